Background: an optimization exercise with open tools, aiming at small area and a short achievable clock period. Do not read the settings as production practice.
At most, simulation tests tie the RTL to the original design; equivalence was not proved.
The runs stand in the order in which they began. Some may have run side by side, so a run need not build on the results above it, and the first need not be the original design.
The series may have gaps, and a smaller design here may also do less where the tests do not look.
No functional check of the RTL was part of runs 2 to 10, 13 and 34.

[flow/design.v]
module fir_16tap (
	input wire				clk,           
	input wire              rst,           
	input wire signed	[15:0]		xin,		 
	output wire signed	[35:0]		yout		 
);
wire signed [15:0]	x_n0,x_n1,x_n2,x_n3,x_n4,x_n5,x_n6,x_n7,x_n8,x_n9,x_n10,x_n11,x_n12,x_n13,x_n14,x_n15;
wire signed [31:0]	y0,y1,y2,y3,y4,y5,y6,y7,y8,y9,y10,y11,y12,y13,y14,y15;
wire signed [15:0] a0,a1,a2,a3,a4,a5,a6,a7,a8,a9,a10,a11,a12,a13,a14,a15;
assign	a0 = 16'd0;			 
assign	a1 = 16'd1;			 
assign	a2 = 16'd2;			 
assign	a3 = 16'd3;			 
assign	a4 = 16'd4;			 
assign	a5 = 16'd5;			 
assign	a6 = 16'd6;			 
assign	a7 = 16'd7;			 
assign	a8 = 16'd8;			 
assign	a9 = 16'd9;			 
assign	a10 = 16'd10;			 
assign	a11 = 16'd11;			 
assign	a12 = 16'd12;			 
assign	a13 = 16'd13;			 
assign	a14 = 16'd14;			 
assign	a15 = 16'd15;			 
assign x_n0=xin;
dff dff1(.rst(rst),.clk(clk),.d(x_n0[15:0]),.q(x_n1[15:0]));
dff dff2(.rst(rst),.clk(clk),.d(x_n1[15:0]),.q(x_n2[15:0]));
dff dff3(.rst(rst),.clk(clk),.d(x_n2[15:0]),.q(x_n3[15:0]));
dff dff4(.rst(rst),.clk(clk),.d(x_n3[15:0]),.q(x_n4[15:0]));
dff dff5(.rst(rst),.clk(clk),.d(x_n4[15:0]),.q(x_n5[15:0]));
dff dff6(.rst(rst),.clk(clk),.d(x_n5[15:0]),.q(x_n6[15:0]));
dff dff7(.rst(rst),.clk(clk),.d(x_n6[15:0]),.q(x_n7[15:0]));
dff dff8(.rst(rst),.clk(clk),.d(x_n7[15:0]),.q(x_n8[15:0]));
dff dff9(.rst(rst),.clk(clk),.d(x_n8[15:0]),.q(x_n9[15:0]));
dff dff10(.rst(rst),.clk(clk),.d(x_n9[15:0]),.q(x_n10[15:0]));
dff dff11(.rst(rst),.clk(clk),.d(x_n10[15:0]),.q(x_n11[15:0]));
dff dff12(.rst(rst),.clk(clk),.d(x_n11[15:0]),.q(x_n12[15:0]));
dff dff13(.rst(rst),.clk(clk),.d(x_n12[15:0]),.q(x_n13[15:0]));
dff dff14(.rst(rst),.clk(clk),.d(x_n13[15:0]),.q(x_n14[15:0]));
dff dff15(.rst(rst),.clk(clk),.d(x_n14[15:0]),.q(x_n15[15:0]));
assign y0=x_n0*a0;
assign y1=x_n1*a1;
assign y2=x_n2*a2;
assign y3=x_n3*a3;
assign y4=x_n4*a4;
assign y5=x_n5*a5;
assign y6=x_n6*a6;
assign y7=x_n7*a7;
assign y8=x_n8*a8;
assign y9=x_n9*a9;
assign y10=x_n10*a10;
assign y11=x_n11*a11;
assign y12=x_n12*a12;
assign y13=x_n13*a13;
assign y14=x_n14*a14;
assign y15=x_n15*a15;
assign yout=y0+y1+y2+y3+y4+y5+y6+y7+y8+y9+y10+y11+y12+y13+y14+y15;
endmodule
module dff (
	input		rst,		 
	input		clk,		 
	input		[15:0]		d,
	output reg	[15:0] 		q
);  
always @ (posedge clk) begin
	if (rst)
		q <= 0;  
    else
		q <= d;
end
endmodule  
[flow/config.mk]
export PLATFORM = sky130hd
export DESIGN_NAME = fir_16tap
export DESIGN_NICKNAME = fir_16tap
export VERILOG_FILES = /design/flow/design.v
export SDC_FILE = /design/flow/constraint.sdc
export NUM_CORES = 4
export LEC_CHECK = 0
export CAP_MARGIN = 20
export CORE_MARGIN = 2
export CORE_UTILIZATION = 40
export SLEW_MARGIN = 20
[flow/run.sh]
#!/bin/bash
# synth_recipe.tcl (not shown) runs the flow's synth.tcl, then flattens the netlist and writes it again
# the make line also repeats each setting of config.mk as NAME=value (left out here)
make -C /OpenROAD-flow-scripts/flow DESIGN_CONFIG=/design/flow/config.mk WORK_HOME=/design/flow/orfs CLKGATE_MAP_FILE= SYNTH_SCRIPT=/design/flow/synth_recipe.tcl finish
[flow/constraint.sdc]
create_clock -name core_clock -period 12.5 [get_ports {clk}]
set_input_delay 2.5000 -clock core_clock [delete_from_list [all_inputs] [get_ports {clk}]]
set_output_delay 2.5000 -clock core_clock [all_outputs]
set_load 0.01 [all_outputs]
==> Implementation_results.wiki, run 1 <==
{| class="wikitable"
! Metric !! Value
|-
| Async set-or-reset flop fraction in the synthesized netlist || 0%
|-
| # DRC || 0
|-
| Setup-violating endpoint count in the final report || 0
|-
| Arr. time, crit path || ~9700 ps
|-
| Layout filler cell count || 5992
|-
| Compound-cell area share of the yosys netlist || around 5.6%
|-
| Final clock skew || about 24 ps
|-
| Type of the most critical hold path || reg -> reg
|-
| Net count after synthesis || 3375
|-
| Final HPWL from detailed placement || 51100 µm
|-
| GP Congestion || 0.853
|-
| Core region area || 63200 µm²
|-
| Post-Place Cells || 3424
|-
| Post-synthesis share of cell area spent on xor and xnor gates || 2.49%
|-
| Number of hold buffers added after cts || 0
|-
| Commonest non-fill, non-tap cells in the layout || inv_1, fa_1, ha_1
|-
| Hold wc startpoint || dff8.q[14]$_SDFF_PP0_
|-
| Final count of hold timing violations || 0
|-
| Pre-Repair DR Iteration Count || 5
|-
| Adder and majority gate portion of the synthesized area || 53.0%
|-
| R2r startpoint || dff11.q[15]$_SDFF_PP0_
|-
| Deepest clock path buffer count || 3
|-
| Global route overflow || 0
|-
| Critical Path Sink Type || output port
|-
| Result of the run || finished clean
|-
| Area share of and/or/nand/nor cells after synthesis || 7.86%
|-
| Cell chosen for the clock root || clkbuf_16
|-
| Number of enable flip-flop cells after synthesis || 0
|-
| Primary FF master, synth || dfxtp_1
|-
| Average detailed-routed wire length per instance || between 15 and 20 µm
|-
| Global-route wire length before repair || just under 100000 µm
|-
| Largest family of logic cells by synthesized area || adder cells
|-
| Final instance area || 28500 µm²
|-
| Number of cells traversed by the worst hold path || 2
|-
| Number of global-route vias before repair || around 18k
|-
| Maximum number of pins on one net before global-route repair || 87
|-
| Worst r2r path cells || 2
|-
| Clock sink count || 240
|-
| Proportion of layout cells with a drive suffix above 1 || 4.62%
|-
| Clock slew at reported path FFs || roughly 70 ps
|-
| Fin cells || 3485
|-
| Chip Width || ~260 µm
|-
| Worst path most repeated cell || fa_1
|-
| Worst Setup Path Type || reg -> out
|-
| Slowest CP cell || fa_1
|-
| Average cell area after synthesis || 10.0 µm²
|-
| Number of antenna diodes || 0
|-
| Initial drt markers || 579
|-
| Count of yosys warnings during synthesis || 1
|-
| Share of the clock period used by the worst path after layout || 97.4%
|-
| Effective utilization at floorplan || 40.6%
|-
| Mux contribution to synthesized area || 0.195%
|-
| Number of nets at the end of the flow || 3438
|-
| Setup TNS after final layout || 0 ps
|-
| Final-report max-slew violation count || 0
|-
| Max-slew headroom at the worst pin || 30.0%
|-
| Top fanout value on the critical path || 6
|-
| Area added between synthesis and finish || 11.0%
|-
| Antenna-violating nets left || 0
|-
| # rows || 92
|-
| Number of vias per cell after detailed routing || 4.60
|-
| Routed vias || between 15k and 20k
|-
| Total of flip-flops plus latches after synthesis || 240
|-
| Sequential fraction of the synthesis area || between 10% and 20%
|-
| Count of pins on the block boundary || 54
|-
| Die Outline Area || 66200 µm²
|-
| Worst hold slack after final layout || between 400 and 500 ps
|-
| Cell Area, Placed || 27100 µm²
|-
| Post-synthesis instance area || 25700 µm²
|-
| Reg-to-reg endpoint || dff12.q[15]$_SDFF_PP0_
|-
| Aggregate routed wire length || 59700 µm
|-
| WP data required || 10000 ps
|-
| Number of I/O port buffers || 53
|-
| Slew at the pin closest to its max-slew limit || 1050 ps
|-
| Minimum clock period after layout || 12180 ps
|-
| Most common cell after layout, fill and taps aside || inv_1
|-
| Antenna violations before repair || 0
|-
| Number of instances in the synthesized netlist || 2553
|-
| Total global routing track utilization || 19.0%
|-
| Endpoint, Worst Hold || dff9.q[14]$_SDFF_PP0_
|-
| H-tree levels || 1
|-
| Number of distinct library cell variants in the gate-level netlist after synthesis || between 60 and 70
|-
| Vert. Die Dim || 257 µm
|-
| CTS tree || done
|-
| MaxCap Viol Count || 0
|-
| Clock Latency Late Sink || 590 ps
|-
| Kind of start point of the critical path || flop
|-
| CTS buffer count || 30
|-
| Largest stage delay on the critical path || 620 ps
|-
| Worst-case register-to-register setup slack || 11510 ps
|-
| Maximum operating frequency || 82.1 MHz
|}
cells by family (layout without fill, tap and decap cells):
kind of cell,Yosys count,after routing
flip-flops,240,240
XOR/XNOR,73,73
AND/OR/NAND/NOR,397,397
AO/OA/AOI/OAI,209,209
buffers and inverters,825,911
adder cells (fa/ha/maj),804,804
multiplexers,5,5
registers in the layout (all words and copies together), names as in the netlist:
signal,flops
dff1.q,16
dff10.q,16
dff11.q,16
dff12.q,16
dff13.q,16
dff14.q,16
dff15.q,16
dff2.q,16
dff3.q,16
dff4.q,16
dff5.q,16
dff6.q,16
dff7.q,16
dff8.q,16
dff9.q,16
per-stage QoR:
stage	utilization [%]	setup WS (ps)
floorplan	-	1340
global placement	43.0	301
detailed placement	43.0	212
CTS	44.8	20.9
global route	45.1	-13.5
finish	45.1	323
synthesized netlist by cell type (3+ instances only):
cell / count / area [µm²]
xor2_1: 23 / 201
o211ai_1: 6 / 45.0
mux2i_1: 5 / 50.1
xnor2_1: 50 / 438
o21ai_0: 21 / 105
ha_1: 333 / 4170
buf_4: 4 / 30.0
o21a_1: 16 / 120
nand2_1: 29 / 109
and4_1: 3 / 26.3
nand4_1: 5 / 31.3
or3_1: 3 / 18.8
o31ai_1: 5 / 37.5
inv_1: 789 / 2960
a21boi_1: 3 / 22.5
nand3_1: 7 / 35.0
nor3_1: 17 / 85.1
o22ai_1: 5 / 31.3
o21bai_1: 4 / 30.0
fa_1: 471 / 9430
nor2_1: 152 / 571
a31oi_1: 6 / 37.5
dfxtp_1: 240 / 4800
a211oi_1: 10 / 75.1
and3_1: 6 / 37.5
nor2b_1: 155 / 970
a21o_1: 26 / 195
clkbuf_1: 30 / 113
a221oi_1: 3 / 26.3
nand2b_1: 13 / 81.3
o21ai_1: 17 / 85.1
a21oi_1: 53 / 265
o31a_1: 3 / 26.3
routing by layer:
| metal | vias up | global-route usage, % | wire [µm] |
|---|---|---|---|
| met3 | 97 | 2.00 | 1360 |
| met1 | 8007 | 23.2 | 24500 |
| met5 | - | 0 | 0 |
| met4 | 0 | 6.20 | 2260 |
| met2 | 210 | 34.8 | 31600 |
| li1 | 7701 | - | - |
worst max path at each step:
stage	startpoint	to	slack, ps	depth (start not counted)
6_report	dff12.q[1]$_SDFF_PP0_	yout[30]	320	33
4_1_cts	dff14.q[2]$_SDFF_PP0_	yout[23]	20	35
3_5_place_dp	dff14.q[3]$_SDFF_PP0_	yout[35]	210	35
3_3_place_gp	dff14.q[2]$_SDFF_PP0_	yout[32]	300	35
2_1_floorplan	dff14.q[2]$_SDFF_PP0_	yout[32]	1340	35
5_1_grt	dff14.q[1]$_SDFF_PP0_	yout[30]	-10	34
critical path, delay by kind of cell, from the launching register on:
family,cells,cell delay (ps)
adder cells (fa/ha/maj),12,5150
flip-flops,1,330
buffers and inverters,9,960
AND/OR/NAND/NOR,2,230
AO/OA/AOI/OAI,10,2430
final cells by class:
cell class	count	area, µm²	area share [%]
Clock buffer	34	817	2.87
Clock inverter	21	199	0.698
Inverter	789	2960	10.4
Multi-Input combinational cell	1488	18000	63.2
Sequential cell	240	4810	16.9
Tap cell	846	1060	3.72
Timing Repair Buffer	67	639	2.24
what timing repair did:
item | 4_1_cts | 5_1_grt
pin swaps | 7 | 19
gates resized for setup | 30 | 42
endpoints found under the setup margin | 15 | 21
setup buffers | 5 | 1
Power of run 1 is not shown: the default activity estimate is doubtful for this run.
==> run 2, diff against run 1 <==
==> flow/design.v (replaced) <==
module fir_16tap (
	input  wire               clk,
	input  wire               rst,
	input  wire signed [15:0] xin,
	output wire signed [35:0] yout
);
reg signed [15:0] d [1:14];      
reg signed [15:0] x15;           
reg signed [22:0] y;
reg signed [19:0] w;
reg        [3:0]  cnt;           
wire              v14 = &cnt[3:1];
wire signed [15:0] x14m = v14 ? d[14] : 16'sd0;
integer k;
always @(posedge clk) begin
	d[1] <= xin;
	for (k = 2; k <= 14; k = k + 1)
		d[k] <= d[k-1];
end
always @(posedge clk) begin
	if (rst) begin
		cnt <= 4'd0;
		x15 <= 16'sd0;
		y   <= 23'sd0;
		w   <= 20'sd0;
	end else begin
		if (cnt != 4'd15)
			cnt <= cnt + 4'd1;
		x15 <= x14m;
		y   <= y + w - 23'sd15 * x15 + xin;
		w   <= w - x14m + xin;
	end
end
assign yout = y;
endmodule
==> run 2 against run 1 <==
- still clean on timing, DRC and antenna
- count of clock-buffer cells in the layout grew 6
- worst hold slack lost 130 ps
- cell count shrank 56%
- non-clock buffer count shrank 13
- flip-flop and latch count grew 47
- sequential share of layout area grew 25 points
- largest cell class is now registers
==> Implementation_results.wiki, run 2 <==
{| class="wikitable"
! Metric !! Value
|-
| Cell chosen for the clock root || clkbuf_16
|-
| Die Outline Area || 31000 µm² (-53%)
|-
| Final clock skew || 15.5 ps (-8.24 ps)
|-
| Max FFs per register || 224
|-
| Average cell area after synthesis || 11.3 µm² (+12%)
|-
| R2r startpoint || x15[6]$_SDFF_PP0_
|-
| Final HPWL from detailed placement || 14900 µm (-71%)
|-
| Count of yosys warnings during synthesis || 2 (+1)
|-
| Total of flip-flops plus latches after synthesis || 287 (+20%)
|-
| Global route overflow || 0 (unchanged)
|-
| Synth top cells by count || dfxtp_1, inv_1, fa_1
|-
| Chip Width || 176 µm (-32%)
|-
| Number of I/O port buffers || 53 (unchanged)
|-
| Primary FF master, synth || dfxtp_1
|-
| Main area contributors after synthesis || dfxtp_1, fa_1, ha_1, inv_1, nor2_1
|-
| Clock sink count || 287 (+20%)
|-
| # rows || 63 (-32%)
|-
| Routed vias || 6655 (-58%)
|-
| Async set-or-reset flop fraction in the synthesized netlist || 0% (unchanged)
|-
| Number of cells traversed by the worst hold path || 0 (-2)
|-
| Slew at the pin closest to its max-slew limit || 850 ps (-199 ps)
|-
| GP Congestion || 0.825 (-3.3%)
|-
| Unrepaired setup endpoints after global routing || false
|-
| WP data required || 12950 ps (+2950 ps)
|-
| Setup-violating endpoint count in the final report || 0 (unchanged)
|-
| Result of the run || finished clean
|-
| Number of enable flip-flop cells after synthesis || 0 (unchanged)
|-
| Sequential fraction of the synthesis area || 48.5% (+30 points)
|-
| Number of nets at the end of the flow || 1309 (-62%)
|-
| Deepest clock path buffer count || 3 (unchanged)
|-
| Total global routing track utilization || 13.9% (-5.1 points)
|-
| Number of global-route vias before repair || 6995 (-61%)
|-
| Commonest non-fill, non-tap cells in the layout || dfxtp_1, inv_1, fa_1
|-
| Cell Area, Placed || 12700 µm² (-53%)
|-
| Aggregate routed wire length || 20300 µm (-66%)
|-
| CTS buffer count || 30 (unchanged)
|-
| Combined area of the multi-input logic cells || 5090 µm² (-72%)
|-
| Number of antenna diodes || 0 (unchanged)
|-
| Number of instances in the synthesized netlist || 1051 (-59%)
|-
| Final count of hold timing violations || 0 (unchanged)
|-
| Worst-case register-to-register setup slack || 7870 ps (-3640 ps)
|-
| Max-slew headroom at the worst pin || 43.3% (+13 points)
|-
| Average detailed-routed wire length per instance || 13.3 µm (-22%)
|-
| Proportion of layout cells with a drive suffix above 1 || 5.31% (+0.68 points)
|-
| Core occupancy in the finished layout || 46.8% (+1.7 points)
|-
| Clock slew at reported path FFs || 60 ps (about the same)
|-
| Minimum clock period after layout || 6650 ps (-5530 ps)
|-
| Core region area || 29400 µm² (-53%)
|-
| Number of gates resized after cts || 0 (-100%)
|-
| Setup TNS after final layout || 0 ps (unchanged)
|-
| Post-synthesis instance area || 11900 µm² (-54%)
|-
| Final instance area || 13800 µm² (-52%)
|-
| Kind of start point of the critical path || primary input
|-
| Arr. time, crit path || 7100 ps (-2580 ps)
|-
| Biggest register || d
|-
| Biggest area consumer among synthesized cells || dfxtp_1
|-
| Top fanout value on the critical path || 11 (+5)
|-
| Maximum number of pins on one net before global-route repair || 70 (-20%)
|-
| Effective utilization at floorplan || 40.3% (-0.28 points)
|-
| Number of hold buffers added after cts || 0 (unchanged)
|-
| Endpoint, Worst Hold || d[6][3]$_DFF_P_
|-
| MaxCap Viol Count || 0 (unchanged)
|-
| Global-route wire length before repair || 34800 µm (-64%)
|-
| Share of the clock period used by the worst path after layout || 53.2% (-44 points)
|-
| Proportion of netlist area held by the largest area contributor || 48.5% (+12 points)
|-
| Hold wc startpoint || d[5][3]$_DFF_P_
|-
| Final-report max-slew violation count || 0 (unchanged)
|-
| Number of vias per cell after detailed routing || 4.38 (-4.8%)
|-
| Dominant cell by count in the synthesized netlist || dfxtp_1
|-
| Post-CTS Setup Repair Bufs || 0 (-5)
|-
| Registers with the most flip-flops || d: 224 flops, y: 23 flops, w: 20 flops
|-
| Vert. Die Dim || 176 µm (-32%)
|-
| Worst Setup Path Type || in -> reg
|-
| Antenna-violating nets left || 0 (unchanged)
|-
| Critical Path Sink Type || flop
|-
| # DRC || 0 (unchanged)
|-
| Number of distinct library cell variants in the gate-level netlist after synthesis || 50 (-21%)
|-
| Clock Latency Late Sink || 570 ps (-20 ps)
|-
| Most common cell after layout, fill and taps aside || dfxtp_1
|-
| Area added between synthesis and finish || 16.0%
|-
| Area of all sequential standard cells || 5750 µm² (+20%)
|-
| Type of the most critical hold path || reg -> reg
|-
| Layout filler cell count || 2691 (-55%)
|-
| Antenna violations before repair || 0 (unchanged)
|-
| H-tree levels || 1 (unchanged)
|-
| Initial drt markers || 373 (-36%)
|-
| Worst r2r path cells || 15 (+13)
|-
| CTS tree || done
|-
| Reg-to-reg endpoint || y[20]$_SDFF_PP0_
|-
| Pre-Repair DR Iteration Count || 4 (-1)
|-
| Count of pins on the block boundary || 54 (unchanged)
|-
| Maximum operating frequency || 150 MHz (+83%)
|-
| Net count after synthesis || 1252 (-63%)
|}
[run 2: cell types whose count changed after synthesis, sizes merged, moves of 32 or more]
cell	change
ha	-259
inv	-563
nor2b	-129
xnor2	-32
nor2	-90
fa	-362
dfxtp	+47
[run 2: stage by stage]
step	instances	setup WS [ps]	hold WS (ps)
after floorplan	1051	6060	310
after global placement	1466	5270	311
after detailed placement	1466	5200	312
after CTS	1521	5810	320
after global routing	1521	5520	325
final	1521	5850	318
[run 2: cell type report]
class | instances | area share [%]
multi-input combinational | 509 | 37.0
timing repair buffer | 54 | 3.88
sequential | 287 | 41.8
clock inverter | 15 | 1.56
clock buffer | 40 | 6.02
inverter | 226 | 6.17
tap | 390 | 3.55
[run 2: worst max-delay path by stage]
stage	to	depth (start not counted)	from	slack (ps)
4_1_cts	y[20]$_SDFF_PP0_	14	xin[15]	5810
5_1_grt	y[20]$_SDFF_PP0_	14	xin[15]	5520
3_3_place_gp	y[20]$_SDFF_PP0_	14	xin[15]	5270
6_report	y[20]$_SDFF_PP0_	14	xin[15]	5850
2_1_floorplan	y[15]$_SDFF_PP0_	15	xin[5]	6060
3_5_place_dp	y[20]$_SDFF_PP0_	14	xin[15]	5200
[run 2: worst max-delay path: stages]
cell	delay (ps)
clkdlybuf4s50_1	950
fa_1	550
fa_1	500
fa_1	540
inv_1	50
fa_1	470
inv_1	40
ha_1	360
a21oi_1	190
o21ai_0	130
a21boi_0	190
o21ai_0	100
a41oi_1	190
mux2_2	350
[run 2: routing by layer]
metal,vias up,part of all wire [%],wire length (µm),GRT usage (%)
met5,-,0,0,0
met3,43,4.2,853,2.52
met1,3189,50,10100,19.8
met4,0,3.2,656,4.79
met2,99,43,8670,21.5
li1,3324,-,-,-
[run 2: cells by family (layout without fill, tap and decap cells)]
family | after synthesis | count (layout) | share of synthesized area (%)
compound gates | 107 | 107 | 6.08
xor+xnor | 40 | 40 | 2.96
fa+ha+maj | 183 | 183 | 26.2
buf+inv | 255 | 335 | 8.55
flops | 287 | 287 | 48.5
mux | 6 | 6 | 0.538
simple gates | 173 | 173 | 7.18
Power of run 2 is not shown: default switching activity piles up to over one toggle a cycle in this logic, so the estimate is an artifact.
==> run 3, diff against run 2 <==
==> flow/design.v (replaced) <==
module fir_16tap (
	input  wire               clk,
	input  wire               rst,
	input  wire signed [15:0] xin,
	output wire signed [35:0] yout
);
reg signed [15:0] d [1:15];      
reg signed [22:0] y;
reg signed [19:0] s;
reg        [3:0]  cnt;           
wire               v15  = &cnt;
wire signed [15:0] x15m = v15 ? d[15] : 16'sd0;
wire signed [19:0] a = s - x15m;
wire signed [22:0] b = y + s - $signed({x15m, 4'd0});
wire signed [19:0] s_n;
wire signed [22:0] y_n;
fir_add #(.N(20)) u_adds (.a(a), .x(xin), .s(s_n));
fir_add #(.N(23)) u_addy (.a(b), .x(xin), .s(y_n));
integer k;
always @(posedge clk) begin
	d[1] <= xin;
	for (k = 2; k <= 15; k = k + 1)
		d[k] <= d[k-1];
end
always @(posedge clk) begin
	if (rst) begin
		cnt <= 4'd0;
		y   <= 23'sd0;
		s   <= 20'sd0;
	end else begin
		if (!v15)
			cnt <= cnt + 4'd1;
		y   <= y_n;
		s   <= s_n;
	end
end
assign yout = y;
endmodule
module fir_add #(parameter N = 20) (
	input  wire signed [N-1:0] a,
	input  wire signed [15:0]  x,
	output wire signed [N-1:0] s
);
assign s = a + x;
endmodule
==> run 3 against run 2 <==
- final area decreased by 13%
- first-iteration DRC count decreased by 29%
- via count decreased by 16%
- largest cell class unchanged
- still clean
- cell count decreased by 14%
==> Implementation_results.wiki, run 3 <==
{| class="wikitable"
! Metric !! Value
|-
| Total global routing track utilization || 13.4% (-0.49 points)
|-
| Core region area || 25000 µm² (-15%)
|-
| Number of cells traversed by the worst hold path || 0 (unchanged)
|-
| Number of antenna diodes || 0 (unchanged)
|-
| # rows || 58 (-7.9%)
|-
| Clock slew at reported path FFs || 70 ps (about the same)
|-
| Async set-or-reset flop fraction in the synthesized netlist || 0% (unchanged)
|-
| Count of yosys warnings during synthesis || 2 (unchanged)
|-
| Global routing met1 resource utilization || 18.6% (-1.1 points)
|-
| Average detailed-routed wire length per instance || 12.8 µm (-4.0%)
|-
| Global route overflow || 0 (unchanged)
|-
| Slew at the pin closest to its max-slew limit || 969 ps (+118 ps)
|-
| CTS tree || done
|-
| Routed vias || 5591 (-16%)
|-
| Cell Area, Placed || 10900 µm² (-14%)
|-
| Hold wc startpoint || d[12][1]$_DFF_P_
|-
| Core occupancy in the finished layout || 47.8% (+1.0 points)
|-
| Aggregate routed wire length || 16700 µm (-18%)
|-
| Number of global-route vias before repair || 5840 (-17%)
|-
| CTS buffer count || 28 (-6.7%)
|-
| Main area contributors after synthesis || dfxtp_1, fa_1, inv_1, ha_1, nor2_1
|-
| H-tree levels || 1 (unchanged)
|-
| Commonest non-fill, non-tap cells in the layout || dfxtp_1, inv_1, nor2_1
|-
| Kind of start point of the critical path || primary input
|-
| Share of the clock period used by the worst path after layout || 41.9% (-11 points)
|-
| Number of gates resized after cts || 0 (unchanged)
|-
| Post-synthesis share of cell area spent on xor and xnor gates || 3.29% (+0.34 points)
|-
| Cell chosen for the clock root || clkbuf_16
|-
| Post-synthesis instance area || 10100 µm² (-15%)
|-
| Chip Width || 163 µm (-7.5%)
|-
| Setup-violating endpoint count in the final report || 0 (unchanged)
|-
| Proportion of netlist area held by the largest area contributor || 56.9% (+8.4 points)
|-
| Peak-usage layer in the global routing report || met2
|-
| Endpoint, Worst Hold || d[13][1]$_DFF_P_
|-
| Deepest clock path buffer count || 3 (unchanged)
|-
| Pre-Repair DR Iteration Count || 4 (unchanged)
|-
| Effective utilization at floorplan || 40.5% (+0.17 points)
|-
| Average cell area after synthesis || 11.3 µm² (+0.12%)
|-
| Number of enable flip-flop cells after synthesis || 0 (unchanged)
|-
| Worst r2r path cells || 15 (unchanged)
|-
| Biggest register || d
|-
| Largest family of logic cells by synthesized area || adder cells
|-
| Final clock skew || 27.1 ps (+11.5 ps)
|-
| Area added between synthesis and finish || 18.0%
|-
| Arr. time, crit path || 5660 ps (-1440 ps)
|-
| Mux contribution to synthesized area || 0.718% (+0.18 points)
|-
| Adder and majority gate portion of the synthesized area || 17.4% (-8.8 points)
|-
| Number of distinct library cell variants in the gate-level netlist after synthesis || 51 (+2.0%)
|-
| Minimum clock period after layout || 5240 ps (-1410 ps)
|-
| Registers with the most flip-flops || d: 240 flops, y: 23 flops, s: 20 flops
|-
| Met3 routing resource usage after global routing || 2.60% (+0.078 points)
|-
| Worst-case register-to-register setup slack || 7590 ps (-280 ps)
|-
| Maximum number of pins on one net before global-route repair || 55 (-21%)
|-
| Reg-to-reg endpoint || y[22]$_SDFF_PP0_
|-
| Layout filler cell count || 2323 (-14%)
|-
| Number of I/O port buffers || 53 (unchanged)
|-
| Biggest area consumer among synthesized cells || dfxtp_1
|-
| Antenna violations before repair || 0 (unchanged)
|-
| GP Congestion || 0.840 (+1.8%)
|-
| Antenna-violating nets left || 0 (unchanged)
|-
| Final instance area || 11900 µm² (-13%)
|-
| Count of pins on the block boundary || 54 (unchanged)
|-
| Final-report max-slew violation count || 0 (unchanged)
|-
| Total of flip-flops plus latches after synthesis || 287 (unchanged)
|-
| Setup TNS after final layout || 0 ps (unchanged)
|-
| WP data required || 12910 ps (-40 ps)
|-
| Vert. Die Dim || 163 µm (-7.5%)
|-
| Global routing usage on met2 || 21.6% (+0.098 points)
|-
| Number of instances in the synthesized netlist || 895 (-15%)
|-
| Dominant cell by count in the synthesized netlist || dfxtp_1
|-
| Sequential fraction of the synthesis area || 56.9% (+8.4 points)
|-
| Most common cell after layout, fill and taps aside || dfxtp_1
|-
| Number of hold buffers added after cts || 0 (unchanged)
|-
| Clock sink count || 287 (unchanged)
|-
| Global-route wire length before repair || 28600 µm (-18%)
|-
| MaxCap Viol Count || 0 (unchanged)
|-
| Maximum operating frequency || 191 MHz (+27%)
|-
| Worst Setup Path Type || in -> reg
|-
| Number of vias per cell after detailed routing || 4.29 (-2.0%)
|-
| Primary FF master, synth || dfxtp_1
|-
| Post-CTS Setup Repair Bufs || 0 (unchanged)
|-
| Net count after synthesis || 1018 (-19%)
|-
| Unrepaired setup endpoints after global routing || false
|-
| Number of nets at the end of the flow || 1076 (-18%)
|-
| Top fanout value on the critical path || 3 (-8)
|-
| Area share of and/or/nand/nor cells after synthesis || 6.82% (-0.36 points)
|-
| Critical Path Sink Type || flop
|-
| Result of the run || finished clean
|-
| Final HPWL from detailed placement || 11900 µm (-20%)
|-
| Proportion of layout cells with a drive suffix above 1 || 6.57% (+1.3 points)
|-
| Compound-cell area share of the yosys netlist || 6.71% (+0.63 points)
|-
| # DRC || 0 (unchanged)
|-
| Max FFs per register || 240 (+7.1%)
|-
| Initial drt markers || 263 (-29%)
|-
| Clock Latency Late Sink || 550 ps (-20 ps)
|-
| Type of the most critical hold path || reg -> reg
|-
| Synth top cells by count || dfxtp_1, inv_1, nor2_1
|-
| Die Outline Area || 26600 µm² (-14%)
|-
| R2r startpoint || cnt[0]$_SDFFE_PP0P_
|-
| Max-slew headroom at the worst pin || 35.4% (-7.9 points)
|-
| Final count of hold timing violations || 0 (unchanged)
|}
==> run 3: cell families after synthesis <==
group | count (synthesis)
buffers and inverters | 208
and+or+nand+nor | 153
DFF | 287
xor gates and xnor gates | 38
AOI/OAI and AO/OA | 97
adders and majority gates | 105
muxes | 7
==> run 3: worst max path at each step <==
stage                       start  depth (start not counted)  slack, ps                to
after floorplan           xin[15]                          9       7540  y[21]$_SDFF_PP0_
after CTS                  xin[4]                         12       7240  y[22]$_SDFF_PP0_
after global placement     xin[4]                         12       6700  y[22]$_SDFF_PP0_
final                      xin[0]                         14       7260  y[21]$_SDFF_PP0_
after global routing      xin[15]                         11       6940  y[20]$_SDFF_PP0_
after detailed placement   xin[2]                         11       6690  y[21]$_SDFF_PP0_
==> run 3: routing by layer <==
metal / part of all wire [%] / wire (µm)
met5: 0 / 0
met4: 2.1 / 345
met3: 4.5 / 756
met2: 43 / 7180
met1: 50 / 8390
==> run 3: final cells by class <==
type	instances	area (µm²)	share of cell area [%]
Clock buffer	33	749	6.28
Clock inverter	18	255	2.14
Sequential cell	287	5750	48.2
Multi-Input combinational cell	400	3530	29.6
Inverter	182	683	5.73
Timing Repair Buffer	54	553	4.64
Tap cell	330	413	3.46
==> run 3: worst max-delay path, stage by stage <==
cell             delay (ps)
clkdlybuf4s50_1         470
inv_1                    80
fa_1                    390
inv_1                    60
ha_1                    160
inv_1                    60
fa_1                    400
nand2b_1                190
a21oi_1                 200
nor2b_1                 100
o21ai_1                 280
a21oi_1                 160
o31ai_1                 250
mux2_2                  360
==> run 3: stage by stage <==
stage	cells	hold slack (ps)	setup slack, ps
after detailed placement	1252	312	6690
after floorplan	895	310	7540
final	1304	306	7260
after global routing	1304	314	6940
after CTS	1303	304	7240
after global placement	1252	310	6700
Power of run 3 is left out for the same reason.
==> run 4, diff against run 3 <==
--- a/flow/config.mk
+++ b/flow/config.mk
@@ -10,2 +10,3 @@
 export CORE_UTILIZATION = 40
 export SLEW_MARGIN = 20
+export SYNTH_HIERARCHICAL = 1
==> run 4 against run 3 <==
- synthesized cell count increased by 24%
- die area rose by 13%
- flip-flop and latch count is the same
==> Implementation_results.wiki, run 4 <==
{| class="wikitable"
! Metric !! Value
|-
| Result of the run || finished clean
|-
| Most common cell after layout, fill and taps aside || dfxtp_1
|-
| Worst Setup Path Type || reg -> reg
|-
| Count of yosys warnings during synthesis || 8 (+6)
|-
| # rows || 62 (+6.9%)
|-
| Final count of hold timing violations || 0 (unchanged)
|-
| Arr. time, crit path || 6020 ps (+360 ps)
|-
| Core region area || 28500 µm² (+14%)
|-
| Global-route wire length before repair || 36500 µm (+28%)
|-
| Aggregate routed wire length || 22300 µm (+34%)
|-
| Antenna violations before repair || 0 (unchanged)
|-
| Sequential fraction of the synthesis area || 50.0% (-6.8 points)
|-
| Die Outline Area || 30100 µm² (+13%)
|-
| CTS tree || done
|-
| Number of hold buffers added after cts || 0 (unchanged)
|-
| Final clock skew || 35.3 ps (+8.17 ps)
|-
| Global route overflow || 0 (unchanged)
|-
| Number of I/O port buffers || 53 (unchanged)
|-
| Total global routing track utilization || 15.0% (+1.5 points)
|-
| PnR worst setup slack || 6860 ps (-397 ps)
|-
| Post-synthesis instance area || 11500 µm² (+14%)
|-
| Slew at the pin closest to its max-slew limit || 994 ps (+25.6 ps)
|-
| Initial drt markers || 361 (+37%)
|-
| Pre-Repair DR Iteration Count || 5 (+1)
|-
| H-tree levels || 1 (unchanged)
|-
| Setup TNS after final layout || 0 ps (unchanged)
|-
| Primary FF master, synth || dfxtp_1
|-
| Synth top cells by count || dfxtp_1, inv_1, ha_1
|-
| Main area contributors after synthesis || dfxtp_1, ha_1, inv_1, fa_1, xnor2_1
|-
| Number of gates resized after cts || 0 (unchanged)
|-
| CTS buffer count || 30 (+7.1%)
|-
| Pre-CTS worst setup slack || 6920 ps (+225 ps)
|-
| Type of the most critical hold path || reg -> reg
|-
| Effective utilization at floorplan || 40.3% (-0.14 points)
|-
| WP data required || 12880 ps (-30 ps)
|-
| Post-CTS Setup Repair Bufs || 0 (unchanged)
|-
| Routed vias || 7650 (+37%)
|-
| Dominant cell by count in the synthesized netlist || dfxtp_1
|-
| Share of the clock period used by the worst path after layout || 45.1% (+3.2 points)
|-
| Deepest clock path buffer count || 3 (unchanged)
|-
| GP Congestion || 0.880 (+4.8%)
|-
| Biggest register || d
|-
| Number of global-route vias before repair || 7206 (+23%)
|-
| Setup-violating endpoint count in the final report || 0 (unchanged)
|-
| Area added between synthesis and finish || 16.4%
|-
| Async set-or-reset flop fraction in the synthesized netlist || 0% (unchanged)
|-
| Top fanout value on the critical path || 17 (+14)
|-
| # DRC || 0 (unchanged)
|-
| Unrepaired setup endpoints after global routing || false
|-
| Final-report max-slew violation count || 0 (unchanged)
|-
| Minimum clock period after layout || 5640 ps (+397 ps)
|-
| Final instance area || 13400 µm² (+12%)
|-
| Count of pins on the block boundary || 54 (unchanged)
|-
| Kind of start point of the critical path || flop
|-
| Vert. Die Dim || 173 µm (+6.4%)
|-
| Clock slew at reported path FFs || 60 ps (about the same)
|-
| Commonest non-fill, non-tap cells in the layout || dfxtp_1, inv_1, ha_1
|-
| Clock sink count || 287 (unchanged)
|-
| Layout filler cell count || 2700 (+16%)
|-
| Number of antenna diodes || 0 (unchanged)
|-
| MaxCap Viol Count || 0 (unchanged)
|-
| Average detailed-routed wire length per instance || 14.2 µm (+11%)
|-
| Proportion of layout cells with a drive suffix above 1 || 7.09% (+0.52 points)
|-
| Number of vias per cell after detailed routing || 4.88 (+14%)
|-
| Biggest area consumer among synthesized cells || dfxtp_1
|-
| Number of instances in the synthesized netlist || 1109 (+24%)
|-
| Number of distinct library cell variants in the gate-level netlist after synthesis || 85 (+67%)
|-
| Net count after synthesis || 1234 (+21%)
|-
| Number of nets at the end of the flow || 1288 (+20%)
|-
| Critical Path Sink Type || flop
|-
| Maximum operating frequency || 177 MHz (-7.0%)
|-
| Max FFs per register || 240 (unchanged)
|-
| Average cell area after synthesis || 10.4 µm² (-8.3%)
|-
| Cell chosen for the clock root || clkbuf_16
|-
| Maximum number of pins on one net before global-route repair || 48 (-13%)
|-
| Total of flip-flops plus latches after synthesis || 287 (unchanged)
|-
| Worst hold slack after final layout || 320 ps (+13.9 ps)
|-
| Proportion of netlist area held by the largest area contributor || 50.0% (-6.8 points)
|-
| Registers with the most flip-flops || d: 240 flops, y: 23 flops, s: 20 flops
|-
| Number of enable flip-flop cells after synthesis || 0 (unchanged)
|-
| Max-slew headroom at the worst pin || 33.7% (-1.7 points)
|-
| Final HPWL from detailed placement || 16700 µm (+40%)
|-
| Chip Width || 173 µm (+6.4%)
|-
| Clock Latency Late Sink || 560 ps (about the same)
|-
| Antenna-violating nets left || 0 (unchanged)
|-
| Cell Area, Placed || 12300 µm² (+13%)
|}
run 4: path summary, 6_finish.rpt:
check / cells after the start / endpoint / slack (ps) / startpoint
setup / recovery: 21 / y[22]$_SDFF_PP0_ / 6860 / cnt[0]$_SDFFE_PP0P_
hold / removal: 0 / d[10][7]$_DFF_P_ / 320 / d[9][7]$_DFF_P_
setup reg to reg: 21 / y[22]$_SDFF_PP0_ / 6860 / cnt[0]$_SDFFE_PP0P_
hold reg to reg: 0 / d[10][7]$_DFF_P_ / 320 / d[9][7]$_DFF_P_
run 4: layout make-up:
type | instances | area (µm²) | share of cell area (%)
sequential | 287 | 5750 | 43.0
tap | 384 | 480 | 3.59
clock buffer | 36 | 803 | 6.01
multi-input combinational | 674 | 5130 | 38.4
inverter | 116 | 435 | 3.26
timing repair buffer | 54 | 533 | 3.99
clock inverter | 18 | 241 | 1.81
run 4: kinds of logic after synthesis:
kind of cell / count (synthesis) / share of synthesized area (%)
AND/OR/NAND/NOR: 256 / 11.5
flip-flops: 287 / 50.0
buffers and inverters: 148 / 5.34
adder cells (fa/ha/maj): 107 / 13.0
multiplexers: 3 / 0.305
XOR/XNOR: 66 / 5.03
AO/OA/AOI/OAI: 242 / 14.8
run 4: critical path, cell delays in order, from the launching register on:
cell      delay, ps
dfxtp_1         390
ha_1            260
and3_1          670
nand2_1         180
inv_1           100
fa_1            400
inv_1            70
ha_1            280
a21o_1          220
or3_1           350
o21a_1          260
a211oi_1        300
or3b_2          170
nand3_1          70
ha_1            440
and3_1          280
a221o_2         390
a21oi_4         160
o211ai_1        100
a31oi_1         200
xnor2_1          70
nor2b_1         120
run 4: routing by layer:
layer | GRT usage, % | routed length, µm
met5 | 0 | 0
met4 | 5.37 | 743
met3 | 2.72 | 1240
met2 | 22.7 | 9340
met1 | 21.3 | 11000
run 4: through the flow:
| stage | std cells | util (%) |
|---|---|---|
| detailed placement | 1515 | 43.3 |
| finish | 1569 | 46.9 |
| CTS | 1569 | 46.9 |
| floorplan | 1109 | - |
| global placement | 1515 | 43.3 |
| global route | 1569 | 46.9 |
Power of run 4 is left out for the same reason.
==> run 5, diff against run 4 <==
==> flow/design.v (replaced) <==
module fir_16tap (
	input  wire               clk,
	input  wire               rst,
	input  wire signed [15:0] xin,
	output wire signed [35:0] yout
);
reg  [15:0] d [1:14];            
reg  [15:0] m;                   
reg  [22:0] y;
reg  [22:0] u;
reg  [3:0]  cnt;                 
wire [22:0] mx = {{7{m[15]}}, m};
wire [22:0] b  = {y[21:0], 1'b0} - u - {mx[18:0], 4'd0};
wire [22:0] y_n;
fir_add u_add (.a(b), .x(xin), .s(y_n));
integer k;
always @(posedge clk) begin
	d[1] <= xin;
	for (k = 2; k <= 14; k = k + 1)
		d[k] <= d[k-1];
end
always @(posedge clk) begin
	if (rst || !(&cnt[3:1]))
		m <= 16'd0;
	else
		m <= d[14];
end
always @(posedge clk) begin
	if (rst) begin
		cnt <= 4'd0;
		y   <= 23'd0;
		u   <= 23'd0;
	end else begin
		if (!(&cnt))
			cnt <= cnt + 4'd1;
		y   <= y_n;
		u   <= y - {mx[18:0], 4'd0} + mx;
	end
end
assign yout = {{13{y[22]}}, y};
endmodule
module fir_add (
	input  wire [22:0] a,
	input  wire [15:0] x,
	output wire [22:0] s
);
assign s = a + {{7{x[15]}}, x};
endmodule
==> run 5 against run 4 <==
- worst hold slack gained 3.1 ps
- cell count shrank 13%
- highest routed layer unchanged
- via count shrank 15%
- register-to-register slack gained 940 ps
- non-clock buffer count is the same
- final area shrank 6.5%
- fmax grew 20%
- sequential share of layout area grew 3.5 points
- core utilization grew 0.73 points
==> Implementation_results.wiki, run 5 <==
{| class="wikitable"
! Metric !! Value
|-
| Unrepaired setup endpoints after global routing || false
|-
| Total of flip-flops plus latches after synthesis || 290 (+1.0%)
|-
| Post-synthesis instance area || 10700 µm² (-6.5%)
|-
| Area added between synthesis and finish || 16.3% (about the same)
|-
| Clock slew at reported path FFs || 60 ps (about the same)
|-
| Average cell area after synthesis || 11.2 µm² (+8.2%)
|-
| Final clock skew || 27.0 ps (-8.23 ps)
|-
| Die Outline Area || 28200 µm² (-6.3%)
|-
| Type of the most critical hold path || reg -> reg
|-
| Post-CTS Setup Repair Bufs || 0 (unchanged)
|-
| Aggregate routed wire length || 19600 µm (-12%)
|-
| Vert. Die Dim || 168 µm (-3.2%)
|-
| Biggest register || d
|-
| Combined area of the multi-input logic cells || 4360 µm² (-15%)
|-
| MaxCap Viol Count || 0 (unchanged)
|-
| Top fanout value on the critical path || 5 (-12)
|-
| Number of hold buffers added after cts || 0 (unchanged)
|-
| Kind of start point of the critical path || flop
|-
| Number of nets at the end of the flow || 1140 (-11%)
|-
| Proportion of netlist area held by the largest area contributor || 54.1% (+4.0 points)
|-
| Count of pins on the block boundary || 54 (unchanged)
|-
| Commonest non-fill, non-tap cells in the layout || dfxtp_1, inv_1, ha_1
|-
| Setup TNS after final layout || 0 ps (unchanged)
|-
| Dominant cell by count in the synthesized netlist || dfxtp_1
|-
| Global route overflow || 0 (unchanged)
|-
| Chip Width || 168 µm (-3.2%)
|-
| CTS buffer count || 28 (-6.7%)
|-
| Antenna violations before repair || 0 (unchanged)
|-
| Layout filler cell count || 2407 (-11%)
|-
| Area of all sequential standard cells || 5810 µm² (+1.0%)
|-
| Pre-Repair DR Iteration Count || 5 (unchanged)
|-
| Synth top cells by count || dfxtp_1, inv_1, ha_1
|-
| Arr. time, crit path || 5150 ps (-870 ps)
|-
| Sequential fraction of the synthesis area || 54.1% (+4.0 points)
|-
| CTS tree || done
|-
| Net count after synthesis || 1083 (-12%)
|-
| Share of the clock period used by the worst path after layout || 37.6% (-7.5 points)
|-
| Global-route wire length before repair || 31700 µm (-13%)
|-
| Number of antenna diodes || 0 (unchanged)
|-
| Cell chosen for the clock root || clkbuf_16
|-
| Slew at the pin closest to its max-slew limit || 737 ps (-258 ps)
|-
| Maximum number of pins on one net before global-route repair || 56 (+17%)
|-
| # rows || 59 (-4.8%)
|-
| Biggest area consumer among synthesized cells || dfxtp_1
|-
| Antenna-violating nets left || 0 (unchanged)
|-
| Number of gates resized after cts || 0 (unchanged)
|-
| Worst Setup Path Type || reg -> reg
|-
| Main area contributors after synthesis || dfxtp_1, ha_1, fa_1, inv_1, xnor2_1
|-
| Final-report max-slew violation count || 0 (unchanged)
|-
| Average detailed-routed wire length per instance || 14.3 µm (+0.39%)
|-
| Number of distinct library cell variants in the gate-level netlist after synthesis || 63 (-26%)
|-
| Setup-violating endpoint count in the final report || 0 (unchanged)
|-
| Number of I/O port buffers || 53 (unchanged)
|-
| Proportion of layout cells with a drive suffix above 1 || 7.53% (+0.44 points)
|-
| WP data required || 12960 ps (+80 ps)
|-
| Number of enable flip-flop cells after synthesis || 0 (unchanged)
|-
| Initial drt markers || 334 (-7.5%)
|-
| Maximum operating frequency || 213 MHz (+20%)
|-
| Count of yosys warnings during synthesis || 8 (unchanged)
|-
| Clock sink count || 290 (+1.0%)
|-
| Clock Latency Late Sink || 540 ps (-20 ps)
|-
| Core region area || 26200 µm² (-8.0%)
|-
| Deepest clock path buffer count || 3 (unchanged)
|-
| Minimum clock period after layout || 4700 ps (-942 ps)
|-
| Async set-or-reset flop fraction in the synthesized netlist || 0% (unchanged)
|-
| Primary FF master, synth || dfxtp_1
|-
| Final HPWL from detailed placement || 14500 µm (-14%)
|-
| Critical Path Sink Type || flop
|-
| GP Congestion || 0.819 (-6.9%)
|-
| Effective utilization at floorplan || 41.0% (+0.64 points)
|-
| Total global routing track utilization || 13.9% (-1.0 points)
|-
| Most common cell after layout, fill and taps aside || dfxtp_1
|-
| Number of global-route vias before repair || 6319 (-12%)
|-
| Final count of hold timing violations || 0 (unchanged)
|-
| Result of the run || finished clean
|-
| H-tree levels || 1 (unchanged)
|-
| Max FFs per register || 224 (-6.7%)
|-
| # DRC || 0 (unchanged)
|-
| Registers with the most flip-flops || d: 224 flops, u: 23 flops, y: 23 flops
|-
| Number of instances in the synthesized netlist || 958 (-14%)
|-
| Routed vias || 6484 (-15%)
|-
| Max-slew headroom at the worst pin || 50.8% (+17 points)
|-
| Number of vias per cell after detailed routing || 4.73 (-3.0%)
|}
==> run 5: metal layers <==
metal	up-vias	global-route usage, %	routed length, µm
met4	0	4.05	359
met3	31	2.56	910
li1	3279	-	-
met5	-	0	0
met1	3050	19.2	9690
met2	124	22.4	8630
==> run 5: critical path, stage by stage (launching register included) <==
cell,delay [ps]
dfxtp_1,360
inv_1,110
fa_1,500
ha_1,390
a21oi_1,110
a31oi_1,550
a2111oi_2,80
o31ai_1,380
nor2b_1,220
nand2b_1,130
xor2_1,250
ha_1,290
nand3_1,100
nor2_1,260
nand2_1,100
nor4b_1,340
o2bb2ai_1,130
a41oi_1,150
nor2b_1,140
==> run 5: cells by family after synthesis <==
logic type	synth area share [%]
DFF	54.1
and+or+nand+nor	8.83
AOI/OAI and AO/OA	11.5
buffers and inverters	5.32
adders and majority gates	14.9
xor gates and xnor gates	4.81
muxes	0.513
==> run 5: area by class of cell <==
cell class | instances | share of cell area [%]
Sequential cell | 290 | 46.5
Clock buffer | 37 | 6.44
Clock inverter | 14 | 1.19
Tap cell | 335 | 3.36
Multi-Input combinational cell | 529 | 34.9
Timing Repair Buffer | 54 | 4.27
Inverter | 112 | 3.37
==> run 5: worst paths after layout <==
path | from | end | slack, ps | cells after the start
max | m[4]$_SDFF_PP0_ | y[21]$_SDFF_PP0_ | 7800 | 18
min reg2reg | d[5][8]$_DFF_P_ | d[6][8]$_DFF_P_ | 320 | 0
min | d[5][8]$_DFF_P_ | d[6][8]$_DFF_P_ | 320 | 0
max reg2reg | m[4]$_SDFF_PP0_ | y[21]$_SDFF_PP0_ | 7800 | 18
==> run 5: modules after synthesis, one instance, submodules excluded <==
module | area [µm²] | cells
fir_16tap | 9570 | 804
fir_add | 1170 | 154
==> run 5: through the flow <==
stage | setup slack [ps] | util (%) | cells | hold WS, ps | instance area (µm²)
after floorplan | 8090 | - | 958 | 310 | 10700
after global placement | 7330 | 44.0 | 1320 | 310 | 11500
after detailed placement | 7290 | 44.0 | 1320 | 312 | 11500
after CTS | 7840 | 47.7 | 1371 | 324 | 12500
after global routing | 7480 | 47.7 | 1371 | 328 | 12500
final | 7800 | 47.7 | 1371 | 323 | 12500
Power of run 5 is left out for the same reason.
==> run 6, diff against run 5 <==
==> flow/flow/run.sh (new file) <==
#!/bin/bash
# The standard layout, with a tighter setup target for timing repair, small
# port buffers and no dummy clock loads.  make's output goes to make.log.
set -euo pipefail
bash standard.sh \
  SETUP_SLACK_MARGIN=9.0 \
  "BUFFER_PORTS_ARGS=-buffer_cell sky130_fd_sc_hd__buf_2" \
  "CTS_ARGS=-sink_clustering_enable -repair_clock_nets -dont_use_dummy_load" \
  finish > make.log 2>&1
==> flow/standard.sh (new file) <==
#!/bin/bash
# synth_recipe.tcl (not shown) runs the flow's synth.tcl, then flattens the netlist and writes it again
# the make line also repeats each setting of config.mk as NAME=value (left out here)
make -C /OpenROAD-flow-scripts/flow DESIGN_CONFIG=/design/flow/config.mk WORK_HOME=/design/flow/orfs CLKGATE_MAP_FILE= SYNTH_SCRIPT=/design/flow/synth_recipe.tcl "${@:-finish}"
removed: flow/run.sh
==> run 6 against run 5 <==
- critical path depth is the same
- first-iteration DRC count shrank 29%
- critical path type unchanged
- final area up 8.6%
- non-clock buffer count rose by 55
- setup slack improved by 610 ps
==> Implementation_results.wiki, run 6 <==
{| class="wikitable"
! Metric !! Value
|-
| Result of the run || finished clean
|-
| Slew at the pin closest to its max-slew limit || 706 ps (-31.2 ps)
|-
| Vert. Die Dim || 168 µm (unchanged)
|-
| Worst r2r path cells || 18 (unchanged)
|-
| Deepest clock path buffer count || 3 (unchanged)
|-
| Maximum number of pins on one net before global-route repair || 56 (unchanged)
|-
| Biggest area consumer among synthesized cells || dfxtp_1
|-
| Main area contributors after synthesis || dfxtp_1, ha_1, fa_1, inv_1, xnor2_1
|-
| Global-route wire length before repair || 34400 µm (+8.6%)
|-
| Endpoint, Worst Hold || d[4][12]$_DFF_P_
|-
| Initial drt markers || 238 (-29%)
|-
| Clock Latency Late Sink || 550 ps (about the same)
|-
| Max-slew headroom at the worst pin || 52.7% (+1.8 points)
|-
| Global route overflow || 0 (unchanged)
|-
| Number of antenna diodes || 0 (unchanged)
|-
| Average cell area after synthesis || 11.2 µm² (unchanged)
|-
| Core region area || 26200 µm² (unchanged)
|-
| Slowest CP cell || fa_1
|-
| Async set-or-reset flop fraction in the synthesized netlist || 0% (unchanged)
|-
| Setup TNS after final layout || 0 ps (unchanged)
|-
| Top fanout value on the critical path || 7 (+2)
|-
| Primary FF master, synth || dfxtp_1
|-
| Setup-violating endpoint count in the final report || 0 (unchanged)
|-
| MaxCap Viol Count || 0 (unchanged)
|-
| Proportion of netlist area held by the largest area contributor || 54.1% (unchanged)
|-
| CTS tree || done
|-
| Worst Setup Path Type || reg -> reg
|-
| Final count of hold timing violations || 0 (unchanged)
|-
| Post-synthesis instance area || 10700 µm² (unchanged)
|-
| Antenna-violating nets left || 0 (unchanged)
|-
| Total global routing track utilization || 15.2% (+1.2 points)
|-
| Pre-Repair DR Iteration Count || 6 (+1)
|-
| Chip Width || 168 µm (unchanged)
|-
| GP Congestion || 0.875 (+6.8%)
|-
| Antenna violations before repair || 0 (unchanged)
|-
| Dominant cell by count in the synthesized netlist || dfxtp_1
|-
| Commonest non-fill, non-tap cells in the layout || dfxtp_1, inv_1, buf_4
|-
| Largest stage delay on the critical path || 580 ps (+30 ps)
|-
| Registers with the most flip-flops || d: 224 flops, u: 23 flops, y: 23 flops
|-
| Total of flip-flops plus latches after synthesis || 290 (unchanged)
|-
| Final clock skew || 38.9 ps (+11.9 ps)
|-
| Number of vias per cell after detailed routing || 4.76 (+0.66%)
|-
| Type of the most critical hold path || reg -> reg
|-
| Max FFs per register || 224 (unchanged)
|-
| Most common cell after layout, fill and taps aside || dfxtp_1
|-
| Clock sink count || 290 (unchanged)
|-
| Net count after synthesis || 1083 (unchanged)
|-
| Count of pins on the block boundary || 54 (unchanged)
|-
| Ordered list of cells on the worst path || inv_1, fa_1, ha_4, a21oi_1, o21ai_2, a32oi_4, a31oi_1, o31ai_1, nor2b_2, xnor2_1, ha_2, nand3_2, nor2_4, nand2_2, nor4b_2, o2bb2ai_1, a41oi_1, nor2b_1
|-
| # rows || 59 (unchanged)
|-
| Share of the clock period used by the worst path after layout || 32.7% (-4.9 points)
|-
| CTS buffer count || 29 (+3.6%)
|-
| WP data required || 12940 ps (-20 ps)
|-
| Final-report max-slew violation count || 0 (unchanged)
|-
| Synth top cells by count || dfxtp_1, inv_1, ha_1
|-
| Worst-case register-to-register setup slack || 8410 ps (+610 ps)
|-
| Number of cells traversed by the worst hold path || 0 (unchanged)
|-
| PnR worst setup slack || 8410 ps (+606 ps)
|-
| Proportion of layout cells with a drive suffix above 1 || 27.9% (+20 points)
|-
| Maximum operating frequency || 244 MHz (+15%)
|-
| Sequential fraction of the synthesis area || 54.1% (unchanged)
|-
| Number of I/O port buffers || 53 (unchanged)
|-
| Die Outline Area || 28200 µm² (unchanged)
|-
| Number of enable flip-flop cells after synthesis || 0 (unchanged)
|-
| Average detailed-routed wire length per instance || 15.1 µm (+5.4%)
|-
| # DRC || 0 (unchanged)
|-
| Number of global-route vias before repair || 6670 (+5.6%)
|-
| Arr. time, crit path || 4540 ps (-610 ps)
|-
| H-tree levels || 1 (unchanged)
|-
| Effective utilization at floorplan || 41.0% (unchanged)
|-
| Area added between synthesis and finish || 26.4%
|-
| Count of yosys warnings during synthesis || 8 (unchanged)
|-
| Critical Path Sink Type || flop
|-
| Hold wc startpoint || d[3][12]$_DFF_P_
|-
| R2r startpoint || m[6]$_SDFF_PP0_
|-
| Biggest register || d
|-
| Aggregate routed wire length || 21200 µm (+8.0%)
|-
| Number of distinct library cell variants in the gate-level netlist after synthesis || 63 (unchanged)
|-
| Clock slew at reported path FFs || 60 ps (about the same)
|-
| Unrepaired setup endpoints after global routing || true
|-
| Final HPWL from detailed placement || 14700 µm (+1.5%)
|-
| Pre-CTS worst setup slack || 7950 ps (+655 ps)
|-
| Routed vias || 6684 (+3.1%)
|-
| Number of instances in the synthesized netlist || 958 (unchanged)
|-
| Minimum clock period after layout || 4090 ps (-606 ps)
|-
| Number of nets at the end of the flow || 1196 (+4.9%)
|-
| Kind of start point of the critical path || flop
|-
| Cell chosen for the clock root || clkbuf_16
|-
| Reg-to-reg endpoint || y[21]$_SDFF_PP0_
|}
==> run 6: cell type report <==
class,instances,area [µm²]
sequential,290,5880
clock buffer,29,726
tap,335,419
fill,2195,12600
inverter,112,420
multi-input combinational,529,5210
timing repair buffer,109,907
==> run 6: repair_timing <==
action / CTS / global route
pin swaps: 38 / 39
gates cloned: 0 / 0
buffers inserted: 31 / 24
endpoints found under the setup margin: 68 / 53
hold buffers: 0 / 0
resized for setup: 132 / 60
hold endpoints to repair: 0 / 0
==> run 6: modules after synthesis (local to each module, per instance) <==
| module | cell area (µm²) | cells inside |
|---|---|---|
| fir_16tap | 9570 | 804 |
| fir_add | 1170 | 154 |
==> run 6: worst max-delay path by stage <==
stage / from / end / depth (start not counted)
6_report: m[6]$_SDFF_PP0_ / y[21]$_SDFF_PP0_ / 18
5_1_grt: m[6]$_SDFF_PP0_ / y[21]$_SDFF_PP0_ / 18
4_1_cts: y[3]$_SDFF_PP0_ / y[21]$_SDFF_PP0_ / 18
3_5_place_dp: xin[0] / y[16]$_SDFF_PP0_ / 11
3_3_place_gp: xin[0] / y[16]$_SDFF_PP0_ / 11
2_1_floorplan: xin[0] / y[16]$_SDFF_PP0_ / 10
==> run 6: logic make-up (layout without fill, tap and decap cells) <==
kind of cell,count (synthesis),after routing,synth area share [%]
DFF,290,290,54.1
and+or+nand+nor,181,181,8.83
AOI/OAI and AO/OA,177,177,11.5
buffers and inverters,139,250,5.32
adders and majority gates,107,107,14.9
xor gates and xnor gates,59,59,4.81
muxes,5,5,0.513
==> run 6: per-layer routing <==
metal	wire length [µm]	track usage, %	part of all wire, %
met4	735	6.09	3.5
met2	9590	24.5	45
met5	0	0	0
met1	9880	20.1	47
met3	947	2.94	4.5
==> run 6: worst max-delay path, delay by kind of cell (launching register included) <==
family          cells  cell delay [ps]
compound gates      7             1200
xor+xnor            1               90
fa+ha+maj           3             1250
buf+inv             1              100
flops               1              350
simple gates        6             1000
==> run 6: per-stage QoR <==
step	hold WS, ps	util, %	instance area, µm²	cells
final	301	51.8	13600	1404
after global routing	298	51.8	13600	1404
after CTS	300	49.9	13100	1380
after detailed placement	312	44.0	11500	1320
after global placement	310	44.0	11500	1320
after floorplan	310	-	11000	958
Power of run 6 is left out for the same reason.
==> run 7, diff against run 6 <==
==> flow/design.v (replaced) <==
module fir_16tap (
	input  wire               clk,
	input  wire               rst,
	input  wire signed [15:0] xin,
	output wire signed [35:0] yout
);
reg  [15:0] d [1:14];            
reg  [15:0] m;                   
reg  [22:0] y;
reg  [22:0] v;
reg  [3:0]  cnt;                 
wire        mv = &cnt[3:1];      
wire [15:0] mn = mv ? d[14] : 16'd0;
wire [22:0] b;
wire [22:0] y_n;
fir_add2 u_b   (.a({y[21:0], 1'b0}), .b(v), .s(b));
fir_addx u_add (.a(b), .x(xin), .s(y_n));
integer k;
always @(posedge clk) begin
	d[1] <= xin;
	for (k = 2; k <= 14; k = k + 1)
		d[k] <= d[k-1];
end
always @(posedge clk) begin
	if (rst) begin
		cnt <= 4'd0;
		m   <= 16'd0;
		y   <= 23'd0;
		v   <= 23'd0;
	end else begin
		if (!(&cnt))
			cnt <= cnt + 4'd1;
		m   <= mn;
		y   <= y_n;
		v   <= {{3{m[15]}}, m, 4'd0} - {{7{m[15]}}, m} - y - {{3{mn[15]}}, mn, 4'd0};
	end
end
assign yout = {{13{y[22]}}, y};
endmodule
module fir_add2 (
	input  wire [22:0] a,
	input  wire [22:0] b,
	output wire [22:0] s
);
assign s = a + b;
endmodule
module fir_addx (
	input  wire [22:0] a,
	input  wire [15:0] x,
	output wire [22:0] s
);
assign s = a + {{7{x[15]}}, x};
endmodule
--- a/flow/flow/run.sh
+++ b/flow/flow/run.sh
@@ -4,5 +4,5 @@
 set -euo pipefail
 bash standard.sh \
-  SETUP_SLACK_MARGIN=9.0 \
+  SETUP_SLACK_MARGIN=8.8 \
   "BUFFER_PORTS_ARGS=-buffer_cell sky130_fd_sc_hd__buf_2" \
   "CTS_ARGS=-sink_clustering_enable -repair_clock_nets -dont_use_dummy_load" \
==> run 7 against run 6 <==
- first-iteration DRC count rose by 2.5%
- count of clock-buffer cells in the layout did not move
- synthesized area rose by 5.8%
- flip-flop and latch count did not move
- fmax rose by 3.5%
- core utilization fell by 0.92 points
- setup slack improved by 140 ps
==> Implementation_results.wiki, run 7 <==
{| class="wikitable"
! Metric !! Value
|-
| Result of the run || finished clean
|-
| Cell type group with the largest total delay on the critical path || compound AO/OA/AOI/OAI gates
|-
| Antenna violations before repair || 0 (unchanged)
|-
| Proportion of layout cells with a drive suffix above 1 || 27.7% (-0.14 points)
|-
| Most common cell after layout, fill and taps aside || dfxtp_1
|-
| Slowest CP cell || fa_1
|-
| Arr. time, crit path || 4330 ps (-210 ps)
|-
| Share of the clock period used by the worst path after layout || 31.6% (-1.1 points)
|-
| Average cell area after synthesis || 10.8 µm² (-3.7%)
|-
| Area share of and/or/nand/nor cells after synthesis || 11.3% (+2.5 points)
|-
| Max FFs per register || 224 (unchanged)
|-
| Final count of hold timing violations || 0 (unchanged)
|-
| Clock slew at reported path FFs || 60 ps (about the same)
|-
| Commonest non-fill, non-tap cells in the layout || dfxtp_1, nor2_1, nand2_1
|-
| Vert. Die Dim || 173 µm (+2.8%)
|-
| Sequential fraction of the synthesis area || 51.1% (-3.0 points)
|-
| Effective utilization at floorplan || 40.8% (-0.20 points)
|-
| Biggest register || d
|-
| Global route overflow || 0 (unchanged)
|-
| Final clock skew || 51.0 ps (+12.0 ps)
|-
| CTS buffer count || 29 (unchanged)
|-
| Routed vias || 7429 (+11%)
|-
| Layout filler cell count || 2449 (+12%)
|-
| CP Buf/Inv Count || 1 (unchanged)
|-
| Die Outline Area || 29800 µm² (+5.6%)
|-
| Number of nets at the end of the flow || 1275 (+6.6%)
|-
| Final HPWL from detailed placement || 16400 µm (+12%)
|-
| Final-report max-slew violation count || 0 (unchanged)
|-
| Largest family of logic cells by synthesized area || compound AO/OA/AOI/OAI gates
|-
| Mux contribution to synthesized area || 0.771% (+0.26 points)
|-
| Synth top cells by count || dfxtp_1, ha_1, nor2_1
|-
| Primary FF master, synth || dfxtp_1
|-
| MaxCap Viol Count || 0 (unchanged)
|-
| Combined area of the multi-input logic cells || 6210 µm² (+19%)
|-
| Initial drt markers || 244 (+2.5%)
|-
| Post-synthesis share of cell area spent on xor and xnor gates || 5.40% (+0.59 points)
|-
| Type of the most critical hold path || reg -> reg
|-
| Biggest area consumer among synthesized cells || dfxtp_1
|-
| Number of instances in the synthesized netlist || 1052 (+9.8%)
|-
| Area added between synthesis and finish || 24.7%
|-
| Total global routing track utilization || 15.3% (+0.16 points)
|-
| Net count after synthesis || 1175 (+8.5%)
|-
| Maximum operating frequency || 253 MHz (+3.5%)
|-
| GP Congestion || 0.853 (-2.5%)
|-
| Max-slew headroom at the worst pin || 44.2% (-8.5 points)
|-
| Top fanout value on the critical path || 5 (-2)
|-
| Async set-or-reset flop fraction in the synthesized netlist || 0% (unchanged)
|-
| Number of hold buffers added after cts || 0 (unchanged)
|-
| # DRC || 0 (unchanged)
|-
| Deepest clock path buffer count || 3 (unchanged)
|-
| CTS tree || done
|-
| Aggregate routed wire length || 23300 µm (+10%)
|-
| Area of all sequential standard cells || 5830 µm² (-0.91%)
|-
| Main area contributors after synthesis || dfxtp_1, ha_1, fa_1, xnor2_1, a21oi_1
|-
| Clock sink count || 290 (unchanged)
|-
| Cell chosen for the clock root || clkbuf_16
|-
| Proportion of netlist area held by the largest area contributor || 51.1% (-3.0 points)
|-
| Number of antenna diodes || 0 (unchanged)
|-
| Antenna-violating nets left || 0 (unchanged)
|-
| Number of global-route vias before repair || 7497 (+12%)
|-
| Count of pins on the block boundary || 54 (unchanged)
|-
| Number of vias per cell after detailed routing || 4.86 (+2.1%)
|-
| Dominant cell by count in the synthesized netlist || dfxtp_1
|-
| Worst path most repeated cell || ha_4
|-
| Number of I/O port buffers || 53 (unchanged)
|-
| Compound-cell area share of the yosys netlist || 14.7% (+3.2 points)
|-
| Average detailed-routed wire length per instance || 15.2 µm (+1.2%)
|-
| WP data required || 12880 ps (-60 ps)
|-
| Setup TNS after final layout || 0 ps (unchanged)
|-
| # rows || 61 (+3.4%)
|-
| Chip Width || 173 µm (+2.8%)
|-
| Post-synthesis instance area || 11400 µm² (+5.8%)
|-
| Clock Latency Late Sink || 550 ps (about the same)
|-
| Maximum number of pins on one net before global-route repair || 74 (+32%)
|-
| Core region area || 27900 µm² (+6.3%)
|-
| Kind of start point of the critical path || flop
|-
| Pre-Repair DR Iteration Count || 5 (-1)
|-
| Adder and majority gate portion of the synthesized area || 13.0% (-2.0 points)
|-
| Critical Path Sink Type || flop
|-
| Number of enable flip-flop cells after synthesis || 0 (unchanged)
|-
| Slew at the pin closest to its max-slew limit || 837 ps (+131 ps)
|-
| Setup-violating endpoint count in the final report || 0 (unchanged)
|-
| Worst Setup Path Type || reg -> reg
|-
| Minimum clock period after layout || 3950 ps (-139 ps)
|-
| Registers with the most flip-flops || d: 224 flops, v: 23 flops, y: 23 flops
|-
| Global-route wire length before repair || 37400 µm (+8.9%)
|-
| Ordered list of cells on the worst path || inv_2, ha_4, and4bb_2, o2111ai_4, a21oi_2, o21a_1, nor2_2, xnor2_2, fa_1, ha_4, or4_4, o21ba_4, a211oi_2, mux2_1
|-
| Count of yosys warnings during synthesis || 8 (unchanged)
|-
| Unrepaired setup endpoints after global routing || true
|-
| Number of distinct library cell variants in the gate-level netlist after synthesis || 76 (+21%)
|-
| Total of flip-flops plus latches after synthesis || 290 (unchanged)
|-
| Largest stage delay on the critical path || 480 ps (-100 ps)
|-
| H-tree levels || 1 (unchanged)
|}
## run 7: changes by cell type after synthesis, moves of 13 or more
cell     previous run  this run
fa_1               35        21
a21oi_1            52        65
inv_1             112        58
nor2_1             47        74
and2_1             19         5
nand2_1            29        62
## run 7: cell families after synthesis
| kind of cell | count (synthesis) |
|---|---|
| AOI/OAI and AO/OA | 229 |
| xor gates and xnor gates | 70 |
| and+or+nand+nor | 257 |
| buffers and inverters | 92 |
| other | 1 |
| adders and majority gates | 105 |
| muxes | 8 |
| DFF | 290 |
## run 7: stage by stage
step           util [%]  instances  area [µm²]  setup WS [ps]  hold WS [ps]
4_1_cts            48.7       1498       13600           8580           289
3_3_place_gp       44.1       1450       12300           7960           310
3_5_place_dp       44.1       1450       12300           7960           312
6_report           50.9       1528       14200           8550           281
5_1_grt            50.9       1528       14200           8450           293
2_1_floorplan         -       1052       11700           8290           310
## run 7: Yosys stat by module (local to each module, per instance)
module | cells | times used
fir_add2 | 157 | 1
fir_16tap | 741 | 1
fir_addx | 154 | 1
## run 7: layout make-up
type	instances	share of cell area [%]
clock buffers	29	5.12
inverters	58	1.54
multi-input cells	670	43.9
flip-flops and latches	290	41.2
well taps	378	3.34
repair buffers	103	4.99
## run 7: path summary, 6_finish.rpt
check / to / depth (start not counted) / startpoint / slack (ps)
worst min-delay path: d[7][9]$_DFF_P_ / 0 / d[6][9]$_DFF_P_ / 280
worst min register to register: d[7][9]$_DFF_P_ / 0 / d[6][9]$_DFF_P_ / 280
worst max register to register: v[21]$_SDFF_PP0_ / 14 / m[4]$_SDFF_PP0_ / 8550
worst max-delay path: v[21]$_SDFF_PP0_ / 14 / m[4]$_SDFF_PP0_ / 8550
## run 7: layer usage
metal	part of all wire [%]	wire length [µm]	GRT usage, %
met1	48	11100	20.5
met2	46	10700	25.2
met3	3.7	873	2.19
met4	2.7	622	5.63
met5	0	0	0
## run 7: what timing repair did
action | CTS | global route
gates resized for setup | 86 | 78
pin swaps | 52 | 60
buffers inserted | 19 | 30
endpoints found under the setup margin | 38 | 43
gates cloned | 0 | 0
Power of run 7 is not shown: the default activity estimate is doubtful for this run.
## Run 8: large edit since run 7, in outline
flow/design.v: 53 -> 520 lines; modules unchanged: 0
  fir_16tap: edited, 39 -> 520 lines, shown in part
  removed: fir_add2, fir_addx
==> module fir_16tap, changes in run 8, first 38 of 513 lines <==
@@ -11,9 +11,490 @@
 reg  [3:0]  cnt;                 
 wire        mv = &cnt[3:1];      
-wire [15:0] mn = mv ? d[14] : 16'd0;
-wire [22:0] b;
-wire [22:0] y_n;
-fir_add2 u_b   (.a({y[21:0], 1'b0}), .b(v), .s(b));
-fir_addx u_add (.a(b), .x(xin), .s(y_n));
+wire [15:0] mn = mv ? {~d[14][15], d[14][14:0]} : 16'h8000;
+wire [15:0] xf = {~xin[15], xin[14:0]};
+wire s1 = ~m[1] ^ ~y[1] ^ 1'b1;
+wire c2 = (~m[1] & ~y[1]) | (~m[1] & 1'b1) | (~y[1] & 1'b1);
+wire s3 = m[0] ^ ~m[4] ^ ~y[4];
+wire c4 = (m[0] & ~m[4]) | (m[0] & ~y[4]) | (~m[4] & ~y[4]);
+wire s5 = m[1] ^ ~m[5] ^ ~y[5];
+wire c6 = (m[1] & ~m[5]) | (m[1] & ~y[5]) | (~m[5] & ~y[5]);
+wire s7 = m[2] ^ ~m[6] ^ ~y[6];
+wire c8 = (m[2] & ~m[6]) | (m[2] & ~y[6]) | (~m[6] & ~y[6]);
+wire s9 = m[3] ^ ~m[7] ^ ~y[7];
+wire c10 = (m[3] & ~m[7]) | (m[3] & ~y[7]) | (~m[7] & ~y[7]);
+wire s11 = m[4] ^ ~m[8] ^ ~y[8];
+wire c12 = (m[4] & ~m[8]) | (m[4] & ~y[8]) | (~m[8] & ~y[8]);
+wire s13 = m[5] ^ ~m[9] ^ ~y[9];
+wire c14 = (m[5] & ~m[9]) | (m[5] & ~y[9]) | (~m[9] & ~y[9]);
+wire s15 = m[6] ^ ~m[10] ^ ~y[10];
+wire c16 = (m[6] & ~m[10]) | (m[6] & ~y[10]) | (~m[10] & ~y[10]);
+wire s17 = m[7] ^ ~m[11] ^ ~y[11];
+wire c18 = (m[7] & ~m[11]) | (m[7] & ~y[11]) | (~m[11] & ~y[11]);
+wire s19 = m[8] ^ ~m[12] ^ ~y[12];
+wire c20 = (m[8] & ~m[12]) | (m[8] & ~y[12]) | (~m[12] & ~y[12]);
+wire s21 = m[9] ^ ~m[13] ^ ~y[13];
+wire c22 = (m[9] & ~m[13]) | (m[9] & ~y[13]) | (~m[13] & ~y[13]);
+wire s23 = m[10] ^ ~m[14] ^ ~y[14];
+wire c24 = (m[10] & ~m[14]) | (m[10] & ~y[14]) | (~m[14] & ~y[14]);
+wire s25 = m[11] ^ ~m[15] ^ ~y[15];
+wire c26 = (m[11] & ~m[15]) | (m[11] & ~y[15]) | (~m[15] & ~y[15]);
+wire s27 = m[12] ^ ~y[16] ^ ~mn[12];
+wire c28 = (m[12] & ~y[16]) | (m[12] & ~mn[12]) | (~y[16] & ~mn[12]);
--- a/flow/config.mk
+++ b/flow/config.mk
@@ -10,3 +10,2 @@
 export CORE_UTILIZATION = 40
 export SLEW_MARGIN = 20
-export SYNTH_HIERARCHICAL = 1
==> run 8 against run 7 <==
- still clean on timing, DRC and antenna
- fmax fell by 12%
- flip-flop and latch count did not move
- routed wire length fell by 34%
- first-iteration DRC count fell by 41%
- sequential share of layout area rose by 9.0 points
- count of clock-buffer cells in the layout did not move
- synthesized cell count fell by 24%
- critical endpoint is now y[14]$_SDFF_PP0_
- largest cell class is now registers
- highest routed layer unchanged
==> Implementation_results.wiki, run 8 <==
{| class="wikitable"
! Metric !! Value
|-
| Result of the run || finished clean
|-
| # DRC || 0 (unchanged)
|-
| Number of enable flip-flop cells after synthesis || 0 (unchanged)
|-
| Maximum number of pins on one net before global-route repair || 67 (-9.5%)
|-
| Max FFs per register || 224 (unchanged)
|-
| Effective utilization at floorplan || 40.7% (-0.044 points)
|-
| Share of the clock period used by the worst path after layout || 35.8% (+4.2 points)
|-
| Final HPWL from detailed placement || 11100 µm (-32%)
|-
| Total global routing track utilization || 12.3% (-3.0 points)
|-
| Top fanout value on the critical path || 2 (-3)
|-
| Antenna violations before repair || 0 (unchanged)
|-
| Number of vias per cell after detailed routing || 4.39 (-9.7%)
|-
| Clock slew at reported path FFs || 60 ps (about the same)
|-
| Biggest register || d
|-
| Worst r2r path cells || 17 (+3)
|-
| Chip Width || 161 µm (-6.6%)
|-
| WP data required || 12940 ps (+60 ps)
|-
| Net count after synthesis || 943 (-20%)
|-
| Area added between synthesis and finish || 17.5%
|-
| Count of pins on the block boundary || 54 (unchanged)
|-
| Post-synthesis instance area || 9880 µm² (-13%)
|-
| Async set-or-reset flop fraction in the synthesized netlist || 0% (unchanged)
|-
| Number of hold buffers added after cts || 0 (unchanged)
|-
| Worst Setup Path Type || in -> reg
|-
| Proportion of layout cells with a drive suffix above 1 || 18.5% (-9.3 points)
|-
| Commonest non-fill, non-tap cells in the layout || dfxtp_1, inv_1, ha_1
|-
| CTS tree || done
|-
| Number of instances in the synthesized netlist || 802 (-24%)
|-
| Unrepaired setup endpoints after global routing || true
|-
| Count of yosys warnings during synthesis || 2 (-6)
|-
| PnR worst setup slack || 8020 ps (-522 ps)
|-
| Area of all sequential standard cells || 5820 µm² (-0.11%)
|-
| Clock sink count || 290 (unchanged)
|-
| Reg-to-reg endpoint || y[19]$_SDFF_PP0_
|-
| Global-route wire length before repair || 25800 µm (-31%)
|-
| Max-slew headroom at the worst pin || 51.6% (+7.4 points)
|-
| Proportion of netlist area held by the largest area contributor || 58.8% (+7.7 points)
|-
| Dominant cell by count in the synthesized netlist || dfxtp_1
|-
| Die Outline Area || 26000 µm² (-13%)
|-
| Arr. time, crit path || 4920 ps (+590 ps)
|-
| Setup-violating endpoint count in the final report || 0 (unchanged)
|-
| Synth top cells by count || dfxtp_1, inv_1, ha_1
|-
| Number of distinct library cell variants in the gate-level netlist after synthesis || 43 (-43%)
|-
| Sequential fraction of the synthesis area || 58.8% (+7.7 points)
|-
| Registers with the most flip-flops || d: 224 flops, v: 23 flops, y: 23 flops
|-
| GP Congestion || 0.789 (-7.6%)
|-
| Vert. Die Dim || 161 µm (-6.6%)
|-
| Antenna-violating nets left || 0 (unchanged)
|-
| Kind of start point of the critical path || primary input
|-
| Pre-CTS worst setup slack || 7280 ps (-683 ps)
|-
| Number of I/O port buffers || 53 (unchanged)
|-
| Initial drt markers || 145 (-41%)
|-
| Total of flip-flops plus latches after synthesis || 290 (unchanged)
|-
| R2r startpoint || y[8]$_SDFF_PP0_
|-
| Routed vias || 5280 (-29%)
|-
| Primary FF master, synth || dfxtp_1
|-
| H-tree levels || 1 (unchanged)
|-
| Global route overflow || 0 (unchanged)
|-
| Layout filler cell count || 2221 (-9.3%)
|-
| Final clock skew || 26.9 ps (-24.1 ps)
|-
| Average cell area after synthesis || 12.3 µm² (+14%)
|-
| Combined area of the multi-input logic cells || 3810 µm² (-39%)
|-
| Final-report max-slew violation count || 0 (unchanged)
|-
| Worst setup endpoint || y[14]$_SDFF_PP0_
|-
| Average detailed-routed wire length per instance || 12.8 µm (-16%)
|-
| Main area contributors after synthesis || dfxtp_1, fa_1, ha_1, inv_1, nor2_1
|-
| Start point of the critical path || xin[0]
|-
| Aggregate routed wire length || 15400 µm (-34%)
|-
| Critical Path Sink Type || flop
|-
| Number of antenna diodes || 0 (unchanged)
|-
| Maximum operating frequency || 223 MHz (-12%)
|-
| Final count of hold timing violations || 0 (unchanged)
|-
| Clock Latency Late Sink || 530 ps (-20 ps)
|-
| # rows || 57 (-6.6%)
|-
| Biggest area consumer among synthesized cells || dfxtp_1
|-
| Cell chosen for the clock root || clkbuf_16
|-
| Core region area || 24200 µm² (-13%)
|-
| Slew at the pin closest to its max-slew limit || 725 ps (-112 ps)
|-
| Pre-Repair DR Iteration Count || 4 (-1)
|-
| Worst-case register-to-register setup slack || 8450 ps (-100 ps)
|-
| Most common cell after layout, fill and taps aside || dfxtp_1
|-
| Minimum clock period after layout || 4480 ps (+522 ps)
|-
| MaxCap Viol Count || 0 (unchanged)
|-
| Deepest clock path buffer count || 3 (unchanged)
|-
| Number of nets at the end of the flow || 1021 (-20%)
|-
| Setup TNS after final layout || 0 ps (unchanged)
|-
| CTS buffer count || 29 (unchanged)
|-
| Type of the most critical hold path || reg -> reg
|-
| Number of global-route vias before repair || 5329 (-29%)
|}
run 8: cell types whose count changed in the layout (fill, tap and decap cells not counted), sizes merged, moves of 26 or more:
cell	delta
nand2	-44
inv	+59
o21ai	-31
fa	+35
buf	-34
xnor2	-28
nor2	-26
a21oi	-46
run 8: how the worst min path moves through the flow:
stage,startpoint,depth (start not counted),slack [ps],to
final,d[11][13]$_DFF_P_,0,310,d[12][13]$_DFF_P_
after floorplan,d[9][0]$_DFF_P_,0,310,d[10][0]$_DFF_P_
after CTS,d[1][14]$_DFF_P_,0,310,d[2][14]$_DFF_P_
after detailed placement,d[10][9]$_DFF_P_,0,310,d[11][9]$_DFF_P_
after global routing,d[13][13]$_DFF_P_,0,320,d[14][13]$_DFF_P_
after global placement,d[5][9]$_DFF_P_,0,310,d[6][9]$_DFF_P_
run 8: critical path, cell delays in order:
cell	delay, ps
buf_6	100
ha_4	140
fa_2	360
a211o_1	270
o211ai_1	180
nor4_2	100
a21oi_2	220
nand2b_1	110
a21oi_2	160
o21bai_1	90
a21oi_2	150
fa_2	440
nor2_1	100
run 8: layer usage:
| metal | track usage (%) | up-vias | part of all wire, % |
|---|---|---|---|
| met1 | 16.4 | 2527 | 47 |
| met2 | 20.2 | 80 | 47 |
| met3 | 2.59 | 29 | 3.8 |
| li1 | - | 2644 | - |
| met4 | 3.61 | 0 | 2.7 |
| met5 | 0 | - | 0 |
run 8: final cells by class:
| cell class | instances | area share, % |
|---|---|---|
| Clock buffer | 29 | 6.25 |
| Inverter | 117 | 3.81 |
| Multi-Input combinational cell | 373 | 32.8 |
| Sequential cell | 290 | 50.2 |
| Tap cell | 324 | 3.49 |
| Timing Repair Buffer | 69 | 3.44 |
run 8: through the flow:
stage,hold WS (ps),area (µm²),util [%],cells
floorplan,310,9920,-,802
global placement,310,10500,43.2,1158
detailed placement,312,10500,43.2,1158
CTS,313,11400,47.1,1194
global route,316,11600,47.8,1202
finish,310,11600,47.8,1202
run 8: cell families (layout without fill, tap and decap cells):
kind of cell | after synthesis | after routing | synth area share [%]
AND/OR/NAND/NOR | 132 | 132 | 6.71
buffers and inverters | 139 | 215 | 5.78
adder cells (fa/ha/maj) | 123 | 123 | 19.8
multiplexers | 1 | 1 | 0.101
XOR/XNOR | 35 | 35 | 3.24
flip-flops | 290 | 290 | 58.8
AO/OA/AOI/OAI | 82 | 82 | 5.55
run 8: timing repair:
item,in CTS,in global routing
gates resized for setup,37,36
endpoints found under the setup margin,39,27
pin swaps,19,16
setup buffers,7,8
Power of run 8 is not shown: the default activity estimate is doubtful for this run.
==> run 9, diff against run 8 <==
==> flow/design.v (replaced) <==
module fir_16tap (
	input  wire               clk,
	input  wire               rst,
	input  wire signed [15:0] xin,
	output wire signed [35:0] yout
);
reg  [15:0] d [1:14];            
reg  [15:0] m;                   
reg  [22:0] y;
reg  [22:0] v;
reg  [3:0]  cnt;                 
wire        mv = &cnt[3:1];      
wire [15:0] mn = mv ? {~d[14][15], d[14][14:0]} : 16'h8000;
wire [15:0] xf = {~xin[15], xin[14:0]};
wire s1 = ~m[1] ^ ~y[1] ^ 1'b1;
wire c2 = (~m[1] & ~y[1]) | (~m[1] & 1'b1) | (~y[1] & 1'b1);
wire s3 = m[0] ^ ~m[4] ^ ~y[4];
wire c4 = (m[0] & ~m[4]) | (m[0] & ~y[4]) | (~m[4] & ~y[4]);
wire s5 = m[1] ^ ~m[5] ^ ~y[5];
wire c6 = (m[1] & ~m[5]) | (m[1] & ~y[5]) | (~m[5] & ~y[5]);
wire s7 = m[2] ^ ~m[6] ^ ~y[6];
wire c8 = (m[2] & ~m[6]) | (m[2] & ~y[6]) | (~m[6] & ~y[6]);
wire s9 = m[3] ^ ~m[7] ^ ~y[7];
wire c10 = (m[3] & ~m[7]) | (m[3] & ~y[7]) | (~m[7] & ~y[7]);
wire s11 = m[4] ^ ~m[8] ^ ~y[8];
wire c12 = (m[4] & ~m[8]) | (m[4] & ~y[8]) | (~m[8] & ~y[8]);
wire s13 = m[5] ^ ~m[9] ^ ~y[9];
wire c14 = (m[5] & ~m[9]) | (m[5] & ~y[9]) | (~m[9] & ~y[9]);
wire s15 = m[6] ^ ~m[10] ^ ~y[10];
wire c16 = (m[6] & ~m[10]) | (m[6] & ~y[10]) | (~m[10] & ~y[10]);
wire s17 = m[7] ^ ~m[11] ^ ~y[11];
wire c18 = (m[7] & ~m[11]) | (m[7] & ~y[11]) | (~m[11] & ~y[11]);
wire s19 = m[8] ^ ~m[12] ^ ~y[12];
wire c20 = (m[8] & ~m[12]) | (m[8] & ~y[12]) | (~m[12] & ~y[12]);
wire s21 = m[9] ^ ~m[13] ^ ~y[13];
wire c22 = (m[9] & ~m[13]) | (m[9] & ~y[13]) | (~m[13] & ~y[13]);
wire s23 = m[10] ^ ~m[14] ^ ~y[14];
wire c24 = (m[10] & ~m[14]) | (m[10] & ~y[14]) | (~m[14] & ~y[14]);
wire s25 = m[11] ^ ~m[15] ^ ~y[15];
wire c26 = (m[11] & ~m[15]) | (m[11] & ~y[15]) | (~m[15] & ~y[15]);
wire s27 = m[12] ^ ~y[16] ^ ~mn[12];
wire c28 = (m[12] & ~y[16]) | (m[12] & ~mn[12]) | (~y[16] & ~mn[12]);
wire s29 = m[13] ^ ~y[17] ^ ~mn[13];
wire c30 = (m[13] & ~y[17]) | (m[13] & ~mn[13]) | (~y[17] & ~mn[13]);
wire s31 = m[14] ^ ~y[18] ^ ~mn[14];
wire c32 = (m[14] & ~y[18]) | (m[14] & ~mn[14]) | (~y[18] & ~mn[14]);
wire s33 = m[15] ^ ~y[19] ^ ~mn[15];
wire c34 = (m[15] & ~y[19]) | (m[15] & ~mn[15]) | (~y[19] & ~mn[15]);
wire s35 = c2 ^ ~m[2] ^ ~y[2];
wire c36 = (c2 & ~m[2]) | (c2 & ~y[2]) | (~m[2] & ~y[2]);
wire s37 = s3 ^ ~mn[0] ^ 1'b1;
wire c38 = (s3 & ~mn[0]) | (s3 & 1'b1) | (~mn[0] & 1'b1);
wire s39 = c4 ^ s5 ^ ~mn[1];
wire c40 = (c4 & s5) | (c4 & ~mn[1]) | (s5 & ~mn[1]);
wire s41 = c6 ^ s7 ^ ~mn[2];
wire c42 = (c6 & s7) | (c6 & ~mn[2]) | (s7 & ~mn[2]);
wire s43 = c8 ^ s9 ^ ~mn[3];
wire c44 = (c8 & s9) | (c8 & ~mn[3]) | (s9 & ~mn[3]);
wire s45 = c10 ^ s11 ^ ~mn[4];
wire c46 = (c10 & s11) | (c10 & ~mn[4]) | (s11 & ~mn[4]);
wire s47 = c12 ^ s13 ^ ~mn[5];
wire c48 = (c12 & s13) | (c12 & ~mn[5]) | (s13 & ~mn[5]);
wire s49 = c14 ^ s15 ^ ~mn[6];
wire c50 = (c14 & s15) | (c14 & ~mn[6]) | (s15 & ~mn[6]);
wire s51 = c16 ^ s17 ^ ~mn[7];
wire c52 = (c16 & s17) | (c16 & ~mn[7]) | (s17 & ~mn[7]);
wire s53 = c18 ^ s19 ^ ~mn[8];
wire c54 = (c18 & s19) | (c18 & ~mn[8]) | (s19 & ~mn[8]);
wire s55 = c20 ^ s21 ^ ~mn[9];
wire c56 = (c20 & s21) | (c20 & ~mn[9]) | (s21 & ~mn[9]);
wire s57 = c22 ^ s23 ^ ~mn[10];
wire c58 = (c22 & s23) | (c22 & ~mn[10]) | (s23 & ~mn[10]);
wire s59 = c24 ^ s25 ^ ~mn[11];
wire c60 = (c24 & s25) | (c24 & ~mn[11]) | (s25 & ~mn[11]);
wire s61 = c26 ^ s27 ^ 1'b1;
wire c62 = (c26 & s27) | (c26 & 1'b1) | (s27 & 1'b1);
wire s63 = c28 ^ s29 ^ 1'b1;
wire c64 = (c28 & s29) | (c28 & 1'b1) | (s29 & 1'b1);
wire s65 = c30 ^ s31 ^ 1'b1;
wire c66 = (c30 & s31) | (c30 & 1'b1) | (s31 & 1'b1);
wire s67 = c32 ^ s33 ^ 1'b1;
wire c68 = (c32 & s33) | (c32 & 1'b1) | (s33 & 1'b1);
wire s69 = c36 ^ ~m[3] ^ ~y[3];
wire c70 = (c36 & ~m[3]) | (c36 & ~y[3]) | (~m[3] & ~y[3]);
wire s71 = c68 ^ c34 ^ ~y[20];
wire c72 = (c68 & c34) | (c68 & ~y[20]) | (c34 & ~y[20]);
wire s73 = c72 ^ ~y[21] ^ 1'b1;
wire c74 = (c72 & ~y[21]) | (c72 & 1'b1) | (~y[21] & 1'b1);
wire s75 = c74 ^ ~y[22] ^ 1'b1;
wire vp76 = ~m[0] ^ ~y[0];
wire vg77 = ~m[0] & ~y[0];
wire vp78 = c70 ^ s37;
wire vg79 = c70 & s37;
wire vp80 = c38 ^ s39;
wire vg81 = c38 & s39;
wire vp82 = c40 ^ s41;
wire vg83 = c40 & s41;
wire vp84 = c42 ^ s43;
wire vg85 = c42 & s43;
wire vp86 = c44 ^ s45;
wire vg87 = c44 & s45;
wire vp88 = c46 ^ s47;
wire vg89 = c46 & s47;
wire vp90 = c48 ^ s49;
wire vg91 = c48 & s49;
wire vp92 = c50 ^ s51;
wire vg93 = c50 & s51;
wire vp94 = c52 ^ s53;
wire vg95 = c52 & s53;
wire vp96 = c54 ^ s55;
wire vg97 = c54 & s55;
wire vp98 = c56 ^ s57;
wire vg99 = c56 & s57;
wire vp100 = c58 ^ s59;
wire vg101 = c58 & s59;
wire vp102 = c60 ^ s61;
wire vg103 = c60 & s61;
wire vp104 = c62 ^ s63;
wire vg105 = c62 & s63;
wire vp106 = c64 ^ s65;
wire vg107 = c64 & s65;
wire vp108 = c66 ^ s67;
wire vg109 = c66 & s67;
wire vG110 = s1 & vg77;
wire vP111 = s69 & s35;
wire vG112 = vg81 | (vp80 & vg79);
wire vP113 = vp80 & vp78;
wire vG114 = vg85 | (vp84 & vg83);
wire vP115 = vp84 & vp82;
wire vG116 = vg89 | (vp88 & vg87);
wire vP117 = vp88 & vp86;
wire vG118 = vg93 | (vp92 & vg91);
wire vP119 = vp92 & vp90;
wire vG120 = vg97 | (vp96 & vg95);
wire vP121 = vp96 & vp94;
wire vG122 = vg101 | (vp100 & vg99);
wire vP123 = vp100 & vp98;
wire vG124 = vg105 | (vp104 & vg103);
wire vP125 = vp104 & vp102;
wire vG126 = vg109 | (vp108 & vg107);
wire vP127 = vp108 & vp106;
wire vP128 = s73 & s71;
wire vG129 = s35 & vG110;
wire vG130 = vP111 & vG110;
wire vG131 = vg83 | (vp82 & vG112);
wire vP132 = vp82 & vP113;
wire vG133 = vG114 | (vP115 & vG112);
wire vP134 = vP115 & vP113;
wire vG135 = vg91 | (vp90 & vG116);
wire vP136 = vp90 & vP117;
wire vG137 = vG118 | (vP119 & vG116);
wire vP138 = vP119 & vP117;
wire vG139 = vg99 | (vp98 & vG120);
wire vP140 = vp98 & vP121;
wire vG141 = vG122 | (vP123 & vG120);
wire vP142 = vP123 & vP121;
wire vG143 = vg107 | (vp106 & vG124);
wire vP144 = vp106 & vP125;
wire vG145 = vG126 | (vP127 & vG124);
wire vP146 = vP127 & vP125;
wire vP147 = s75 & vP128;
wire vG148 = vg79 | (vp78 & vG130);
wire vG149 = vG112 | (vP113 & vG130);
wire vG150 = vG131 | (vP132 & vG130);
wire vG151 = vG133 | (vP134 & vG130);
wire vG152 = vg95 | (vp94 & vG137);
wire vP153 = vp94 & vP138;
wire vG154 = vG120 | (vP121 & vG137);
wire vP155 = vP121 & vP138;
wire vG156 = vG139 | (vP140 & vG137);
wire vP157 = vP140 & vP138;
wire vG158 = vG141 | (vP142 & vG137);
wire vP159 = vP142 & vP138;
wire vG160 = s71 & vG145;
wire vP161 = s71 & vP146;
wire vG162 = vP128 & vG145;
wire vP163 = vP128 & vP146;
wire vG164 = vP147 & vG145;
wire vP165 = vP147 & vP146;
wire vG166 = vg87 | (vp86 & vG151);
wire vG167 = vG116 | (vP117 & vG151);
wire vG168 = vG135 | (vP136 & vG151);
wire vG169 = vG137 | (vP138 & vG151);
wire vG170 = vG152 | (vP153 & vG151);
wire vG171 = vG154 | (vP155 & vG151);
wire vG172 = vG156 | (vP157 & vG151);
wire vG173 = vG158 | (vP159 & vG151);
wire vG174 = vg103 | (vp102 & vG173);
wire vG175 = vG124 | (vP125 & vG173);
wire vG176 = vG143 | (vP144 & vG173);
wire vG177 = vG145 | (vP146 & vG173);
wire vG178 = vG160 | (vP161 & vG173);
wire vG179 = vG162 | (vP163 & vG173);
wire vG180 = vG164 | (vP165 & vG173);
wire vs181 = s1 ^ vg77;
wire vs182 = s35 ^ vG110;
wire vs183 = s69 ^ vG129;
wire vs184 = vp78 ^ vG130;
wire vs185 = vp80 ^ vG148;
wire vs186 = vp82 ^ vG149;
wire vs187 = vp84 ^ vG150;
wire vs188 = vp86 ^ vG151;
wire vs189 = vp88 ^ vG166;
wire vs190 = vp90 ^ vG167;
wire vs191 = vp92 ^ vG168;
wire vs192 = vp94 ^ vG169;
wire vs193 = vp96 ^ vG170;
wire vs194 = vp98 ^ vG171;
wire vs195 = vp100 ^ vG172;
wire vs196 = vp102 ^ vG173;
wire vs197 = vp104 ^ vG174;
wire vs198 = vp106 ^ vG175;
wire vs199 = vp108 ^ vG176;
wire vs200 = s71 ^ vG177;
wire vs201 = s73 ^ vG178;
wire vs202 = s75 ^ vG179;
wire bp203 = y[0] ^ v[1];
wire bg204 = y[0] & v[1];
wire bp205 = y[1] ^ v[2];
wire bg206 = y[1] & v[2];
wire bp207 = y[2] ^ v[3];
wire bg208 = y[2] & v[3];
wire bp209 = y[3] ^ v[4];
wire bg210 = y[3] & v[4];
wire bp211 = y[4] ^ v[5];
wire bg212 = y[4] & v[5];
wire bp213 = y[5] ^ v[6];
wire bg214 = y[5] & v[6];
wire bp215 = y[6] ^ v[7];
wire bg216 = y[6] & v[7];
wire bp217 = y[7] ^ v[8];
wire bg218 = y[7] & v[8];
wire bp219 = y[8] ^ v[9];
wire bg220 = y[8] & v[9];
wire bp221 = y[9] ^ v[10];
wire bg222 = y[9] & v[10];
wire bp223 = y[10] ^ v[11];
wire bg224 = y[10] & v[11];
wire bp225 = y[11] ^ v[12];
wire bg226 = y[11] & v[12];
wire bp227 = y[12] ^ v[13];
wire bg228 = y[12] & v[13];
wire bp229 = y[13] ^ v[14];
wire bg230 = y[13] & v[14];
wire bp231 = y[14] ^ v[15];
wire bg232 = y[14] & v[15];
wire bp233 = y[15] ^ v[16];
wire bg234 = y[15] & v[16];
wire bp235 = y[16] ^ v[17];
wire bg236 = y[16] & v[17];
wire bp237 = y[17] ^ v[18];
wire bg238 = y[17] & v[18];
wire bp239 = y[18] ^ v[19];
wire bg240 = y[18] & v[19];
wire bp241 = y[19] ^ v[20];
wire bg242 = y[19] & v[20];
wire bp243 = y[20] ^ v[21];
wire bg244 = y[20] & v[21];
wire bp245 = y[21] ^ v[22];
wire bg246 = y[21] & v[22];
wire bG247 = bg208 | (bp207 & bg206);
wire bP248 = bp207 & bp205;
wire bG249 = bg212 | (bp211 & bg210);
wire bP250 = bp211 & bp209;
wire bG251 = bg216 | (bp215 & bg214);
wire bP252 = bp215 & bp213;
wire bG253 = bg220 | (bp219 & bg218);
wire bP254 = bp219 & bp217;
wire bG255 = bg224 | (bp223 & bg222);
wire bP256 = bp223 & bp221;
wire bG257 = bg228 | (bp227 & bg226);
wire bP258 = bp227 & bp225;
wire bG259 = bg232 | (bp231 & bg230);
wire bP260 = bp231 & bp229;
wire bG261 = bg236 | (bp235 & bg234);
wire bP262 = bp235 & bp233;
wire bG263 = bg240 | (bp239 & bg238);
wire bP264 = bp239 & bp237;
wire bG265 = bg244 | (bp243 & bg242);
wire bP266 = bp243 & bp241;
wire bG267 = bg206 | (bp205 & bg204);
wire bG268 = bG247 | (bP248 & bg204);
wire bG269 = bg214 | (bp213 & bG249);
wire bP270 = bp213 & bP250;
wire bG271 = bG251 | (bP252 & bG249);
wire bP272 = bP252 & bP250;
wire bG273 = bg222 | (bp221 & bG253);
wire bP274 = bp221 & bP254;
wire bG275 = bG255 | (bP256 & bG253);
wire bP276 = bP256 & bP254;
wire bG277 = bg230 | (bp229 & bG257);
wire bP278 = bp229 & bP258;
wire bG279 = bG259 | (bP260 & bG257);
wire bP280 = bP260 & bP258;
wire bG281 = bg238 | (bp237 & bG261);
wire bP282 = bp237 & bP262;
wire bG283 = bG263 | (bP264 & bG261);
wire bP284 = bP264 & bP262;
wire bG285 = bg246 | (bp245 & bG265);
wire bP286 = bp245 & bP266;
wire bG287 = bg210 | (bp209 & bG268);
wire bG288 = bG249 | (bP250 & bG268);
wire bG289 = bG269 | (bP270 & bG268);
wire bG290 = bG271 | (bP272 & bG268);
wire bG291 = bg226 | (bp225 & bG275);
wire bP292 = bp225 & bP276;
wire bG293 = bG257 | (bP258 & bG275);
wire bP294 = bP258 & bP276;
wire bG295 = bG277 | (bP278 & bG275);
wire bP296 = bP278 & bP276;
wire bG297 = bG279 | (bP280 & bG275);
wire bP298 = bP280 & bP276;
wire bG299 = bg242 | (bp241 & bG283);
wire bP300 = bp241 & bP284;
wire bG301 = bG265 | (bP266 & bG283);
wire bP302 = bP266 & bP284;
wire bG303 = bG285 | (bP286 & bG283);
wire bP304 = bP286 & bP284;
wire bG305 = bg218 | (bp217 & bG290);
wire bG306 = bG253 | (bP254 & bG290);
wire bG307 = bG273 | (bP274 & bG290);
wire bG308 = bG275 | (bP276 & bG290);
wire bG309 = bG291 | (bP292 & bG290);
wire bG310 = bG293 | (bP294 & bG290);
wire bG311 = bG295 | (bP296 & bG290);
wire bG312 = bG297 | (bP298 & bG290);
wire bG313 = bg234 | (bp233 & bG312);
wire bG314 = bG261 | (bP262 & bG312);
wire bG315 = bG281 | (bP282 & bG312);
wire bG316 = bG283 | (bP284 & bG312);
wire bG317 = bG299 | (bP300 & bG312);
wire bG318 = bG301 | (bP302 & bG312);
wire bG319 = bG303 | (bP304 & bG312);
wire bs320 = bp205 ^ bg204;
wire bs321 = bp207 ^ bG267;
wire bs322 = bp209 ^ bG268;
wire bs323 = bp211 ^ bG287;
wire bs324 = bp213 ^ bG288;
wire bs325 = bp215 ^ bG289;
wire bs326 = bp217 ^ bG290;
wire bs327 = bp219 ^ bG305;
wire bs328 = bp221 ^ bG306;
wire bs329 = bp223 ^ bG307;
wire bs330 = bp225 ^ bG308;
wire bs331 = bp227 ^ bG309;
wire bs332 = bp229 ^ bG310;
wire bs333 = bp231 ^ bG311;
wire bs334 = bp233 ^ bG312;
wire bs335 = bp235 ^ bG313;
wire bs336 = bp237 ^ bG314;
wire bs337 = bp239 ^ bG315;
wire bs338 = bp241 ^ bG316;
wire bs339 = bp243 ^ bG317;
wire bs340 = bp245 ^ bG318;
wire [22:0] bsum341 = {bs340,bs339,bs338,bs337,bs336,bs335,bs334,bs333,bs332,bs331,bs330,bs329,bs328,bs327,bs326,bs325,bs324,bs323,bs322,bs321,bs320,bp203,v[0]};
wire yp342 = bsum341[0] ^ xf[0];
wire yg343 = bsum341[0] & xf[0];
wire yp344 = bsum341[1] ^ xf[1];
wire yg345 = bsum341[1] & xf[1];
wire yp346 = bsum341[2] ^ xf[2];
wire yg347 = bsum341[2] & xf[2];
wire yp348 = bsum341[3] ^ xf[3];
wire yg349 = bsum341[3] & xf[3];
wire yp350 = bsum341[4] ^ xf[4];
wire yg351 = bsum341[4] & xf[4];
wire yp352 = bsum341[5] ^ xf[5];
wire yg353 = bsum341[5] & xf[5];
wire yp354 = bsum341[6] ^ xf[6];
wire yg355 = bsum341[6] & xf[6];
wire yp356 = bsum341[7] ^ xf[7];
wire yg357 = bsum341[7] & xf[7];
wire yp358 = bsum341[8] ^ xf[8];
wire yg359 = bsum341[8] & xf[8];
wire yp360 = bsum341[9] ^ xf[9];
wire yg361 = bsum341[9] & xf[9];
wire yp362 = bsum341[10] ^ xf[10];
wire yg363 = bsum341[10] & xf[10];
wire yp364 = bsum341[11] ^ xf[11];
wire yg365 = bsum341[11] & xf[11];
wire yp366 = bsum341[12] ^ xf[12];
wire yg367 = bsum341[12] & xf[12];
wire yp368 = bsum341[13] ^ xf[13];
wire yg369 = bsum341[13] & xf[13];
wire yp370 = bsum341[14] ^ xf[14];
wire yg371 = bsum341[14] & xf[14];
wire yp372 = bsum341[15] ^ xf[15];
wire yg373 = bsum341[15] & xf[15];
wire yG374 = yg345 | (yp344 & yg343);
wire yG375 = yg349 | (yp348 & yg347);
wire yP376 = yp348 & yp346;
wire yG377 = yg353 | (yp352 & yg351);
wire yP378 = yp352 & yp350;
wire yG379 = yg357 | (yp356 & yg355);
wire yP380 = yp356 & yp354;
wire yG381 = yg361 | (yp360 & yg359);
wire yP382 = yp360 & yp358;
wire yG383 = yg365 | (yp364 & yg363);
wire yP384 = yp364 & yp362;
wire yG385 = yg369 | (yp368 & yg367);
wire yP386 = yp368 & yp366;
wire yG387 = yg373 | (yp372 & yg371);
wire yP388 = yp372 & yp370;
wire yP389 = bsum341[17] & bsum341[16];
wire yP390 = bsum341[19] & bsum341[18];
wire yP391 = bsum341[21] & bsum341[20];
wire yG392 = yg347 | (yp346 & yG374);
wire yG393 = yG375 | (yP376 & yG374);
wire yG394 = yg355 | (yp354 & yG377);
wire yP395 = yp354 & yP378;
wire yG396 = yG379 | (yP380 & yG377);
wire yP397 = yP380 & yP378;
wire yG398 = yg363 | (yp362 & yG381);
wire yP399 = yp362 & yP382;
wire yG400 = yG383 | (yP384 & yG381);
wire yP401 = yP384 & yP382;
wire yG402 = yg371 | (yp370 & yG385);
wire yP403 = yp370 & yP386;
wire yG404 = yG387 | (yP388 & yG385);
wire yP405 = yP388 & yP386;
wire yP406 = bsum341[18] & yP389;
wire yP407 = yP390 & yP389;
wire yP408 = bsum341[22] & yP391;
wire yG409 = yg351 | (yp350 & yG393);
wire yG410 = yG377 | (yP378 & yG393);
wire yG411 = yG394 | (yP395 & yG393);
wire yG412 = yG396 | (yP397 & yG393);
wire yG413 = yg367 | (yp366 & yG400);
wire yP414 = yp366 & yP401;
wire yG415 = yG385 | (yP386 & yG400);
wire yP416 = yP386 & yP401;
wire yG417 = yG402 | (yP403 & yG400);
wire yP418 = yP403 & yP401;
wire yG419 = yG404 | (yP405 & yG400);
wire yP420 = yP405 & yP401;
wire yP421 = bsum341[20] & yP407;
wire yP422 = yP391 & yP407;
wire yP423 = yP408 & yP407;
wire yG424 = yg359 | (yp358 & yG412);
wire yG425 = yG381 | (yP382 & yG412);
wire yG426 = yG398 | (yP399 & yG412);
wire yG427 = yG400 | (yP401 & yG412);
wire yG428 = yG413 | (yP414 & yG412);
wire yG429 = yG415 | (yP416 & yG412);
wire yG430 = yG417 | (yP418 & yG412);
wire yG431 = yG419 | (yP420 & yG412);
wire yG432 = bsum341[16] & yG431;
wire yG433 = yP389 & yG431;
wire yG434 = yP406 & yG431;
wire yG435 = yP407 & yG431;
wire yG436 = yP421 & yG431;
wire yG437 = yP422 & yG431;
wire yG438 = yP423 & yG431;
wire ys439 = yp344 ^ yg343;
wire ys440 = yp346 ^ yG374;
wire ys441 = yp348 ^ yG392;
wire ys442 = yp350 ^ yG393;
wire ys443 = yp352 ^ yG409;
wire ys444 = yp354 ^ yG410;
wire ys445 = yp356 ^ yG411;
wire ys446 = yp358 ^ yG412;
wire ys447 = yp360 ^ yG424;
wire ys448 = yp362 ^ yG425;
wire ys449 = yp364 ^ yG426;
wire ys450 = yp366 ^ yG427;
wire ys451 = yp368 ^ yG428;
wire ys452 = yp370 ^ yG429;
wire ys453 = yp372 ^ yG430;
wire ys454 = bsum341[16] ^ yG431;
wire ys455 = bsum341[17] ^ yG432;
wire ys456 = bsum341[18] ^ yG433;
wire ys457 = bsum341[19] ^ yG434;
wire ys458 = bsum341[20] ^ yG435;
wire ys459 = bsum341[21] ^ yG436;
wire ys460 = bsum341[22] ^ yG437;
wire [22:0] y_n = {ys460,ys459,ys458,ys457,ys456,ys455,ys454,ys453,ys452,ys451,ys450,ys449,ys448,ys447,ys446,ys445,ys444,ys443,ys442,ys441,ys440,ys439,yp342};
wire [22:0] v_n = {vs202,vs201,vs200,vs199,vs198,vs197,vs196,vs195,vs194,vs193,vs192,vs191,vs190,vs189,vs188,vs187,vs186,vs185,vs184,vs183,vs182,vs181,vp76};
integer k;
always @(posedge clk) begin
	d[1] <= xin;
	for (k = 2; k <= 14; k = k + 1)
		d[k] <= d[k-1];
end
always @(posedge clk) begin
	if (rst) begin
		cnt <= 4'd0;
		m   <= 16'h8000;
		y   <= 23'd0;
		v   <= 23'h7f8000;
	end else begin
		if (!(&cnt))
			cnt <= cnt + 4'd1;
		m   <= mn;
		y   <= y_n;
		v   <= v_n;
	end
end
assign yout = {{13{y[22]}}, y};
endmodule
==> run 9 against run 8 <==
- still clean
- non-clock buffer count grew 6
- global-route usage grew 0.33 points
- cell count shrank 0.50%
- critical endpoint is now y[16]$_SDFF_PP0_
==> Implementation_results.wiki, run 9 <==
{| class="wikitable"
! Metric !! Value
|-
| Result of the run || finished clean
|-
| Area added between synthesis and finish || 17.6% (about the same)
|-
| Max-slew headroom at the worst pin || 49.4% (-2.3 points)
|-
| Unrepaired setup endpoints after global routing || true
|-
| Core region area || 24000 µm² (-0.88%)
|-
| Primary FF master, synth || dfxtp_1
|-
| Most common cell after layout, fill and taps aside || dfxtp_1
|-
| Layout filler cell count || 2154 (-3.0%)
|-
| Maximum number of pins on one net before global-route repair || 68 (+1.5%)
|-
| Number of hold buffers added after cts || 0 (unchanged)
|-
| Average cell area after synthesis || 12.3 µm² (-0.26%)
|-
| Final HPWL from detailed placement || 10600 µm (-4.2%)
|-
| Aggregate routed wire length || 15500 µm (+0.78%)
|-
| Clock slew at reported path FFs || 60 ps (about the same)
|-
| Endpoint, Worst Hold || d[12][2]$_DFF_P_
|-
| Sequential fraction of the synthesis area || 59.8% (+1.0 points)
|-
| Arr. time, crit path || 4790 ps (-130 ps)
|-
| Main area contributors after synthesis || dfxtp_1, fa_1, ha_1, inv_1, nor2_1
|-
| MaxCap Viol Count || 0 (unchanged)
|-
| Pre-Repair DR Iteration Count || 4 (unchanged)
|-
| Number of I/O port buffers || 53 (unchanged)
|-
| Maximum operating frequency || 226 MHz (+1.3%)
|-
| Cell chosen for the clock root || clkbuf_16
|-
| Max FFs per register || 224 (unchanged)
|-
| Biggest register || d
|-
| Number of distinct library cell variants in the gate-level netlist after synthesis || 59 (+37%)
|-
| WP data required || 12870 ps (-70 ps)
|-
| Number of antenna diodes || 0 (unchanged)
|-
| Worst r2r path cells || 18 (+1)
|-
| Registers with the most flip-flops || d: 224 flops, v: 23 flops, y: 23 flops
|-
| Final count of hold timing violations || 0 (unchanged)
|-
| Synth top cells by count || dfxtp_1, inv_1, ha_1
|-
| Net count after synthesis || 913 (-3.2%)
|-
| Antenna violations before repair || 0 (unchanged)
|-
| Start point of the critical path || xin[0]
|-
| Top fanout value on the critical path || 3 (+1)
|-
| Count of pins on the block boundary || 54 (unchanged)
|-
| Final-report max-slew violation count || 0 (unchanged)
|-
| Global routing usage on met2 || 20.0% (-0.24 points)
|-
| Routed vias || 5225 (-1.0%)
|-
| Dominant cell by count in the synthesized netlist || dfxtp_1
|-
| # rows || 57 (unchanged)
|-
| Met3 routing resource usage after global routing || 2.57% (-0.022 points)
|-
| Critical Path Sink Type || flop
|-
| Proportion of netlist area held by the largest area contributor || 59.8% (+1.0 points)
|-
| Global routing met1 resource utilization || 17.3% (+0.86 points)
|-
| Total of flip-flops plus latches after synthesis || 290 (unchanged)
|-
| Number of global-route vias before repair || 5276 (-0.99%)
|-
| Setup TNS after final layout || 0 ps (unchanged)
|-
| GP Congestion || 0.801 (+1.5%)
|-
| Total global routing track utilization || 12.6% (+0.33 points)
|-
| Commonest non-fill, non-tap cells in the layout || dfxtp_1, inv_1, ha_1
|-
| Number of instances in the synthesized netlist || 790 (-1.5%)
|-
| Deepest clock path buffer count || 3 (unchanged)
|-
| Async set-or-reset flop fraction in the synthesized netlist || 0% (unchanged)
|-
| # DRC || 0 (unchanged)
|-
| R2r startpoint || y[2]$_SDFF_PP0_
|-
| Global-route wire length before repair || 26000 µm (+0.75%)
|-
| Number of vias per cell after detailed routing || 4.37 (-0.55%)
|-
| Final clock skew || 36.7 ps (+9.86 ps)
|-
| Chip Width || 160 µm (-0.86%)
|-
| CTS tree || done
|-
| Vert. Die Dim || 160 µm (-0.86%)
|-
| Share of the clock period used by the worst path after layout || 35.4% (-0.45 points)
|-
| Global route overflow || 0 (unchanged)
|-
| Initial drt markers || 136 (-6.2%)
|-
| Count of yosys warnings during synthesis || 2 (unchanged)
|-
| Reg-to-reg endpoint || y[16]$_SDFF_PP0_
|-
| H-tree levels || 1 (unchanged)
|-
| Average detailed-routed wire length per instance || 13.0 µm (+1.3%)
|-
| Hold wc startpoint || d[11][2]$_DFF_P_
|-
| Peak-usage layer in the global routing report || met2
|-
| Clock Latency Late Sink || 540 ps (about the same)
|-
| Number of enable flip-flop cells after synthesis || 0 (unchanged)
|-
| Kind of start point of the critical path || primary input
|-
| Worst Setup Path Type || in -> reg
|-
| Worst-case register-to-register setup slack || 8290 ps (-160 ps)
|-
| Minimum clock period after layout || 4420 ps (-55.9 ps)
|-
| Effective utilization at floorplan || 40.4% (-0.36 points)
|-
| Setup-violating endpoint count in the final report || 0 (unchanged)
|-
| Number of cells traversed by the worst hold path || 0 (unchanged)
|-
| Post-synthesis instance area || 9700 µm² (-1.7%)
|-
| Type of the most critical hold path || reg -> reg
|-
| Die Outline Area || 25500 µm² (-1.7%)
|-
| Clock sink count || 290 (unchanged)
|-
| CTS buffer count || 29 (unchanged)
|-
| Number of nets at the end of the flow || 997 (-2.4%)
|-
| Biggest area consumer among synthesized cells || dfxtp_1
|-
| Proportion of layout cells with a drive suffix above 1 || 19.2% (+0.70 points)
|-
| Slew at the pin closest to its max-slew limit || 759 ps (+34.0 ps)
|-
| Antenna-violating nets left || 0 (unchanged)
|}
-- run 9: cell count changes in the layout (fill, tap and decap cells not counted), sizes merged, moves of 4 or more --
cell,change
a21o,-7
and2,+4
buf,+6
fa,-15
inv,-30
nand2b,-7
nor2,+7
nor2b,-4
nor3,+16
o21ai,+9
xor2,+4
-- run 9: critical path, stage by stage --
cell      delay, ps
buf_8           100
ha_4            150
fa_2            380
a211oi_4        250
o21ai_2         110
a21oi_4         220
nor3b_2          80
o21a_1          230
nor2_2          120
o21ai_2          90
a21o_1          180
ha_4            230
nor2b_1         130
-- run 9: how the worst max path moves through the flow --
stage	endpoint	depth (start not counted)
after floorplan	y[16]$_SDFF_PP0_	12
after global placement	y[17]$_SDFF_PP0_	14
after detailed placement	y[21]$_SDFF_PP0_	12
after CTS	y[21]$_SDFF_PP0_	12
after global routing	y[17]$_SDFF_PP0_	14
final	y[16]$_SDFF_PP0_	13
-- run 9: final cells by class --
class / instances / area, µm² / area share [%]
Clock buffer: 29 / 726 / 6.36
Inverter: 87 / 327 / 2.86
Multi-Input combinational cell: 391 / 3680 / 32.3
Sequential cell: 290 / 5820 / 51.0
Tap cell: 324 / 405 / 3.55
Timing Repair Buffer: 75 / 452 / 3.96
-- run 9: cells by family after synthesis --
kind of cell               count (synthesis)  share of synthesized area (%)
adders and majority gates                105                           16.7
muxes                                      2                          0.219
and+or+nand+nor                          160                           8.35
buffers and inverters                    109                           4.80
xor gates and xnor gates                  36                           3.33
DFF                                      290                           59.8
AOI/OAI and AO/OA                         88                           6.77
-- run 9: layer usage --
metal  up-vias  routed length, µm
met4         0                371
met2        65               6820
li1       2696                  -
met1      2431               7710
met3        33                592
met5         -                  0
-- run 9: metrics by stage --
stage	std cells	hold WS [ps]	setup slack (ps)	area [µm²]	util (%)
after detailed placement	1146	312	7340	10300	42.8
after global routing	1196	285	7980	11400	47.5
after CTS	1190	288	8080	11300	46.8
after global placement	1146	310	7380	10300	42.8
after floorplan	790	310	7810	9750	-
final	1196	287	8080	11400	47.5
-- run 9: repair_timing --
action                                 4_1_cts  5_1_grt
endpoints found under the hold margin        0        0
resized for setup                           29       24
setup endpoints to repair                   38       31
setup buffers                               15        6
pin swaps                                   17       14
Power of run 9 is not shown: the default activity estimate is doubtful for this run.
==> run 10, diff against run 9 <==
--- a/flow/config.mk
+++ b/flow/config.mk
@@ -9,3 +9,6 @@
 export CORE_MARGIN = 2
 export CORE_UTILIZATION = 40
+export CTS_BUF_LIST = sky130_fd_sc_hd__clkbuf_4 sky130_fd_sc_hd__clkbuf_8
+export CTS_CLUSTER_DIAMETER = 80
+export CTS_CLUSTER_SIZE = 30
 export SLEW_MARGIN = 20
==> run 10 against run 9 <==
- routed wire length is the same
- cell count unchanged
- sequential share of layout area unchanged
- fmax did not move
- largest cell class unchanged
==> Implementation_results.wiki, run 10 <==
{| class="wikitable"
! Metric !! Value
|-
| Result of the run || finished clean
|-
| Count of pins on the block boundary || 54 (unchanged)
|-
| Unrepaired setup endpoints after global routing || true
|-
| Proportion of layout cells with a drive suffix above 1 || 19.2% (unchanged)
|-
| Average cell area after synthesis || 12.3 µm² (unchanged)
|-
| Routed vias || 5225 (unchanged)
|-
| Aggregate routed wire length || 15500 µm (unchanged)
|-
| Post-synthesis instance area || 9700 µm² (unchanged)
|-
| Number of distinct library cell variants in the gate-level netlist after synthesis || 59 (unchanged)
|-
| Clock slew at reported path FFs || 60 ps (about the same)
|-
| WP data required || 12870 ps (about the same)
|-
| Final-report max-slew violation count || 0 (unchanged)
|-
| Maximum number of pins on one net before global-route repair || 68 (unchanged)
|-
| Minimum clock period after layout || 4420 ps (unchanged)
|-
| Async set-or-reset flop fraction in the synthesized netlist || 0% (unchanged)
|-
| Number of vias per cell after detailed routing || 4.37 (unchanged)
|-
| Mux contribution to synthesized area || 0.219% (unchanged)
|-
| Slowest CP cell || fa_2
|-
| Number of antenna diodes || 0 (unchanged)
|-
| CTS tree || done
|-
| Number of I/O port buffers || 53 (unchanged)
|-
| Biggest register || d
|-
| Deepest clock path buffer count || 3 (unchanged)
|-
| Count of yosys warnings during synthesis || 2 (unchanged)
|-
| Antenna violations before repair || 0 (unchanged)
|-
| Dominant cell by count in the synthesized netlist || dfxtp_1
|-
| Total of flip-flops plus latches after synthesis || 290 (unchanged)
|-
| Setup-violating endpoint count in the final report || 0 (unchanged)
|-
| # rows || 57 (unchanged)
|-
| Final clock skew || 36.7 ps (unchanged)
|-
| CP Buf/Inv Count || 1 (unchanged)
|-
| Total global routing track utilization || 12.6% (unchanged)
|-
| Post-synthesis share of cell area spent on xor and xnor gates || 3.33% (unchanged)
|-
| Core region area || 24000 µm² (unchanged)
|-
| Area added between synthesis and finish || 17.6% (unchanged)
|-
| Cell type group with the largest total delay on the critical path || compound AO/OA/AOI/OAI gates
|-
| # DRC || 0 (unchanged)
|-
| Effective utilization at floorplan || 40.4% (unchanged)
|-
| Number of enable flip-flop cells after synthesis || 0 (unchanged)
|-
| Clock Latency Late Sink || 540 ps (about the same)
|-
| Area share of and/or/nand/nor cells after synthesis || 8.35% (unchanged)
|-
| CTS buffer count || 29 (unchanged)
|-
| Most common cell after layout, fill and taps aside || dfxtp_1
|-
| Average detailed-routed wire length per instance || 13.0 µm (unchanged)
|-
| H-tree levels || 1 (unchanged)
|-
| Main area contributors after synthesis || dfxtp_1, fa_1, ha_1, inv_1, nor2_1
|-
| Setup TNS after final layout || 0 ps (unchanged)
|-
| Largest stage delay on the critical path || 380 ps (about the same)
|-
| Global route overflow || 0 (unchanged)
|-
| Commonest non-fill, non-tap cells in the layout || dfxtp_1, inv_1, ha_1
|-
| Primary FF master, synth || dfxtp_1
|-
| Net count after synthesis || 913 (unchanged)
|-
| Max FFs per register || 224 (unchanged)
|-
| Number of instances in the synthesized netlist || 790 (unchanged)
|-
| Cell chosen for the clock root || clkbuf_16
|-
| Arr. time, crit path || 4790 ps (about the same)
|-
| Global-route wire length before repair || 26000 µm (unchanged)
|-
| Kind of start point of the critical path || primary input
|-
| Chip Width || 160 µm (unchanged)
|-
| Number of global-route vias before repair || 5276 (unchanged)
|-
| Maximum operating frequency || 226 MHz (unchanged)
|-
| Registers with the most flip-flops || d: 224 flops, v: 23 flops, y: 23 flops
|-
| Initial drt markers || 136 (unchanged)
|-
| Largest family of logic cells by synthesized area || adder cells
|-
| Critical Path Sink Type || flop
|-
| GP Congestion || 0.801 (unchanged)
|-
| MaxCap Viol Count || 0 (unchanged)
|-
| Slew at the pin closest to its max-slew limit || 759 ps (unchanged)
|-
| Top fanout value on the critical path || 3 (unchanged)
|-
| Type of the most critical hold path || reg -> reg
|-
| Ordered list of cells on the worst path || buf_8, ha_4, fa_2, a211oi_4, o21ai_2, a21oi_4, nor3b_2, o21a_1, nor2_2, o21ai_2, a21o_1, ha_4, nor2b_1
|-
| Vert. Die Dim || 160 µm (unchanged)
|-
| Synth top cells by count || dfxtp_1, inv_1, ha_1
|-
| Pre-Repair DR Iteration Count || 4 (unchanged)
|-
| Number of nets at the end of the flow || 997 (unchanged)
|-
| Compound-cell area share of the yosys netlist || 6.77% (unchanged)
|-
| Worst Setup Path Type || in -> reg
|-
| Adder and majority gate portion of the synthesized area || 16.7% (unchanged)
|-
| Share of the clock period used by the worst path after layout || 35.4% (unchanged)
|-
| Antenna-violating nets left || 0 (unchanged)
|-
| Max-slew headroom at the worst pin || 49.4% (unchanged)
|-
| Clock sink count || 290 (unchanged)
|-
| Sequential fraction of the synthesis area || 59.8% (unchanged)
|-
| Final HPWL from detailed placement || 10600 µm (unchanged)
|-
| Biggest area consumer among synthesized cells || dfxtp_1
|-
| Proportion of netlist area held by the largest area contributor || 59.8% (unchanged)
|-
| Die Outline Area || 25500 µm² (unchanged)
|-
| Final count of hold timing violations || 0 (unchanged)
|}
run 10: repair_timing:
| action | in CTS | in global routing |
|---|---|---|
| hold buffers | 0 | 0 |
| resized for setup | 29 | 24 |
| pin swaps | 17 | 14 |
| setup buffers | 15 | 6 |
| endpoints found under the hold margin | 0 | 0 |
| setup endpoints to repair | 38 | 31 |
run 10: cells by family (layout without fill, tap and decap cells):
kind of cell / Yosys count / count (layout)
xor+xnor: 36 / 36
fa+ha+maj: 105 / 105
flops: 290 / 290
compound gates: 88 / 88
simple gates: 160 / 160
mux: 2 / 2
buf+inv: 109 / 191
run 10: layout make-up:
cell class	instances	area (µm²)
inverter	87	327
tap	324	405
clock buffer	29	726
timing repair buffer	75	452
sequential	290	5820
fill	2154	12600
multi-input combinational	391	3680
run 10: final timing paths:
path | start | endpoint | slack, ps | cells after the start
worst min register to register | d[11][2]$_DFF_P_ | d[12][2]$_DFF_P_ | 290 | 0
worst max register to register | y[2]$_SDFF_PP0_ | y[16]$_SDFF_PP0_ | 8290 | 18
worst min-delay path | d[11][2]$_DFF_P_ | d[12][2]$_DFF_P_ | 290 | 0
worst max-delay path | xin[0] | y[16]$_SDFF_PP0_ | 8080 | 13
run 10: metrics by stage:
| stage | util, % | instance area, µm² | std cells | hold WS [ps] | setup slack [ps] |
|---|---|---|---|---|---|
| finish | 47.5 | 11400 | 1196 | 287 | 8080 |
| global route | 47.5 | 11400 | 1196 | 285 | 7980 |
| CTS | 46.8 | 11300 | 1190 | 288 | 8080 |
| detailed placement | 42.8 | 10300 | 1146 | 312 | 7340 |
| global placement | 42.8 | 10300 | 1146 | 310 | 7380 |
| floorplan | - | 9750 | 790 | 310 | 7810 |
run 10: layer usage:
metal	global-route usage [%]	up-vias	wire length, µm
met4	4.30	0	371
li1	-	2696	-
met5	0	-	0
met3	2.57	33	592
met2	20.0	65	6820
met1	17.3	2431	7710
Power of run 10 is not shown: the default activity estimate is doubtful for this run.
==> run 11, diff against run 10 <==
==> flow/design.v (replaced) <==
module fir_16tap (
	input  wire               clk,
	input  wire               rst,
	input  wire signed [15:0] xin,
	output wire signed [35:0] yout
);
reg  [15:0] d [1:14];            
reg  [15:0] m;                   
reg  [22:0] y;
reg  [22:0] v;
reg  [3:0]  cnt;                 
wire        mv = &cnt[3:1];      
wire [15:0] mn = mv ? {~d[14][15], d[14][14:0]} : 16'h8000;
wire [15:0] xf = {~xin[15], xin[14:0]};
wire [22:0] y_n, v_n;
wire [22:0] p = {y[21:0], 1'b0} ^ v;    
wire [22:0] g = {y[21:0], 1'b0} & v;
fir_v u_v (.y(y), .m(m), .mn(mn), .s(v_n));
fir_y u_y (.p(p), .g(g), .xf(xf), .s(y_n));
integer k;
always @(posedge clk) begin
	d[1] <= xin;
	for (k = 2; k <= 14; k = k + 1)
		d[k] <= d[k-1];
end
always @(posedge clk) begin
	if (rst) begin
		cnt <= 4'd0;
		m   <= 16'h8000;
		y   <= 23'd0;
		v   <= 23'h7f8000;
	end else begin
		if (!(&cnt))
			cnt <= cnt + 4'd1;
		m   <= mn;
		y   <= y_n;
		v   <= v_n;
	end
end
assign yout = {{13{y[22]}}, y};
endmodule
module fir_v (
	input  wire [22:0] y,
	input  wire [15:0] m,
	input  wire [15:0] mn,
	output wire [22:0] s
);
wire s1 = ~m[1] ^ ~y[1] ^ 1'b1;
wire c2 = (~m[1] & ~y[1]) | (~m[1] & 1'b1) | (~y[1] & 1'b1);
wire s3 = m[0] ^ ~m[4] ^ ~y[4];
wire c4 = (m[0] & ~m[4]) | (m[0] & ~y[4]) | (~m[4] & ~y[4]);
wire s5 = m[1] ^ ~m[5] ^ ~y[5];
wire c6 = (m[1] & ~m[5]) | (m[1] & ~y[5]) | (~m[5] & ~y[5]);
wire s7 = m[2] ^ ~m[6] ^ ~y[6];
wire c8 = (m[2] & ~m[6]) | (m[2] & ~y[6]) | (~m[6] & ~y[6]);
wire s9 = m[3] ^ ~m[7] ^ ~y[7];
wire c10 = (m[3] & ~m[7]) | (m[3] & ~y[7]) | (~m[7] & ~y[7]);
wire s11 = m[4] ^ ~m[8] ^ ~y[8];
wire c12 = (m[4] & ~m[8]) | (m[4] & ~y[8]) | (~m[8] & ~y[8]);
wire s13 = m[5] ^ ~m[9] ^ ~y[9];
wire c14 = (m[5] & ~m[9]) | (m[5] & ~y[9]) | (~m[9] & ~y[9]);
wire s15 = m[6] ^ ~m[10] ^ ~y[10];
wire c16 = (m[6] & ~m[10]) | (m[6] & ~y[10]) | (~m[10] & ~y[10]);
wire s17 = m[7] ^ ~m[11] ^ ~y[11];
wire c18 = (m[7] & ~m[11]) | (m[7] & ~y[11]) | (~m[11] & ~y[11]);
wire s19 = m[8] ^ ~m[12] ^ ~y[12];
wire c20 = (m[8] & ~m[12]) | (m[8] & ~y[12]) | (~m[12] & ~y[12]);
wire s21 = m[9] ^ ~m[13] ^ ~y[13];
wire c22 = (m[9] & ~m[13]) | (m[9] & ~y[13]) | (~m[13] & ~y[13]);
wire s23 = m[10] ^ ~m[14] ^ ~y[14];
wire c24 = (m[10] & ~m[14]) | (m[10] & ~y[14]) | (~m[14] & ~y[14]);
wire s25 = m[11] ^ ~m[15] ^ ~y[15];
wire c26 = (m[11] & ~m[15]) | (m[11] & ~y[15]) | (~m[15] & ~y[15]);
wire s27 = m[12] ^ ~y[16] ^ ~mn[12];
wire c28 = (m[12] & ~y[16]) | (m[12] & ~mn[12]) | (~y[16] & ~mn[12]);
wire s29 = m[13] ^ ~y[17] ^ ~mn[13];
wire c30 = (m[13] & ~y[17]) | (m[13] & ~mn[13]) | (~y[17] & ~mn[13]);
wire s31 = m[14] ^ ~y[18] ^ ~mn[14];
wire c32 = (m[14] & ~y[18]) | (m[14] & ~mn[14]) | (~y[18] & ~mn[14]);
wire s33 = m[15] ^ ~y[19] ^ ~mn[15];
wire c34 = (m[15] & ~y[19]) | (m[15] & ~mn[15]) | (~y[19] & ~mn[15]);
wire s35 = c2 ^ ~m[2] ^ ~y[2];
wire c36 = (c2 & ~m[2]) | (c2 & ~y[2]) | (~m[2] & ~y[2]);
wire s37 = s3 ^ ~mn[0] ^ 1'b1;
wire c38 = (s3 & ~mn[0]) | (s3 & 1'b1) | (~mn[0] & 1'b1);
wire s39 = c4 ^ s5 ^ ~mn[1];
wire c40 = (c4 & s5) | (c4 & ~mn[1]) | (s5 & ~mn[1]);
wire s41 = c6 ^ s7 ^ ~mn[2];
wire c42 = (c6 & s7) | (c6 & ~mn[2]) | (s7 & ~mn[2]);
wire s43 = c8 ^ s9 ^ ~mn[3];
wire c44 = (c8 & s9) | (c8 & ~mn[3]) | (s9 & ~mn[3]);
wire s45 = c10 ^ s11 ^ ~mn[4];
wire c46 = (c10 & s11) | (c10 & ~mn[4]) | (s11 & ~mn[4]);
wire s47 = c12 ^ s13 ^ ~mn[5];
wire c48 = (c12 & s13) | (c12 & ~mn[5]) | (s13 & ~mn[5]);
wire s49 = c14 ^ s15 ^ ~mn[6];
wire c50 = (c14 & s15) | (c14 & ~mn[6]) | (s15 & ~mn[6]);
wire s51 = c16 ^ s17 ^ ~mn[7];
wire c52 = (c16 & s17) | (c16 & ~mn[7]) | (s17 & ~mn[7]);
wire s53 = c18 ^ s19 ^ ~mn[8];
wire c54 = (c18 & s19) | (c18 & ~mn[8]) | (s19 & ~mn[8]);
wire s55 = c20 ^ s21 ^ ~mn[9];
wire c56 = (c20 & s21) | (c20 & ~mn[9]) | (s21 & ~mn[9]);
wire s57 = c22 ^ s23 ^ ~mn[10];
wire c58 = (c22 & s23) | (c22 & ~mn[10]) | (s23 & ~mn[10]);
wire s59 = c24 ^ s25 ^ ~mn[11];
wire c60 = (c24 & s25) | (c24 & ~mn[11]) | (s25 & ~mn[11]);
wire s61 = c26 ^ s27 ^ 1'b1;
wire c62 = (c26 & s27) | (c26 & 1'b1) | (s27 & 1'b1);
wire s63 = c28 ^ s29 ^ 1'b1;
wire c64 = (c28 & s29) | (c28 & 1'b1) | (s29 & 1'b1);
wire s65 = c30 ^ s31 ^ 1'b1;
wire c66 = (c30 & s31) | (c30 & 1'b1) | (s31 & 1'b1);
wire s67 = c32 ^ s33 ^ 1'b1;
wire c68 = (c32 & s33) | (c32 & 1'b1) | (s33 & 1'b1);
wire s69 = c36 ^ ~m[3] ^ ~y[3];
wire c70 = (c36 & ~m[3]) | (c36 & ~y[3]) | (~m[3] & ~y[3]);
wire s71 = c68 ^ c34 ^ ~y[20];
wire c72 = (c68 & c34) | (c68 & ~y[20]) | (c34 & ~y[20]);
wire s73 = c72 ^ ~y[21] ^ 1'b1;
wire c74 = (c72 & ~y[21]) | (c72 & 1'b1) | (~y[21] & 1'b1);
wire s75 = c74 ^ ~y[22] ^ 1'b1;
wire vp76 = ~m[0] ^ ~y[0];
wire vg77 = ~m[0] & ~y[0];
wire vp78 = c70 ^ s37;
wire vg79 = c70 & s37;
wire vp80 = c38 ^ s39;
wire vg81 = c38 & s39;
wire vp82 = c40 ^ s41;
wire vg83 = c40 & s41;
wire vp84 = c42 ^ s43;
wire vg85 = c42 & s43;
wire vp86 = c44 ^ s45;
wire vg87 = c44 & s45;
wire vp88 = c46 ^ s47;
wire vg89 = c46 & s47;
wire vp90 = c48 ^ s49;
wire vg91 = c48 & s49;
wire vp92 = c50 ^ s51;
wire vg93 = c50 & s51;
wire vp94 = c52 ^ s53;
wire vg95 = c52 & s53;
wire vp96 = c54 ^ s55;
wire vg97 = c54 & s55;
wire vp98 = c56 ^ s57;
wire vg99 = c56 & s57;
wire vp100 = c58 ^ s59;
wire vg101 = c58 & s59;
wire vp102 = c60 ^ s61;
wire vg103 = c60 & s61;
wire vp104 = c62 ^ s63;
wire vg105 = c62 & s63;
wire vp106 = c64 ^ s65;
wire vg107 = c64 & s65;
wire vp108 = c66 ^ s67;
wire vg109 = c66 & s67;
wire [22:0] vsum110 = {s75,s73,s71,c66,c64,c62,c60,c58,c56,c54,c52,c50,c48,c46,c44,c42,c40,c38,c70,s69,s35,s1,~m[0]} + {1'b0,1'b0,1'b0,s67,s65,s63,s61,s59,s57,s55,s53,s51,s49,s47,s45,s43,s41,s39,s37,1'b0,1'b0,1'b0,~y[0]};
assign s = {vsum110[22],vsum110[21],vsum110[20],vsum110[19],vsum110[18],vsum110[17],vsum110[16],vsum110[15],vsum110[14],vsum110[13],vsum110[12],vsum110[11],vsum110[10],vsum110[9],vsum110[8],vsum110[7],vsum110[6],vsum110[5],vsum110[4],vsum110[3],vsum110[2],vsum110[1],vsum110[0]};
endmodule
module fir_y (
	input  wire [22:0] p,
	input  wire [22:0] g,
	input  wire [15:0] xf,
	output wire [22:0] s
);
wire q1 = p[0] ^ xf[0];
wire k2 = g[0] | (p[0] & xf[0]);
wire q3 = p[1] ^ xf[1];
wire k4 = g[1] | (p[1] & xf[1]);
wire q5 = p[2] ^ xf[2];
wire k6 = g[2] | (p[2] & xf[2]);
wire q7 = p[3] ^ xf[3];
wire k8 = g[3] | (p[3] & xf[3]);
wire q9 = p[4] ^ xf[4];
wire k10 = g[4] | (p[4] & xf[4]);
wire q11 = p[5] ^ xf[5];
wire k12 = g[5] | (p[5] & xf[5]);
wire q13 = p[6] ^ xf[6];
wire k14 = g[6] | (p[6] & xf[6]);
wire q15 = p[7] ^ xf[7];
wire k16 = g[7] | (p[7] & xf[7]);
wire q17 = p[8] ^ xf[8];
wire k18 = g[8] | (p[8] & xf[8]);
wire q19 = p[9] ^ xf[9];
wire k20 = g[9] | (p[9] & xf[9]);
wire q21 = p[10] ^ xf[10];
wire k22 = g[10] | (p[10] & xf[10]);
wire q23 = p[11] ^ xf[11];
wire k24 = g[11] | (p[11] & xf[11]);
wire q25 = p[12] ^ xf[12];
wire k26 = g[12] | (p[12] & xf[12]);
wire q27 = p[13] ^ xf[13];
wire k28 = g[13] | (p[13] & xf[13]);
wire q29 = p[14] ^ xf[14];
wire k30 = g[14] | (p[14] & xf[14]);
wire q31 = p[15] ^ xf[15];
wire k32 = g[15] | (p[15] & xf[15]);
wire yp33 = k2 ^ q3;
wire yg34 = k2 & q3;
wire yp35 = k4 ^ q5;
wire yg36 = k4 & q5;
wire yp37 = k6 ^ q7;
wire yg38 = k6 & q7;
wire yp39 = k8 ^ q9;
wire yg40 = k8 & q9;
wire yp41 = k10 ^ q11;
wire yg42 = k10 & q11;
wire yp43 = k12 ^ q13;
wire yg44 = k12 & q13;
wire yp45 = k14 ^ q15;
wire yg46 = k14 & q15;
wire yp47 = k16 ^ q17;
wire yg48 = k16 & q17;
wire yp49 = k18 ^ q19;
wire yg50 = k18 & q19;
wire yp51 = k20 ^ q21;
wire yg52 = k20 & q21;
wire yp53 = k22 ^ q23;
wire yg54 = k22 & q23;
wire yp55 = k24 ^ q25;
wire yg56 = k24 & q25;
wire yp57 = k26 ^ q27;
wire yg58 = k26 & q27;
wire yp59 = k28 ^ q29;
wire yg60 = k28 & q29;
wire yp61 = k30 ^ q31;
wire yg62 = k30 & q31;
wire yp63 = k32 ^ p[16];
wire yg64 = k32 & p[16];
wire yp65 = g[16] ^ p[17];
wire yg66 = g[16] & p[17];
wire yp67 = g[17] ^ p[18];
wire yg68 = g[17] & p[18];
wire yp69 = g[18] ^ p[19];
wire yg70 = g[18] & p[19];
wire yp71 = g[19] ^ p[20];
wire yg72 = g[19] & p[20];
wire yp73 = g[20] ^ p[21];
wire yg74 = g[20] & p[21];
wire yp75 = g[21] ^ p[22];
wire yg76 = g[21] & p[22];
wire [22:0] ysum77 = {g[21],g[20],g[19],g[18],g[17],g[16],k32,k30,k28,k26,k24,k22,k20,k18,k16,k14,k12,k10,k8,k6,k4,k2,q1} + {p[22],p[21],p[20],p[19],p[18],p[17],p[16],q31,q29,q27,q25,q23,q21,q19,q17,q15,q13,q11,q9,q7,q5,q3,1'b0};
assign s = {ysum77[22],ysum77[21],ysum77[20],ysum77[19],ysum77[18],ysum77[17],ysum77[16],ysum77[15],ysum77[14],ysum77[13],ysum77[12],ysum77[11],ysum77[10],ysum77[9],ysum77[8],ysum77[7],ysum77[6],ysum77[5],ysum77[4],ysum77[3],ysum77[2],ysum77[1],ysum77[0]};
endmodule
--- a/flow/config.mk
+++ b/flow/config.mk
@@ -9,6 +9,4 @@
 export CORE_MARGIN = 2
 export CORE_UTILIZATION = 40
-export CTS_BUF_LIST = sky130_fd_sc_hd__clkbuf_4 sky130_fd_sc_hd__clkbuf_8
-export CTS_CLUSTER_DIAMETER = 80
-export CTS_CLUSTER_SIZE = 30
 export SLEW_MARGIN = 20
+export SYNTH_HIERARCHICAL = 1
==> run 11 against run 10 <==
- still clean on timing, DRC and antenna
- non-clock buffer count is 7 higher
- global-route usage increased by 1.5 points
- cell count up 7.6%
- routed wire length rose by 18%
- final area up 8.6%
- core utilization rose by 1.7 points
- critical endpoint is now y[17]$_SDFF_PP0_
==> Implementation_results.wiki, run 11 <==
{| class="wikitable"
! Metric !! Value
|-
| Result of the run || finished clean
|-
| Aggregate routed wire length || 18300 µm (+18%)
|-
| Number of hold buffers added after cts || 0 (unchanged)
|-
| Pre-CTS worst setup slack || 7480 ps (+142 ps)
|-
| Critical Path Sink Type || flop
|-
| Share of the clock period used by the worst path after layout || 34.4% (-0.92 points)
|-
| Primary FF master, synth || dfxtp_1
|-
| Deepest clock path buffer count || 3 (unchanged)
|-
| Vert. Die Dim || 164 µm (+2.8%)
|-
| Average detailed-routed wire length per instance || 14.2 µm (+9.8%)
|-
| Area added between synthesis and finish || 20.6%
|-
| Most common cell after layout, fill and taps aside || dfxtp_1
|-
| Setup-violating endpoint count in the final report || 0 (unchanged)
|-
| Count of pins on the block boundary || 54 (unchanged)
|-
| WP data required || 12850 ps (-20 ps)
|-
| Met3 routed wirelength || 683 µm (+15%)
|-
| Number of vias per cell after detailed routing || 4.57 (+4.6%)
|-
| Number of enable flip-flop cells after synthesis || 0 (unchanged)
|-
| Initial drt markers || 201 (+48%)
|-
| Total of flip-flops plus latches after synthesis || 290 (unchanged)
|-
| Global route overflow || 0 (unchanged)
|-
| Biggest area consumer among synthesized cells || dfxtp_1
|-
| # DRC || 0 (unchanged)
|-
| Cell Area, Placed || 11100 µm² (+7.8%)
|-
| Chip Width || 164 µm (+2.8%)
|-
| Top fanout value on the critical path || 4 (+1)
|-
| Main area contributors after synthesis || dfxtp_1, ha_1, fa_1, inv_1, xnor2_1
|-
| Final instance area || 12400 µm² (+8.6%)
|-
| Kind of start point of the critical path || primary input
|-
| Arr. time, crit path || 4660 ps (-130 ps)
|-
| Maximum number of pins on one net before global-route repair || 53 (-22%)
|-
| Async set-or-reset flop fraction in the synthesized netlist || 0% (unchanged)
|-
| PnR worst setup slack || 8200 ps (+115 ps)
|-
| Effective utilization at floorplan || 40.8% (+0.44 points)
|-
| Clock sink count || 290 (unchanged)
|-
| Top routing layer in use || met4
|-
| Unrepaired setup endpoints after global routing || true
|-
| Final count of hold timing violations || 0 (unchanged)
|-
| Number of antenna diodes || 0 (unchanged)
|-
| Cell chosen for the clock root || clkbuf_16
|-
| Max FFs per register || 224 (unchanged)
|-
| Clock Latency Late Sink || 540 ps (about the same)
|-
| Post-synthesis instance area || 10300 µm² (+5.9%)
|-
| Registers with the most flip-flops || d: 224 flops, v: 23 flops, y: 23 flops
|-
| Count of yosys warnings during synthesis || 8 (+6)
|-
| Setup TNS after final layout || 0 ps (unchanged)
|-
| Final-report max-slew violation count || 0 (unchanged)
|-
| # rows || 58 (+1.8%)
|-
| Number of instances in the synthesized netlist || 877 (+11%)
|-
| CTS tree || done
|-
| Die Outline Area || 27000 µm² (+5.8%)
|-
| Commonest non-fill, non-tap cells in the layout || dfxtp_1, inv_1, ha_1
|-
| MaxCap Viol Count || 0 (unchanged)
|-
| Slew at the pin closest to its max-slew limit || 992 ps (+233 ps)
|-
| Worst Setup Path Type || in -> reg
|-
| Clock slew at reported path FFs || 60 ps (about the same)
|-
| Number of nets at the end of the flow || 1093 (+9.6%)
|-
| Number of distinct library cell variants in the gate-level netlist after synthesis || 73 (+24%)
|-
| H-tree levels || 1 (unchanged)
|-
| Proportion of netlist area held by the largest area contributor || 56.5% (-3.3 points)
|-
| M1 WL || 9000 µm (+17%)
|-
| Net count after synthesis || 1011 (+11%)
|-
| CTS buffer count || 28 (-3.4%)
|-
| Antenna violations before repair || 0 (unchanged)
|-
| Maximum operating frequency || 232 MHz (+2.7%)
|-
| Proportion of layout cells with a drive suffix above 1 || 24.0% (+4.9 points)
|-
| Number of I/O port buffers || 53 (unchanged)
|-
| Antenna-violating nets left || 0 (unchanged)
|-
| Global-route wire length before repair || 30100 µm (+16%)
|-
| Synth top cells by count || dfxtp_1, ha_1, inv_1
|-
| Average cell area after synthesis || 11.7 µm² (-4.6%)
|-
| Pre-Repair DR Iteration Count || 4 (unchanged)
|-
| Minimum clock period after layout || 4300 ps (-115 ps)
|-
| Dominant cell by count in the synthesized netlist || dfxtp_1
|-
| Final clock skew || 50.2 ps (+13.4 ps)
|-
| GP Congestion || 0.799 (-0.25%)
|-
| Max-slew headroom at the worst pin || 33.9% (-16 points)
|-
| Biggest register || d
|-
| Wire length on met2 || 8370 µm (+23%)
|-
| Sequential fraction of the synthesis area || 56.5% (-3.3 points)
|-
| Number of global-route vias before repair || 5969 (+13%)
|-
| Core occupancy in the finished layout || 49.2% (+1.7 points)
|-
| Routed vias || 5881 (+13%)
|-
| Total global routing track utilization || 14.1% (+1.5 points)
|-
| Core region area || 25200 µm² (+4.8%)
|-
| Type of the most critical hold path || reg -> reg
|-
| Final HPWL from detailed placement || 13100 µm (+23%)
|}
run 11: final cells by class:
type | count | area (µm²)
clock buffers | 28 | 701
multi-input cells | 476 | 4570
well taps | 330 | 413
fillers | 2197 | 12800
repair buffers | 82 | 574
flip-flops and latches | 290 | 5820
inverters | 81 | 312
run 11: timing repair:
action                                  CTS  global route
endpoints found under the setup margin   37            39
pin swaps                                50            25
resized for setup                        63            25
setup buffers                            23             6
hold endpoints to repair                  0             0
run 11: metal layers:
layer	vias up	track usage [%]
met1	2770	20.0
li1	3016	-
met5	-	0
met4	0	4.27
met3	24	2.07
met2	71	22.3
run 11: per-stage QoR:
stage | hold WS [ps] | instances
after floorplan | 310 | 877
after global placement | 310 | 1230
after detailed placement | 312 | 1230
after CTS | 288 | 1281
after global routing | 296 | 1287
final | 289 | 1287
run 11: cells by family after synthesis:
| kind of cell | after synthesis | share of synthesized area [%] |
|---|---|---|
| other cells | 1 | 0.0365 |
| xor+xnor | 35 | 2.98 |
| fa+ha+maj | 116 | 16.4 |
| simple gates | 200 | 10.7 |
| flops | 290 | 56.5 |
| compound gates | 121 | 8.21 |
| buf+inv | 111 | 4.93 |
| mux | 3 | 0.292 |
run 11: Yosys stat by module (local to each module, per instance):
module | flip-flops and latches | area (µm²) | times used | cells
fir_16tap | 290 | 6860 | 1 | 447
fir_y | 0 | 1440 | 1 | 185
fir_v | 0 | 1980 | 1 | 245
run 11: worst paths after layout:
kind	from	endpoint	slack, ps	cells past startpoint
worst max-delay path	xin[0]	y[17]$_SDFF_PP0_	8200	14
worst min register to register	d[4][8]$_DFF_P_	d[5][8]$_DFF_P_	290	0
worst min-delay path	d[4][8]$_DFF_P_	d[5][8]$_DFF_P_	290	0
worst max register to register	y[11]$_SDFF_PP0_	v[18]$_SDFF_PP1_	8990	10
run 11: worst max-delay path: stages:
cell      delay (ps)
buf_8            100
ha_4             140
or2_4            240
ha_4             160
inv_2             50
fa_2             220
nor2b_4           40
o31a_1           320
o31ai_4          190
buf_6            150
o21bai_4          60
a221oi_2         270
xnor2_1           80
nor2b_1          120
Power of run 11 is not shown: the default activity estimate is doubtful for this run.
==> run 12, diff against run 11 <==
--- a/flow/design.v
+++ b/flow/design.v
@@ -13,9 +13,8 @@
 wire [15:0] mn = mv ? {~d[14][15], d[14][14:0]} : 16'h8000;
 wire [15:0] xf = {~xin[15], xin[14:0]};
-wire [22:0] y_n, v_n;
-wire [22:0] p = {y[21:0], 1'b0} ^ v;    
-wire [22:0] g = {y[21:0], 1'b0} & v;
+wire [22:0] b, y_n, v_n;
 fir_v u_v (.y(y), .m(m), .mn(mn), .s(v_n));
-fir_y u_y (.p(p), .g(g), .xf(xf), .s(y_n));
+fir_b u_b (.y(y), .v(v), .s(b));
+fir_y u_y (.b(b), .xf(xf), .s(y_n));
 integer k;
 always @(posedge clk) begin
@@ -158,87 +157,94 @@
 assign s = {vsum110[22],vsum110[21],vsum110[20],vsum110[19],vsum110[18],vsum110[17],vsum110[16],vsum110[15],vsum110[14],vsum110[13],vsum110[12],vsum110[11],vsum110[10],vsum110[9],vsum110[8],vsum110[7],vsum110[6],vsum110[5],vsum110[4],vsum110[3],vsum110[2],vsum110[1],vsum110[0]};
 endmodule
+module fir_b (
+	input  wire [22:0] y,
+	input  wire [22:0] v,
+	output wire [22:0] s
+);
+wire bp1 = y[0] ^ v[1];
+wire bg2 = y[0] & v[1];
+wire bp3 = y[1] ^ v[2];
+wire bg4 = y[1] & v[2];
+wire bp5 = y[2] ^ v[3];
+wire bg6 = y[2] & v[3];
+wire bp7 = y[3] ^ v[4];
+wire bg8 = y[3] & v[4];
+wire bp9 = y[4] ^ v[5];
+wire bg10 = y[4] & v[5];
+wire bp11 = y[5] ^ v[6];
+wire bg12 = y[5] & v[6];
+wire bp13 = y[6] ^ v[7];
+wire bg14 = y[6] & v[7];
+wire bp15 = y[7] ^ v[8];
+wire bg16 = y[7] & v[8];
+wire bp17 = y[8] ^ v[9];
+wire bg18 = y[8] & v[9];
+wire bp19 = y[9] ^ v[10];
+wire bg20 = y[9] & v[10];
+wire bp21 = y[10] ^ v[11];
+wire bg22 = y[10] & v[11];
+wire bp23 = y[11] ^ v[12];
+wire bg24 = y[11] & v[12];
+wire bp25 = y[12] ^ v[13];
+wire bg26 = y[12] & v[13];
+wire bp27 = y[13] ^ v[14];
+wire bg28 = y[13] & v[14];
+wire bp29 = y[14] ^ v[15];
+wire bg30 = y[14] & v[15];
+wire bp31 = y[15] ^ v[16];
+wire bg32 = y[15] & v[16];
+wire bp33 = y[16] ^ v[17];
+wire bg34 = y[16] & v[17];
+wire bp35 = y[17] ^ v[18];
+wire bg36 = y[17] & v[18];
+wire bp37 = y[18] ^ v[19];
+wire bg38 = y[18] & v[19];
+wire bp39 = y[19] ^ v[20];
+wire bg40 = y[19] & v[20];
+wire bp41 = y[20] ^ v[21];
+wire bg42 = y[20] & v[21];
+wire bp43 = y[21] ^ v[22];
+wire bg44 = y[21] & v[22];
+wire [22:0] bsum45 = {y[21],y[20],y[19],y[18],y[17],y[16],y[15],y[14],y[13],y[12],y[11],y[10],y[9],y[8],y[7],y[6],y[5],y[4],y[3],y[2],y[1],y[0],v[0]} + {v[22],v[21],v[20],v[19],v[18],v[17],v[16],v[15],v[14],v[13],v[12],v[11],v[10],v[9],v[8],v[7],v[6],v[5],v[4],v[3],v[2],v[1],1'b0};
+assign s = {bsum45[22],bsum45[21],bsum45[20],bsum45[19],bsum45[18],bsum45[17],bsum45[16],bsum45[15],bsum45[14],bsum45[13],bsum45[12],bsum45[11],bsum45[10],bsum45[9],bsum45[8],bsum45[7],bsum45[6],bsum45[5],bsum45[4],bsum45[3],bsum45[2],bsum45[1],bsum45[0]};
+endmodule
 module fir_y (
-	input  wire [22:0] p,
-	input  wire [22:0] g,
+	input  wire [22:0] b,
 	input  wire [15:0] xf,
 	output wire [22:0] s
 );
-wire q1 = p[0] ^ xf[0];
-wire k2 = g[0] | (p[0] & xf[0]);
-wire q3 = p[1] ^ xf[1];
-wire k4 = g[1] | (p[1] & xf[1]);
-wire q5 = p[2] ^ xf[2];
-wire k6 = g[2] | (p[2] & xf[2]);
-wire q7 = p[3] ^ xf[3];
-wire k8 = g[3] | (p[3] & xf[3]);
-wire q9 = p[4] ^ xf[4];
-wire k10 = g[4] | (p[4] & xf[4]);
-wire q11 = p[5] ^ xf[5];
-wire k12 = g[5] | (p[5] & xf[5]);
-wire q13 = p[6] ^ xf[6];
-wire k14 = g[6] | (p[6] & xf[6]);
-wire q15 = p[7] ^ xf[7];
-wire k16 = g[7] | (p[7] & xf[7]);
-wire q17 = p[8] ^ xf[8];
-wire k18 = g[8] | (p[8] & xf[8]);
-wire q19 = p[9] ^ xf[9];
-wire k20 = g[9] | (p[9] & xf[9]);
-wire q21 = p[10] ^ xf[10];
-wire k22 = g[10] | (p[10] & xf[10]);
-wire q23 = p[11] ^ xf[11];
-wire k24 = g[11] | (p[11] & xf[11]);
-wire q25 = p[12] ^ xf[12];
-wire k26 = g[12] | (p[12] & xf[12]);
-wire q27 = p[13] ^ xf[13];
-wire k28 = g[13] | (p[13] & xf[13]);
-wire q29 = p[14] ^ xf[14];
-wire k30 = g[14] | (p[14] & xf[14]);
-wire q31 = p[15] ^ xf[15];
-wire k32 = g[15] | (p[15] & xf[15]);
-wire yp33 = k2 ^ q3;
-wire yg34 = k2 & q3;
-wire yp35 = k4 ^ q5;
-wire yg36 = k4 & q5;
-wire yp37 = k6 ^ q7;
-wire yg38 = k6 & q7;
-wire yp39 = k8 ^ q9;
-wire yg40 = k8 & q9;
-wire yp41 = k10 ^ q11;
-wire yg42 = k10 & q11;
-wire yp43 = k12 ^ q13;
-wire yg44 = k12 & q13;
-wire yp45 = k14 ^ q15;
-wire yg46 = k14 & q15;
-wire yp47 = k16 ^ q17;
-wire yg48 = k16 & q17;
-wire yp49 = k18 ^ q19;
-wire yg50 = k18 & q19;
-wire yp51 = k20 ^ q21;
-wire yg52 = k20 & q21;
-wire yp53 = k22 ^ q23;
-wire yg54 = k22 & q23;
-wire yp55 = k24 ^ q25;
-wire yg56 = k24 & q25;
-wire yp57 = k26 ^ q27;
-wire yg58 = k26 & q27;
-wire yp59 = k28 ^ q29;
-wire yg60 = k28 & q29;
-wire yp61 = k30 ^ q31;
-wire yg62 = k30 & q31;
-wire yp63 = k32 ^ p[16];
-wire yg64 = k32 & p[16];
-wire yp65 = g[16] ^ p[17];
-wire yg66 = g[16] & p[17];
-wire yp67 = g[17] ^ p[18];
-wire yg68 = g[17] & p[18];
-wire yp69 = g[18] ^ p[19];
-wire yg70 = g[18] & p[19];
-wire yp71 = g[19] ^ p[20];
-wire yg72 = g[19] & p[20];
-wire yp73 = g[20] ^ p[21];
-wire yg74 = g[20] & p[21];
-wire yp75 = g[21] ^ p[22];
-wire yg76 = g[21] & p[22];
-wire [22:0] ysum77 = {g[21],g[20],g[19],g[18],g[17],g[16],k32,k30,k28,k26,k24,k22,k20,k18,k16,k14,k12,k10,k8,k6,k4,k2,q1} + {p[22],p[21],p[20],p[19],p[18],p[17],p[16],q31,q29,q27,q25,q23,q21,q19,q17,q15,q13,q11,q9,q7,q5,q3,1'b0};
-assign s = {ysum77[22],ysum77[21],ysum77[20],ysum77[19],ysum77[18],ysum77[17],ysum77[16],ysum77[15],ysum77[14],ysum77[13],ysum77[12],ysum77[11],ysum77[10],ysum77[9],ysum77[8],ysum77[7],ysum77[6],ysum77[5],ysum77[4],ysum77[3],ysum77[2],ysum77[1],ysum77[0]};
-endmodule
+wire yp1 = b[0] ^ xf[0];
+wire yg2 = b[0] & xf[0];
+wire yp3 = b[1] ^ xf[1];
+wire yg4 = b[1] & xf[1];
+wire yp5 = b[2] ^ xf[2];
+wire yg6 = b[2] & xf[2];
+wire yp7 = b[3] ^ xf[3];
+wire yg8 = b[3] & xf[3];
+wire yp9 = b[4] ^ xf[4];
+wire yg10 = b[4] & xf[4];
+wire yp11 = b[5] ^ xf[5];
+wire yg12 = b[5] & xf[5];
+wire yp13 = b[6] ^ xf[6];
+wire yg14 = b[6] & xf[6];
+wire yp15 = b[7] ^ xf[7];
+wire yg16 = b[7] & xf[7];
+wire yp17 = b[8] ^ xf[8];
+wire yg18 = b[8] & xf[8];
+wire yp19 = b[9] ^ xf[9];
+wire yg20 = b[9] & xf[9];
+wire yp21 = b[10] ^ xf[10];
+wire yg22 = b[10] & xf[10];
+wire yp23 = b[11] ^ xf[11];
+wire yg24 = b[11] & xf[11];
+wire yp25 = b[12] ^ xf[12];
+wire yg26 = b[12] & xf[12];
+wire yp27 = b[13] ^ xf[13];
+wire yg28 = b[13] & xf[13];
+wire yp29 = b[14] ^ xf[14];
+wire yg30 = b[14] & xf[14];
+wire yp31 = b[15] ^ xf[15];
+wire yg32 = b[15] & xf[15];
+wire [22:0] ysum33 = {b[22],b[21],b[20],b[19],b[18],b[17],b[16],b[15],b[14],b[13],b[12],b[11],b[10],b[9],b[8],b[7],b[6],b[5],b[4],b[3],b[2],b[1],b[0]} + {1'b0,1'b0,1'b0,1'b0,1'b0,1'b0,1'b0,xf[15],xf[14],xf[13],xf[12],xf[11],xf[10],xf[9],xf[8],xf[7],xf[6],xf[5],xf[4],xf[3],xf[2],xf[1],xf[0]};
+assign s = {ysum33[22],ysum33[21],ysum33[20],ysum33[19],ysum33[18],ysum33[17],ysum33[16],ysum33[15],ysum33[14],ysum33[13],ysum33[12],ysum33[11],ysum33[10],ysum33[9],ysum33[8],ysum33[7],ysum33[6],ysum33[5],ysum33[4],ysum33[3],ysum33[2],ysum33[1],ysum33[0]};
+endmodule
==> flow/flow/run.sh (replaced) <==
#!/bin/bash
# The standard layout, with a tighter setup target for timing repair, small
# port buffers and a clock tree of small buffers without dummy loads.
# make's output goes to make.log.
set -euo pipefail
bash standard.sh \
  SETUP_SLACK_MARGIN=8.8 \
  "BUFFER_PORTS_ARGS=-buffer_cell sky130_fd_sc_hd__buf_2" \
  "CTS_ARGS=-sink_clustering_enable -repair_clock_nets -dont_use_dummy_load -buf_list {sky130_fd_sc_hd__clkbuf_8} -sink_clustering_size 20 -sink_clustering_max_diameter 50" \
  finish > make.log 2>&1
--- a/flow/config.mk
+++ b/flow/config.mk
@@ -8,5 +8,5 @@
 export CAP_MARGIN = 20
 export CORE_MARGIN = 2
-export CORE_UTILIZATION = 40
+export CORE_UTILIZATION = 65
 export SLEW_MARGIN = 20
 export SYNTH_HIERARCHICAL = 1
==> run 12 against run 11 <==
- still clean on timing, DRC and antenna
- count of clock-buffer cells in the layout shrank 4
- register-to-register slack lost 200 ps
- flip-flop and latch count is the same
- cell count shrank 4.8%
- synthesized cell count grew 6.7%
- worst hold slack gained 11 ps
- first-iteration DRC count grew 54%
- sequential share of layout area grew 1.9 points
- routed wire length grew 11%
- setup slack gained 370 ps
==> Implementation_results.wiki, run 12 <==
{| class="wikitable"
! Metric !! Value
|-
| Result of the run || finished clean
|-
| Max-slew headroom at the worst pin || 38.7% (+4.8 points)
|-
| Maximum operating frequency || 254 MHz (+9.3%)
|-
| Number of antenna diodes || 0 (unchanged)
|-
| Global-route wire length before repair || 32300 µm (+7.3%)
|-
| Vert. Die Dim || 131 µm (-20%)
|-
| Cell type group with the largest total delay on the critical path || compound AO/OA/AOI/OAI gates
|-
| Start point of the critical path || xin[0]
|-
| Main area contributors after synthesis || dfxtp_1, ha_1, fa_1, inv_1, xnor2_1
|-
| Cell chosen for the clock root || clkbuf_8
|-
| Reg-to-reg endpoint || y[22]$_SDFF_PP0_
|-
| Setup-violating endpoint count in the final report || 0 (unchanged)
|-
| Commonest non-fill, non-tap cells in the layout || dfxtp_1, inv_1, nor2_1
|-
| Area added between synthesis and finish || 13.3%
|-
| Dominant cell by count in the synthesized netlist || dfxtp_1
|-
| Worst Setup Path Type || in -> reg
|-
| Deepest clock path buffer count || 3 (unchanged)
|-
| Number of hold buffers added after cts || 0 (unchanged)
|-
| Final-report max-slew violation count || 0 (unchanged)
|-
| Final HPWL from detailed placement || 14300 µm (+9.7%)
|-
| Share of the clock period used by the worst path after layout || 31.5% (-2.9 points)
|-
| Most common cell after layout, fill and taps aside || dfxtp_1
|-
| Average cell area after synthesis || 11.2 µm² (-4.2%)
|-
| Final clock skew || 59.7 ps (+9.58 ps)
|-
| CP Buf/Inv Count || 1 (-2)
|-
| Kind of start point of the critical path || primary input
|-
| Antenna violations before repair || 0 (unchanged)
|-
| Number of I/O port buffers || 53 (unchanged)
|-
| CTS buffer count || 24 (-14%)
|-
| Core region area || 15800 µm² (-37%)
|-
| PnR worst setup slack || 8560 ps (+366 ps)
|-
| Net count after synthesis || 1049 (+3.8%)
|-
| Largest stage delay on the critical path || 350 ps (+30 ps)
|-
| Die Outline Area || 17200 µm² (-36%)
|-
| Pre-Repair DR Iteration Count || 5 (+1)
|-
| Arr. time, crit path || 4360 ps (-300 ps)
|-
| Proportion of netlist area held by the largest area contributor || 55.3% (-1.2 points)
|-
| H-tree levels || 1 (unchanged)
|-
| Type of the most critical hold path || reg -> reg
|-
| Core occupancy in the finished layout || 75.2% (+26 points)
|-
| Registers with the most flip-flops || d: 224 flops, v: 23 flops, y: 23 flops
|-
| Primary FF master, synth || dfxtp_1
|-
| Final count of hold timing violations || 0 (unchanged)
|-
| Effective utilization at floorplan || 66.4% (+26 points)
|-
| Routed vias || 6555 (+11%)
|-
| Clock slew at reported path FFs || 100 ps (+40 ps)
|-
| CTS tree || done
|-
| Cell Area, Placed || 11000 µm² (-0.98%)
|-
| Antenna-violating nets left || 0 (unchanged)
|-
| Aggregate routed wire length || 20300 µm (+11%)
|-
| # DRC || 0 (unchanged)
|-
| Chip Width || 131 µm (-20%)
|-
| Count of yosys warnings during synthesis || 8 (unchanged)
|-
| Global route overflow || 0 (unchanged)
|-
| Unrepaired setup endpoints after global routing || true
|-
| Setup TNS after final layout || 0 ps (unchanged)
|-
| Number of global-route vias before repair || 6575 (+10%)
|-
| Maximum number of pins on one net before global-route repair || 53 (unchanged)
|-
| Synth top cells by count || dfxtp_1, inv_1, ha_1
|-
| Clock sink count || 290 (unchanged)
|-
| Number of nets at the end of the flow || 1124 (+2.8%)
|-
| Number of distinct library cell variants in the gate-level netlist after synthesis || 73 (unchanged)
|-
| Worst-case register-to-register setup slack || 8790 ps (-200 ps)
|-
| Average detailed-routed wire length per instance || 16.6 µm (+17%)
|-
| Critical Path Sink Type || flop
|-
| # rows || 46 (-21%)
|-
| WP data required || 12920 ps (+70 ps)
|-
| Async set-or-reset flop fraction in the synthesized netlist || 0% (unchanged)
|-
| Total of flip-flops plus latches after synthesis || 290 (unchanged)
|-
| Minimum clock period after layout || 3940 ps (-366 ps)
|-
| Biggest register || d
|}
==> run 12: changes by cell type in the layout (fill, tap and decap cells not counted), sizes merged, moves of 4 or more <==
cell    before  now
nor2        50   59
nand2b       3    7
xnor2       24   36
nand4        4   10
or2         28   11
nand3        6   15
a21o        13   18
nand2       35   48
xor2        11   20
clkbuf      28   24
a21oi       36   58
ha          85   63
==> run 12: kinds of logic (layout without fill, tap and decap cells) <==
| kind of cell | count (synthesis) | count (layout) | share of synthesized area [%] |
|---|---|---|---|
| flip-flops | 290 | 290 | 55.3 |
| AND/OR/NAND/NOR | 221 | 221 | 11.1 |
| AO/OA/AOI/OAI | 157 | 157 | 10.2 |
| adder cells (fa/ha/maj) | 95 | 95 | 13.6 |
| buffers and inverters | 115 | 188 | 4.95 |
| XOR/XNOR | 56 | 56 | 4.67 |
| multiplexers | 2 | 2 | 0.191 |
==> run 12: routing by layer <==
layer / GRT usage, % / wire [µm] / vias to the layer above
met3: 4.17 / 918 / 51
met5: 0 / 0 / -
met4: 8.51 / 760 / 0
met2: 38.7 / 9660 / 191
met1: 30.0 / 8960 / 3098
li1: - / - / 3215
==> run 12: area by class of cell <==
type,count,area (µm²)
Tap cell,216,270
Clock buffer,24,330
Inverter,84,315
Timing Repair Buffer,80,502
Fill cell,1099,3930
Sequential cell,290,5820
Multi-Input combinational cell,531,4660
==> run 12: Yosys stat by module, one instance, submodules excluded <==
| module | area [µm²] | cells inside | flops+latches |
|---|---|---|---|
| fir_b | 1030 | 138 | 0 |
| fir_16tap | 6580 | 424 | 290 |
| fir_y | 922 | 129 | 0 |
| fir_v | 1980 | 245 | 0 |
==> run 12: what timing repair did <==
action,CTS,global route
setup endpoints to repair,33,34
pin swaps,11,20
buffers inserted,11,16
resized for setup,31,47
==> run 12: worst min-delay path by stage <==
stage	slack, ps	from	depth (start not counted)	to
detailed placement	310	d[4][5]$_DFF_P_	0	d[5][5]$_DFF_P_
global placement	310	d[6][3]$_DFF_P_	0	d[7][3]$_DFF_P_
finish	300	d[12][13]$_DFF_P_	0	d[13][13]$_DFF_P_
floorplan	310	d[9][0]$_DFF_P_	0	d[10][0]$_DFF_P_
global route	300	d[12][13]$_DFF_P_	0	d[13][13]$_DFF_P_
CTS	310	d[10][15]$_DFF_P_	0	d[11][15]$_DFF_P_
==> run 12: per-stage QoR <==
| step | cells | hold WS [ps] |
|---|---|---|
| 6_report | 1225 | 301 |
| 5_1_grt | 1225 | 299 |
| 4_1_cts | 1209 | 306 |
| 3_5_place_dp | 1174 | 312 |
| 3_3_place_gp | 1174 | 310 |
| 2_1_floorplan | 936 | 310 |
Power of run 12 is not shown: the default activity estimate is doubtful for this run.
==> run 13, diff against run 12 <==
==> flow/design.v: back to that of run 9 <==
--- a/flow/config.mk
+++ b/flow/config.mk
@@ -10,3 +10,2 @@
 export CORE_UTILIZATION = 65
 export SLEW_MARGIN = 20
-export SYNTH_HIERARCHICAL = 1
==> run 13 against run 12 <==
- still clean on timing, DRC and antenna
- core utilization shrank 0.86 points
- final area down 9.2%
- non-clock buffer count is 11 lower
- sequential share of layout area increased by 4.9 points
- synthesized cell count is 16% lower
- cell count down 15%
- via count shrank 19%
- critical path type unchanged
==> Implementation_results.wiki, run 13 <==
{| class="wikitable"
! Metric !! Value
|-
| Net count after synthesis || 913 (-13%)
|-
| Core region area || 14500 µm² (-8.2%)
|-
| # DRC || 0 (unchanged)
|-
| WP data required || 12880 ps (-40 ps)
|-
| Most common cell after layout, fill and taps aside || dfxtp_1
|-
| Global route overflow || 0 (unchanged)
|-
| Core occupancy in the finished layout || 74.3% (-0.86 points)
|-
| Proportion of layout cells with a drive suffix above 1 || a little under a fifth
|-
| Critical Path Sink Type || flop
|-
| Number of instances in the synthesized netlist || 790
|-
| Main area contributors after synthesis || dfxtp_1, fa_1, ha_1, inv_1, nor2_1
|-
| Final HPWL from detailed placement || 11200 µm (-22%)
|-
| Setup TNS after final layout || 0 ps (unchanged)
|-
| Post-synthesis instance area || 9700 µm²
|-
| Setup-violating endpoint count in the final report || 0 (unchanged)
|-
| Clock slew at reported path FFs || 110 ps (about the same)
|-
| # rows || 44 (-4.3%)
|-
| Number of antenna diodes || 0 (unchanged)
|-
| Number of I/O port buffers || 53 (unchanged)
|-
| Chip Width || 126 µm (-3.8%)
|-
| CTS tree || done
|-
| Total of flip-flops plus latches after synthesis || 290 (unchanged)
|-
| Average cell area after synthesis || 12.3 µm² (+9.4%)
|-
| Registers with the most flip-flops || d: 224 flops, v: 23 flops, y: 23 flops
|-
| Unrepaired setup endpoints after global routing || true
|-
| Maximum number of pins on one net before global-route repair || 68 (+28%)
|-
| Top fanout value on the critical path || 3
|-
| Kind of start point of the critical path || primary input
|-
| Primary FF master, synth || dfxtp_1
|-
| Minimum clock period after layout || 4490 ps (+550 ps)
|-
| Routed vias || 5295 (-19%)
|-
| Worst r2r path cells || 19
|-
| Max FFs per register || 224
|-
| Slew at the pin closest to its max-slew limit || 781 ps
|-
| Maximum operating frequency || 223 MHz (-12%)
|-
| Global-route wire length before repair || 26100 µm (-19%)
|-
| H-tree levels || 1 (unchanged)
|-
| Count of pins on the block boundary || 54
|-
| Cell chosen for the clock root || clkbuf_8
|-
| Number of hold buffers added after cts || 0 (unchanged)
|-
| Post-synthesis share of cell area spent on xor and xnor gates || 3.33% (-1.3 points)
|-
| CTS buffer count || 24 (unchanged)
|-
| Compound-cell area share of the yosys netlist || 6.77% (-3.4 points)
|-
| Final clock skew || 53.5 ps (-6.20 ps)
|-
| Number of vias per cell after detailed routing || 5.07
|-
| Sequential fraction of the synthesis area || 59.8%
|-
| Arr. time, crit path || 4870 ps (+510 ps)
|-
| Adder and majority gate portion of the synthesized area || 16.7% (+3.1 points)
|-
| Hold wc startpoint || d[1][1]$_DFF_P_
|-
| Deepest clock path buffer count || 3 (unchanged)
|-
| Die Outline Area || 15900 µm² (-7.4%)
|-
| Number of cells traversed by the worst hold path || 0 (unchanged)
|-
| Number of global-route vias before repair || 5506 (-16%)
|-
| Dominant cell by count in the synthesized netlist || dfxtp_1
|-
| Synth top cells by count || dfxtp_1, inv_1, ha_1
|-
| Vert. Die Dim || 126 µm (-3.8%)
|-
| Clock Latency Late Sink || roughly 530 ps
|-
| Endpoint, Worst Hold || d[2][1]$_DFF_P_
|-
| Share of the clock period used by the worst path after layout || 35.9% (+4.4 points)
|-
| Aggregate routed wire length || 15900 µm (-22%)
|-
| Total global routing track utilization || 20.3%
|-
| Worst Setup Path Type || in -> reg
|-
| Number of distinct library cell variants in the gate-level netlist after synthesis || 59 (-19%)
|-
| Area share of and/or/nand/nor cells after synthesis || 8.35% (-2.8 points)
|-
| Antenna-violating nets left || 0 (unchanged)
|-
| Antenna violations before repair || 0 (unchanged)
|-
| Area added between synthesis and finish || 11.3%
|-
| Largest family of logic cells by synthesized area || adder cells
|-
| Pre-Repair DR Iteration Count || 4 (-1)
|-
| Biggest register || d
|-
| Mux contribution to synthesized area || 0.219% (+0.029 points)
|-
| Proportion of netlist area held by the largest area contributor || 59.8% (+4.6 points)
|-
| Effective utilization at floorplan || 66.8% (+0.38 points)
|-
| GP Congestion || between 0.8 and 0.9
|-
| Commonest non-fill, non-tap cells in the layout || dfxtp_1, inv_1, ha_1
|-
| Number of nets at the end of the flow || 986 (-12%)
|-
| Final count of hold timing violations || 0 (unchanged)
|-
| Final-report max-slew violation count || 0 (unchanged)
|-
| Type of the most critical hold path || reg -> reg
|-
| MaxCap Viol Count || 0
|-
| Initial drt markers || 179
|-
| Async set-or-reset flop fraction in the synthesized netlist || 0% (unchanged)
|-
| Biggest area consumer among synthesized cells || dfxtp_1
|-
| R2r startpoint || y[2]$_SDFF_PP0_
|-
| Average detailed-routed wire length per instance || 15.2 µm (-8.2%)
|-
| Worst-case register-to-register setup slack || 8200 ps (-590 ps)
|-
| Count of yosys warnings during synthesis || 2 (-6)
|-
| Number of enable flip-flop cells after synthesis || 0
|-
| Result of the run || finished clean
|-
| Max-slew headroom at the worst pin || 48.0% (+9.3 points)
|-
| Reg-to-reg endpoint || y[21]$_SDFF_PP0_
|-
| Clock sink count || 290 (unchanged)
|}
-- run 13: stage by stage --
stage	hold slack, ps	std cells	worst slack (ps)	area, µm²
after global placement	310	1006	7400	10100
final	297	1045	8010	10800
after global routing	306	1045	7960	10800
after detailed placement	312	1006	7280	10100
after floorplan	310	790	7810	9750
after CTS	302	1038	7920	10600
-- run 13: kinds of logic after synthesis --
| group | Yosys count |
|---|---|
| adders and majority gates | 105 |
| AOI/OAI and AO/OA | 88 |
| DFF | 290 |
| muxes | 2 |
| and+or+nand+nor | 160 |
| buffers and inverters | 109 |
| xor gates and xnor gates | 36 |
-- run 13: worst max-delay path by stage --
stage,slack [ps],to,depth (start not counted),from
6_report,8010,y[21]$_SDFF_PP0_,12,xin[0]
5_1_grt,7960,y[21]$_SDFF_PP0_,12,xin[0]
4_1_cts,7920,y[21]$_SDFF_PP0_,12,xin[0]
3_5_place_dp,7280,y[21]$_SDFF_PP0_,12,xin[0]
3_3_place_gp,7400,y[21]$_SDFF_PP0_,12,xin[0]
2_1_floorplan,7810,y[16]$_SDFF_PP0_,12,xin[0]
-- run 13: what timing repair did --
| action | in CTS | in global routing |
|---|---|---|
| pin swaps | 13 | 22 |
| resized for setup | 18 | 45 |
| buffers inserted | 8 | 7 |
| setup endpoints to repair | 41 | 28 |
-- run 13: final cells by class --
| cell class | count | area, µm² |
|---|---|---|
| Fill cell | 1005 | 3730 |
| Sequential cell | 290 | 5820 |
| Multi-Input combinational cell | 391 | 3680 |
| Timing Repair Buffer | 69 | 418 |
| Clock buffer | 24 | 330 |
| Tap cell | 184 | 230 |
| Inverter | 87 | 327 |
-- run 13: metal layers --
| metal | GRT usage [%] | routed length (µm) | up-vias |
|---|---|---|---|
| met3 | 2.59 | 508 | 25 |
| met2 | 33.8 | 7370 | 83 |
| met1 | 28.1 | 7720 | 2516 |
| li1 | - | - | 2671 |
| met4 | 5.75 | 293 | 0 |
| met5 | 0 | 0 | - |
-- run 13: critical path, cell delays in order --
cell and delay (ps):
buf_8 100, ha_4 150, fa_2 370, a211oi_4 240, o21ai_2 110, a21oi_2 240, nor3_2 80, o31ai_4 280
nand3b_4 210, a211oi_2 40, a211oi_2 200, mux2_1 340
Power of run 13 is not shown: the default activity estimate is doubtful for this run.
==> run 14, diff against run 13 <==
==> flow/design.v: back to that of run 12 <==
--- a/flow/config.mk
+++ b/flow/config.mk
@@ -6,6 +6,8 @@
 export NUM_CORES = 4
 export LEC_CHECK = 0
+export ABC_AREA = 1
 export CAP_MARGIN = 20
 export CORE_MARGIN = 2
 export CORE_UTILIZATION = 65
 export SLEW_MARGIN = 20
+export SYNTH_HIERARCHICAL = 1
==> run 14 against run 13 <==
- still clean on timing, DRC and antenna
- global-route usage is 5.5 points higher
- clock skew up 10 ps
- non-clock buffer count down 15
- core utilization shrank 4.0 points
- die area is 21% higher
- worst hold slack worse by 25 ps
- final area grew 17%
- critical path type is now reg -> out
==> Implementation_results.wiki, run 14 <==
{| class="wikitable"
! Metric !! Value
|-
| Average cell area after synthesis || 8.37 µm² (-32%)
|-
| CTS buffer count || 24 (unchanged)
|-
| Kind of start point of the critical path || flop
|-
| CTS tree || done
|-
| Cell type group with the largest total delay on the critical path || flip-flops
|-
| Final-report max-slew violation count || 0 (unchanged)
|-
| Fin cells || 1696 (+62%)
|-
| Critical Path Sink Type || output port
|-
| Initial drt markers || 377 (+110%)
|-
| Biggest area consumer among synthesized cells || dfxtp_1
|-
| Pre-Repair DR Iteration Count || 5 (+1)
|-
| Core occupancy in the finished layout || 70.3% (-4.0 points)
|-
| Number of instances in the synthesized netlist || 1412 (+79%)
|-
| Proportion of netlist area held by the largest area contributor || 49.1% (-11 points)
|-
| Average detailed-routed wire length per instance || 14.5 µm (-4.5%)
|-
| Clock sink count || 290 (unchanged)
|-
| Hold wc startpoint || d[13][6]$_DFF_P_
|-
| Number of nets at the end of the flow || 1582 (+60%)
|-
| Number of vias per cell after detailed routing || 4.90 (-3.4%)
|-
| Die Outline Area || 19300 µm² (+21%)
|-
| Antenna violations before repair || 0 (unchanged)
|-
| Setup-violating endpoint count in the final report || 0 (unchanged)
|-
| Area added between synthesis and finish || 6.53%
|-
| Number of distinct library cell variants in the gate-level netlist after synthesis || 31 (-47%)
|-
| Setup TNS after final layout || 0 ps (unchanged)
|-
| Registers with the most flip-flops || d: 224 flops, v: 23 flops, y: 23 flops
|-
| Max FFs per register || 224 (unchanged)
|-
| # DRC || 0 (unchanged)
|-
| Type of the most critical hold path || reg -> reg
|-
| Clock Latency Late Sink || 550 ps (+20 ps)
|-
| # rows || 49 (+11%)
|-
| Post-Place Cells || 1671 (+66%)
|-
| Routed vias || 8303 (+57%)
|-
| Main area contributors after synthesis || dfxtp_1, nand2_1, inv_1, ha_1, fa_1
|-
| Number of antenna diodes || 0 (unchanged)
|-
| Aggregate routed wire length || 24600 µm (+55%)
|-
| CP Buf/Inv Count || 1 (unchanged)
|-
| Global route overflow || 0 (unchanged)
|-
| Sequential fraction of the synthesis area || 49.1% (-11 points)
|-
| Final clock skew || 63.5 ps (+9.96 ps)
|-
| Final HPWL from detailed placement || 19300 µm (+72%)
|-
| Result of the run || finished clean
|-
| Maximum number of pins on one net before global-route repair || 64 (-5.9%)
|-
| MaxCap Viol Count || 0 (unchanged)
|-
| Unrepaired setup endpoints after global routing || true
|-
| Number of global-route vias before repair || 8198 (+49%)
|-
| Cell chosen for the clock root || clkbuf_8
|-
| Reg-to-reg endpoint || v[22]$_SDFF_PP1_
|-
| Total of flip-flops plus latches after synthesis || 290 (unchanged)
|-
| Layout filler cell count || 1439 (+43%)
|-
| Worst r2r path cells || 20 (+1)
|-
| Share of the clock period used by the worst path after layout || 29.2% (-6.7 points)
|-
| Global-route wire length before repair || 39500 µm (+52%)
|-
| Slew at the pin closest to its max-slew limit || 821 ps (+40.5 ps)
|-
| Proportion of layout cells with a drive suffix above 1 || 10.4% (-8.8 points)
|-
| Deepest clock path buffer count || 3 (unchanged)
|-
| Maximum operating frequency || 274 MHz (+23%)
|-
| Vert. Die Dim || 139 µm (+10%)
|-
| Count of pins on the block boundary || 54 (unchanged)
|-
| Biggest register || d
|-
| Commonest non-fill, non-tap cells in the layout || nand2_1, inv_1, dfxtp_1
|-
| WP data required || 10000 ps (-2880 ps)
|-
| Endpoint, Worst Hold || d[14][6]$_DFF_P_
|-
| Most common cell after layout, fill and taps aside || nand2_1
|-
| Effective utilization at floorplan || 66.0% (-0.75 points)
|-
| Number of enable flip-flop cells after synthesis || 0 (unchanged)
|-
| Net count after synthesis || 1525 (+67%)
|-
| R2r startpoint || cnt[2]$_SDFFE_PP0N_
|-
| Number of I/O port buffers || 53 (unchanged)
|-
| Arr. time, crit path || 1150 ps (-3720 ps)
|-
| Core region area || 17900 µm² (+23%)
|-
| Clock slew at reported path FFs || 110 ps (about the same)
|-
| Chip Width || 139 µm (+10%)
|-
| Count of yosys warnings during synthesis || 8 (+6)
|-
| Total global routing track utilization || 25.7% (+5.5 points)
|-
| Async set-or-reset flop fraction in the synthesized netlist || 0% (unchanged)
|-
| Slowest CP cell || dfxtp_2
|-
| Final count of hold timing violations || 0 (unchanged)
|-
| Largest stage delay on the critical path || 440 ps (+70 ps)
|-
| H-tree levels || 1 (unchanged)
|-
| Primary FF master, synth || dfxtp_1
|-
| Minimum clock period after layout || 3650 ps (-837 ps)
|-
| Number of cells traversed by the worst hold path || 0 (unchanged)
|-
| Synth top cells by count || nand2_1, dfxtp_1, inv_1
|-
| Ordered list of cells on the worst path || buf_2
|-
| Antenna-violating nets left || 0 (unchanged)
|-
| Dominant cell by count in the synthesized netlist || nand2_1
|-
| Max-slew headroom at the worst pin || 45.3% (-2.7 points)
|-
| Top fanout value on the critical path || 3 (unchanged)
|-
| Worst-case register-to-register setup slack || 9040 ps (+840 ps)
|-
| Worst Setup Path Type || reg -> out
|-
| Post-synthesis instance area || 11800 µm² (+22%)
|-
| GP Congestion || 0.907 (+8.2%)
|-
| Post-CTS Setup Repair Bufs || 0 (-8)
|}
## run 14: changes by cell type after synthesis, moves of 10 or more
cell     change
xnor2_1     -10
o21ai_0     -12
nand4_1     +11
nor2_1      +77
inv_1      +201
nor3_2      +14
nand3_1     +53
xor2_1      +11
o21a_1      -10
nor2b_1     -16
nand2_1    +339
nor3_1      -12
a21oi_1     +18
## run 14: kinds of logic (layout without fill, tap and decap cells)
group,count (synthesis),in the layout,share of synthesized area [%]
and+or+nand+nor,628,629,23.0
xor gates and xnor gates,36,36,2.67
buffers and inverters,312,366,10.7
adders and majority gates,95,95,12.1
DFF,290,290,49.1
AOI/OAI and AO/OA,51,51,2.47
## run 14: layout make-up
type	count	area [µm²]	share of cell area [%]
Sequential cell	290	5830	46.3
Multi-Input combinational cell	811	4790	38.0
Inverter	288	1080	8.59
Timing Repair Buffer	54	273	2.17
Clock buffer	24	330	2.62
Tap cell	229	287	2.28
## run 14: per-stage QoR
| stage | hold WS, ps | area (µm²) | setup WS (ps) |
|---|---|---|---|
| 2_1_floorplan | 310 | 11800 | 8740 |
| 3_3_place_gp | 310 | 12200 | 8260 |
| 4_1_cts | 270 | 12600 | 8800 |
| 6_report | 272 | 12600 | 8850 |
| 5_1_grt | 271 | 12600 | 8770 |
| 3_5_place_dp | 312 | 12200 | 8300 |
## run 14: metal layers
metal / wire length, µm / share of wire (%) / track usage (%)
met1: 11100 / 45 / 33.7
met5: 0 / 0 / 0
met2: 11900 / 48 / 45.4
met3: 1020 / 4.1 / 3.52
met4: 616 / 2.5 / 6.22
## run 14: worst max path at each step
stage / from / cells after the start / to
2_1_floorplan: xin[0] / 11 / y[16]$_SDFF_PP0_
3_3_place_gp: xin[9] / 11 / y[18]$_SDFF_PP0_
3_5_place_dp: xin[9] / 11 / y[18]$_SDFF_PP0_
4_1_cts: y[3]$_SDFF_PP0_ / 1 / yout[3]
5_1_grt: cnt[2]$_SDFFE_PP0N_ / 20 / v[22]$_SDFF_PP1_
6_report: y[15]$_SDFF_PP0_ / 1 / yout[15]
## run 14: repair_timing
action	in CTS	in global routing
gates resized for setup	11	11
pin swaps	0	1
setup endpoints to repair	24	28
cloned	0	1
hold buffers	0	0
## run 14: Yosys stat by module (local to each module, per instance)
module | flops+latches | area, µm² | copies in the design
fir_16tap | 290 | 6730 | 1
fir_v | 0 | 2310 | 1
fir_b | 0 | 1470 | 1
fir_y | 0 | 1320 | 1
Power of run 14 is not shown: the default activity estimate is doubtful for this run.
==> run 15, diff against run 14 <==
--- a/flow/flow/run.sh
+++ b/flow/flow/run.sh
@@ -5,5 +5,5 @@
 set -euo pipefail
 bash standard.sh \
-  SETUP_SLACK_MARGIN=8.8 \
+  SETUP_SLACK_MARGIN=8.5 \
   "BUFFER_PORTS_ARGS=-buffer_cell sky130_fd_sc_hd__buf_2" \
   "CTS_ARGS=-sink_clustering_enable -repair_clock_nets -dont_use_dummy_load -buf_list {sky130_fd_sc_hd__clkbuf_8} -sink_clustering_size 20 -sink_clustering_max_diameter 50" \
--- a/flow/config.mk
+++ b/flow/config.mk
@@ -6,5 +6,4 @@
 export NUM_CORES = 4
 export LEC_CHECK = 0
-export ABC_AREA = 1
 export CAP_MARGIN = 20
 export CORE_MARGIN = 2
==> run 15 against run 14 <==
- register-to-register slack worse by 370 ps
- final area is 9.3% lower
- highest routed layer unchanged
- largest cell class unchanged
- count of clock-buffer cells in the layout fell by 1
- critical endpoint is now y[14]$_SDFF_PP0_
- core utilization grew 1.8 points
- clock skew barely moved
==> Implementation_results.wiki, run 15 <==
{| class="wikitable"
! Metric !! Value
|-
| Antenna violations before repair || 0 (unchanged)
|-
| Post-Place Cells || 1175 (-30%)
|-
| Number of vias per cell after detailed routing || 5.36 (+9.4%)
|-
| Post-synthesis instance area || 10500 µm² (-11%)
|-
| CTS tree || done
|-
| Pre-Repair DR Iteration Count || 5 (unchanged)
|-
| Chip Width || 131 µm (-5.5%)
|-
| Arr. time, crit path || 4370 ps (+3220 ps)
|-
| Core region area || 15800 µm² (-12%)
|-
| Global-route wire length before repair || 33100 µm (-16%)
|-
| Max FFs per register || 224 (unchanged)
|-
| Result of the run || finished clean
|-
| Biggest register || d
|-
| Minimum clock period after layout || 3980 ps (+327 ps)
|-
| Share of the clock period used by the worst path after layout || 31.8% (+2.6 points)
|-
| Average detailed-routed wire length per instance || 16.8 µm (+16%)
|-
| Global routing usage on met2 || 41.5% (-3.9 points)
|-
| Worst r2r path cells || 11 (-45%)
|-
| Max-slew headroom at the worst pin || 36.2% (-9.1 points)
|-
| Final-report max-slew violation count || 0 (unchanged)
|-
| Top fanout value on the critical path || 3 (unchanged)
|-
| Cell chosen for the clock root || clkbuf_8
|-
| # rows || 46 (-6.1%)
|-
| Aggregate routed wire length || 20400 µm (-17%)
|-
| Total of flip-flops plus latches after synthesis || 290 (unchanged)
|-
| Start point of the critical path || xin[0]
|-
| Proportion of netlist area held by the largest area contributor || 55.3% (+6.1 points)
|-
| Unrepaired setup endpoints after global routing || false
|-
| Global routing met1 resource utilization || 30.5% (-3.3 points)
|-
| Final HPWL from detailed placement || 15100 µm (-22%)
|-
| Proportion of layout cells with a drive suffix above 1 || 14.5% (+4.1 points)
|-
| Final count of hold timing violations || 0 (unchanged)
|-
| Routed vias || 6482 (-22%)
|-
| Net count after synthesis || 1049 (-31%)
|-
| Type of the most critical hold path || reg -> reg
|-
| Critical Path Sink Type || flop
|-
| Total global routing track utilization || 23.9% (-1.8 points)
|-
| # DRC || 0 (unchanged)
|-
| Dominant cell by count in the synthesized netlist || dfxtp_1
|-
| Number of global-route vias before repair || 6679 (-19%)
|-
| Peak-usage layer in the global routing report || met2
|-
| Number of instances in the synthesized netlist || 936 (-34%)
|-
| MaxCap Viol Count || 0 (unchanged)
|-
| Count of pins on the block boundary || 54 (unchanged)
|-
| Number of enable flip-flop cells after synthesis || 0 (unchanged)
|-
| Vert. Die Dim || 131 µm (-5.5%)
|-
| CTS buffer count || 23 (-4.2%)
|-
| Maximum operating frequency || 251 MHz (-8.2%)
|-
| Commonest non-fill, non-tap cells in the layout || dfxtp_1, inv_1, nor2_1
|-
| GP Congestion || 0.921 (+1.5%)
|-
| Number of I/O port buffers || 53 (unchanged)
|-
| Setup-violating endpoint count in the final report || 0 (unchanged)
|-
| Effective utilization at floorplan || 66.4% (+0.37 points)
|-
| Biggest area consumer among synthesized cells || dfxtp_1
|-
| Initial drt markers || 313 (-17%)
|-
| Deepest clock path buffer count || 3 (unchanged)
|-
| Sequential fraction of the synthesis area || 55.3% (+6.1 points)
|-
| Global route overflow || 0 (unchanged)
|-
| Final clock skew || 64.0 ps (+0.476 ps)
|-
| Synth top cells by count || dfxtp_1, inv_1, ha_1
|-
| Clock Latency Late Sink || 540 ps (about the same)
|-
| Worst-case register-to-register setup slack || 8670 ps (-370 ps)
|-
| Clock slew at reported path FFs || 100 ps (about the same)
|-
| Average cell area after synthesis || 11.2 µm² (+34%)
|-
| Worst Setup Path Type || in -> reg
|-
| WP data required || 12890 ps (+2890 ps)
|-
| Fin cells || 1210 (-29%)
|-
| Reg-to-reg endpoint || v[15]$_SDFF_PP1_
|-
| Worst setup endpoint || y[14]$_SDFF_PP0_
|-
| Slew at the pin closest to its max-slew limit || 957 ps (+136 ps)
|-
| Number of antenna diodes || 0 (unchanged)
|-
| Primary FF master, synth || dfxtp_1
|-
| Main area contributors after synthesis || dfxtp_1, ha_1, fa_1, inv_1, xnor2_1
|-
| R2r startpoint || y[5]$_SDFF_PP0_
|-
| Maximum number of pins on one net before global-route repair || 53 (-17%)
|-
| Count of yosys warnings during synthesis || 8 (unchanged)
|-
| Area added between synthesis and finish || 8.66%
|-
| Antenna-violating nets left || 0 (unchanged)
|-
| Die Outline Area || 17200 µm² (-11%)
|-
| Met3 routing resource usage after global routing || 3.67% (+0.14 points)
|-
| H-tree levels || 1 (unchanged)
|-
| Number of distinct library cell variants in the gate-level netlist after synthesis || 73 (+140%)
|-
| Kind of start point of the critical path || primary input
|-
| Number of nets at the end of the flow || 1109 (-30%)
|-
| Async set-or-reset flop fraction in the synthesized netlist || 0% (unchanged)
|-
| Clock sink count || 290 (unchanged)
|-
| Most common cell after layout, fill and taps aside || dfxtp_1
|-
| Setup TNS after final layout || 0 ps (unchanged)
|-
| Registers with the most flip-flops || d: 224 flops, v: 23 flops, y: 23 flops
|}
[run 15: worst min-delay path by stage]
stage                          start                to  depth (start not counted)
floorplan            d[9][0]$_DFF_P_  d[10][0]$_DFF_P_                          0
global placement    d[3][13]$_DFF_P_  d[4][13]$_DFF_P_                          0
detailed placement  d[3][15]$_DFF_P_  d[4][15]$_DFF_P_                          0
CTS                  d[4][5]$_DFF_P_   d[5][5]$_DFF_P_                          0
global route         d[4][5]$_DFF_P_   d[5][5]$_DFF_P_                          0
finish               d[4][5]$_DFF_P_   d[5][5]$_DFF_P_                          0
[run 15: logic make-up (layout without fill, tap and decap cells)]
| family | after synthesis | in the layout | synth area share [%] |
|---|---|---|---|
| AO/OA/AOI/OAI | 157 | 157 | 10.2 |
| XOR/XNOR | 56 | 56 | 4.67 |
| adder cells (fa/ha/maj) | 95 | 95 | 13.6 |
| buffers and inverters | 115 | 173 | 4.95 |
| flip-flops | 290 | 290 | 55.3 |
| multiplexers | 2 | 2 | 0.191 |
| AND/OR/NAND/NOR | 221 | 221 | 11.1 |
[run 15: area by class of cell]
| type | instances | area [µm²] |
|---|---|---|
| Sequential cell | 290 | 5810 |
| Fill cell | 1131 | 4410 |
| Multi-Input combinational cell | 531 | 4340 |
| Timing Repair Buffer | 66 | 369 |
| Clock buffer | 23 | 317 |
| Inverter | 84 | 315 |
| Tap cell | 216 | 270 |
[run 15: worst max-delay path, cell delays in order]
cell,delay (ps)
buf_6,100
ha_4,150
fa_2,340
a21o_1,210
a31oi_4,230
o21ai_4,110
a221oi_4,330
o21ai_2,110
xor2_1,140
and2b_1,160
[run 15: per-module statistics from Yosys (local to each module, per instance)]
module	area, µm²	flip-flops and latches	cells inside	times used
fir_16tap	6580	290	424	1
fir_b	1030	0	138	1
fir_v	1980	0	245	1
fir_y	922	0	129	1
[run 15: timing repair]
action	CTS	global route
setup buffers	0	12
hold buffers	0	0
gates cloned	0	0
endpoints found under the setup margin	4	17
gates resized for setup	5	21
pin swaps	1	14
[run 15: layer usage]
metal / part of all wire (%) / up-vias
li1: - / 3191
met1: 43 / 3071
met2: 49 / 174
met3: 4.3 / 46
met4: 3.9 / 0
met5: 0 / -
[run 15: per-stage QoR]
| stage | utilization, % | setup WS, ps | area (µm²) | hold WS, ps |
|---|---|---|---|---|
| after detailed placement | 68.8 | 7930 | 10900 | 312 |
| after CTS | 71.0 | 8510 | 11200 | 272 |
| final | 72.1 | 8520 | 11400 | 272 |
| after global placement | 68.8 | 7980 | 10900 | 309 |
| after global routing | 72.1 | 8480 | 11400 | 276 |
| after floorplan | - | 8260 | 10500 | 310 |
Power of run 15 is not shown: the default activity estimate is doubtful for this run.
==> run 16, diff against run 15 <==
--- a/flow/flow/run.sh
+++ b/flow/flow/run.sh
@@ -5,5 +5,5 @@
 set -euo pipefail
 bash standard.sh \
-  SETUP_SLACK_MARGIN=8.5 \
+  SETUP_SLACK_MARGIN=8.2 \
   "BUFFER_PORTS_ARGS=-buffer_cell sky130_fd_sc_hd__buf_2" \
   "CTS_ARGS=-sink_clustering_enable -repair_clock_nets -dont_use_dummy_load -buf_list {sky130_fd_sc_hd__clkbuf_8} -sink_clustering_size 20 -sink_clustering_max_diameter 50" \
==> run 16 against run 15 <==
- still clean
- routed wire length down 4.7%
- worst hold slack better by 24 ps
- count of clock-buffer cells in the layout unchanged
- critical path depth down 1
- clock skew down 11 ps
- global-route usage down 1.2 points
- final area down 2.0%
- setup slack worse by 94 ps
- highest routed layer unchanged
==> Implementation_results.wiki, run 16 <==
{| class="wikitable"
! Metric !! Value
|-
| Minimum clock period after layout || 4070 ps (+94.1 ps)
|-
| Clock Latency Late Sink || 530 ps (about the same)
|-
| Biggest area consumer among synthesized cells || dfxtp_1
|-
| Area of all sequential standard cells || 5810 µm² (unchanged)
|-
| Core region area || 15800 µm² (unchanged)
|-
| Result of the run || finished clean
|-
| Max FFs per register || 224 (unchanged)
|-
| Share of the clock period used by the worst path after layout || 32.6% (+0.75 points)
|-
| Async set-or-reset flop fraction in the synthesized netlist || 0% (unchanged)
|-
| Slew at the pin closest to its max-slew limit || 949 ps (-7.82 ps)
|-
| Setup-violating endpoint count in the final report || 0 (unchanged)
|-
| Effective utilization at floorplan || 66.4% (unchanged)
|-
| Chip Width || 131 µm (unchanged)
|-
| Count of yosys warnings during synthesis || 8 (unchanged)
|-
| Final clock skew || 52.6 ps (-11.4 ps)
|-
| Registers with the most flip-flops || d: 224 flops, v: 23 flops, y: 23 flops
|-
| Antenna-violating nets left || 0 (unchanged)
|-
| WP data required || 12900 ps (about the same)
|-
| Number of nets at the end of the flow || 1096 (-1.2%)
|-
| CTS buffer count || 23 (unchanged)
|-
| Count of pins on the block boundary || 54 (unchanged)
|-
| Vert. Die Dim || 131 µm (unchanged)
|-
| MaxCap Viol Count || 0 (unchanged)
|-
| Cell Area, Placed || 10800 µm² (-0.33%)
|-
| Number of cells traversed by the worst hold path || 0 (unchanged)
|-
| Layout filler cell count || 1168 (+3.3%)
|-
| Average cell area after synthesis || 11.2 µm² (unchanged)
|-
| Number of global-route vias before repair || 6497 (-2.7%)
|-
| Primary FF master, synth || dfxtp_1
|-
| Total global routing track utilization || 22.7% (-1.2 points)
|-
| Post-synthesis instance area || 10500 µm² (unchanged)
|-
| Final instance area || 11200 µm² (-2.0%)
|-
| Number of vias per cell after detailed routing || 5.35 (-0.11%)
|-
| Initial drt markers || 405 (+29%)
|-
| Synth top cells by count || dfxtp_1, inv_1, ha_1
|-
| H-tree levels || 1 (unchanged)
|-
| Core occupancy in the finished layout || 70.7% (-1.4 points)
|-
| # DRC || 0 (unchanged)
|-
| GP Congestion || 0.892 (-3.1%)
|-
| Top fanout value on the critical path || 5 (+2)
|-
| Commonest non-fill, non-tap cells in the layout || dfxtp_1, inv_1, ha_1
|-
| Number of antenna diodes || 0 (unchanged)
|-
| Biggest register || d
|-
| Global-route wire length before repair || 31600 µm (-4.5%)
|-
| Routed vias || 6405 (-1.2%)
|-
| Most common cell after layout, fill and taps aside || dfxtp_1
|-
| Number of I/O port buffers || 53 (unchanged)
|-
| Total of flip-flops plus latches after synthesis || 290 (unchanged)
|-
| Clock sink count || 290 (unchanged)
|-
| CTS tree || done
|-
| Setup TNS after final layout || 0 ps (unchanged)
|-
| Critical Path Sink Type || flop
|-
| Maximum operating frequency || 245 MHz (-2.3%)
|-
| Unrepaired setup endpoints after global routing || false
|-
| Maximum number of pins on one net before global-route repair || 53 (unchanged)
|-
| Antenna violations before repair || 0 (unchanged)
|-
| Combined area of the multi-input logic cells || 4210 µm² (-2.9%)
|-
| Cell chosen for the clock root || clkbuf_8
|-
| Proportion of netlist area held by the largest area contributor || 55.3% (unchanged)
|-
| Global route overflow || 0 (unchanged)
|-
| Clock slew at reported path FFs || 110 ps (about the same)
|-
| Max-slew headroom at the worst pin || 36.7% (+0.52 points)
|-
| Pre-CTS worst setup slack || 7920 ps (-9.31 ps)
|-
| Final count of hold timing violations || 0 (unchanged)
|-
| Post-CTS Setup Repair Bufs || 0 (unchanged)
|-
| Worst Setup Path Type || in -> reg
|-
| Final-report max-slew violation count || 0 (unchanged)
|-
| Number of enable flip-flop cells after synthesis || 0 (unchanged)
|-
| # rows || 46 (unchanged)
|-
| Dominant cell by count in the synthesized netlist || dfxtp_1
|-
| PnR worst setup slack || 8430 ps (-94.1 ps)
|-
| Aggregate routed wire length || 19400 µm (-4.7%)
|-
| Final HPWL from detailed placement || 14500 µm (-4.3%)
|-
| Kind of start point of the critical path || primary input
|-
| Number of instances in the synthesized netlist || 936 (unchanged)
|-
| Arr. time, crit path || 4480 ps (+110 ps)
|-
| Die Outline Area || 17200 µm² (unchanged)
|-
| Net count after synthesis || 1049 (unchanged)
|-
| Proportion of layout cells with a drive suffix above 1 || 11.8% (-2.7 points)
|-
| Pre-Repair DR Iteration Count || 5 (unchanged)
|-
| Type of the most critical hold path || reg -> reg
|-
| Main area contributors after synthesis || dfxtp_1, ha_1, fa_1, inv_1, xnor2_1
|-
| Deepest clock path buffer count || 3 (unchanged)
|-
| Sequential fraction of the synthesis area || 55.3% (unchanged)
|-
| Average detailed-routed wire length per instance || 16.2 µm (-3.7%)
|-
| Number of distinct library cell variants in the gate-level netlist after synthesis || 73 (unchanged)
|-
| Area added between synthesis and finish || 6.48%
|-
| Worst r2r path cells || 18 (+7)
|}
[run 16: cell counts after synthesis]
Identical to the previous run, type by type.
[run 16: layout make-up]
cell class	count	share of cell area, %
tap	216	2.42
clock buffer	23	2.83
timing repair buffer	53	2.37
multi-input combinational	531	37.7
sequential	290	51.9
inverter	84	2.82
[run 16: stage by stage]
step / instances / hold slack (ps)
after global placement: 1174 / 310
after CTS: 1197 / 299
after detailed placement: 1174 / 312
after floorplan: 936 / 310
after global routing: 1197 / 299
final: 1197 / 296
[run 16: path summary, 6_finish.rpt]
path / start / endpoint / slack (ps)
worst max-delay path: xin[6] / y[19]$_SDFF_PP0_ / 8430
worst max register to register: y[0]$_SDFF_PP0_ / y[18]$_SDFF_PP0_ / 8460
worst min register to register: d[11][11]$_DFF_P_ / d[12][11]$_DFF_P_ / 300
worst min-delay path: d[11][11]$_DFF_P_ / d[12][11]$_DFF_P_ / 300
[run 16: cells by family after synthesis]
logic type                 Yosys count  share of synthesized area, %
DFF                                290                          55.3
and+or+nand+nor                    221                          11.1
AOI/OAI and AO/OA                  157                          10.2
buffers and inverters              115                          4.95
adders and majority gates           95                          13.6
xor gates and xnor gates            56                          4.67
muxes                                2                         0.191
[run 16: layer usage]
metal,GRT usage [%],share of wire (%)
met3,3.90,5.0
met1,30.0,45
met4,7.49,2.6
met5,0,0
met2,38.2,47
[run 16: critical path: stages]
cell     delay, ps
buf_2          110
ha_1           340
nand2_1        140
o21ai_0        190
a21oi_1         90
o21ai_0        610
a21oi_1        190
xnor2_1        160
nor2b_1        140
[run 16: Yosys stat by module (local to each module, per instance)]
module | area [µm²] | times used | flip-flops and latches
fir_b | 1030 | 1 | 0
fir_y | 922 | 1 | 0
fir_v | 1980 | 1 | 0
fir_16tap | 6580 | 1 | 290
[run 16: what timing repair did]
item	4_1_cts	5_1_grt
endpoints found under the setup margin	0	9
hold buffers	0	0
gates resized for setup	0	5
Power of run 16 is not shown: the default activity estimate is doubtful for this run.
==> run 17, diff against run 16 <==
==> flow/flow/run.sh (replaced) <==
#!/bin/bash
# The standard layout, with: ORFS synthesis run through flow/my_synth.tcl,
# which is synth_recipe.tcl with Yosys's abc pass given flow/abc.script;
# a tighter setup target for timing repair; small port buffers; and a clock
# tree of small buffers without dummy loads.  make's output goes to make.log.
set -euo pipefail
export MY_ABC_SCRIPT="$PWD/flow/abc.script"
bash standard.sh \
  "SYNTH_SCRIPT=$PWD/flow/my_synth.tcl"  \
  SETUP_SLACK_MARGIN=8.5 \
  "BUFFER_PORTS_ARGS=-buffer_cell sky130_fd_sc_hd__buf_2" \
  "CTS_ARGS=-sink_clustering_enable -repair_clock_nets -dont_use_dummy_load -buf_list {sky130_fd_sc_hd__clkbuf_8} -sink_clustering_size 20 -sink_clustering_max_diameter 50" \
  finish > make.log 2>&1
==> flow/flow/abc.script (new file) <==
&get -n
&st
&syn2
&dch
&nf
&put
buffer -c
topo
stime -c
upsize -c
dnsize -c
==> flow/flow/my_synth.tcl (new file) <==
proc synth {args} { yosys synth -nofsm -noshare {*}$args }
proc abc {args} {
  set i [lsearch -exact $args -script]
  if {$i >= 0 && [info exists ::env(MY_ABC_SCRIPT)]} { lset args [expr {$i + 1}] $::env(MY_ABC_SCRIPT) }
  yosys abc {*}$args
}
source $::env(SCRIPTS_DIR)/synth.tcl
# left out here: clear keep_hierarchy, flatten, clean up, hide names made inside functions, write 1_2_yosys.v
==> run 17 against run 16 <==
- cell count grew 2.4%
- routed wire length grew 18%
- global-route usage grew 4.3 points
==> Implementation_results.wiki, run 17 <==
{| class="wikitable"
! Metric !! Value
|-
| Registers with the most flip-flops || d: 224 flops, v: 23 flops, y: 23 flops
|-
| Minimum clock period after layout || 3940 ps (-136 ps)
|-
| Post-synthesis share of cell area spent on xor and xnor gates || 5.40% (+0.73 points)
|-
| Count of pins on the block boundary || 54 (unchanged)
|-
| MaxCap Viol Count || 0 (unchanged)
|-
| Arr. time, crit path || 4330 ps (-150 ps)
|-
| # rows || 46 (unchanged)
|-
| Final HPWL from detailed placement || 17800 µm (+23%)
|-
| Maximum operating frequency || 254 MHz (+3.5%)
|-
| Antenna-violating nets left || 0 (unchanged)
|-
| Biggest area consumer among synthesized cells || dfxtp_1
|-
| Global route overflow || 0 (unchanged)
|-
| Proportion of netlist area held by the largest area contributor || 55.0% (-0.20 points)
|-
| Type of the most critical hold path || reg -> reg
|-
| Antenna violations before repair || 0 (unchanged)
|-
| Critical Path Sink Type || flop
|-
| Die Outline Area || 17300 µm² (+0.36%)
|-
| Max-slew headroom at the worst pin || 31.1% (-5.6 points)
|-
| CTS tree || done
|-
| Global-route wire length before repair || 36500 µm (+15%)
|-
| Average cell area after synthesis || 10.9 µm² (-3.0%)
|-
| Aggregate routed wire length || 22800 µm (+18%)
|-
| Effective utilization at floorplan || 66.4% (about the same)
|-
| Number of nets at the end of the flow || 1125 (+2.6%)
|-
| H-tree levels || 1 (unchanged)
|-
| Async set-or-reset flop fraction in the synthesized netlist || 0% (unchanged)
|-
| Synth top cells by count || dfxtp_1, nand2_1, inv_1
|-
| WP data required || 12900 ps (about the same)
|-
| # DRC || 0 (unchanged)
|-
| Biggest register || d
|-
| Top fanout value on the critical path || 3 (-2)
|-
| Proportion of layout cells with a drive suffix above 1 || 13.1% (+1.2 points)
|-
| Number of antenna diodes || 0 (unchanged)
|-
| CTS buffer count || 24 (+4.3%)
|-
| Initial drt markers || 361 (-11%)
|-
| Worst r2r path cells || 14 (-4)
|-
| Number of vias per cell after detailed routing || 5.44 (+1.7%)
|-
| Count of yosys warnings during synthesis || 8 (unchanged)
|-
| Share of the clock period used by the worst path after layout || 31.5% (-1.1 points)
|-
| Primary FF master, synth || dfxtp_1
|-
| Number of distinct library cell variants in the gate-level netlist after synthesis || 63 (-14%)
|-
| Unrepaired setup endpoints after global routing || false
|-
| Routed vias || 6673 (+4.2%)
|-
| Worst Setup Path Type || in -> reg
|-
| Number of global-route vias before repair || 7124 (+9.7%)
|-
| Pre-Repair DR Iteration Count || 4 (-1)
|-
| Slew at the pin closest to its max-slew limit || 1030 ps (+83.9 ps)
|-
| Core region area || 15900 µm² (+0.36%)
|-
| Clock sink count || 290 (unchanged)
|-
| Maximum number of pins on one net before global-route repair || 53 (unchanged)
|-
| Number of enable flip-flop cells after synthesis || 0 (unchanged)
|-
| Area share of and/or/nand/nor cells after synthesis || 12.4% (+1.2 points)
|-
| Total global routing track utilization || 27.0% (+4.3 points)
|-
| Result of the run || finished clean
|-
| Area of all sequential standard cells || 5810 µm² (unchanged)
|-
| Clock Latency Late Sink || 570 ps (+40 ps)
|-
| Average detailed-routed wire length per instance || 18.6 µm (+15%)
|-
| Most common cell after layout, fill and taps aside || dfxtp_1
|-
| Deepest clock path buffer count || 3 (unchanged)
|-
| Main area contributors after synthesis || dfxtp_1, ha_1, fa_1, a21oi_1, nand2_1
|-
| Clock slew at reported path FFs || 110 ps (about the same)
|-
| Area added between synthesis and finish || 6.57% (about the same)
|-
| Net count after synthesis || 1082 (+3.1%)
|-
| Compound-cell area share of the yosys netlist || 9.03% (-1.2 points)
|-
| GP Congestion || 0.887 (-0.64%)
|-
| Final clock skew || 94.8 ps (+42.2 ps)
|-
| Number of I/O port buffers || 53 (unchanged)
|-
| Largest family of logic cells by synthesized area || adder cells
|-
| Setup-violating endpoint count in the final report || 0 (unchanged)
|-
| Layout filler cell count || 1156 (-1.0%)
|-
| Commonest non-fill, non-tap cells in the layout || dfxtp_1, nand2_1, inv_1
|-
| Number of instances in the synthesized netlist || 969 (+3.5%)
|-
| Sequential fraction of the synthesis area || 55.0% (-0.20 points)
|-
| Combined area of the multi-input logic cells || 4300 µm² (+2.0%)
|-
| Setup TNS after final layout || 0 ps (unchanged)
|-
| Dominant cell by count in the synthesized netlist || dfxtp_1
|-
| Mux contribution to synthesized area || 0.0949% (-0.096 points)
|-
| Kind of start point of the critical path || primary input
|-
| Final-report max-slew violation count || 0 (unchanged)
|-
| Adder and majority gate portion of the synthesized area || 13.5% (-0.050 points)
|-
| Max FFs per register || 224 (unchanged)
|-
| Total of flip-flops plus latches after synthesis || 290 (unchanged)
|-
| Vert. Die Dim || 131 µm (+0.18%)
|-
| Chip Width || 131 µm (+0.18%)
|-
| Final count of hold timing violations || 0 (unchanged)
|-
| Number of cells traversed by the worst hold path || 0 (unchanged)
|-
| Post-synthesis instance area || 10500 µm² (+0.37%)
|-
| Cell chosen for the clock root || clkbuf_8
|}
==> run 17: logic make-up (layout without fill, tap and decap cells) <==
logic type	count (synthesis)	after routing
compound gates	149	149
xor+xnor	65	65
fa+ha+maj	95	95
buf+inv	107	148
flops	290	290
mux	1	1
simple gates	262	262
==> run 17: metal layers <==
layer	track usage, %	wire [µm]	up-vias
met4	7.79	658	0
met1	34.0	9870	3215
met5	0	0	-
met3	4.48	991	46
met2	48.0	11300	175
li1	-	-	3237
==> run 17: area by class of cell <==
type | count | area share, %
multi-input combinational | 572 | 38.3
clock buffer | 24 | 2.94
inverter | 71 | 2.37
sequential | 290 | 51.7
timing repair buffer | 53 | 2.36
tap | 216 | 2.40
==> run 17: timing repair <==
item,4_1_cts,5_1_grt
setup buffers,0,0
endpoints found under the hold margin,0,0
endpoints found under the setup margin,0,2
gates resized for setup,0,2
hold buffers,0,0
==> run 17: final timing paths <==
kind	startpoint	slack, ps	end
setup reg to reg	y[1]$_SDFF_PP0_	8770	y[16]$_SDFF_PP0_
hold reg to reg	d[1][8]$_DFF_P_	270	d[2][8]$_DFF_P_
setup / recovery	xin[0]	8560	y[14]$_SDFF_PP0_
hold / removal	d[1][8]$_DFF_P_	270	d[2][8]$_DFF_P_
==> run 17: Yosys stat by module, one instance, submodules excluded <==
module     area, µm²  cells inside  copies in the design  flip-flops and latches
fir_16tap       6550           423                     1                     290
fir_v           1960           249                     1                       0
fir_b           1100           162                     1                       0
fir_y            931           135                     1                       0
==> run 17: through the flow <==
step                      util, %  hold slack (ps)  cell area (µm²)  std cells  worst slack (ps)
after floorplan                 -              310            10600        969              8490
after global placement       68.6              309            10900       1202              8060
after detailed placement     68.6              312            10900       1202              7960
after CTS                    70.7              266            11200       1226              8550
after global routing         70.8              265            11200       1226              8490
final                        70.8              268            11200       1226              8560
==> run 17: worst max-delay path, cell delays in order <==
cell,delay [ps]
buf_2,90
ha_2,220
fa_2,260
nand3_2,80
a21oi_1,250
nor2b_1,120
o41ai_1,540
xor2_1,120
nor2b_1,150
Power of run 17 is not shown: the default activity estimate is doubtful for this run.
==> run 18, diff against run 17 <==
==> flow/design.v: back to that of run 11 <==
--- a/flow/flow/run.sh
+++ b/flow/flow/run.sh
@@ -1,5 +1,6 @@
 #!/bin/bash
 # The standard layout, with: ORFS synthesis run through flow/my_synth.tcl,
-# which is synth_recipe.tcl with Yosys's abc pass given flow/abc.script;
+# which is synth_recipe.tcl with Yosys's abc pass given flow/abc.script,
+# and without the full-adder extraction (ADDER_MAP_FILE empty);
 # a tighter setup target for timing repair; small port buffers; and a clock
 # tree of small buffers without dummy loads.  make's output goes to make.log.
@@ -7,5 +8,5 @@
 export MY_ABC_SCRIPT="$PWD/flow/abc.script"
 bash standard.sh \
-  "SYNTH_SCRIPT=$PWD/flow/my_synth.tcl"  \
+  "SYNTH_SCRIPT=$PWD/flow/my_synth.tcl" ADDER_MAP_FILE= \
   SETUP_SLACK_MARGIN=8.5 \
   "BUFFER_PORTS_ARGS=-buffer_cell sky130_fd_sc_hd__buf_2" \
==> flow/flow/abc.script (replaced) <==
&get -n
&st
&dch
&nf -R 1000
&put
buffer -c
topo
stime -c
upsize -c
dnsize -c
==> run 18 against run 17 <==
- routed wire length fell by 19%
- fmax fell by 0.23%
- critical endpoint is now y[19]$_SDFF_PP0_
- still clean on timing, DRC and antenna
- cell count fell by 1.5%
- count of clock-buffer cells in the layout fell by 2
- critical path depth rose by 2
- non-clock buffer count rose by 8
- largest cell class unchanged
- highest routed layer unchanged
- critical path type unchanged
- synthesized cell count fell by 1.0%
==> Implementation_results.wiki, run 18 <==
{| class="wikitable"
! Metric !! Value
|-
| Share of the clock period used by the worst path after layout || 31.6% (+0.074 points)
|-
| Die Outline Area || 16600 µm² (-4.0%)
|-
| Proportion of layout cells with a drive suffix above 1 || 18.3% (+5.3 points)
|-
| Max-slew headroom at the worst pin || 52.1% (+21 points)
|-
| Number of distinct library cell variants in the gate-level netlist after synthesis || 58 (-7.9%)
|-
| Effective utilization at floorplan || 66.5% (+0.13 points)
|-
| Proportion of netlist area held by the largest area contributor || 57.4% (+2.4 points)
|-
| Global route overflow || 0 (unchanged)
|-
| Antenna-violating nets left || 0 (unchanged)
|-
| Core region area || 15200 µm² (-4.3%)
|-
| Cell chosen for the clock root || clkbuf_8
|-
| Chip Width || 129 µm (-2.0%)
|-
| Number of nets at the end of the flow || 1040 (-7.6%)
|-
| MaxCap Viol Count || 0 (unchanged)
|-
| Unrepaired setup endpoints after global routing || true
|-
| Worst hold slack after final layout || 277 ps (+8.49 ps)
|-
| Worst Setup Path Type || in -> reg
|-
| Worst-case register-to-register setup slack || 8920 ps (+150 ps)
|-
| Kind of start point of the critical path || primary input
|-
| Average detailed-routed wire length per instance || 15.4 µm (-17%)
|-
| Final clock skew || 57.8 ps (-37.0 ps)
|-
| Reg-to-reg endpoint || v[15]$_SDFF_PP1_
|-
| Number of hold buffers added after cts || 0 (unchanged)
|-
| Global-route wire length before repair || 30200 µm (-17%)
|-
| Maximum number of pins on one net before global-route repair || 67 (+26%)
|-
| CTS tree || done
|-
| Final-report max-slew violation count || 0 (unchanged)
|-
| Count of pins on the block boundary || 54 (unchanged)
|-
| Max FFs per register || 224 (unchanged)
|-
| Hold wc startpoint || d[6][0]$_DFF_P_
|-
| Total of flip-flops plus latches after synthesis || 290 (unchanged)
|-
| Initial drt markers || 386 (+6.9%)
|-
| Number of enable flip-flop cells after synthesis || 0 (unchanged)
|-
| Cell Area, Placed || 10600 µm² (-3.1%)
|-
| Slew at the pin closest to its max-slew limit || 718 ps (-315 ps)
|-
| WP data required || 12890 ps (about the same)
|-
| Clock slew at reported path FFs || 90 ps (-20 ps)
|-
| Setup TNS after final layout || 0 ps (unchanged)
|-
| Pre-CTS worst setup slack || 7900 ps (-57.0 ps)
|-
| Commonest non-fill, non-tap cells in the layout || dfxtp_1, nor2_1, xnor2_1
|-
| Final count of hold timing violations || 0 (unchanged)
|-
| Synth top cells by count || dfxtp_1, nor2_1, xnor2_1
|-
| Final instance area || 11100 µm² (-1.4%)
|-
| Pre-Repair DR Iteration Count || 5 (+1)
|-
| Area added between synthesis and finish || 9.60%
|-
| GP Congestion || 0.873 (-1.6%)
|-
| H-tree levels || 1 (unchanged)
|-
| Result of the run || finished clean
|-
| Type of the most critical hold path || reg -> reg
|-
| Critical Path Sink Type || flop
|-
| Average cell area after synthesis || 10.5 µm² (-3.1%)
|-
| Arr. time, crit path || 4340 ps (about the same)
|-
| Sequential fraction of the synthesis area || 57.4% (+2.4 points)
|-
| Number of instances in the synthesized netlist || 959 (-1.0%)
|-
| # rows || 45 (-2.2%)
|-
| Biggest register || d
|-
| Top fanout value on the critical path || 3 (unchanged)
|-
| # DRC || 0 (unchanged)
|-
| Maximum operating frequency || 253 MHz (-0.23%)
|-
| Number of vias per cell after detailed routing || 5.23 (-3.9%)
|-
| Number of I/O port buffers || 53 (unchanged)
|-
| Aggregate routed wire length || 18600 µm (-19%)
|-
| Total global routing track utilization || 22.7% (-4.3 points)
|-
| Worst r2r path cells || 14 (unchanged)
|-
| Deepest clock path buffer count || 3 (unchanged)
|-
| Dominant cell by count in the synthesized netlist || dfxtp_1
|-
| Main area contributors after synthesis || dfxtp_1, xnor2_1, xor2_1, nor2_1, nor2b_1
|-
| Net count after synthesis || 977 (-9.7%)
|-
| Clock Latency Late Sink || 540 ps (-30 ps)
|-
| Number of global-route vias before repair || 6214 (-13%)
|-
| Most common cell after layout, fill and taps aside || dfxtp_1
|-
| Routed vias || 6319 (-5.3%)
|-
| Count of yosys warnings during synthesis || 8 (unchanged)
|-
| PnR worst setup slack || 8550 ps (-9.27 ps)
|-
| Async set-or-reset flop fraction in the synthesized netlist || 0% (unchanged)
|-
| Vert. Die Dim || 129 µm (-2.0%)
|-
| Number of cells traversed by the worst hold path || 0 (unchanged)
|-
| Biggest area consumer among synthesized cells || dfxtp_1
|-
| Setup-violating endpoint count in the final report || 0 (unchanged)
|-
| CTS buffer count || 22 (-8.3%)
|-
| R2r startpoint || m[5]$_SDFF_PP0_
|-
| Clock sink count || 290 (unchanged)
|-
| Final HPWL from detailed placement || 13100 µm (-26%)
|-
| Post-synthesis instance area || 10100 µm² (-4.1%)
|-
| Registers with the most flip-flops || d: 224 flops, v: 23 flops, y: 23 flops
|-
| Endpoint, Worst Hold || d[7][0]$_DFF_P_
|-
| Number of antenna diodes || 0 (unchanged)
|-
| Primary FF master, synth || dfxtp_1
|-
| Antenna violations before repair || 0 (unchanged)
|-
| Minimum clock period after layout || 3950 ps (+9.27 ps)
|}
==> run 18: Yosys stat by module (local to each module, per instance) <==
module	area (µm²)	cells inside	flip-flops and latches	copies in the design
fir_16tap	6840	468	290	1
fir_y	1350	200	0	1
fir_v	1920	291	0	1
==> run 18: logic make-up (layout without fill, tap and decap cells) <==
logic type / Yosys count / in the layout / share of synthesized area [%]
buffers and inverters: 33 / 94 / 1.83
other: 1 / 1 / 0.0371
DFF: 290 / 290 / 57.4
xor gates and xnor gates: 147 / 147 / 13.3
and+or+nand+nor: 342 / 342 / 18.1
adders and majority gates: 4 / 4 / 0.396
AOI/OAI and AO/OA: 142 / 142 / 8.87
==> run 18: final cells by class <==
cell class | count | area, µm²
tap | 188 | 235
multi-input combinational | 636 | 4370
inverter | 11 | 41.3
timing repair buffer | 61 | 325
clock buffer | 22 | 303
sequential | 290 | 5810
fill | 1103 | 4120
==> run 18: timing repair <==
action,in CTS,in global routing
gates cloned,0,0
setup endpoints to repair,1,7
buffers inserted,2,5
pin swaps,2,10
resized for setup,2,25
==> run 18: how the worst max path moves through the flow <==
stage / startpoint / to / slack [ps]
finish: xin[6] / y[19]$_SDFF_PP0_ / 8550
global route: xin[8] / y[22]$_SDFF_PP0_ / 8460
CTS: xin[13] / y[22]$_SDFF_PP0_ / 8540
detailed placement: xin[12] / y[22]$_SDFF_PP0_ / 7900
global placement: xin[13] / y[22]$_SDFF_PP0_ / 7870
floorplan: xin[4] / y[16]$_SDFF_PP0_ / 8390
==> run 18: critical path, cell delays in order <==
cell and delay [ps]:
buf_2 140, xor2_2 200, xnor2_2 220, buf_4 160
a21oi_2 70, and3_1 220, a21oi_2 160, a21oi_2 130
o41ai_2 280, xnor2_1 110, nor2b_1 150
==> run 18: per-stage QoR <==
step	instances	util (%)
finish	1208	72.9
global route	1208	72.9
CTS	1203	71.7
detailed placement	1179	69.5
global placement	1179	69.5
floorplan	959	-
==> run 18: metal layers <==
| metal | track usage [%] | vias to the layer above | wire (µm) |
|---|---|---|---|
| met3 | 3.37 | 36 | 776 |
| met5 | 0 | - | 0 |
| li1 | - | 3186 | - |
| met2 | 37.7 | 123 | 8710 |
| met1 | 31.3 | 2974 | 8630 |
| met4 | 6.20 | 0 | 442 |
Power of run 18 is not shown: the default activity estimate is doubtful for this run.
==> run 19, diff against run 18 <==
==> flow/design.v: back to that of run 12 <==
--- a/flow/flow/run.sh
+++ b/flow/flow/run.sh
@@ -1,6 +1,5 @@
 #!/bin/bash
 # The standard layout, with: ORFS synthesis run through flow/my_synth.tcl,
-# which is synth_recipe.tcl with Yosys's abc pass given flow/abc.script,
-# and without the full-adder extraction (ADDER_MAP_FILE empty);
+# which is synth_recipe.tcl with Yosys's abc pass given flow/abc.script;
 # a tighter setup target for timing repair; small port buffers; and a clock
 # tree of small buffers without dummy loads.  make's output goes to make.log.
==> run 19 against run 18 <==
- final area rose by 0.78%
- synthesized area rose by 2.3%
- worst hold slack barely moved
- via count rose by 0.43%
- critical path depth rose by 3
- flip-flop and latch count did not move
- non-clock buffer count fell by 4
- fmax barely moved
- clock skew rose by 6.1 ps
- first-iteration DRC count fell by 13%
==> Implementation_results.wiki, run 19 <==
{| class="wikitable"
! Metric !! Value
|-
| Maximum operating frequency || 253 MHz (about the same)
|-
| Cell chosen for the clock root || clkbuf_8
|-
| Core region area || 15700 µm² (+3.4%)
|-
| H-tree levels || 1 (unchanged)
|-
| Number of antenna diodes || 0 (unchanged)
|-
| Unrepaired setup endpoints after global routing || true
|-
| Chip Width || 130 µm (+1.1%)
|-
| Antenna-violating nets left || 0 (unchanged)
|-
| Setup TNS after final layout || 0 ps (unchanged)
|-
| Antenna violations before repair || 0 (unchanged)
|-
| Number of instances in the synthesized netlist || 991 (+3.3%)
|-
| Count of yosys warnings during synthesis || 8 (unchanged)
|-
| Effective utilization at floorplan || 65.9% (-0.66 points)
|-
| Async set-or-reset flop fraction in the synthesized netlist || 0% (unchanged)
|-
| Average cell area after synthesis || 10.4 µm² (-0.97%)
|-
| Main area contributors after synthesis || dfxtp_1, xnor2_1, xor2_1, nand2_1, nor2b_1
|-
| Biggest area consumer among synthesized cells || dfxtp_1
|-
| Final-report max-slew violation count || 0 (unchanged)
|-
| Count of pins on the block boundary || 54 (unchanged)
|-
| GP Congestion || 0.872 (-0.13%)
|-
| # rows || 46 (+2.2%)
|-
| Number of hold buffers added after cts || 0 (unchanged)
|-
| Slew at the pin closest to its max-slew limit || 667 ps (-50.7 ps)
|-
| Deepest clock path buffer count || 3 (unchanged)
|-
| Global route overflow || 0 (unchanged)
|-
| Average detailed-routed wire length per instance || 14.3 µm (-6.8%)
|-
| # DRC || 0 (unchanged)
|-
| Final clock skew || 63.9 ps (+6.10 ps)
|-
| Share of the clock period used by the worst path after layout || 31.6% (about the same)
|-
| CTS buffer count || 22 (unchanged)
|-
| Arr. time, crit path || 4370 ps (+30 ps)
|-
| Worst r2r path cells || 18 (+4)
|-
| Number of vias per cell after detailed routing || 5.02 (-4.0%)
|-
| Most common cell after layout, fill and taps aside || dfxtp_1
|-
| Critical Path Sink Type || flop
|-
| WP data required || 12920 ps (+30 ps)
|-
| Setup-violating endpoint count in the final report || 0 (unchanged)
|-
| Post-synthesis instance area || 10300 µm² (+2.3%)
|-
| Clock slew at reported path FFs || 110 ps (+20 ps)
|-
| Max-slew headroom at the worst pin || 55.5% (+3.4 points)
|-
| Result of the run || finished clean
|-
| Sequential fraction of the synthesis area || 56.1% (-1.3 points)
|-
| Net count after synthesis || 1009 (+3.3%)
|-
| Number of distinct library cell variants in the gate-level netlist after synthesis || 63 (+8.6%)
|-
| Total global routing track utilization || 21.4% (-1.3 points)
|-
| Worst Setup Path Type || in -> reg
|-
| Number of cells traversed by the worst hold path || 0 (unchanged)
|-
| CTS tree || done
|-
| Routed vias || 6346 (+0.43%)
|-
| Number of global-route vias before repair || 5899 (-5.1%)
|-
| Type of the most critical hold path || reg -> reg
|-
| Number of I/O port buffers || 53 (unchanged)
|-
| Total of flip-flops plus latches after synthesis || 290 (unchanged)
|-
| Area added between synthesis and finish || 7.93%
|-
| Clock sink count || 290 (unchanged)
|-
| Initial drt markers || 337 (-13%)
|-
| Maximum number of pins on one net before global-route repair || 67 (unchanged)
|-
| Number of nets at the end of the flow || 1068 (+2.7%)
|-
| Top fanout value on the critical path || 4 (+1)
|-
| Dominant cell by count in the synthesized netlist || dfxtp_1
|-
| Minimum clock period after layout || 3950 ps (-0.140 ps)
|-
| Proportion of netlist area held by the largest area contributor || 56.1% (-1.3 points)
|-
| Clock Latency Late Sink || 550 ps (about the same)
|-
| Primary FF master, synth || dfxtp_1
|-
| MaxCap Viol Count || 0 (unchanged)
|-
| Final HPWL from detailed placement || 13300 µm (+0.89%)
|-
| Commonest non-fill, non-tap cells in the layout || dfxtp_1, xnor2_1, nand2_1
|-
| Biggest register || d
|-
| Pre-Repair DR Iteration Count || 4 (-1)
|-
| Proportion of layout cells with a drive suffix above 1 || 15.1% (-3.3 points)
|-
| Global-route wire length before repair || 28400 µm (-6.0%)
|-
| Registers with the most flip-flops || d: 224 flops, v: 23 flops, y: 23 flops
|-
| Vert. Die Dim || 130 µm (+1.1%)
|-
| Number of enable flip-flop cells after synthesis || 0 (unchanged)
|-
| Aggregate routed wire length || 18100 µm (-2.5%)
|-
| Max FFs per register || 224 (unchanged)
|-
| Kind of start point of the critical path || primary input
|-
| Final count of hold timing violations || 0 (unchanged)
|-
| Die Outline Area || 16900 µm² (+2.3%)
|-
| Synth top cells by count || dfxtp_1, xnor2_1, nand2_1
|}
run 19: kinds of logic (layout without fill, tap and decap cells):
logic type,after synthesis,count (layout),synth area share (%)
AND/OR/NAND/NOR,329,329,16.9
flip-flops,290,290,56.1
AO/OA/AOI/OAI,168,168,10.2
XOR/XNOR,168,168,14.6
buffers and inverters,32,89,1.75
adder cells (fa/ha/maj),4,4,0.387
run 19: Yosys stat by module (local to each module, per instance):
module	area, µm²	times used
fir_16tap	6540	1
fir_v	1920	1
fir_b	1060	1
fir_y	832	1
run 19: layer usage:
layer / track usage, % / up-vias / part of all wire, % / wire, µm
met5: 0 / - / 0 / 0
met4: 5.44 / 0 / 2.2 / 393
met3: 3.94 / 34 / 5.2 / 943
met2: 33.7 / 134 / 43 / 7700
met1: 30.7 / 2854 / 50 / 9050
li1: - / 3324 / - / -
run 19: area by class of cell:
type / instances / area [µm²]
flip-flops and latches: 290 / 5810
fillers: 1212 / 4540
multi-input cells: 669 / 4450
clock buffers: 22 / 303
repair buffers: 57 / 298
well taps: 216 / 270
inverters: 10 / 37.5
run 19: timing repair:
item / 4_1_cts / 5_1_grt
resized for setup: 0 / 12
setup endpoints to repair: 0 / 8
hold endpoints to repair: 0 / 0
buffers inserted: 0 / 3
run 19: worst paths after layout:
path / slack [ps] / start / endpoint
setup / recovery: 8550 / xin[1] / y[20]$_SDFF_PP0_
hold / removal: 280 / d[8][8]$_DFF_P_ / d[9][8]$_DFF_P_
setup reg to reg: 8720 / y[6]$_SDFF_PP0_ / y[22]$_SDFF_PP0_
hold reg to reg: 280 / d[8][8]$_DFF_P_ / d[9][8]$_DFF_P_
run 19: critical path: stages:
cell	delay, ps
buf_4	130
xor2_2	140
and3_4	210
a21o_4	190
a31o_4	230
nand3_4	90
nand2_4	60
a21oi_4	170
nor2b_4	70
nand3_4	100
nor2b_4	50
buf_4	120
xor2_1	130
nor2b_1	140
run 19: through the flow:
stage / instances / setup WS, ps / hold slack (ps) / area [µm²] / util [%]
2_1_floorplan: 991 / 8300 / 310 / 10400 / -
3_3_place_gp: 1239 / 7990 / 310 / 10800 / 68.6
3_5_place_dp: 1239 / 7930 / 312 / 10800 / 68.6
4_1_cts: 1261 / 8520 / 280 / 11100 / 70.6
5_1_grt: 1264 / 8460 / 276 / 11200 / 71.1
6_report: 1264 / 8550 / 277 / 11200 / 71.1
Power of run 19 is not shown: the default activity estimate is doubtful for this run.
==> run 20, diff against run 19 <==
==> flow/design.v: back to that of run 11 <==
==> flow/flow/run.sh (replaced) <==
#!/bin/bash
# The standard layout, with: ORFS synthesis run through flow/my_synth.tcl,
# which is synth_recipe.tcl with Yosys's abc pass given flow/abc.script,
# and without the full-adder extraction (ADDER_MAP_FILE empty);
# a tighter setup target for timing repair; small port buffers; and a clock
# tree of small buffers without dummy loads.  make's output goes to make.log.
set -euo pipefail
export MY_ABC_SCRIPT="$PWD/flow/abc.script"
bash standard.sh \
  "SYNTH_SCRIPT=$PWD/flow/my_synth.tcl" ADDER_MAP_FILE= \
  SETUP_SLACK_MARGIN=8.7 \
  "BUFFER_PORTS_ARGS=-buffer_cell sky130_fd_sc_hd__buf_2" \
  "CTS_ARGS=-sink_clustering_enable -repair_clock_nets -dont_use_dummy_load -buf_list {sky130_fd_sc_hd__clkbuf_8} -sink_clustering_size 20 -sink_clustering_max_diameter 50" \
  finish > make.log 2>&1
==> run 20 against run 19 <==
- still clean on timing, DRC and antenna
- worst hold slack worse by 20 ps
- non-clock buffer count up 27
- synthesized cell count fell by 3.2%
- global-route usage is 1.8 points higher
- clock skew grew 36 ps
- cell count decreased by 2.6%
- count of clock-buffer cells in the layout did not move
- via count up 1.1%
- flip-flop and latch count unchanged
- highest routed layer unchanged
==> Implementation_results.wiki, run 20 <==
{| class="wikitable"
! Metric !! Value
|-
| Registers with the most flip-flops || d: 224 flops, v: 23 flops, y: 23 flops
|-
| Layout filler cell count || 1024 (-16%)
|-
| Core region area || 15200 µm² (-3.2%)
|-
| CTS buffer count || 22 (unchanged)
|-
| Chip Width || 129 µm (-1.1%)
|-
| Area of all sequential standard cells || 5810 µm² (unchanged)
|-
| Count of yosys warnings during synthesis || 8 (unchanged)
|-
| Critical Path Sink Type || flop
|-
| Total global routing track utilization || 23.2% (+1.8 points)
|-
| Commonest non-fill, non-tap cells in the layout || dfxtp_1, nor2_1, xnor2_1
|-
| CP Buf/Inv Count || 2 (unchanged)
|-
| Biggest area consumer among synthesized cells || dfxtp_1
|-
| Aggregate routed wire length || 19400 µm (+7.1%)
|-
| GP Congestion || 0.879 (+0.86%)
|-
| Net count after synthesis || 977 (-3.2%)
|-
| Result of the run || finished clean
|-
| Max-slew headroom at the worst pin || 50.9% (-4.6 points)
|-
| Main area contributors after synthesis || dfxtp_1, xnor2_1, xor2_1, nor2_1, nor2b_1
|-
| Final clock skew || 99.9 ps (+36.0 ps)
|-
| Kind of start point of the critical path || primary input
|-
| Final count of hold timing violations || 0 (unchanged)
|-
| Maximum operating frequency || 254 MHz (+0.43%)
|-
| Deepest clock path buffer count || 3 (unchanged)
|-
| MaxCap Viol Count || 0 (unchanged)
|-
| PnR worst setup slack || 8570 ps (+16.7 ps)
|-
| Vert. Die Dim || 129 µm (-1.1%)
|-
| Synth top cells by count || dfxtp_1, nor2_1, xnor2_1
|-
| # DRC || 0 (unchanged)
|-
| Proportion of layout cells with a drive suffix above 1 || 22.7% (+7.6 points)
|-
| Average cell area after synthesis || 10.5 µm² (+0.98%)
|-
| Number of instances in the synthesized netlist || 959 (-3.2%)
|-
| Final-report max-slew violation count || 0 (unchanged)
|-
| Global-route wire length before repair || 30600 µm (+7.9%)
|-
| Sequential fraction of the synthesis area || 57.4% (+1.3 points)
|-
| # rows || 45 (-2.2%)
|-
| Worst r2r path cells || 14 (-4)
|-
| Number of cells traversed by the worst hold path || 0 (unchanged)
|-
| Maximum number of pins on one net before global-route repair || 67 (unchanged)
|-
| Number of enable flip-flop cells after synthesis || 0 (unchanged)
|-
| Setup-violating endpoint count in the final report || 0 (unchanged)
|-
| Global route overflow || 0 (unchanged)
|-
| Proportion of netlist area held by the largest area contributor || 57.4% (+1.3 points)
|-
| H-tree levels || 1 (unchanged)
|-
| Antenna-violating nets left || 0 (unchanged)
|-
| Clock Latency Late Sink || 560 ps (about the same)
|-
| Largest stage delay on the critical path || 310 ps (+80 ps)
|-
| Number of vias per cell after detailed routing || 5.21 (+3.8%)
|-
| Pre-CTS worst setup slack || 7990 ps (+60.2 ps)
|-
| Dominant cell by count in the synthesized netlist || dfxtp_1
|-
| Area added between synthesis and finish || 13.9%
|-
| Core occupancy in the finished layout || 75.8% (+4.7 points)
|-
| Number of hold buffers added after cts || 0 (unchanged)
|-
| Type of the most critical hold path || reg -> reg
|-
| Share of the clock period used by the worst path after layout || 31.4% (-0.13 points)
|-
| Number of distinct library cell variants in the gate-level netlist after synthesis || 58 (-7.9%)
|-
| Average detailed-routed wire length per instance || 15.7 µm (+10%)
|-
| WP data required || 12890 ps (-30 ps)
|-
| Die Outline Area || 16600 µm² (-2.2%)
|-
| Initial drt markers || 283 (-16%)
|-
| Arr. time, crit path || 4320 ps (-50 ps)
|-
| Setup TNS after final layout || 0 ps (unchanged)
|-
| Slew at the pin closest to its max-slew limit || 736 ps (+68.7 ps)
|-
| Effective utilization at floorplan || 66.5% (+0.66 points)
|-
| Async set-or-reset flop fraction in the synthesized netlist || 0% (unchanged)
|-
| Combined area of the multi-input logic cells || 4580 µm² (+2.9%)
|-
| Number of global-route vias before repair || 6455 (+9.4%)
|-
| Routed vias || 6418 (+1.1%)
|-
| Number of I/O port buffers || 53 (unchanged)
|-
| Antenna violations before repair || 0 (unchanged)
|-
| Worst Setup Path Type || in -> reg
|-
| Slowest CP cell || o31ai_2
|-
| Ordered list of cells on the worst path || buf_6, xor2_4, xnor2_2, buf_4, nand2_2, o21ai_2, a21oi_2, nor3_2, nor2_2, o31ai_2, xor2_1, nor2b_1
|-
| Number of antenna diodes || 0 (unchanged)
|-
| Stages on worst setup path || 12 (-2)
|-
| Clock slew at reported path FFs || 110 ps (about the same)
|-
| Worst hold slack after final layout || 257 ps (-19.7 ps)
|-
| Most common cell after layout, fill and taps aside || dfxtp_1
|-
| Clock sink count || 290 (unchanged)
|-
| Minimum clock period after layout || 3930 ps (-16.7 ps)
|-
| Top fanout value on the critical path || 3 (-1)
|-
| Cell type group with the largest total delay on the critical path || XOR/XNOR gates
|-
| Total of flip-flops plus latches after synthesis || 290 (unchanged)
|-
| Cell chosen for the clock root || clkbuf_8
|-
| CTS tree || done
|-
| Pre-Repair DR Iteration Count || 4 (unchanged)
|-
| Count of pins on the block boundary || 54 (unchanged)
|-
| Primary FF master, synth || dfxtp_1
|-
| Number of nets at the end of the flow || 1063 (-0.47%)
|-
| Post-synthesis instance area || 10100 µm² (-2.3%)
|-
| Biggest register || d
|-
| Unrepaired setup endpoints after global routing || true
|-
| Max FFs per register || 224 (unchanged)
|-
| Final HPWL from detailed placement || 13100 µm (-1.3%)
|}
==> run 20: cell types whose count changed in the layout (fill, tap and decap cells not counted), moves of 6 or more <==
cell / delta
xor2_1: -6
a21oi_1: -14
nor2_1: +24
and2_1: +21
nand2_1: -42
buf_4: +25
xnor2_1: -26
nor2_2: +6
a21oi_2: +11
nand2_2: +6
o21ai_0: -24
a21oi_4: +8
==> run 20: modules after synthesis (local to each module, per instance) <==
| module | area, µm² | cells inside |
|---|---|---|
| fir_16tap | 6840 | 468 |
| fir_v | 1920 | 291 |
| fir_y | 1350 | 200 |
==> run 20: kinds of logic (layout without fill, tap and decap cells) <==
logic type,count (synthesis),after routing,synth area share (%)
AND/OR/NAND/NOR,342,342,18.1
flip-flops,290,290,57.4
XOR/XNOR,147,147,13.3
AO/OA/AOI/OAI,142,142,8.87
buffers and inverters,33,117,1.83
adder cells (fa/ha/maj),4,4,0.396
other,1,1,0.0371
==> run 20: final timing paths <==
check | startpoint | end | slack (ps)
setup reg to reg | m[5]$_SDFF_PP0_ | v[15]$_SDFF_PP1_ | 8950
hold / removal | d[12][2]$_DFF_P_ | d[13][2]$_DFF_P_ | 260
hold reg to reg | d[12][2]$_DFF_P_ | d[13][2]$_DFF_P_ | 260
setup / recovery | xin[6] | y[16]$_SDFF_PP0_ | 8570
==> run 20: routing by layer <==
layer	up-vias	part of all wire (%)	global-route usage (%)
met5	-	0	0
met4	0	2.9	8.18
met3	45	5.0	3.74
met2	142	47	39.5
met1	3003	45	30.1
li1	3228	-	-
==> run 20: worst reg2reg max path: stages (launching register included) <==
cell and delay (ps):
dfxtp_1 490, xnor2_1 180, xnor2_1 160, or2_1 160
or2b_1 250, a21oi_1 330, nand2b_1 250, nor2_1 80
a211oi_2 340, o21ai_1 190, a21boi_1 330, inv_1 70
a21oi_1 200, xor2_1 100, or2_2 280
==> run 20: cell type report <==
cell class	instances	share of cell area [%]
sequential	290	50.4
multi-input combinational	636	39.8
timing repair buffer	84	4.75
clock buffer	22	2.63
tap	188	2.04
inverter	11	0.359
==> run 20: stage by stage <==
stage	cell area, µm²	std cells
floorplan	10200	959
global placement	10600	1179
detailed placement	10600	1179
CTS	11300	1221
global route	11500	1231
finish	11500	1231
==> run 20: repair_timing <==
| item | CTS | global route |
|---|---|---|
| resized for setup | 40 | 35 |
| cloned | 0 | 0 |
| endpoints found under the setup margin | 7 | 27 |
| pin swaps | 25 | 10 |
| setup buffers | 20 | 10 |
Power of run 20 is not shown: the default activity estimate is doubtful for this run.
==> run 21, diff against run 20 <==
--- a/flow/flow/run.sh
+++ b/flow/flow/run.sh
@@ -9,5 +9,5 @@
 bash standard.sh \
   "SYNTH_SCRIPT=$PWD/flow/my_synth.tcl" ADDER_MAP_FILE= \
-  SETUP_SLACK_MARGIN=8.7 \
+  SETUP_SLACK_MARGIN=8.5 \
   "BUFFER_PORTS_ARGS=-buffer_cell sky130_fd_sc_hd__buf_2" \
   "CTS_ARGS=-sink_clustering_enable -repair_clock_nets -dont_use_dummy_load -buf_list {sky130_fd_sc_hd__clkbuf_8} -sink_clustering_size 20 -sink_clustering_max_diameter 50" \
==> flow/flow/abc.script (replaced) <==
&get -n
&st
&dch
&nf -R 1000
&put
topo
stime -c
==> run 21 against run 20 <==
- still clean on timing, DRC and antenna
- count of clock-buffer cells in the layout is 1 higher
- worst hold slack better by 2.4 ps
- critical path depth is 3 lower
- final area is 3.7% lower
- die area is 3.0% lower
- sequential share of layout area is 1.9 points higher
- clock skew is 32 ps lower
- register-to-register slack worse by 200 ps
- setup slack worse by 40 ps
- cell count is 2.0% lower
- routed wire length is 4.4% lower
- flip-flop and latch count stayed put
==> Implementation_results.wiki, run 21 <==
{| class="wikitable"
! Metric !! Value
|-
| Commonest non-fill, non-tap cells in the layout || dfxtp_1, nor2_1, xnor2_1
|-
| Final count of hold timing violations || 0 (unchanged)
|-
| Setup-violating endpoint count in the final report || 0 (unchanged)
|-
| Stages on worst setup path || 9 (-3)
|-
| Number of vias per cell after detailed routing || 5.24 (+0.48%)
|-
| Ordered list of cells on the worst path || buf_2, xnor2_1, xor2_2, a21oi_1, o21ai_1, a21o_1, a31oi_1, xnor2_1, nor2b_1
|-
| Vert. Die Dim || 127 µm (-1.5%)
|-
| Maximum number of pins on one net before global-route repair || 67 (unchanged)
|-
| Post-synthesis instance area || 9800 µm² (-3.1%)
|-
| Worst path most repeated cell || xnor2_1
|-
| # DRC || 0 (unchanged)
|-
| Die Outline Area || 16100 µm² (-3.0%)
|-
| Primary FF master, synth || dfxtp_1
|-
| Number of nets at the end of the flow || 1042 (-2.0%)
|-
| Routed vias || 6318 (-1.6%)
|-
| Number of I/O port buffers || 53 (unchanged)
|-
| CP Buf/Inv Count || 1 (-1)
|-
| Arr. time, crit path || 4320 ps (about the same)
|-
| Final HPWL from detailed placement || 13000 µm (-0.43%)
|-
| Proportion of netlist area held by the largest area contributor || 59.3% (+1.8 points)
|-
| Number of instances in the synthesized netlist || 951 (-0.83%)
|-
| Proportion of layout cells with a drive suffix above 1 || 15.7% (-7.1 points)
|-
| Number of antenna diodes || 0 (unchanged)
|-
| Most common cell after layout, fill and taps aside || dfxtp_1
|-
| Core occupancy in the finished layout || 75.7% (about the same)
|-
| Result of the run || finished clean
|-
| Global-route wire length before repair || 29800 µm (-2.7%)
|-
| Clock Latency Late Sink || 540 ps (-20 ps)
|-
| Final clock skew || 67.6 ps (-32.3 ps)
|-
| GP Congestion || 0.887 (+0.85%)
|-
| Share of the clock period used by the worst path after layout || 31.8% (+0.32 points)
|-
| Async set-or-reset flop fraction in the synthesized netlist || 0% (unchanged)
|-
| Max FFs per register || 224 (unchanged)
|-
| Max-slew headroom at the worst pin || 50.6% (-0.36 points)
|-
| Aggregate routed wire length || 18500 µm (-4.4%)
|-
| WP data required || 12850 ps (-40 ps)
|-
| Kind of start point of the critical path || primary input
|-
| # rows || 44 (-2.2%)
|-
| Maximum operating frequency || 252 MHz (-1.0%)
|-
| Number of enable flip-flop cells after synthesis || 0 (unchanged)
|-
| Total of flip-flops plus latches after synthesis || 290 (unchanged)
|-
| Dominant cell by count in the synthesized netlist || dfxtp_1
|-
| Effective utilization at floorplan || 66.9% (+0.39 points)
|-
| MaxCap Viol Count || 0 (unchanged)
|-
| Core region area || 14600 µm² (-3.7%)
|-
| Setup TNS after final layout || 0 ps (unchanged)
|-
| Start point of the critical path || xin[8]
|-
| Clock slew at reported path FFs || 110 ps (about the same)
|-
| Main area contributors after synthesis || dfxtp_1, xnor2_1, xor2_1, nor2b_1, nor2_1
|-
| Pre-Repair DR Iteration Count || 5 (+1)
|-
| Net count after synthesis || 969 (-0.82%)
|-
| Biggest register || d
|-
| Worst-case register-to-register setup slack || 8750 ps (-200 ps)
|-
| Chip Width || 127 µm (-1.5%)
|-
| Count of yosys warnings during synthesis || 8 (unchanged)
|-
| Number of hold buffers added after cts || 0 (unchanged)
|-
| Biggest area consumer among synthesized cells || dfxtp_1
|-
| Initial drt markers || 307 (+8.5%)
|-
| Global route overflow || 0 (unchanged)
|-
| Minimum clock period after layout || 3970 ps (+39.9 ps)
|-
| Clock sink count || 290 (unchanged)
|-
| Average detailed-routed wire length per instance || 15.4 µm (-2.4%)
|-
| Largest stage delay on the critical path || 330 ps (+20 ps)
|-
| Antenna violations before repair || 0 (unchanged)
|-
| Reg-to-reg endpoint || v[22]$_SDFF_PP1_
|-
| Unrepaired setup endpoints after global routing || true
|-
| Critical Path Sink Type || flop
|-
| Worst setup endpoint || y[17]$_SDFF_PP0_
|-
| Worst Setup Path Type || in -> reg
|-
| Sequential fraction of the synthesis area || 59.3% (+1.8 points)
|-
| Average cell area after synthesis || 10.3 µm² (-2.3%)
|-
| Antenna-violating nets left || 0 (unchanged)
|-
| Worst r2r path cells || 14 (unchanged)
|-
| Slew at the pin closest to its max-slew limit || 741 ps (+5.38 ps)
|-
| Post-Place Cells || 1175 (-0.34%)
|-
| H-tree levels || 1 (unchanged)
|-
| R2r startpoint || m[7]$_SDFF_PP0_
|-
| Number of distinct library cell variants in the gate-level netlist after synthesis || 33 (-43%)
|-
| Deepest clock path buffer count || 3 (unchanged)
|-
| Type of the most critical hold path || reg -> reg
|-
| Fin cells || 1206 (-2.0%)
|-
| Area added between synthesis and finish || 13.2%
|-
| CTS tree || done
|-
| CTS buffer count || 23 (+4.5%)
|-
| Registers with the most flip-flops || d: 224 flops, v: 23 flops, y: 23 flops
|-
| Top fanout value on the critical path || 4 (+1)
|-
| Cell type group with the largest total delay on the critical path || compound AO/OA/AOI/OAI gates
|-
| Final-report max-slew violation count || 0 (unchanged)
|-
| Synth top cells by count || dfxtp_1, nor2_1, xnor2_1
|-
| Number of global-route vias before repair || 6379 (-1.2%)
|-
| Total global routing track utilization || 22.8% (-0.38 points)
|-
| Count of pins on the block boundary || 54 (unchanged)
|-
| Cell chosen for the clock root || clkbuf_8
|-
| Slowest CP cell || xnor2_1
|}
==> run 21: changes by cell type in the layout (fill, tap and decap cells not counted), moves of 9 or more <==
cell	change
and2_0	+49
and2_1	-33
and2_2	-12
buf_4	-21
clkinv_1	+9
inv_1	-10
nor2b_1	+11
or2_0	+21
or2_1	-13
==> run 21: what timing repair did <==
item                                    in CTS  in global routing
endpoints found under the setup margin       6                 13
pin swaps                                    1                 16
buffers inserted                             1                  7
gates resized for setup                      1                 64
==> run 21: area by class of cell <==
| cell class | count | area [µm²] |
|---|---|---|
| flip-flops and latches | 290 | 5810 |
| multi-input cells | 636 | 4350 |
| fillers | 1006 | 3550 |
| repair buffers | 62 | 343 |
| clock buffers | 23 | 317 |
| well taps | 184 | 230 |
| inverters | 11 | 45.0 |
==> run 21: how the worst min path moves through the flow <==
stage                       from                end  cells past startpoint
2_1_floorplan    d[9][0]$_DFF_P_   d[10][0]$_DFF_P_                      0
3_3_place_gp     d[6][7]$_DFF_P_    d[7][7]$_DFF_P_                      0
3_5_place_dp   d[13][11]$_DFF_P_  d[14][11]$_DFF_P_                      0
4_1_cts          d[3][2]$_DFF_P_    d[4][2]$_DFF_P_                      0
5_1_grt          d[3][2]$_DFF_P_    d[4][2]$_DFF_P_                      0
6_report         d[3][2]$_DFF_P_    d[4][2]$_DFF_P_                      0
==> run 21: cell families after synthesis <==
family	synth area share [%]
and+or+nand+nor	17.4
other	0.0383
adders and majority gates	0.409
buffers and inverters	1.49
xor gates and xnor gates	13.1
DFF	59.3
AOI/OAI and AO/OA	8.26
==> run 21: per-stage QoR <==
step / hold WS, ps / setup slack, ps / instance area, µm²
after floorplan: 310 / 8420 / 10000
after global placement: 309 / 7930 / 10400
after detailed placement: 312 / 7950 / 10400
after CTS: 268 / 8520 / 10700
after global routing: 260 / 8380 / 11100
final: 260 / 8530 / 11100
==> run 21: Yosys stat by module (local to each module, per instance) <==
module	flops+latches	copies in the design
fir_16tap	290	1
fir_y	0	1
fir_v	0	1
==> run 21: layer usage <==
layer | part of all wire, % | vias up | GRT usage, %
li1 | - | 3193 | -
met1 | 45 | 2913 | 29.5
met2 | 46 | 153 | 38.5
met3 | 4.9 | 59 | 4.22
met4 | 4.0 | 0 | 8.47
met5 | 0 | - | 0
Power of run 21 is not shown: the default activity estimate is doubtful for this run.
==> run 22, diff against run 21 <==
==> flow/design.v: back to that of run 12 <==
--- a/flow/flow/run.sh
+++ b/flow/flow/run.sh
@@ -1,6 +1,5 @@
 #!/bin/bash
 # The standard layout, with: ORFS synthesis run through flow/my_synth.tcl,
-# which is synth_recipe.tcl with Yosys's abc pass given flow/abc.script,
-# and without the full-adder extraction (ADDER_MAP_FILE empty);
+# which is synth_recipe.tcl with Yosys's abc pass given flow/abc.script;
 # a tighter setup target for timing repair; small port buffers; and a clock
 # tree of small buffers without dummy loads.  make's output goes to make.log.
==> flow/flow/abc.script (replaced) <==
&get -n
&st
&dch
&nf -R 1000
&put
buffer -c
topo
stime -c
upsize -c
dnsize -c
--- a/flow/config.mk
+++ b/flow/config.mk
@@ -8,5 +8,5 @@
 export CAP_MARGIN = 20
 export CORE_MARGIN = 2
-export CORE_UTILIZATION = 65
+export CORE_UTILIZATION = 75
 export SLEW_MARGIN = 20
 export SYNTH_HIERARCHICAL = 1
==> run 22 against run 21 <==
- via count rose by 6.7%
- non-clock buffer count down 4
- final area rose by 0.39%
- still clean on timing, DRC and antenna
- first-iteration DRC count rose by 68%
==> Implementation_results.wiki, run 22 <==
{| class="wikitable"
! Metric !! Value
|-
| Result of the run || finished clean
|-
| Setup TNS after final layout || 0 ps (unchanged)
|-
| H-tree levels || 1 (unchanged)
|-
| Mux contribution to synthesized area || 0% (unchanged)
|-
| Biggest register || d
|-
| Area added between synthesis and finish || 7.58%
|-
| MaxCap Viol Count || 0 (unchanged)
|-
| Max FFs per register || 224 (unchanged)
|-
| Adder and majority gate portion of the synthesized area || 0.387% (-0.022 points)
|-
| Total global routing track utilization || 27.1% (+4.3 points)
|-
| Clock Latency Late Sink || 550 ps (about the same)
|-
| GP Congestion || 0.910 (+2.7%)
|-
| Number of vias per cell after detailed routing || 5.51 (+5.1%)
|-
| Final count of hold timing violations || 0 (unchanged)
|-
| CTS buffer count || 22 (-4.3%)
|-
| Biggest area consumer among synthesized cells || dfxtp_1
|-
| Cell chosen for the clock root || clkbuf_8
|-
| Maximum operating frequency || 246 MHz (-2.5%)
|-
| Proportion of layout cells with a drive suffix above 1 || 15.5% (-0.12 points)
|-
| Area share of and/or/nand/nor cells after synthesis || 16.9% (-0.47 points)
|-
| Critical Path Sink Type || flop
|-
| Average detailed-routed wire length per instance || 16.4 µm (+7.0%)
|-
| Synth top cells by count || dfxtp_1, xnor2_1, nand2_1
|-
| Initial drt markers || 517 (+68%)
|-
| Number of enable flip-flop cells after synthesis || 0 (unchanged)
|-
| Antenna violations before repair || 0 (unchanged)
|-
| Unrepaired setup endpoints after global routing || true
|-
| Antenna-violating nets left || 0 (unchanged)
|-
| Dominant cell by count in the synthesized netlist || dfxtp_1
|-
| # rows || 42 (-4.5%)
|-
| Cell Area, Placed || 10700 µm² (+3.0%)
|-
| Main area contributors after synthesis || dfxtp_1, xnor2_1, xor2_1, nand2_1, nor2b_1
|-
| Worst-case register-to-register setup slack || 8540 ps (-210 ps)
|-
| Clock slew at reported path FFs || 100 ps (about the same)
|-
| Pre-Repair DR Iteration Count || 5 (unchanged)
|-
| Core region area || 13300 µm² (-8.9%)
|-
| Number of antenna diodes || 0 (unchanged)
|-
| Max-slew headroom at the worst pin || 54.1% (+3.6 points)
|-
| Slew at the pin closest to its max-slew limit || 688 ps (-53.5 ps)
|-
| Share of the clock period used by the worst path after layout || 32.6% (+0.80 points)
|-
| Final instance area || 11100 µm² (+0.39%)
|-
| Async set-or-reset flop fraction in the synthesized netlist || 0% (unchanged)
|-
| Net count after synthesis || 1009 (+4.1%)
|-
| Number of global-route vias before repair || 6537 (+2.5%)
|-
| WP data required || 12860 ps (about the same)
|-
| Worst Setup Path Type || in -> reg
|-
| Final clock skew || 73.3 ps (+5.68 ps)
|-
| Registers with the most flip-flops || d: 224 flops, v: 23 flops, y: 23 flops
|-
| Number of instances in the synthesized netlist || 991 (+4.2%)
|-
| Average cell area after synthesis || 10.4 µm² (+1.4%)
|-
| Deepest clock path buffer count || 3 (unchanged)
|-
| Commonest non-fill, non-tap cells in the layout || dfxtp_1, xnor2_1, nand2_1
|-
| Type of the most critical hold path || reg -> reg
|-
| Global route overflow || 0 (unchanged)
|-
| Sequential fraction of the synthesis area || 56.1% (-3.2 points)
|-
| # DRC || 0 (unchanged)
|-
| Compound-cell area share of the yosys netlist || 10.2% (+2.0 points)
|-
| Post-synthesis instance area || 10300 µm² (+5.6%)
|-
| CTS tree || done
|-
| Count of yosys warnings during synthesis || 8 (unchanged)
|-
| Top fanout value on the critical path || 4 (unchanged)
|-
| Layout filler cell count || 767 (-24%)
|-
| Die Outline Area || 14800 µm² (-8.2%)
|-
| Final HPWL from detailed placement || 14400 µm (+10%)
|-
| Clock sink count || 290 (unchanged)
|-
| Vert. Die Dim || 121 µm (-4.2%)
|-
| Minimum clock period after layout || 4070 ps (+99.8 ps)
|-
| Effective utilization at floorplan || 77.5% (+11 points)
|-
| Number of I/O port buffers || 53 (unchanged)
|-
| PnR worst setup slack || 8430 ps (-99.8 ps)
|-
| Count of pins on the block boundary || 54 (unchanged)
|-
| Proportion of netlist area held by the largest area contributor || 56.1% (-3.2 points)
|-
| Chip Width || 121 µm (-4.2%)
|-
| Primary FF master, synth || dfxtp_1
|-
| Arr. time, crit path || 4430 ps (+110 ps)
|-
| Setup-violating endpoint count in the final report || 0 (unchanged)
|-
| Total of flip-flops plus latches after synthesis || 290 (unchanged)
|-
| Routed vias || 6744 (+6.7%)
|-
| Number of nets at the end of the flow || 1069 (+2.6%)
|-
| Maximum number of pins on one net before global-route repair || 67 (unchanged)
|-
| Final-report max-slew violation count || 0 (unchanged)
|-
| Most common cell after layout, fill and taps aside || dfxtp_1
|-
| Global-route wire length before repair || 31500 µm (+6.0%)
|-
| Number of distinct library cell variants in the gate-level netlist after synthesis || 63 (+91%)
|-
| Number of hold buffers added after cts || 0 (unchanged)
|-
| Pre-CTS worst setup slack || 7910 ps (-38.2 ps)
|-
| Post-synthesis share of cell area spent on xor and xnor gates || 14.6% (+1.4 points)
|-
| Largest family of logic cells by synthesized area || simple AND/OR/NAND/NOR gates
|-
| Kind of start point of the critical path || primary input
|-
| Aggregate routed wire length || 20100 µm (+8.6%)
|}
==> run 22: cell types whose count changed in the layout (fill, tap and decap cells not counted), sizes merged, moves of 6 or more <==
| cell | before | now |
|---|---|---|
| nand2 | 57 | 93 |
| nor2 | 107 | 73 |
| o21ai | 41 | 65 |
| and2 | 51 | 28 |
| xnor2 | 80 | 101 |
| and2b | 0 | 10 |
| clkinv | 9 | 0 |
| inv | 1 | 10 |
| nor2b | 65 | 57 |
| nand3 | 14 | 20 |
==> run 22: cells by family after synthesis <==
logic type | count (synthesis)
flip-flops | 290
buffers and inverters | 32
AND/OR/NAND/NOR | 329
AO/OA/AOI/OAI | 168
adder cells (fa/ha/maj) | 4
XOR/XNOR | 168
==> run 22: layout make-up <==
| cell class | count | area (µm²) | area share, % |
|---|---|---|---|
| clock buffers | 22 | 303 | 2.72 |
| well taps | 176 | 220 | 1.98 |
| inverters | 10 | 37.5 | 0.337 |
| multi-input cells | 669 | 4460 | 40.1 |
| flip-flops and latches | 290 | 5810 | 52.2 |
| repair buffers | 58 | 305 | 2.74 |
==> run 22: per-stage QoR <==
stage               cells  utilization, %  hold WS (ps)
finish               1225            83.4           287
floorplan             991               -           310
global placement     1199            80.4           309
CTS                  1224            82.9           285
detailed placement   1199            80.4           312
global route         1225            83.4           289
==> run 22: worst paths after layout <==
kind         cells after the start               end              from
min                              0  d[12][7]$_DFF_P_  d[11][7]$_DFF_P_
min reg2reg                      0  d[12][7]$_DFF_P_  d[11][7]$_DFF_P_
max reg2reg                     18  y[21]$_SDFF_PP0_   y[1]$_SDFF_PP0_
max                             12  y[21]$_SDFF_PP0_            xin[8]
==> run 22: modules after synthesis, one instance, submodules excluded <==
module / flip-flops and latches / area [µm²] / cells inside / copies in the design
fir_16tap: 290 / 6540 / 401 / 1
fir_b: 0 / 1060 / 171 / 1
fir_y: 0 / 832 / 128 / 1
fir_v: 0 / 1920 / 291 / 1
==> run 22: timing repair <==
item,in CTS,in global routing
setup endpoints to repair,3,4
gates cloned,0,0
hold endpoints to repair,0,0
pin swaps,1,1
buffers inserted,3,1
resized for setup,3,13
==> run 22: routing by layer <==
layer | track usage [%] | part of all wire [%] | wire length [µm]
met1 | 36.2 | 45 | 9020
met2 | 45.7 | 46 | 9360
met3 | 4.70 | 6.1 | 1220
met4 | 7.47 | 2.6 | 532
met5 | 0 | 0 | 0
==> run 22: critical path: stages <==
cell and delay [ps]:
buf_2 120, xnor2_1 210, nor2_1 280, nand2_1 150
nor2_1 230, a21oi_4 100, nor2b_4 150, nand3_4 110
nor2b_4 190, nand3_2 100, nor2b_1 160, nor2b_1 120
Power of run 22 is not shown: the default activity estimate is doubtful for this run.
==> run 23, diff against run 22 <==
--- a/flow/flow/run.sh
+++ b/flow/flow/run.sh
@@ -10,4 +10,4 @@
   SETUP_SLACK_MARGIN=8.5 \
   "BUFFER_PORTS_ARGS=-buffer_cell sky130_fd_sc_hd__buf_2" \
-  "CTS_ARGS=-sink_clustering_enable -repair_clock_nets -dont_use_dummy_load -buf_list {sky130_fd_sc_hd__clkbuf_8} -sink_clustering_size 20 -sink_clustering_max_diameter 50" \
+  "CTS_ARGS=-sink_clustering_enable -repair_clock_nets -dont_use_dummy_load -buf_list {sky130_fd_sc_hd__clkbuf_4 sky130_fd_sc_hd__clkbuf_8} -sink_clustering_size 12 -sink_clustering_max_diameter 40" \
   finish > make.log 2>&1
--- a/flow/config.mk
+++ b/flow/config.mk
@@ -8,5 +8,5 @@
 export CAP_MARGIN = 20
 export CORE_MARGIN = 2
-export CORE_UTILIZATION = 75
+export CORE_UTILIZATION = 65
 export SLEW_MARGIN = 20
 export SYNTH_HIERARCHICAL = 1
==> run 23 against run 22 <==
- die area is 15% higher
- final area is 2.2% higher
- flip-flop and latch count stayed put
- synthesized cell count stayed put
- non-clock buffer count is 3 higher
- core utilization is 11 points lower
- routed wire length is 9.2% lower
- critical path type unchanged
- largest cell class unchanged
- highest routed layer unchanged
==> Implementation_results.wiki, run 23 <==
{| class="wikitable"
! Metric !! Value
|-
| Number of instances in the synthesized netlist || 991 (unchanged)
|-
| Sequential fraction of the synthesis area || 56.1% (unchanged)
|-
| Worst hold slack after final layout || 310 ps (+23.6 ps)
|-
| WP data required || 12860 ps (about the same)
|-
| Effective utilization at floorplan || 65.9% (-12 points)
|-
| Most common cell after layout, fill and taps aside || dfxtp_1
|-
| Aggregate routed wire length || 18300 µm (-9.2%)
|-
| Mux contribution to synthesized area || 0% (unchanged)
|-
| Final count of hold timing violations || 0 (unchanged)
|-
| Arr. time, crit path || 4280 ps (-150 ps)
|-
| Number of antenna diodes || 0 (unchanged)
|-
| Biggest area consumer among synthesized cells || dfxtp_1
|-
| Antenna-violating nets left || 0 (unchanged)
|-
| Global-route wire length before repair || 28600 µm (-9.2%)
|-
| # rows || 46 (+9.5%)
|-
| Worst setup endpoint || y[21]$_SDFF_PP0_
|-
| Clock slew at reported path FFs || 60 ps (-40 ps)
|-
| Number of global-route vias before repair || 5996 (-8.3%)
|-
| Proportion of layout cells with a drive suffix above 1 || 16.6% (+1.1 points)
|-
| MaxCap Viol Count || 0 (unchanged)
|-
| Critical Path Sink Type || flop
|-
| Maximum number of pins on one net before global-route repair || 67 (unchanged)
|-
| Reg-to-reg endpoint || y[21]$_SDFF_PP0_
|-
| Core region area || 15700 µm² (+18%)
|-
| Commonest non-fill, non-tap cells in the layout || dfxtp_1, xnor2_1, nand2_1
|-
| Setup TNS after final layout || 0 ps (unchanged)
|-
| Worst r2r path cells || 18 (unchanged)
|-
| # DRC || 0 (unchanged)
|-
| Number of distinct library cell variants in the gate-level netlist after synthesis || 63 (unchanged)
|-
| Kind of start point of the critical path || primary input
|-
| Type of the most critical hold path || reg -> reg
|-
| Dominant cell by count in the synthesized netlist || dfxtp_1
|-
| Main area contributors after synthesis || dfxtp_1, xnor2_1, xor2_1, nand2_1, nor2b_1
|-
| GP Congestion || 0.872 (-4.3%)
|-
| Routed vias || 6446 (-4.4%)
|-
| Average cell area after synthesis || 10.4 µm² (unchanged)
|-
| Adder and majority gate portion of the synthesized area || 0.387% (unchanged)
|-
| Unrepaired setup endpoints after global routing || false
|-
| Count of pins on the block boundary || 54 (unchanged)
|-
| Die Outline Area || 16900 µm² (+15%)
|-
| Cell chosen for the clock root || clkbuf_8
|-
| Net count after synthesis || 1009 (unchanged)
|-
| Clock Latency Late Sink || 520 ps (-30 ps)
|-
| Setup-violating endpoint count in the final report || 0 (unchanged)
|-
| Result of the run || finished clean
|-
| Post-synthesis share of cell area spent on xor and xnor gates || 14.6% (unchanged)
|-
| Total of flip-flops plus latches after synthesis || 290 (unchanged)
|-
| Final clock skew || 54.7 ps (-18.6 ps)
|-
| Total global routing track utilization || 21.8% (-5.3 points)
|-
| Number of nets at the end of the flow || 1085 (+1.5%)
|-
| Antenna violations before repair || 0 (unchanged)
|-
| Primary FF master, synth || dfxtp_1
|-
| Share of the clock period used by the worst path after layout || 31.4% (-1.2 points)
|-
| Worst-case register-to-register setup slack || 8780 ps (+240 ps)
|-
| Global route overflow || 0 (unchanged)
|-
| H-tree levels || 2 (+1)
|-
| Final HPWL from detailed placement || 13300 µm (-7.8%)
|-
| Biggest register || d
|-
| Chip Width || 130 µm (+7.2%)
|-
| Number of I/O port buffers || 53 (unchanged)
|-
| Max-slew headroom at the worst pin || 56.5% (+2.4 points)
|-
| Compound-cell area share of the yosys netlist || 10.2% (unchanged)
|-
| Post-synthesis instance area || 10300 µm² (unchanged)
|-
| Count of yosys warnings during synthesis || 8 (unchanged)
|-
| Average detailed-routed wire length per instance || 14.3 µm (-13%)
|-
| Initial drt markers || 334 (-35%)
|-
| Pre-Repair DR Iteration Count || 5 (unchanged)
|-
| R2r startpoint || y[6]$_SDFF_PP0_
|-
| Vert. Die Dim || 130 µm (+7.2%)
|-
| Number of vias per cell after detailed routing || 5.03 (-8.6%)
|-
| Area added between synthesis and finish || 9.95%
|-
| Registers with the most flip-flops || d: 224 flops, v: 23 flops, y: 23 flops
|-
| CTS buffer count || 35 (+59%)
|-
| Start point of the critical path || xin[1]
|-
| Maximum operating frequency || 255 MHz (+3.8%)
|-
| Async set-or-reset flop fraction in the synthesized netlist || 0% (unchanged)
|-
| Number of enable flip-flop cells after synthesis || 0 (unchanged)
|-
| Area share of and/or/nand/nor cells after synthesis || 16.9% (unchanged)
|-
| Final-report max-slew violation count || 0 (unchanged)
|-
| Clock sink count || 290 (unchanged)
|-
| Proportion of netlist area held by the largest area contributor || 56.1% (unchanged)
|-
| Worst Setup Path Type || in -> reg
|-
| Largest family of logic cells by synthesized area || simple AND/OR/NAND/NOR gates
|-
| Top fanout value on the critical path || 4 (unchanged)
|-
| Minimum clock period after layout || 3920 ps (-147 ps)
|-
| Deepest clock path buffer count || 3 (unchanged)
|-
| CTS tree || done
|-
| Synth top cells by count || dfxtp_1, xnor2_1, nand2_1
|-
| Slew at the pin closest to its max-slew limit || 652 ps (-35.7 ps)
|-
| Max FFs per register || 224 (unchanged)
|}
==> run 23: cell counts after synthesis <==
Identical to the previous run, type by type.
==> run 23: what timing repair did <==
item,CTS,global route
hold buffers,0,0
buffers inserted,1,6
endpoints found under the setup margin,2,6
endpoints found under the hold margin,0,0
resized for setup,1,15
pin swaps,0,5
==> run 23: kinds of logic (layout without fill, tap and decap cells) <==
| kind of cell | count (synthesis) | after routing |
|---|---|---|
| AND/OR/NAND/NOR | 329 | 329 |
| flip-flops | 290 | 290 |
| AO/OA/AOI/OAI | 168 | 168 |
| XOR/XNOR | 168 | 168 |
| buffers and inverters | 32 | 106 |
| adder cells (fa/ha/maj) | 4 | 4 |
==> run 23: metal layers <==
| layer | track usage, % | routed length (µm) | vias up |
|---|---|---|---|
| met5 | 0 | 0 | - |
| met4 | 7.27 | 392 | 0 |
| met3 | 4.39 | 832 | 37 |
| met2 | 33.6 | 7930 | 134 |
| met1 | 30.9 | 9130 | 2909 |
| li1 | - | - | 3366 |
==> run 23: final cells by class <==
type / instances / area (µm²)
tap: 216 / 270
fill: 1181 / 4330
inverter: 10 / 37.5
clock buffer: 35 / 482
timing repair buffer: 61 / 332
multi-input combinational: 669 / 4450
sequential: 290 / 5810
==> run 23: worst min-delay path by stage <==
stage	depth (start not counted)	slack, ps	end	startpoint
after floorplan	0	310	d[10][0]$_DFF_P_	d[9][0]$_DFF_P_
after global placement	0	310	d[8][15]$_DFF_P_	d[7][15]$_DFF_P_
after detailed placement	0	310	d[11][14]$_DFF_P_	d[10][14]$_DFF_P_
after CTS	0	310	d[3][8]$_DFF_P_	d[2][8]$_DFF_P_
after global routing	0	310	d[6][7]$_DFF_P_	d[5][7]$_DFF_P_
final	0	310	d[3][8]$_DFF_P_	d[2][8]$_DFF_P_
==> run 23: per-module statistics from Yosys (local to each module, per instance) <==
| module | cells | times used | flops+latches |
|---|---|---|---|
| fir_b | 171 | 1 | 0 |
| fir_y | 128 | 1 | 0 |
| fir_16tap | 401 | 1 | 290 |
| fir_v | 291 | 1 | 0 |
==> run 23: critical path: stages <==
cell	delay [ps]
buf_6	100
xor2_2	150
and3_4	220
a21o_4	100
a31o_4	170
nand3_4	80
nand2_4	90
a21oi_4	60
nor2b_4	140
nand3_4	100
nor2b_4	170
nand3_2	110
nor2b_1	160
nor2b_1	120
==> run 23: through the flow <==
step / cells / setup slack (ps) / utilization (%) / cell area (µm²)
final: 1281 / 8580 / 72.4 / 11400
after detailed placement: 1239 / 7930 / 68.6 / 10800
after floorplan: 991 / 8300 / - / 10400
after global routing: 1281 / 8490 / 72.4 / 11400
after global placement: 1239 / 7990 / 68.6 / 10800
after CTS: 1275 / 8500 / 71.7 / 11300
Power of run 23 is not shown: the default activity estimate is doubtful for this run.
==> run 24, diff against run 23 <==
==> flow/design.v: back to that of run 11 <==
==> flow/flow/run.sh (replaced) <==
#!/bin/bash
# The standard layout, with:
# - ORFS synthesis run through flow/my_synth.tcl, which is synth_recipe.tcl
#   with Yosys's abc pass given flow/abc.script and the full-adder
#   extraction limited to full adders in module fir_v;
# - a tighter setup target for timing repair;
# - small port buffers;
# - a clock tree of small buffers without dummy loads.
# make's output goes to make.log.
set -euo pipefail
export MY_ABC_SCRIPT="$PWD/flow/abc.script"
export MY_EXTRACT_FA="-fa fir_v"
bash standard.sh \
  "SYNTH_SCRIPT=$PWD/flow/my_synth.tcl" \
  SETUP_SLACK_MARGIN=8.5 \
  "BUFFER_PORTS_ARGS=-buffer_cell sky130_fd_sc_hd__buf_2" \
  "CTS_ARGS=-sink_clustering_enable -repair_clock_nets -dont_use_dummy_load -buf_list {sky130_fd_sc_hd__clkbuf_8} -sink_clustering_size 20 -sink_clustering_max_diameter 50" \
  finish > make.log 2>&1
==> flow/flow/abc.script (replaced) <==
&get -n
&st
&dch
&nf -R 1000
&put
topo
stime -c
--- a/flow/flow/my_synth.tcl
+++ b/flow/flow/my_synth.tcl
@@ -5,4 +5,8 @@
   yosys abc {*}$args
 }
+proc extract_fa {args} {
+  if {[info exists ::env(MY_EXTRACT_FA)]} { set args $::env(MY_EXTRACT_FA) }
+  yosys extract_fa {*}$args
+}
 source $::env(SCRIPTS_DIR)/synth.tcl
 # left out here: clear keep_hierarchy, flatten, clean up, hide names made inside functions, write 1_2_yosys.v
==> run 24 against run 23 <==
- routed wire length is 4.6% lower
- global-route usage is 0.71 points higher
- fmax is 2.4% lower
- die area is 6.5% lower
- final area is 5.0% lower
- clock skew is 2.6 ps higher
- synthesized area is 6.7% lower
- worst hold slack worse by 21 ps
- still clean on timing, DRC and antenna
==> Implementation_results.wiki, run 24 <==
{| class="wikitable"
! Metric !! Value
|-
| Final-report max-slew violation count || 0 (unchanged)
|-
| Share of the clock period used by the worst path after layout || 32.2% (+0.78 points)
|-
| Arr. time, crit path || 4430 ps (+150 ps)
|-
| Routed vias || 5894 (-8.6%)
|-
| Critical Path Sink Type || flop
|-
| Commonest non-fill, non-tap cells in the layout || dfxtp_1, nor2_1, nor2b_1
|-
| Global-route wire length before repair || 29000 µm (+1.3%)
|-
| Cell chosen for the clock root || clkbuf_8
|-
| Final HPWL from detailed placement || 12800 µm (-3.2%)
|-
| Fin cells || 1145 (-11%)
|-
| Deepest clock path buffer count || 3 (unchanged)
|-
| H-tree levels || 1 (-1)
|-
| Worst Setup Path Type || in -> reg
|-
| Total global routing track utilization || 22.5% (+0.71 points)
|-
| Antenna-violating nets left || 0 (unchanged)
|-
| Cell Area, Placed || 10300 µm² (-4.7%)
|-
| CTS tree || done
|-
| Most common cell after layout, fill and taps aside || dfxtp_1
|-
| WP data required || 12910 ps (+50 ps)
|-
| Final count of hold timing violations || 0 (unchanged)
|-
| Kind of start point of the critical path || primary input
|-
| Biggest register || d
|-
| Average cell area after synthesis || 10.8 µm² (+3.8%)
|-
| CTS buffer count || 23 (-34%)
|-
| Proportion of layout cells with a drive suffix above 1 || 14.6% (-2.1 points)
|-
| Biggest area consumer among synthesized cells || dfxtp_1
|-
| Number of global-route vias before repair || 5993 (-0.050%)
|-
| Dominant cell by count in the synthesized netlist || dfxtp_1
|-
| Pre-Repair DR Iteration Count || 4 (-1)
|-
| Clock Latency Late Sink || 540 ps (+20 ps)
|-
| Number of enable flip-flop cells after synthesis || 0 (unchanged)
|-
| Chip Width || 126 µm (-3.3%)
|-
| Slew at the pin closest to its max-slew limit || 704 ps (+52.3 ps)
|-
| Count of pins on the block boundary || 54 (unchanged)
|-
| Max-slew headroom at the worst pin || 53.0% (-3.5 points)
|-
| CP Buf/Inv Count || 1 (unchanged)
|-
| Minimum clock period after layout || 4020 ps (+97.2 ps)
|-
| Initial drt markers || 339 (+1.5%)
|-
| Total of flip-flops plus latches after synthesis || 290 (unchanged)
|-
| Max FFs per register || 224 (unchanged)
|-
| Cell type group with the largest total delay on the critical path || compound AO/OA/AOI/OAI gates
|-
| Number of vias per cell after detailed routing || 5.15 (+2.3%)
|-
| Global route overflow || 0 (unchanged)
|-
| Sequential fraction of the synthesis area || 60.2% (+4.1 points)
|-
| Vert. Die Dim || 126 µm (-3.3%)
|-
| Number of antenna diodes || 0 (unchanged)
|-
| Core region area || 14500 µm² (-7.5%)
|-
| Number of I/O port buffers || 53 (unchanged)
|-
| Proportion of netlist area held by the largest area contributor || 60.2% (+4.1 points)
|-
| Maximum number of pins on one net before global-route repair || 67 (unchanged)
|-
| Unrepaired setup endpoints after global routing || true
|-
| Number of instances in the synthesized netlist || 890 (-10%)
|-
| Net count after synthesis || 938 (-7.0%)
|-
| # DRC || 0 (unchanged)
|-
| Type of the most critical hold path || reg -> reg
|-
| Effective utilization at floorplan || 66.4% (+0.55 points)
|-
| Clock sink count || 290 (unchanged)
|-
| Ordered list of cells on the worst path || clkbuf_4, xnor2_4, xor2_2, a21oi_2, nand3b_1, and3_4, a21oi_4, a21oi_4, o41ai_4, xnor2_1, nor2b_1
|-
| Top fanout value on the critical path || 3 (-1)
|-
| Setup TNS after final layout || 0 ps (unchanged)
|-
| MaxCap Viol Count || 0 (unchanged)
|-
| Number of distinct library cell variants in the gate-level netlist after synthesis || 34 (-46%)
|-
| Worst hold slack after final layout || 289 ps (-21.4 ps)
|-
| Largest stage delay on the critical path || 320 ps (+100 ps)
|-
| Final instance area || 10800 µm² (-5.0%)
|-
| GP Congestion || 0.945 (+8.4%)
|-
| Async set-or-reset flop fraction in the synthesized netlist || 0% (unchanged)
|-
| Primary FF master, synth || dfxtp_1
|-
| Registers with the most flip-flops || d: 224 flops, v: 23 flops, y: 23 flops
|-
| Post-Place Cells || 1114 (-10%)
|-
| Worst path most repeated cell || a21oi_4
|-
| Antenna violations before repair || 0 (unchanged)
|-
| Average detailed-routed wire length per instance || 15.2 µm (+6.7%)
|-
| Slowest CP cell || o41ai_4
|-
| Aggregate routed wire length || 17400 µm (-4.6%)
|-
| Area added between synthesis and finish || 12.0%
|-
| Final clock skew || 57.3 ps (+2.61 ps)
|-
| Setup-violating endpoint count in the final report || 0 (unchanged)
|-
| Number of hold buffers added after cts || 0 (unchanged)
|-
| Main area contributors after synthesis || dfxtp_1, fa_1, xnor2_1, nor2_1, nor2b_1
|-
| Synth top cells by count || dfxtp_1, nor2_1, xnor2_1
|-
| Count of yosys warnings during synthesis || 8 (unchanged)
|-
| Layout filler cell count || 1033 (-13%)
|-
| Post-synthesis instance area || 9650 µm² (-6.7%)
|-
| Result of the run || finished clean
|-
| Clock slew at reported path FFs || 100 ps (+40 ps)
|-
| Maximum operating frequency || 249 MHz (-2.4%)
|-
| Number of nets at the end of the flow || 1011 (-6.8%)
|-
| Die Outline Area || 15800 µm² (-6.5%)
|-
| # rows || 44 (-4.3%)
|}
## run 24: modules after synthesis, one instance, submodules excluded
| module | copies in the design | flops+latches | area (µm²) | cells inside |
|---|---|---|---|---|
| fir_16tap | 1 | 290 | 6760 | 460 |
| fir_v | 1 | 0 | 1700 | 230 |
| fir_y | 1 | 0 | 1200 | 200 |
## run 24: worst paths after layout
kind,startpoint,end,slack (ps),cells past startpoint
setup reg to reg,cnt[1]$_SDFFE_PP0N_,v[22]$_SDFF_PP1_,8730,16
hold / removal,d[12][12]$_DFF_P_,d[13][12]$_DFF_P_,290,0
hold reg to reg,d[12][12]$_DFF_P_,d[13][12]$_DFF_P_,290,0
setup / recovery,xin[2],y[19]$_SDFF_PP0_,8480,11
## run 24: worst register-to-register path, delay by kind of cell (launching register included)
kind	cells	cell delay, ps
AO/OA/AOI/OAI	3	590
XOR/XNOR	2	270
adder cells (fa/ha/maj)	1	520
buffers and inverters	1	120
flip-flops	1	430
AND/OR/NAND/NOR	9	1730
## run 24: repair_timing
item	in CTS	in global routing
pin swaps	0	10
resized for setup	2	31
buffers inserted	0	8
endpoints found under the setup margin	3	14
## run 24: layout make-up
class	count	area, µm²	share of cell area (%)
Clock buffer	23	317	2.93
Inverter	46	173	1.60
Multi-Input combinational cell	540	3950	36.6
Sequential cell	290	5810	53.7
Tap cell	184	230	2.13
Timing Repair Buffer	62	335	3.10
## run 24: layer usage
metal | track usage [%] | vias up | part of all wire, % | wire length (µm)
met1 | 30.7 | 2801 | 46 | 7990
li1 | - | 2926 | - | -
met3 | 3.95 | 35 | 4.6 | 806
met2 | 37.1 | 132 | 47 | 8150
met4 | 6.79 | 0 | 2.8 | 486
met5 | 0 | - | 0 | 0
## run 24: metrics by stage
step	utilization [%]	setup WS (ps)
3_3_place_gp	70.7	7970
4_1_cts	72.9	8520
5_1_grt	74.4	8430
3_5_place_dp	70.7	7950
2_1_floorplan	-	8420
6_report	74.4	8480
## run 24: logic make-up after synthesis
logic type      share of synthesized area, %
fa+ha+maj                               6.33
flops                                   60.2
other cells                           0.0389
simple gates                            14.7
buf+inv                                 2.88
compound gates                          6.65
xor+xnor                                9.26
Power of run 24 is not shown: the default activity estimate is doubtful for this run.
==> run 25, diff against run 24 <==
==> flow/flow/abc.script (replaced) <==
&get -n
&st
&dch
&nf -R 1000
&put
buffer -c
topo
stime -c
upsize -c
dnsize -c
==> run 25 against run 24 <==
- clock skew grew 5.5 ps
- critical path depth grew 2
- still clean on timing, DRC and antenna
- final area grew 1.8%
- largest cell class unchanged
- register-to-register slack gained 150 ps
- synthesized cell count grew 0.90%
- via count shrank 0.73%
- die area grew 2.9%
- setup slack gained 74 ps
==> Implementation_results.wiki, run 25 <==
{| class="wikitable"
! Metric !! Value
|-
| Main area contributors after synthesis || dfxtp_1, fa_1, xnor2_1, nor2_1, xor2_1
|-
| Type of the most critical hold path || reg -> reg
|-
| Combined area of the multi-input logic cells || 4120 µm² (+4.2%)
|-
| Number of cells traversed by the worst hold path || 0 (unchanged)
|-
| Setup TNS after final layout || 0 ps (unchanged)
|-
| Max FFs per register || 224 (unchanged)
|-
| Biggest register || d
|-
| Sequential fraction of the synthesis area || 58.4% (-1.7 points)
|-
| Largest family of logic cells by synthesized area || simple AND/OR/NAND/NOR gates
|-
| Aggregate routed wire length || 18300 µm (+4.9%)
|-
| Async set-or-reset flop fraction in the synthesized netlist || 0% (unchanged)
|-
| Primary FF master, synth || dfxtp_1
|-
| Average detailed-routed wire length per instance || 15.9 µm (+4.1%)
|-
| Number of hold buffers added after cts || 0 (unchanged)
|-
| Clock Latency Late Sink || 550 ps (about the same)
|-
| Maximum operating frequency || 253 MHz (+1.9%)
|-
| Area added between synthesis and finish || 10.7%
|-
| Antenna violations before repair || 1 (+1)
|-
| Maximum number of pins on one net before global-route repair || 67 (unchanged)
|-
| Cell chosen for the clock root || clkbuf_8
|-
| Post-synthesis instance area || 9940 µm² (+3.0%)
|-
| # rows || 45 (+2.3%)
|-
| Clock slew at reported path FFs || 110 ps (about the same)
|-
| Pre-Repair DR Iteration Count || 4 (unchanged)
|-
| Routed vias || 5851 (-0.73%)
|-
| Biggest area consumer among synthesized cells || dfxtp_1
|-
| GP Congestion || 0.884 (-6.4%)
|-
| Max-slew headroom at the worst pin || 52.6% (-0.42 points)
|-
| Most common cell after layout, fill and taps aside || dfxtp_1
|-
| Number of distinct library cell variants in the gate-level netlist after synthesis || 56 (+65%)
|-
| Initial drt markers || 242 (-29%)
|-
| Global-route wire length before repair || 29400 µm (+1.5%)
|-
| Final clock skew || 62.8 ps (+5.45 ps)
|-
| Die Outline Area || 16300 µm² (+2.9%)
|-
| Proportion of layout cells with a drive suffix above 1 || 20.7% (+6.2 points)
|-
| Count of pins on the block boundary || 54 (unchanged)
|-
| Number of nets at the end of the flow || 1014 (+0.30%)
|-
| Result of the run || finished clean
|-
| Number of vias per cell after detailed routing || 5.07 (-1.4%)
|-
| Proportion of netlist area held by the largest area contributor || 58.4% (-1.7 points)
|-
| Synth top cells by count || dfxtp_1, nor2_1, xnor2_1
|-
| Area share of and/or/nand/nor cells after synthesis || 15.6% (+0.90 points)
|-
| Global route overflow || 0 (unchanged)
|-
| Slew at the pin closest to its max-slew limit || 711 ps (+6.24 ps)
|-
| Dominant cell by count in the synthesized netlist || dfxtp_1
|-
| Top fanout value on the critical path || 3 (unchanged)
|-
| # DRC || 0 (unchanged)
|-
| Share of the clock period used by the worst path after layout || 31.6% (-0.59 points)
|-
| Net count after synthesis || 946 (+0.85%)
|-
| Worst r2r path cells || 17 (+1)
|-
| Top routing layer in use || met4
|-
| Total of flip-flops plus latches after synthesis || 290 (unchanged)
|-
| Layout filler cell count || 1100 (+6.5%)
|-
| Vert. Die Dim || 128 µm (+1.4%)
|-
| Kind of start point of the critical path || primary input
|-
| Antenna-violating nets left || 0 (unchanged)
|-
| Final HPWL from detailed placement || 13400 µm (+4.3%)
|-
| Met3 routed wirelength || 783 µm (-2.9%)
|-
| Number of I/O port buffers || 53 (unchanged)
|-
| Average cell area after synthesis || 11.1 µm² (+2.1%)
|-
| Fin cells || 1153 (+0.70%)
|-
| Final count of hold timing violations || 0 (unchanged)
|-
| Post-Place Cells || 1118 (+0.36%)
|-
| Commonest non-fill, non-tap cells in the layout || dfxtp_1, nor2_1, xnor2_1, buf_2, inv_1
|-
| M1 WL || 8510 µm (+6.5%)
|-
| Arr. time, crit path || 4320 ps (-110 ps)
|-
| Number of enable flip-flop cells after synthesis || 0 (unchanged)
|-
| Chip Width || 128 µm (+1.4%)
|-
| Adder and majority gate portion of the synthesized area || 6.14% (-0.18 points)
|-
| Setup-violating endpoint count in the final report || 0 (unchanged)
|-
| Number of global-route vias before repair || 5996 (+0.050%)
|-
| Number of instances in the synthesized netlist || 898 (+0.90%)
|-
| WP data required || 12870 ps (-40 ps)
|-
| Final-report max-slew violation count || 0 (unchanged)
|-
| Count of yosys warnings during synthesis || 8 (unchanged)
|-
| CTS tree || done
|-
| Critical Path Sink Type || flop
|-
| Compound-cell area share of the yosys netlist || 7.18% (+0.53 points)
|-
| CTS buffer count || 23 (unchanged)
|-
| Total global routing track utilization || 22.9% (+0.37 points)
|-
| Wire length on met2 || 8610 µm (+5.6%)
|-
| H-tree levels || 1 (unchanged)
|-
| Core region area || 15100 µm² (+3.8%)
|-
| Area of all sequential standard cells || 5810 µm² (unchanged)
|-
| Mux contribution to synthesized area || 0% (unchanged)
|-
| Minimum clock period after layout || 3950 ps (-73.8 ps)
|-
| Post-synthesis share of cell area spent on xor and xnor gates || 9.44% (+0.19 points)
|-
| Clock sink count || 290 (unchanged)
|-
| Effective utilization at floorplan || 65.9% (-0.55 points)
|-
| Registers with the most flip-flops || d: 224 flops, v: 23 flops, y: 23 flops
|-
| Deepest clock path buffer count || 3 (unchanged)
|-
| Worst Setup Path Type || in -> reg
|-
| Unrepaired setup endpoints after global routing || true
|-
| MaxCap Viol Count || 0 (unchanged)
|}
==> run 25: cell types whose count changed in the layout (fill, tap and decap cells not counted), moves of 7 or more <==
cell      change
and2_0       -38
and2_1       +22
and2_2       +12
and2b_2       +7
clkinv_1     -46
inv_1        +46
nor2b_1      -12
or2_0         -9
or2_2         +8
==> run 25: logic make-up after synthesis <==
| kind of cell | after synthesis |
|---|---|
| other | 1 |
| buffers and inverters | 68 |
| xor gates and xnor gates | 102 |
| DFF | 290 |
| AOI/OAI and AO/OA | 115 |
| and+or+nand+nor | 291 |
| adders and majority gates | 31 |
==> run 25: worst max-delay path, cell delays in order <==
cell     delay (ps)
buf_2           160
xnor2_4         180
xor2_2          190
buf_4           150
nand3_1         110
nand2_2         140
inv_1            80
o21ai_4         190
nand3_1         130
nand2_2         120
a41oi_2         100
xnor2_1         140
nor2b_1         120
==> run 25: cell type report <==
cell class | count | area share (%)
sequential | 290 | 52.8
inverter | 46 | 1.57
tap | 188 | 2.14
multi-input combinational | 540 | 37.4
timing repair buffer | 65 | 3.23
clock buffer | 23 | 2.88
antenna | 1 | 0.0227
==> run 25: what timing repair did <==
| item | in CTS | in global routing |
|---|---|---|
| resized for setup | 7 | 31 |
| endpoints found under the setup margin | 2 | 9 |
| pin swaps | 5 | 12 |
| endpoints found under the hold margin | 0 | 0 |
| setup buffers | 2 | 9 |
==> run 25: Yosys stat by module (local to each module, per instance) <==
module	flops+latches	cell area [µm²]	times used	cells
fir_16tap	290	6840	1	468
fir_v	0	1750	1	230
fir_y	0	1350	1	200
==> run 25: routing by layer <==
metal	global-route usage (%)	vias up
met3	3.76	36
met1	31.4	2766
li1	-	2941
met5	0	-
met2	38.1	108
met4	5.82	0
==> run 25: worst paths after layout <==
| kind | slack, ps | from | end |
|---|---|---|---|
| min | 280 | d[9][10]$_DFF_P_ | d[10][10]$_DFF_P_ |
| min reg2reg | 280 | d[9][10]$_DFF_P_ | d[10][10]$_DFF_P_ |
| max reg2reg | 8880 | cnt[1]$_SDFFE_PP0N_ | v[22]$_SDFF_PP1_ |
| max | 8550 | xin[2] | y[22]$_SDFF_PP0_ |
==> run 25: per-stage QoR <==
step	utilization [%]	cell area (µm²)	setup slack (ps)	hold slack, ps
detailed placement	68.9	10400	7960	312
CTS	71.4	10800	8500	280
global route	72.9	11000	8410	270
floorplan	-	10000	8390	310
global placement	68.9	10400	7950	309
finish	72.9	11000	8550	277
Power of run 25 is not shown: the default activity estimate is doubtful for this run.
==> run 26, diff against run 25 <==
--- a/flow/flow/run.sh
+++ b/flow/flow/run.sh
@@ -14,5 +14,5 @@
   "SYNTH_SCRIPT=$PWD/flow/my_synth.tcl" \
   SETUP_SLACK_MARGIN=8.5 \
-  "BUFFER_PORTS_ARGS=-buffer_cell sky130_fd_sc_hd__buf_2" \
+  "BUFFER_PORTS_ARGS=-buffer_cell sky130_fd_sc_hd__buf_1" \
   "CTS_ARGS=-sink_clustering_enable -repair_clock_nets -dont_use_dummy_load -buf_list {sky130_fd_sc_hd__clkbuf_8} -sink_clustering_size 20 -sink_clustering_max_diameter 50" \
   finish > make.log 2>&1
==> run 26 against run 25 <==
- cell count barely moved
- clock skew up 26 ps
- synthesized cell count unchanged
- via count fell by 0.10%
- highest routed layer unchanged
==> Implementation_results.wiki, run 26 <==
{| class="wikitable"
! Metric !! Value
|-
| Result of the run || finished clean
|-
| Count of pins on the block boundary || 54 (unchanged)
|-
| Cell Area, Placed || 10300 µm² (-0.63%)
|-
| Final count of hold timing violations || 0 (unchanged)
|-
| Type of the most critical hold path || reg -> reg
|-
| Global-route wire length before repair || 29000 µm (-1.5%)
|-
| Main area contributors after synthesis || dfxtp_1, fa_1, xnor2_1, nor2_1, xor2_1
|-
| Area of all sequential standard cells || 5810 µm² (unchanged)
|-
| CTS tree || done
|-
| Post-synthesis instance area || 9940 µm² (unchanged)
|-
| Biggest register || d
|-
| Maximum operating frequency || 253 MHz (-0.18%)
|-
| Average cell area after synthesis || 11.1 µm² (unchanged)
|-
| Aggregate routed wire length || 18100 µm (-1.3%)
|-
| Routed vias || 5845 (-0.10%)
|-
| MaxCap Viol Count || 0 (unchanged)
|-
| Count of yosys warnings during synthesis || 8 (unchanged)
|-
| Slew at the pin closest to its max-slew limit || 698 ps (-12.5 ps)
|-
| Max FFs per register || 224 (unchanged)
|-
| Maximum number of pins on one net before global-route repair || 67 (unchanged)
|-
| Number of vias per cell after detailed routing || 5.07 (about the same)
|-
| Minimum clock period after layout || 3950 ps (+7.22 ps)
|-
| Chip Width || 128 µm (unchanged)
|-
| Max-slew headroom at the worst pin || 53.5% (+0.83 points)
|-
| Final HPWL from detailed placement || 13000 µm (-2.9%)
|-
| Dominant cell by count in the synthesized netlist || dfxtp_1
|-
| Number of hold buffers added after cts || 0 (unchanged)
|-
| Combined area of the multi-input logic cells || 4190 µm² (+1.7%)
|-
| Effective utilization at floorplan || 65.9% (unchanged)
|-
| Total of flip-flops plus latches after synthesis || 290 (unchanged)
|-
| Setup-violating endpoint count in the final report || 0 (unchanged)
|-
| Antenna-violating nets left || 0 (unchanged)
|-
| Pre-Repair DR Iteration Count || 4 (unchanged)
|-
| Clock Latency Late Sink || 550 ps (about the same)
|-
| Number of I/O port buffers || 53 (unchanged)
|-
| WP data required || 12830 ps (-40 ps)
|-
| Arr. time, crit path || 4280 ps (-40 ps)
|-
| GP Congestion || 0.912 (+3.2%)
|-
| Net count after synthesis || 946 (unchanged)
|-
| Worst Setup Path Type || in -> reg
|-
| Biggest area consumer among synthesized cells || dfxtp_1
|-
| Number of instances in the synthesized netlist || 898 (unchanged)
|-
| Cell chosen for the clock root || clkbuf_8
|-
| Share of the clock period used by the worst path after layout || 31.6% (+0.058 points)
|-
| Async set-or-reset flop fraction in the synthesized netlist || 0% (unchanged)
|-
| Worst r2r path cells || 15 (-2)
|-
| Unrepaired setup endpoints after global routing || true
|-
| Registers with the most flip-flops || d: 224 flops, v: 23 flops, y: 23 flops
|-
| # rows || 45 (unchanged)
|-
| # DRC || 0 (unchanged)
|-
| Number of cells traversed by the worst hold path || 0 (unchanged)
|-
| Number of distinct library cell variants in the gate-level netlist after synthesis || 56 (unchanged)
|-
| CTS buffer count || 22 (-4.3%)
|-
| Number of global-route vias before repair || 5988 (-0.13%)
|-
| Core region area || 15100 µm² (unchanged)
|-
| Proportion of netlist area held by the largest area contributor || 58.4% (unchanged)
|-
| Final instance area || 11000 µm² (+0.20%)
|-
| Primary FF master, synth || dfxtp_1
|-
| Number of antenna diodes || 0 (-1)
|-
| Worst-case register-to-register setup slack || 8850 ps (-30 ps)
|-
| Final clock skew || 88.4 ps (+25.7 ps)
|-
| Kind of start point of the critical path || primary input
|-
| Average detailed-routed wire length per instance || 15.7 µm (-1.2%)
|-
| Synth top cells by count || dfxtp_1, nor2_1, xnor2_1
|-
| Clock slew at reported path FFs || 110 ps (about the same)
|-
| Global route overflow || 0 (unchanged)
|-
| Area added between synthesis and finish || 11.0%
|-
| Sequential fraction of the synthesis area || 58.4% (unchanged)
|-
| Die Outline Area || 16300 µm² (unchanged)
|-
| Total global routing track utilization || 22.3% (-0.51 points)
|-
| Layout filler cell count || 1093 (-0.64%)
|-
| Number of nets at the end of the flow || 1014 (unchanged)
|-
| Deepest clock path buffer count || 3 (unchanged)
|-
| Final-report max-slew violation count || 0 (unchanged)
|-
| Top fanout value on the critical path || 4 (+1)
|-
| Antenna violations before repair || 0 (-1)
|-
| Vert. Die Dim || 128 µm (unchanged)
|-
| Setup TNS after final layout || 0 ps (unchanged)
|-
| H-tree levels || 1 (unchanged)
|-
| Critical Path Sink Type || flop
|-
| Clock sink count || 290 (unchanged)
|-
| Number of enable flip-flop cells after synthesis || 0 (unchanged)
|-
| Commonest non-fill, non-tap cells in the layout || dfxtp_1, nor2_1, xnor2_1
|-
| Initial drt markers || 327 (+35%)
|-
| Proportion of layout cells with a drive suffix above 1 || 16.5% (-4.3 points)
|-
| Most common cell after layout, fill and taps aside || dfxtp_1
|}
-- run 26: path summary, 6_finish.rpt --
check / from / endpoint
hold reg to reg: d[3][5]$_DFF_P_ / d[4][5]$_DFF_P_
setup reg to reg: y[7]$_SDFF_PP0_ / v[22]$_SDFF_PP1_
setup / recovery: xin[3] / y[22]$_SDFF_PP0_
hold / removal: d[3][5]$_DFF_P_ / d[4][5]$_DFF_P_
-- run 26: area by class of cell --
type                       instances  area share, %
sequential                       290           52.6
multi-input combinational        540           38.0
timing repair buffer              66           2.94
clock buffer                      22           2.75
tap                              188           2.13
inverter                          46           1.57
-- run 26: critical path, stage by stage --
cell and delay, ps:
clkbuf_2 150, xnor2_4 250, xor2_4 230, nand3_1 130, nand2_2 120, inv_1 60
o21ai_2 200, nand3_1 110, nand2_2 120, a41oi_2 110, xnor2_1 150, nor2b_1 130
-- run 26: through the flow --
stage	hold slack [ps]	worst slack, ps	util [%]	std cells
global route	283	8460	73.1	1152
floorplan	310	8390	-	898
global placement	310	7900	68.5	1118
detailed placement	312	7940	68.5	1118
finish	277	8550	73.1	1152
CTS	279	8500	70.7	1141
-- run 26: cell families after synthesis --
family,Yosys count,share of synthesized area (%)
other,1,0.0377
flip-flops,290,58.4
adder cells (fa/ha/maj),31,6.14
buffers and inverters,68,3.19
XOR/XNOR,102,9.44
AO/OA/AOI/OAI,115,7.18
AND/OR/NAND/NOR,291,15.6
-- run 26: metal layers --
| metal | part of all wire, % | vias to the layer above | GRT usage [%] | wire (µm) |
|---|---|---|---|---|
| met5 | 0 | - | 0 | 0 |
| met4 | 2.1 | 0 | 5.95 | 376 |
| met3 | 4.4 | 31 | 3.63 | 786 |
| met2 | 46 | 106 | 36.0 | 8380 |
| met1 | 47 | 2767 | 31.8 | 8510 |
| li1 | - | 2941 | - | - |
-- run 26: modules after synthesis (local to each module, per instance) --
module | times used | area, µm² | cells inside
fir_y | 1 | 1350 | 200
fir_16tap | 1 | 6840 | 468
fir_v | 1 | 1750 | 230
-- run 26: timing repair --
action,CTS,global route
endpoints found under the setup margin,3,8
pin swaps,4,20
gates resized for setup,4,59
setup buffers,1,11
Power of run 26 is not shown: the default activity estimate is doubtful for this run.
==> run 27, diff against run 26 <==
--- a/flow/flow/run.sh
+++ b/flow/flow/run.sh
@@ -13,6 +13,6 @@
 bash standard.sh \
   "SYNTH_SCRIPT=$PWD/flow/my_synth.tcl" \
-  SETUP_SLACK_MARGIN=8.5 \
-  "BUFFER_PORTS_ARGS=-buffer_cell sky130_fd_sc_hd__buf_1" \
+  SETUP_SLACK_MARGIN=8.4 \
+  "BUFFER_PORTS_ARGS=-buffer_cell sky130_fd_sc_hd__buf_2" \
   "CTS_ARGS=-sink_clustering_enable -repair_clock_nets -dont_use_dummy_load -buf_list {sky130_fd_sc_hd__clkbuf_8} -sink_clustering_size 20 -sink_clustering_max_diameter 50" \
   finish > make.log 2>&1
==> run 27 against run 26 <==
- register-to-register slack is essentially flat
- flip-flop and latch count is the same
- non-clock buffer count decreased by 9
- count of clock-buffer cells in the layout rose by 2
- clock skew shrank 21 ps
- setup slack improved by 1.5 ps
- critical path type unchanged
- largest cell class unchanged
==> Implementation_results.wiki, run 27 <==
{| class="wikitable"
! Metric !! Value
|-
| Result of the run || finished clean
|-
| Final-report max-slew violation count || 0 (unchanged)
|-
| Post-synthesis instance area || 9940 µm² (unchanged)
|-
| Commonest non-fill, non-tap cells in the layout || dfxtp_1, nor2_1, xnor2_1
|-
| Setup TNS after final layout || 0 ps (unchanged)
|-
| Primary FF master, synth || dfxtp_1
|-
| Area added between synthesis and finish || 8.28%
|-
| Clock sink count || 290 (unchanged)
|-
| Aggregate routed wire length || 18000 µm (-0.28%)
|-
| Maximum number of pins on one net before global-route repair || 67 (unchanged)
|-
| Global routing usage on met2 || 37.7% (+1.7 points)
|-
| Core region area || 15100 µm² (unchanged)
|-
| Total global routing track utilization || 22.9% (+0.55 points)
|-
| Effective utilization at floorplan || 65.9% (unchanged)
|-
| Endpoint, Worst Hold || d[6][2]$_DFF_P_
|-
| # DRC || 0 (unchanged)
|-
| R2r startpoint || cnt[1]$_SDFFE_PP0N_
|-
| Vert. Die Dim || 128 µm (unchanged)
|-
| Async set-or-reset flop fraction in the synthesized netlist || 0% (unchanged)
|-
| Clock slew at reported path FFs || 110 ps (about the same)
|-
| # rows || 45 (unchanged)
|-
| Top fanout value on the critical path || 5 (+1)
|-
| Average detailed-routed wire length per instance || 15.7 µm (+0.33%)
|-
| Clock Latency Late Sink || 560 ps (about the same)
|-
| Number of nets at the end of the flow || 1007 (-0.69%)
|-
| Number of enable flip-flop cells after synthesis || 0 (unchanged)
|-
| Final HPWL from detailed placement || 13200 µm (+1.9%)
|-
| Pre-Repair DR Iteration Count || 4 (unchanged)
|-
| Arr. time, crit path || 4340 ps (+60 ps)
|-
| Minimum clock period after layout || 3950 ps (-1.48 ps)
|-
| Slew at the pin closest to its max-slew limit || 691 ps (-7.39 ps)
|-
| Biggest area consumer among synthesized cells || dfxtp_1
|-
| Unrepaired setup endpoints after global routing || true
|-
| Maximum operating frequency || 253 MHz (about the same)
|-
| Cell chosen for the clock root || clkbuf_8
|-
| Chip Width || 128 µm (unchanged)
|-
| Kind of start point of the critical path || primary input
|-
| Setup-violating endpoint count in the final report || 0 (unchanged)
|-
| Type of the most critical hold path || reg -> reg
|-
| Peak-usage layer in the global routing report || met2
|-
| Reg-to-reg endpoint || v[21]$_SDFF_PP1_
|-
| Worst-case register-to-register setup slack || 8850 ps (about the same)
|-
| Biggest register || d
|-
| Number of antenna diodes || 0 (unchanged)
|-
| Antenna-violating nets left || 0 (unchanged)
|-
| CTS tree || done
|-
| Final count of hold timing violations || 0 (unchanged)
|-
| Number of instances in the synthesized netlist || 898 (unchanged)
|-
| Global routing met1 resource utilization || 32.0% (+0.16 points)
|-
| WP data required || 12890 ps (+60 ps)
|-
| H-tree levels || 1 (unchanged)
|-
| Met3 routing resource usage after global routing || 3.63% (unchanged)
|-
| Critical Path Sink Type || flop
|-
| Deepest clock path buffer count || 3 (unchanged)
|-
| Main area contributors after synthesis || dfxtp_1, fa_1, xnor2_1, nor2_1, xor2_1
|-
| Count of yosys warnings during synthesis || 8 (unchanged)
|-
| CTS buffer count || 24 (+9.1%)
|-
| Max-slew headroom at the worst pin || 53.9% (+0.49 points)
|-
| Initial drt markers || 201 (-39%)
|-
| Proportion of layout cells with a drive suffix above 1 || 17.9% (+1.4 points)
|-
| Worst r2r path cells || 16 (+1)
|-
| Worst Setup Path Type || in -> reg
|-
| GP Congestion || 0.855 (-6.3%)
|-
| Count of pins on the block boundary || 54 (unchanged)
|-
| Registers with the most flip-flops || d: 224 flops, v: 23 flops, y: 23 flops
|-
| Global-route wire length before repair || 29300 µm (+1.2%)
|-
| Number of I/O port buffers || 53 (unchanged)
|-
| Die Outline Area || 16300 µm² (unchanged)
|-
| Dominant cell by count in the synthesized netlist || dfxtp_1
|-
| Hold wc startpoint || d[5][2]$_DFF_P_
|-
| Total of flip-flops plus latches after synthesis || 290 (unchanged)
|-
| Number of distinct library cell variants in the gate-level netlist after synthesis || 56 (unchanged)
|-
| MaxCap Viol Count || 0 (unchanged)
|-
| Global route overflow || 0 (unchanged)
|-
| Number of cells traversed by the worst hold path || 0 (unchanged)
|-
| Share of the clock period used by the worst path after layout || 31.6% (about the same)
|-
| Number of vias per cell after detailed routing || 5.08 (about the same)
|-
| Max FFs per register || 224 (unchanged)
|-
| Antenna violations before repair || 0 (unchanged)
|-
| Average cell area after synthesis || 11.1 µm² (unchanged)
|-
| Sequential fraction of the synthesis area || 58.4% (unchanged)
|-
| Final clock skew || 67.3 ps (-21.1 ps)
|-
| Routed vias || 5814 (-0.53%)
|-
| Number of global-route vias before repair || 5979 (-0.15%)
|-
| Net count after synthesis || 946 (unchanged)
|-
| Synth top cells by count || dfxtp_1, nor2_1, xnor2_1
|-
| Most common cell after layout, fill and taps aside || dfxtp_1
|-
| Proportion of netlist area held by the largest area contributor || 58.4% (unchanged)
|}
==> run 27: logic make-up after synthesis <==
logic type	synth area share [%]
AND/OR/NAND/NOR	15.6
AO/OA/AOI/OAI	7.18
adder cells (fa/ha/maj)	6.14
buffers and inverters	3.19
other	0.0377
flip-flops	58.4
XOR/XNOR	9.44
==> run 27: how the worst max path moves through the flow <==
stage               slack [ps]          endpoint    start
finish                    8550  y[22]$_SDFF_PP0_  xin[14]
global route              8390  y[22]$_SDFF_PP0_  xin[13]
CTS                       8480  y[22]$_SDFF_PP0_  xin[13]
detailed placement        7950  y[22]$_SDFF_PP0_  xin[13]
global placement          7940  y[22]$_SDFF_PP0_  xin[12]
floorplan                 8390  y[20]$_SDFF_PP0_   xin[4]
==> run 27: critical path, stage by stage <==
cell	delay, ps
buf_2	120
a21oi_1	380
xor2_2	310
a21oi_1	140
o21ai_0	270
nand3_1	120
o2111ai_1	110
a41oi_1	80
xnor2_1	170
nor2b_1	130
==> run 27: layout make-up <==
| class | count | area (µm²) |
|---|---|---|
| Clock buffer | 24 | 330 |
| Fill cell | 1101 | 4330 |
| Inverter | 46 | 173 |
| Multi-Input combinational cell | 540 | 3920 |
| Sequential cell | 290 | 5810 |
| Tap cell | 188 | 235 |
| Timing Repair Buffer | 57 | 295 |
==> run 27: per-stage QoR <==
stage	util [%]	setup WS, ps	hold slack [ps]	instance area (µm²)	cells
floorplan	-	8390	310	9980	898
global placement	68.6	7940	310	10300	1118
detailed placement	68.6	7950	312	10300	1118
CTS	70.8	8480	290	10700	1142
global route	71.3	8390	284	10800	1145
finish	71.3	8550	291	10800	1145
==> run 27: what timing repair did <==
action	CTS	global route
gates resized for setup	0	9
hold buffers	0	0
setup buffers	0	3
endpoints found under the setup margin	0	4
==> run 27: Yosys stat by module (local to each module, per instance) <==
module	cells	cell area [µm²]
fir_v	230	1750
fir_y	200	1350
fir_16tap	468	6840
==> run 27: metal layers <==
| layer | part of all wire, % | vias to the layer above |
|---|---|---|
| met4 | 2.2 | 0 |
| met3 | 5.1 | 33 |
| li1 | - | 2930 |
| met2 | 45 | 103 |
| met5 | 0 | - |
| met1 | 47 | 2748 |
Power of run 27 is not shown: the default activity estimate is doubtful for this run.
==> run 28, diff against run 27 <==
--- a/flow/flow/run.sh
+++ b/flow/flow/run.sh
@@ -13,5 +13,5 @@
 bash standard.sh \
   "SYNTH_SCRIPT=$PWD/flow/my_synth.tcl" \
-  SETUP_SLACK_MARGIN=8.4 \
+  SETUP_SLACK_MARGIN=8.0 \
   "BUFFER_PORTS_ARGS=-buffer_cell sky130_fd_sc_hd__buf_2" \
   "CTS_ARGS=-sink_clustering_enable -repair_clock_nets -dont_use_dummy_load -buf_list {sky130_fd_sc_hd__clkbuf_8} -sink_clustering_size 20 -sink_clustering_max_diameter 50" \
==> run 28 against run 27 <==
- flip-flop and latch count stayed put
- critical path type unchanged
- highest routed layer unchanged
- synthesized cell count stayed put
- non-clock buffer count is 3 lower
- routed wire length is 4.2% lower
- via count is 0.60% lower
- die area stayed put
- critical path depth is 3 higher
- setup slack worse by 70 ps
- sequential share of layout area is 0.58 points higher
- global-route usage is 1.1 points lower
- first-iteration DRC count is 12% higher
==> Implementation_results.wiki, run 28 <==
{| class="wikitable"
! Metric !! Value
|-
| Dominant cell by count in the synthesized netlist || dfxtp_1
|-
| Number of global-route vias before repair || 5848 (-2.2%)
|-
| Main area contributors after synthesis || dfxtp_1, fa_1, xnor2_1, nor2_1, xor2_1
|-
| Total of flip-flops plus latches after synthesis || 290 (unchanged)
|-
| Most common cell after layout, fill and taps aside || dfxtp_1
|-
| Registers with the most flip-flops || d: 224 flops, v: 23 flops, y: 23 flops
|-
| Chip Width || 128 µm (unchanged)
|-
| Total global routing track utilization || 21.7% (-1.1 points)
|-
| Clock slew at reported path FFs || 90 ps (-20 ps)
|-
| Kind of start point of the critical path || primary input
|-
| Arr. time, crit path || 4420 ps (+80 ps)
|-
| Biggest area consumer among synthesized cells || dfxtp_1
|-
| Result of the run || finished clean
|-
| Worst hold slack after final layout || 278 ps (-12.8 ps)
|-
| Final count of hold timing violations || 0 (unchanged)
|-
| Top fanout value on the critical path || 4 (-1)
|-
| Sequential fraction of the synthesis area || 58.4% (unchanged)
|-
| Layout filler cell count || 1125 (+2.2%)
|-
| Number of instances in the synthesized netlist || 898 (unchanged)
|-
| Share of the clock period used by the worst path after layout || 32.2% (+0.56 points)
|-
| Slew at the pin closest to its max-slew limit || 694 ps (+3.19 ps)
|-
| Async set-or-reset flop fraction in the synthesized netlist || 0% (unchanged)
|-
| Maximum operating frequency || 249 MHz (-1.8%)
|-
| Pre-Repair DR Iteration Count || 4 (unchanged)
|-
| Die Outline Area || 16300 µm² (unchanged)
|-
| Hold wc startpoint || d[8][10]$_DFF_P_
|-
| Antenna violations before repair || 0 (unchanged)
|-
| Combined area of the multi-input logic cells || 3820 µm² (-2.7%)
|-
| Ordered list of cells on the worst path || buf_2, and2_1, nor2_2, nor3_2, nor2b_2, a21oi_1, o21ai_2, a21oi_2, nor3_2, nor2_2, o31ai_1, xor2_1, nor2b_1
|-
| Core region area || 15100 µm² (unchanged)
|-
| Number of I/O port buffers || 53 (unchanged)
|-
| Number of distinct library cell variants in the gate-level netlist after synthesis || 56 (unchanged)
|-
| H-tree levels || 1 (unchanged)
|-
| Initial drt markers || 226 (+12%)
|-
| Number of hold buffers added after cts || 0 (unchanged)
|-
| Antenna-violating nets left || 0 (unchanged)
|-
| Effective utilization at floorplan || 65.9% (unchanged)
|-
| CTS tree || done
|-
| Worst r2r path cells || 17 (+1)
|-
| Vert. Die Dim || 128 µm (unchanged)
|-
| Clock Latency Late Sink || 560 ps (about the same)
|-
| MaxCap Viol Count || 0 (unchanged)
|-
| Routed vias || 5779 (-0.60%)
|-
| Proportion of layout cells with a drive suffix above 1 || 16.0% (-1.8 points)
|-
| Number of cells traversed by the worst hold path || 0 (unchanged)
|-
| Average cell area after synthesis || 11.1 µm² (unchanged)
|-
| Proportion of netlist area held by the largest area contributor || 58.4% (unchanged)
|-
| Minimum clock period after layout || 4020 ps (+70.5 ps)
|-
| Commonest non-fill, non-tap cells in the layout || dfxtp_1, nor2_1, xnor2_1
|-
| Biggest register || d
|-
| Final clock skew || 52.2 ps (-15.2 ps)
|-
| GP Congestion || 0.855 (about the same)
|-
| Synth top cells by count || dfxtp_1, nor2_1, xnor2_1
|-
| # rows || 45 (unchanged)
|-
| Number of nets at the end of the flow || 1005 (-0.20%)
|-
| Slowest CP cell || a21oi_1
|-
| Max-slew headroom at the worst pin || 53.7% (-0.21 points)
|-
| Cell chosen for the clock root || clkbuf_8
|-
| Clock sink count || 290 (unchanged)
|-
| Critical Path Sink Type || flop
|-
| Setup-violating endpoint count in the final report || 0 (unchanged)
|-
| Area of all sequential standard cells || 5810 µm² (unchanged)
|-
| R2r startpoint || cnt[1]$_SDFFE_PP0N_
|-
| Setup TNS after final layout || 0 ps (unchanged)
|-
| Global-route wire length before repair || 28300 µm (-3.6%)
|-
| Final HPWL from detailed placement || 12800 µm (-3.7%)
|-
| Post-synthesis instance area || 9940 µm² (unchanged)
|-
| Final-report max-slew violation count || 0 (unchanged)
|-
| WP data required || 12900 ps (about the same)
|-
| Maximum number of pins on one net before global-route repair || 67 (unchanged)
|-
| Global route overflow || 0 (unchanged)
|-
| Count of pins on the block boundary || 54 (unchanged)
|-
| Max FFs per register || 224 (unchanged)
|-
| Number of gates resized after cts || 0 (unchanged)
|-
| Count of yosys warnings during synthesis || 8 (unchanged)
|-
| Unrepaired setup endpoints after global routing || false
|-
| # DRC || 0 (unchanged)
|-
| Number of vias per cell after detailed routing || 5.06 (-0.43%)
|-
| Deepest clock path buffer count || 3 (unchanged)
|-
| Type of the most critical hold path || reg -> reg
|-
| Number of antenna diodes || 0 (unchanged)
|-
| CTS buffer count || 25 (+4.2%)
|-
| Primary FF master, synth || dfxtp_1
|-
| Aggregate routed wire length || 17200 µm (-4.2%)
|-
| Average detailed-routed wire length per instance || 15.1 µm (-4.1%)
|-
| Number of enable flip-flop cells after synthesis || 0 (unchanged)
|-
| Net count after synthesis || 946 (unchanged)
|-
| Area added between synthesis and finish || 7.13%
|-
| Largest stage delay on the critical path || 290 ps (-90 ps)
|-
| Post-CTS Setup Repair Bufs || 0 (unchanged)
|-
| Start point of the critical path || xin[4]
|-
| Worst Setup Path Type || in -> reg
|}
## run 28: cell counts after synthesis
Identical to the previous run, type by type.
## run 28: worst max-delay path: cells and delay by family
kind / cells / cell delay (ps)
AO/OA/AOI/OAI: 4 / 660
AND/OR/NAND/NOR: 7 / 1010
XOR/XNOR: 1 / 150
buffers and inverters: 1 / 100
## run 28: path summary, 6_finish.rpt
path         slack, ps                to
max               8480  y[16]$_SDFF_PP0_
min reg2reg        280  d[9][10]$_DFF_P_
max reg2reg       8900  v[22]$_SDFF_PP1_
min                280  d[9][10]$_DFF_P_
## run 28: cells by family after synthesis
family	synth area share [%]
other	0.0377
flip-flops	58.4
buffers and inverters	3.19
adder cells (fa/ha/maj)	6.14
AND/OR/NAND/NOR	15.6
AO/OA/AOI/OAI	7.18
XOR/XNOR	9.44
## run 28: final cells by class
cell class | count | area share, %
multi-input cells | 540 | 35.8
well taps | 188 | 2.21
repair buffers | 54 | 2.56
inverters | 46 | 1.62
flip-flops and latches | 290 | 54.5
clock buffers | 25 | 3.23
## run 28: through the flow
step	cell area [µm²]	util [%]	instances	worst slack (ps)
2_1_floorplan	9940	-	898	8310
3_3_place_gp	10300	68.3	1118	7960
3_5_place_dp	10300	68.3	1118	7940
4_1_cts	10600	70.6	1143	8500
5_1_grt	10600	70.6	1143	8280
6_report	10600	70.6	1143	8480
## run 28: layer usage
layer  share of wire, %  track usage [%]  vias up
met5                  0                0        -
met3                4.3             3.63       37
met2                 45             34.7      101
met1                 48             30.9     2711
li1                   -                -     2930
met4                2.7             6.27        0
## run 28: per-module statistics from Yosys (local to each module, per instance)
module / cell area [µm²] / flops+latches / cells inside
fir_16tap: 6840 / 290 / 468
fir_y: 1350 / 0 / 200
fir_v: 1750 / 0 / 230
Power of run 28 is not shown: the default activity estimate is doubtful for this run.
==> run 29, diff against run 28 <==
--- a/flow/flow/run.sh
+++ b/flow/flow/run.sh
@@ -13,5 +13,5 @@
 bash standard.sh \
   "SYNTH_SCRIPT=$PWD/flow/my_synth.tcl" \
-  SETUP_SLACK_MARGIN=8.0 \
+  SETUP_SLACK_MARGIN=8.2 \
   "BUFFER_PORTS_ARGS=-buffer_cell sky130_fd_sc_hd__buf_2" \
   "CTS_ARGS=-sink_clustering_enable -repair_clock_nets -dont_use_dummy_load -buf_list {sky130_fd_sc_hd__clkbuf_8} -sink_clustering_size 20 -sink_clustering_max_diameter 50" \
==> run 29 against run 28 <==
- global-route usage stayed put
- final area is the same
- die area unchanged
- synthesized area stayed put
- core utilization unchanged
- setup slack unchanged
- fmax unchanged
- sequential share of layout area unchanged
- via count unchanged
- non-clock buffer count stayed put
- synthesized cell count stayed put
- critical path depth stayed put
- critical path type unchanged
- critical endpoint unchanged
==> Implementation_results.wiki, run 29 <==
{| class="wikitable"
! Metric !! Value
|-
| Critical Path Sink Type || flop
|-
| Arr. time, crit path || 4420 ps (about the same)
|-
| Area of all sequential standard cells || 5810 µm² (unchanged)
|-
| WP data required || 12900 ps (about the same)
|-
| Antenna violations before repair || 0 (unchanged)
|-
| Post-synthesis instance area || 9940 µm² (unchanged)
|-
| Share of the clock period used by the worst path after layout || 32.2% (unchanged)
|-
| Clock Latency Late Sink || 560 ps (about the same)
|-
| Number of nets at the end of the flow || 1005 (unchanged)
|-
| Number of instances in the synthesized netlist || 898 (unchanged)
|-
| Commonest non-fill, non-tap cells in the layout || dfxtp_1, nor2_1, xnor2_1
|-
| Average detailed-routed wire length per instance || 15.1 µm (unchanged)
|-
| Clock slew at reported path FFs || 90 ps (about the same)
|-
| Number of antenna diodes || 0 (unchanged)
|-
| Top fanout value on the critical path || 4 (unchanged)
|-
| Antenna-violating nets left || 0 (unchanged)
|-
| # rows || 45 (unchanged)
|-
| Worst Setup Path Type || in -> reg
|-
| Effective utilization at floorplan || 65.9% (unchanged)
|-
| Chip Width || 128 µm (unchanged)
|-
| Registers with the most flip-flops || d: 224 flops, v: 23 flops, y: 23 flops
|-
| Layout filler cell count || 1125 (unchanged)
|-
| Core region area || 15100 µm² (unchanged)
|-
| Async set-or-reset flop fraction in the synthesized netlist || 0% (unchanged)
|-
| Kind of start point of the critical path || primary input
|-
| Deepest clock path buffer count || 3 (unchanged)
|-
| Net count after synthesis || 946 (unchanged)
|-
| Slowest CP cell || a21oi_1
|-
| Routed vias || 5779 (unchanged)
|-
| Initial drt markers || 226 (unchanged)
|-
| Cell chosen for the clock root || clkbuf_8
|-
| Biggest register || d
|-
| H-tree levels || 1 (unchanged)
|-
| Average cell area after synthesis || 11.1 µm² (unchanged)
|-
| Area added between synthesis and finish || 7.13% (unchanged)
|-
| Count of yosys warnings during synthesis || 8 (unchanged)
|-
| Clock sink count || 290 (unchanged)
|-
| Unrepaired setup endpoints after global routing || false
|-
| Max FFs per register || 224 (unchanged)
|-
| Global route overflow || 0 (unchanged)
|-
| Cell type group with the largest total delay on the critical path || simple AND/OR/NAND/NOR gates
|-
| Setup-violating endpoint count in the final report || 0 (unchanged)
|-
| Result of the run || finished clean
|-
| Worst hold slack after final layout || 278 ps (unchanged)
|-
| Total of flip-flops plus latches after synthesis || 290 (unchanged)
|-
| Count of pins on the block boundary || 54 (unchanged)
|-
| Proportion of netlist area held by the largest area contributor || 58.4% (unchanged)
|-
| CP Buf/Inv Count || 1 (unchanged)
|-
| Final HPWL from detailed placement || 12800 µm (unchanged)
|-
| Maximum operating frequency || 249 MHz (unchanged)
|-
| Number of distinct library cell variants in the gate-level netlist after synthesis || 56 (unchanged)
|-
| Vert. Die Dim || 128 µm (unchanged)
|-
| Global-route wire length before repair || 28300 µm (unchanged)
|-
| MaxCap Viol Count || 0 (unchanged)
|-
| Largest stage delay on the critical path || 290 ps (about the same)
|-
| Post-Place Cells || 1118 (unchanged)
|-
| Final clock skew || 52.2 ps (unchanged)
|-
| Combined area of the multi-input logic cells || 3820 µm² (unchanged)
|-
| Primary FF master, synth || dfxtp_1
|-
| Post-CTS Setup Repair Bufs || 0 (unchanged)
|-
| Final count of hold timing violations || 0 (unchanged)
|-
| Main area contributors after synthesis || dfxtp_1, fa_1, xnor2_1, nor2_1, xor2_1
|-
| Number of global-route vias before repair || 5848 (unchanged)
|-
| Biggest area consumer among synthesized cells || dfxtp_1
|-
| Synth top cells by count || dfxtp_1, nor2_1, xnor2_1
|-
| Setup TNS after final layout || 0 ps (unchanged)
|-
| Dominant cell by count in the synthesized netlist || dfxtp_1
|-
| # DRC || 0 (unchanged)
|-
| Maximum number of pins on one net before global-route repair || 67 (unchanged)
|-
| Number of vias per cell after detailed routing || 5.06 (unchanged)
|-
| Number of I/O port buffers || 53 (unchanged)
|-
| Pre-Repair DR Iteration Count || 4 (unchanged)
|-
| GP Congestion || 0.855 (unchanged)
|-
| Most common cell after layout, fill and taps aside || dfxtp_1
|-
| CTS tree || done
|-
| Number of enable flip-flop cells after synthesis || 0 (unchanged)
|-
| Final-report max-slew violation count || 0 (unchanged)
|-
| Number of hold buffers added after cts || 0 (unchanged)
|-
| Aggregate routed wire length || 17200 µm (unchanged)
|-
| Fin cells || 1143 (unchanged)
|-
| Die Outline Area || 16300 µm² (unchanged)
|-
| Total global routing track utilization || 21.7% (unchanged)
|-
| Minimum clock period after layout || 4020 ps (unchanged)
|-
| Sequential fraction of the synthesis area || 58.4% (unchanged)
|-
| Max-slew headroom at the worst pin || 53.7% (unchanged)
|-
| Slew at the pin closest to its max-slew limit || 694 ps (unchanged)
|-
| Ordered list of cells on the worst path || buf_2, and2_1, nor2_2, nor3_2, nor2b_2, a21oi_1, o21ai_2, a21oi_2, nor3_2, nor2_2, o31ai_1, xor2_1, nor2b_1
|-
| Proportion of layout cells with a drive suffix above 1 || 16.0% (unchanged)
|-
| Number of gates resized after cts || 0 (unchanged)
|-
| CTS buffer count || 25 (unchanged)
|-
| Type of the most critical hold path || reg -> reg
|}
## run 29: through the flow
| stage | setup WS (ps) | utilization [%] | cell area, µm² |
|---|---|---|---|
| floorplan | 8310 | - | 9940 |
| global placement | 7960 | 68.3 | 10300 |
| detailed placement | 7940 | 68.3 | 10300 |
| CTS | 8500 | 70.6 | 10600 |
| global route | 8280 | 70.6 | 10600 |
| finish | 8480 | 70.6 | 10600 |
## run 29: cells by family after synthesis
kind of cell               synth area share (%)
and+or+nand+nor                            15.6
other                                    0.0377
AOI/OAI and AO/OA                          7.18
DFF                                        58.4
buffers and inverters                      3.19
adders and majority gates                  6.14
xor gates and xnor gates                   9.44
## run 29: routing by layer
layer  vias up  GRT usage (%)  part of all wire (%)
met2       101           34.7                    45
met5         -              0                     0
met4         0           6.27                   2.7
li1       2930              -                     -
met1      2711           30.9                    48
met3        37           3.63                   4.3
## run 29: final cells by class
class | count | share of cell area [%]
Multi-Input combinational cell | 540 | 35.8
Inverter | 46 | 1.62
Sequential cell | 290 | 54.5
Timing Repair Buffer | 54 | 2.56
Tap cell | 188 | 2.21
Clock buffer | 25 | 3.23
## run 29: per-module statistics from Yosys, one instance, submodules excluded
module,cells inside,flops+latches
fir_16tap,468,290
fir_v,230,0
fir_y,200,0
## run 29: worst reg2reg max path, delay by kind of cell, from the launching register on
kind / cells / cell delay (ps)
adder cells (fa/ha/maj): 1 / 530
XOR/XNOR: 2 / 460
flip-flops: 1 / 430
buffers and inverters: 1 / 50
AO/OA/AOI/OAI: 2 / 220
AND/OR/NAND/NOR: 11 / 1770
## run 29: final timing paths
path,cells past startpoint,end,slack [ps],startpoint
min,0,d[9][10]$_DFF_P_,280,d[8][10]$_DFF_P_
max reg2reg,17,v[22]$_SDFF_PP1_,8900,cnt[1]$_SDFFE_PP0N_
max,13,y[16]$_SDFF_PP0_,8480,xin[4]
min reg2reg,0,d[9][10]$_DFF_P_,280,d[8][10]$_DFF_P_
Power of run 29 is not shown: the default activity estimate is doubtful for this run.
==> run 30, diff against run 29 <==
--- a/flow/flow/run.sh
+++ b/flow/flow/run.sh
@@ -13,5 +13,5 @@
 bash standard.sh \
   "SYNTH_SCRIPT=$PWD/flow/my_synth.tcl" \
-  SETUP_SLACK_MARGIN=8.2 \
+  SETUP_SLACK_MARGIN=8.3 \
   "BUFFER_PORTS_ARGS=-buffer_cell sky130_fd_sc_hd__buf_2" \
   "CTS_ARGS=-sink_clustering_enable -repair_clock_nets -dont_use_dummy_load -buf_list {sky130_fd_sc_hd__clkbuf_8} -sink_clustering_size 20 -sink_clustering_max_diameter 50" \
==> flow/flow/abc.script (replaced) <==
&get -n
&st
&dch
&nf -R 1000
&put
topo
stime -c
==> run 30 against run 29 <==
- routed wire length rose by 1.3%
- setup slack got worse by 75 ps
- core utilization rose by 1.6 points
- cell count fell by 0.17%
- critical path depth did not move
- critical endpoint unchanged
- highest routed layer unchanged
==> Implementation_results.wiki, run 30 <==
{| class="wikitable"
! Metric !! Value
|-
| Chip Width || 126 µm (-1.4%)
|-
| Proportion of netlist area held by the largest area contributor || 60.2% (+1.7 points)
|-
| Top fanout value on the critical path || 4 (unchanged)
|-
| Number of instances in the synthesized netlist || 890 (-0.89%)
|-
| Number of hold buffers added after cts || 0 (unchanged)
|-
| Final count of hold timing violations || 0 (unchanged)
|-
| Core region area || 14500 µm² (-3.7%)
|-
| Mux contribution to synthesized area || 0% (unchanged)
|-
| Number of nets at the end of the flow || 1007 (+0.20%)
|-
| Number of I/O port buffers || 53 (unchanged)
|-
| Post-synthesis instance area || 9650 µm² (-2.9%)
|-
| Result of the run || finished clean
|-
| Max FFs per register || 224 (unchanged)
|-
| Aggregate routed wire length || 17500 µm (+1.3%)
|-
| Number of antenna diodes || 0 (unchanged)
|-
| Antenna violations before repair || 0 (unchanged)
|-
| Commonest non-fill, non-tap cells in the layout || dfxtp_1, nor2_1, xnor2_1
|-
| Global-route wire length before repair || 28900 µm (+2.2%)
|-
| Die Outline Area || 15800 µm² (-2.8%)
|-
| Total of flip-flops plus latches after synthesis || 290 (unchanged)
|-
| Average detailed-routed wire length per instance || 15.3 µm (+1.5%)
|-
| Setup TNS after final layout || 0 ps (unchanged)
|-
| MaxCap Viol Count || 0 (unchanged)
|-
| Count of pins on the block boundary || 54 (unchanged)
|-
| Sequential fraction of the synthesis area || 60.2% (+1.7 points)
|-
| Primary FF master, synth || dfxtp_1
|-
| Adder and majority gate portion of the synthesized area || 6.33% (+0.18 points)
|-
| Start point of the critical path || xin[4]
|-
| Cell chosen for the clock root || clkbuf_8
|-
| Max-slew headroom at the worst pin || 50.5% (-3.3 points)
|-
| Compound-cell area share of the yosys netlist || 6.65% (-0.53 points)
|-
| Slew at the pin closest to its max-slew limit || 743 ps (+48.8 ps)
|-
| Type of the most critical hold path || reg -> reg
|-
| Largest family of logic cells by synthesized area || simple AND/OR/NAND/NOR gates
|-
| Global route overflow || 0 (unchanged)
|-
| Global routing met1 resource utilization || 30.6% (-0.30 points)
|-
| Worst Setup Path Type || in -> reg
|-
| Number of enable flip-flop cells after synthesis || 0 (unchanged)
|-
| Share of the clock period used by the worst path after layout || 32.8% (+0.60 points)
|-
| Number of vias per cell after detailed routing || 5.12 (+1.3%)
|-
| Proportion of layout cells with a drive suffix above 1 || 10.2% (-5.8 points)
|-
| Routed vias || 5845 (+1.1%)
|-
| GP Congestion || 0.910 (+6.4%)
|-
| Most common cell after layout, fill and taps aside || dfxtp_1
|-
| Post-synthesis share of cell area spent on xor and xnor gates || 9.26% (-0.19 points)
|-
| Initial drt markers || 383 (+69%)
|-
| R2r startpoint || cnt[1]$_SDFFE_PP0N_
|-
| Setup-violating endpoint count in the final report || 0 (unchanged)
|-
| CTS tree || done
|-
| Final clock skew || 56.1 ps (+3.86 ps)
|-
| Count of yosys warnings during synthesis || 8 (unchanged)
|-
| # rows || 44 (-2.2%)
|-
| Area share of and/or/nand/nor cells after synthesis || 14.7% (-0.90 points)
|-
| Critical Path Sink Type || flop
|-
| Registers with the most flip-flops || d: 224 flops, v: 23 flops, y: 23 flops
|-
| WP data required || 12850 ps (-50 ps)
|-
| Clock slew at reported path FFs || 100 ps (about the same)
|-
| Maximum number of pins on one net before global-route repair || 67 (unchanged)
|-
| CTS buffer count || 24 (-4.0%)
|-
| Synth top cells by count || dfxtp_1, nor2_1, xnor2_1
|-
| Final-report max-slew violation count || 0 (unchanged)
|-
| Peak-usage layer in the global routing report || met2
|-
| Pre-Repair DR Iteration Count || 5 (+1)
|-
| Clock Latency Late Sink || 540 ps (-20 ps)
|-
| Number of global-route vias before repair || 6006 (+2.7%)
|-
| Average cell area after synthesis || 10.8 µm² (-2.0%)
|-
| Minimum clock period after layout || 4100 ps (+74.6 ps)
|-
| Vert. Die Dim || 126 µm (-1.4%)
|-
| Effective utilization at floorplan || 66.4% (+0.55 points)
|-
| Antenna-violating nets left || 0 (unchanged)
|-
| Biggest register || d
|-
| Maximum operating frequency || 244 MHz (-1.8%)
|-
| Net count after synthesis || 938 (-0.85%)
|-
| Clock sink count || 290 (unchanged)
|-
| H-tree levels || 1 (unchanged)
|-
| Final HPWL from detailed placement || 12800 µm (+0.73%)
|-
| Global routing usage on met2 || 37.2% (+2.6 points)
|-
| Main area contributors after synthesis || dfxtp_1, fa_1, xnor2_1, nor2_1, nor2b_1
|-
| Async set-or-reset flop fraction in the synthesized netlist || 0% (unchanged)
|-
| Unrepaired setup endpoints after global routing || true
|-
| Biggest area consumer among synthesized cells || dfxtp_1
|-
| Area added between synthesis and finish || 8.63%
|-
| Dominant cell by count in the synthesized netlist || dfxtp_1
|-
| Number of distinct library cell variants in the gate-level netlist after synthesis || 34 (-39%)
|-
| Hold wc startpoint || d[13][3]$_DFF_P_
|-
| Deepest clock path buffer count || 3 (unchanged)
|-
| Kind of start point of the critical path || primary input
|-
| Layout filler cell count || 1059 (-5.9%)
|-
| Met3 routing resource usage after global routing || 4.08% (+0.45 points)
|-
| # DRC || 0 (unchanged)
|-
| Arr. time, crit path || 4440 ps (+20 ps)
|-
| Total global routing track utilization || 22.6% (+0.86 points)
|}
run 30: final timing paths:
check                                         to  slack (ps)  cells past startpoint
worst max-delay path            y[16]$_SDFF_PP0_        8400                     13
worst min-delay path            d[14][3]$_DFF_P_         270                      0
worst max register to register  v[22]$_SDFF_PP1_        8690                     16
worst min register to register  d[14][3]$_DFF_P_         270                      0
run 30: cell type report:
type / count / area [µm²] / share of cell area [%]
Clock buffer: 24 / 330 / 3.15
Tap cell: 184 / 230 / 2.20
Multi-Input combinational cell: 540 / 3650 / 34.8
Inverter: 46 / 173 / 1.65
Timing Repair Buffer: 57 / 295 / 2.82
Sequential cell: 290 / 5810 / 55.4
run 30: per-module statistics from Yosys, one instance, submodules excluded:
module | area [µm²] | flops+latches
fir_v | 1700 | 0
fir_y | 1200 | 0
fir_16tap | 6760 | 290
run 30: critical path, cell delays in order:
cell     delay (ps)
buf_2           110
and2_0          160
nor2_1          180
o21ai_0         120
nor2b_2         190
a21oi_1         240
o21ai_1         130
a21oi_2         170
nor3_1           80
nor2_2          180
o31ai_2          90
xor2_1          140
nor2b_1         150
run 30: through the flow:
stage	instances	instance area [µm²]	utilization (%)	hold slack (ps)	setup slack, ps
5_1_grt	1141	10500	72.1	265	8230
3_5_place_dp	1114	10100	69.5	312	7770
3_3_place_gp	1114	10100	69.5	310	7850
4_1_cts	1140	10400	71.8	272	8350
2_1_floorplan	890	9700	-	310	8300
6_report	1141	10500	72.1	268	8400
run 30: what timing repair did:
item                                    4_1_cts  5_1_grt
pin swaps                                     1        1
buffers inserted                              2        1
endpoints found under the setup margin        1        9
gates resized for setup                       0        9
run 30: kinds of logic (layout without fill, tap and decap cells):
| kind of cell | Yosys count | count (layout) |
|---|---|---|
| XOR/XNOR | 102 | 102 |
| adder cells (fa/ha/maj) | 31 | 31 |
| flip-flops | 290 | 290 |
| AO/OA/AOI/OAI | 115 | 115 |
| buffers and inverters | 60 | 127 |
| AND/OR/NAND/NOR | 291 | 291 |
| other | 1 | 1 |
run 30: per-layer routing:
metal / vias up / share of wire [%]
met2: 136 / 46
met4: 0 / 2.9
li1: 2931 / -
met1: 2746 / 46
met3: 32 / 4.6
met5: - / 0
Power of run 30 is not shown: the default activity estimate is doubtful for this run.
==> run 31, diff against run 30 <==
--- a/flow/flow/run.sh
+++ b/flow/flow/run.sh
@@ -13,5 +13,5 @@
 bash standard.sh \
   "SYNTH_SCRIPT=$PWD/flow/my_synth.tcl" \
-  SETUP_SLACK_MARGIN=8.3 \
+  SETUP_SLACK_MARGIN=8.4 \
   "BUFFER_PORTS_ARGS=-buffer_cell sky130_fd_sc_hd__buf_2" \
   "CTS_ARGS=-sink_clustering_enable -repair_clock_nets -dont_use_dummy_load -buf_list {sky130_fd_sc_hd__clkbuf_8} -sink_clustering_size 20 -sink_clustering_max_diameter 50" \
--- a/flow/config.mk
+++ b/flow/config.mk
@@ -8,5 +8,5 @@
 export CAP_MARGIN = 20
 export CORE_MARGIN = 2
-export CORE_UTILIZATION = 65
+export CORE_UTILIZATION = 70
 export SLEW_MARGIN = 20
 export SYNTH_HIERARCHICAL = 1
==> run 31 against run 30 <==
- setup slack improved by 46 ps
- core utilization rose by 7.3 points
- synthesized cell count did not move
- die area fell by 6.9%
- clock skew fell by 3.9 ps
- register-to-register slack barely moved
- routed wire length rose by 8.1%
- non-clock buffer count fell by 2
- sequential share of layout area fell by 0.65 points
- still clean
- critical endpoint is now y[15]$_SDFF_PP0_
- worst hold slack improved by 20 ps
- first-iteration DRC count rose by 27%
- final area rose by 1.2%
==> Implementation_results.wiki, run 31 <==
{| class="wikitable"
! Metric !! Value
|-
| Result of the run || finished clean
|-
| Max-slew headroom at the worst pin || 50.4% (-0.12 points)
|-
| Global-route wire length before repair || 30800 µm (+6.4%)
|-
| Number of hold buffers added after cts || 0 (unchanged)
|-
| Maximum number of pins on one net before global-route repair || 67 (unchanged)
|-
| Number of I/O port buffers || 53 (unchanged)
|-
| Sequential fraction of the synthesis area || 60.2% (unchanged)
|-
| Average detailed-routed wire length per instance || 16.7 µm (+9.3%)
|-
| Aggregate routed wire length || 18900 µm (+8.1%)
|-
| Worst Setup Path Type || in -> reg
|-
| Critical Path Sink Type || flop
|-
| Clock slew at reported path FFs || 110 ps (about the same)
|-
| Reg-to-reg endpoint || v[22]$_SDFF_PP1_
|-
| Most common cell after layout, fill and taps aside || dfxtp_1
|-
| Final HPWL from detailed placement || 14200 µm (+10%)
|-
| Worst r2r path cells || 16 (unchanged)
|-
| Number of nets at the end of the flow || 1002 (-0.50%)
|-
| Die Outline Area || 14700 µm² (-6.9%)
|-
| Clock sink count || 290 (unchanged)
|-
| Biggest area consumer among synthesized cells || dfxtp_1
|-
| Arr. time, crit path || 4430 ps (about the same)
|-
| Deepest clock path buffer count || 3 (unchanged)
|-
| Pre-Repair DR Iteration Count || 5 (unchanged)
|-
| WP data required || 12870 ps (+20 ps)
|-
| GP Congestion || 0.894 (-1.7%)
|-
| Start point of the critical path || xin[2]
|-
| Core region area || 13300 µm² (-8.2%)
|-
| Cell chosen for the clock root || clkbuf_8
|-
| Average cell area after synthesis || 10.8 µm² (unchanged)
|-
| Minimum clock period after layout || 4050 ps (-46.2 ps)
|-
| Number of vias per cell after detailed routing || 5.33 (+4.0%)
|-
| Number of distinct library cell variants in the gate-level netlist after synthesis || 34 (unchanged)
|-
| Registers with the most flip-flops || d: 224 flops, v: 23 flops, y: 23 flops
|-
| Final clock skew || 52.1 ps (-3.91 ps)
|-
| Number of enable flip-flop cells after synthesis || 0 (unchanged)
|-
| Antenna-violating nets left || 0 (unchanged)
|-
| Setup TNS after final layout || 0 ps (unchanged)
|-
| Total global routing track utilization || 26.7% (+4.1 points)
|-
| Number of global-route vias before repair || 6311 (+5.1%)
|-
| Dominant cell by count in the synthesized netlist || dfxtp_1
|-
| Net count after synthesis || 938 (unchanged)
|-
| Synth top cells by count || dfxtp_1, nor2_1, xnor2_1
|-
| Slew at the pin closest to its max-slew limit || 745 ps (+1.73 ps)
|-
| Top fanout value on the critical path || 3 (-1)
|-
| Proportion of layout cells with a drive suffix above 1 || 12.6% (+2.4 points)
|-
| Commonest non-fill, non-tap cells in the layout || dfxtp_1, nor2_1, xnor2_1
|-
| Primary FF master, synth || dfxtp_1
|-
| H-tree levels || 1 (unchanged)
|-
| Count of pins on the block boundary || 54 (unchanged)
|-
| Unrepaired setup endpoints after global routing || true
|-
| Setup-violating endpoint count in the final report || 0 (unchanged)
|-
| Number of antenna diodes || 0 (unchanged)
|-
| Vert. Die Dim || 121 µm (-3.5%)
|-
| Max FFs per register || 224 (unchanged)
|-
| Type of the most critical hold path || reg -> reg
|-
| CTS buffer count || 21 (-13%)
|-
| Clock Latency Late Sink || 530 ps (about the same)
|-
| # rows || 42 (-4.5%)
|-
| CTS tree || done
|-
| # DRC || 0 (unchanged)
|-
| Antenna violations before repair || 0 (unchanged)
|-
| Total of flip-flops plus latches after synthesis || 290 (unchanged)
|-
| Async set-or-reset flop fraction in the synthesized netlist || 0% (unchanged)
|-
| Biggest register || d
|-
| Kind of start point of the critical path || primary input
|-
| Main area contributors after synthesis || dfxtp_1, fa_1, xnor2_1, nor2_1, nor2b_1
|-
| Effective utilization at floorplan || 72.3% (+5.9 points)
|-
| R2r startpoint || cnt[1]$_SDFFE_PP0N_
|-
| Proportion of netlist area held by the largest area contributor || 60.2% (unchanged)
|-
| Maximum operating frequency || 247 MHz (+1.1%)
|-
| Routed vias || 6009 (+2.8%)
|-
| Post-synthesis instance area || 9650 µm² (unchanged)
|-
| MaxCap Viol Count || 0 (unchanged)
|-
| Final-report max-slew violation count || 0 (unchanged)
|-
| Area added between synthesis and finish || 9.92%
|-
| Count of yosys warnings during synthesis || 8 (unchanged)
|-
| Number of instances in the synthesized netlist || 890 (unchanged)
|-
| Chip Width || 121 µm (-3.5%)
|-
| Worst setup endpoint || y[15]$_SDFF_PP0_
|-
| Final count of hold timing violations || 0 (unchanged)
|-
| Worst hold slack after final layout || 288 ps (+20.3 ps)
|-
| Worst-case register-to-register setup slack || 8690 ps (about the same)
|-
| Share of the clock period used by the worst path after layout || 32.4% (-0.37 points)
|-
| Initial drt markers || 485 (+27%)
|-
| Global route overflow || 0 (unchanged)
|}
==> run 31: cell counts after synthesis <==
Identical to the previous run, type by type.
==> run 31: worst min path at each step <==
stage	start	to	cells past startpoint	slack, ps
finish	d[2][2]$_DFF_P_	d[3][2]$_DFF_P_	0	290
global route	d[10][2]$_DFF_P_	d[11][2]$_DFF_P_	0	280
CTS	d[2][2]$_DFF_P_	d[3][2]$_DFF_P_	0	290
detailed placement	d[5][4]$_DFF_P_	d[6][4]$_DFF_P_	0	310
global placement	d[5][9]$_DFF_P_	d[6][9]$_DFF_P_	0	310
floorplan	d[9][0]$_DFF_P_	d[10][0]$_DFF_P_	0	310
==> run 31: what timing repair did <==
action                                  4_1_cts  5_1_grt
buffers inserted                              0        1
endpoints found under the hold margin         0        0
gates resized for setup                       0       23
endpoints found under the setup margin        0       11
==> run 31: area by class of cell <==
class	instances	area (µm²)
sequential	290	5810
fill	820	2740
tap	176	220
clock buffer	21	289
timing repair buffer	55	280
multi-input combinational	540	3840
inverter	46	173
==> run 31: cell families (layout without fill, tap and decap cells) <==
logic type	after synthesis	count (layout)	synth area share [%]
compound gates	115	115	6.65
simple gates	291	291	14.7
fa+ha+maj	31	31	6.33
other cells	1	1	0.0389
buf+inv	60	122	2.88
xor+xnor	102	102	9.26
flops	290	290	60.2
==> run 31: per-module statistics from Yosys, one instance, submodules excluded <==
| module | cells inside | cell area, µm² | flops+latches |
|---|---|---|---|
| fir_16tap | 460 | 6760 | 290 |
| fir_v | 230 | 1700 | 0 |
| fir_y | 200 | 1200 | 0 |
==> run 31: stage by stage <==
stage | worst slack [ps] | instance area [µm²] | std cells | utilization [%]
2_1_floorplan | 8400 | 9800 | 890 | -
3_3_place_gp | 7920 | 10200 | 1106 | 76.3
3_5_place_dp | 7950 | 10200 | 1106 | 76.3
4_1_cts | 8440 | 10500 | 1127 | 78.5
5_1_grt | 8350 | 10600 | 1128 | 79.5
6_report | 8450 | 10600 | 1128 | 79.5
==> run 31: layer usage <==
layer | wire, µm | track usage (%) | vias up
li1 | - | - | 2916
met3 | 1020 | 4.75 | 47
met2 | 9250 | 46.6 | 165
met5 | 0 | 0 | -
met4 | 513 | 7.40 | 0
met1 | 8100 | 34.3 | 2881
==> run 31: worst max-delay path, cell delays in order <==
cell	delay, ps
buf_2	150
xnor2_4	170
xor2_2	250
a21oi_2	110
nand3b_1	200
and3_1	180
a21oi_2	180
a21oi_2	120
o31ai_1	310
xor2_1	100
nor2b_1	140
Power of run 31 is not shown: the default activity estimate is doubtful for this run.
==> run 32, diff against run 31 <==
--- a/flow/config.mk
+++ b/flow/config.mk
@@ -8,5 +8,6 @@
 export CAP_MARGIN = 20
 export CORE_MARGIN = 2
-export CORE_UTILIZATION = 70
+export CORE_UTILIZATION = 65
+export GPL_TIMING_DRIVEN = 1
 export SLEW_MARGIN = 20
 export SYNTH_HIERARCHICAL = 1
==> run 32 against run 31 <==
- register-to-register slack about the same
- setup slack better by 30 ps
- final area decreased by 0.60%
- global-route usage fell by 2.9 points
- critical path type unchanged
- largest cell class unchanged
==> Implementation_results.wiki, run 32 <==
{| class="wikitable"
! Metric !! Value
|-
| Dominant cell by count in the synthesized netlist || dfxtp_1
|-
| Slew at the pin closest to its max-slew limit || 751 ps (+6.74 ps)
|-
| Kind of start point of the critical path || primary input
|-
| Number of global-route vias before repair || 6008 (-4.8%)
|-
| Slowest CP cell || a21oi_1
|-
| Clock slew at reported path FFs || 110 ps (about the same)
|-
| # DRC || 0 (unchanged)
|-
| Average detailed-routed wire length per instance || 16.3 µm (-2.4%)
|-
| Initial drt markers || 285 (-41%)
|-
| Global route overflow || 0 (unchanged)
|-
| Cell chosen for the clock root || clkbuf_8
|-
| Proportion of netlist area held by the largest area contributor || 60.2% (unchanged)
|-
| Async set-or-reset flop fraction in the synthesized netlist || 0% (unchanged)
|-
| Worst Setup Path Type || in -> reg
|-
| Pre-Repair DR Iteration Count || 5 (unchanged)
|-
| Final HPWL from detailed placement || 13500 µm (-4.3%)
|-
| Max-slew headroom at the worst pin || 49.9% (-0.45 points)
|-
| WP data required || 12910 ps (+40 ps)
|-
| Worst hold slack after final layout || 288 ps (+0.0930 ps)
|-
| Main area contributors after synthesis || dfxtp_1, fa_1, xnor2_1, nor2_1, nor2b_1
|-
| Effective utilization at floorplan || 66.4% (-5.9 points)
|-
| Unrepaired setup endpoints after global routing || true
|-
| Top fanout value on the critical path || 3 (unchanged)
|-
| Type of the most critical hold path || reg -> reg
|-
| Chip Width || 126 µm (+3.6%)
|-
| # rows || 44 (+4.8%)
|-
| Area of all sequential standard cells || 5810 µm² (unchanged)
|-
| Number of instances in the synthesized netlist || 890 (unchanged)
|-
| Antenna-violating nets left || 0 (unchanged)
|-
| Commonest non-fill, non-tap cells in the layout || dfxtp_1, nor2_1, xnor2_1
|-
| Maximum number of pins on one net before global-route repair || 67 (unchanged)
|-
| Number of vias per cell after detailed routing || 5.22 (-2.1%)
|-
| MaxCap Viol Count || 0 (unchanged)
|-
| H-tree levels || 1 (unchanged)
|-
| Number of enable flip-flop cells after synthesis || 0 (unchanged)
|-
| Vert. Die Dim || 126 µm (+3.6%)
|-
| Count of pins on the block boundary || 54 (unchanged)
|-
| Antenna violations before repair || 0 (unchanged)
|-
| Arr. time, crit path || 4430 ps (about the same)
|-
| Maximum operating frequency || 249 MHz (+0.74%)
|-
| Setup-violating endpoint count in the final report || 0 (unchanged)
|-
| Sequential fraction of the synthesis area || 60.2% (unchanged)
|-
| Setup TNS after final layout || 0 ps (unchanged)
|-
| Number of distinct library cell variants in the gate-level netlist after synthesis || 34 (unchanged)
|-
| Clock sink count || 290 (unchanged)
|-
| Core region area || 14500 µm² (+8.9%)
|-
| CTS buffer count || 22 (+4.8%)
|-
| Proportion of layout cells with a drive suffix above 1 || 11.3% (-1.3 points)
|-
| Clock Latency Late Sink || 540 ps (about the same)
|-
| Number of nets at the end of the flow || 1002 (unchanged)
|-
| Final clock skew || 54.9 ps (+2.78 ps)
|-
| Final instance area || 10500 µm² (-0.60%)
|-
| Area added between synthesis and finish || 9.26%
|-
| GP Congestion || 0.888 (-0.62%)
|-
| Ordered list of cells on the worst path || buf_2, a21oi_1, xnor2_1, nand2_1, nor2_1, a21oi_2, nor3_1, nor2_2, o31ai_1, xor2_1, nor2b_1
|-
| Max FFs per register || 224 (unchanged)
|-
| Registers with the most flip-flops || d: 224 flops, v: 23 flops, y: 23 flops
|-
| Biggest area consumer among synthesized cells || dfxtp_1
|-
| Global-route wire length before repair || 30000 µm (-2.6%)
|-
| Count of yosys warnings during synthesis || 8 (unchanged)
|-
| Synth top cells by count || dfxtp_1, nor2_1, xnor2_1
|-
| Total of flip-flops plus latches after synthesis || 290 (unchanged)
|-
| Combined area of the multi-input logic cells || 3760 µm² (-2.1%)
|-
| Average cell area after synthesis || 10.8 µm² (unchanged)
|-
| Result of the run || finished clean
|-
| Routed vias || 5926 (-1.4%)
|-
| Biggest register || d
|-
| Deepest clock path buffer count || 3 (unchanged)
|-
| Share of the clock period used by the worst path after layout || 32.2% (-0.24 points)
|-
| Total global routing track utilization || 23.8% (-2.9 points)
|-
| CTS tree || done
|-
| Net count after synthesis || 938 (unchanged)
|-
| Final count of hold timing violations || 0 (unchanged)
|-
| Critical Path Sink Type || flop
|-
| Final-report max-slew violation count || 0 (unchanged)
|-
| Primary FF master, synth || dfxtp_1
|-
| Number of antenna diodes || 0 (unchanged)
|-
| Minimum clock period after layout || 4020 ps (-29.8 ps)
|-
| Number of I/O port buffers || 53 (unchanged)
|-
| Post-synthesis instance area || 9650 µm² (unchanged)
|-
| Layout filler cell count || 987 (+20%)
|-
| Most common cell after layout, fill and taps aside || dfxtp_1
|-
| Aggregate routed wire length || 18600 µm (-1.7%)
|-
| Cell Area, Placed || 10200 µm² (about the same)
|-
| Largest stage delay on the critical path || 330 ps (+20 ps)
|-
| Die Outline Area || 15800 µm² (+7.4%)
|}
==> run 32: changes by cell type in the layout (fill, tap and decap cells not counted), moves of 3 or more <==
cell     change
xnor2_2      -3
xnor2_1      +3
xor2_1       +6
xor2_2       -6
==> run 32: worst paths after layout <==
path	end	from	depth (start not counted)	slack, ps
worst min register to register	d[5][3]$_DFF_P_	d[4][3]$_DFF_P_	0	290
worst max register to register	v[19]$_SDFF_PP1_	m[1]$_SDFF_PP0_	12	8700
worst max-delay path	y[16]$_SDFF_PP0_	xin[3]	11	8480
worst min-delay path	d[5][3]$_DFF_P_	d[4][3]$_DFF_P_	0	290
==> run 32: routing by layer <==
| metal | up-vias | track usage, % | wire length [µm] |
|---|---|---|---|
| met5 | - | 0 | 0 |
| met4 | 0 | 8.86 | 637 |
| met3 | 44 | 4.16 | 888 |
| met2 | 178 | 39.5 | 8640 |
| met1 | 2776 | 31.8 | 8400 |
| li1 | 2928 | - | - |
==> run 32: repair_timing <==
item | CTS | global route
hold endpoints to repair | 0 | 0
endpoints found under the setup margin | 0 | 11
hold buffers | 0 | 0
setup buffers | 0 | 0
resized for setup | 0 | 9
==> run 32: area by class of cell <==
class,count,area share [%]
Sequential cell,290,55.1
Multi-Input combinational cell,540,35.7
Clock buffer,22,2.87
Timing Repair Buffer,54,2.59
Tap cell,184,2.18
Inverter,46,1.64
==> run 32: cells by family (layout without fill, tap and decap cells) <==
group                    count (synthesis)  count (layout)  share of synthesized area, %
AND/OR/NAND/NOR                        291             291                          14.7
flip-flops                             290             290                          60.2
AO/OA/AOI/OAI                          115             115                          6.65
XOR/XNOR                               102             102                          9.26
buffers and inverters                   60             122                          2.88
adder cells (fa/ha/maj)                 31              31                          6.33
other                                    1               1                        0.0389
==> run 32: modules after synthesis, one instance, submodules excluded <==
module | cells | times used
fir_y | 200 | 1
fir_v | 230 | 1
fir_16tap | 460 | 1
==> run 32: stage by stage <==
stage | setup slack (ps) | utilization [%] | instances
global route | 8360 | 72.6 | 1136
CTS | 8520 | 72.3 | 1136
finish | 8480 | 72.6 | 1136
floorplan | 8400 | - | 890
detailed placement | 7920 | 70.2 | 1114
global placement | 7970 | 70.2 | 1114
==> run 32: critical path, delay by kind of cell <==
family / cells / cell delay (ps)
compound gates: 3 / 740
xor+xnor: 2 / 330
buf+inv: 1 / 120
simple gates: 5 / 750
Power of run 32 is not shown: the default activity estimate is doubtful for this run.
==> run 33, diff against run 32 <==
--- a/flow/config.mk
+++ b/flow/config.mk
@@ -9,5 +9,4 @@
 export CORE_MARGIN = 2
 export CORE_UTILIZATION = 65
-export GPL_TIMING_DRIVEN = 1
 export SLEW_MARGIN = 20
 export SYNTH_HIERARCHICAL = 1
==> run 33 against run 32 <==
- die area is the same
- fmax unchanged
- sequential share of layout area unchanged
- non-clock buffer count stayed put
- still clean on timing, DRC and antenna
- synthesized area stayed put
==> Implementation_results.wiki, run 33 <==
{| class="wikitable"
! Metric !! Value
|-
| H-tree levels || 1 (unchanged)
|-
| Initial drt markers || 285 (unchanged)
|-
| Final clock skew || 54.9 ps (unchanged)
|-
| # rows || 44 (unchanged)
|-
| Type of the most critical hold path || reg -> reg
|-
| Primary FF master, synth || dfxtp_1
|-
| WP data required || 12910 ps (about the same)
|-
| Number of antenna diodes || 0 (unchanged)
|-
| Die Outline Area || 15800 µm² (unchanged)
|-
| Number of enable flip-flop cells after synthesis || 0 (unchanged)
|-
| Chip Width || 126 µm (unchanged)
|-
| Clock slew at reported path FFs || 110 ps (about the same)
|-
| Adder and majority gate portion of the synthesized area || 6.33% (unchanged)
|-
| Async set-or-reset flop fraction in the synthesized netlist || 0% (unchanged)
|-
| Setup TNS after final layout || 0 ps (unchanged)
|-
| Number of vias per cell after detailed routing || 5.22 (unchanged)
|-
| Total of flip-flops plus latches after synthesis || 290 (unchanged)
|-
| Commonest non-fill, non-tap cells in the layout || dfxtp_1, nor2_1, xnor2_1
|-
| Post-synthesis instance area || 9650 µm² (unchanged)
|-
| Registers with the most flip-flops || d: 224 flops, v: 23 flops, y: 23 flops
|-
| Biggest register || d
|-
| Number of nets at the end of the flow || 1002 (unchanged)
|-
| Mux contribution to synthesized area || 0% (unchanged)
|-
| Kind of start point of the critical path || primary input
|-
| Number of instances in the synthesized netlist || 890 (unchanged)
|-
| Result of the run || finished clean
|-
| Cell chosen for the clock root || clkbuf_8
|-
| Max FFs per register || 224 (unchanged)
|-
| MaxCap Viol Count || 0 (unchanged)
|-
| Proportion of netlist area held by the largest area contributor || 60.2% (unchanged)
|-
| Clock sink count || 290 (unchanged)
|-
| Biggest area consumer among synthesized cells || dfxtp_1
|-
| Antenna-violating nets left || 0 (unchanged)
|-
| Critical Path Sink Type || flop
|-
| Post-synthesis share of cell area spent on xor and xnor gates || 9.26% (unchanged)
|-
| Routed vias || 5926 (unchanged)
|-
| Global-route wire length before repair || 30000 µm (unchanged)
|-
| Dominant cell by count in the synthesized netlist || dfxtp_1
|-
| # DRC || 0 (unchanged)
|-
| Largest family of logic cells by synthesized area || simple AND/OR/NAND/NOR gates
|-
| CTS tree || done
|-
| Total global routing track utilization || 23.8% (unchanged)
|-
| Area share of and/or/nand/nor cells after synthesis || 14.7% (unchanged)
|-
| Aggregate routed wire length || 18600 µm (unchanged)
|-
| Area added between synthesis and finish || 9.26% (unchanged)
|-
| Count of yosys warnings during synthesis || 8 (unchanged)
|-
| Unrepaired setup endpoints after global routing || true
|-
| Slew at the pin closest to its max-slew limit || 751 ps (unchanged)
|-
| Sequential fraction of the synthesis area || 60.2% (unchanged)
|-
| Global route overflow || 0 (unchanged)
|-
| Effective utilization at floorplan || 66.4% (unchanged)
|-
| Vert. Die Dim || 126 µm (unchanged)
|-
| Net count after synthesis || 938 (unchanged)
|-
| Number of global-route vias before repair || 6008 (unchanged)
|-
| Average detailed-routed wire length per instance || 16.3 µm (unchanged)
|-
| Most common cell after layout, fill and taps aside || dfxtp_1
|-
| Maximum number of pins on one net before global-route repair || 67 (unchanged)
|-
| CTS buffer count || 22 (unchanged)
|-
| Count of pins on the block boundary || 54 (unchanged)
|-
| Share of the clock period used by the worst path after layout || 32.2% (unchanged)
|-
| Worst Setup Path Type || in -> reg
|-
| Top fanout value on the critical path || 3 (unchanged)
|-
| Final-report max-slew violation count || 0 (unchanged)
|-
| Number of I/O port buffers || 53 (unchanged)
|-
| Arr. time, crit path || 4430 ps (about the same)
|-
| Main area contributors after synthesis || dfxtp_1, fa_1, xnor2_1, nor2_1, nor2b_1
|-
| Pre-Repair DR Iteration Count || 5 (unchanged)
|-
| Proportion of layout cells with a drive suffix above 1 || 11.3% (unchanged)
|-
| Number of distinct library cell variants in the gate-level netlist after synthesis || 34 (unchanged)
|-
| Setup-violating endpoint count in the final report || 0 (unchanged)
|-
| Core region area || 14500 µm² (unchanged)
|-
| Deepest clock path buffer count || 3 (unchanged)
|-
| Final HPWL from detailed placement || 13500 µm (unchanged)
|-
| Minimum clock period after layout || 4020 ps (unchanged)
|-
| Antenna violations before repair || 0 (unchanged)
|-
| Worst-case register-to-register setup slack || 8700 ps (about the same)
|-
| Max-slew headroom at the worst pin || 49.9% (unchanged)
|-
| Compound-cell area share of the yosys netlist || 6.65% (unchanged)
|-
| Final count of hold timing violations || 0 (unchanged)
|-
| Clock Latency Late Sink || 540 ps (about the same)
|-
| GP Congestion || 0.888 (unchanged)
|-
| Average cell area after synthesis || 10.8 µm² (unchanged)
|-
| Synth top cells by count || dfxtp_1, nor2_1, xnor2_1
|-
| Maximum operating frequency || 249 MHz (unchanged)
|}
[run 33: cell counts after synthesis]
Identical to the previous run, type by type.
[run 33: area by class of cell]
cell class | instances | area, µm²
clock buffer | 22 | 303
fill | 987 | 3990
tap | 184 | 230
multi-input combinational | 540 | 3760
inverter | 46 | 173
timing repair buffer | 54 | 273
sequential | 290 | 5810
[run 33: per-module statistics from Yosys, one instance, submodules excluded]
module	copies in the design	cell area, µm²	cells	flops+latches
fir_16tap	1	6760	460	290
fir_v	1	1700	230	0
fir_y	1	1200	200	0
[run 33: cell families after synthesis]
family,Yosys count
AOI/OAI and AO/OA,115
xor gates and xnor gates,102
adders and majority gates,31
buffers and inverters,60
DFF,290
other,1
and+or+nand+nor,291
[run 33: path summary, 6_finish.rpt]
check	start	end	depth (start not counted)
worst max-delay path	xin[3]	y[16]$_SDFF_PP0_	11
worst min-delay path	d[4][3]$_DFF_P_	d[5][3]$_DFF_P_	0
worst max register to register	m[1]$_SDFF_PP0_	v[19]$_SDFF_PP1_	12
worst min register to register	d[4][3]$_DFF_P_	d[5][3]$_DFF_P_	0
[run 33: metal layers]
metal  share of wire (%)  GRT usage, %  routed length, µm  up-vias
met4                 3.4          8.86                637        0
met1                  45          31.8               8400     2776
met2                  47          39.5               8640      178
met3                 4.8          4.16                888       44
met5                   0             0                  0        -
li1                    -             -                  -     2928
[run 33: per-stage QoR]
stage / util (%) / instances / setup slack, ps / hold slack (ps) / cell area, µm²
3_5_place_dp: 70.2 / 1114 / 7920 / 312 / 10200
2_1_floorplan: - / 890 / 8400 / 310 / 9800
5_1_grt: 72.6 / 1136 / 8360 / 290 / 10500
3_3_place_gp: 70.2 / 1114 / 7970 / 310 / 10200
4_1_cts: 72.3 / 1136 / 8520 / 289 / 10500
6_report: 72.6 / 1136 / 8480 / 288 / 10500
[run 33: worst max-delay path: stages]
cell and delay, ps:
buf_2 120, a21oi_1 330, xnor2_1 220, nand2_1 140, nor2_1 160, a21oi_2 100, nor3_1 180, nor2_2 110
o31ai_1 310, xor2_1 110, nor2b_1 160
[run 33: what timing repair did]
item | CTS | global route
hold buffers | 0 | 0
buffers inserted | 0 | 0
resized for setup | 0 | 9
endpoints found under the hold margin | 0 | 0
endpoints found under the setup margin | 0 | 11
Power of run 33 is not shown: the default activity estimate is doubtful for this run.
==> run 34, diff against run 33 <==
--- a/flow/design.v
+++ b/flow/design.v
@@ -10,11 +10,13 @@
 reg  [22:0] v;
 reg  [3:0]  cnt;                 
+reg         rr;                  
+wire [22:0] ye = rr ? 23'd0 : y;    
 wire        mv = &cnt[3:1];      
 wire [15:0] mn = mv ? {~d[14][15], d[14][14:0]} : 16'h8000;
 wire [15:0] xf = {~xin[15], xin[14:0]};
 wire [22:0] y_n, v_n;
-wire [22:0] p = {y[21:0], 1'b0} ^ v;    
-wire [22:0] g = {y[21:0], 1'b0} & v;
-fir_v u_v (.y(y), .m(m), .mn(mn), .s(v_n));
+wire [22:0] p = {ye[21:0], 1'b0} ^ v;   
+wire [22:0] g = {ye[21:0], 1'b0} & v;
+fir_v u_v (.y(ye), .m(m), .mn(mn), .s(v_n));
 fir_y u_y (.p(p), .g(g), .xf(xf), .s(y_n));
 integer k;
@@ -25,8 +27,11 @@
 end
 always @(posedge clk) begin
+	rr <= rst;
+	y  <= y_n;
+end
+always @(posedge clk) begin
 	if (rst) begin
 		cnt <= 4'd0;
 		m   <= 16'h8000;
-		y   <= 23'd0;
 		v   <= 23'h7f8000;
 	end else begin
@@ -34,9 +39,8 @@
 			cnt <= cnt + 4'd1;
 		m   <= mn;
-		y   <= y_n;
 		v   <= v_n;
 	end
 end
-assign yout = {{13{y[22]}}, y};
+assign yout = {{13{ye[22]}}, ye};
 endmodule
 module fir_v (
==> run 34 against run 33 <==
- worst hold slack improved by 2.7 ps
- final area increased by 0.42%
- critical endpoint is now yout[21]
- fmax is 2.4% lower
- core utilization is 0.30 points higher
- cell count up 0.88%
- clock skew is 17 ps higher
- count of clock-buffer cells in the layout is 2 higher
- synthesized cell count rose by 0.67%
- highest routed layer unchanged
==> Implementation_results.wiki, run 34 <==
{| class="wikitable"
! Metric !! Value
|-
| Share of the clock period used by the worst path after layout || 33.0% (+0.79 points)
|-
| Worst Setup Path Type || reg -> out
|-
| Core region area || 14500 µm² (unchanged)
|-
| Primary FF master, synth || dfxtp_1
|-
| Global route overflow || 0 (unchanged)
|-
| H-tree levels || 1 (unchanged)
|-
| Layout filler cell count || 1028 (+4.2%)
|-
| Slowest CP cell || dfxtp_4
|-
| Worst-case register-to-register setup slack || 8580 ps (-120 ps)
|-
| Top fanout value on the critical path || 23 (+20)
|-
| Number of instances in the synthesized netlist || 896 (+0.67%)
|-
| GP Congestion || 0.885 (-0.35%)
|-
| Setup-violating endpoint count in the final report || 0 (unchanged)
|-
| Antenna-violating nets left || 0 (unchanged)
|-
| Arr. time, crit path || 1620 ps (-2810 ps)
|-
| Clock slew at reported path FFs || 110 ps (about the same)
|-
| Post-synthesis instance area || 9660 µm² (+0.12%)
|-
| Number of global-route vias before repair || 6271 (+4.4%)
|-
| Cell chosen for the clock root || clkbuf_8
|-
| Maximum operating frequency || 243 MHz (-2.4%)
|-
| Final clock skew || 72.2 ps (+17.3 ps)
|-
| Vert. Die Dim || 126 µm (about the same)
|-
| Minimum clock period after layout || 4120 ps (+98.7 ps)
|-
| Pre-Repair DR Iteration Count || 5 (unchanged)
|-
| Chip Width || 126 µm (about the same)
|-
| Number of nets at the end of the flow || 1012 (+1.0%)
|-
| Final-report max-slew violation count || 0 (unchanged)
|-
| Number of I/O port buffers || 53 (unchanged)
|-
| Count of pins on the block boundary || 54 (unchanged)
|-
| Critical Path Sink Type || output port
|-
| CTS buffer count || 24 (+9.1%)
|-
| Core occupancy in the finished layout || 72.9% (+0.30 points)
|-
| Count of yosys warnings during synthesis || 8 (unchanged)
|-
| Initial drt markers || 338 (+19%)
|-
| Unrepaired setup endpoints after global routing || true
|-
| # DRC || 0 (unchanged)
|-
| Aggregate routed wire length || 19700 µm (+6.1%)
|-
| Net count after synthesis || 944 (+0.64%)
|-
| Dominant cell by count in the synthesized netlist || dfxtp_1
|-
| Number of vias per cell after detailed routing || 5.25 (+0.60%)
|-
| Main area contributors after synthesis || dfxtp_1, fa_1, xnor2_1, nor2_1, nor2b_1
|-
| Final instance area || 10600 µm² (+0.42%)
|-
| Total of flip-flops plus latches after synthesis || 291 (+0.34%)
|-
| Async set-or-reset flop fraction in the synthesized netlist || 0% (unchanged)
|-
| Proportion of layout cells with a drive suffix above 1 || 12.6% (+1.2 points)
|-
| Cell type group with the largest total delay on the critical path || flip-flops
|-
| Antenna violations before repair || 0 (unchanged)
|-
| Deepest clock path buffer count || 3 (unchanged)
|-
| Area added between synthesis and finish || 9.58%
|-
| Type of the most critical hold path || reg -> reg
|-
| Global-route wire length before repair || 31200 µm (+3.9%)
|-
| # rows || 44 (unchanged)
|-
| Max FFs per register || 224 (unchanged)
|-
| WP data required || 10000 ps (-2910 ps)
|-
| Synth top cells by count || dfxtp_1, nor2_1, xnor2_1
|-
| CTS tree || done
|-
| Final HPWL from detailed placement || 13900 µm (+2.7%)
|-
| Largest stage delay on the critical path || 470 ps (+140 ps)
|-
| Routed vias || 6014 (+1.5%)
|-
| Setup TNS after final layout || 0 ps (unchanged)
|-
| Proportion of netlist area held by the largest area contributor || 60.3% (+0.14 points)
|-
| Effective utilization at floorplan || 66.5% (+0.077 points)
|-
| Cell Area, Placed || 10100 µm² (-1.0%)
|-
| Maximum number of pins on one net before global-route repair || 45 (-33%)
|-
| Commonest non-fill, non-tap cells in the layout || dfxtp_1, nor2_1, xnor2_1
|-
| Number of enable flip-flop cells after synthesis || 0 (unchanged)
|-
| Biggest area consumer among synthesized cells || dfxtp_1
|-
| Kind of start point of the critical path || flop
|-
| Die Outline Area || 15900 µm² (+0.11%)
|-
| Average detailed-routed wire length per instance || 17.2 µm (+5.2%)
|-
| Slew at the pin closest to its max-slew limit || 919 ps (+168 ps)
|-
| Clock Latency Late Sink || 560 ps (+20 ps)
|-
| Biggest register || d
|-
| Final count of hold timing violations || 0 (unchanged)
|-
| Registers with the most flip-flops || d: 224 flops, v: 23 flops, y: 23 flops
|-
| Clock sink count || 291 (+0.34%)
|-
| Sequential fraction of the synthesis area || 60.3% (+0.14 points)
|-
| Total global routing track utilization || 24.6% (+0.77 points)
|-
| Max-slew headroom at the worst pin || 38.7% (-11 points)
|-
| CP Buf/Inv Count || 1 (unchanged)
|-
| Ordered list of cells on the worst path || nor2b_1, buf_2
|-
| Most common cell after layout, fill and taps aside || dfxtp_1
|-
| MaxCap Viol Count || 0 (unchanged)
|-
| Result of the run || finished clean
|-
| Number of antenna diodes || 0 (unchanged)
|-
| Number of distinct library cell variants in the gate-level netlist after synthesis || 32 (-5.9%)
|-
| Average cell area after synthesis || 10.8 µm² (-0.55%)
|}
-- run 34: changes by cell type after synthesis, sizes merged, moves of 2 or more --
cell	before	now
nor2	99	102
nand2	52	55
xor2	37	34
and2	40	42
a31oi	5	3
a21oi	54	56
nand3	14	18
o21a	4	2
-- run 34: timing repair --
| action | in CTS | in global routing |
|---|---|---|
| cloned | 0 | 0 |
| pin swaps | 0 | 3 |
| hold endpoints to repair | 0 | 0 |
| endpoints found under the setup margin | 40 | 38 |
| gates resized for setup | 14 | 23 |
| setup buffers | 0 | 3 |
| hold buffers | 0 | 0 |
-- run 34: cell families after synthesis --
group | after synthesis | share of synthesized area [%]
adder cells (fa/ha/maj) | 30 | 6.22
buffers and inverters | 61 | 2.91
AO/OA/AOI/OAI | 112 | 6.36
other | 1 | 0.0388
AND/OR/NAND/NOR | 301 | 15.1
flip-flops | 291 | 60.3
XOR/XNOR | 100 | 9.06
-- run 34: Yosys stat by module, one instance, submodules excluded --
module / flops+latches / copies in the design / cells inside
fir_16tap: 291 / 1 / 461
fir_v: 0 / 1 / 235
fir_y: 0 / 1 / 200
-- run 34: path summary, 6_finish.rpt --
check	startpoint	endpoint	cells past startpoint
setup / recovery	rr$_DFF_P_	yout[21]	2
hold / removal	d[13][1]$_DFF_P_	d[14][1]$_DFF_P_	0
setup reg to reg	rr$_DFF_P_	v[22]$_SDFF_PP1_	15
hold reg to reg	d[13][1]$_DFF_P_	d[14][1]$_DFF_P_	0
-- run 34: area by class of cell --
class                      count  area (µm²)  share of cell area (%)
tap                          184         230                    2.17
timing repair buffer          56         288                    2.72
sequential                   291        5830                    55.1
clock buffer                  24         330                    3.12
multi-input combinational    544        3730                    35.3
inverter                      47         176                    1.67
-- run 34: layer usage --
| metal | routed length (µm) | track usage (%) |
|---|---|---|
| met2 | 9570 | 42.3 |
| met1 | 8410 | 31.4 |
| met4 | 652 | 8.27 |
| met5 | 0 | 0 |
| met3 | 1060 | 4.89 |
-- run 34: metrics by stage --
step	instances	setup slack [ps]	hold WS [ps]
after detailed placement	1119	7850	312
after CTS	1143	8350	287
after global routing	1146	8280	291
after floorplan	896	8400	310
after global placement	1119	7980	310
final	1146	8380	291
Power of run 34 is not shown: the default activity estimate is doubtful for this run.
==> run 35, diff against run 34 <==
--- a/flow/design.v
+++ b/flow/design.v
@@ -10,13 +10,11 @@
 reg  [22:0] v;
 reg  [3:0]  cnt;                 
-reg         rr;                  
-wire [22:0] ye = rr ? 23'd0 : y;    
 wire        mv = &cnt[3:1];      
 wire [15:0] mn = mv ? {~d[14][15], d[14][14:0]} : 16'h8000;
 wire [15:0] xf = {~xin[15], xin[14:0]};
 wire [22:0] y_n, v_n;
-wire [22:0] p = {ye[21:0], 1'b0} ^ v;   
-wire [22:0] g = {ye[21:0], 1'b0} & v;
-fir_v u_v (.y(ye), .m(m), .mn(mn), .s(v_n));
+wire [22:0] p = {y[21:0], 1'b0} ^ v;    
+wire [22:0] g = {y[21:0], 1'b0} & v;
+fir_v u_v (.y(y), .m(m), .mn(mn), .s(v_n));
 fir_y u_y (.p(p), .g(g), .xf(xf), .s(y_n));
 integer k;
@@ -27,11 +25,8 @@
 end
 always @(posedge clk) begin
-	rr <= rst;
-	y  <= y_n;
-end
-always @(posedge clk) begin
 	if (rst) begin
 		cnt <= 4'd0;
 		m   <= 16'h8000;
+		y   <= 23'd0;
 		v   <= 23'h7f8000;
 	end else begin
@@ -39,8 +34,9 @@
 			cnt <= cnt + 4'd1;
 		m   <= mn;
+		y   <= y_n;
 		v   <= v_n;
 	end
 end
-assign yout = {{13{ye[22]}}, ye};
+assign yout = {{13{y[22]}}, y};
 endmodule
 module fir_v (
--- a/flow/config.mk
+++ b/flow/config.mk
@@ -6,7 +6,7 @@
 export NUM_CORES = 4
 export LEC_CHECK = 0
-export CAP_MARGIN = 20
+export CAP_MARGIN = 5
 export CORE_MARGIN = 2
 export CORE_UTILIZATION = 65
-export SLEW_MARGIN = 20
+export SLEW_MARGIN = 5
 export SYNTH_HIERARCHICAL = 1
==> run 35 against run 34 <==
- still clean on timing, DRC and antenna
- clock skew fell by 17 ps
- register-to-register slack improved by 120 ps
- synthesized cell count fell by 0.67%
- fmax rose by 2.5%
- final area fell by 0.41%
- synthesized area fell by 0.12%
==> Implementation_results.wiki, run 35 <==
{| class="wikitable"
! Metric !! Value
|-
| Cell type group with the largest total delay on the critical path || simple AND/OR/NAND/NOR gates
|-
| Chip Width || 126 µm (about the same)
|-
| Pre-CTS worst setup slack || 7920 ps (+67.7 ps)
|-
| Biggest area consumer among synthesized cells || dfxtp_1
|-
| Arr. time, crit path || 4430 ps (+2810 ps)
|-
| Setup TNS after final layout || 0 ps (unchanged)
|-
| Type of the most critical hold path || reg -> reg
|-
| Final count of hold timing violations || 0 (unchanged)
|-
| Maximum number of pins on one net before global-route repair || 67 (+49%)
|-
| Minimum clock period after layout || 4020 ps (-98.7 ps)
|-
| Clock Latency Late Sink || 540 ps (-20 ps)
|-
| Final instance area || 10500 µm² (-0.41%)
|-
| Clock sink count || 290 (-0.34%)
|-
| Most common cell after layout, fill and taps aside || dfxtp_1
|-
| Max-slew headroom at the worst pin || 49.9% (+11 points)
|-
| Clock slew at reported path FFs || 110 ps (about the same)
|-
| Total of flip-flops plus latches after synthesis || 290 (-0.34%)
|-
| Share of the clock period used by the worst path after layout || 32.2% (-0.79 points)
|-
| Initial drt markers || 285 (-16%)
|-
| Top fanout value on the critical path || 3 (-87%)
|-
| Final-report max-slew violation count || 0 (unchanged)
|-
| Synth top cells by count || dfxtp_1, nor2_1, xnor2_1
|-
| Final HPWL from detailed placement || 13500 µm (-2.6%)
|-
| Main area contributors after synthesis || dfxtp_1, fa_1, xnor2_1, nor2_1, nor2b_1
|-
| Aggregate routed wire length || 18600 µm (-5.7%)
|-
| Antenna violations before repair || 0 (unchanged)
|-
| Number of distinct library cell variants in the gate-level netlist after synthesis || 34 (+6.3%)
|-
| Routed vias || 5926 (-1.5%)
|-
| WP data required || 12910 ps (+2910 ps)
|-
| Number of antenna diodes || 0 (unchanged)
|-
| Global-route wire length before repair || 30000 µm (-3.7%)
|-
| H-tree levels || 1 (unchanged)
|-
| GP Congestion || 0.888 (+0.35%)
|-
| Antenna-violating nets left || 0 (unchanged)
|-
| Cell chosen for the clock root || clkbuf_8
|-
| Count of yosys warnings during synthesis || 8 (unchanged)
|-
| Largest stage delay on the critical path || 330 ps (-140 ps)
|-
| Number of nets at the end of the flow || 1002 (-0.99%)
|-
| Unrepaired setup endpoints after global routing || true
|-
| Slowest CP cell || a21oi_1
|-
| Critical Path Sink Type || flop
|-
| Area added between synthesis and finish || 9.26%
|-
| # DRC || 0 (unchanged)
|-
| CTS buffer count || 22 (-8.3%)
|-
| Layout filler cell count || 987 (-4.0%)
|-
| # rows || 44 (unchanged)
|-
| Proportion of layout cells with a drive suffix above 1 || 11.3% (-1.2 points)
|-
| Number of enable flip-flop cells after synthesis || 0 (unchanged)
|-
| Worst Setup Path Type || in -> reg
|-
| Pre-Repair DR Iteration Count || 5 (unchanged)
|-
| PnR worst setup slack || 8480 ps (+98.7 ps)
|-
| Post-synthesis instance area || 9650 µm² (-0.12%)
|-
| Slew at the pin closest to its max-slew limit || 751 ps (-168 ps)
|-
| Async set-or-reset flop fraction in the synthesized netlist || 0% (unchanged)
|-
| Kind of start point of the critical path || primary input
|-
| Ordered list of cells on the worst path || buf_2, a21oi_1, xnor2_1, nand2_1, nor2_1, a21oi_2, nor3_1, nor2_2, o31ai_1, xor2_1, nor2b_1
|-
| Number of instances in the synthesized netlist || 890 (-0.67%)
|-
| Number of global-route vias before repair || 6008 (-4.2%)
|-
| Average cell area after synthesis || 10.8 µm² (+0.56%)
|-
| Proportion of netlist area held by the largest area contributor || 60.2% (-0.14 points)
|-
| Final clock skew || 54.9 ps (-17.3 ps)
|-
| Effective utilization at floorplan || 66.4% (-0.077 points)
|-
| Average detailed-routed wire length per instance || 16.3 µm (-4.9%)
|-
| Setup-violating endpoint count in the final report || 0 (unchanged)
|-
| Total global routing track utilization || 23.8% (-0.77 points)
|-
| Count of pins on the block boundary || 54 (unchanged)
|-
| Deepest clock path buffer count || 3 (unchanged)
|-
| Post-CTS Setup Repair Bufs || 0 (unchanged)
|-
| Result of the run || finished clean
|-
| Global route overflow || 0 (unchanged)
|-
| CTS tree || done
|-
| Registers with the most flip-flops || d: 224 flops, v: 23 flops, y: 23 flops
|-
| CP Buf/Inv Count || 1 (unchanged)
|-
| Dominant cell by count in the synthesized netlist || dfxtp_1
|-
| Vert. Die Dim || 126 µm (about the same)
|-
| Primary FF master, synth || dfxtp_1
|-
| Number of I/O port buffers || 53 (unchanged)
|-
| Max FFs per register || 224 (unchanged)
|-
| Worst hold slack after final layout || 288 ps (-2.71 ps)
|-
| MaxCap Viol Count || 0 (unchanged)
|-
| Core region area || 14500 µm² (unchanged)
|-
| Biggest register || d
|-
| Die Outline Area || 15800 µm² (-0.11%)
|-
| Commonest non-fill, non-tap cells in the layout || dfxtp_1, nor2_1, xnor2_1
|-
| Cell Area, Placed || 10200 µm² (+1.1%)
|-
| Maximum operating frequency || 249 MHz (+2.5%)
|-
| Number of vias per cell after detailed routing || 5.22 (-0.60%)
|-
| Net count after synthesis || 938 (-0.64%)
|-
| Sequential fraction of the synthesis area || 60.2% (-0.14 points)
|}
run 35: cells by family after synthesis:
family / count (synthesis) / synth area share (%)
AOI/OAI and AO/OA: 115 / 6.65
other: 1 / 0.0389
DFF: 290 / 60.2
xor gates and xnor gates: 102 / 9.26
adders and majority gates: 31 / 6.33
buffers and inverters: 60 / 2.88
and+or+nand+nor: 291 / 14.7
run 35: through the flow:
stage | cells | utilization (%)
after floorplan | 890 | -
after global placement | 1114 | 70.2
after detailed placement | 1114 | 70.2
after CTS | 1136 | 72.3
after global routing | 1136 | 72.6
final | 1136 | 72.6
run 35: worst paths after layout:
path	from	end	slack (ps)	cells after the start
max	xin[3]	y[16]$_SDFF_PP0_	8480	11
min	d[4][3]$_DFF_P_	d[5][3]$_DFF_P_	290	0
max reg2reg	m[1]$_SDFF_PP0_	v[19]$_SDFF_PP1_	8700	12
min reg2reg	d[4][3]$_DFF_P_	d[5][3]$_DFF_P_	290	0
run 35: cell type report:
type / count / area, µm² / area share, %
multi-input combinational: 540 / 3760 / 35.7
tap: 184 / 230 / 2.18
timing repair buffer: 54 / 273 / 2.59
inverter: 46 / 173 / 1.64
clock buffer: 22 / 303 / 2.87
sequential: 290 / 5810 / 55.1
run 35: Yosys stat by module (local to each module, per instance):
module	flip-flops and latches	cell area, µm²
fir_16tap	290	6760
fir_v	0	1700
fir_y	0	1200
run 35: routing by layer:
metal	part of all wire (%)	GRT usage, %	vias to the layer above	routed length [µm]
met3	4.8	4.16	44	888
li1	-	-	2928	-
met5	0	0	-	0
met2	47	39.5	178	8640
met1	45	31.8	2776	8400
met4	3.4	8.86	0	637
run 35: what timing repair did:
action,in CTS,in global routing
hold buffers,0,0
setup endpoints to repair,0,11
gates resized for setup,0,9
Power of run 35 is not shown: the default activity estimate is doubtful for this run.
==> run 36, diff against run 35 <==
--- a/flow/config.mk
+++ b/flow/config.mk
@@ -6,7 +6,8 @@
 export NUM_CORES = 4
 export LEC_CHECK = 0
-export CAP_MARGIN = 5
+export CAP_MARGIN = 20
 export CORE_MARGIN = 2
 export CORE_UTILIZATION = 65
-export SLEW_MARGIN = 5
+export SLEW_MARGIN = 20
 export SYNTH_HIERARCHICAL = 1
+export TNS_END_PERCENT = 10
==> run 36 against run 35 <==
- die area did not move
- cell count rose by 0.26%
- still clean
- largest cell class unchanged
- critical path type unchanged
- critical path depth did not move
- highest routed layer unchanged
- register-to-register slack got worse by 90 ps
==> Implementation_results.wiki, run 36 <==
{| class="wikitable"
! Metric !! Value
|-
| Mux contribution to synthesized area || 0% (unchanged)
|-
| Global routing met1 resource utilization || 33.5% (+1.7 points)
|-
| Global route overflow || 0 (unchanged)
|-
| Cell chosen for the clock root || clkbuf_8
|-
| Setup-violating endpoint count in the final report || 0 (unchanged)
|-
| Post-Place Cells || 1114 (unchanged)
|-
| Largest family of logic cells by synthesized area || simple AND/OR/NAND/NOR gates
|-
| WP data required || 12850 ps (-60 ps)
|-
| Core region area || 14500 µm² (unchanged)
|-
| Routed vias || 5959 (+0.56%)
|-
| Number of enable flip-flop cells after synthesis || 0 (unchanged)
|-
| Slowest CP cell || a21oi_1
|-
| Clock sink count || 290 (unchanged)
|-
| Total of flip-flops plus latches after synthesis || 290 (unchanged)
|-
| Setup TNS after final layout || 0 ps (unchanged)
|-
| Final-report max-slew violation count || 0 (unchanged)
|-
| Primary FF master, synth || dfxtp_1
|-
| Clock slew at reported path FFs || 110 ps (about the same)
|-
| Total global routing track utilization || 25.3% (+1.5 points)
|-
| Type of the most critical hold path || reg -> reg
|-
| # DRC || 0 (unchanged)
|-
| Final count of hold timing violations || 0 (unchanged)
|-
| Biggest register || d
|-
| Maximum operating frequency || 244 MHz (-1.9%)
|-
| Number of I/O port buffers || 53 (unchanged)
|-
| Arr. time, crit path || 4450 ps (+20 ps)
|-
| Max-slew headroom at the worst pin || 49.5% (-0.43 points)
|-
| Met3 routing resource usage after global routing || 3.82% (-0.34 points)
|-
| Largest stage delay on the critical path || 300 ps (-30 ps)
|-
| Compound-cell area share of the yosys netlist || 6.65% (unchanged)
|-
| Sequential fraction of the synthesis area || 60.2% (unchanged)
|-
| MaxCap Viol Count || 0 (unchanged)
|-
| Post-synthesis share of cell area spent on xor and xnor gates || 9.26% (unchanged)
|-
| Initial drt markers || 389 (+36%)
|-
| CTS tree || done
|-
| Slew at the pin closest to its max-slew limit || 758 ps (+6.50 ps)
|-
| Layout filler cell count || 972 (-1.5%)
|-
| Pre-Repair DR Iteration Count || 5 (unchanged)
|-
| Cell Area, Placed || 10200 µm² (-0.18%)
|-
| Unrepaired setup endpoints after global routing || true
|-
| Registers with the most flip-flops || d: 224 flops, v: 23 flops, y: 23 flops
|-
| Number of distinct library cell variants in the gate-level netlist after synthesis || 34 (unchanged)
|-
| Clock Latency Late Sink || 550 ps (about the same)
|-
| Effective utilization at floorplan || 66.4% (unchanged)
|-
| Final instance area || 10600 µm² (+0.37%)
|-
| Area added between synthesis and finish || 9.66%
|-
| Cell type group with the largest total delay on the critical path || simple AND/OR/NAND/NOR gates
|-
| Top fanout value on the critical path || 4 (+1)
|-
| Synth top cells by count || dfxtp_1, nor2_1, xnor2_1
|-
| Number of global-route vias before repair || 6253 (+4.1%)
|-
| Max FFs per register || 224 (unchanged)
|-
| CP Buf/Inv Count || 1 (unchanged)
|-
| Peak-usage layer in the global routing report || met2
|-
| Number of nets at the end of the flow || 1005 (+0.30%)
|-
| GP Congestion || 0.902 (+1.5%)
|-
| Deepest clock path buffer count || 3 (unchanged)
|-
| Final HPWL from detailed placement || 14400 µm (+6.4%)
|-
| Dominant cell by count in the synthesized netlist || dfxtp_1
|-
| Biggest area consumer among synthesized cells || dfxtp_1
|-
| Vert. Die Dim || 126 µm (unchanged)
|-
| Net count after synthesis || 938 (unchanged)
|-
| Commonest non-fill, non-tap cells in the layout || dfxtp_1, nor2_1, xnor2_1
|-
| Number of vias per cell after detailed routing || 5.23 (+0.29%)
|-
| Proportion of layout cells with a drive suffix above 1 || 11.6% (+0.28 points)
|-
| Aggregate routed wire length || 19500 µm (+5.2%)
|-
| H-tree levels || 1 (unchanged)
|-
| Ordered list of cells on the worst path || buf_2, a21oi_1, xor2_2, nand3_1, nand2_2, a21oi_2, nor3_1, nor2_2, o31ai_1, xor2_1, nor2b_1
|-
| Number of antenna diodes || 0 (unchanged)
|-
| Average cell area after synthesis || 10.8 µm² (unchanged)
|-
| Number of instances in the synthesized netlist || 890 (unchanged)
|-
| Chip Width || 126 µm (unchanged)
|-
| Final clock skew || 61.5 ps (+6.59 ps)
|-
| Die Outline Area || 15800 µm² (unchanged)
|-
| Average detailed-routed wire length per instance || 17.2 µm (+5.0%)
|-
| Count of pins on the block boundary || 54 (unchanged)
|-
| Post-synthesis instance area || 9650 µm² (unchanged)
|-
| Maximum number of pins on one net before global-route repair || 67 (unchanged)
|-
| Proportion of netlist area held by the largest area contributor || 60.2% (unchanged)
|-
| Share of the clock period used by the worst path after layout || 32.8% (+0.62 points)
|-
| Result of the run || finished clean
|-
| CTS buffer count || 24 (+9.1%)
|-
| Area share of and/or/nand/nor cells after synthesis || 14.7% (unchanged)
|-
| Antenna-violating nets left || 0 (unchanged)
|-
| Kind of start point of the critical path || primary input
|-
| Critical Path Sink Type || flop
|-
| Worst Setup Path Type || in -> reg
|-
| Main area contributors after synthesis || dfxtp_1, fa_1, xnor2_1, nor2_1, nor2b_1
|-
| Global-route wire length before repair || 31900 µm (+6.3%)
|-
| Antenna violations before repair || 0 (unchanged)
|-
| Adder and majority gate portion of the synthesized area || 6.33% (unchanged)
|-
| Fin cells || 1139 (+0.26%)
|-
| Count of yosys warnings during synthesis || 8 (unchanged)
|-
| Async set-or-reset flop fraction in the synthesized netlist || 0% (unchanged)
|-
| Minimum clock period after layout || 4100 ps (+77.7 ps)
|-
| # rows || 44 (unchanged)
|-
| Global routing usage on met2 || 43.1% (+3.6 points)
|-
| Most common cell after layout, fill and taps aside || dfxtp_1
|}
[run 36: changes by cell type in the layout (fill, tap and decap cells not counted), sizes merged]
cell,delta
buf,+1
clkbuf,+2
[run 36: worst reg2reg max path, stage by stage (launching register included)]
cell      delay, ps
dfxtp_1         460
and3_4          400
and2_0          250
clkinv_1        110
fa_1            540
xor2_1          390
nand2_1         100
nand2_1         100
a211oi_1         60
nor2_1          230
nand3_1         120
nand2_1         140
nand4_1         120
o211ai_1        200
nand2_1         150
nor2_1          160
xnor2_1         100
or2_0           200
[run 36: cell type report]
type	instances	area (µm²)	share of cell area, %
sequential	290	5810	54.9
timing repair buffer	55	280	2.65
clock buffer	24	330	3.12
multi-input combinational	540	3760	35.6
tap	184	230	2.18
inverter	46	173	1.63
[run 36: timing repair]
item	4_1_cts	5_1_grt
pin swaps	0	2
hold buffers	0	0
gates resized for setup	1	13
setup endpoints to repair	7	11
cloned	0	0
setup buffers	0	1
[run 36: through the flow]
stage	hold slack, ps	setup slack, ps	utilization, %
floorplan	310	8380	-
global placement	310	7830	70.1
detailed placement	312	7760	70.1
CTS	288	8270	72.3
global route	294	8300	72.8
finish	284	8400	72.8
[run 36: cell families after synthesis]
| kind of cell | count (synthesis) |
|---|---|
| AOI/OAI and AO/OA | 115 |
| xor gates and xnor gates | 102 |
| adders and majority gates | 31 |
| buffers and inverters | 60 |
| DFF | 290 |
| other | 1 |
| and+or+nand+nor | 291 |
[run 36: final timing paths]
check,slack (ps),end,startpoint,cells after the start
hold / removal,280,d[13][5]$_DFF_P_,d[12][5]$_DFF_P_,0
setup / recovery,8400,y[16]$_SDFF_PP0_,xin[2],11
setup reg to reg,8610,v[22]$_SDFF_PP1_,cnt[1]$_SDFFE_PP0N_,17
hold reg to reg,280,d[13][5]$_DFF_P_,d[12][5]$_DFF_P_,0
[run 36: metal layers]
layer	up-vias	part of all wire, %
li1	2938	-
met4	0	3.2
met1	2823	44
met5	-	0
met2	148	48
met3	50	4.5
[run 36: per-module statistics from Yosys (local to each module, per instance)]
module	flip-flops and latches	area, µm²	cells	copies in the design
fir_16tap	290	6760	460	1
fir_v	0	1700	230	1
fir_y	0	1200	200	1
Power of run 36 is not shown: the default activity estimate is doubtful for this run.
==> run 37, diff against run 36 <==
==> flow/flow/abc.script (replaced) <==
&get -n
&st
&dch
&nf
&put
topo
stime -c
--- a/flow/config.mk
+++ b/flow/config.mk
@@ -11,3 +11,2 @@
 export SLEW_MARGIN = 20
 export SYNTH_HIERARCHICAL = 1
-export TNS_END_PERCENT = 10
==> run 37 against run 36 <==
- still clean on timing, DRC and antenna
- clock skew rose by 8.5 ps
- global-route usage fell by 1.7 points
- worst hold slack improved by 3.4 ps
- die area rose by 2.5%
- flip-flop and latch count did not move
==> Implementation_results.wiki, run 37 <==
{| class="wikitable"
! Metric !! Value
|-
| Setup-violating endpoint count in the final report || 0 (unchanged)
|-
| Number of distinct library cell variants in the gate-level netlist after synthesis || 39 (+15%)
|-
| Setup TNS after final layout || 0 ps (unchanged)
|-
| CP Buf/Inv Count || 1 (unchanged)
|-
| Layout filler cell count || 1067 (+9.8%)
|-
| Effective utilization at floorplan || 65.9% (-0.56 points)
|-
| Commonest non-fill, non-tap cells in the layout || dfxtp_1, nor2_1, xnor2_1
|-
| Kind of start point of the critical path || primary input
|-
| Total of flip-flops plus latches after synthesis || 290 (unchanged)
|-
| Global-route wire length before repair || 30300 µm (-5.1%)
|-
| Number of global-route vias before repair || 6068 (-3.0%)
|-
| Number of instances in the synthesized netlist || 915 (+2.8%)
|-
| Max-slew headroom at the worst pin || 45.8% (-3.7 points)
|-
| Final count of hold timing violations || 0 (unchanged)
|-
| Number of enable flip-flop cells after synthesis || 0 (unchanged)
|-
| Pre-Repair DR Iteration Count || 5 (unchanged)
|-
| Post-synthesis share of cell area spent on xor and xnor gates || 9.74% (+0.49 points)
|-
| Dominant cell by count in the synthesized netlist || dfxtp_1
|-
| Core region area || 15000 µm² (+3.4%)
|-
| Final clock skew || 70.0 ps (+8.49 ps)
|-
| Number of vias per cell after detailed routing || 5.24 (+0.15%)
|-
| Mux contribution to synthesized area || 0% (unchanged)
|-
| Number of nets at the end of the flow || 1034 (+2.9%)
|-
| Slowest CP cell || o221ai_1
|-
| Most common cell after layout, fill and taps aside || dfxtp_1
|-
| # DRC || 0 (unchanged)
|-
| Maximum number of pins on one net before global-route repair || 67 (unchanged)
|-
| Area added between synthesis and finish || 10.7%
|-
| Antenna violations before repair || 0 (unchanged)
|-
| Clock sink count || 290 (unchanged)
|-
| Compound-cell area share of the yosys netlist || 7.46% (+0.81 points)
|-
| Chip Width || 127 µm (+1.2%)
|-
| Minimum clock period after layout || 4070 ps (-27.0 ps)
|-
| Cell chosen for the clock root || clkbuf_8
|-
| Aggregate routed wire length || 19000 µm (-3.0%)
|-
| Type of the most critical hold path || reg -> reg
|-
| Biggest register || d
|-
| Adder and majority gate portion of the synthesized area || 6.17% (-0.16 points)
|-
| CTS tree || done
|-
| # rows || 45 (+2.3%)
|-
| Worst Setup Path Type || in -> reg
|-
| Proportion of netlist area held by the largest area contributor || 58.6% (-1.5 points)
|-
| Count of yosys warnings during synthesis || 8 (unchanged)
|-
| Total global routing track utilization || 23.7% (-1.7 points)
|-
| Final-report max-slew violation count || 0 (unchanged)
|-
| Result of the run || finished clean
|-
| GP Congestion || 0.914 (+1.3%)
|-
| Global route overflow || 0 (unchanged)
|-
| Routed vias || 6141 (+3.1%)
|-
| H-tree levels || 1 (unchanged)
|-
| Async set-or-reset flop fraction in the synthesized netlist || 0% (unchanged)
|-
| Biggest area consumer among synthesized cells || dfxtp_1
|-
| CTS buffer count || 24 (unchanged)
|-
| Average detailed-routed wire length per instance || 16.2 µm (-5.7%)
|-
| Antenna-violating nets left || 0 (unchanged)
|-
| Number of antenna diodes || 0 (unchanged)
|-
| Average cell area after synthesis || 10.8 µm² (-0.24%)
|-
| Die Outline Area || 16200 µm² (+2.5%)
|-
| Max FFs per register || 224 (unchanged)
|-
| WP data required || 12860 ps (about the same)
|-
| Area share of and/or/nand/nor cells after synthesis || 15.2% (+0.48 points)
|-
| Share of the clock period used by the worst path after layout || 32.6% (-0.22 points)
|-
| Largest family of logic cells by synthesized area || simple AND/OR/NAND/NOR gates
|-
| Vert. Die Dim || 127 µm (+1.2%)
|-
| Primary FF master, synth || dfxtp_1
|-
| Maximum operating frequency || 246 MHz (+0.66%)
|-
| Initial drt markers || 375 (-3.6%)
|-
| Number of hold buffers added after cts || 0 (unchanged)
|-
| Deepest clock path buffer count || 3 (unchanged)
|-
| Ordered list of cells on the worst path || buf_2, a21oi_2, xor2_2, nand2_1, o221ai_1, a21oi_1, o41ai_2, xnor2_1, nor2b_1
|-
| Final HPWL from detailed placement || 14200 µm (-1.4%)
|-
| Sequential fraction of the synthesis area || 58.6% (-1.5 points)
|-
| Count of pins on the block boundary || 54 (unchanged)
|-
| Registers with the most flip-flops || d: 224 flops, v: 23 flops, y: 23 flops
|-
| Clock Latency Late Sink || 540 ps (about the same)
|-
| Post-synthesis instance area || 9900 µm² (+2.6%)
|-
| Arr. time, crit path || 4430 ps (-20 ps)
|-
| Main area contributors after synthesis || dfxtp_1, fa_1, xnor2_1, nor2_1, xor2_1
|-
| Cell type group with the largest total delay on the critical path || compound AO/OA/AOI/OAI gates
|-
| Unrepaired setup endpoints after global routing || true
|-
| Critical Path Sink Type || flop
|-
| Proportion of layout cells with a drive suffix above 1 || 12.6% (+0.98 points)
|-
| Clock slew at reported path FFs || 100 ps (about the same)
|-
| Synth top cells by count || dfxtp_1, nor2_1, xnor2_1
|-
| Largest stage delay on the critical path || 320 ps (+20 ps)
|-
| Top fanout value on the critical path || 6 (+2)
|-
| MaxCap Viol Count || 0 (unchanged)
|-
| Slew at the pin closest to its max-slew limit || 811 ps (+52.8 ps)
|-
| Net count after synthesis || 963 (+2.7%)
|-
| Number of I/O port buffers || 53 (unchanged)
|}
[run 37: final timing paths]
path	startpoint	endpoint	slack, ps	depth (start not counted)
setup / recovery	xin[5]	y[19]$_SDFF_PP0_	8430	9
hold / removal	d[6][10]$_DFF_P_	d[7][10]$_DFF_P_	290	0
setup reg to reg	cnt[1]$_SDFFE_PP0N_	v[22]$_SDFF_PP1_	8680	12
hold reg to reg	d[6][10]$_DFF_P_	d[7][10]$_DFF_P_	290	0
[run 37: what timing repair did]
action                     CTS  global route
setup endpoints to repair    0             8
gates resized for setup      0            12
buffers inserted             0             5
[run 37: Yosys stat by module (local to each module, per instance)]
module	copies in the design	cell area [µm²]	flip-flops and latches
fir_v	1	1820	0
fir_y	1	1310	0
fir_16tap	1	6780	290
[run 37: cell type report]
cell class / count / area, µm² / share of cell area, %
Sequential cell: 290 / 5810 / 53.0
Multi-Input combinational cell: 566 / 4110 / 37.5
Clock buffer: 24 / 330 / 3.01
Timing Repair Buffer: 59 / 310 / 2.83
Tap cell: 188 / 235 / 2.15
Inverter: 45 / 169 / 1.54
[run 37: worst register-to-register path: stages, from the launching register on]
cell	delay, ps
dfxtp_1	450
and3_2	440
and2_0	190
clkinv_1	90
fa_1	490
xnor2_1	530
o21ai_0	290
a21oi_1	230
o221ai_1	230
a21oi_1	320
nor2_1	100
xnor2_1	130
or2_0	200
[run 37: layer usage]
metal,wire (µm),GRT usage [%]
met1,8860,33.9
met2,8660,37.7
met3,1040,4.19
met4,400,6.33
met5,0,0
[run 37: cell families after synthesis]
family,after synthesis
AO/OA/AOI/OAI,126
XOR/XNOR,107
adder cells (fa/ha/maj),31
buffers and inverters,59
flip-flops,290
other,1
AND/OR/NAND/NOR,301
[run 37: through the flow]
step | area, µm² | instances | util [%] | hold slack (ps) | setup WS [ps]
4_1_cts | 10900 | 1167 | 72.2 | 289 | 8440
2_1_floorplan | 10100 | 915 | - | 310 | 8370
3_3_place_gp | 10500 | 1143 | 70.0 | 309 | 7840
6_report | 11000 | 1172 | 72.9 | 288 | 8430
5_1_grt | 11000 | 1172 | 72.9 | 287 | 8270
3_5_place_dp | 10500 | 1143 | 70.0 | 312 | 7890
Power of run 37 is not shown: the default activity estimate is doubtful for this run.
==> run 38, diff against run 37 <==
==> flow/flow/abc.script (replaced) <==
&get -n
&st
&syn2
&dch
&nf
&put
buffer -c
topo
stime -c
upsize -c
dnsize -c
==> run 38 against run 37 <==
- clock skew down 12 ps
- routed wire length grew 0.71%
- die area is 2.4% higher
- sequential share of layout area is 0.48 points higher
- critical path type unchanged
==> Implementation_results.wiki, run 38 <==
{| class="wikitable"
! Metric !! Value
|-
| Aggregate routed wire length || 19100 µm (+0.71%)
|-
| Final HPWL from detailed placement || 14200 µm (-0.26%)
|-
| Setup TNS after final layout || 0 ps (unchanged)
|-
| Clock slew at reported path FFs || 100 ps (about the same)
|-
| # DRC || 0 (unchanged)
|-
| Count of pins on the block boundary || 54 (unchanged)
|-
| Number of distinct library cell variants in the gate-level netlist after synthesis || 62 (+59%)
|-
| Global route overflow || 0 (unchanged)
|-
| MaxCap Viol Count || 0 (unchanged)
|-
| Biggest register || d
|-
| Chip Width || 129 µm (+1.2%)
|-
| Synth top cells by count || dfxtp_1, nor2_1, nand2_1
|-
| H-tree levels || 1 (unchanged)
|-
| Number of antenna diodes || 0 (unchanged)
|-
| Type of the most critical hold path || reg -> reg
|-
| Layout filler cell count || 1056 (-1.0%)
|-
| Max-slew headroom at the worst pin || 33.2% (-13 points)
|-
| Unrepaired setup endpoints after global routing || false
|-
| Final clock skew || 58.0 ps (-12.0 ps)
|-
| Average detailed-routed wire length per instance || 16.3 µm (+0.62%)
|-
| Antenna violations before repair || 0 (unchanged)
|-
| Area added between synthesis and finish || 7.10%
|-
| Effective utilization at floorplan || 66.7% (+0.88 points)
|-
| Core region area || 15200 µm² (+1.1%)
|-
| Post-synthesis instance area || 10100 µm² (+2.5%)
|-
| Maximum operating frequency || 250 MHz (+1.7%)
|-
| Antenna-violating nets left || 0 (unchanged)
|-
| CTS buffer count || 22 (-8.3%)
|-
| Combined area of the multi-input logic cells || 4090 µm² (-0.52%)
|-
| Result of the run || finished clean
|-
| Share of the clock period used by the worst path after layout || 32.0% (-0.55 points)
|-
| Number of hold buffers added after cts || 0 (unchanged)
|-
| Number of instances in the synthesized netlist || 934 (+2.1%)
|-
| Clock Latency Late Sink || 520 ps (-20 ps)
|-
| # rows || 45 (unchanged)
|-
| Number of vias per cell after detailed routing || 5.23 (-0.22%)
|-
| Kind of start point of the critical path || primary input
|-
| Pre-Repair DR Iteration Count || 5 (unchanged)
|-
| CTS tree || done
|-
| Number of nets at the end of the flow || 1035 (+0.097%)
|-
| Deepest clock path buffer count || 3 (unchanged)
|-
| Average cell area after synthesis || 10.9 µm² (+0.39%)
|-
| Die Outline Area || 16600 µm² (+2.4%)
|-
| Routed vias || 6133 (-0.13%)
|-
| Proportion of netlist area held by the largest area contributor || 57.2% (-1.4 points)
|-
| Max FFs per register || 224 (unchanged)
|-
| Area of all sequential standard cells || 5810 µm² (about the same)
|-
| Main area contributors after synthesis || dfxtp_1, fa_1, xor2_1, xnor2_1, nor2_1
|-
| Registers with the most flip-flops || d: 224 flops, v: 23 flops, y: 23 flops
|-
| Number of global-route vias before repair || 6169 (+1.7%)
|-
| Dominant cell by count in the synthesized netlist || dfxtp_1
|-
| WP data required || 12870 ps (about the same)
|-
| Vert. Die Dim || 129 µm (+1.2%)
|-
| Clock sink count || 290 (unchanged)
|-
| Net count after synthesis || 982 (+2.0%)
|-
| Arr. time, crit path || 4380 ps (-50 ps)
|-
| Initial drt markers || 427 (+14%)
|-
| Top fanout value on the critical path || 4 (-2)
|-
| Primary FF master, synth || dfxtp_1
|-
| Count of yosys warnings during synthesis || 8 (unchanged)
|-
| Most common cell after layout, fill and taps aside || dfxtp_1
|-
| Global-route wire length before repair || 30400 µm (+0.34%)
|-
| Proportion of layout cells with a drive suffix above 1 || 12.7% (+0.089 points)
|-
| Critical Path Sink Type || flop
|-
| Worst Setup Path Type || in -> reg
|-
| Slew at the pin closest to its max-slew limit || 1000 ps (+192 ps)
|-
| Async set-or-reset flop fraction in the synthesized netlist || 0% (unchanged)
|-
| Total of flip-flops plus latches after synthesis || 290 (unchanged)
|-
| Total global routing track utilization || 23.4% (-0.30 points)
|-
| Sequential fraction of the synthesis area || 57.2% (-1.4 points)
|-
| Number of I/O port buffers || 53 (unchanged)
|-
| Final-report max-slew violation count || 0 (unchanged)
|-
| Biggest area consumer among synthesized cells || dfxtp_1
|-
| Final count of hold timing violations || 0 (unchanged)
|-
| Minimum clock period after layout || 4000 ps (-68.4 ps)
|-
| Commonest non-fill, non-tap cells in the layout || dfxtp_1, nor2_1, nand2_1
|-
| Cell chosen for the clock root || clkbuf_8
|-
| Maximum number of pins on one net before global-route repair || 53 (-21%)
|-
| Number of enable flip-flop cells after synthesis || 0 (unchanged)
|-
| GP Congestion || 0.927 (+1.4%)
|-
| Setup-violating endpoint count in the final report || 0 (unchanged)
|}
==> run 38: path summary, 6_finish.rpt <==
path / end / slack [ps] / cells after the start / start
max: y[21]$_SDFF_PP0_ / 8500 / 10 / xin[4]
max reg2reg: v[22]$_SDFF_PP1_ / 8790 / 12 / cnt[1]$_SDFFE_PP0N_
min reg2reg: d[5][1]$_DFF_P_ / 260 / 0 / d[4][1]$_DFF_P_
min: d[5][1]$_DFF_P_ / 260 / 0 / d[4][1]$_DFF_P_
==> run 38: critical path: stages <==
cell	delay, ps
buf_2	130
xor2_2	230
xor2_2	300
o21a_1	220
o31ai_4	100
a31oi_2	280
o21ai_2	130
a31oi_1	260
xor2_1	100
nor2b_1	140
==> run 38: cells by family after synthesis <==
logic type      Yosys count  share of synthesized area, %
compound gates          132                          8.81
xor+xnor                104                          9.72
fa+ha+maj                30                          5.92
buf+inv                  68                          3.17
flops                   290                          57.2
other cells               1                        0.0370
simple gates            309                          15.1
==> run 38: timing repair <==
action / 4_1_cts / 5_1_grt
setup endpoints to repair: 0 / 10
gates resized for setup: 0 / 6
endpoints found under the hold margin: 0 / 0
buffers inserted: 0 / 0
==> run 38: per-module statistics from Yosys, one instance, submodules excluded <==
module,cells inside,flops+latches,times used
fir_v,252,0,1
fir_y,196,0,1
fir_16tap,486,290,1
==> run 38: cell type report <==
class | count | area share (%)
tap | 188 | 2.16
sequential | 290 | 53.4
timing repair buffer | 53 | 2.44
clock buffer | 22 | 2.79
multi-input combinational | 576 | 37.6
inverter | 44 | 1.52
==> run 38: stage by stage <==
step           hold slack [ps]  worst slack (ps)  instances  instance area (µm²)  util, %
2_1_floorplan              310              8390        934                10200        -
3_3_place_gp               310              8010       1151                10500     69.3
3_5_place_dp               312              7970       1151                10500     69.3
4_1_cts                    259              8510       1173                10800     71.3
5_1_grt                    251              8400       1173                10900     71.5
6_report                   260              8500       1173                10900     71.5
==> run 38: routing by layer <==
layer / GRT usage (%) / part of all wire [%] / vias up
met5: 0 / 0 / -
met2: 39.0 / 46 / 146
met3: 4.53 / 5.1 / 33
met4: 5.75 / 2.1 / 0
met1: 31.7 / 47 / 2887
li1: - / - / 3067
Power of run 38 is not shown: the default activity estimate is doubtful for this run.
==> run 39, diff against run 38 <==
==> flow/flow/abc.script (replaced) <==
&get -n
&st
&syn2
&dch
&nf -R 1000
&put
topo
stime -c
==> run 39 against run 38 <==
- worst hold slack gained 18 ps
- count of clock-buffer cells in the layout is the same
- non-clock buffer count grew 17
- first-iteration DRC count shrank 13%
- core utilization grew 2.6 points
- final area shrank 0.50%
- critical path type unchanged
- critical endpoint unchanged
- highest routed layer unchanged
==> Implementation_results.wiki, run 39 <==
{| class="wikitable"
! Metric !! Value
|-
| Die Outline Area || 15900 µm² (-4.1%)
|-
| Final count of hold timing violations || 0 (unchanged)
|-
| Average cell area after synthesis || 10.5 µm² (-3.0%)
|-
| Worst r2r path cells || 15 (+3)
|-
| Top fanout value on the critical path || 3 (-1)
|-
| Worst setup endpoint || y[21]$_SDFF_PP0_
|-
| Number of vias per cell after detailed routing || 5.25 (+0.48%)
|-
| Maximum operating frequency || 223 MHz (-11%)
|-
| Cell chosen for the clock root || clkbuf_8
|-
| Final-report max-slew violation count || 0 (unchanged)
|-
| Worst Setup Path Type || in -> reg
|-
| Clock sink count || 290 (unchanged)
|-
| Effective utilization at floorplan || 66.6% (-0.15 points)
|-
| Main area contributors after synthesis || dfxtp_1, fa_1, nor2_1, xnor2_1, xor2_1
|-
| Start point of the critical path || xin[2]
|-
| GP Congestion || 0.918 (-0.95%)
|-
| Area of all sequential standard cells || 5810 µm² (about the same)
|-
| Number of I/O port buffers || 53 (unchanged)
|-
| Number of antenna diodes || 0 (unchanged)
|-
| Number of hold buffers added after cts || 0 (unchanged)
|-
| Reg-to-reg endpoint || v[22]$_SDFF_PP1_
|-
| Max-slew headroom at the worst pin || 40.5% (+7.3 points)
|-
| # DRC || 0 (unchanged)
|-
| Arr. time, crit path || 4820 ps (+440 ps)
|-
| Maximum number of pins on one net before global-route repair || 53 (unchanged)
|-
| Number of global-route vias before repair || 6134 (-0.57%)
|-
| Number of nets at the end of the flow || 1050 (+1.4%)
|-
| Result of the run || finished clean
|-
| Deepest clock path buffer count || 3 (unchanged)
|-
| Critical Path Sink Type || flop
|-
| Setup TNS after final layout || 0 ps (unchanged)
|-
| Kind of start point of the critical path || primary input
|-
| Final HPWL from detailed placement || 12900 µm (-8.7%)
|-
| Max FFs per register || 224 (unchanged)
|-
| Unrepaired setup endpoints after global routing || true
|-
| Core region area || 14600 µm² (-4.0%)
|-
| Proportion of layout cells with a drive suffix above 1 || 13.9% (+1.2 points)
|-
| Dominant cell by count in the synthesized netlist || dfxtp_1
|-
| Number of instances in the synthesized netlist || 922 (-1.3%)
|-
| Worst-case register-to-register setup slack || 8550 ps (-240 ps)
|-
| Antenna violations before repair || 0 (unchanged)
|-
| Aggregate routed wire length || 18700 µm (-1.8%)
|-
| Sequential fraction of the synthesis area || 59.8% (+2.5 points)
|-
| Layout filler cell count || 986 (-6.6%)
|-
| Primary FF master, synth || dfxtp_1
|-
| Async set-or-reset flop fraction in the synthesized netlist || 0% (unchanged)
|-
| Chip Width || 126 µm (-2.1%)
|-
| Antenna-violating nets left || 0 (unchanged)
|-
| WP data required || 12840 ps (-30 ps)
|-
| Post-synthesis instance area || 9710 µm² (-4.3%)
|-
| Clock slew at reported path FFs || 90 ps (about the same)
|-
| Area added between synthesis and finish || 11.3%
|-
| Clock Latency Late Sink || 560 ps (+40 ps)
|-
| Initial drt markers || 372 (-13%)
|-
| Global-route wire length before repair || 29300 µm (-3.4%)
|-
| H-tree levels || 1 (unchanged)
|-
| Commonest non-fill, non-tap cells in the layout || dfxtp_1, nor2_1, nand2_1
|-
| Share of the clock period used by the worst path after layout || 35.9% (+3.9 points)
|-
| Average detailed-routed wire length per instance || 15.8 µm (-2.7%)
|-
| Minimum clock period after layout || 4490 ps (+482 ps)
|-
| MaxCap Viol Count || 0 (unchanged)
|-
| Pre-Repair DR Iteration Count || 6 (+1)
|-
| Global route overflow || 0 (unchanged)
|-
| Combined area of the multi-input logic cells || 3880 µm² (-5.2%)
|-
| Type of the most critical hold path || reg -> reg
|-
| Biggest register || d
|-
| Routed vias || 6220 (+1.4%)
|-
| Registers with the most flip-flops || d: 224 flops, v: 23 flops, y: 23 flops
|-
| Total global routing track utilization || 22.8% (-0.55 points)
|-
| Final clock skew || 86.6 ps (+28.6 ps)
|-
| # rows || 44 (-2.2%)
|-
| Total of flip-flops plus latches after synthesis || 290 (unchanged)
|-
| CTS buffer count || 22 (unchanged)
|-
| Vert. Die Dim || 126 µm (-2.1%)
|-
| R2r startpoint || m[1]$_SDFF_PP0_
|-
| Biggest area consumer among synthesized cells || dfxtp_1
|-
| Count of yosys warnings during synthesis || 8 (unchanged)
|-
| Slew at the pin closest to its max-slew limit || 893 ps (-109 ps)
|-
| Setup-violating endpoint count in the final report || 0 (unchanged)
|-
| Net count after synthesis || 970 (-1.2%)
|-
| Proportion of netlist area held by the largest area contributor || 59.8% (+2.5 points)
|-
| CTS tree || done
|-
| Number of enable flip-flop cells after synthesis || 0 (unchanged)
|-
| Most common cell after layout, fill and taps aside || dfxtp_1
|-
| Synth top cells by count || dfxtp_1, nor2_1, nand2_1
|-
| Number of distinct library cell variants in the gate-level netlist after synthesis || 38 (-39%)
|-
| Count of pins on the block boundary || 54 (unchanged)
|}
==> run 39: cell count changes in the layout (fill, tap and decap cells not counted), sizes merged, moves of 6 or more <==
cell / change
xor2: -19
inv: -42
nor2b: -9
clkinv: +46
nor2: +36
nand2b: -6
and2: -8
buf: +17
xnor2: +8
a21o: -6
==> run 39: logic make-up after synthesis <==
kind of cell / share of synthesized area (%)
XOR/XNOR: 8.30
flip-flops: 59.8
multiplexers: 0.116
AND/OR/NAND/NOR: 16.0
other: 0.0386
adder cells (fa/ha/maj): 6.29
buffers and inverters: 2.94
AO/OA/AOI/OAI: 6.56
==> run 39: final cells by class <==
class	count	area share (%)
repair buffers	70	3.77
flip-flops and latches	290	53.8
inverters	48	1.67
clock buffers	22	2.80
well taps	184	2.13
multi-input cells	570	35.9
==> run 39: how the worst min path moves through the flow <==
| stage | from | end | slack, ps | cells past startpoint |
|---|---|---|---|---|
| 2_1_floorplan | d[9][0]$_DFF_P_ | d[10][0]$_DFF_P_ | 310 | 0 |
| 3_3_place_gp | d[7][14]$_DFF_P_ | d[8][14]$_DFF_P_ | 310 | 0 |
| 3_5_place_dp | d[9][10]$_DFF_P_ | d[10][10]$_DFF_P_ | 310 | 0 |
| 4_1_cts | d[3][12]$_DFF_P_ | d[4][12]$_DFF_P_ | 280 | 0 |
| 5_1_grt | d[3][12]$_DFF_P_ | d[4][12]$_DFF_P_ | 280 | 0 |
| 6_report | d[3][12]$_DFF_P_ | d[4][12]$_DFF_P_ | 280 | 0 |
==> run 39: layer usage <==
layer  part of all wire, %  global-route usage (%)  vias up
met1                    44                    31.4     2954
met2                    48                    37.3      177
met3                   5.3                    3.95       40
met5                     0                       0        -
met4                   2.8                    7.24        0
li1                      -                       -     3049
==> run 39: modules after synthesis (local to each module, per instance) <==
module     copies in the design  flip-flops and latches
fir_16tap                     1                     290
fir_v                         1                       0
fir_y                         1                       0
==> run 39: worst max-delay path, cell delays in order <==
cell,delay [ps]
buf_12,110
xor2_4,180
xnor2_2,220
a21oi_2,100
nand2b_4,160
nor2_4,90
a211oi_2,40
nand3b_1,200
nor2_1,180
nor2_1,110
or3_1,320
o211ai_1,180
a31oi_1,140
xor2_1,160
nor2b_1,130
==> run 39: timing repair <==
action                                  4_1_cts  5_1_grt
endpoints found under the hold margin         0        0
endpoints found under the setup margin       12       15
setup buffers                                 4       12
pin swaps                                     8       24
resized for setup                            18       42
==> run 39: metrics by stage <==
stage                     instances  hold slack, ps  cell area (µm²)  util (%)  worst slack, ps
after global routing           1184             283            10800      74.1             7900
after global placement         1146             309            10100      69.4             7590
after floorplan                 922             310             9720         -             7920
after detailed placement       1146             312            10100      69.4             7520
final                          1184             278            10800      74.1             8010
after CTS                      1172             282            10500      72.2             8100
Power of run 39 is not shown: the default activity estimate is doubtful for this run.
==> run 40, diff against run 39 <==
==> flow/flow/abc.script (replaced) <==
strash
dch
map -a
topo
stime -c
==> run 40 against run 39 <==
- still clean
- register-to-register slack better by 150 ps
- final area rose by 4.2%
- core utilization hardly changed
- worst hold slack improved by 4.1 ps
- non-clock buffer count down 3
- die area up 4.3%
- first-iteration DRC count is 31% lower
- routed wire length is 4.6% lower
- synthesized cell count increased by 22%
- count of clock-buffer cells in the layout did not move
- setup slack improved by 510 ps
- highest routed layer unchanged
==> Implementation_results.wiki, run 40 <==
{| class="wikitable"
! Metric !! Value
|-
| Kind of start point of the critical path || primary input
|-
| # rows || 45 (+2.3%)
|-
| Primary FF master, synth || dfxtp_1
|-
| Worst Setup Path Type || in -> reg
|-
| Cell type group with the largest total delay on the critical path || simple AND/OR/NAND/NOR gates
|-
| Number of hold buffers added after cts || 0 (unchanged)
|-
| Async set-or-reset flop fraction in the synthesized netlist || 0% (unchanged)
|-
| Die Outline Area || 16600 µm² (+4.3%)
|-
| Result of the run || finished clean
|-
| Slowest CP cell || a21oi_1
|-
| Deepest clock path buffer count || 3 (unchanged)
|-
| Synth top cells by count || dfxtp_1, nor2_1, clkinv_1
|-
| Area of all sequential standard cells || 5810 µm² (about the same)
|-
| Max-slew headroom at the worst pin || 51.3% (+11 points)
|-
| Main area contributors after synthesis || dfxtp_1, nor2_1, clkinv_1, fa_1, and2_2
|-
| Unrepaired setup endpoints after global routing || true
|-
| Average detailed-routed wire length per instance || 12.9 µm (-19%)
|-
| Number of vias per cell after detailed routing || 4.76 (-9.4%)
|-
| Top fanout value on the critical path || 5 (+2)
|-
| Global-route wire length before repair || 29600 µm (+1.0%)
|-
| Antenna violations before repair || 0 (unchanged)
|-
| Largest stage delay on the critical path || 200 ps (-120 ps)
|-
| Total of flip-flops plus latches after synthesis || 290 (unchanged)
|-
| Critical Path Sink Type || flop
|-
| Vert. Die Dim || 129 µm (+2.1%)
|-
| Share of the clock period used by the worst path after layout || 31.8% (-4.1 points)
|-
| Biggest area consumer among synthesized cells || dfxtp_1
|-
| Initial drt markers || 255 (-31%)
|-
| CTS tree || done
|-
| Routed vias || 6599 (+6.1%)
|-
| Number of instances in the synthesized netlist || 1124 (+22%)
|-
| H-tree levels || 1 (unchanged)
|-
| Aggregate routed wire length || 17900 µm (-4.6%)
|-
| Global route overflow || 0 (unchanged)
|-
| Ordered list of cells on the worst path || buf_2, and2_4, nor2_2, nand2_2, inv_4, nor2_4, a21oi_1, inv_2, a21oi_2, o21ai_2, nand3_1, o211ai_1, nand3_1, o2111ai_2, xor2_1, inv_2, nor2_1
|-
| Final HPWL from detailed placement || 13300 µm (+2.5%)
|-
| Post-Place Cells || 1353 (+18%)
|-
| Number of global-route vias before repair || 6438 (+5.0%)
|-
| MaxCap Viol Count || 0 (unchanged)
|-
| Clock sink count || 290 (unchanged)
|-
| Final count of hold timing violations || 0 (unchanged)
|-
| Number of distinct library cell variants in the gate-level netlist after synthesis || 30 (-21%)
|-
| Sequential fraction of the synthesis area || 57.2% (-2.6 points)
|-
| Commonest non-fill, non-tap cells in the layout || dfxtp_1, nor2_1, clkinv_1
|-
| Count of yosys warnings during synthesis || 8 (unchanged)
|-
| Cell Area, Placed || 10700 µm² (+6.1%)
|-
| Fin cells || 1387 (+17%)
|-
| Total global routing track utilization || 22.4% (-0.42 points)
|-
| Cell chosen for the clock root || clkbuf_8
|-
| Maximum operating frequency || 252 MHz (+13%)
|-
| Max FFs per register || 224 (unchanged)
|-
| Layout filler cell count || 1117 (+13%)
|-
| Average cell area after synthesis || 9.03 µm² (-14%)
|-
| Final clock skew || 37.9 ps (-48.7 ps)
|-
| Arr. time, crit path || 4360 ps (-460 ps)
|-
| Proportion of netlist area held by the largest area contributor || 57.2% (-2.6 points)
|-
| Registers with the most flip-flops || d: 224 flops, v: 23 flops, y: 23 flops
|-
| Count of pins on the block boundary || 54 (unchanged)
|-
| Pre-Repair DR Iteration Count || 5 (-1)
|-
| GP Congestion || 0.925 (+0.74%)
|-
| Area added between synthesis and finish || 11.0%
|-
| Antenna-violating nets left || 0 (unchanged)
|-
| Effective utilization at floorplan || 66.8% (+0.18 points)
|-
| WP data required || 12880 ps (+40 ps)
|-
| Number of I/O port buffers || 53 (unchanged)
|-
| Type of the most critical hold path || reg -> reg
|-
| # DRC || 0 (unchanged)
|-
| Chip Width || 129 µm (+2.1%)
|-
| Setup-violating endpoint count in the final report || 0 (unchanged)
|-
| Clock Latency Late Sink || 540 ps (-20 ps)
|-
| Biggest register || d
|-
| Core occupancy in the finished layout || 74.1% (about the same)
|-
| Net count after synthesis || 1172 (+21%)
|-
| Dominant cell by count in the synthesized netlist || dfxtp_1
|-
| Number of antenna diodes || 0 (unchanged)
|-
| CTS buffer count || 22 (unchanged)
|-
| Most common cell after layout, fill and taps aside || dfxtp_1
|-
| Proportion of layout cells with a drive suffix above 1 || 19.2% (+5.3 points)
|-
| Number of enable flip-flop cells after synthesis || 0 (unchanged)
|-
| Number of nets at the end of the flow || 1249 (+19%)
|-
| Core region area || 15200 µm² (+4.2%)
|-
| Combined area of the multi-input logic cells || 3740 µm² (-3.7%)
|-
| Final instance area || 11300 µm² (+4.2%)
|-
| Minimum clock period after layout || 3970 ps (-512 ps)
|-
| Maximum number of pins on one net before global-route repair || 65 (+23%)
|-
| Clock slew at reported path FFs || 100 ps (about the same)
|-
| CP Buf/Inv Count || 4 (+3)
|-
| Slew at the pin closest to its max-slew limit || 731 ps (-162 ps)
|-
| Final-report max-slew violation count || 0 (unchanged)
|-
| Setup TNS after final layout || 0 ps (unchanged)
|-
| Post-synthesis instance area || 10100 µm² (+4.5%)
|}
## run 40: changes by cell type in the layout (fill, tap and decap cells not counted), sizes merged, moves of 13 or more
cell    before  now
inv          2   15
nor3         9   23
clkinv      46  196
nor2       141  265
nor2b       43    0
and2        29   43
xnor2       57   15
## run 40: layout make-up
cell class	instances	share of cell area (%)
Tap cell	188	2.09
Sequential cell	290	51.6
Inverter	211	7.21
Clock buffer	22	2.69
Multi-Input combinational cell	609	33.2
Timing Repair Buffer	67	3.29
## run 40: worst paths after layout
check	start	end	slack, ps	depth (start not counted)
worst max-delay path	xin[4]	y[19]$_SDFF_PP0_	8530	17
worst min-delay path	d[2][2]$_DFF_P_	d[3][2]$_DFF_P_	280	0
worst max register to register	y[7]$_SDFF_PP0_	v[22]$_SDFF_PP1_	8700	17
worst min register to register	d[2][2]$_DFF_P_	d[3][2]$_DFF_P_	280	0
## run 40: repair_timing
action / CTS / global route
endpoints found under the setup margin: 0 / 12
setup buffers: 0 / 12
gates resized for setup: 0 / 56
## run 40: modules after synthesis, one instance, submodules excluded
module	cells	flip-flops and latches	cell area, µm²	copies in the design
fir_v	303	0	1860	1
fir_16tap	514	290	6830	1
fir_y	307	0	1460	1
## run 40: layer usage
layer | up-vias | routed length, µm | track usage, %
met5 | - | 0 | 0
met3 | 40 | 929 | 3.33
met4 | 0 | 497 | 6.71
met2 | 112 | 8000 | 36.6
li1 | 3494 | - | -
met1 | 2953 | 8450 | 31.2
## run 40: metrics by stage
stage,setup WS [ps],hold WS (ps)
finish,8530,282
global route,8330,284
CTS,8410,286
detailed placement,7850,312
global placement,7870,309
floorplan,8250,310
## run 40: logic make-up (layout without fill, tap and decap cells)
kind of cell             Yosys count  after routing  share of synthesized area, %
AO/OA/AOI/OAI                     94             94                          5.17
AND/OR/NAND/NOR                  433            433                          18.4
other                              1              1                        0.0370
XOR/XNOR                          51             51                          4.40
buffers and inverters            225            300                          8.84
flip-flops                       290            290                          57.2
adder cells (fa/ha/maj)           30             30                          5.92
Power of run 40 is not shown: the default activity estimate is doubtful for this run.
==> run 41, diff against run 40 <==
--- a/flow/flow/run.sh
+++ b/flow/flow/run.sh
@@ -2,6 +2,7 @@
 # The standard layout, with:
 # - ORFS synthesis run through flow/my_synth.tcl, which is synth_recipe.tcl
-#   with Yosys's abc pass given flow/abc.script and the full-adder
-#   extraction limited to full adders in module fir_v;
+#   with Yosys's abc pass given flow/abc.script (flow/abc_y.script for
+#   module fir_y) and the full-adder extraction limited to full adders in
+#   module fir_v;
 # - a tighter setup target for timing repair;
 # - small port buffers;
@@ -10,4 +11,5 @@
 set -euo pipefail
 export MY_ABC_SCRIPT="$PWD/flow/abc.script"
+export MY_ABC_SCRIPT_Y="$PWD/flow/abc_y.script"
 export MY_EXTRACT_FA="-fa fir_v"
 bash standard.sh \
==> flow/flow/abc.script (replaced) <==
&get -n
&st
&dch
&nf -R 1000
&put
topo
stime -c
==> flow/flow/abc_y.script (new file) <==
&get -n
&st
&syn2
&dch
&nf
&put
buffer -c
topo
stime -c
upsize -c
dnsize -c
--- a/flow/flow/my_synth.tcl
+++ b/flow/flow/my_synth.tcl
@@ -2,6 +2,10 @@
 proc abc {args} {
   set i [lsearch -exact $args -script]
-  if {$i >= 0 && [info exists ::env(MY_ABC_SCRIPT)]} { lset args [expr {$i + 1}] $::env(MY_ABC_SCRIPT) }
-  yosys abc {*}$args
+  if {$i < 0 || ![info exists ::env(MY_ABC_SCRIPT_Y)]} { yosys abc {*}$args; return }
+  set rest $args
+  lset rest [expr {$i + 1}] $::env(MY_ABC_SCRIPT)
+  yosys abc {*}$rest fir_16tap fir_v
+  lset args [expr {$i + 1}] $::env(MY_ABC_SCRIPT_Y)
+  yosys abc {*}$args fir_y
 }
 proc extract_fa {args} {
--- a/flow/config.mk
+++ b/flow/config.mk
@@ -8,5 +8,5 @@
 export CAP_MARGIN = 20
 export CORE_MARGIN = 2
-export CORE_UTILIZATION = 65
+export CORE_UTILIZATION = 60
 export SLEW_MARGIN = 20
 export SYNTH_HIERARCHICAL = 1
==> run 41 against run 40 <==
- die area is 4.9% higher
- critical path type unchanged
- first-iteration DRC count is 1.6% higher
- worst hold slack worse by 23 ps
- critical path depth is 8 lower
- critical endpoint is now y[22]$_SDFF_PP0_
- via count is 14% lower
==> Implementation_results.wiki, run 41 <==
{| class="wikitable"
! Metric !! Value
|-
| Cell Area, Placed || 10300 µm² (-4.3%)
|-
| Type of the most critical hold path || reg -> reg
|-
| Proportion of layout cells with a drive suffix above 1 || 10.8% (-8.3 points)
|-
| Max FFs per register || 224 (unchanged)
|-
| Cell type group with the largest total delay on the critical path || compound AO/OA/AOI/OAI gates
|-
| Number of I/O port buffers || 53 (unchanged)
|-
| Area of all sequential standard cells || 5810 µm² (about the same)
|-
| Number of vias per cell after detailed routing || 4.89 (+2.9%)
|-
| Number of antenna diodes || 0 (unchanged)
|-
| Global-route wire length before repair || 28700 µm (-3.1%)
|-
| Global route overflow || 0 (unchanged)
|-
| Unrepaired setup endpoints after global routing || true
|-
| Worst-case register-to-register setup slack || 8700 ps (about the same)
|-
| Routed vias || 5707 (-14%)
|-
| WP data required || 12860 ps (-20 ps)
|-
| GP Congestion || 0.854 (-7.7%)
|-
| Post-synthesis share of cell area spent on xor and xnor gates || 9.78% (+5.4 points)
|-
| Worst Setup Path Type || in -> reg
|-
| Area share of and/or/nand/nor cells after synthesis || 14.4% (-4.0 points)
|-
| Commonest non-fill, non-tap cells in the layout || dfxtp_1, nor2_1, nor2b_1
|-
| Top fanout value on the critical path || 6 (+1)
|-
| Arr. time, crit path || 4380 ps (+20 ps)
|-
| Number of gates resized after cts || 1 (+1)
|-
| Vert. Die Dim || 132 µm (+2.4%)
|-
| CTS buffer count || 24 (+9.1%)
|-
| Number of enable flip-flop cells after synthesis || 0 (unchanged)
|-
| Net count after synthesis || 934 (-20%)
|-
| Initial drt markers || 259 (+1.6%)
|-
| Number of hold buffers added after cts || 0 (unchanged)
|-
| Combined area of the multi-input logic cells || 3790 µm² (+1.4%)
|-
| Synth top cells by count || dfxtp_1, nor2_1, nor2b_1
|-
| Critical Path Sink Type || flop
|-
| Final instance area || 10600 µm² (-5.6%)
|-
| Dominant cell by count in the synthesized netlist || dfxtp_1
|-
| Reg-to-reg endpoint || v[15]$_SDFF_PP1_
|-
| # DRC || 0 (unchanged)
|-
| Kind of start point of the critical path || primary input
|-
| Clock slew at reported path FFs || 110 ps (about the same)
|-
| Die Outline Area || 17400 µm² (+4.9%)
|-
| Average cell area after synthesis || 11.1 µm² (+23%)
|-
| Maximum operating frequency || 249 MHz (-1.1%)
|-
| Biggest register || d
|-
| Final-report max-slew violation count || 0 (unchanged)
|-
| Aggregate routed wire length || 17100 µm (-4.4%)
|-
| Core region area || 15900 µm² (+4.9%)
|-
| Slew at the pin closest to its max-slew limit || 749 ps (+17.9 ps)
|-
| H-tree levels || 1 (unchanged)
|-
| Post-CTS Setup Repair Bufs || 0 (unchanged)
|-
| Start point of the critical path || xin[10]
|-
| Primary FF master, synth || dfxtp_1
|-
| Sequential fraction of the synthesis area || 59.0% (+1.8 points)
|-
| Registers with the most flip-flops || d: 224 flops, v: 23 flops, y: 23 flops
|-
| Setup-violating endpoint count in the final report || 0 (unchanged)
|-
| Final HPWL from detailed placement || 12600 µm (-5.2%)
|-
| Count of yosys warnings during synthesis || 8 (unchanged)
|-
| Main area contributors after synthesis || dfxtp_1, fa_1, xnor2_1, nor2b_1, xor2_1
|-
| Antenna violations before repair || 0 (unchanged)
|-
| CP Buf/Inv Count || 1 (-3)
|-
| Chip Width || 132 µm (+2.4%)
|-
| Worst r2r path cells || 12 (-5)
|-
| Biggest area consumer among synthesized cells || dfxtp_1
|-
| Proportion of netlist area held by the largest area contributor || 59.0% (+1.8 points)
|-
| Share of the clock period used by the worst path after layout || 32.1% (+0.36 points)
|-
| Total of flip-flops plus latches after synthesis || 290 (unchanged)
|-
| Mux contribution to synthesized area || 0% (unchanged)
|-
| Result of the run || finished clean
|-
| Final clock skew || 63.0 ps (+25.0 ps)
|-
| Cell chosen for the clock root || clkbuf_8
|-
| Minimum clock period after layout || 4020 ps (+45.0 ps)
|-
| Adder and majority gate portion of the synthesized area || 6.20% (+0.29 points)
|-
| Total global routing track utilization || 20.3% (-2.1 points)
|}
## run 41: changes by cell type in the layout (fill, tap and decap cells not counted), moves of 13 or more
cell / previous run / this run
clkinv_1: 188 / 45
nand2_1: 68 / 49
nor2_1: 228 / 85
nor2_4: 14 / 0
nor3_1: 22 / 4
xnor2_1: 15 / 58
buf_4: 14 / 1
nand2b_1: 0 / 13
and2_0: 0 / 38
nor2b_1: 0 / 60
nor2_2: 23 / 0
and2_2: 38 / 0
## run 41: cell type report
cell class | count | area share [%]
clock buffer | 24 | 3.11
inverter | 45 | 1.59
multi-input combinational | 537 | 35.6
sequential | 290 | 54.6
tap | 216 | 2.54
timing repair buffer | 54 | 2.56
## run 41: logic make-up (layout without fill, tap and decap cells)
| family | Yosys count | count (layout) |
|---|---|---|
| AOI/OAI and AO/OA | 120 | 120 |
| xor gates and xnor gates | 103 | 103 |
| adders and majority gates | 31 | 31 |
| buffers and inverters | 59 | 123 |
| DFF | 290 | 290 |
| other | 1 | 1 |
| and+or+nand+nor | 282 | 282 |
## run 41: per-layer routing
layer  GRT usage (%)  part of all wire (%)
met1            29.3                    50
met2            32.1                    43
met3            3.46                   4.1
met4            5.25                   2.5
met5               0                     0
## run 41: per-stage QoR
step | setup WS [ps] | hold slack, ps | utilization [%]
final | 8480 | 259 | 66.7
after global routing | 8350 | 260 | 66.7
after CTS | 8530 | 266 | 66.6
after detailed placement | 7970 | 312 | 64.5
after global placement | 8000 | 310 | 64.5
after floorplan | 8400 | 310 | -
## run 41: how the worst min path moves through the flow
stage                 startpoint           endpoint  slack (ps)  depth (start not counted)
2_1_floorplan    d[9][0]$_DFF_P_   d[10][0]$_DFF_P_         310                          0
3_3_place_gp    d[7][12]$_DFF_P_   d[8][12]$_DFF_P_         310                          0
3_5_place_dp   d[11][14]$_DFF_P_  d[12][14]$_DFF_P_         310                          0
4_1_cts         d[13][4]$_DFF_P_   d[14][4]$_DFF_P_         270                          0
5_1_grt         d[13][4]$_DFF_P_   d[14][4]$_DFF_P_         260                          0
6_report        d[13][4]$_DFF_P_   d[14][4]$_DFF_P_         260                          0
## run 41: per-module statistics from Yosys, one instance, submodules excluded
module	times used	cell area, µm²
fir_16tap	1	6760
fir_v	1	1700
fir_y	1	1390
Power of run 41 is not shown: the default activity estimate is doubtful for this run.
==> run 42, diff against run 41 <==
==> flow/flow/abc_y.script (replaced) <==
&get -n
&st
&dch
&nf -R 1000
&put
buffer -c
topo
stime -c
upsize -c
dnsize -c
==> run 42 against run 41 <==
- non-clock buffer count rose by 2
- still clean
- largest cell class unchanged
- cell count rose by 0.60%
- flip-flop and latch count unchanged
- global-route usage rose by 0.091 points
- fmax increased by 0.78%
- critical path depth up 2
- synthesized area down 0.42%
- critical endpoint is now y[20]$_SDFF_PP0_
- core utilization rose by 0.37 points
- critical path type unchanged
- via count is 1.1% higher
==> Implementation_results.wiki, run 42 <==
{| class="wikitable"
! Metric !! Value
|-
| Minimum clock period after layout || 3990 ps (-31.1 ps)
|-
| CTS tree || done
|-
| Initial drt markers || 279 (+7.7%)
|-
| Number of I/O port buffers || 53 (unchanged)
|-
| Hold wc startpoint || d[7][8]$_DFF_P_
|-
| Main area contributors after synthesis || dfxtp_1, fa_1, xnor2_1, nor2_1, nor2b_1
|-
| Number of instances in the synthesized netlist || 890
|-
| Start point of the critical path || xin[3]
|-
| Kind of start point of the critical path || primary input
|-
| Share of the clock period used by the worst path after layout || 31.9% (-0.25 points)
|-
| Routed vias || 5772 (+1.1%)
|-
| Pre-Repair DR Iteration Count || 4
|-
| Biggest register || d
|-
| Core region area || 15900 µm² (unchanged)
|-
| Dominant cell by count in the synthesized netlist || dfxtp_1
|-
| Count of yosys warnings during synthesis || 8 (unchanged)
|-
| Async set-or-reset flop fraction in the synthesized netlist || 0%
|-
| Unrepaired setup endpoints after global routing || false
|-
| Slew at the pin closest to its max-slew limit || 729 ps (-19.4 ps)
|-
| Average cell area after synthesis || 11.0 µm² (-0.87%)
|-
| Result of the run || finished clean
|-
| Maximum operating frequency || 251 MHz (+0.78%)
|-
| Slowest CP cell || a21oi_1
|-
| Setup-violating endpoint count in the final report || 0 (unchanged)
|-
| Vert. Die Dim || 132 µm (-0.20%)
|-
| MaxCap Viol Count || 0
|-
| Global route overflow || 0 (unchanged)
|-
| Setup TNS after final layout || 0 ps
|-
| Final HPWL from detailed placement || 12600 µm (about the same)
|-
| Primary FF master, synth || dfxtp_1
|-
| Die Outline Area || 17400 µm² (-0.41%)
|-
| Critical Path Sink Type || flop
|-
| GP Congestion || 0.920 (+7.7%)
|-
| Total of flip-flops plus latches after synthesis || 290 (unchanged)
|-
| # rows || 46
|-
| Clock Latency Late Sink || 560 ps
|-
| Layout filler cell count || ~1.3k
|-
| Biggest area consumer among synthesized cells || dfxtp_1
|-
| Global-route wire length before repair || 29000 µm (+1.1%)
|-
| Average detailed-routed wire length per instance || 14.5 µm
|-
| Arr. time, crit path || 4350 ps (-30 ps)
|-
| Deepest clock path buffer count || 3
|-
| Maximum number of pins on one net before global-route repair || 67
|-
| Aggregate routed wire length || 17000 µm (-0.34%)
|-
| Clock sink count || 290
|-
| Number of nets at the end of the flow || 1007
|-
| Most common cell after layout, fill and taps aside || dfxtp_1
|-
| H-tree levels || 1 (unchanged)
|-
| Number of vias per cell after detailed routing || 4.92 (+0.54%)
|-
| Max-slew headroom at the worst pin || 51.4%
|-
| Synth top cells by count || dfxtp_1, nor2_1, xnor2_1
|-
| Cell Area, Placed || 10300 µm² (about the same)
|-
| CP Buf/Inv Count || 1 (unchanged)
|-
| Area added between synthesis and finish || 9.12%
|-
| WP data required || 12860 ps (about the same)
|-
| Count of pins on the block boundary || 54
|-
| Net count after synthesis || 938 (+0.43%)
|-
| Final count of hold timing violations || 0
|-
| Worst path most repeated cell || nor2_2
|-
| Number of distinct library cell variants in the gate-level netlist after synthesis || 49
|-
| Number of enable flip-flop cells after synthesis || 0 (unchanged)
|-
| Sequential fraction of the synthesis area || 59.2% (+0.25 points)
|-
| R2r startpoint || cnt[1]$_SDFFE_PP0N_
|-
| Registers with the most flip-flops || d: 224 flops, v: 23 flops, y: 23 flops
|-
| Proportion of netlist area held by the largest area contributor || 59.2% (+0.25 points)
|-
| Cell chosen for the clock root || clkbuf_8
|-
| CTS buffer count || 25 (+4.2%)
|-
| Total global routing track utilization || 20.4% (+0.091 points)
|-
| Proportion of layout cells with a drive suffix above 1 || 13.3% (+2.4 points)
|-
| Max FFs per register || 224 (unchanged)
|-
| Final-report max-slew violation count || 0 (unchanged)
|-
| Commonest non-fill, non-tap cells in the layout || dfxtp_1, nor2_1, xnor2_1
|-
| Worst Setup Path Type || in -> reg
|-
| # DRC || 0 (unchanged)
|-
| Core occupancy in the finished layout || 67.1% (+0.37 points)
|-
| Area of all sequential standard cells || 5810 µm² (unchanged)
|-
| Combined area of the multi-input logic cells || 3810 µm² (+0.69%)
|-
| Effective utilization at floorplan || 61.5%
|-
| Cell type group with the largest total delay on the critical path || compound AO/OA/AOI/OAI gates
|-
| Top fanout value on the critical path || 3 (-3)
|-
| Largest stage delay on the critical path || 340 ps
|-
| Type of the most critical hold path || reg -> reg
|-
| Final clock skew || 104 ps (+40.9 ps)
|-
| Number of antenna diodes || 0 (unchanged)
|-
| Post-synthesis instance area || 9800 µm²
|-
| Number of global-route vias before repair || 5990
|-
| Final instance area || 10700 µm² (+0.55%)
|-
| Clock slew at reported path FFs || 100 ps (about the same)
|-
| Antenna violations before repair || 0 (unchanged)
|-
| Chip Width || 132 µm (-0.20%)
|-
| Antenna-violating nets left || 0
|-
| Ordered list of cells on the worst path || buf_2, a21oi_1, xnor2_2, nand2_2, nor2_2, a21oi_2, nor3_2, nor2_2, o41ai_2, xnor2_1, nor2b_1
|}
run 42: cell count changes in the layout (fill, tap and decap cells not counted), sizes merged, moves of 4 or more:
cell	delta
nor2	+14
a21oi	+10
nand2b	-10
nand3	+6
a21o	-5
and2	-5
o21ai	+5
xor2	-5
a31oi	-4
xnor2	+4
run 42: cell type report:
| cell class | instances | area share [%] |
|---|---|---|
| sequential | 290 | 54.3 |
| multi-input combinational | 540 | 35.7 |
| clock buffer | 25 | 3.22 |
| timing repair buffer | 56 | 2.69 |
| tap | 216 | 2.53 |
| inverter | 46 | 1.61 |
run 42: worst register-to-register path: cells and delay by family, from the launching register on:
kind	cells	cell delay (ps)
AND/OR/NAND/NOR	11	1910
XOR/XNOR	2	330
buffers and inverters	1	120
flip-flops	1	430
adder cells (fa/ha/maj)	1	560
AO/OA/AOI/OAI	2	270
run 42: final timing paths:
check | to | slack [ps] | depth (start not counted)
min | d[8][8]$_DFF_P_ | 260 | 0
max reg2reg | v[22]$_SDFF_PP1_ | 8710 | 17
min reg2reg | d[8][8]$_DFF_P_ | 260 | 0
max | y[20]$_SDFF_PP0_ | 8510 | 11
run 42: what timing repair did:
item | 4_1_cts | 5_1_grt
setup endpoints to repair | 3 | 8
hold buffers | 0 | 0
buffers inserted | 0 | 2
gates resized for setup | 2 | 13
pin swaps | 0 | 2
endpoints found under the hold margin | 0 | 0
run 42: metal layers:
metal,vias to the layer above,wire length (µm),track usage [%]
met2,107,7960,34.4
met3,25,711,3.84
met4,0,282,4.41
li1,2932,-,-
met5,-,0,0
met1,2708,8080,27.8
run 42: metrics by stage:
step           hold WS, ps  worst slack, ps  std cells
3_5_place_dp           312             7820       1146
3_3_place_gp           310             7870       1146
4_1_cts                254             8450       1171
6_report               263             8510       1173
5_1_grt                269             8400       1173
2_1_floorplan          310             8390        890
run 42: logic make-up after synthesis:
family	synth area share, %
and+or+nand+nor	14.9
DFF	59.2
AOI/OAI and AO/OA	7.14
xor gates and xnor gates	9.57
buffers and inverters	2.83
adders and majority gates	6.23
other	0.0383
run 42: modules after synthesis (local to each module, per instance):
module | area, µm² | times used
fir_v | 1700 | 1
fir_16tap | 6760 | 1
fir_y | 1350 | 1
Power of run 42 is not shown: the default activity estimate is doubtful for this run.
==> run 43, diff against run 42 <==
--- a/flow/flow/run.sh
+++ b/flow/flow/run.sh
@@ -2,7 +2,6 @@
 # The standard layout, with:
 # - ORFS synthesis run through flow/my_synth.tcl, which is synth_recipe.tcl
-#   with Yosys's abc pass given flow/abc.script (flow/abc_y.script for
-#   module fir_y) and the full-adder extraction limited to full adders in
-#   module fir_v;
+#   with Yosys's abc pass given flow/abc.script and the full-adder
+#   extraction limited to full adders in module fir_v;
 # - a tighter setup target for timing repair;
 # - small port buffers;
@@ -11,5 +10,4 @@
 set -euo pipefail
 export MY_ABC_SCRIPT="$PWD/flow/abc.script"
-export MY_ABC_SCRIPT_Y="$PWD/flow/abc_y.script"
 export MY_EXTRACT_FA="-fa fir_v"
 bash standard.sh \
==> flow/flow/my_synth.tcl (replaced) <==
proc synth {args} { yosys synth -nofsm -noshare {*}$args }
proc abc {args} {
  set i [lsearch -exact $args -script]
  if {$i >= 0 && [info exists ::env(MY_ABC_SCRIPT)]} { lset args [expr {$i + 1}] $::env(MY_ABC_SCRIPT) }
  yosys abc {*}$args
}
proc extract_fa {args} {
  if {[info exists ::env(MY_EXTRACT_FA)]} { set args $::env(MY_EXTRACT_FA) }
  yosys extract_fa {*}$args
}
source $::env(SCRIPTS_DIR)/synth.tcl
# left out here: clear keep_hierarchy, flatten, clean up, hide names made inside functions, write 1_2_yosys.v
removed: flow/flow/abc_y.script
==> run 43 against run 42 <==
- cell count is 0.26% lower
- synthesized area down 1.5%
- global-route usage rose by 1.4 points
- critical path type unchanged
==> Implementation_results.wiki, run 43 <==
{| class="wikitable"
! Metric !! Value
|-
| Final-report max-slew violation count || 0 (unchanged)
|-
| Setup TNS after final layout || 0 ps (unchanged)
|-
| Result of the run || finished clean
|-
| Effective utilization at floorplan || 61.0% (-0.49 points)
|-
| Stages on worst setup path || 11 (unchanged)
|-
| Minimum clock period after layout || 3950 ps (-36.6 ps)
|-
| Arr. time, crit path || 4330 ps (-20 ps)
|-
| Number of vias per cell after detailed routing || 4.94 (+0.34%)
|-
| Pre-Repair DR Iteration Count || 4 (unchanged)
|-
| Count of pins on the block boundary || 54 (unchanged)
|-
| Final count of hold timing violations || 0 (unchanged)
|-
| Number of nets at the end of the flow || 1004 (-0.30%)
|-
| Cell type group with the largest total delay on the critical path || compound AO/OA/AOI/OAI gates
|-
| Worst r2r path cells || 17 (unchanged)
|-
| Cell Area, Placed || 10200 µm² (-0.32%)
|-
| Number of cells traversed by the worst hold path || 0 (unchanged)
|-
| CTS buffer count || 23 (-8.0%)
|-
| Antenna violations before repair || 0 (unchanged)
|-
| Count of yosys warnings during synthesis || 8 (unchanged)
|-
| Final HPWL from detailed placement || 13500 µm (+7.4%)
|-
| Routed vias || 5777 (+0.087%)
|-
| Number of distinct library cell variants in the gate-level netlist after synthesis || 34 (-31%)
|-
| Global route overflow || 0 (unchanged)
|-
| GP Congestion || 0.887 (-3.6%)
|-
| Slowest CP cell || o31ai_2
|-
| Vert. Die Dim || 131 µm (-0.74%)
|-
| Async set-or-reset flop fraction in the synthesized netlist || 0% (unchanged)
|-
| Main area contributors after synthesis || dfxtp_1, fa_1, xnor2_1, nor2_1, nor2b_1
|-
| Top fanout value on the critical path || 3 (unchanged)
|-
| Dominant cell by count in the synthesized netlist || dfxtp_1
|-
| Setup-violating endpoint count in the final report || 0 (unchanged)
|-
| Number of antenna diodes || 0 (unchanged)
|-
| Max-slew headroom at the worst pin || 51.8% (+0.44 points)
|-
| Initial drt markers || 261 (-6.5%)
|-
| Clock Latency Late Sink || 550 ps (about the same)
|-
| Top routing layer in use || met4
|-
| CP Buf/Inv Count || 1 (unchanged)
|-
| Worst-case register-to-register setup slack || 8750 ps (+40 ps)
|-
| Maximum operating frequency || 253 MHz (+0.93%)
|-
| Biggest register || d
|-
| WP data required || 12870 ps (about the same)
|-
| Clock slew at reported path FFs || 100 ps (about the same)
|-
| Core region area || 15800 µm² (-0.72%)
|-
| MaxCap Viol Count || 0 (unchanged)
|-
| Worst Setup Path Type || in -> reg
|-
| Antenna-violating nets left || 0 (unchanged)
|-
| Die Outline Area || 17100 µm² (-1.5%)
|-
| H-tree levels || 1 (unchanged)
|-
| Slew at the pin closest to its max-slew limit || 723 ps (-6.66 ps)
|-
| Critical Path Sink Type || flop
|-
| Registers with the most flip-flops || d: 224 flops, v: 23 flops, y: 23 flops
|-
| Unrepaired setup endpoints after global routing || true
|-
| CTS tree || done
|-
| Total global routing track utilization || 21.8% (+1.4 points)
|-
| Area added between synthesis and finish || 10.4%
|-
| Aggregate routed wire length || 18000 µm (+5.7%)
|-
| Share of the clock period used by the worst path after layout || 31.6% (-0.29 points)
|-
| Average detailed-routed wire length per instance || 15.4 µm (+6.0%)
|-
| Global-route wire length before repair || 29100 µm (+0.29%)
|-
| Total of flip-flops plus latches after synthesis || 290 (unchanged)
|-
| Number of instances in the synthesized netlist || 890 (unchanged)
|-
| Biggest area consumer among synthesized cells || dfxtp_1
|-
| M1 WL || 8430 µm (+4.3%)
|-
| Worst path most repeated cell || a21oi_2
|-
| Number of enable flip-flop cells after synthesis || 0 (unchanged)
|-
| Wire length on met2 || 8220 µm (+3.2%)
|-
| Layout filler cell count || 1202 (-7.3%)
|-
| Kind of start point of the critical path || primary input
|-
| Core occupancy in the finished layout || 67.3% (+0.22 points)
|-
| Synth top cells by count || dfxtp_1, nor2_1, xnor2_1
|-
| Cell chosen for the clock root || clkbuf_8
|-
| Average cell area after synthesis || 10.8 µm² (-1.5%)
|-
| Deepest clock path buffer count || 3 (unchanged)
|-
| Met3 routed wirelength || 744 µm (+4.6%)
|-
| Most common cell after layout, fill and taps aside || dfxtp_1
|-
| Post-Place Cells || 1146 (unchanged)
|-
| Reg-to-reg endpoint || v[22]$_SDFF_PP1_
|-
| Net count after synthesis || 938 (unchanged)
|-
| Chip Width || 131 µm (-0.74%)
|-
| Proportion of layout cells with a drive suffix above 1 || 12.3% (-1.0 points)
|-
| Type of the most critical hold path || reg -> reg
|-
| Hold wc startpoint || d[13][14]$_DFF_P_
|-
| Number of I/O port buffers || 53 (unchanged)
|-
| Post-synthesis instance area || 9650 µm² (-1.5%)
|-
| Fin cells || 1170 (-0.26%)
|-
| Final clock skew || 45.8 ps (-58.1 ps)
|-
| # DRC || 0 (unchanged)
|-
| Largest stage delay on the critical path || 290 ps (-50 ps)
|-
| Ordered list of cells on the worst path || buf_2, xnor2_4, xor2_2, a21oi_2, nand3b_1, and3_1, a21oi_2, a21oi_2, o31ai_2, xor2_1, nor2b_1
|-
| Number of global-route vias before repair || 5937 (-0.88%)
|-
| Maximum number of pins on one net before global-route repair || 67 (unchanged)
|-
| Clock sink count || 290 (unchanged)
|-
| Proportion of netlist area held by the largest area contributor || 60.2% (+0.91 points)
|-
| Primary FF master, synth || dfxtp_1
|-
| Sequential fraction of the synthesis area || 60.2% (+0.91 points)
|-
| Commonest non-fill, non-tap cells in the layout || dfxtp_1, nor2_1, xnor2_1
|-
| Max FFs per register || 224 (unchanged)
|-
| R2r startpoint || cnt[1]$_SDFFE_PP0N_
|-
| Endpoint, Worst Hold || d[14][14]$_DFF_P_
|-
| # rows || 46 (unchanged)
|-
| Final instance area || 10700 µm² (-0.40%)
|}
[run 43: worst max-delay path by stage]
| stage | from | endpoint | slack [ps] |
|---|---|---|---|
| floorplan | xin[6] | y[16]$_SDFF_PP0_ | 8400 |
| global placement | xin[12] | y[22]$_SDFF_PP0_ | 7960 |
| detailed placement | xin[2] | y[22]$_SDFF_PP0_ | 7950 |
| CTS | cnt[1]$_SDFFE_PP0N_ | v[22]$_SDFF_PP1_ | 8480 |
| global route | xin[8] | y[21]$_SDFF_PP0_ | 8380 |
| finish | xin[2] | y[15]$_SDFF_PP0_ | 8550 |
[run 43: per-layer routing]
layer | up-vias | track usage, %
met5 | - | 0
met1 | 2710 | 29.2
met4 | 0 | 7.57
met2 | 103 | 36.3
li1 | 2923 | -
met3 | 41 | 3.58
[run 43: kinds of logic (layout without fill, tap and decap cells)]
group | Yosys count | after routing | share of synthesized area, %
xor+xnor | 102 | 102 | 9.26
simple gates | 291 | 291 | 14.7
buf+inv | 60 | 124 | 2.88
fa+ha+maj | 31 | 31 | 6.33
flops | 290 | 290 | 60.2
other cells | 1 | 1 | 0.0389
compound gates | 115 | 115 | 6.65
[run 43: timing repair]
action / 4_1_cts / 5_1_grt
gates resized for setup: 0 / 17
setup endpoints to repair: 0 / 12
hold buffers: 0 / 0
buffers inserted: 0 / 1
[run 43: area by class of cell]
class / instances / area, µm² / area share [%]
clock buffer: 23 / 317 / 2.97
inverter: 46 / 173 / 1.62
timing repair buffer: 55 / 280 / 2.63
multi-input combinational: 540 / 3810 / 35.7
sequential: 290 / 5810 / 54.5
tap: 216 / 270 / 2.54
[run 43: stage by stage]
stage,hold WS [ps],setup slack (ps)
finish,297,8550
global route,301,8380
CTS,298,8480
detailed placement,312,7950
global placement,309,7960
floorplan,310,8400
[run 43: modules after synthesis (local to each module, per instance)]
| module | times used | flops+latches | cells inside | cell area (µm²) |
|---|---|---|---|---|
| fir_v | 1 | 0 | 230 | 1700 |
| fir_16tap | 1 | 290 | 460 | 6760 |
| fir_y | 1 | 0 | 200 | 1200 |
Power of run 43 is not shown: the default activity estimate is doubtful for this run.
==> run 44, diff against run 43 <==
--- a/flow/config.mk
+++ b/flow/config.mk
@@ -8,5 +8,5 @@
 export CAP_MARGIN = 20
 export CORE_MARGIN = 2
-export CORE_UTILIZATION = 60
+export CORE_UTILIZATION = 55
 export SLEW_MARGIN = 20
 export SYNTH_HIERARCHICAL = 1
==> run 44 against run 43 <==
- via count is 1.2% higher
- largest cell class unchanged
- final area is 0.83% higher
- sequential share of layout area is 0.45 points lower
- worst hold slack hardly changed
- first-iteration DRC count is 21% higher
- die area is 8.8% higher
==> Implementation_results.wiki, run 44 <==
{| class="wikitable"
! Metric !! Value
|-
| Total global routing track utilization || 19.6% (-2.2 points)
|-
| Worst Setup Path Type || in -> reg
|-
| Average detailed-routed wire length per instance || 14.8 µm (-4.1%)
|-
| Chip Width || 136 µm (+4.3%)
|-
| Registers with the most flip-flops || d: 224 flops, v: 23 flops, y: 23 flops
|-
| Max FFs per register || 224 (unchanged)
|-
| Core region area || 17200 µm² (+8.9%)
|-
| Number of hold buffers added after cts || 0 (unchanged)
|-
| Global-route wire length before repair || 28900 µm (-0.78%)
|-
| Share of the clock period used by the worst path after layout || 32.2% (+0.62 points)
|-
| Count of yosys warnings during synthesis || 8 (unchanged)
|-
| Clock slew at reported path FFs || 90 ps (about the same)
|-
| Setup-violating endpoint count in the final report || 0 (unchanged)
|-
| # rows || 48 (+4.3%)
|-
| Pre-Repair DR Iteration Count || 5 (+1)
|-
| Most common cell after layout, fill and taps aside || dfxtp_1
|-
| Post-synthesis instance area || 9650 µm² (unchanged)
|-
| Clock sink count || 290 (unchanged)
|-
| Clock Latency Late Sink || 560 ps (about the same)
|-
| Result of the run || finished clean
|-
| Number of I/O port buffers || 53 (unchanged)
|-
| Vert. Die Dim || 136 µm (+4.3%)
|-
| Proportion of layout cells with a drive suffix above 1 || 13.1% (+0.80 points)
|-
| Initial drt markers || 315 (+21%)
|-
| Setup TNS after final layout || 0 ps (unchanged)
|-
| Slew at the pin closest to its max-slew limit || 736 ps (+13.7 ps)
|-
| Primary FF master, synth || dfxtp_1
|-
| Deepest clock path buffer count || 3 (unchanged)
|-
| Net count after synthesis || 938 (unchanged)
|-
| GP Congestion || 0.906 (+2.2%)
|-
| Final count of hold timing violations || 0 (unchanged)
|-
| Final-report max-slew violation count || 0 (unchanged)
|-
| Sequential fraction of the synthesis area || 60.2% (unchanged)
|-
| Total of flip-flops plus latches after synthesis || 290 (unchanged)
|-
| Type of the most critical hold path || reg -> reg
|-
| Dominant cell by count in the synthesized netlist || dfxtp_1
|-
| Top fanout value on the critical path || 4 (+1)
|-
| Max-slew headroom at the worst pin || 50.9% (-0.91 points)
|-
| Effective utilization at floorplan || 56.0% (-5.0 points)
|-
| Number of antenna diodes || 0 (unchanged)
|-
| Global route overflow || 0 (unchanged)
|-
| H-tree levels || 1 (unchanged)
|-
| WP data required || 12850 ps (-20 ps)
|-
| Biggest register || d
|-
| Antenna-violating nets left || 0 (unchanged)
|-
| Number of distinct library cell variants in the gate-level netlist after synthesis || 34 (unchanged)
|-
| Async set-or-reset flop fraction in the synthesized netlist || 0% (unchanged)
|-
| CTS buffer count || 24 (+4.3%)
|-
| MaxCap Viol Count || 0 (unchanged)
|-
| # DRC || 0 (unchanged)
|-
| Unrepaired setup endpoints after global routing || true
|-
| Final clock skew || 66.5 ps (+20.7 ps)
|-
| Biggest area consumer among synthesized cells || dfxtp_1
|-
| Commonest non-fill, non-tap cells in the layout || dfxtp_1, nor2_1, xnor2_1
|-
| Minimum clock period after layout || 4030 ps (+77.3 ps)
|-
| Area added between synthesis and finish || 11.3%
|-
| Synth top cells by count || dfxtp_1, nor2_1, xnor2_1
|-
| Number of nets at the end of the flow || 1007 (+0.30%)
|-
| Number of enable flip-flop cells after synthesis || 0 (unchanged)
|-
| Number of vias per cell after detailed routing || 4.95 (+0.17%)
|-
| Cell chosen for the clock root || clkbuf_8
|-
| Main area contributors after synthesis || dfxtp_1, fa_1, xnor2_1, nor2_1, nor2b_1
|-
| Critical Path Sink Type || flop
|-
| Routed vias || 5846 (+1.2%)
|-
| CTS tree || done
|-
| Count of pins on the block boundary || 54 (unchanged)
|-
| Arr. time, crit path || 4380 ps (+50 ps)
|-
| Antenna violations before repair || 0 (unchanged)
|-
| Number of instances in the synthesized netlist || 890 (unchanged)
|-
| Final HPWL from detailed placement || 12500 µm (-7.6%)
|-
| Maximum number of pins on one net before global-route repair || 67 (unchanged)
|-
| Number of global-route vias before repair || 5972 (+0.59%)
|-
| Die Outline Area || 18600 µm² (+8.8%)
|-
| Average cell area after synthesis || 10.8 µm² (unchanged)
|-
| Proportion of netlist area held by the largest area contributor || 60.2% (unchanged)
|-
| Maximum operating frequency || 248 MHz (-1.9%)
|-
| Kind of start point of the critical path || primary input
|-
| Aggregate routed wire length || 17500 µm (-3.1%)
|}
-- run 44: layout make-up --
class | instances | area, µm²
Sequential cell | 290 | 5810
Inverter | 46 | 173
Clock buffer | 24 | 330
Multi-Input combinational cell | 540 | 3850
Tap cell | 225 | 282
Fill cell | 1417 | 6500
Timing Repair Buffer | 57 | 295
-- run 44: cells by family (layout without fill, tap and decap cells) --
family / Yosys count / count (layout) / share of synthesized area (%)
AND/OR/NAND/NOR: 291 / 291 / 14.7
flip-flops: 290 / 290 / 60.2
AO/OA/AOI/OAI: 115 / 115 / 6.65
XOR/XNOR: 102 / 102 / 9.26
buffers and inverters: 60 / 127 / 2.88
adder cells (fa/ha/maj): 31 / 31 / 6.33
other: 1 / 1 / 0.0389
-- run 44: path summary, 6_finish.rpt --
path | from | to | slack (ps) | cells past startpoint
setup reg to reg | cnt[1]$_SDFFE_PP0N_ | v[22]$_SDFF_PP1_ | 8650 | 16
hold reg to reg | d[6][15]$_DFF_P_ | d[7][15]$_DFF_P_ | 300 | 0
hold / removal | d[6][15]$_DFF_P_ | d[7][15]$_DFF_P_ | 300 | 0
setup / recovery | xin[5] | y[19]$_SDFF_PP0_ | 8470 | 11
-- run 44: critical path, cell delays in order --
cell and delay (ps):
buf_2 120, and2_4 170, nor2_2 60, xnor2_2 280
a21oi_2 130, and3_1 210, a21oi_2 210, a21oi_4 110
o41ai_2 370, xnor2_1 100, nor2b_1 130
-- run 44: routing by layer --
metal  share of wire (%)  up-vias  global-route usage (%)
li1                    -     2930                       -
met3                 5.4       38                    4.21
met2                  44      144                    31.2
met1                  46     2734                    25.7
met5                   0        -                       0
met4                 4.5        0                    8.91
-- run 44: stage by stage --
step,hold WS (ps),utilization (%),instance area [µm²],instances,setup slack [ps]
6_report,297,62.3,10700,1182,8470
5_1_grt,290,62.3,10700,1182,8330
4_1_cts,299,61.4,10600,1179,8450
3_5_place_dp,312,59.5,10300,1155,7930
3_3_place_gp,310,59.5,10300,1155,7880
2_1_floorplan,310,-,9800,890,8400
-- run 44: timing repair --
item | 4_1_cts | 5_1_grt
setup endpoints to repair | 2 | 10
setup buffers | 0 | 3
gates resized for setup | 1 | 23
pin swaps | 0 | 5
-- run 44: modules after synthesis (local to each module, per instance) --
| module | flip-flops and latches | copies in the design | area [µm²] | cells inside |
|---|---|---|---|---|
| fir_16tap | 290 | 1 | 6760 | 460 |
| fir_v | 0 | 1 | 1700 | 230 |
| fir_y | 0 | 1 | 1200 | 200 |
Power of run 44 is not shown: the default activity estimate is doubtful for this run.
==> run 45, diff against run 44 <==
--- a/flow/flow/run.sh
+++ b/flow/flow/run.sh
@@ -13,5 +13,5 @@
 bash standard.sh \
   "SYNTH_SCRIPT=$PWD/flow/my_synth.tcl" \
-  SETUP_SLACK_MARGIN=8.4 \
+  SETUP_SLACK_MARGIN=8.45 \
   "BUFFER_PORTS_ARGS=-buffer_cell sky130_fd_sc_hd__buf_2" \
   "CTS_ARGS=-sink_clustering_enable -repair_clock_nets -dont_use_dummy_load -buf_list {sky130_fd_sc_hd__clkbuf_8} -sink_clustering_size 20 -sink_clustering_max_diameter 50" \
--- a/flow/config.mk
+++ b/flow/config.mk
@@ -8,5 +8,5 @@
 export CAP_MARGIN = 20
 export CORE_MARGIN = 2
-export CORE_UTILIZATION = 55
+export CORE_UTILIZATION = 60
 export SLEW_MARGIN = 20
 export SYNTH_HIERARCHICAL = 1
==> run 45 against run 44 <==
- via count shrank 0.80%
- still clean on timing, DRC and antenna
- setup slack lost 35 ps
- final area grew 0.15%
- flip-flop and latch count is the same
- die area shrank 8.1%
- first-iteration DRC count shrank 15%
- cell count shrank 0.68%
- routed wire length grew 2.8%
- highest routed layer unchanged
- sequential share of layout area shrank 0.082 points
- synthesized cell count is the same
- worst hold slack lost 35 ps
- synthesized area is the same
==> Implementation_results.wiki, run 45 <==
{| class="wikitable"
! Metric !! Value
|-
| Pre-Repair DR Iteration Count || 4 (-1)
|-
| Antenna-violating nets left || 0 (unchanged)
|-
| MaxCap Viol Count || 0 (unchanged)
|-
| Registers with the most flip-flops || d: 224 flops, v: 23 flops, y: 23 flops
|-
| Clock sink count || 290 (unchanged)
|-
| Mux contribution to synthesized area || 0% (unchanged)
|-
| Proportion of netlist area held by the largest area contributor || 60.2% (unchanged)
|-
| Main area contributors after synthesis || dfxtp_1, fa_1, xnor2_1, nor2_1, nor2b_1
|-
| Total global routing track utilization || 21.6% (+2.0 points)
|-
| PnR worst setup slack || 8440 ps (-35.0 ps)
|-
| Chip Width || 131 µm (-4.1%)
|-
| Count of yosys warnings during synthesis || 8 (unchanged)
|-
| Routed vias || 5799 (-0.80%)
|-
| GP Congestion || 0.881 (-2.8%)
|-
| Compound-cell area share of the yosys netlist || 6.65% (unchanged)
|-
| Net count after synthesis || 938 (unchanged)
|-
| Share of the clock period used by the worst path after layout || 32.5% (+0.28 points)
|-
| Biggest area consumer among synthesized cells || dfxtp_1
|-
| Effective utilization at floorplan || 61.0% (+5.0 points)
|-
| CTS tree || done
|-
| Biggest register || d
|-
| Number of I/O port buffers || 53 (unchanged)
|-
| Core occupancy in the finished layout || 68.0% (+5.6 points)
|-
| Number of distinct library cell variants in the gate-level netlist after synthesis || 34 (unchanged)
|-
| Worst Setup Path Type || in -> reg
|-
| Post-synthesis share of cell area spent on xor and xnor gates || 9.26% (unchanged)
|-
| H-tree levels || 1 (unchanged)
|-
| Kind of start point of the critical path || primary input
|-
| Result of the run || finished clean
|-
| Worst-case register-to-register setup slack || 8690 ps (+40 ps)
|-
| Count of pins on the block boundary || 54 (unchanged)
|-
| Slowest CP cell || o21ai_2
|-
| Maximum number of pins on one net before global-route repair || 67 (unchanged)
|-
| Global route overflow || 0 (unchanged)
|-
| Average detailed-routed wire length per instance || 15.3 µm (+3.5%)
|-
| Critical Path Sink Type || flop
|-
| Setup-violating endpoint count in the final report || 0 (unchanged)
|-
| Dominant cell by count in the synthesized netlist || dfxtp_1
|-
| Deepest clock path buffer count || 3 (unchanged)
|-
| # DRC || 0 (unchanged)
|-
| Synth top cells by count || dfxtp_1, nor2_1, xnor2_1
|-
| Number of nets at the end of the flow || 1008 (+0.099%)
|-
| # rows || 46 (-4.2%)
|-
| CTS buffer count || 24 (unchanged)
|-
| Area share of and/or/nand/nor cells after synthesis || 14.7% (unchanged)
|-
| Largest stage delay on the critical path || 250 ps (-120 ps)
|-
| Average cell area after synthesis || 10.8 µm² (unchanged)
|-
| Unrepaired setup endpoints after global routing || true
|-
| Number of cells traversed by the worst hold path || 0 (unchanged)
|-
| Arr. time, crit path || 4410 ps (+30 ps)
|-
| Largest family of logic cells by synthesized area || simple AND/OR/NAND/NOR gates
|-
| Number of vias per cell after detailed routing || 4.94 (-0.13%)
|-
| Core region area || 15800 µm² (-8.2%)
|-
| Async set-or-reset flop fraction in the synthesized netlist || 0% (unchanged)
|-
| Reg-to-reg endpoint || v[19]$_SDFF_PP1_
|-
| Pre-CTS worst setup slack || 7860 ps (-70.8 ps)
|-
| Total of flip-flops plus latches after synthesis || 290 (unchanged)
|-
| Final count of hold timing violations || 0 (unchanged)
|-
| Worst path most repeated cell || nand3_1
|-
| Number of antenna diodes || 0 (unchanged)
|-
| Vert. Die Dim || 131 µm (-4.1%)
|-
| Max FFs per register || 224 (unchanged)
|-
| WP data required || 12850 ps (about the same)
|-
| Maximum operating frequency || 246 MHz (-0.86%)
|-
| Primary FF master, synth || dfxtp_1
|-
| Ordered list of cells on the worst path || buf_2, xnor2_2, xor2_2, nand3_1, nand2_2, clkinv_1, o21ai_2, nand3_1, nand2_1, a41oi_1, xnor2_1, nor2b_1
|-
| Most common cell after layout, fill and taps aside || dfxtp_1
|-
| Die Outline Area || 17100 µm² (-8.1%)
|-
| Final instance area || 10800 µm² (+0.15%)
|-
| Worst r2r path cells || 12 (-4)
|-
| Post-synthesis instance area || 9650 µm² (unchanged)
|}
==> run 45: cell count changes in the layout (fill, tap and decap cells not counted) <==
| cell | change |
|---|---|
| o21ai_0 | +1 |
| nor2_4 | +1 |
| a21oi_4 | -1 |
| buf_4 | +1 |
| o31ai_2 | +1 |
| xnor2_1 | -2 |
| o31ai_1 | -1 |
| nor2_1 | -1 |
| xnor2_2 | +2 |
| o21ai_1 | -1 |
| a21oi_2 | +1 |
==> run 45: layer usage <==
| layer | part of all wire, % | track usage, % |
|---|---|---|
| met5 | 0 | 0 |
| met4 | 2.4 | 6.57 |
| met3 | 5.2 | 3.30 |
| met2 | 47 | 36.5 |
| met1 | 46 | 29.0 |
==> run 45: Yosys stat by module (local to each module, per instance) <==
| module | flops+latches | copies in the design | cells inside |
|---|---|---|---|
| fir_v | 0 | 1 | 230 |
| fir_16tap | 290 | 1 | 460 |
| fir_y | 0 | 1 | 200 |
==> run 45: cells by family (layout without fill, tap and decap cells) <==
logic type               after synthesis  in the layout
AND/OR/NAND/NOR                      291            291
flip-flops                           290            290
AO/OA/AOI/OAI                        115            115
XOR/XNOR                             102            102
buffers and inverters                 60            128
adder cells (fa/ha/maj)               31             31
other                                  1              1
==> run 45: worst max-delay path by stage <==
stage | startpoint | endpoint | slack (ps) | cells past startpoint
2_1_floorplan | xin[4] | y[16]$_SDFF_PP0_ | 8410 | 12
3_3_place_gp | xin[13] | y[22]$_SDFF_PP0_ | 7880 | 10
5_1_grt | xin[9] | y[22]$_SDFF_PP0_ | 8360 | 10
3_5_place_dp | xin[5] | y[16]$_SDFF_PP0_ | 7860 | 12
6_report | xin[3] | y[22]$_SDFF_PP0_ | 8440 | 12
4_1_cts | xin[7] | y[16]$_SDFF_PP0_ | 8460 | 11
==> run 45: repair_timing <==
action / 4_1_cts / 5_1_grt
pin swaps: 0 / 4
endpoints found under the setup margin: 5 / 9
buffers inserted: 0 / 4
gates resized for setup: 3 / 19
==> run 45: layout make-up <==
| cell class | instances | area, µm² |
|---|---|---|
| Timing Repair Buffer | 58 | 303 |
| Tap cell | 216 | 270 |
| Sequential cell | 290 | 5810 |
| Multi-Input combinational cell | 540 | 3870 |
| Inverter | 46 | 173 |
| Fill cell | 1232 | 5070 |
| Clock buffer | 24 | 330 |
==> run 45: metrics by stage <==
stage / instances / hold WS (ps)
final: 1174 / 262
after global placement: 1146 / 310
after CTS: 1170 / 267
after global routing: 1174 / 252
after detailed placement: 1146 / 312
after floorplan: 890 / 310
Power of run 45 is not shown: the default activity estimate is doubtful for this run.
==> run 46, diff against run 45 <==
--- a/flow/flow/run.sh
+++ b/flow/flow/run.sh
@@ -13,5 +13,5 @@
 bash standard.sh \
   "SYNTH_SCRIPT=$PWD/flow/my_synth.tcl" \
-  SETUP_SLACK_MARGIN=8.45 \
+  SETUP_SLACK_MARGIN=8.35 \
   "BUFFER_PORTS_ARGS=-buffer_cell sky130_fd_sc_hd__buf_2" \
   "CTS_ARGS=-sink_clustering_enable -repair_clock_nets -dont_use_dummy_load -buf_list {sky130_fd_sc_hd__clkbuf_8} -sink_clustering_size 20 -sink_clustering_max_diameter 50" \
==> run 46 against run 45 <==
- critical path type unchanged
- flip-flop and latch count unchanged
- critical endpoint is now y[19]$_SDFF_PP0_
- count of clock-buffer cells in the layout shrank 1
- synthesized cell count unchanged
- setup slack gained 33 ps
- cell count fell by 0.26%
- via count down 0.57%
- critical path depth fell by 1
- final area decreased by 1.6%
==> Implementation_results.wiki, run 46 <==
{| class="wikitable"
! Metric !! Value
|-
| Result of the run || finished clean
|-
| Pre-Repair DR Iteration Count || 5 (+1)
|-
| Slew at the pin closest to its max-slew limit || 728 ps
|-
| Max-slew headroom at the worst pin || 51.5%
|-
| Area added between synthesis and finish || 9.68%
|-
| H-tree levels || 1 (unchanged)
|-
| Proportion of layout cells with a drive suffix above 1 || 11.0%
|-
| Start point of the critical path || xin[1]
|-
| Setup-violating endpoint count in the final report || 0 (unchanged)
|-
| Initial drt markers || 326
|-
| Kind of start point of the critical path || primary input
|-
| Count of pins on the block boundary || 54 (unchanged)
|-
| Post-synthesis instance area || 9650 µm² (unchanged)
|-
| Share of the clock period used by the worst path after layout || 32.2% (-0.26 points)
|-
| Number of I/O port buffers || 53 (unchanged)
|-
| Global-route wire length before repair || 27600 µm
|-
| Synth top cells by count || dfxtp_1, nor2_1, xnor2_1
|-
| Maximum operating frequency || 248 MHz (+0.81%)
|-
| # rows || 46 (unchanged)
|-
| Top fanout value on the critical path || 3
|-
| CTS buffer count || 23 (-4.2%)
|-
| Number of instances in the synthesized netlist || between 800 and 900
|-
| Core region area || 15800 µm² (unchanged)
|-
| Clock sink count || 290 (unchanged)
|-
| MaxCap Viol Count || 0 (unchanged)
|-
| Final clock skew || 60.5 ps
|-
| Total of flip-flops plus latches after synthesis || 290 (unchanged)
|-
| Proportion of netlist area held by the largest area contributor || 60.2% (unchanged)
|-
| Worst Setup Path Type || in -> reg
|-
| Effective utilization at floorplan || 61.0% (unchanged)
|-
| Biggest area consumer among synthesized cells || dfxtp_1
|-
| Most common cell after layout, fill and taps aside || dfxtp_1
|-
| Number of antenna diodes || 0 (unchanged)
|-
| Combined area of the multi-input logic cells || 3730 µm² (-3.6%)
|-
| Layout filler cell count || 1243 (+0.89%)
|-
| Aggregate routed wire length || 17100 µm
|-
| Number of nets at the end of the flow || 1005 (-0.30%)
|-
| Maximum number of pins on one net before global-route repair || 67 (unchanged)
|-
| Chip Width || 131 µm (unchanged)
|-
| Clock slew at reported path FFs || 100 ps
|-
| Main area contributors after synthesis || dfxtp_1, fa_1, xnor2_1, nor2_1, nor2b_1
|-
| Registers with the most flip-flops || d: 224 flops, v: 23 flops, y: 23 flops
|-
| Hold wc startpoint || d[11][15]$_DFF_P_
|-
| Deepest clock path buffer count || 3 (unchanged)
|-
| Primary FF master, synth || dfxtp_1
|-
| Arr. time, crit path || 4440 ps (+30 ps)
|-
| Final HPWL from detailed placement || 12600 µm
|-
| Vert. Die Dim || 131 µm (unchanged)
|-
| Average cell area after synthesis || 10.8 µm² (unchanged)
|-
| Antenna violations before repair || 0
|-
| Number of hold buffers added after cts || 0
|-
| Final instance area || 10600 µm² (-1.6%)
|-
| Commonest non-fill, non-tap cells in the layout || dfxtp_1, nor2_1, xnor2_1
|-
| WP data required || 12910 ps (+60 ps)
|-
| Number of global-route vias before repair || 5725
|-
| Average detailed-routed wire length per instance || 14.6 µm (-4.7%)
|-
| Number of distinct library cell variants in the gate-level netlist after synthesis || 34 (unchanged)
|-
| Routed vias || 5766 (-0.57%)
|-
| GP Congestion || 0.877 (-0.47%)
|-
| Antenna-violating nets left || 0 (unchanged)
|-
| Area of all sequential standard cells || 5810 µm² (unchanged)
|-
| Sequential fraction of the synthesis area || between 60 and 70%
|-
| Total global routing track utilization || 20.6% (-0.99 points)
|-
| Count of yosys warnings during synthesis || 8 (unchanged)
|-
| Cell chosen for the clock root || clkbuf_8
|-
| Clock Latency Late Sink || 550 ps
|-
| Net count after synthesis || 938 (unchanged)
|-
| Global route overflow || 0 (unchanged)
|-
| Biggest register || d
|-
| Max FFs per register || 224 (unchanged)
|-
| Die Outline Area || 17100 µm² (unchanged)
|-
| Final-report max-slew violation count || 0
|-
| R2r startpoint || cnt[1]$_SDFFE_PP0N_
|-
| Final count of hold timing violations || 0 (unchanged)
|-
| Number of vias per cell after detailed routing || 4.92 (-0.31%)
|-
| Number of enable flip-flop cells after synthesis || 0
|-
| Critical Path Sink Type || flop
|-
| Unrepaired setup endpoints after global routing || true
|-
| Cell Area, Placed || around 10000 µm²
|-
| Minimum clock period after layout || 4030 ps
|-
| Async set-or-reset flop fraction in the synthesized netlist || 0% (unchanged)
|-
| # DRC || 0 (unchanged)
|-
| CTS tree || done
|-
| Setup TNS after final layout || 0 ps
|-
| Pre-CTS worst setup slack || 7890 ps (+26.2 ps)
|-
| PnR worst setup slack || 8470 ps (+32.6 ps)
|-
| Dominant cell by count in the synthesized netlist || dfxtp_1
|-
| Type of the most critical hold path || reg -> reg
|}
[run 46: cell families after synthesis]
| kind of cell | synth area share [%] |
|---|---|
| AO/OA/AOI/OAI | 6.65 |
| XOR/XNOR | 9.26 |
| adder cells (fa/ha/maj) | 6.33 |
| buffers and inverters | 2.88 |
| flip-flops | 60.2 |
| other | 0.0389 |
| AND/OR/NAND/NOR | 14.7 |
[run 46: repair_timing]
item / in CTS / in global routing
gates cloned: 0 / 0
pin swaps: 0 / 3
endpoints found under the hold margin: 0 / 0
endpoints found under the setup margin: 2 / 9
buffers inserted: 0 / 2
resized for setup: 1 / 13
[run 46: path summary, 6_finish.rpt]
kind,to,slack [ps],cells after the start
setup / recovery,y[19]$_SDFF_PP0_,8470,11
hold / removal,d[12][15]$_DFF_P_,280,0
setup reg to reg,v[22]$_SDFF_PP1_,8640,16
hold reg to reg,d[12][15]$_DFF_P_,280,0
[run 46: metal layers]
layer  part of all wire [%]  global-route usage, %  wire length (µm)  up-vias
li1                       -                      -                 -     2931
met1                     47                   28.0              8080     2699
met2                     46                   34.0              7770      103
met3                    4.5                   3.22               766       33
met4                    2.6                   7.01               448        0
met5                      0                      0                 0        -
[run 46: per-module statistics from Yosys, one instance, submodules excluded]
module	times used	cells
fir_y	1	200
fir_v	1	230
fir_16tap	1	460
[run 46: cell type report]
| type | count | area share [%] |
|---|---|---|
| clock buffers | 23 | 2.99 |
| flip-flops and latches | 290 | 54.8 |
| inverters | 46 | 1.63 |
| multi-input cells | 540 | 35.3 |
| well taps | 216 | 2.55 |
| repair buffers | 56 | 2.72 |
[run 46: worst max-delay path, cell delays in order]
cell and delay (ps):
buf_2 120, xor2_1 250, nor2b_4 220, a21oi_1 110, nand3b_1 210, and3_1 180, a21oi_2 180, a21oi_2 120
o41ai_2 310, xnor2_1 100, nor2b_1 130
[run 46: stage by stage]
step	util, %	hold slack [ps]	cells
CTS	66.3	284	1169
finish	66.9	284	1171
global placement	64.3	310	1146
global route	66.9	284	1171
floorplan	-	310	890
detailed placement	64.3	312	1146
Power of run 46 is not shown: the default activity estimate is doubtful for this run.
==> run 47, diff against run 46 <==
--- a/flow/flow/run.sh
+++ b/flow/flow/run.sh
@@ -13,6 +13,6 @@
 bash standard.sh \
   "SYNTH_SCRIPT=$PWD/flow/my_synth.tcl" \
-  SETUP_SLACK_MARGIN=8.35 \
+  SETUP_SLACK_MARGIN=8.4 \
   "BUFFER_PORTS_ARGS=-buffer_cell sky130_fd_sc_hd__buf_2" \
-  "CTS_ARGS=-sink_clustering_enable -repair_clock_nets -dont_use_dummy_load -buf_list {sky130_fd_sc_hd__clkbuf_8} -sink_clustering_size 20 -sink_clustering_max_diameter 50" \
+  "CTS_ARGS=-sink_clustering_enable -repair_clock_nets -dont_use_dummy_load -buf_list {sky130_fd_sc_hd__clkbuf_16} -sink_clustering_size 32 -sink_clustering_max_diameter 60" \
   finish > make.log 2>&1
==> run 47 against run 46 <==
- clock skew down 8.9 ps
- non-clock buffer count up 1
- fmax up 1.3%
==> Implementation_results.wiki, run 47 <==
{| class="wikitable"
! Metric !! Value
|-
| Synth top cells by count || dfxtp_1, nor2_1, xnor2_1
|-
| Biggest area consumer among synthesized cells || dfxtp_1
|-
| Chip Width || 131 µm (unchanged)
|-
| Share of the clock period used by the worst path after layout || 31.8% (-0.41 points)
|-
| Layout filler cell count || 1188 (-4.4%)
|-
| Primary FF master, synth || dfxtp_1
|-
| Final count of hold timing violations || 0 (unchanged)
|-
| Dominant cell by count in the synthesized netlist || dfxtp_1
|-
| Number of instances in the synthesized netlist || 890 (unchanged)
|-
| Setup TNS after final layout || 0 ps (unchanged)
|-
| Net count after synthesis || 938 (unchanged)
|-
| Number of global-route vias before repair || 5950 (+3.9%)
|-
| Aggregate routed wire length || 18200 µm (+6.5%)
|-
| # DRC || 0 (unchanged)
|-
| Sequential fraction of the synthesis area || 60.2% (unchanged)
|-
| Slew at the pin closest to its max-slew limit || 729 ps (+1.52 ps)
|-
| Antenna-violating nets left || 0 (unchanged)
|-
| Count of yosys warnings during synthesis || 8 (unchanged)
|-
| Kind of start point of the critical path || primary input
|-
| Deepest clock path buffer count || 3 (unchanged)
|-
| Start point of the critical path || xin[2]
|-
| Largest stage delay on the critical path || 290 ps (-20 ps)
|-
| Slowest CP cell || o31ai_2
|-
| Effective utilization at floorplan || 61.0% (unchanged)
|-
| Global-route wire length before repair || 29200 µm (+5.8%)
|-
| Number of vias per cell after detailed routing || 4.96 (+0.81%)
|-
| Result of the run || finished clean
|-
| Worst Setup Path Type || in -> reg
|-
| Average cell area after synthesis || 10.8 µm² (unchanged)
|-
| Number of distinct library cell variants in the gate-level netlist after synthesis || 34 (unchanged)
|-
| Number of enable flip-flop cells after synthesis || 0 (unchanged)
|-
| Cell Area, Placed || 10200 µm² (+0.57%)
|-
| Worst path most repeated cell || a21oi_2
|-
| Registers with the most flip-flops || d: 224 flops, v: 23 flops, y: 23 flops
|-
| Average detailed-routed wire length per instance || 15.6 µm (+7.0%)
|-
| Final instance area || 10800 µm² (+2.4%)
|-
| MaxCap Viol Count || 0 (unchanged)
|-
| CP Buf/Inv Count || 1 (unchanged)
|-
| Area added between synthesis and finish || 12.3%
|-
| # rows || 46 (unchanged)
|-
| Reg-to-reg endpoint || v[22]$_SDFF_PP1_
|-
| Initial drt markers || 297 (-8.9%)
|-
| Number of hold buffers added after cts || 0 (unchanged)
|-
| Count of pins on the block boundary || 54 (unchanged)
|-
| GP Congestion || 0.887 (+1.1%)
|-
| Proportion of netlist area held by the largest area contributor || 60.2% (unchanged)
|-
| Clock sink count || 290 (unchanged)
|-
| Maximum operating frequency || 251 MHz (+1.3%)
|-
| Routed vias || 5788 (+0.38%)
|-
| Max FFs per register || 224 (unchanged)
|-
| CTS buffer count || 17 (-26%)
|-
| Final-report max-slew violation count || 0 (unchanged)
|-
| Most common cell after layout, fill and taps aside || dfxtp_1
|-
| WP data required || 12820 ps (-90 ps)
|-
| Global route overflow || 0 (unchanged)
|-
| Maximum number of pins on one net before global-route repair || 67 (unchanged)
|-
| Commonest non-fill, non-tap cells in the layout || dfxtp_1, nor2_1, nor2b_1
|-
| Setup-violating endpoint count in the final report || 0 (unchanged)
|-
| Die Outline Area || 17100 µm² (unchanged)
|-
| Biggest register || d
|-
| Number of antenna diodes || 0 (unchanged)
|-
| Worst r2r path cells || 17 (+1)
|-
| Async set-or-reset flop fraction in the synthesized netlist || 0% (unchanged)
|-
| R2r startpoint || cnt[1]$_SDFFE_PP0N_
|-
| Total of flip-flops plus latches after synthesis || 290 (unchanged)
|-
| Worst-case register-to-register setup slack || 8720 ps (+80 ps)
|-
| Ordered list of cells on the worst path || buf_2, xnor2_4, xor2_2, a21oi_2, nand3b_1, and3_1, a21oi_2, a21oi_2, o31ai_2, xor2_1, nor2b_1
|-
| Final clock skew || 51.6 ps (-8.92 ps)
|-
| Arr. time, crit path || 4300 ps (-140 ps)
|-
| Post-synthesis instance area || 9650 µm² (unchanged)
|-
| Worst setup endpoint || y[15]$_SDFF_PP0_
|-
| Clock Latency Late Sink || 500 ps (-50 ps)
|-
| Type of the most critical hold path || reg -> reg
|-
| Final HPWL from detailed placement || 13500 µm (+7.1%)
|-
| Stages on worst setup path || 11 (unchanged)
|-
| Number of nets at the end of the flow || 1000 (-0.50%)
|-
| Max-slew headroom at the worst pin || 51.4% (-0.10 points)
|-
| Cell chosen for the clock root || clkbuf_16
|-
| Cell type group with the largest total delay on the critical path || compound AO/OA/AOI/OAI gates
|-
| Critical Path Sink Type || flop
|-
| Main area contributors after synthesis || dfxtp_1, fa_1, xnor2_1, nor2_1, nor2b_1
|-
| H-tree levels || 1 (unchanged)
|-
| Total global routing track utilization || 21.9% (+1.3 points)
|-
| Core region area || 15800 µm² (unchanged)
|-
| Pre-Repair DR Iteration Count || 4 (-1)
|-
| Number of I/O port buffers || 53 (unchanged)
|-
| CTS tree || done
|-
| Clock slew at reported path FFs || 100 ps (about the same)
|-
| Top fanout value on the critical path || 3 (unchanged)
|-
| Antenna violations before repair || 0 (unchanged)
|-
| Unrepaired setup endpoints after global routing || true
|-
| Vert. Die Dim || 131 µm (unchanged)
|-
| Minimum clock period after layout || 3980 ps (-51.6 ps)
|-
| Proportion of layout cells with a drive suffix above 1 || 13.1% (+2.1 points)
|}
## run 47: area by class of cell
class                           count  area, µm²  share of cell area (%)
Clock buffer                       17        425                    3.92
Multi-Input combinational cell    540       3870                    35.7
Sequential cell                   290       5810                    53.6
Tap cell                          216        270                    2.49
Timing Repair Buffer               57        295                    2.72
Inverter                           46        173                    1.59
## run 47: how the worst min path moves through the flow
stage                startpoint                 to  slack [ps]  cells after the start
6_report        d[9][8]$_DFF_P_   d[10][8]$_DFF_P_         280                      0
5_1_grt        d[11][7]$_DFF_P_   d[12][7]$_DFF_P_         290                      0
4_1_cts        d[2][12]$_DFF_P_   d[3][12]$_DFF_P_         290                      0
3_5_place_dp   d[9][14]$_DFF_P_  d[10][14]$_DFF_P_         310                      0
3_3_place_gp   d[4][15]$_DFF_P_   d[5][15]$_DFF_P_         310                      0
2_1_floorplan   d[9][0]$_DFF_P_   d[10][0]$_DFF_P_         310                      0
## run 47: routing by layer
layer	up-vias	track usage (%)	wire (µm)
met3	42	3.54	629
met1	2735	29.5	8560
li1	2915	-	-
met2	96	36.7	8430
met4	0	6.76	552
met5	-	0	0
## run 47: kinds of logic after synthesis
logic type / Yosys count / share of synthesized area [%]
AOI/OAI and AO/OA: 115 / 6.65
xor gates and xnor gates: 102 / 9.26
adders and majority gates: 31 / 6.33
buffers and inverters: 60 / 2.88
DFF: 290 / 60.2
other: 1 / 0.0389
and+or+nand+nor: 291 / 14.7
## run 47: repair_timing
item                                    CTS  global route
gates resized for setup                   0            33
setup buffers                             0             3
endpoints found under the setup margin    0            13
## run 47: per-stage QoR
stage / setup WS (ps) / std cells / hold slack, ps / utilization, %
floorplan: 8400 / 890 / 310 / -
global placement: 7960 / 1146 / 309 / 64.7
detailed placement: 7950 / 1146 / 312 / 64.7
CTS: 8440 / 1163 / 286 / 67.4
global route: 8370 / 1166 / 286 / 68.5
finish: 8520 / 1166 / 283 / 68.5
## run 47: Yosys stat by module, one instance, submodules excluded
module,flops+latches,cell area [µm²],copies in the design,cells
fir_16tap,290,6760,1,460
fir_v,0,1700,1,230
fir_y,0,1200,1,200
Power of run 47 is not shown: the default activity estimate is doubtful for this run.
==> run 48, diff against run 47 <==
--- a/flow/flow/run.sh
+++ b/flow/flow/run.sh
@@ -15,4 +15,4 @@
   SETUP_SLACK_MARGIN=8.4 \
   "BUFFER_PORTS_ARGS=-buffer_cell sky130_fd_sc_hd__buf_2" \
-  "CTS_ARGS=-sink_clustering_enable -repair_clock_nets -dont_use_dummy_load -buf_list {sky130_fd_sc_hd__clkbuf_16} -sink_clustering_size 32 -sink_clustering_max_diameter 60" \
+  "CTS_ARGS=-sink_clustering_enable -repair_clock_nets -dont_use_dummy_load -buf_list {sky130_fd_sc_hd__clkbuf_8} -sink_clustering_size 22 -sink_clustering_max_diameter 40" \
   finish > make.log 2>&1
==> run 48 against run 47 <==
- cell count increased by 0.94%
- first-iteration DRC count decreased by 23%
- via count increased by 0.50%
- routed wire length decreased by 0.80%
- clock skew increased by 28 ps
- fmax increased by 1.3%
- final area decreased by 0.85%
- synthesized area unchanged
- critical path type unchanged
- sequential share of layout area increased by 0.46 points
- non-clock buffer count decreased by 3
- setup slack improved by 53 ps
==> Implementation_results.wiki, run 48 <==
{| class="wikitable"
! Metric !! Value
|-
| Antenna-violating nets left || 0 (unchanged)
|-
| Global routing met1 resource utilization || 29.1% (-0.47 points)
|-
| Post-synthesis instance area || 9650 µm² (unchanged)
|-
| Final clock skew || 79.9 ps (+28.4 ps)
|-
| Die Outline Area || 17100 µm² (unchanged)
|-
| Async set-or-reset flop fraction in the synthesized netlist || 0% (unchanged)
|-
| Slew at the pin closest to its max-slew limit || 730 ps (+0.754 ps)
|-
| Ordered list of cells on the worst path || buf_2, xnor2_1, xor2_2, nand2_1, nor2_1, nand3_1, nand2_1, a41oi_1, xnor2_1, nor2b_1
|-
| Pre-Repair DR Iteration Count || 4 (unchanged)
|-
| CTS tree || done
|-
| Number of I/O port buffers || 53 (unchanged)
|-
| Count of pins on the block boundary || 54 (unchanged)
|-
| Global-route wire length before repair || 29300 µm (+0.31%)
|-
| Kind of start point of the critical path || primary input
|-
| Share of the clock period used by the worst path after layout || 31.4% (-0.42 points)
|-
| # DRC || 0 (unchanged)
|-
| Synth top cells by count || dfxtp_1, nor2_1, xnor2_1
|-
| Dominant cell by count in the synthesized netlist || dfxtp_1
|-
| Top fanout value on the critical path || 4 (+1)
|-
| Total global routing track utilization || 22.0% (+0.089 points)
|-
| Clock slew at reported path FFs || 110 ps (about the same)
|-
| Count of yosys warnings during synthesis || 8 (unchanged)
|-
| Type of the most critical hold path || reg -> reg
|-
| Average detailed-routed wire length per instance || 15.3 µm (-1.7%)
|-
| Minimum clock period after layout || 3930 ps (-52.9 ps)
|-
| Sequential fraction of the synthesis area || 60.2% (unchanged)
|-
| Peak-usage layer in the global routing report || met2
|-
| Unrepaired setup endpoints after global routing || true
|-
| Final-report max-slew violation count || 0 (unchanged)
|-
| Critical Path Sink Type || flop
|-
| Clock Latency Late Sink || 590 ps (+90 ps)
|-
| Number of global-route vias before repair || 6039 (+1.5%)
|-
| Slowest CP cell || xnor2_1
|-
| Max FFs per register || 224 (unchanged)
|-
| MaxCap Viol Count || 0 (unchanged)
|-
| Main area contributors after synthesis || dfxtp_1, fa_1, xnor2_1, nor2_1, nor2b_1
|-
| Initial drt markers || 230 (-23%)
|-
| Final HPWL from detailed placement || 13500 µm (unchanged)
|-
| Max-slew headroom at the worst pin || 51.3% (about the same)
|-
| Setup-violating endpoint count in the final report || 0 (unchanged)
|-
| Setup TNS after final layout || 0 ps (unchanged)
|-
| Total of flip-flops plus latches after synthesis || 290 (unchanged)
|-
| Aggregate routed wire length || 18000 µm (-0.80%)
|-
| Core region area || 15800 µm² (unchanged)
|-
| Number of distinct library cell variants in the gate-level netlist after synthesis || 34 (unchanged)
|-
| Met3 routing resource usage after global routing || 4.19% (+0.65 points)
|-
| Deepest clock path buffer count || 3 (unchanged)
|-
| Number of vias per cell after detailed routing || 4.94 (-0.44%)
|-
| H-tree levels || 1 (unchanged)
|-
| Most common cell after layout, fill and taps aside || dfxtp_1
|-
| Routed vias || 5817 (+0.50%)
|-
| Antenna violations before repair || 0 (unchanged)
|-
| Maximum number of pins on one net before global-route repair || 67 (unchanged)
|-
| Cell chosen for the clock root || clkbuf_8
|-
| PnR worst setup slack || 8570 ps (+52.9 ps)
|-
| Global routing usage on met2 || 36.7% (unchanged)
|-
| Area added between synthesis and finish || 11.3%
|-
| GP Congestion || 0.887 (unchanged)
|-
| Commonest non-fill, non-tap cells in the layout || dfxtp_1, nor2_1, xnor2_1
|-
| Maximum operating frequency || 255 MHz (+1.3%)
|-
| Layout filler cell count || 1200 (+1.0%)
|-
| WP data required || 12890 ps (+70 ps)
|-
| Arr. time, crit path || 4320 ps (+20 ps)
|-
| Biggest register || d
|-
| Number of instances in the synthesized netlist || 890 (unchanged)
|-
| CTS buffer count || 31 (+14)
|-
| # rows || 46 (unchanged)
|-
| Post-CTS Setup Repair Bufs || 0 (unchanged)
|-
| Global route overflow || 0 (unchanged)
|-
| Number of nets at the end of the flow || 1011 (+1.1%)
|-
| Number of gates resized after cts || 0 (unchanged)
|-
| Primary FF master, synth || dfxtp_1
|-
| Proportion of layout cells with a drive suffix above 1 || 12.7% (-0.36 points)
|-
| Biggest area consumer among synthesized cells || dfxtp_1
|-
| Worst hold slack after final layout || 272 ps (-11.3 ps)
|-
| Result of the run || finished clean
|-
| Number of hold buffers added after cts || 0 (unchanged)
|-
| Number of enable flip-flop cells after synthesis || 0 (unchanged)
|-
| Effective utilization at floorplan || 61.0% (unchanged)
|-
| Number of antenna diodes || 0 (unchanged)
|-
| Proportion of netlist area held by the largest area contributor || 60.2% (unchanged)
|-
| Vert. Die Dim || 131 µm (unchanged)
|-
| Worst Setup Path Type || in -> reg
|-
| Chip Width || 131 µm (unchanged)
|-
| Average cell area after synthesis || 10.8 µm² (unchanged)
|-
| Pre-CTS worst setup slack || 7950 ps (unchanged)
|-
| Registers with the most flip-flops || d: 224 flops, v: 23 flops, y: 23 flops
|-
| Net count after synthesis || 938 (unchanged)
|-
| Final count of hold timing violations || 0 (unchanged)
|-
| Clock sink count || 290 (unchanged)
|-
| Largest stage delay on the critical path || 300 ps (about the same)
|}
run 48: changes by cell type in the layout (fill, tap and decap cells not counted), moves of 3 or more:
| cell | delta |
|---|---|
| clkbuf_8 | +31 |
| clkbuf_16 | -17 |
| buf_4 | -3 |
| xnor2_1 | +3 |
| xnor2_2 | -3 |
run 48: per-stage QoR:
step | util (%) | instance area, µm² | cells
after floorplan | - | 9800 | 890
after global placement | 64.7 | 10200 | 1146
after detailed placement | 64.7 | 10200 | 1146
after CTS | 67.4 | 10700 | 1177
after global routing | 67.9 | 10700 | 1177
final | 67.9 | 10700 | 1177
run 48: cell type report:
cell class / instances / area [µm²] / share of cell area [%]
Sequential cell: 290 / 5810 / 54.0
Multi-Input combinational cell: 540 / 3800 / 35.3
Clock buffer: 31 / 427 / 3.97
Timing Repair Buffer: 54 / 273 / 2.54
Tap cell: 216 / 270 / 2.51
Inverter: 46 / 173 / 1.61
run 48: per-module statistics from Yosys, one instance, submodules excluded:
module | times used | flops+latches
fir_16tap | 1 | 290
fir_v | 1 | 0
fir_y | 1 | 0
run 48: cells by family (layout without fill, tap and decap cells):
family          after synthesis  after routing  synth area share (%)
compound gates              115            115                  6.65
flops                       290            290                  60.2
xor+xnor                    102            102                  9.26
other cells                   1              1                0.0389
fa+ha+maj                    31             31                  6.33
buf+inv                      60            131                  2.88
simple gates                291            291                  14.7
run 48: final timing paths:
| kind | startpoint | slack [ps] | endpoint | depth (start not counted) |
|---|---|---|---|---|
| setup / recovery | xin[13] | 8570 | y[22]$_SDFF_PP0_ | 10 |
| hold / removal | d[9][0]$_DFF_P_ | 270 | d[10][0]$_DFF_P_ | 0 |
| setup reg to reg | m[1]$_SDFF_PP0_ | 8710 | v[19]$_SDFF_PP1_ | 12 |
| hold reg to reg | d[9][0]$_DFF_P_ | 270 | d[10][0]$_DFF_P_ | 0 |
run 48: critical path, delay by kind of cell:
kind | cells | cell delay, ps
AND/OR/NAND/NOR | 5 | 760
AO/OA/AOI/OAI | 1 | 170
XOR/XNOR | 3 | 770
buffers and inverters | 1 | 120
run 48: per-layer routing:
layer,share of wire [%],vias to the layer above,wire length (µm)
li1,-,2939,-
met2,46,113,8210
met1,47,2718,8480
met3,4.0,47,724
met4,3.4,0,618
met5,0,-,0
Power of run 48 is not shown: the default activity estimate is doubtful for this run.
==> run 49, diff against run 48 <==
==> flow/run.sh (new file) <==
#!/bin/bash
# synth_recipe.tcl (not shown) runs the flow's synth.tcl, then flattens the netlist and writes it again
# the make line also repeats each setting of config.mk as NAME=value (left out here)
make -C /OpenROAD-flow-scripts/flow DESIGN_CONFIG=/design/flow/config.mk WORK_HOME=/design/flow/orfs CLKGATE_MAP_FILE= SYNTH_SCRIPT=/design/flow/synth_recipe.tcl finish
--- a/flow/config.mk
+++ b/flow/config.mk
@@ -9,4 +9,8 @@
 export CORE_MARGIN = 2
 export CORE_UTILIZATION = 60
+export CTS_BUF_LIST = sky130_fd_sc_hd__clkbuf_8
+export CTS_CLUSTER_DIAMETER = 50
+export CTS_CLUSTER_SIZE = 20
+export SETUP_SLACK_MARGIN = 5
 export SLEW_MARGIN = 20
 export SYNTH_HIERARCHICAL = 1
removed: flow/flow/run.sh
removed: flow/flow/abc.script
removed: flow/flow/my_synth.tcl
removed: flow/standard.sh
==> run 49 against run 48 <==
- count of clock-buffer cells in the layout down 8
- critical path depth up 2
- final area up 5.9%
- cell count down 1.6%
- largest cell class unchanged
==> Implementation_results.wiki, run 49 <==
{| class="wikitable"
! Metric !! Value
|-
| Result of the run || finished clean
|-
| Main area contributors after synthesis || dfxtp_1, ha_1, fa_1, inv_1, xnor2_1
|-
| Layout filler cell count || 1227 (+2.3%)
|-
| Global-route wire length before repair || 30200 µm (+3.2%)
|-
| Number of antenna diodes || 0 (unchanged)
|-
| Maximum number of pins on one net before global-route repair || 53 (-21%)
|-
| Total global routing track utilization || 21.1% (-0.91 points)
|-
| Share of the clock period used by the worst path after layout || 39.9% (+8.5 points)
|-
| Number of cells traversed by the worst hold path || 0 (unchanged)
|-
| Effective utilization at floorplan || 61.8% (+0.77 points)
|-
| M1 WL || 8620 µm (+1.6%)
|-
| Async set-or-reset flop fraction in the synthesized netlist || 0% (unchanged)
|-
| Deepest clock path buffer count || 3 (unchanged)
|-
| Maximum operating frequency || 201 MHz (-21%)
|-
| Average detailed-routed wire length per instance || 16.0 µm (+4.5%)
|-
| Number of distinct library cell variants in the gate-level netlist after synthesis || 73 (+110%)
|-
| Final HPWL from detailed placement || 13700 µm (+1.4%)
|-
| Number of global-route vias before repair || 6018 (-0.35%)
|-
| Chip Width || 135 µm (+3.1%)
|-
| Post-CTS Setup Repair Bufs || 0 (unchanged)
|-
| Commonest non-fill, non-tap cells in the layout || dfxtp_1, ha_1, inv_1
|-
| Initial drt markers || 365 (+59%)
|-
| Number of instances in the synthesized netlist || 877 (-1.5%)
|-
| Top fanout value on the critical path || 11 (+7)
|-
| Start point of the critical path || xin[15]
|-
| GP Congestion || 0.911 (+2.7%)
|-
| Global route overflow || 0 (unchanged)
|-
| Setup TNS after final layout || 0 ps (unchanged)
|-
| Worst setup endpoint || y[22]$_SDFF_PP0_
|-
| Area added between synthesis and finish || 10.7%
|-
| Slew at the pin closest to its max-slew limit || 884 ps (+154 ps)
|-
| Core region area || 16600 µm² (+5.1%)
|-
| Unrepaired setup endpoints after global routing || false
|-
| Setup-violating endpoint count in the final report || 0 (unchanged)
|-
| # DRC || 0 (unchanged)
|-
| CTS tree || done
|-
| Biggest register || d
|-
| Most common cell after layout, fill and taps aside || dfxtp_1
|-
| Number of nets at the end of the flow || 1059 (+4.7%)
|-
| Number of hold buffers added after cts || 0 (unchanged)
|-
| Reg-to-reg endpoint || v[22]$_SDFF_PP1_
|-
| Aggregate routed wire length || 18500 µm (+2.8%)
|-
| Synth top cells by count || dfxtp_1, ha_1, inv_1
|-
| Count of pins on the block boundary || 54 (unchanged)
|-
| Clock slew at reported path FFs || 100 ps (about the same)
|-
| Average cell area after synthesis || 11.7 µm² (+8.1%)
|-
| # rows || 47 (+2.2%)
|-
| Final clock skew || 30.1 ps (-49.8 ps)
|-
| Arr. time, crit path || 5410 ps (+1090 ps)
|-
| Max-slew headroom at the worst pin || 41.0% (-10 points)
|-
| Kind of start point of the critical path || primary input
|-
| R2r startpoint || cnt[2]$_SDFFE_PP0N_
|-
| Type of the most critical hold path || reg -> reg
|-
| Routed vias || 5959 (+2.4%)
|-
| Max FFs per register || 224 (unchanged)
|-
| Vert. Die Dim || 135 µm (+3.1%)
|-
| Die Outline Area || 18200 µm² (+6.3%)
|-
| Sequential fraction of the synthesis area || 56.5% (-3.7 points)
|-
| Proportion of netlist area held by the largest area contributor || 56.5% (-3.7 points)
|-
| H-tree levels || 1 (unchanged)
|-
| Net count after synthesis || 1011 (+7.8%)
|-
| Dominant cell by count in the synthesized netlist || dfxtp_1
|-
| Critical Path Sink Type || flop
|-
| Minimum clock period after layout || 4980 ps (+1060 ps)
|-
| Post-synthesis instance area || 10300 µm² (+6.5%)
|-
| Final count of hold timing violations || 0 (unchanged)
|-
| Final-report max-slew violation count || 0 (unchanged)
|-
| MaxCap Viol Count || 0 (unchanged)
|-
| Worst-case register-to-register setup slack || 8400 ps (-310 ps)
|-
| Wire length on met2 || 8700 µm (+6.0%)
|-
| Total of flip-flops plus latches after synthesis || 290 (unchanged)
|-
| Clock Latency Late Sink || 570 ps (-20 ps)
|-
| Met3 routed wirelength || 729 µm (+0.69%)
|-
| Worst Setup Path Type || in -> reg
|-
| Antenna-violating nets left || 0 (unchanged)
|-
| Number of enable flip-flop cells after synthesis || 0 (unchanged)
|-
| CTS buffer count || 22 (-29%)
|-
| Biggest area consumer among synthesized cells || dfxtp_1
|-
| Number of gates resized after cts || 0 (unchanged)
|-
| Pre-Repair DR Iteration Count || 5 (+1)
|-
| Worst r2r path cells || 15 (+3)
|-
| Proportion of layout cells with a drive suffix above 1 || 8.64% (-4.1 points)
|-
| Registers with the most flip-flops || d: 224 flops, v: 23 flops, y: 23 flops
|-
| Cell chosen for the clock root || clkbuf_8
|-
| Antenna violations before repair || 0 (unchanged)
|-
| Clock sink count || 290 (unchanged)
|-
| WP data required || 12920 ps (+30 ps)
|-
| Primary FF master, synth || dfxtp_1
|-
| Number of vias per cell after detailed routing || 5.15 (+4.1%)
|-
| Number of I/O port buffers || 53 (unchanged)
|-
| Count of yosys warnings during synthesis || 8 (unchanged)
|-
| Top routing layer in use || met4
|}
## run 49: cell types whose count changed after synthesis, moves of 40 or more
cell | previous run | this run
clkinv_1 | 46 | 0
inv_1 | 0 | 80
and2_0 | 40 | 0
ha_1 | 0 | 85
xnor2_1 | 65 | 24
nor2_1 | 99 | 50
## run 49: area by class of cell
class	instances	area, µm²	share of cell area (%)
clock buffers	23	317	2.78
well taps	220	275	2.42
repair buffers	54	538	4.73
multi-input cells	476	3970	34.8
flip-flops and latches	290	5810	51.0
inverters	81	304	2.67
clock inverters	14	174	1.53
## run 49: worst min path at each step
stage	from	end
after floorplan	d[9][0]$_DFF_P_	d[10][0]$_DFF_P_
after global placement	d[6][14]$_DFF_P_	d[7][14]$_DFF_P_
after detailed placement	d[10][6]$_DFF_P_	d[11][6]$_DFF_P_
after CTS	d[1][7]$_DFF_P_	d[2][7]$_DFF_P_
after global routing	d[1][14]$_DFF_P_	d[2][14]$_DFF_P_
final	d[1][7]$_DFF_P_	d[2][7]$_DFF_P_
## run 49: worst max-delay path: stages
cell	delay, ps
clkdlybuf4s50_1	470
inv_1	40
ha_1	170
or2_2	290
ha_1	510
a21oi_1	130
o21ai_2	250
a41oi_1	120
or3b_1	430
o31ai_2	270
xnor2_1	90
nor2b_1	130
## run 49: stage by stage
stage | setup WS [ps] | utilization, % | std cells | hold WS, ps | area (µm²)
after floorplan | 7780 | - | 877 | 310 | 10300
after global placement | 7010 | 65.4 | 1121 | 310 | 10900
after detailed placement | 6970 | 65.4 | 1121 | 312 | 10900
after CTS | 7550 | 68.4 | 1158 | 313 | 11400
after global routing | 7340 | 68.4 | 1158 | 320 | 11400
final | 7520 | 68.4 | 1158 | 314 | 11400
## run 49: cell families (layout without fill, tap and decap cells)
logic type	Yosys count	count (layout)	synth area share, %
AO/OA/AOI/OAI	121	121	8.21
XOR/XNOR	35	35	2.98
other	1	1	0.0365
AND/OR/NAND/NOR	200	200	10.7
multiplexers	3	3	0.292
adder cells (fa/ha/maj)	116	116	16.4
flip-flops	290	290	56.5
buffers and inverters	111	172	4.93
## run 49: metal layers
layer / vias up / GRT usage (%)
met4: 0 / 5.96
met3: 43 / 3.15
met1: 2835 / 29.2
met2: 122 / 34.8
li1: 2959 / -
met5: - / 0
## run 49: Yosys stat by module (local to each module, per instance)
module | cells inside | area, µm² | flops+latches | copies in the design
fir_16tap | 447 | 6860 | 290 | 1
fir_v | 245 | 1980 | 0 | 1
fir_y | 185 | 1440 | 0 | 1
Power of run 49 is not shown: the default activity estimate is doubtful for this run.

==> port drivers added, routing unchanged <==
How much do the figures lean on ideal ports? The routed layouts below were timed once more, with nothing changed but the port constraints.
Step 1: set_driving_cell puts a clkbuf_16 on clk and a buf_2 on each other input, an assumption about the parent block.
Step 2 adds t to the input delays and takes it off the output delays; t is the mean of the earliest and latest rising clock arrival at the registers after step 1. Input paths then give back, and output paths get back, about the clock's delay inside the block.
a / b / c = no drivers / after step 1 / after step 2; a / b = the first two.
run	t, ns	setup slack, ns	cell pins on the clock port's net
run 1	0.635	0.323 / 0.265 / 0.900	1
run 2	0.607	5.848 / 5.875 / 5.268	1
run 3	0.582	7.257 / 7.282 / 6.700	1
run 4	0.591	6.860 / 6.860 / 6.860	1
run 5	0.576	7.802 / 7.802 / 7.281	1
run 6	0.577	8.408 / 8.408 / 7.985	1
run 7	0.568	8.547 / 8.547 / 8.017	1
run 8	0.560	8.024 / 8.035 / 7.474	1
run 9	0.572	8.080 / 8.090 / 7.518	1
run 10	0.572	8.080 / 8.090 / 7.518	1
run 11	0.559	8.195 / 8.201 / 7.642	1
run 12	0.569	8.561 / 8.553 / 7.984	1
run 13	0.549	8.011 / 8.012 / 7.463	1
run 14	0.572	8.848 / 8.808 / 8.377	1
run 15	0.546	8.520 / 8.527 / 7.981	1
run 16	0.548	8.426 / 8.444 / 7.896	1
run 17	0.561	8.562 / 8.566 / 8.013	1
run 18	0.551	8.553 / 8.570 / 8.019	1
run 19	0.552	8.553 / 8.570 / 8.018	1
run 20	0.548	8.570 / 8.571 / 8.023	1
run 21	0.544	8.530 / 8.530 / 7.986	1
run 22	0.548	8.430 / 8.441 / 7.892	1
run 23	0.528	8.577 / 8.574 / 8.046	1
run 24	0.548	8.480 / 8.499 / 7.950	1
run 25	0.557	8.554 / 8.573 / 8.016	1
run 26	0.542	8.547 / 8.559 / 8.016	1
run 27	0.568	8.548 / 8.565 / 7.998	1
run 28	0.572	8.478 / 8.491 / 7.920	1
run 29	0.572	8.478 / 8.491 / 7.920	1
run 30	0.546	8.403 / 8.422 / 7.876	1
run 31	0.541	8.449 / 8.462 / 7.921	1
run 32	0.556	8.479 / 8.500 / 7.944	1
run 33	0.556	8.479 / 8.500 / 7.944	1
run 34	0.558	8.380 / 8.344 / 7.914	1
run 35	0.556	8.479 / 8.500 / 7.944	1
run 36	0.561	8.401 / 8.412 / 7.851	1
run 37	0.544	8.428 / 8.437 / 7.893	1
run 38	0.545	8.497 / 8.510 / 7.965	1
run 39	0.551	8.015 / 8.003 / 7.452	1
run 40	0.561	8.526 / 8.543 / 7.982	1
run 41	0.567	8.481 / 8.499 / 7.932	1
run 42	0.552	8.512 / 8.532 / 7.980	1
run 43	0.567	8.549 / 8.567 / 8.000	1
run 44	0.564	8.472 / 8.491 / 7.927	1
run 45	0.549	8.437 / 8.454 / 7.905	1
run 46	0.563	8.469 / 8.486 / 7.923	1
run 47	0.516	8.521 / 8.544 / 8.028	1
run 48	0.592	8.574 / 8.587 / 7.995	1
run 49	0.597	7.516 / 7.528 / 6.931	1
After both steps every run listed still meets setup and hold. For run 49, which loses most, drivers alone change the setup slack by +0.012 ns; drivers and shift together by -0.585 ns.
